Background: an optimization exercise with open tools, aiming at small area, a short achievable clock period and few clock cycles. Do not read the settings as production practice. In this exercise RTL edits were held to simulation tests only and were not proved equivalent to the original. Runs are listed by start time; runs that overlapped did not see each other's results, and the first one shown may already differ from the original design. The series may have gaps, and a smaller design here may also do less where the tests do not look.

**flow/run.sh**
```bash
#!/bin/bash
# synth_recipe.tcl (not shown) runs the flow's synth.tcl, then flattens the netlist and writes it again
# the make line also repeats each setting of config.mk as NAME=value (left out here)
make -C /OpenROAD-flow-scripts/flow DESIGN_CONFIG=/design/flow/config.mk WORK_HOME=/design/flow/orfs CLKGATE_MAP_FILE= SYNTH_SCRIPT=/design/flow/synth_recipe.tcl finish
```
**flow/config.mk**
```make
export PLATFORM = sky130hd
export DESIGN_NAME = milestone1
export DESIGN_NICKNAME = milestone1
export VERILOG_FILES = /design/flow/design.v
export SDC_FILE = /design/flow/constraint.sdc
export NUM_CORES = 4
export LEC_CHECK = 0
export CAP_MARGIN = 20
export CORE_MARGIN = 2
export CORE_UTILIZATION = 40
export SLEW_MARGIN = 20
```
**flow/constraint.sdc**
```tcl
create_clock -name core_clock -period 20.0 [get_ports {clock}]
set_input_delay 4.0000 -clock core_clock [delete_from_list [all_inputs] [get_ports {clock}]]
set_output_delay 4.0000 -clock core_clock [all_outputs]
set_load 0.01 [all_outputs]
```
**flow/design.v**
```verilog
typedef enum logic [1:0] {
	S_IDLE,
	S_ENABLE_UART_RX,
	S_WAIT_UART_RX,
	S_M1_enable
} top_state_type;
typedef enum logic [4:0] {
	S_M1_IDLE,
	LEAD_IN_0,
	LEAD_IN_1,
	LEAD_IN_2,
	LEAD_IN_3,
	LEAD_IN_4,
	LEAD_IN_5,
	COMM_CASE_1_0,
	COMM_CASE_1_1,
	COMM_CASE_1_2,
	COMM_CASE_1_3,
	COMM_CASE_1_4,
	COMM_CASE_1_5,
	COMM_CASE_2_0,
	COMM_CASE_2_1,
	COMM_CASE_2_2,
	COMM_CASE_2_3,
	COMM_CASE_2_4,
	COMM_CASE_2_5,
	LEAD_OUT_0,
	LEAD_OUT_1,
	LEAD_OUT_2,
	LEAD_OUT_3,
	LEAD_OUT_4,
	LEAD_OUT_5
} M1_state_type;
typedef enum logic [1:0] {
	S_RXC_IDLE,
	S_RXC_SYNC,
	S_RXC_ASSEMBLE_DATA,
	S_RXC_STOP_BIT
} RX_Controller_state_type;
typedef enum logic [2:0] {
	S_US_IDLE,
	S_US_STRIP_FILE_HEADER_1,
	S_US_STRIP_FILE_HEADER_2,
	S_US_START_FIRST_BYTE_RECEIVE,
	S_US_WRITE_FIRST_BYTE,
	S_US_START_SECOND_BYTE_RECEIVE,
	S_US_WRITE_SECOND_BYTE
} UART_SRAM_state_type;
typedef enum logic [3:0] {
	S_VS_WAIT_NEW_PIXEL_ROW,
	S_VS_NEW_PIXEL_ROW_DELAY_1,
	S_VS_NEW_PIXEL_ROW_DELAY_2,
	S_VS_NEW_PIXEL_ROW_DELAY_3,
	S_VS_NEW_PIXEL_ROW_DELAY_4,
	S_VS_NEW_PIXEL_ROW_DELAY_5,
	S_VS_FETCH_PIXEL_DATA_0,
	S_VS_FETCH_PIXEL_DATA_1,
	S_VS_FETCH_PIXEL_DATA_2,
	S_VS_FETCH_PIXEL_DATA_3
} VGA_SRAM_state_type;
`timescale 1ns/100ps
`default_nettype none
module milestone1 (
		input logic clock,                    
		input logic Resetn,
		input logic Enable,
		output	logic [17:0] SRAM_address,
		output 	logic [15:0] SRAM_write_data,
		output	logic SRAM_we_n,
		input		logic [15:0] SRAM_read_data,
		output   logic M1_end
);
logic SRAM_ready;
M1_state_type state;
logic [17:0] U_address; 
logic [17:0] V_address;
logic [17:0] Y_address;
logic [17:0] RGB_address;
logic [63:0] U_values;  
logic [63:0] V_values; 
logic [31:0] Y_values;  
logic [63:0] temp_U;  
logic [63:0] temp_V;  
logic [31:0] temp_prime;  
logic [7:0] Uprime_values;  
logic [7:0] Vprime_values;  
logic [31:0] RGB_values;  
logic [7:0] redo, rede, greeno, greene, blueo, bluee;  
logic [31:0] red_calc, green_calc, blue_calc;  
logic [31:0] Uprime_odd;  
logic [31:0] Vprime_odd;  
logic FC_check;  
logic [7:0] some_counter;  
logic [7:0] pic_end;  
logic [31:0] mult_op1, mult_op2, mult_op3, mult_op4, mult_op5, mult_op6, Mult_result1, Mult_result2, Mult_result3;  
logic [63:0] Mult_result1_long, Mult_result2_long, Mult_result3_long;  
always_ff @(posedge clock or negedge Resetn) begin
	if (~Resetn) begin
		state <= S_M1_IDLE;
		SRAM_address <= 18'h00000;
		SRAM_write_data <= 16'h0000;
		SRAM_we_n <= 1'b1;
		U_address <= 18'd38400; 
		V_address <= 18'd57600;
		Y_address <= 18'h00000;
		RGB_address <= 18'd146944;
		U_values <= 64'b000000;
		V_values <= 64'b000000;
		Y_values <= 32'b00000;
		Uprime_values <= 16'b0000;
		Vprime_values <= 16'b0000;
		Uprime_odd <= 32'b00000;
		Vprime_odd <= 32'b00000;
		RGB_values <= 48'b000000;
		M1_end <= 1'b0;
		some_counter <= 8'b000;
		pic_end <= 8'b000;
		temp_U <= 64'b000000;
		temp_V <= 64'b000000;
		FC_check <= 1'b0;
		end 
		else begin
			case(state)
			S_M1_IDLE: begin
				if (Enable == 1 && pic_end != 240) begin
					U_values <= 64'b000000;
					V_values <= 64'b000000;
					Y_values <= 32'b00000;
					SRAM_we_n <= 1'b1;
					Uprime_values <= 16'b0000;
					Vprime_values <= 16'b0000;
					Uprime_odd <= 32'b00000;
					Vprime_odd <= 32'b00000;
					RGB_values <= 48'b000000;
					some_counter <= 8'h000;
					temp_U <= 64'b000000;
					temp_V <= 64'b000000;
					SRAM_we_n <= 1;
					SRAM_address <= U_address;  
					U_address <= U_address + 1'h1;  
					FC_check <= 1'b0;
					state <= LEAD_IN_0;		
				end
				else  if (pic_end >= 240) begin
					SRAM_we_n <= 1;
					M1_end <= 1'b1;	
				end
			end	
			LEAD_IN_0: begin  
				SRAM_address <= V_address;
				V_address <= V_address + 1'h1;			
				state <= LEAD_IN_1;
			end
			LEAD_IN_1: begin  
				SRAM_address <= Y_address;
				Y_address <= Y_address + 1'h1;		
				state <= LEAD_IN_2;
			end
			LEAD_IN_2: begin  
				SRAM_address <= U_address;
				U_address <= U_address + 1'h1;		
				U_values[63:48] <= SRAM_read_data;  
				state <= LEAD_IN_3;
			end
			LEAD_IN_3: begin  
				SRAM_address <= V_address;
				V_address <= V_address + 1'h1;
				V_values[63:48] <= SRAM_read_data;  
				state <= LEAD_IN_4;
			end
			LEAD_IN_4: begin
				Y_values[31:16] <= SRAM_read_data;  
				state <= LEAD_IN_5;
			end
			LEAD_IN_5:begin  
				U_values[47:32] <= SRAM_read_data;
				state <= COMM_CASE_1_0;			
			end
			COMM_CASE_1_0: begin
				if (FC_check == 0) begin 
					Uprime_values[7:0] <= U_values[63:56];
					Vprime_values[7:0] <= V_values[63:56];
					V_values[47:32] <= SRAM_read_data;
				end else begin
					Uprime_values[7:0] <= U_values[47:40];
					Vprime_values[7:0] <= V_values[47:40];
				end
				Uprime_odd[31:0] <= {{8{temp_prime[31]}},temp_prime[31:8]}; 
				SRAM_we_n <= 1;
				if (some_counter >= 'd156)
					SRAM_address <= U_address;
				else begin
					SRAM_address <= U_address;
					U_address <= U_address + 1'h1;
				end
				state <= COMM_CASE_1_1;
			end
			COMM_CASE_1_1: begin
				Vprime_odd[31:0] <= {{8{temp_prime[31]}},temp_prime[31:8]};
				if (FC_check == 1) begin
					temp_U[63:8] <= U_values[55:0];
					temp_V[63:8] <= V_values[55:0];
				end						
				if (some_counter >= 'd156)
					SRAM_address <= V_address;
				else begin
					SRAM_address <= V_address;
					V_address <= V_address + 1'h1;
				end
				state <= COMM_CASE_1_2;
			end
			COMM_CASE_1_2: begin
				if (FC_check == 1) begin
					U_values[63:0] <= temp_U[63:0];
					V_values[63:0] <= temp_V[63:0];
				end
				RGB_values[31:24] <= rede;  
				RGB_values[23:16] <= bluee;  
				if (some_counter >= 159)
					SRAM_address <= Y_address;
				else begin
					SRAM_address <= Y_address;	
					Y_address <= Y_address + 1'h1;
				end
				state <= COMM_CASE_1_3;				
			end
			COMM_CASE_1_3: begin				
				if (FC_check == 0)
					U_values[31:16] <= SRAM_read_data;
				else
					U_values[23:8] <= SRAM_read_data;
				SRAM_address <= RGB_address;
				RGB_address <= RGB_address + 1'h1;	
				SRAM_we_n <= 0;
				SRAM_write_data <= {{RGB_values[31:24]}, {greene[7:0]}};  
				state <= COMM_CASE_1_4;
			end
			COMM_CASE_1_4: begin
				if (FC_check == 0)
					V_values[31:16] <= SRAM_read_data;
				else
					V_values[23:8] <= SRAM_read_data;
				RGB_values[15:8] <= redo;  
				RGB_values[7:0] <= blueo;  
				SRAM_address <= RGB_address;
				RGB_address <= RGB_address + 1'h1;
				SRAM_write_data <= {{RGB_values[23:16]}, {redo[7:0]}};
				some_counter <= some_counter + 1;
				state <= COMM_CASE_1_5;	
			end
			COMM_CASE_1_5: begin
				Y_values[15:0] <= SRAM_read_data;
				SRAM_write_data <= {{greeno[7:0]}, {RGB_values[7:0]}};
				SRAM_address <= RGB_address;
				RGB_address <= RGB_address + 1'h1;
				if(some_counter == 159)  
					state <= LEAD_OUT_0;	
				else
					state <= COMM_CASE_2_0;
			end
			COMM_CASE_2_0: begin
				if (FC_check == 0) begin
					Uprime_values[7:0] <= U_values[55:48];
					Vprime_values[7:0] <= V_values[55:48];
				end else begin
					Uprime_values[7:0] <= U_values[47:40];
					Vprime_values[7:0] <= V_values[47:40];
				end
				Uprime_odd[31:0] <= {{8{temp_prime[31]}},temp_prime[31:8]};
				SRAM_we_n <= 1;
				SRAM_address <= Y_address;
				Y_address <= Y_address + 1'h1;
				state <= COMM_CASE_2_1;
			end
			COMM_CASE_2_1: begin
				Vprime_odd[31:0] <= {{8{temp_prime[31]}},temp_prime[31:8]}; 
				state <= COMM_CASE_2_2;
			end
			COMM_CASE_2_2: begin
				if (FC_check == 1) begin
					temp_U[63:8] <= U_values[55:0];
					temp_V[63:8] <= V_values[55:0];
				end	
				RGB_values[31:24] <= rede;  
				RGB_values[23:16] <= bluee;  
				state <= COMM_CASE_2_3;
			end
			COMM_CASE_2_3: begin
				if (FC_check == 1) begin
					U_values[63:0] <= temp_U[63:0];
					V_values[63:0] <= temp_V[63:0];
				end	
				Y_values[31:16] <= SRAM_read_data;
				SRAM_address <= RGB_address;
				SRAM_we_n <= 0;
				SRAM_write_data <= {{RGB_values[31:24]}, {greene[7:0]}};  
				RGB_address <= RGB_address + 1'h1;	
				state <= COMM_CASE_2_4;
			end
			COMM_CASE_2_4: begin
				RGB_values[15:8] <= redo;  
				RGB_values[7:0] <= blueo;  
				some_counter <= some_counter + 1;
				SRAM_address <= RGB_address;
				RGB_address <= RGB_address + 1'h1;	
				SRAM_write_data <= {{RGB_values[23:16]}, {redo[7:0]}};
				FC_check <= 1;
				state <= COMM_CASE_2_5;
			end
			COMM_CASE_2_5: begin
				SRAM_address <= RGB_address;
				RGB_address <= RGB_address + 1'h1;	
				SRAM_write_data <= {{greeno[7:0]}, {RGB_values[7:0]}};
				if(some_counter == 159) begin
					state <= LEAD_OUT_0;	
				end
				else
					state <= COMM_CASE_1_0;
			end
			LEAD_OUT_0: begin
				SRAM_we_n <= 1;
				Uprime_values[7:0] <= U_values[47:40];
				Vprime_values[7:0] <= V_values[47:40];		
				Uprime_odd[31:0] <= {{8{temp_prime[31]}},temp_prime[31:8]};
				state <= LEAD_OUT_1;
			end
			LEAD_OUT_1: begin
				Vprime_odd[31:0] <= {{8{temp_prime[31]}},temp_prime[31:8]};
				state <= LEAD_OUT_2;
			end
			LEAD_OUT_2: begin
				RGB_values[31:24] <= rede;  
				RGB_values[23:16] <= bluee;  
				state <= LEAD_OUT_3;
			end
			LEAD_OUT_3: begin
				SRAM_address <= RGB_address;
				SRAM_write_data <= {{RGB_values[31:24]}, {greene[7:0]}};  
				SRAM_we_n <= 0;
				RGB_address <= RGB_address + 1;
				state <= LEAD_OUT_4;
			end
			LEAD_OUT_4: begin
				RGB_values[15:8] <= redo;  
				RGB_values[7:0] <= blueo;  
				FC_check <= 0;
				SRAM_address <= RGB_address;
				SRAM_write_data <= {{RGB_values[23:16]}, {redo[7:0]}};	
				RGB_address <= RGB_address + 1;
				state <= LEAD_OUT_5;
			end
			LEAD_OUT_5: begin
				SRAM_address <= RGB_address;
				SRAM_write_data <= {{greeno[7:0]}, {RGB_values[7:0]}};
				RGB_address <= RGB_address + 1'h1;
				pic_end <= pic_end + 1;
				state <= S_M1_IDLE;
			end
			default: state <= S_M1_IDLE;
			endcase			
end
end
always_comb begin
	mult_op1 = 0;
	mult_op2 = 0;
	mult_op3 = 0;
	mult_op4 = 0;
	mult_op5 = 0;
	mult_op6 = 0;
	case(state)
	COMM_CASE_1_0: begin
	if (FC_check == 0) begin
		mult_op1 = 32'd21;
		mult_op2 = U_values[63:56] + U_values[39:32];
		mult_op3 = -32'd52; 
		mult_op4 = U_values[63:56] + U_values[47:40];
		mult_op5 = 32'd159;
		mult_op6 = U_values[63:56] + U_values[55:48];
	end
	else if (some_counter == 158) begin
		mult_op1 = 32'd21;
		mult_op2 = U_values[63:56] + U_values[39:32];
		mult_op3 = -32'd52; 
		mult_op4 = U_values[55:48] + U_values[39:32];
		mult_op5 = 32'd159;
		mult_op6 = U_values[47:40] + U_values[39:32];
	end
	else begin
		mult_op1 = 32'd21;
		mult_op2 = U_values[63:56] + U_values[23:16];
		mult_op3 = -32'd52; 
		mult_op4 = U_values[55:48] + U_values[31:24];
		mult_op5 = 32'd159;
		mult_op6 = U_values[47:40] + U_values[39:32];
	end
	end
	COMM_CASE_1_1: begin
	if (FC_check == 0) begin
		mult_op1 = 32'd21;
		mult_op2 = V_values[63:56] + V_values[39:32];
		mult_op3 = -32'd52; 
		mult_op4 = V_values[63:56] + V_values[47:40];
		mult_op5 = 32'd159;
		mult_op6 = V_values[63:56] + V_values[55:48];
	end 
	else if (some_counter == 158) begin
		mult_op1 = 32'd21;
		mult_op2 = V_values[63:56] + V_values[39:32];
		mult_op3 = -32'd52; 
		mult_op4 = V_values[55:48] + V_values[39:32];
		mult_op5 = 32'd159;
		mult_op6 = V_values[47:40] + V_values[39:32];
	end
	else begin	
		mult_op1 = 32'd21;
		mult_op2 = V_values[63:56] + V_values[23:16];
		mult_op3 = -32'd52; 
		mult_op4 = V_values[55:48] + V_values[31:24];
		mult_op5 = 32'd159;
		mult_op6 = V_values[47:40] + V_values[39:32];
	end
	end
	COMM_CASE_1_2: begin
		mult_op1 = Y_values[31:24] + (-32'd16);
		mult_op2 = 32'd76284;
		mult_op3 = Vprime_values[7:0] + (-32'd128);
		mult_op4 = 32'd104595;
		mult_op5 = Uprime_values[7:0] + (-32'd128);
		mult_op6 = 32'd132251;
	end
	COMM_CASE_1_3: begin
		mult_op1 = Y_values[31:24] + (-32'd16);
		mult_op2 = 32'd76284;
		mult_op3 = Vprime_values[7:0] + (-32'd128);
		mult_op4 = -32'd53281;
		mult_op5 = Uprime_values[7:0] + (-32'd128);
		mult_op6 = -32'd25624;
	end
	COMM_CASE_1_4: begin
		mult_op1 = Y_values[23:16] + (-32'd16);
		mult_op2 = 32'd76284;
		mult_op3 = Vprime_odd[31:0] + (-32'd128);
		mult_op4 = 32'd104595;
		mult_op5 = Uprime_odd[31:0] + (-32'd128);
		mult_op6 = 32'd132251;
	end
	COMM_CASE_1_5: begin
		mult_op1 = Y_values[23:16] + (-32'd16);
		mult_op2 = 32'd76284;
		mult_op3 = Vprime_odd[31:0] + (-32'd128);
		mult_op4 = -32'd53281;
		mult_op5 = Uprime_odd[31:0] + (-32'd128);
		mult_op6 = -32'd25624;
	end
	COMM_CASE_2_0: begin
	if (FC_check == 0) begin
		mult_op1 = 32'd21;
		mult_op2 = U_values[63:56] + U_values[31:24];
		mult_op3 = -32'd52; 
		mult_op4 = U_values[63:56] + U_values[39:32];
		mult_op5 = 32'd159;
		mult_op6 = U_values[55:48] + U_values[47:40];
	end 
	else if (some_counter == 157) begin
		mult_op1 = 32'd21;
		mult_op2 = U_values[63:56] + U_values[31:24];
		mult_op3 = -32'd52; 
		mult_op4 = U_values[55:48] + U_values[31:24];
		mult_op5 = 32'd159;
		mult_op6 = U_values[47:40] + U_values[39:32];
	end else begin	
		mult_op1 = 32'd21;
		mult_op2 = U_values[63:56] + U_values[23:16];
		mult_op3 = -32'd52; 
		mult_op4 = U_values[55:48] + U_values[31:24];
		mult_op5 = 32'd159;
		mult_op6 = U_values[47:40] + U_values[39:32];
	end
	end
	COMM_CASE_2_1: begin
	if (FC_check == 0) begin
		mult_op1 = 32'd21;
		mult_op2 = V_values[63:56] + V_values[31:24];
		mult_op3 = -32'd52; 
		mult_op4 = V_values[63:56] + V_values[39:32];
		mult_op5 = 32'd159;
		mult_op6 = V_values[55:48] + V_values[47:40];
	end else if (some_counter == 157) begin
		mult_op1 = 32'd21;
		mult_op2 = V_values[63:56] + V_values[31:24];
		mult_op3 = -32'd52; 
		mult_op4 = V_values[55:48] + V_values[31:24];
		mult_op5 = 32'd159;
		mult_op6 = V_values[47:40] + V_values[39:32];
	end else begin	
		mult_op1 = 32'd21;
		mult_op2 = V_values[63:56] + V_values[23:16];
		mult_op3 = -32'd52; 
		mult_op4 = V_values[55:48] + V_values[31:24];
		mult_op5 = 32'd159;
		mult_op6 = V_values[47:40] + V_values[39:32];
	end
	end
	COMM_CASE_2_2: begin
		mult_op1 = Y_values[15:8] + (-32'd16);
		mult_op2 = 32'd76284;
		mult_op3 = Vprime_values[7:0] + (-32'd128);
		mult_op4 = 32'd104595;
		mult_op5 = Uprime_values[7:0] + (-32'd128);
		mult_op6 = 32'd132251;
	end
	COMM_CASE_2_3: begin
		mult_op1 = Y_values[15:8] + (-32'd16);
		mult_op2 = 32'd76284;
		mult_op3 = Vprime_values[7:0] + (-32'd128);
		mult_op4 = -32'd53281;
		mult_op5 = Uprime_values[7:0] + (-32'd128);
		mult_op6 = -32'd25624;
	end
	COMM_CASE_2_4: begin
		mult_op1 = Y_values[7:0] + (-32'd16);
		mult_op2 = 32'd76284;
		mult_op3 = Vprime_odd[31:0] + (-32'd128);
		mult_op4 = 32'd104595;
		mult_op5 = Uprime_odd[31:0] + (-32'd128);
		mult_op6 = 32'd132251;
	end
	COMM_CASE_2_5: begin
		mult_op1 = Y_values[7:0] + (-32'd16);
		mult_op2 = 32'd76284;
		mult_op3 = Vprime_odd[31:0] + (-32'd128);
		mult_op4 = -32'd53281;
		mult_op5 = Uprime_odd[31:0] + (-32'd128);
		mult_op6 = -32'd25624;
	end
	LEAD_OUT_0: begin
		mult_op1 = 32'd21;
		mult_op2 = U_values[63:56] + U_values[47:40];
		mult_op3 = -32'd52; 
		mult_op4 = U_values[55:48] + U_values[47:40];
		mult_op5 = 32'd159;
		mult_op6 = U_values[47:40] + U_values[47:40];
	end
	LEAD_OUT_1: begin
		mult_op1 = 32'd21;
		mult_op2 = V_values[63:56] + V_values[47:40];
		mult_op3 = -32'd52; 
		mult_op4 = V_values[55:48] + V_values[47:40];
		mult_op5 = 32'd159;
		mult_op6 = V_values[47:40] + V_values[47:40];
	end
	LEAD_OUT_2: begin
		mult_op1 = Y_values[15:8] + (-32'd16);
		mult_op2 = 32'd76284;
		mult_op3 = Vprime_values[7:0] + (-32'd128);
		mult_op4 = 32'd104595;
		mult_op5 = Uprime_values[7:0] + (-32'd128);
		mult_op6 = 32'd132251;
	end
	LEAD_OUT_3: begin
		mult_op1 = Y_values[15:8] + (-32'd16);
		mult_op2 = 32'd76284;
		mult_op3 = Vprime_values[7:0] + (-32'd128);
		mult_op4 = -32'd53281;
		mult_op5 = Uprime_values[7:0] + (-32'd128);
		mult_op6 = -32'd25624;
	end
	LEAD_OUT_4: begin
		mult_op1 = Y_values[7:0] + (-32'd16);
		mult_op2 = 32'd76284;
		mult_op3 = Vprime_odd[31:0] + (-32'd128);
		mult_op4 = 32'd104595;
		mult_op5 = Uprime_odd[31:0] + (-32'd128);
		mult_op6 = 32'd132251;
	end
	LEAD_OUT_5: begin
		mult_op1 = Y_values[7:0] + (-32'd16);
		mult_op2 = 32'd76284;
		mult_op3 = Vprime_odd[31:0] + (-32'd128);
		mult_op4 = -32'd53281;
		mult_op5 = Uprime_odd[31:0] + (-32'd128);
		mult_op6 = -32'd25624;
	end
	endcase
end
assign Mult_result1_long = mult_op1* mult_op2;
assign Mult_result2_long = mult_op3* mult_op4;
assign Mult_result3_long = mult_op5* mult_op6;
assign Mult_result1 = Mult_result1_long[31:0];
assign Mult_result2 = Mult_result2_long[31:0];
assign Mult_result3 = Mult_result3_long[31:0];
assign temp_prime[31:0] = Mult_result1 + Mult_result2 + Mult_result3 + 32'd128;
always_comb begin
	red_calc = Mult_result1 + Mult_result2;
	green_calc = Mult_result1 + Mult_result2 + Mult_result3;
	blue_calc = Mult_result1 + Mult_result3;
	if(red_calc[31] == 1) begin
		redo = 8'd0;
		rede = 8'd0;
	end else 
	if(red_calc[30:24] > 0) begin
			redo = 8'd255;
			rede = 8'd255;
	end else begin
		redo = red_calc[23:16];
		rede = red_calc[23:16];
	end
	if(green_calc[31] == 1) begin
		greeno = 8'd0;
		greene = 8'd0;
	end else 
	if(green_calc[30:24] > 0) begin
			greeno = 8'd255;
			greene = 8'd255;
	end else begin
		greeno = green_calc[23:16];
		greene = green_calc[23:16];
	end
	if(blue_calc[31] == 1) begin
		blueo = 8'd0;
		bluee = 8'd0;
	end else 
	if(blue_calc[30:24] > 0) begin
			blueo = 8'd255;
			bluee = 8'd255;
	end else begin
		blueo = blue_calc[23:16];
		bluee = blue_calc[23:16];
	end
end
endmodule
```
==> results of run 1 <==
## final cells by class
cell class	count	area share, %
Clock buffer	73	2.04
Clock inverter	16	0.348
Inverter	1281	6.86
Multi-Input combinational cell	5283	68.7
Sequential cell	458	16.4
Tap cell	2175	3.88
Timing Repair Buffer	147	1.80
## worst max-delay path: cells and delay by family, from the launching register on
| kind | cells | cell delay (ps) |
|---|---|---|
| fa+ha+maj | 18 | 7760 |
| xor+xnor | 3 | 980 |
| compound gates | 17 | 3680 |
| simple gates | 18 | 4040 |
| flops | 1 | 1060 |
| buf+inv | 12 | 810 |
## layer usage
metal	up-vias	GRT usage, %	part of all wire [%]	wire length (um)
met5	-	0	0	0
met4	0	9.69	4.4	9720
li1	23500	-	-	-
met2	1933	41.6	45	99300
met3	381	3.14	6.5	14300
met1	26300	37.4	44	97600
## cells by family (layout without fill, tap and decap cells)
group / Yosys count / after routing / synth area share, %
compound gates: 1418 / 1418 / 14.4
other cells: 2 / 54 / 0.0115
mux: 38 / 38 / 0.603
xor+xnor: 400 / 400 / 5.47
buf+inv: 1546 / 1517 / 9.05
simple gates: 1850 / 1850 / 12.8
fa+ha+maj: 1523 / 1523 / 40.1
flops: 458 / 458 / 17.6
## cell usage after synthesis (17+ instances only)
cell      number
a211oi_1      41
a21o_1        90
a21oi_1      375
a221o_1       18
a221oi_1      35
a222oi_1      35
a22o_1        73
a22oi_1      120
a31oi_1       45
and2_1        26
and3_1        38
buf_1         23
buf_2         17
clkbuf_1     211
dfrtp_1      443
fa_1         941
ha_1         582
inv_1       1280
mux2i_1       28
nand2_1      767
nand2b_1      70
nand3_1       89
nand4_1       32
nor2_1       497
nor2b_1       58
nor3_1       106
o211ai_1      22
o21a_1        31
o21ai_0      309
o21ai_1       17
o21bai_1      48
o22ai_1       27
or2_2         38
or3_1         35
xnor2_1      271
xor2_1       123
## stage by stage
stage,util [%],area (um^2),worst slack [ps]
after detailed placement,42.2,68400,1800
after CTS,43.2,70100,1690
after global placement,42.2,68400,1990
after global routing,43.2,70100,256
final,43.2,70100,1530
after floorplan,-,65400,3490
## flip-flops by register name (all words and copies together) (netlist names)
register	flops
SRAM_address	18
M1_end	1
some_counter	8
state	5
temp_U	48
RGB_values	24
Y_values	32
Uprime_values	8
U_address	18
temp_V	48
FC_check	1
U_values	56
Vprime_odd	24
pic_end	8
SRAM_we_n	1
V_values	56
SRAM_write_data	16
Uprime_odd	24
V_address	18
RGB_address	18
Y_address	18
Vprime_values	8
## worst paths after layout
| kind | start | end | slack [ps] | depth (start not counted) |
|---|---|---|---|---|
| setup / recovery | state[4] | SRAM_write_data[3] | 1530 | 68 |
| hold / removal | Y_address[17] | Y_address[17] | 480 | 1 |
| setup reg to reg | state[4] | SRAM_write_data[3] | 1530 | 68 |
| hold reg to reg | Y_address[17] | Y_address[17] | 480 | 1 |
| max in group asynchronous | Resetn | Vprime_odd[13] | 14280 | 3 |
| min in group asynchronous | Resetn | Y_address[14] | 3390 | 1 |
==> flow_summary.ini, run 1 <==
[synth]
syn_area_per_cell_um2 = 9.01
syn_inst = 7235
synth-seq-cells = 458
synthTopCellsByArea = fa_1, dfrtp_1, ha_1
syn_area_um2 = 65200
yosysTopAreaCell = fa_1
synth.distinct_cells = 115
yosys_warnings = 1
ys_seq_area_share_pct = 17.6
synth-edff-count = 0
synth_ff_type = dfrtp_1
synth_top_area_share_pct = 28.9
async_flop_share_pct = 100

[global_routing]
grt_max_degree = 151
gr-total-overflow = 0
antenna_found_initial = 4
grt_pass1_wl_um = 335000
grt_pass1_vias = 52600
track_usage_pct = 26.5

[clock_network]
cts_buffers = 49
postCtsResizedCells = 0
cts_hold_buf = 0
clk_pin_slew_ps = 70
htreeDepth = 2
clk_latency_ps = 640
root_buffer = clkbuf_16
post_cts_buffers = 0
clock_sinks = 458
cts_tree = built
clk_path_buf_depth = 3

[timing]
whs_ps = 475
period_share_pct = 92.4
fin_crit_ps = 18470
final.setup_skew_ps = 50.7
tightest_slew_ps = 1260
relSlewSlack_pct = 15.9
fin_tns_setup_ps = 0
slew_viol_final = 0
setup_viol = 0
finalHoldViolations = 0
rsz0062_at_grt = false
clock.fmax_ghz = 0.0541

[status]
status = no timing/DRC/antenna violations

[routing]
routed_wl_um = 221000
wl_per_cell_um = 23.4
avgViaCountPerCell = 5.53
drtIter0Drc = 5121
detailroute.via_count = 52100
dr.pass1.iters = 7
drc = 0
ant_nets = 0

[place]
place_congestion = 1.00
port_buffers = 54
dpl.cell_count = 9344
dp_hpwl_um = 182000

[setup_path]
critPathMaxStageDelay_ps = 1060
cpMaxStageDelayCell = dfrtp_1
cp.required_ps = 20480
start_kind = flip-flop
crit_type = reg2reg
cpMostUsedCell = fa_1
cp-end-kind = flip-flop
cp_max_fo = 38
crit_arrival_ps = 18960

[floorplan]
core-area_um2 = 162000
die_w_um = 408
num_rows = 148
die_y_um = 408
die-area_um2 = 166000
ioPinCount = 55
start_util_pct = 40.2

[layout]
mostFrequentLayoutCells = inv_1, fa_1, nand2_1
seqCellArea_um2 = 11500
fillers = 16100
fin_nets = 8762
multi_input_area_um2 = 48200
num_antenna_cells = 0
layout-drive-gt1-share_pct = 4.37
mostFrequentLayoutCell = inv_1
fin_cells = 9433
areaGrowthSynthToFinish_pct = 7.59

[hold_path]
holdCritPathClass = reg2reg

[run]
maxCapViolations = 0
Testbench counts, summed over its fixed seeds: cycles 928,328.
Power of run 1 is left out: the tool's default activity adds up to more than one toggle a clock period on the data nets, which glitch-free logic cannot reach.
==> run 2, diff against run 1 <==
==> flow/design.v (replaced) <==
`timescale 1ns/100ps
`default_nettype none
module milestone1 (
		input logic clock,
		input logic Resetn,
		input logic Enable,
		output	logic [17:0] SRAM_address,
		output 	logic [15:0] SRAM_write_data,
		output	logic SRAM_we_n,
		input		logic [15:0] SRAM_read_data,
		output   logic M1_end
);
localparam [1:0] S_IDLE = 2'd0, S_BLK = 2'd1, S_FRM = 2'd2, S_DONE = 2'd3;
logic [1:0] state;
logic [2:0] pos;         
logic [7:0] col;         
logic [15:0] m;          
logic fin;               
logic have_prev;         
logic [17:0] rgb_addr;
logic [7:0] up0, up1, up2, up3, up4, up5, ust;
logic [7:0] vp0, vp1, vp2, vp3, vp4, vp5, vst;
logic [15:0] yreg;
logic [9:0] uo, vo;      
logic [7:0] b0reg;
wire [7:0] in_hi = SRAM_read_data[15:8];
wire [7:0] in_lo = SRAM_read_data[7:0];
wire f_v = (pos == 3'd3);    
wire [7:0] fa = f_v ? vp0 : up0;
wire [7:0] fb = f_v ? vp1 : up1;
wire [7:0] fc = f_v ? vp2 : up2;
wire [7:0] fd = f_v ? vp3 : up3;
wire [7:0] fe = f_v ? vp4 : up4;
wire [7:0] ff = f_v ? vp5 : up5;
wire [8:0] s1 = fa + ff;
wire [8:0] s2 = fb + fe;
wire [8:0] s3 = fc + fd;
wire [17:0] fsum = (18'd0 + s1) + (18'd0 + {s1, 2'd0}) + (18'd0 + {s1, 4'd0}) + (18'd0 + {{~s2}, 2'd0}) + (18'd0 + {s2, 4'd0}) + (18'd0 + {{~s2}, 6'd0}) + (18'd0 + {~s3}) + (18'd0 + {s3, 5'd0}) + (18'd0 + {s3, 7'd0}) + 18'd227013;
wire [9:0] fout = fsum[17:8];
wire even = (pos == 3'd3);
wire [7:0] py = even ? yreg[15:8] : yreg[7:0];
wire [9:0] pu = even ? {2'b00, up3} : uo;
wire [9:0] pv = even ? {2'b00, vp2} : vo;
wire [26:0] rs = (27'd0 + {{~py}, 2'd0}) + (27'd0 + {py, 9'd0}) + (27'd0 + {py, 11'd0}) + (27'd0 + {py, 13'd0}) + (27'd0 + {py, 16'd0}) + (27'd0 + {~{~pv[9],pv[8:0]}}) + (27'd0 + {{~pv[9],pv[8:0]}, 2'd0}) + (27'd0 + {{~pv[9],pv[8:0]}, 4'd0}) + (27'd0 + {{~pv[9],pv[8:0]}, 7'd0}) + (27'd0 + {{~{~pv[9],pv[8:0]}}, 11'd0}) + (27'd0 + {{~pv[9],pv[8:0]}, 13'd0}) + (27'd0 + {{~{~pv[9],pv[8:0]}}, 15'd0}) + (27'd0 + {{~pv[9],pv[8:0]}, 17'd0}) + 27'd30437573;
wire [26:0] gs = (27'd0 + {{~py}, 2'd0}) + (27'd0 + {py, 9'd0}) + (27'd0 + {py, 11'd0}) + (27'd0 + {py, 13'd0}) + (27'd0 + {py, 16'd0}) + (27'd0 + {{~pu[9],pu[8:0]}, 3'd0}) + (27'd0 + {{~{~pu[9],pu[8:0]}}, 5'd0}) + (27'd0 + {{~{~pu[9],pu[8:0]}}, 10'd0}) + (27'd0 + {{~pu[9],pu[8:0]}, 13'd0}) + (27'd0 + {{~{~pu[9],pu[8:0]}}, 15'd0}) + (27'd0 + {~{~pv[9],pv[8:0]}}) + (27'd0 + {{~{~pv[9],pv[8:0]}}, 5'd0}) + (27'd0 + {{~{~pv[9],pv[8:0]}}, 12'd0}) + (27'd0 + {{~pv[9],pv[8:0]}, 14'd0}) + (27'd0 + {{~{~pv[9],pv[8:0]}}, 16'd0}) + 27'd77626117;
wire [26:0] bs = (27'd0 + {{~py}, 2'd0}) + (27'd0 + {py, 9'd0}) + (27'd0 + {py, 11'd0}) + (27'd0 + {py, 13'd0}) + (27'd0 + {py, 16'd0}) + (27'd0 + {~{~pu[9],pu[8:0]}}) + (27'd0 + {{~{~pu[9],pu[8:0]}}, 2'd0}) + (27'd0 + {{~pu[9],pu[8:0]}, 5'd0}) + (27'd0 + {{~pu[9],pu[8:0]}, 7'd0}) + (27'd0 + {{~pu[9],pu[8:0]}, 10'd0}) + (27'd0 + {{~pu[9],pu[8:0]}, 17'd0}) + 27'd48350409;
function automatic [7:0] clip(input logic [26:0] s);
	if (s[26]) clip = 8'd0;
	else if (|s[25:24]) clip = 8'd255;
	else clip = s[23:16];
endfunction
wire [7:0] rc = clip(rs);
wire [7:0] gc = clip(gs);
wire [7:0] bc = clip(bs);
always_ff @(posedge clock) begin
	if (state == S_FRM && pos == 3'd2) yreg <= SRAM_read_data;
	if (state == S_FRM && pos == 3'd3) begin
		vo <= fout;
		b0reg <= bc;
	end
	if (state == S_FRM && pos == 3'd4) uo <= fout;
	case (pos)
		3'd1: SRAM_write_data <= {b0reg, rc};
		3'd2: SRAM_write_data <= {gc, bc};
		default: SRAM_write_data <= {rc, gc};
	endcase
end
logic u_sh;
logic [7:0] u_new;
always_comb begin
	u_sh = 1'b0;
	u_new = up5;
	if (state == S_BLK) begin
		case (pos)
			3'd2: begin u_sh = 1'b1; u_new = in_hi; end
			3'd3, 3'd4, 3'd5: u_sh = 1'b1;
			3'd6: begin u_sh = 1'b1; u_new = ust; end
			default: ;
		endcase
	end else if (state == S_FRM) begin
		if (pos == 3'd0 && col == 8'd0) begin u_sh = 1'b1; u_new = in_hi; end
		if (pos == 3'd3) begin
			u_sh = 1'b1;
			if (col <= 8'd156) u_new = col[0] ? in_hi : ust;
		end
	end
end
wire u_ld = (state == S_BLK && pos == 3'd2) || (state == S_FRM && (pos == 3'd0 && col == 8'd0 || pos == 3'd3 && col[0]));
logic v_sh;
logic [7:0] v_new;
always_comb begin
	v_sh = 1'b0;
	v_new = vp5;
	if (state == S_BLK) begin
		case (pos)
			3'd3: begin v_sh = 1'b1; v_new = in_hi; end
			3'd4, 3'd5: v_sh = 1'b1;
			3'd6: begin v_sh = 1'b1; v_new = vst; end
			default: ;
		endcase
	end else if (state == S_FRM) begin
		if (col == 8'd0 && pos == 3'd1) begin v_sh = 1'b1; v_new = in_hi; end
		if (col == 8'd0 && pos == 3'd2) begin v_sh = 1'b1; v_new = vst; end
		if (pos == 3'd3) begin
			v_sh = 1'b1;
			if (col <= 8'd155) v_new = col[0] ? vst : in_hi;
		end
	end
end
wire v_ld = (state == S_BLK && pos == 3'd3) || (state == S_FRM && (pos == 3'd1 && col == 8'd0 || pos == 3'd3 && !col[0]));
always_ff @(posedge clock) begin
	if (u_sh) begin
		up0 <= up1; up1 <= up2; up2 <= up3; up3 <= up4; up4 <= up5; up5 <= u_new;
	end
	if (u_ld) ust <= in_lo;
	if (v_sh) begin
		vp0 <= vp1; vp1 <= vp2; vp2 <= vp3; vp3 <= vp4; vp4 <= vp5; vp5 <= v_new;
	end
	if (v_ld) vst <= in_lo;
end
wire [14:0] mh = m[15:1];
logic [17:0] c_addr;
logic c_v;
logic [1:0] c_off;
always_comb begin
	c_addr = (c_v ? 18'd57600 : 18'd38400) + {3'd0, mh} + {16'd0, c_off};
end
logic [1:0] n_state;
logic [2:0] n_pos;
logic n_rd, n_wr;
always_comb begin
	n_state = state;
	n_pos = pos + 3'd1;
	c_v = 1'b0;
	c_off = 2'd2;
	n_rd = 1'b0;
	n_wr = 1'b0;
	case (state)
		S_IDLE: begin
			n_pos = 3'd0;
			if (Enable) begin
				n_state = S_BLK;
				n_rd = 1'b1; c_v = 1'b0; c_off = 2'd0;    
			end
		end
		S_BLK: begin
			case (pos)
				3'd0: begin n_rd = 1'b1; c_v = 1'b1; c_off = 2'd0; end  
				3'd4: begin n_rd = 1'b1; c_v = 1'b0; c_off = 2'd1; end  
				3'd5: begin n_rd = 1'b1; c_v = 1'b1; c_off = 2'd1; end  
				3'd6: begin n_state = S_FRM; n_pos = 3'd0; n_rd = 1'b1; end  
				default: ;
			endcase
		end
		S_FRM: begin
			case (pos)
				3'd0: begin
					c_v = ~col[0];
					n_rd = ~fin & (col[0] ? (col <= 8'd155) : (col <= 8'd154));
				end
				3'd1: n_wr = have_prev;
				3'd2: n_wr = have_prev;
				3'd3: begin
					n_wr = ~fin;
					if (fin) n_state = S_DONE;
				end
				3'd4: begin
					n_pos = 3'd0;
					if (col == 8'd159) begin
						if (m != 16'd38399) begin n_state = S_BLK; n_rd = 1'b1; c_v = 1'b0; c_off = 2'd1; end
					end else n_rd = 1'b1;    
				end
				default: ;
			endcase
		end
		default: n_pos = 3'd0;
	endcase
end
wire [15:0] m_inc = m + 16'd1;
always_ff @(posedge clock or negedge Resetn) begin
	if (~Resetn) begin
		state <= S_IDLE;
		pos <= 3'd0;
		SRAM_we_n <= 1'b1;
		M1_end <= 1'b0;
	end else begin
		state <= n_state;
		pos <= n_pos;
		SRAM_we_n <= ~n_wr;
		if (state == S_FRM && pos == 3'd3 && fin) M1_end <= 1'b1;
	end
end
always_ff @(posedge clock) begin
	if (state == S_IDLE) begin
		m <= 16'd0;
		col <= 8'd0;
		fin <= 1'b0;
		have_prev <= 1'b0;
		rgb_addr <= 18'd146944;
	end else begin
		if (state == S_FRM && pos == 3'd4) begin
			have_prev <= 1'b1;
			if (col == 8'd159) begin
				col <= 8'd0;
				if (m == 16'd38399) fin <= 1'b1;
			end else col <= col + 8'd1;
			m <= m_inc;
		end
		if (n_wr) rgb_addr <= rgb_addr + 18'd1;
	end
	if (n_wr) SRAM_address <= rgb_addr;
	else if (state == S_FRM && pos == 3'd4 && n_state == S_FRM) SRAM_address <= {2'b00, m_inc};
	else if (state == S_BLK && pos == 3'd6) SRAM_address <= {2'b00, m};
	else if (state == S_IDLE) SRAM_address <= 18'd38400;
	else SRAM_address <= c_addr;
end
endmodule
==> flow_summary.ini, run 2 <==
[clock_network]
root_buffer = clkbuf_16
clk_path_buf_depth = 3
cts_hold_buf = 0
postCtsResizedCells = 0
cts_tree = built
clk_pin_slew_ps = 60
htreeDepth = 1
clk_latency_ps = 570
clock_sinks = 241
post_cts_buffers = 0
cts_buffers = 27

[global_routing]
grt-busiest-layer = met2
grt_pass1_vias = 16600
met2_usage_pct = 33.8
gr-total-overflow = 0
grt_util_met3_pct = 3.05
grt_pass1_wl_um = 93000
grtUsageMet1_pct = 27.1
track_usage_pct = 20.1
grt_max_degree = 58
antenna_found_initial = 3

[synth]
synth.distinct_cells = 88
synth_top_family_by_area = adder cells
ys_seq_area_share_pct = 28.3
synth-seq-cells = 241
synth_top_area_share_pct = 20.6
syn_area_um2 = 22700
yosysTopAreaCell = edfxtp_1
synthMuxAreaShare_pct = 3.06
synth-simple-area-share_pct = 9.39
synth_most_common_cell = inv_1
synth_common_cells = inv_1, ha_1, fa_1
synthTopCellsByArea = edfxtp_1, fa_1, ha_1
synth-edff-count = 156
post_synth_xor_area_fraction_pct = 5.20
syn_inst = 2186
async_flop_share_pct = 2.90
yosys_warnings = 1
synth-compound-area-share_pct = 12.3
synth_adder_area_share_pct = 35.4
syn_area_per_cell_um2 = 10.4
synth_ff_type = edfxtp_1

[timing]
relSlewSlack_pct = 29.9
period_share_pct = 49.9
tightest_slew_ps = 1050
clock.fmax_ghz = 0.100
whs_ps = 441
rsz0062_at_grt = false
final.setup_skew_ps = 15.4
finalHoldViolations = 0
slew_viol_final = 0
fin_tns_setup_ps = 0
fin_crit_ps = 9970
setup_viol = 0

[setup_path]
critPathMaxStageDelay_ps = 700
crit_arrival_ps = 10480
cpMostUsedCell = fa_1
cpMaxStageDelayCell = dfrtp_1
cp.required_ps = 20510
crit_type = reg2reg
cp_max_fo = 33
start_kind = flip-flop
cp-end-kind = flip-flop

[status]
status = no timing/DRC/antenna violations

[place]
dp_hpwl_um = 47000
place_congestion = 0.885
port_buffers = 54

[floorplan]
die_w_um = 242
core-area_um2 = 56300
start_util_pct = 40.4
ioPinCount = 55
die-area_um2 = 58700
num_rows = 87
die_y_um = 242

[routing]
dr.pass1.iters = 6
drtIter0Drc = 958
detailroute.via_count = 16000
drc = 0
ant_nets = 0
avgViaCountPerCell = 5.30
routed_wl_um = 59300
wl_per_cell_um = 19.7

[layout]
seqCellArea_um2 = 6420
areaGrowthSynthToFinish_pct = 10.4
fillers = 5260
layout-drive-gt1-share_pct = 6.32
mostFrequentLayoutCell = inv_1
post-route-util_pct = 44.6
mostFrequentLayoutCells = inv_1, ha_1, fa_1
multi_input_area_um2 = 14900
fin_nets = 2778
num_antenna_cells = 0
reg.largest.list = SRAM_address x18, rgb_addr x18

[hold_path]
holdCritPathClass = reg2reg

[run]
maxCapViolations = 0
run 2: cell types whose count changed after synthesis, sizes merged, moves of 156 or more:
cell and change:
a21oi -277, clkbuf -169, dfrtp -437, edfxtp +156
fa -730, ha -276, inv -959, nand2 -660
nor2 -366, o21ai -243, xnor2 -200
run 2: routing by layer:
layer,share of wire [%],routed length (um)
met4,2.8,1670
met2,47,28200
met3,4.2,2490
met5,0.069,41
met1,45,26900
run 2: metrics by stage:
step                area [um^2]  instances  setup WS, ps
global placement          24200       2969         10320
floorplan                 22700       2186         11150
CTS                       25100       3018         10030
finish                    25100       3018         10030
global route              25100       3018          9300
detailed placement        24200       2969         10090
run 2: cell families (layout without fill, tap and decap cells):
logic type / Yosys count / count (layout)
xor gates and xnor gates: 135 / 135
adders and majority gates: 517 / 517
and+or+nand+nor: 438 / 438
AOI/OAI and AO/OA: 414 / 414
DFF: 241 / 241
muxes: 64 / 64
buffers and inverters: 377 / 453
run 2: path summary, 6_finish.rpt:
path	start	endpoint	slack (ps)	cells past startpoint
max in group asynchronous	Resetn	SRAM_we_n	15870	1
min in group asynchronous	Resetn	pos[1]	3770	1
min	vp4[2]	vp3[2]	440	0
min reg2reg	vp4[2]	vp3[2]	440	0
max	pos[2]	SRAM_write_data[14]	10030	29
max reg2reg	pos[2]	SRAM_write_data[14]	10030	29
run 2: final cells by class:
cell class / count / share of cell area, %
Sequential cell: 241 / 25.6
Clock inverter: 12 / 0.449
Clock buffer: 37 / 3.00
Multi-Input combinational cell: 1568 / 59.4
Tap cell: 756 / 3.77
Inverter: 323 / 4.83
Timing Repair Buffer: 81 / 2.96
run 2: critical path: cells and delay by family (launching register included):
family / cells / cell delay (ps)
flip-flops: 1 / 700
multiplexers: 2 / 1350
AND/OR/NAND/NOR: 4 / 600
adder cells (fa/ha/maj): 9 / 4090
AO/OA/AOI/OAI: 10 / 2100
buffers and inverters: 3 / 650
XOR/XNOR: 1 / 410
Testbench counts for the RTL of run 2, summed over its fixed seeds: cycles 774,744.
Power of run 2 is not shown: the default activity estimate is doubtful for this run.
==> run 3, diff against run 2 <==
==> flow/design.v (replaced) <==
`timescale 1ns/100ps
`default_nettype none
module milestone1 (
		input logic clock,
		input logic Resetn,
		input logic Enable,
		output	logic [17:0] SRAM_address,
		output 	logic [15:0] SRAM_write_data,
		output	logic SRAM_we_n,
		input		logic [15:0] SRAM_read_data,
		output   logic M1_end
);
localparam [1:0] S_IDLE = 2'd0, S_BLK = 2'd1, S_FRM = 2'd2, S_DONE = 2'd3;
logic [1:0] state;
logic [2:0] pos;         
logic [7:0] col;         
logic [15:0] m;          
logic fin;               
logic have_prev;         
logic [17:0] rgb_addr;
logic [7:0] up0, up1, up2, up3, up4, up5, ust;
logic [7:0] vp0, vp1, vp2, vp3, vp4, vp5, vst;
logic [7:0] ylo;         
logic [7:0] py;
logic [9:0] pu, pv;
logic [7:0] b0reg;
logic fsel;              
wire [7:0] in_hi = SRAM_read_data[15:8];
wire [7:0] in_lo = SRAM_read_data[7:0];
wire frm = (state == S_FRM);
wire [7:0] fa = fsel ? vp0 : up0;
wire [7:0] fb = fsel ? vp1 : up1;
wire [7:0] fc = fsel ? vp2 : up2;
wire [7:0] fd = fsel ? vp3 : up3;
wire [7:0] fe = fsel ? vp4 : up4;
wire [7:0] ff = fsel ? vp5 : up5;
wire [8:0] s1 = fa + ff;
wire [8:0] s2 = fb + fe;
wire [8:0] s3 = fc + fd;
wire [8:0] ft_r1 = s1;
wire [8:0] ft_r2 = s1;
wire [8:0] ft_r3 = s1;
wire [8:0] ft_r4 = {~s2};
wire [8:0] ft_r5 = s2;
wire [8:0] ft_r6 = {~s2};
wire [8:0] ft_r7 = {~s3};
wire [8:0] ft_r8 = s3;
wire [8:0] ft_r9 = s3;
wire ft_10;
wire ft_11;
assign ft_10 = ft_r1[7] ^ ft_r2[5];
assign ft_11 = ft_r1[7] & ft_r2[5];
wire ft_12;
wire ft_13;
assign ft_12 = ft_r1[8] ^ ft_r2[6];
assign ft_13 = ft_r1[8] & ft_r2[6];
wire ft_14;
wire ft_15;
assign ft_14 = ft_r1[5] ^ ft_r2[3];
assign ft_15 = ft_r1[5] & ft_r2[3];
wire ft_16;
wire ft_17;
assign ft_16 = ft_r1[6] ^ ft_r2[4] ^ ft_r3[2];
assign ft_17 = (ft_r1[6] & ft_r2[4]) | (ft_r1[6] & ft_r3[2]) | (ft_r2[4] & ft_r3[2]);
wire ft_18;
wire ft_19;
assign ft_18 = ft_r4[4] ^ ft_r5[2] ^ ft_r6[0];
assign ft_19 = (ft_r4[4] & ft_r5[2]) | (ft_r4[4] & ft_r6[0]) | (ft_r5[2] & ft_r6[0]);
wire ft_20;
wire ft_21;
assign ft_20 = ft_r3[3] ^ ft_r4[5] ^ ft_r5[3];
assign ft_21 = (ft_r3[3] & ft_r4[5]) | (ft_r3[3] & ft_r5[3]) | (ft_r4[5] & ft_r5[3]);
wire ft_22;
wire ft_23;
assign ft_22 = ft_r6[1] ^ ft_r7[7] ^ ft_r8[2];
assign ft_23 = (ft_r6[1] & ft_r7[7]) | (ft_r6[1] & ft_r8[2]) | (ft_r7[7] & ft_r8[2]);
wire ft_24;
wire ft_25;
assign ft_24 = ft_r9[0] ^ 1'b1;
assign ft_25 = ft_r9[0] & 1'b1;
wire ft_26;
wire ft_27;
assign ft_26 = ft_r3[4] ^ ft_r4[6] ^ ft_r5[4];
assign ft_27 = (ft_r3[4] & ft_r4[6]) | (ft_r3[4] & ft_r5[4]) | (ft_r4[6] & ft_r5[4]);
wire ft_28;
wire ft_29;
assign ft_28 = ft_r6[2] ^ ft_r7[8] ^ ft_r8[3];
assign ft_29 = (ft_r6[2] & ft_r7[8]) | (ft_r6[2] & ft_r8[3]) | (ft_r7[8] & ft_r8[3]);
wire ft_30;
wire ft_31;
assign ft_30 = ft_r9[1] ^ ft_11 ^ ft_12;
assign ft_31 = (ft_r9[1] & ft_11) | (ft_r9[1] & ft_12) | (ft_11 & ft_12);
wire ft_32;
wire ft_33;
assign ft_32 = ft_r2[7] ^ ft_r3[5] ^ ft_r4[7];
assign ft_33 = (ft_r2[7] & ft_r3[5]) | (ft_r2[7] & ft_r4[7]) | (ft_r3[5] & ft_r4[7]);
wire ft_34;
wire ft_35;
assign ft_34 = ft_r5[5] ^ ft_r6[3] ^ ft_r8[4];
assign ft_35 = (ft_r5[5] & ft_r6[3]) | (ft_r5[5] & ft_r8[4]) | (ft_r6[3] & ft_r8[4]);
wire ft_36;
wire ft_37;
assign ft_36 = ft_r9[2] ^ 1'b1 ^ ft_13;
assign ft_37 = (ft_r9[2] & 1'b1) | (ft_r9[2] & ft_13) | (1'b1 & ft_13);
wire ft_38;
wire ft_39;
assign ft_38 = ft_r2[8] ^ ft_r3[6] ^ ft_r4[8];
assign ft_39 = (ft_r2[8] & ft_r3[6]) | (ft_r2[8] & ft_r4[8]) | (ft_r3[6] & ft_r4[8]);
wire ft_40;
wire ft_41;
assign ft_40 = ft_r5[6] ^ ft_r6[4] ^ ft_r8[5];
assign ft_41 = (ft_r5[6] & ft_r6[4]) | (ft_r5[6] & ft_r8[5]) | (ft_r6[4] & ft_r8[5]);
wire ft_42;
wire ft_43;
assign ft_42 = ft_r9[3] ^ 1'b1;
assign ft_43 = ft_r9[3] & 1'b1;
wire ft_44;
wire ft_45;
assign ft_44 = ft_r3[7] ^ ft_r5[7] ^ ft_r6[5];
assign ft_45 = (ft_r3[7] & ft_r5[7]) | (ft_r3[7] & ft_r6[5]) | (ft_r5[7] & ft_r6[5]);
wire ft_46;
wire ft_47;
assign ft_46 = ft_r3[8] ^ ft_r5[8];
assign ft_47 = ft_r3[8] & ft_r5[8];
wire ft_48;
wire ft_49;
assign ft_48 = ft_r1[2] ^ ft_r2[0];
assign ft_49 = ft_r1[2] & ft_r2[0];
wire ft_50;
wire ft_51;
assign ft_50 = ft_r1[3] ^ ft_r2[1];
assign ft_51 = ft_r1[3] & ft_r2[1];
wire ft_52;
wire ft_53;
assign ft_52 = ft_r1[4] ^ ft_r2[2] ^ ft_r3[0];
assign ft_53 = (ft_r1[4] & ft_r2[2]) | (ft_r1[4] & ft_r3[0]) | (ft_r2[2] & ft_r3[0]);
wire ft_54;
wire ft_55;
assign ft_54 = ft_r4[2] ^ ft_r5[0];
assign ft_55 = ft_r4[2] & ft_r5[0];
wire ft_56;
wire ft_57;
assign ft_56 = ft_r3[1] ^ ft_r4[3] ^ ft_r5[1];
assign ft_57 = (ft_r3[1] & ft_r4[3]) | (ft_r3[1] & ft_r5[1]) | (ft_r4[3] & ft_r5[1]);
wire ft_58;
wire ft_59;
assign ft_58 = ft_r7[5] ^ ft_r8[0] ^ ft_14;
assign ft_59 = (ft_r7[5] & ft_r8[0]) | (ft_r7[5] & ft_14) | (ft_r8[0] & ft_14);
wire ft_60;
wire ft_61;
assign ft_60 = ft_r7[6] ^ ft_r8[1] ^ 1'b1;
assign ft_61 = (ft_r7[6] & ft_r8[1]) | (ft_r7[6] & 1'b1) | (ft_r8[1] & 1'b1);
wire ft_62;
wire ft_63;
assign ft_62 = ft_15 ^ ft_16 ^ ft_18;
assign ft_63 = (ft_15 & ft_16) | (ft_15 & ft_18) | (ft_16 & ft_18);
wire ft_64;
wire ft_65;
assign ft_64 = ft_10 ^ ft_17 ^ ft_19;
assign ft_65 = (ft_10 & ft_17) | (ft_10 & ft_19) | (ft_17 & ft_19);
wire ft_66;
wire ft_67;
assign ft_66 = ft_20 ^ ft_22 ^ ft_24;
assign ft_67 = (ft_20 & ft_22) | (ft_20 & ft_24) | (ft_22 & ft_24);
wire ft_68;
wire ft_69;
assign ft_68 = ft_21 ^ ft_23 ^ ft_25;
assign ft_69 = (ft_21 & ft_23) | (ft_21 & ft_25) | (ft_23 & ft_25);
wire ft_70;
wire ft_71;
assign ft_70 = ft_26 ^ ft_28 ^ ft_30;
assign ft_71 = (ft_26 & ft_28) | (ft_26 & ft_30) | (ft_28 & ft_30);
wire ft_72;
wire ft_73;
assign ft_72 = ft_27 ^ ft_29 ^ ft_31;
assign ft_73 = (ft_27 & ft_29) | (ft_27 & ft_31) | (ft_29 & ft_31);
wire ft_74;
wire ft_75;
assign ft_74 = ft_32 ^ ft_34 ^ ft_36;
assign ft_75 = (ft_32 & ft_34) | (ft_32 & ft_36) | (ft_34 & ft_36);
wire ft_76;
wire ft_77;
assign ft_76 = ft_33 ^ ft_35 ^ ft_37;
assign ft_77 = (ft_33 & ft_35) | (ft_33 & ft_37) | (ft_35 & ft_37);
wire ft_78;
wire ft_79;
assign ft_78 = ft_38 ^ ft_40 ^ ft_42;
assign ft_79 = (ft_38 & ft_40) | (ft_38 & ft_42) | (ft_40 & ft_42);
wire ft_80;
wire ft_81;
assign ft_80 = ft_r8[6] ^ ft_r9[4] ^ ft_39;
assign ft_81 = (ft_r8[6] & ft_r9[4]) | (ft_r8[6] & ft_39) | (ft_r9[4] & ft_39);
wire ft_82;
wire ft_83;
assign ft_82 = ft_41 ^ ft_43 ^ ft_44;
assign ft_83 = (ft_41 & ft_43) | (ft_41 & ft_44) | (ft_43 & ft_44);
wire ft_84;
wire ft_85;
assign ft_84 = ft_r6[6] ^ ft_r8[7] ^ ft_r9[5];
assign ft_85 = (ft_r6[6] & ft_r8[7]) | (ft_r6[6] & ft_r9[5]) | (ft_r8[7] & ft_r9[5]);
wire ft_86;
wire ft_87;
assign ft_86 = 1'b1 ^ ft_45 ^ ft_46;
assign ft_87 = (1'b1 & ft_45) | (1'b1 & ft_46) | (ft_45 & ft_46);
wire ft_88;
wire ft_89;
assign ft_88 = ft_r6[7] ^ ft_r8[8] ^ ft_r9[6];
assign ft_89 = (ft_r6[7] & ft_r8[8]) | (ft_r6[7] & ft_r9[6]) | (ft_r8[8] & ft_r9[6]);
wire ft_90;
wire ft_91;
assign ft_90 = 1'b1 ^ ft_47;
assign ft_91 = 1'b1 & ft_47;
wire ft_92;
wire ft_93;
assign ft_92 = ft_r6[8] ^ ft_r9[7];
assign ft_93 = ft_r6[8] & ft_r9[7];
wire ft_94;
wire ft_95;
assign ft_94 = ft_r4[0] ^ ft_r7[2];
assign ft_95 = ft_r4[0] & ft_r7[2];
wire ft_96;
wire ft_97;
assign ft_96 = ft_r4[1] ^ ft_r7[3] ^ ft_49;
assign ft_97 = (ft_r4[1] & ft_r7[3]) | (ft_r4[1] & ft_49) | (ft_r7[3] & ft_49);
wire ft_98;
wire ft_99;
assign ft_98 = ft_r7[4] ^ ft_51 ^ ft_52;
assign ft_99 = (ft_r7[4] & ft_51) | (ft_r7[4] & ft_52) | (ft_51 & ft_52);
wire ft_100;
wire ft_101;
assign ft_100 = ft_53 ^ ft_55 ^ ft_56;
assign ft_101 = (ft_53 & ft_55) | (ft_53 & ft_56) | (ft_55 & ft_56);
wire ft_102;
wire ft_103;
assign ft_102 = ft_57 ^ ft_59 ^ ft_60;
assign ft_103 = (ft_57 & ft_59) | (ft_57 & ft_60) | (ft_59 & ft_60);
wire ft_104;
wire ft_105;
assign ft_104 = ft_61 ^ ft_63 ^ ft_64;
assign ft_105 = (ft_61 & ft_63) | (ft_61 & ft_64) | (ft_63 & ft_64);
wire ft_106;
wire ft_107;
assign ft_106 = ft_65 ^ ft_67 ^ ft_68;
assign ft_107 = (ft_65 & ft_67) | (ft_65 & ft_68) | (ft_67 & ft_68);
wire ft_108;
wire ft_109;
assign ft_108 = ft_69 ^ ft_71 ^ ft_72;
assign ft_109 = (ft_69 & ft_71) | (ft_69 & ft_72) | (ft_71 & ft_72);
wire ft_110;
wire ft_111;
assign ft_110 = ft_73 ^ ft_75 ^ ft_76;
assign ft_111 = (ft_73 & ft_75) | (ft_73 & ft_76) | (ft_75 & ft_76);
wire ft_112;
wire ft_113;
assign ft_112 = ft_77 ^ ft_79 ^ ft_80;
assign ft_113 = (ft_77 & ft_79) | (ft_77 & ft_80) | (ft_79 & ft_80);
wire ft_114;
wire ft_115;
assign ft_114 = ft_81 ^ ft_83 ^ ft_84;
assign ft_115 = (ft_81 & ft_83) | (ft_81 & ft_84) | (ft_83 & ft_84);
wire ft_116;
wire ft_117;
assign ft_116 = ft_85 ^ ft_87 ^ ft_88;
assign ft_117 = (ft_85 & ft_87) | (ft_85 & ft_88) | (ft_87 & ft_88);
wire ft_118;
wire ft_119;
assign ft_118 = 1'b1 ^ ft_89 ^ ft_91;
assign ft_119 = (1'b1 & ft_89) | (1'b1 & ft_91) | (ft_89 & ft_91);
wire ft_120;
wire ft_121;
assign ft_120 = ft_r1[0] ^ ft_r7[0];
assign ft_121 = ft_r1[0] & ft_r7[0];
wire ft_122;
wire ft_123;
assign ft_122 = ft_r1[1] ^ ft_r7[1];
assign ft_123 = ft_r1[1] & ft_r7[1];
wire ft_124;
wire ft_125;
assign ft_124 = 1'b1 ^ ft_48 ^ ft_94;
assign ft_125 = (1'b1 & ft_48) | (1'b1 & ft_94) | (ft_48 & ft_94);
wire ft_126;
wire ft_127;
assign ft_126 = ft_50 ^ ft_95 ^ ft_96;
assign ft_127 = (ft_50 & ft_95) | (ft_50 & ft_96) | (ft_95 & ft_96);
wire ft_128;
wire ft_129;
assign ft_128 = ft_54 ^ ft_97 ^ ft_98;
assign ft_129 = (ft_54 & ft_97) | (ft_54 & ft_98) | (ft_97 & ft_98);
wire ft_130;
wire ft_131;
assign ft_130 = ft_58 ^ ft_99 ^ ft_100;
assign ft_131 = (ft_58 & ft_99) | (ft_58 & ft_100) | (ft_99 & ft_100);
wire ft_132;
wire ft_133;
assign ft_132 = ft_62 ^ ft_101 ^ ft_102;
assign ft_133 = (ft_62 & ft_101) | (ft_62 & ft_102) | (ft_101 & ft_102);
wire ft_134;
wire ft_135;
assign ft_134 = ft_66 ^ ft_103 ^ ft_104;
assign ft_135 = (ft_66 & ft_103) | (ft_66 & ft_104) | (ft_103 & ft_104);
wire ft_136;
wire ft_137;
assign ft_136 = ft_70 ^ ft_105 ^ ft_106;
assign ft_137 = (ft_70 & ft_105) | (ft_70 & ft_106) | (ft_105 & ft_106);
wire ft_138;
wire ft_139;
assign ft_138 = ft_74 ^ ft_107 ^ ft_108;
assign ft_139 = (ft_74 & ft_107) | (ft_74 & ft_108) | (ft_107 & ft_108);
wire ft_140;
wire ft_141;
assign ft_140 = ft_78 ^ ft_109 ^ ft_110;
assign ft_141 = (ft_78 & ft_109) | (ft_78 & ft_110) | (ft_109 & ft_110);
wire ft_142;
wire ft_143;
assign ft_142 = ft_82 ^ ft_111 ^ ft_112;
assign ft_143 = (ft_82 & ft_111) | (ft_82 & ft_112) | (ft_111 & ft_112);
wire ft_144;
wire ft_145;
assign ft_144 = ft_86 ^ ft_113 ^ ft_114;
assign ft_145 = (ft_86 & ft_113) | (ft_86 & ft_114) | (ft_113 & ft_114);
wire ft_146;
wire ft_147;
assign ft_146 = ft_90 ^ ft_115 ^ ft_116;
assign ft_147 = (ft_90 & ft_115) | (ft_90 & ft_116) | (ft_115 & ft_116);
wire ft_148;
wire ft_149;
assign ft_148 = ft_92 ^ ft_117 ^ ft_118;
assign ft_149 = (ft_92 & ft_117) | (ft_92 & ft_118) | (ft_117 & ft_118);
wire ft_150;
wire ft_151;
assign ft_150 = ft_r9[8] ^ ft_93 ^ ft_119;
assign ft_151 = (ft_r9[8] & ft_93) | (ft_r9[8] & ft_119) | (ft_93 & ft_119);
wire [17:0] ft_a = {1'b1, 1'b1, ft_149, ft_147, ft_145, ft_143, ft_141, ft_139, ft_137, ft_135, ft_133, ft_131, ft_129, ft_127, ft_125, ft_123, ft_121, 1'b1};
wire [17:0] ft_b = {1'b0, ft_151, ft_150, ft_148, ft_146, ft_144, ft_142, ft_140, ft_138, ft_136, ft_134, ft_132, ft_130, ft_128, ft_126, ft_124, ft_122, ft_120};
wire [17:0] fsum = ft_a + ft_b;
wire [9:0] fout = fsum[17:8];
wire [7:0] rt_r1 = {~py};
wire [7:0] rt_r2 = py;
wire [7:0] rt_r3 = py;
wire [7:0] rt_r4 = py;
wire [7:0] rt_r5 = py;
wire [9:0] rt_r6 = {~{~pv[9],pv[8:0]}};
wire [9:0] rt_r7 = {~pv[9],pv[8:0]};
wire [9:0] rt_r8 = {~pv[9],pv[8:0]};
wire [9:0] rt_r9 = {~pv[9],pv[8:0]};
wire [9:0] rt_r10 = {~{~pv[9],pv[8:0]}};
wire [9:0] rt_r11 = {~pv[9],pv[8:0]};
wire [9:0] rt_r12 = {~{~pv[9],pv[8:0]}};
wire [9:0] rt_r13 = {~pv[9],pv[8:0]};
wire rt_14;
wire rt_15;
assign rt_14 = rt_r2[4] ^ rt_r3[2] ^ rt_r4[0];
assign rt_15 = (rt_r2[4] & rt_r3[2]) | (rt_r2[4] & rt_r4[0]) | (rt_r3[2] & rt_r4[0]);
wire rt_16;
wire rt_17;
assign rt_16 = rt_r2[5] ^ rt_r3[3] ^ rt_r4[1];
assign rt_17 = (rt_r2[5] & rt_r3[3]) | (rt_r2[5] & rt_r4[1]) | (rt_r3[3] & rt_r4[1]);
wire rt_18;
wire rt_19;
assign rt_18 = rt_r2[6] ^ rt_r3[4] ^ rt_r4[2];
assign rt_19 = (rt_r2[6] & rt_r3[4]) | (rt_r2[6] & rt_r4[2]) | (rt_r3[4] & rt_r4[2]);
wire rt_20;
wire rt_21;
assign rt_20 = rt_r2[7] ^ rt_r3[5] ^ rt_r4[3];
assign rt_21 = (rt_r2[7] & rt_r3[5]) | (rt_r2[7] & rt_r4[3]) | (rt_r3[5] & rt_r4[3]);
wire rt_22;
wire rt_23;
assign rt_22 = rt_r5[0] ^ rt_r9[9];
assign rt_23 = rt_r5[0] & rt_r9[9];
wire rt_24;
wire rt_25;
assign rt_24 = rt_r3[6] ^ rt_r4[4] ^ rt_r5[1];
assign rt_25 = (rt_r3[6] & rt_r4[4]) | (rt_r3[6] & rt_r5[1]) | (rt_r4[4] & rt_r5[1]);
wire rt_26;
wire rt_27;
assign rt_26 = rt_r10[6] ^ rt_r11[4];
assign rt_27 = rt_r10[6] & rt_r11[4];
wire rt_28;
wire rt_29;
assign rt_28 = rt_r3[7] ^ rt_r4[5] ^ rt_r5[2];
assign rt_29 = (rt_r3[7] & rt_r4[5]) | (rt_r3[7] & rt_r5[2]) | (rt_r4[5] & rt_r5[2]);
wire rt_30;
wire rt_31;
assign rt_30 = rt_r10[7] ^ rt_r11[5];
assign rt_31 = rt_r10[7] & rt_r11[5];
wire rt_32;
wire rt_33;
assign rt_32 = rt_r4[6] ^ rt_r5[3] ^ rt_r10[8];
assign rt_33 = (rt_r4[6] & rt_r5[3]) | (rt_r4[6] & rt_r10[8]) | (rt_r5[3] & rt_r10[8]);
wire rt_34;
wire rt_35;
assign rt_34 = rt_r4[7] ^ rt_r5[4] ^ rt_r10[9];
assign rt_35 = (rt_r4[7] & rt_r5[4]) | (rt_r4[7] & rt_r10[9]) | (rt_r5[4] & rt_r10[9]);
wire rt_36;
wire rt_37;
assign rt_36 = rt_r1[4] ^ rt_r6[6];
assign rt_37 = rt_r1[4] & rt_r6[6];
wire rt_38;
wire rt_39;
assign rt_38 = rt_r1[5] ^ rt_r6[7] ^ rt_r7[5];
assign rt_39 = (rt_r1[5] & rt_r6[7]) | (rt_r1[5] & rt_r7[5]) | (rt_r6[7] & rt_r7[5]);
wire rt_40;
wire rt_41;
assign rt_40 = rt_r8[3] ^ rt_r9[0];
assign rt_41 = rt_r8[3] & rt_r9[0];
wire rt_42;
wire rt_43;
assign rt_42 = rt_r1[6] ^ rt_r6[8] ^ rt_r7[6];
assign rt_43 = (rt_r1[6] & rt_r6[8]) | (rt_r1[6] & rt_r7[6]) | (rt_r6[8] & rt_r7[6]);
wire rt_44;
wire rt_45;
assign rt_44 = rt_r8[4] ^ rt_r9[1];
assign rt_45 = rt_r8[4] & rt_r9[1];
wire rt_46;
wire rt_47;
assign rt_46 = rt_r1[7] ^ rt_r2[0] ^ rt_r6[9];
assign rt_47 = (rt_r1[7] & rt_r2[0]) | (rt_r1[7] & rt_r6[9]) | (rt_r2[0] & rt_r6[9]);
wire rt_48;
wire rt_49;
assign rt_48 = rt_r7[7] ^ rt_r8[5] ^ rt_r9[2];
assign rt_49 = (rt_r7[7] & rt_r8[5]) | (rt_r7[7] & rt_r9[2]) | (rt_r8[5] & rt_r9[2]);
wire rt_50;
wire rt_51;
assign rt_50 = rt_r2[1] ^ rt_r7[8] ^ rt_r8[6];
assign rt_51 = (rt_r2[1] & rt_r7[8]) | (rt_r2[1] & rt_r8[6]) | (rt_r7[8] & rt_r8[6]);
wire rt_52;
wire rt_53;
assign rt_52 = rt_r2[2] ^ rt_r3[0] ^ rt_r7[9];
assign rt_53 = (rt_r2[2] & rt_r3[0]) | (rt_r2[2] & rt_r7[9]) | (rt_r3[0] & rt_r7[9]);
wire rt_54;
wire rt_55;
assign rt_54 = rt_r8[7] ^ rt_r9[4];
assign rt_55 = rt_r8[7] & rt_r9[4];
wire rt_56;
wire rt_57;
assign rt_56 = rt_r2[3] ^ rt_r3[1] ^ rt_r8[8];
assign rt_57 = (rt_r2[3] & rt_r3[1]) | (rt_r2[3] & rt_r8[8]) | (rt_r3[1] & rt_r8[8]);
wire rt_58;
wire rt_59;
assign rt_58 = rt_r9[5] ^ rt_r10[1] ^ 1'b1;
assign rt_59 = (rt_r9[5] & rt_r10[1]) | (rt_r9[5] & 1'b1) | (rt_r10[1] & 1'b1);
wire rt_60;
wire rt_61;
assign rt_60 = rt_r8[9] ^ rt_r9[6] ^ rt_r10[2];
assign rt_61 = (rt_r8[9] & rt_r9[6]) | (rt_r8[9] & rt_r10[2]) | (rt_r9[6] & rt_r10[2]);
wire rt_62;
wire rt_63;
assign rt_62 = rt_r11[0] ^ 1'b1 ^ rt_14;
assign rt_63 = (rt_r11[0] & 1'b1) | (rt_r11[0] & rt_14) | (1'b1 & rt_14);
wire rt_64;
wire rt_65;
assign rt_64 = rt_r9[7] ^ rt_r10[3] ^ rt_r11[1];
assign rt_65 = (rt_r9[7] & rt_r10[3]) | (rt_r9[7] & rt_r11[1]) | (rt_r10[3] & rt_r11[1]);
wire rt_66;
wire rt_67;
assign rt_66 = 1'b1 ^ rt_15 ^ rt_16;
assign rt_67 = (1'b1 & rt_15) | (1'b1 & rt_16) | (rt_15 & rt_16);
wire rt_68;
wire rt_69;
assign rt_68 = rt_r9[8] ^ rt_r10[4] ^ rt_r11[2];
assign rt_69 = (rt_r9[8] & rt_r10[4]) | (rt_r9[8] & rt_r11[2]) | (rt_r10[4] & rt_r11[2]);
wire rt_70;
wire rt_71;
assign rt_70 = rt_r12[0] ^ rt_17 ^ rt_18;
assign rt_71 = (rt_r12[0] & rt_17) | (rt_r12[0] & rt_18) | (rt_17 & rt_18);
wire rt_72;
wire rt_73;
assign rt_72 = rt_r10[5] ^ rt_r11[3] ^ rt_r12[1];
assign rt_73 = (rt_r10[5] & rt_r11[3]) | (rt_r10[5] & rt_r12[1]) | (rt_r11[3] & rt_r12[1]);
wire rt_74;
wire rt_75;
assign rt_74 = rt_19 ^ rt_20 ^ rt_22;
assign rt_75 = (rt_19 & rt_20) | (rt_19 & rt_22) | (rt_20 & rt_22);
wire rt_76;
wire rt_77;
assign rt_76 = rt_r12[2] ^ rt_r13[0] ^ rt_21;
assign rt_77 = (rt_r12[2] & rt_r13[0]) | (rt_r12[2] & rt_21) | (rt_r13[0] & rt_21);
wire rt_78;
wire rt_79;
assign rt_78 = rt_23 ^ rt_24 ^ rt_26;
assign rt_79 = (rt_23 & rt_24) | (rt_23 & rt_26) | (rt_24 & rt_26);
wire rt_80;
wire rt_81;
assign rt_80 = rt_r12[3] ^ rt_r13[1] ^ rt_25;
assign rt_81 = (rt_r12[3] & rt_r13[1]) | (rt_r12[3] & rt_25) | (rt_r13[1] & rt_25);
wire rt_82;
wire rt_83;
assign rt_82 = rt_27 ^ rt_28 ^ rt_30;
assign rt_83 = (rt_27 & rt_28) | (rt_27 & rt_30) | (rt_28 & rt_30);
wire rt_84;
wire rt_85;
assign rt_84 = rt_r11[6] ^ rt_r12[4] ^ rt_r13[2];
assign rt_85 = (rt_r11[6] & rt_r12[4]) | (rt_r11[6] & rt_r13[2]) | (rt_r12[4] & rt_r13[2]);
wire rt_86;
wire rt_87;
assign rt_86 = rt_29 ^ rt_31 ^ rt_32;
assign rt_87 = (rt_29 & rt_31) | (rt_29 & rt_32) | (rt_31 & rt_32);
wire rt_88;
wire rt_89;
assign rt_88 = rt_r11[7] ^ rt_r12[5] ^ rt_r13[3];
assign rt_89 = (rt_r11[7] & rt_r12[5]) | (rt_r11[7] & rt_r13[3]) | (rt_r12[5] & rt_r13[3]);
wire rt_90;
wire rt_91;
assign rt_90 = 1'b1 ^ rt_33 ^ rt_34;
assign rt_91 = (1'b1 & rt_33) | (1'b1 & rt_34) | (rt_33 & rt_34);
wire rt_92;
wire rt_93;
assign rt_92 = rt_r5[5] ^ rt_r11[8] ^ rt_r12[6];
assign rt_93 = (rt_r5[5] & rt_r11[8]) | (rt_r5[5] & rt_r12[6]) | (rt_r11[8] & rt_r12[6]);
wire rt_94;
wire rt_95;
assign rt_94 = rt_r13[4] ^ rt_35;
assign rt_95 = rt_r13[4] & rt_35;
wire rt_96;
wire rt_97;
assign rt_96 = rt_r5[6] ^ rt_r11[9] ^ rt_r12[7];
assign rt_97 = (rt_r5[6] & rt_r11[9]) | (rt_r5[6] & rt_r12[7]) | (rt_r11[9] & rt_r12[7]);
wire rt_98;
wire rt_99;
assign rt_98 = rt_r13[5] ^ 1'b1;
assign rt_99 = rt_r13[5] & 1'b1;
wire rt_100;
wire rt_101;
assign rt_100 = rt_r5[7] ^ rt_r12[8] ^ rt_r13[6];
assign rt_101 = (rt_r5[7] & rt_r12[8]) | (rt_r5[7] & rt_r13[6]) | (rt_r12[8] & rt_r13[6]);
wire rt_102;
wire rt_103;
assign rt_102 = rt_r1[0] ^ rt_r6[2];
assign rt_103 = rt_r1[0] & rt_r6[2];
wire rt_104;
wire rt_105;
assign rt_104 = rt_r1[1] ^ rt_r6[3];
assign rt_105 = rt_r1[1] & rt_r6[3];
wire rt_106;
wire rt_107;
assign rt_106 = rt_r1[2] ^ rt_r6[4] ^ rt_r7[2];
assign rt_107 = (rt_r1[2] & rt_r6[4]) | (rt_r1[2] & rt_r7[2]) | (rt_r6[4] & rt_r7[2]);
wire rt_108;
wire rt_109;
assign rt_108 = rt_r1[3] ^ rt_r6[5] ^ rt_r7[3];
assign rt_109 = (rt_r1[3] & rt_r6[5]) | (rt_r1[3] & rt_r7[3]) | (rt_r6[5] & rt_r7[3]);
wire rt_110;
wire rt_111;
assign rt_110 = rt_r7[4] ^ rt_r8[2] ^ 1'b1;
assign rt_111 = (rt_r7[4] & rt_r8[2]) | (rt_r7[4] & 1'b1) | (rt_r8[2] & 1'b1);
wire rt_112;
wire rt_113;
assign rt_112 = 1'b1 ^ rt_37 ^ rt_38;
assign rt_113 = (1'b1 & rt_37) | (1'b1 & rt_38) | (rt_37 & rt_38);
wire rt_114;
wire rt_115;
assign rt_114 = rt_39 ^ rt_41 ^ rt_42;
assign rt_115 = (rt_39 & rt_41) | (rt_39 & rt_42) | (rt_41 & rt_42);
wire rt_116;
wire rt_117;
assign rt_116 = rt_43 ^ rt_45 ^ rt_46;
assign rt_117 = (rt_43 & rt_45) | (rt_43 & rt_46) | (rt_45 & rt_46);
wire rt_118;
wire rt_119;
assign rt_118 = rt_r9[3] ^ rt_47 ^ rt_49;
assign rt_119 = (rt_r9[3] & rt_47) | (rt_r9[3] & rt_49) | (rt_47 & rt_49);
wire rt_120;
wire rt_121;
assign rt_120 = rt_r10[0] ^ rt_51 ^ rt_52;
assign rt_121 = (rt_r10[0] & rt_51) | (rt_r10[0] & rt_52) | (rt_51 & rt_52);
wire rt_122;
wire rt_123;
assign rt_122 = rt_53 ^ rt_55 ^ rt_56;
assign rt_123 = (rt_53 & rt_55) | (rt_53 & rt_56) | (rt_55 & rt_56);
wire rt_124;
wire rt_125;
assign rt_124 = rt_57 ^ rt_59 ^ rt_60;
assign rt_125 = (rt_57 & rt_59) | (rt_57 & rt_60) | (rt_59 & rt_60);
wire rt_126;
wire rt_127;
assign rt_126 = rt_61 ^ rt_63 ^ rt_64;
assign rt_127 = (rt_61 & rt_63) | (rt_61 & rt_64) | (rt_63 & rt_64);
wire rt_128;
wire rt_129;
assign rt_128 = rt_65 ^ rt_67 ^ rt_68;
assign rt_129 = (rt_65 & rt_67) | (rt_65 & rt_68) | (rt_67 & rt_68);
wire rt_130;
wire rt_131;
assign rt_130 = rt_69 ^ rt_71 ^ rt_72;
assign rt_131 = (rt_69 & rt_71) | (rt_69 & rt_72) | (rt_71 & rt_72);
wire rt_132;
wire rt_133;
assign rt_132 = rt_73 ^ rt_75 ^ rt_76;
assign rt_133 = (rt_73 & rt_75) | (rt_73 & rt_76) | (rt_75 & rt_76);
wire rt_134;
wire rt_135;
assign rt_134 = rt_77 ^ rt_79 ^ rt_80;
assign rt_135 = (rt_77 & rt_79) | (rt_77 & rt_80) | (rt_79 & rt_80);
wire rt_136;
wire rt_137;
assign rt_136 = rt_81 ^ rt_83 ^ rt_84;
assign rt_137 = (rt_81 & rt_83) | (rt_81 & rt_84) | (rt_83 & rt_84);
wire rt_138;
wire rt_139;
assign rt_138 = rt_85 ^ rt_87 ^ rt_88;
assign rt_139 = (rt_85 & rt_87) | (rt_85 & rt_88) | (rt_87 & rt_88);
wire rt_140;
wire rt_141;
assign rt_140 = rt_89 ^ rt_91 ^ rt_92;
assign rt_141 = (rt_89 & rt_91) | (rt_89 & rt_92) | (rt_91 & rt_92);
wire rt_142;
wire rt_143;
assign rt_142 = rt_93 ^ rt_95 ^ rt_96;
assign rt_143 = (rt_93 & rt_95) | (rt_93 & rt_96) | (rt_95 & rt_96);
wire rt_144;
wire rt_145;
assign rt_144 = 1'b1 ^ rt_97 ^ rt_99;
assign rt_145 = (1'b1 & rt_97) | (1'b1 & rt_99) | (rt_97 & rt_99);
wire rt_146;
wire rt_147;
assign rt_146 = rt_r12[9] ^ rt_r13[7] ^ 1'b1;
assign rt_147 = (rt_r12[9] & rt_r13[7]) | (rt_r12[9] & 1'b1) | (rt_r13[7] & 1'b1);
wire rt_148;
wire rt_149;
assign rt_148 = rt_r7[0] ^ 1'b1;
assign rt_149 = rt_r7[0] & 1'b1;
wire rt_150;
wire rt_151;
assign rt_150 = rt_r7[1] ^ rt_103 ^ rt_104;
assign rt_151 = (rt_r7[1] & rt_103) | (rt_r7[1] & rt_104) | (rt_103 & rt_104);
wire rt_152;
wire rt_153;
assign rt_152 = rt_r8[0] ^ rt_105 ^ rt_106;
assign rt_153 = (rt_r8[0] & rt_105) | (rt_r8[0] & rt_106) | (rt_105 & rt_106);
wire rt_154;
wire rt_155;
assign rt_154 = rt_r8[1] ^ rt_107 ^ rt_108;
assign rt_155 = (rt_r8[1] & rt_107) | (rt_r8[1] & rt_108) | (rt_107 & rt_108);
wire rt_156;
wire rt_157;
assign rt_156 = rt_36 ^ rt_109 ^ rt_110;
assign rt_157 = (rt_36 & rt_109) | (rt_36 & rt_110) | (rt_109 & rt_110);
wire rt_158;
wire rt_159;
assign rt_158 = rt_40 ^ rt_111 ^ rt_112;
assign rt_159 = (rt_40 & rt_111) | (rt_40 & rt_112) | (rt_111 & rt_112);
wire rt_160;
wire rt_161;
assign rt_160 = rt_44 ^ rt_113 ^ rt_114;
assign rt_161 = (rt_44 & rt_113) | (rt_44 & rt_114) | (rt_113 & rt_114);
wire rt_162;
wire rt_163;
assign rt_162 = rt_48 ^ rt_115 ^ rt_116;
assign rt_163 = (rt_48 & rt_115) | (rt_48 & rt_116) | (rt_115 & rt_116);
wire rt_164;
wire rt_165;
assign rt_164 = rt_50 ^ rt_117 ^ rt_118;
assign rt_165 = (rt_50 & rt_117) | (rt_50 & rt_118) | (rt_117 & rt_118);
wire rt_166;
wire rt_167;
assign rt_166 = rt_54 ^ rt_119 ^ rt_120;
assign rt_167 = (rt_54 & rt_119) | (rt_54 & rt_120) | (rt_119 & rt_120);
wire rt_168;
wire rt_169;
assign rt_168 = rt_58 ^ rt_121 ^ rt_122;
assign rt_169 = (rt_58 & rt_121) | (rt_58 & rt_122) | (rt_121 & rt_122);
wire rt_170;
wire rt_171;
assign rt_170 = rt_62 ^ rt_123 ^ rt_124;
assign rt_171 = (rt_62 & rt_123) | (rt_62 & rt_124) | (rt_123 & rt_124);
wire rt_172;
wire rt_173;
assign rt_172 = rt_66 ^ rt_125 ^ rt_126;
assign rt_173 = (rt_66 & rt_125) | (rt_66 & rt_126) | (rt_125 & rt_126);
wire rt_174;
wire rt_175;
assign rt_174 = rt_70 ^ rt_127 ^ rt_128;
assign rt_175 = (rt_70 & rt_127) | (rt_70 & rt_128) | (rt_127 & rt_128);
wire rt_176;
wire rt_177;
assign rt_176 = rt_74 ^ rt_129 ^ rt_130;
assign rt_177 = (rt_74 & rt_129) | (rt_74 & rt_130) | (rt_129 & rt_130);
wire rt_178;
wire rt_179;
assign rt_178 = rt_78 ^ rt_131 ^ rt_132;
assign rt_179 = (rt_78 & rt_131) | (rt_78 & rt_132) | (rt_131 & rt_132);
wire rt_180;
wire rt_181;
assign rt_180 = rt_82 ^ rt_133 ^ rt_134;
assign rt_181 = (rt_82 & rt_133) | (rt_82 & rt_134) | (rt_133 & rt_134);
wire rt_182;
wire rt_183;
assign rt_182 = rt_86 ^ rt_135 ^ rt_136;
assign rt_183 = (rt_86 & rt_135) | (rt_86 & rt_136) | (rt_135 & rt_136);
wire rt_184;
wire rt_185;
assign rt_184 = rt_90 ^ rt_137 ^ rt_138;
assign rt_185 = (rt_90 & rt_137) | (rt_90 & rt_138) | (rt_137 & rt_138);
wire rt_186;
wire rt_187;
assign rt_186 = rt_94 ^ rt_139 ^ rt_140;
assign rt_187 = (rt_94 & rt_139) | (rt_94 & rt_140) | (rt_139 & rt_140);
wire rt_188;
wire rt_189;
assign rt_188 = rt_98 ^ rt_141 ^ rt_142;
assign rt_189 = (rt_98 & rt_141) | (rt_98 & rt_142) | (rt_141 & rt_142);
wire rt_190;
wire rt_191;
assign rt_190 = rt_100 ^ rt_143 ^ rt_144;
assign rt_191 = (rt_100 & rt_143) | (rt_100 & rt_144) | (rt_143 & rt_144);
wire rt_192;
wire rt_193;
assign rt_192 = rt_101 ^ rt_145 ^ rt_146;
assign rt_193 = (rt_101 & rt_145) | (rt_101 & rt_146) | (rt_145 & rt_146);
wire rt_194;
wire rt_195;
assign rt_194 = rt_r13[8] ^ rt_147;
assign rt_195 = rt_r13[8] & rt_147;
wire [26:0] rt_a = {rt_r13[9], rt_193, rt_191, rt_189, rt_187, rt_185, rt_183, rt_181, rt_179, rt_177, rt_175, rt_173, rt_171, rt_169, rt_167, rt_165, rt_163, rt_161, rt_159, rt_157, rt_155, rt_153, rt_151, rt_149, rt_102, rt_r6[1], rt_r6[0]};
wire [26:0] rt_b = {rt_195, rt_194, rt_192, rt_190, rt_188, rt_186, rt_184, rt_182, rt_180, rt_178, rt_176, rt_174, rt_172, rt_170, rt_168, rt_166, rt_164, rt_162, rt_160, rt_158, rt_156, rt_154, rt_152, rt_150, rt_148, 1'b0, 1'b1};
wire [26:0] rs = rt_a + rt_b;
wire [7:0] gt_r1 = {~py};
wire [7:0] gt_r2 = py;
wire [7:0] gt_r3 = py;
wire [7:0] gt_r4 = py;
wire [7:0] gt_r5 = py;
wire [9:0] gt_r6 = {~pu[9],pu[8:0]};
wire [9:0] gt_r7 = {~{~pu[9],pu[8:0]}};
wire [9:0] gt_r8 = {~{~pu[9],pu[8:0]}};
wire [9:0] gt_r9 = {~pu[9],pu[8:0]};
wire [9:0] gt_r10 = {~{~pu[9],pu[8:0]}};
wire [9:0] gt_r11 = {~{~pv[9],pv[8:0]}};
wire [9:0] gt_r12 = {~{~pv[9],pv[8:0]}};
wire [9:0] gt_r13 = {~{~pv[9],pv[8:0]}};
wire [9:0] gt_r14 = {~pv[9],pv[8:0]};
wire [9:0] gt_r15 = {~{~pv[9],pv[8:0]}};
wire gt_16;
wire gt_17;
assign gt_16 = gt_r2[5] ^ gt_r3[3];
assign gt_17 = gt_r2[5] & gt_r3[3];
wire gt_18;
wire gt_19;
assign gt_18 = gt_r2[7] ^ gt_r3[5];
assign gt_19 = gt_r2[7] & gt_r3[5];
wire gt_20;
wire gt_21;
assign gt_20 = gt_r3[6] ^ gt_r4[4];
assign gt_21 = gt_r3[6] & gt_r4[4];
wire gt_22;
wire gt_23;
assign gt_22 = gt_r3[7] ^ gt_r4[5];
assign gt_23 = gt_r3[7] & gt_r4[5];
wire gt_24;
wire gt_25;
assign gt_24 = gt_r1[7] ^ gt_r2[0];
assign gt_25 = gt_r1[7] & gt_r2[0];
wire gt_26;
wire gt_27;
assign gt_26 = gt_r2[2] ^ gt_r3[0];
assign gt_27 = gt_r2[2] & gt_r3[0];
wire gt_28;
wire gt_29;
assign gt_28 = gt_r2[3] ^ gt_r3[1] ^ gt_r6[9];
assign gt_29 = (gt_r2[3] & gt_r3[1]) | (gt_r2[3] & gt_r6[9]) | (gt_r3[1] & gt_r6[9]);
wire gt_30;
wire gt_31;
assign gt_30 = gt_r7[7] ^ gt_r8[2];
assign gt_31 = gt_r7[7] & gt_r8[2];
wire gt_32;
wire gt_33;
assign gt_32 = gt_r2[4] ^ gt_r3[2] ^ gt_r4[0];
assign gt_33 = (gt_r2[4] & gt_r3[2]) | (gt_r2[4] & gt_r4[0]) | (gt_r3[2] & gt_r4[0]);
wire gt_34;
wire gt_35;
assign gt_34 = gt_r7[8] ^ gt_r8[3] ^ gt_r9[0];
assign gt_35 = (gt_r7[8] & gt_r8[3]) | (gt_r7[8] & gt_r9[0]) | (gt_r8[3] & gt_r9[0]);
wire gt_36;
wire gt_37;
assign gt_36 = gt_r12[8] ^ gt_r13[1];
assign gt_37 = gt_r12[8] & gt_r13[1];
wire gt_38;
wire gt_39;
assign gt_38 = gt_r4[1] ^ gt_r7[9] ^ gt_r8[4];
assign gt_39 = (gt_r4[1] & gt_r7[9]) | (gt_r4[1] & gt_r8[4]) | (gt_r7[9] & gt_r8[4]);
wire gt_40;
wire gt_41;
assign gt_40 = gt_r9[1] ^ gt_r12[9] ^ gt_r13[2];
assign gt_41 = (gt_r9[1] & gt_r12[9]) | (gt_r9[1] & gt_r13[2]) | (gt_r12[9] & gt_r13[2]);
wire gt_42;
wire gt_43;
assign gt_42 = gt_r14[0] ^ 1'b1 ^ gt_16;
assign gt_43 = (gt_r14[0] & 1'b1) | (gt_r14[0] & gt_16) | (1'b1 & gt_16);
wire gt_44;
wire gt_45;
assign gt_44 = gt_r2[6] ^ gt_r3[4] ^ gt_r4[2];
assign gt_45 = (gt_r2[6] & gt_r3[4]) | (gt_r2[6] & gt_r4[2]) | (gt_r3[4] & gt_r4[2]);
wire gt_46;
wire gt_47;
assign gt_46 = gt_r8[5] ^ gt_r9[2] ^ gt_r10[0];
assign gt_47 = (gt_r8[5] & gt_r9[2]) | (gt_r8[5] & gt_r10[0]) | (gt_r9[2] & gt_r10[0]);
wire gt_48;
wire gt_49;
assign gt_48 = gt_r13[3] ^ gt_r14[1] ^ gt_17;
assign gt_49 = (gt_r13[3] & gt_r14[1]) | (gt_r13[3] & gt_17) | (gt_r14[1] & gt_17);
wire gt_50;
wire gt_51;
assign gt_50 = gt_r4[3] ^ gt_r5[0] ^ gt_r8[6];
assign gt_51 = (gt_r4[3] & gt_r5[0]) | (gt_r4[3] & gt_r8[6]) | (gt_r5[0] & gt_r8[6]);
wire gt_52;
wire gt_53;
assign gt_52 = gt_r9[3] ^ gt_r10[1] ^ gt_r13[4];
assign gt_53 = (gt_r9[3] & gt_r10[1]) | (gt_r9[3] & gt_r13[4]) | (gt_r10[1] & gt_r13[4]);
wire gt_54;
wire gt_55;
assign gt_54 = gt_r14[2] ^ gt_r15[0] ^ gt_18;
assign gt_55 = (gt_r14[2] & gt_r15[0]) | (gt_r14[2] & gt_18) | (gt_r15[0] & gt_18);
wire gt_56;
wire gt_57;
assign gt_56 = gt_r5[1] ^ gt_r8[7] ^ gt_r9[4];
assign gt_57 = (gt_r5[1] & gt_r8[7]) | (gt_r5[1] & gt_r9[4]) | (gt_r8[7] & gt_r9[4]);
wire gt_58;
wire gt_59;
assign gt_58 = gt_r10[2] ^ gt_r13[5] ^ gt_r14[3];
assign gt_59 = (gt_r10[2] & gt_r13[5]) | (gt_r10[2] & gt_r14[3]) | (gt_r13[5] & gt_r14[3]);
wire gt_60;
wire gt_61;
assign gt_60 = gt_r15[1] ^ gt_19 ^ gt_20;
assign gt_61 = (gt_r15[1] & gt_19) | (gt_r15[1] & gt_20) | (gt_19 & gt_20);
wire gt_62;
wire gt_63;
assign gt_62 = gt_r5[2] ^ gt_r8[8] ^ gt_r9[5];
assign gt_63 = (gt_r5[2] & gt_r8[8]) | (gt_r5[2] & gt_r9[5]) | (gt_r8[8] & gt_r9[5]);
wire gt_64;
wire gt_65;
assign gt_64 = gt_r10[3] ^ gt_r13[6] ^ gt_r14[4];
assign gt_65 = (gt_r10[3] & gt_r13[6]) | (gt_r10[3] & gt_r14[4]) | (gt_r13[6] & gt_r14[4]);
wire gt_66;
wire gt_67;
assign gt_66 = gt_r15[2] ^ gt_21 ^ gt_22;
assign gt_67 = (gt_r15[2] & gt_21) | (gt_r15[2] & gt_22) | (gt_21 & gt_22);
wire gt_68;
wire gt_69;
assign gt_68 = gt_r4[6] ^ gt_r5[3] ^ gt_r8[9];
assign gt_69 = (gt_r4[6] & gt_r5[3]) | (gt_r4[6] & gt_r8[9]) | (gt_r5[3] & gt_r8[9]);
wire gt_70;
wire gt_71;
assign gt_70 = gt_r9[6] ^ gt_r10[4] ^ gt_r13[7];
assign gt_71 = (gt_r9[6] & gt_r10[4]) | (gt_r9[6] & gt_r13[7]) | (gt_r10[4] & gt_r13[7]);
wire gt_72;
wire gt_73;
assign gt_72 = gt_r14[5] ^ gt_r15[3] ^ gt_23;
assign gt_73 = (gt_r14[5] & gt_r15[3]) | (gt_r14[5] & gt_23) | (gt_r15[3] & gt_23);
wire gt_74;
wire gt_75;
assign gt_74 = gt_r4[7] ^ gt_r5[4] ^ gt_r9[7];
assign gt_75 = (gt_r4[7] & gt_r5[4]) | (gt_r4[7] & gt_r9[7]) | (gt_r5[4] & gt_r9[7]);
wire gt_76;
wire gt_77;
assign gt_76 = gt_r10[5] ^ gt_r13[8] ^ gt_r14[6];
assign gt_77 = (gt_r10[5] & gt_r13[8]) | (gt_r10[5] & gt_r14[6]) | (gt_r13[8] & gt_r14[6]);
wire gt_78;
wire gt_79;
assign gt_78 = gt_r5[5] ^ gt_r9[8] ^ gt_r10[6];
assign gt_79 = (gt_r5[5] & gt_r9[8]) | (gt_r5[5] & gt_r10[6]) | (gt_r9[8] & gt_r10[6]);
wire gt_80;
wire gt_81;
assign gt_80 = gt_r13[9] ^ gt_r14[7];
assign gt_81 = gt_r13[9] & gt_r14[7];
wire gt_82;
wire gt_83;
assign gt_82 = gt_r5[6] ^ gt_r9[9];
assign gt_83 = gt_r5[6] & gt_r9[9];
wire gt_84;
wire gt_85;
assign gt_84 = gt_r1[3] ^ gt_r6[2];
assign gt_85 = gt_r1[3] & gt_r6[2];
wire gt_86;
wire gt_87;
assign gt_86 = gt_r1[4] ^ gt_r6[3] ^ gt_r7[1];
assign gt_87 = (gt_r1[4] & gt_r6[3]) | (gt_r1[4] & gt_r7[1]) | (gt_r6[3] & gt_r7[1]);
wire gt_88;
wire gt_89;
assign gt_88 = gt_r1[5] ^ gt_r6[4] ^ gt_r7[2];
assign gt_89 = (gt_r1[5] & gt_r6[4]) | (gt_r1[5] & gt_r7[2]) | (gt_r6[4] & gt_r7[2]);
wire gt_90;
wire gt_91;
assign gt_90 = gt_r1[6] ^ gt_r6[5] ^ gt_r7[3];
assign gt_91 = (gt_r1[6] & gt_r6[5]) | (gt_r1[6] & gt_r7[3]) | (gt_r6[5] & gt_r7[3]);
wire gt_92;
wire gt_93;
assign gt_92 = gt_r11[8] ^ gt_r12[3];
assign gt_93 = gt_r11[8] & gt_r12[3];
wire gt_94;
wire gt_95;
assign gt_94 = gt_r6[6] ^ gt_r7[4] ^ gt_r11[9];
assign gt_95 = (gt_r6[6] & gt_r7[4]) | (gt_r6[6] & gt_r11[9]) | (gt_r7[4] & gt_r11[9]);
wire gt_96;
wire gt_97;
assign gt_96 = gt_r12[4] ^ 1'b1 ^ gt_24;
assign gt_97 = (gt_r12[4] & 1'b1) | (gt_r12[4] & gt_24) | (1'b1 & gt_24);
wire gt_98;
wire gt_99;
assign gt_98 = gt_r2[1] ^ gt_r6[7] ^ gt_r7[5];
assign gt_99 = (gt_r2[1] & gt_r6[7]) | (gt_r2[1] & gt_r7[5]) | (gt_r6[7] & gt_r7[5]);
wire gt_100;
wire gt_101;
assign gt_100 = gt_r8[0] ^ gt_r12[5] ^ gt_25;
assign gt_101 = (gt_r8[0] & gt_r12[5]) | (gt_r8[0] & gt_25) | (gt_r12[5] & gt_25);
wire gt_102;
wire gt_103;
assign gt_102 = gt_r6[8] ^ gt_r7[6] ^ gt_r8[1];
assign gt_103 = (gt_r6[8] & gt_r7[6]) | (gt_r6[8] & gt_r8[1]) | (gt_r7[6] & gt_r8[1]);
wire gt_104;
wire gt_105;
assign gt_104 = gt_r12[6] ^ 1'b1 ^ gt_26;
assign gt_105 = (gt_r12[6] & 1'b1) | (gt_r12[6] & gt_26) | (1'b1 & gt_26);
wire gt_106;
wire gt_107;
assign gt_106 = gt_r12[7] ^ gt_r13[0] ^ 1'b1;
assign gt_107 = (gt_r12[7] & gt_r13[0]) | (gt_r12[7] & 1'b1) | (gt_r13[0] & 1'b1);
wire gt_108;
wire gt_109;
assign gt_108 = gt_27 ^ gt_28 ^ gt_30;
assign gt_109 = (gt_27 & gt_28) | (gt_27 & gt_30) | (gt_28 & gt_30);
wire gt_110;
wire gt_111;
assign gt_110 = 1'b1 ^ gt_29 ^ gt_31;
assign gt_111 = (1'b1 & gt_29) | (1'b1 & gt_31) | (gt_29 & gt_31);
wire gt_112;
wire gt_113;
assign gt_112 = gt_32 ^ gt_34 ^ gt_36;
assign gt_113 = (gt_32 & gt_34) | (gt_32 & gt_36) | (gt_34 & gt_36);
wire gt_114;
wire gt_115;
assign gt_114 = gt_33 ^ gt_35 ^ gt_37;
assign gt_115 = (gt_33 & gt_35) | (gt_33 & gt_37) | (gt_35 & gt_37);
wire gt_116;
wire gt_117;
assign gt_116 = gt_38 ^ gt_40 ^ gt_42;
assign gt_117 = (gt_38 & gt_40) | (gt_38 & gt_42) | (gt_40 & gt_42);
wire gt_118;
wire gt_119;
assign gt_118 = gt_39 ^ gt_41 ^ gt_43;
assign gt_119 = (gt_39 & gt_41) | (gt_39 & gt_43) | (gt_41 & gt_43);
wire gt_120;
wire gt_121;
assign gt_120 = gt_44 ^ gt_46 ^ gt_48;
assign gt_121 = (gt_44 & gt_46) | (gt_44 & gt_48) | (gt_46 & gt_48);
wire gt_122;
wire gt_123;
assign gt_122 = gt_45 ^ gt_47 ^ gt_49;
assign gt_123 = (gt_45 & gt_47) | (gt_45 & gt_49) | (gt_47 & gt_49);
wire gt_124;
wire gt_125;
assign gt_124 = gt_50 ^ gt_52 ^ gt_54;
assign gt_125 = (gt_50 & gt_52) | (gt_50 & gt_54) | (gt_52 & gt_54);
wire gt_126;
wire gt_127;
assign gt_126 = gt_51 ^ gt_53 ^ gt_55;
assign gt_127 = (gt_51 & gt_53) | (gt_51 & gt_55) | (gt_53 & gt_55);
wire gt_128;
wire gt_129;
assign gt_128 = gt_56 ^ gt_58 ^ gt_60;
assign gt_129 = (gt_56 & gt_58) | (gt_56 & gt_60) | (gt_58 & gt_60);
wire gt_130;
wire gt_131;
assign gt_130 = gt_57 ^ gt_59 ^ gt_61;
assign gt_131 = (gt_57 & gt_59) | (gt_57 & gt_61) | (gt_59 & gt_61);
wire gt_132;
wire gt_133;
assign gt_132 = gt_62 ^ gt_64 ^ gt_66;
assign gt_133 = (gt_62 & gt_64) | (gt_62 & gt_66) | (gt_64 & gt_66);
wire gt_134;
wire gt_135;
assign gt_134 = gt_63 ^ gt_65 ^ gt_67;
assign gt_135 = (gt_63 & gt_65) | (gt_63 & gt_67) | (gt_65 & gt_67);
wire gt_136;
wire gt_137;
assign gt_136 = gt_68 ^ gt_70 ^ gt_72;
assign gt_137 = (gt_68 & gt_70) | (gt_68 & gt_72) | (gt_70 & gt_72);
wire gt_138;
wire gt_139;
assign gt_138 = gt_r15[4] ^ gt_69 ^ gt_71;
assign gt_139 = (gt_r15[4] & gt_69) | (gt_r15[4] & gt_71) | (gt_69 & gt_71);
wire gt_140;
wire gt_141;
assign gt_140 = gt_73 ^ gt_74 ^ gt_76;
assign gt_141 = (gt_73 & gt_74) | (gt_73 & gt_76) | (gt_74 & gt_76);
wire gt_142;
wire gt_143;
assign gt_142 = gt_r15[5] ^ 1'b1 ^ gt_75;
assign gt_143 = (gt_r15[5] & 1'b1) | (gt_r15[5] & gt_75) | (1'b1 & gt_75);
wire gt_144;
wire gt_145;
assign gt_144 = gt_77 ^ gt_78 ^ gt_80;
assign gt_145 = (gt_77 & gt_78) | (gt_77 & gt_80) | (gt_78 & gt_80);
wire gt_146;
wire gt_147;
assign gt_146 = gt_r10[7] ^ gt_r14[8] ^ gt_r15[6];
assign gt_147 = (gt_r10[7] & gt_r14[8]) | (gt_r10[7] & gt_r15[6]) | (gt_r14[8] & gt_r15[6]);
wire gt_148;
wire gt_149;
assign gt_148 = gt_79 ^ gt_81 ^ gt_82;
assign gt_149 = (gt_79 & gt_81) | (gt_79 & gt_82) | (gt_81 & gt_82);
wire gt_150;
wire gt_151;
assign gt_150 = gt_r5[7] ^ gt_r10[8] ^ gt_r14[9];
assign gt_151 = (gt_r5[7] & gt_r10[8]) | (gt_r5[7] & gt_r14[9]) | (gt_r10[8] & gt_r14[9]);
wire gt_152;
wire gt_153;
assign gt_152 = gt_r15[7] ^ 1'b1 ^ gt_83;
assign gt_153 = (gt_r15[7] & 1'b1) | (gt_r15[7] & gt_83) | (1'b1 & gt_83);
wire gt_154;
wire gt_155;
assign gt_154 = gt_r7[0] ^ gt_r11[5];
assign gt_155 = gt_r7[0] & gt_r11[5];
wire gt_156;
wire gt_157;
assign gt_156 = gt_r11[6] ^ gt_r12[1] ^ gt_85;
assign gt_157 = (gt_r11[6] & gt_r12[1]) | (gt_r11[6] & gt_85) | (gt_r12[1] & gt_85);
wire gt_158;
wire gt_159;
assign gt_158 = gt_r11[7] ^ gt_r12[2] ^ gt_87;
assign gt_159 = (gt_r11[7] & gt_r12[2]) | (gt_r11[7] & gt_87) | (gt_r12[2] & gt_87);
wire gt_160;
wire gt_161;
assign gt_160 = 1'b1 ^ gt_89 ^ gt_90;
assign gt_161 = (1'b1 & gt_89) | (1'b1 & gt_90) | (gt_89 & gt_90);
wire gt_162;
wire gt_163;
assign gt_162 = gt_91 ^ gt_93 ^ gt_94;
assign gt_163 = (gt_91 & gt_93) | (gt_91 & gt_94) | (gt_93 & gt_94);
wire gt_164;
wire gt_165;
assign gt_164 = gt_95 ^ gt_97 ^ gt_98;
assign gt_165 = (gt_95 & gt_97) | (gt_95 & gt_98) | (gt_97 & gt_98);
wire gt_166;
wire gt_167;
assign gt_166 = gt_99 ^ gt_101 ^ gt_102;
assign gt_167 = (gt_99 & gt_101) | (gt_99 & gt_102) | (gt_101 & gt_102);
wire gt_168;
wire gt_169;
assign gt_168 = gt_103 ^ gt_105 ^ gt_106;
assign gt_169 = (gt_103 & gt_105) | (gt_103 & gt_106) | (gt_105 & gt_106);
wire gt_170;
wire gt_171;
assign gt_170 = gt_107 ^ gt_109 ^ gt_110;
assign gt_171 = (gt_107 & gt_109) | (gt_107 & gt_110) | (gt_109 & gt_110);
wire gt_172;
wire gt_173;
assign gt_172 = gt_111 ^ gt_113 ^ gt_114;
assign gt_173 = (gt_111 & gt_113) | (gt_111 & gt_114) | (gt_113 & gt_114);
wire gt_174;
wire gt_175;
assign gt_174 = gt_115 ^ gt_117 ^ gt_118;
assign gt_175 = (gt_115 & gt_117) | (gt_115 & gt_118) | (gt_117 & gt_118);
wire gt_176;
wire gt_177;
assign gt_176 = gt_119 ^ gt_121 ^ gt_122;
assign gt_177 = (gt_119 & gt_121) | (gt_119 & gt_122) | (gt_121 & gt_122);
wire gt_178;
wire gt_179;
assign gt_178 = gt_123 ^ gt_125 ^ gt_126;
assign gt_179 = (gt_123 & gt_125) | (gt_123 & gt_126) | (gt_125 & gt_126);
wire gt_180;
wire gt_181;
assign gt_180 = gt_127 ^ gt_129 ^ gt_130;
assign gt_181 = (gt_127 & gt_129) | (gt_127 & gt_130) | (gt_129 & gt_130);
wire gt_182;
wire gt_183;
assign gt_182 = gt_131 ^ gt_133 ^ gt_134;
assign gt_183 = (gt_131 & gt_133) | (gt_131 & gt_134) | (gt_133 & gt_134);
wire gt_184;
wire gt_185;
assign gt_184 = gt_135 ^ gt_137 ^ gt_138;
assign gt_185 = (gt_135 & gt_137) | (gt_135 & gt_138) | (gt_137 & gt_138);
wire gt_186;
wire gt_187;
assign gt_186 = gt_139 ^ gt_141 ^ gt_142;
assign gt_187 = (gt_139 & gt_141) | (gt_139 & gt_142) | (gt_141 & gt_142);
wire gt_188;
wire gt_189;
assign gt_188 = gt_143 ^ gt_145 ^ gt_146;
assign gt_189 = (gt_143 & gt_145) | (gt_143 & gt_146) | (gt_145 & gt_146);
wire gt_190;
wire gt_191;
assign gt_190 = gt_147 ^ gt_149 ^ gt_150;
assign gt_191 = (gt_147 & gt_149) | (gt_147 & gt_150) | (gt_149 & gt_150);
wire gt_192;
wire gt_193;
assign gt_192 = gt_r10[9] ^ gt_r15[8] ^ gt_151;
assign gt_193 = (gt_r10[9] & gt_r15[8]) | (gt_r10[9] & gt_151) | (gt_r15[8] & gt_151);
wire gt_194;
wire gt_195;
assign gt_194 = gt_r1[0] ^ gt_r11[2];
assign gt_195 = gt_r1[0] & gt_r11[2];
wire gt_196;
wire gt_197;
assign gt_196 = gt_r1[1] ^ gt_r6[0] ^ gt_r11[3];
assign gt_197 = (gt_r1[1] & gt_r6[0]) | (gt_r1[1] & gt_r11[3]) | (gt_r6[0] & gt_r11[3]);
wire gt_198;
wire gt_199;
assign gt_198 = gt_r1[2] ^ gt_r6[1] ^ gt_r11[4];
assign gt_199 = (gt_r1[2] & gt_r6[1]) | (gt_r1[2] & gt_r11[4]) | (gt_r6[1] & gt_r11[4]);
wire gt_200;
wire gt_201;
assign gt_200 = gt_r12[0] ^ gt_84 ^ gt_154;
assign gt_201 = (gt_r12[0] & gt_84) | (gt_r12[0] & gt_154) | (gt_84 & gt_154);
wire gt_202;
wire gt_203;
assign gt_202 = gt_86 ^ gt_155 ^ gt_156;
assign gt_203 = (gt_86 & gt_155) | (gt_86 & gt_156) | (gt_155 & gt_156);
wire gt_204;
wire gt_205;
assign gt_204 = gt_88 ^ gt_157 ^ gt_158;
assign gt_205 = (gt_88 & gt_157) | (gt_88 & gt_158) | (gt_157 & gt_158);
wire gt_206;
wire gt_207;
assign gt_206 = gt_92 ^ gt_159 ^ gt_160;
assign gt_207 = (gt_92 & gt_159) | (gt_92 & gt_160) | (gt_159 & gt_160);
wire gt_208;
wire gt_209;
assign gt_208 = gt_96 ^ gt_161 ^ gt_162;
assign gt_209 = (gt_96 & gt_161) | (gt_96 & gt_162) | (gt_161 & gt_162);
wire gt_210;
wire gt_211;
assign gt_210 = gt_100 ^ gt_163 ^ gt_164;
assign gt_211 = (gt_100 & gt_163) | (gt_100 & gt_164) | (gt_163 & gt_164);
wire gt_212;
wire gt_213;
assign gt_212 = gt_104 ^ gt_165 ^ gt_166;
assign gt_213 = (gt_104 & gt_165) | (gt_104 & gt_166) | (gt_165 & gt_166);
wire gt_214;
wire gt_215;
assign gt_214 = gt_108 ^ gt_167 ^ gt_168;
assign gt_215 = (gt_108 & gt_167) | (gt_108 & gt_168) | (gt_167 & gt_168);
wire gt_216;
wire gt_217;
assign gt_216 = gt_112 ^ gt_169 ^ gt_170;
assign gt_217 = (gt_112 & gt_169) | (gt_112 & gt_170) | (gt_169 & gt_170);
wire gt_218;
wire gt_219;
assign gt_218 = gt_116 ^ gt_171 ^ gt_172;
assign gt_219 = (gt_116 & gt_171) | (gt_116 & gt_172) | (gt_171 & gt_172);
wire gt_220;
wire gt_221;
assign gt_220 = gt_120 ^ gt_173 ^ gt_174;
assign gt_221 = (gt_120 & gt_173) | (gt_120 & gt_174) | (gt_173 & gt_174);
wire gt_222;
wire gt_223;
assign gt_222 = gt_124 ^ gt_175 ^ gt_176;
assign gt_223 = (gt_124 & gt_175) | (gt_124 & gt_176) | (gt_175 & gt_176);
wire gt_224;
wire gt_225;
assign gt_224 = gt_128 ^ gt_177 ^ gt_178;
assign gt_225 = (gt_128 & gt_177) | (gt_128 & gt_178) | (gt_177 & gt_178);
wire gt_226;
wire gt_227;
assign gt_226 = gt_132 ^ gt_179 ^ gt_180;
assign gt_227 = (gt_132 & gt_179) | (gt_132 & gt_180) | (gt_179 & gt_180);
wire gt_228;
wire gt_229;
assign gt_228 = gt_136 ^ gt_181 ^ gt_182;
assign gt_229 = (gt_136 & gt_181) | (gt_136 & gt_182) | (gt_181 & gt_182);
wire gt_230;
wire gt_231;
assign gt_230 = gt_140 ^ gt_183 ^ gt_184;
assign gt_231 = (gt_140 & gt_183) | (gt_140 & gt_184) | (gt_183 & gt_184);
wire gt_232;
wire gt_233;
assign gt_232 = gt_144 ^ gt_185 ^ gt_186;
assign gt_233 = (gt_144 & gt_185) | (gt_144 & gt_186) | (gt_185 & gt_186);
wire gt_234;
wire gt_235;
assign gt_234 = gt_148 ^ gt_187 ^ gt_188;
assign gt_235 = (gt_148 & gt_187) | (gt_148 & gt_188) | (gt_187 & gt_188);
wire gt_236;
wire gt_237;
assign gt_236 = gt_152 ^ gt_189 ^ gt_190;
assign gt_237 = (gt_152 & gt_189) | (gt_152 & gt_190) | (gt_189 & gt_190);
wire gt_238;
wire gt_239;
assign gt_238 = gt_153 ^ gt_191 ^ gt_192;
assign gt_239 = (gt_153 & gt_191) | (gt_153 & gt_192) | (gt_191 & gt_192);
wire gt_240;
wire gt_241;
assign gt_240 = gt_r15[9] ^ gt_193;
assign gt_241 = gt_r15[9] & gt_193;
wire [26:0] gt_a = {1'b1, gt_239, gt_237, gt_235, gt_233, gt_231, gt_229, gt_227, gt_225, gt_223, gt_221, gt_219, gt_217, gt_215, gt_213, gt_211, gt_209, gt_207, gt_205, gt_203, gt_201, gt_199, gt_197, gt_195, 1'b1, gt_r11[1], gt_r11[0]};
wire [26:0] gt_b = {gt_241, gt_240, gt_238, gt_236, gt_234, gt_232, gt_230, gt_228, gt_226, gt_224, gt_222, gt_220, gt_218, gt_216, gt_214, gt_212, gt_210, gt_208, gt_206, gt_204, gt_202, gt_200, gt_198, gt_196, gt_194, 1'b0, 1'b1};
wire [26:0] gs = gt_a + gt_b;
wire [7:0] bt_r1 = {~py};
wire [7:0] bt_r2 = py;
wire [7:0] bt_r3 = py;
wire [7:0] bt_r4 = py;
wire [7:0] bt_r5 = py;
wire [9:0] bt_r6 = {~{~pu[9],pu[8:0]}};
wire [9:0] bt_r7 = {~{~pu[9],pu[8:0]}};
wire [9:0] bt_r8 = {~pu[9],pu[8:0]};
wire [9:0] bt_r9 = {~pu[9],pu[8:0]};
wire [9:0] bt_r10 = {~pu[9],pu[8:0]};
wire [9:0] bt_r11 = {~pu[9],pu[8:0]};
wire bt_12;
wire bt_13;
assign bt_12 = bt_r2[5] ^ bt_r3[3];
assign bt_13 = bt_r2[5] & bt_r3[3];
wire bt_14;
wire bt_15;
assign bt_14 = bt_r2[6] ^ bt_r3[4];
assign bt_15 = bt_r2[6] & bt_r3[4];
wire bt_16;
wire bt_17;
assign bt_16 = bt_r2[7] ^ bt_r3[5] ^ bt_r4[3];
assign bt_17 = (bt_r2[7] & bt_r3[5]) | (bt_r2[7] & bt_r4[3]) | (bt_r3[5] & bt_r4[3]);
wire bt_18;
wire bt_19;
assign bt_18 = bt_r1[4] ^ bt_r6[6];
assign bt_19 = bt_r1[4] & bt_r6[6];
wire bt_20;
wire bt_21;
assign bt_20 = bt_r1[5] ^ bt_r6[7] ^ bt_r7[5];
assign bt_21 = (bt_r1[5] & bt_r6[7]) | (bt_r1[5] & bt_r7[5]) | (bt_r6[7] & bt_r7[5]);
wire bt_22;
wire bt_23;
assign bt_22 = bt_r8[2] ^ bt_r9[0];
assign bt_23 = bt_r8[2] & bt_r9[0];
wire bt_24;
wire bt_25;
assign bt_24 = bt_r1[6] ^ bt_r6[8] ^ bt_r7[6];
assign bt_25 = (bt_r1[6] & bt_r6[8]) | (bt_r1[6] & bt_r7[6]) | (bt_r6[8] & bt_r7[6]);
wire bt_26;
wire bt_27;
assign bt_26 = bt_r8[3] ^ bt_r9[1];
assign bt_27 = bt_r8[3] & bt_r9[1];
wire bt_28;
wire bt_29;
assign bt_28 = bt_r1[7] ^ bt_r2[0] ^ bt_r6[9];
assign bt_29 = (bt_r1[7] & bt_r2[0]) | (bt_r1[7] & bt_r6[9]) | (bt_r2[0] & bt_r6[9]);
wire bt_30;
wire bt_31;
assign bt_30 = bt_r7[7] ^ bt_r8[4] ^ bt_r9[2];
assign bt_31 = (bt_r7[7] & bt_r8[4]) | (bt_r7[7] & bt_r9[2]) | (bt_r8[4] & bt_r9[2]);
wire bt_32;
wire bt_33;
assign bt_32 = bt_r2[1] ^ bt_r7[8] ^ bt_r8[5];
assign bt_33 = (bt_r2[1] & bt_r7[8]) | (bt_r2[1] & bt_r8[5]) | (bt_r7[8] & bt_r8[5]);
wire bt_34;
wire bt_35;
assign bt_34 = bt_r9[3] ^ bt_r10[0] ^ 1'b1;
assign bt_35 = (bt_r9[3] & bt_r10[0]) | (bt_r9[3] & 1'b1) | (bt_r10[0] & 1'b1);
wire bt_36;
wire bt_37;
assign bt_36 = bt_r2[2] ^ bt_r3[0] ^ bt_r7[9];
assign bt_37 = (bt_r2[2] & bt_r3[0]) | (bt_r2[2] & bt_r7[9]) | (bt_r3[0] & bt_r7[9]);
wire bt_38;
wire bt_39;
assign bt_38 = bt_r8[6] ^ bt_r9[4] ^ bt_r10[1];
assign bt_39 = (bt_r8[6] & bt_r9[4]) | (bt_r8[6] & bt_r10[1]) | (bt_r9[4] & bt_r10[1]);
wire bt_40;
wire bt_41;
assign bt_40 = bt_r2[3] ^ bt_r3[1] ^ bt_r8[7];
assign bt_41 = (bt_r2[3] & bt_r3[1]) | (bt_r2[3] & bt_r8[7]) | (bt_r3[1] & bt_r8[7]);
wire bt_42;
wire bt_43;
assign bt_42 = bt_r9[5] ^ bt_r10[2];
assign bt_43 = bt_r9[5] & bt_r10[2];
wire bt_44;
wire bt_45;
assign bt_44 = bt_r2[4] ^ bt_r3[2] ^ bt_r4[0];
assign bt_45 = (bt_r2[4] & bt_r3[2]) | (bt_r2[4] & bt_r4[0]) | (bt_r3[2] & bt_r4[0]);
wire bt_46;
wire bt_47;
assign bt_46 = bt_r8[8] ^ bt_r9[6] ^ bt_r10[3];
assign bt_47 = (bt_r8[8] & bt_r9[6]) | (bt_r8[8] & bt_r10[3]) | (bt_r9[6] & bt_r10[3]);
wire bt_48;
wire bt_49;
assign bt_48 = bt_r4[1] ^ bt_r8[9] ^ bt_r9[7];
assign bt_49 = (bt_r4[1] & bt_r8[9]) | (bt_r4[1] & bt_r9[7]) | (bt_r8[9] & bt_r9[7]);
wire bt_50;
wire bt_51;
assign bt_50 = bt_r10[4] ^ 1'b1 ^ bt_12;
assign bt_51 = (bt_r10[4] & 1'b1) | (bt_r10[4] & bt_12) | (1'b1 & bt_12);
wire bt_52;
wire bt_53;
assign bt_52 = bt_r4[2] ^ bt_r9[8] ^ bt_r10[5];
assign bt_53 = (bt_r4[2] & bt_r9[8]) | (bt_r4[2] & bt_r10[5]) | (bt_r9[8] & bt_r10[5]);
wire bt_54;
wire bt_55;
assign bt_54 = 1'b1 ^ bt_13 ^ bt_14;
assign bt_55 = (1'b1 & bt_13) | (1'b1 & bt_14) | (bt_13 & bt_14);
wire bt_56;
wire bt_57;
assign bt_56 = bt_r5[0] ^ bt_r9[9] ^ bt_r10[6];
assign bt_57 = (bt_r5[0] & bt_r9[9]) | (bt_r5[0] & bt_r10[6]) | (bt_r9[9] & bt_r10[6]);
wire bt_58;
wire bt_59;
assign bt_58 = 1'b1 ^ bt_15 ^ bt_16;
assign bt_59 = (1'b1 & bt_15) | (1'b1 & bt_16) | (bt_15 & bt_16);
wire bt_60;
wire bt_61;
assign bt_60 = bt_r3[6] ^ bt_r4[4] ^ bt_r5[1];
assign bt_61 = (bt_r3[6] & bt_r4[4]) | (bt_r3[6] & bt_r5[1]) | (bt_r4[4] & bt_r5[1]);
wire bt_62;
wire bt_63;
assign bt_62 = bt_r10[7] ^ bt_r11[0] ^ bt_17;
assign bt_63 = (bt_r10[7] & bt_r11[0]) | (bt_r10[7] & bt_17) | (bt_r11[0] & bt_17);
wire bt_64;
wire bt_65;
assign bt_64 = bt_r3[7] ^ bt_r4[5] ^ bt_r5[2];
assign bt_65 = (bt_r3[7] & bt_r4[5]) | (bt_r3[7] & bt_r5[2]) | (bt_r4[5] & bt_r5[2]);
wire bt_66;
wire bt_67;
assign bt_66 = bt_r10[8] ^ bt_r11[1];
assign bt_67 = bt_r10[8] & bt_r11[1];
wire bt_68;
wire bt_69;
assign bt_68 = bt_r4[6] ^ bt_r5[3] ^ bt_r10[9];
assign bt_69 = (bt_r4[6] & bt_r5[3]) | (bt_r4[6] & bt_r10[9]) | (bt_r5[3] & bt_r10[9]);
wire bt_70;
wire bt_71;
assign bt_70 = bt_r1[1] ^ bt_r6[3];
assign bt_71 = bt_r1[1] & bt_r6[3];
wire bt_72;
wire bt_73;
assign bt_72 = bt_r1[2] ^ bt_r6[4];
assign bt_73 = bt_r1[2] & bt_r6[4];
wire bt_74;
wire bt_75;
assign bt_74 = bt_r1[3] ^ bt_r6[5] ^ bt_r7[3];
assign bt_75 = (bt_r1[3] & bt_r6[5]) | (bt_r1[3] & bt_r7[3]) | (bt_r6[5] & bt_r7[3]);
wire bt_76;
wire bt_77;
assign bt_76 = bt_r7[4] ^ bt_r8[1] ^ 1'b1;
assign bt_77 = (bt_r7[4] & bt_r8[1]) | (bt_r7[4] & 1'b1) | (bt_r8[1] & 1'b1);
wire bt_78;
wire bt_79;
assign bt_78 = 1'b1 ^ bt_19 ^ bt_20;
assign bt_79 = (1'b1 & bt_19) | (1'b1 & bt_20) | (bt_19 & bt_20);
wire bt_80;
wire bt_81;
assign bt_80 = bt_21 ^ bt_23 ^ bt_24;
assign bt_81 = (bt_21 & bt_23) | (bt_21 & bt_24) | (bt_23 & bt_24);
wire bt_82;
wire bt_83;
assign bt_82 = bt_25 ^ bt_27 ^ bt_28;
assign bt_83 = (bt_25 & bt_27) | (bt_25 & bt_28) | (bt_27 & bt_28);
wire bt_84;
wire bt_85;
assign bt_84 = bt_29 ^ bt_31 ^ bt_32;
assign bt_85 = (bt_29 & bt_31) | (bt_29 & bt_32) | (bt_31 & bt_32);
wire bt_86;
wire bt_87;
assign bt_86 = bt_33 ^ bt_35 ^ bt_36;
assign bt_87 = (bt_33 & bt_35) | (bt_33 & bt_36) | (bt_35 & bt_36);
wire bt_88;
wire bt_89;
assign bt_88 = bt_37 ^ bt_39 ^ bt_40;
assign bt_89 = (bt_37 & bt_39) | (bt_37 & bt_40) | (bt_39 & bt_40);
wire bt_90;
wire bt_91;
assign bt_90 = bt_41 ^ bt_43 ^ bt_44;
assign bt_91 = (bt_41 & bt_43) | (bt_41 & bt_44) | (bt_43 & bt_44);
wire bt_92;
wire bt_93;
assign bt_92 = bt_45 ^ bt_47 ^ bt_48;
assign bt_93 = (bt_45 & bt_47) | (bt_45 & bt_48) | (bt_47 & bt_48);
wire bt_94;
wire bt_95;
assign bt_94 = bt_49 ^ bt_51 ^ bt_52;
assign bt_95 = (bt_49 & bt_51) | (bt_49 & bt_52) | (bt_51 & bt_52);
wire bt_96;
wire bt_97;
assign bt_96 = bt_53 ^ bt_55 ^ bt_56;
assign bt_97 = (bt_53 & bt_55) | (bt_53 & bt_56) | (bt_55 & bt_56);
wire bt_98;
wire bt_99;
assign bt_98 = bt_57 ^ bt_59 ^ bt_60;
assign bt_99 = (bt_57 & bt_59) | (bt_57 & bt_60) | (bt_59 & bt_60);
wire bt_100;
wire bt_101;
assign bt_100 = bt_61 ^ bt_63 ^ bt_64;
assign bt_101 = (bt_61 & bt_63) | (bt_61 & bt_64) | (bt_63 & bt_64);
wire bt_102;
wire bt_103;
assign bt_102 = bt_r11[2] ^ bt_65 ^ bt_67;
assign bt_103 = (bt_r11[2] & bt_65) | (bt_r11[2] & bt_67) | (bt_65 & bt_67);
wire bt_104;
wire bt_105;
assign bt_104 = bt_r4[7] ^ bt_r5[4] ^ bt_r11[3];
assign bt_105 = (bt_r4[7] & bt_r5[4]) | (bt_r4[7] & bt_r11[3]) | (bt_r5[4] & bt_r11[3]);
wire bt_106;
wire bt_107;
assign bt_106 = bt_r5[5] ^ bt_r11[4];
assign bt_107 = bt_r5[5] & bt_r11[4];
wire bt_108;
wire bt_109;
assign bt_108 = bt_r5[6] ^ bt_r11[5];
assign bt_109 = bt_r5[6] & bt_r11[5];
wire bt_110;
wire bt_111;
assign bt_110 = bt_r5[7] ^ bt_r11[6];
assign bt_111 = bt_r5[7] & bt_r11[6];
wire bt_112;
wire bt_113;
assign bt_112 = bt_r1[0] ^ bt_r6[2];
assign bt_113 = bt_r1[0] & bt_r6[2];
wire bt_114;
wire bt_115;
assign bt_114 = bt_r7[1] ^ 1'b1 ^ bt_70;
assign bt_115 = (bt_r7[1] & 1'b1) | (bt_r7[1] & bt_70) | (1'b1 & bt_70);
wire bt_116;
wire bt_117;
assign bt_116 = bt_r7[2] ^ bt_71 ^ bt_72;
assign bt_117 = (bt_r7[2] & bt_71) | (bt_r7[2] & bt_72) | (bt_71 & bt_72);
wire bt_118;
wire bt_119;
assign bt_118 = bt_r8[0] ^ bt_73 ^ bt_74;
assign bt_119 = (bt_r8[0] & bt_73) | (bt_r8[0] & bt_74) | (bt_73 & bt_74);
wire bt_120;
wire bt_121;
assign bt_120 = bt_18 ^ bt_75 ^ bt_76;
assign bt_121 = (bt_18 & bt_75) | (bt_18 & bt_76) | (bt_75 & bt_76);
wire bt_122;
wire bt_123;
assign bt_122 = bt_22 ^ bt_77 ^ bt_78;
assign bt_123 = (bt_22 & bt_77) | (bt_22 & bt_78) | (bt_77 & bt_78);
wire bt_124;
wire bt_125;
assign bt_124 = bt_26 ^ bt_79 ^ bt_80;
assign bt_125 = (bt_26 & bt_79) | (bt_26 & bt_80) | (bt_79 & bt_80);
wire bt_126;
wire bt_127;
assign bt_126 = bt_30 ^ bt_81 ^ bt_82;
assign bt_127 = (bt_30 & bt_81) | (bt_30 & bt_82) | (bt_81 & bt_82);
wire bt_128;
wire bt_129;
assign bt_128 = bt_34 ^ bt_83 ^ bt_84;
assign bt_129 = (bt_34 & bt_83) | (bt_34 & bt_84) | (bt_83 & bt_84);
wire bt_130;
wire bt_131;
assign bt_130 = bt_38 ^ bt_85 ^ bt_86;
assign bt_131 = (bt_38 & bt_85) | (bt_38 & bt_86) | (bt_85 & bt_86);
wire bt_132;
wire bt_133;
assign bt_132 = bt_42 ^ bt_87 ^ bt_88;
assign bt_133 = (bt_42 & bt_87) | (bt_42 & bt_88) | (bt_87 & bt_88);
wire bt_134;
wire bt_135;
assign bt_134 = bt_46 ^ bt_89 ^ bt_90;
assign bt_135 = (bt_46 & bt_89) | (bt_46 & bt_90) | (bt_89 & bt_90);
wire bt_136;
wire bt_137;
assign bt_136 = bt_50 ^ bt_91 ^ bt_92;
assign bt_137 = (bt_50 & bt_91) | (bt_50 & bt_92) | (bt_91 & bt_92);
wire bt_138;
wire bt_139;
assign bt_138 = bt_54 ^ bt_93 ^ bt_94;
assign bt_139 = (bt_54 & bt_93) | (bt_54 & bt_94) | (bt_93 & bt_94);
wire bt_140;
wire bt_141;
assign bt_140 = bt_58 ^ bt_95 ^ bt_96;
assign bt_141 = (bt_58 & bt_95) | (bt_58 & bt_96) | (bt_95 & bt_96);
wire bt_142;
wire bt_143;
assign bt_142 = bt_62 ^ bt_97 ^ bt_98;
assign bt_143 = (bt_62 & bt_97) | (bt_62 & bt_98) | (bt_97 & bt_98);
wire bt_144;
wire bt_145;
assign bt_144 = bt_66 ^ bt_99 ^ bt_100;
assign bt_145 = (bt_66 & bt_99) | (bt_66 & bt_100) | (bt_99 & bt_100);
wire bt_146;
wire bt_147;
assign bt_146 = bt_68 ^ bt_101 ^ bt_102;
assign bt_147 = (bt_68 & bt_101) | (bt_68 & bt_102) | (bt_101 & bt_102);
wire bt_148;
wire bt_149;
assign bt_148 = bt_69 ^ bt_103 ^ bt_104;
assign bt_149 = (bt_69 & bt_103) | (bt_69 & bt_104) | (bt_103 & bt_104);
wire bt_150;
wire bt_151;
assign bt_150 = 1'b1 ^ bt_105 ^ bt_106;
assign bt_151 = (1'b1 & bt_105) | (1'b1 & bt_106) | (bt_105 & bt_106);
wire bt_152;
wire bt_153;
assign bt_152 = 1'b1 ^ bt_107 ^ bt_108;
assign bt_153 = (1'b1 & bt_107) | (1'b1 & bt_108) | (bt_107 & bt_108);
wire bt_154;
wire bt_155;
assign bt_154 = 1'b1 ^ bt_109 ^ bt_110;
assign bt_155 = (1'b1 & bt_109) | (1'b1 & bt_110) | (bt_109 & bt_110);
wire bt_156;
wire bt_157;
assign bt_156 = bt_r11[7] ^ bt_111;
assign bt_157 = bt_r11[7] & bt_111;
wire bt_158;
wire bt_159;
assign bt_158 = bt_r11[8] ^ 1'b1;
assign bt_159 = bt_r11[8] & 1'b1;
wire [26:0] bt_a = {bt_r11[9], bt_157, bt_155, bt_153, bt_151, bt_149, bt_147, bt_145, bt_143, bt_141, bt_139, bt_137, bt_135, bt_133, bt_131, bt_129, bt_127, bt_125, bt_123, bt_121, bt_119, bt_117, bt_115, bt_113, bt_r7[0], bt_r6[1], bt_r6[0]};
wire [26:0] bt_b = {bt_159, bt_158, bt_156, bt_154, bt_152, bt_150, bt_148, bt_146, bt_144, bt_142, bt_140, bt_138, bt_136, bt_134, bt_132, bt_130, bt_128, bt_126, bt_124, bt_122, bt_120, bt_118, bt_116, bt_114, bt_112, 1'b0, 1'b1};
wire [26:0] bs = bt_a + bt_b;
function automatic [7:0] clip(input logic [26:0] s);
	if (s[26]) clip = 8'd0;
	else if (|s[25:24]) clip = 8'd255;
	else clip = s[23:16];
endfunction
wire [7:0] rc = clip(rs);
wire [7:0] gc = clip(gs);
wire [7:0] bc = clip(bs);
always_ff @(posedge clock) begin
	py <= (pos == 3'd2) ? in_hi : ylo;
	if (frm && pos == 3'd2) ylo <= in_lo;
	if (frm && pos == 3'd2) pu <= {2'b00, up3};
	else if (frm && pos == 3'd4) pu <= fout;
	if (frm && pos == 3'd2) pv <= {2'b00, vp2};
	else if (frm && pos == 3'd3) pv <= fout;
	if (frm && pos == 3'd3) b0reg <= bc;
	case (pos)
		3'd1: SRAM_write_data <= {b0reg, rc};
		3'd2: SRAM_write_data <= {gc, bc};
		default: SRAM_write_data <= {rc, gc};
	endcase
end
logic u_sh;
logic [7:0] u_new;
always_comb begin
	u_sh = 1'b0;
	u_new = up5;
	if (state == S_BLK) begin
		case (pos)
			3'd2: begin u_sh = 1'b1; u_new = in_hi; end
			3'd3, 3'd4, 3'd5: u_sh = 1'b1;
			3'd6: begin u_sh = 1'b1; u_new = ust; end
			default: ;
		endcase
	end else if (frm) begin
		if (pos == 3'd0 && col == 8'd0) begin u_sh = 1'b1; u_new = in_hi; end
		if (pos == 3'd3) begin
			u_sh = 1'b1;
			if (col <= 8'd156) u_new = col[0] ? in_hi : ust;
		end
	end
end
wire u_ld = (state == S_BLK && pos == 3'd2) || (frm && (pos == 3'd0 && col == 8'd0 || pos == 3'd3 && col[0]));
logic v_sh;
logic [7:0] v_new;
always_comb begin
	v_sh = 1'b0;
	v_new = vp5;
	if (state == S_BLK) begin
		case (pos)
			3'd3: begin v_sh = 1'b1; v_new = in_hi; end
			3'd4, 3'd5: v_sh = 1'b1;
			3'd6: begin v_sh = 1'b1; v_new = vst; end
			default: ;
		endcase
	end else if (frm) begin
		if (col == 8'd0 && pos == 3'd1) begin v_sh = 1'b1; v_new = in_hi; end
		if (col == 8'd0 && pos == 3'd2) begin v_sh = 1'b1; v_new = vst; end
		if (pos == 3'd3) begin
			v_sh = 1'b1;
			if (col <= 8'd155) v_new = col[0] ? vst : in_hi;
		end
	end
end
wire v_ld = (state == S_BLK && pos == 3'd3) || (frm && (pos == 3'd1 && col == 8'd0 || pos == 3'd3 && !col[0]));
always_ff @(posedge clock) begin
	if (u_sh) begin
		up0 <= up1; up1 <= up2; up2 <= up3; up3 <= up4; up4 <= up5; up5 <= u_new;
	end
	if (u_ld) ust <= in_lo;
	if (v_sh) begin
		vp0 <= vp1; vp1 <= vp2; vp2 <= vp3; vp3 <= vp4; vp4 <= vp5; vp5 <= v_new;
	end
	if (v_ld) vst <= in_lo;
end
wire [14:0] mh = m[15:1];
logic [17:0] c_addr;
logic c_v;
logic [1:0] c_off;
always_comb begin
	c_addr = (c_v ? 18'd57600 : 18'd38400) + {3'd0, mh} + {16'd0, c_off};
end
logic [1:0] n_state;
logic [2:0] n_pos;
logic n_rd, n_wr;
always_comb begin
	n_state = state;
	n_pos = pos + 3'd1;
	c_v = 1'b0;
	c_off = 2'd2;
	n_rd = 1'b0;
	n_wr = 1'b0;
	case (state)
		S_IDLE: begin
			n_pos = 3'd0;
			if (Enable) begin
				n_state = S_BLK;
				n_rd = 1'b1;    
			end
		end
		S_BLK: begin
			case (pos)
				3'd0: begin n_rd = 1'b1; c_v = 1'b1; c_off = 2'd0; end  
				3'd4: begin n_rd = 1'b1; c_v = 1'b0; c_off = 2'd1; end  
				3'd5: begin n_rd = 1'b1; c_v = 1'b1; c_off = 2'd1; end  
				3'd6: begin n_state = S_FRM; n_pos = 3'd0; n_rd = 1'b1; end  
				default: ;
			endcase
		end
		S_FRM: begin
			case (pos)
				3'd0: begin
					c_v = ~col[0];
					n_rd = ~fin & (col[0] ? (col <= 8'd155) : (col <= 8'd154));
				end
				3'd1: n_wr = have_prev;
				3'd2: n_wr = have_prev;
				3'd3: begin
					n_wr = ~fin;
					if (fin) n_state = S_DONE;
				end
				3'd4: begin
					n_pos = 3'd0;
					if (col == 8'd159) begin
						if (m != 16'd38399) begin n_state = S_BLK; n_rd = 1'b1; c_v = 1'b0; c_off = 2'd1; end
					end else n_rd = 1'b1;    
				end
				default: ;
			endcase
		end
		default: n_pos = 3'd0;
	endcase
end
wire [15:0] m_inc = m + 16'd1;
always_ff @(posedge clock or negedge Resetn) begin
	if (~Resetn) begin
		state <= S_IDLE;
		pos <= 3'd0;
		SRAM_we_n <= 1'b1;
		M1_end <= 1'b0;
	end else begin
		state <= n_state;
		pos <= n_pos;
		SRAM_we_n <= ~n_wr;
		if (frm && pos == 3'd3 && fin) M1_end <= 1'b1;
	end
end
always_ff @(posedge clock) begin
	fsel <= (n_pos == 3'd3);
	if (state == S_IDLE) begin
		m <= 16'd0;
		col <= 8'd0;
		fin <= 1'b0;
		have_prev <= 1'b0;
		rgb_addr <= 18'd146944;
	end else begin
		if (frm && pos == 3'd4) begin
			have_prev <= 1'b1;
			if (col == 8'd159) begin
				col <= 8'd0;
				if (m == 16'd38399) fin <= 1'b1;
			end else col <= col + 8'd1;
			m <= m_inc;
		end
		if (n_wr) rgb_addr <= rgb_addr + 18'd1;
	end
	if (n_wr) SRAM_address <= rgb_addr;
	else if (frm && pos == 3'd4 && n_state == S_FRM) SRAM_address <= {2'b00, m_inc};
	else if (state == S_BLK && pos == 3'd6) SRAM_address <= {2'b00, m};
	else if (state == S_IDLE) SRAM_address <= 18'd38400;
	else SRAM_address <= c_addr;
end
endmodule
==> flow_summary.ini, run 3 <==
[status]
status = no timing/DRC/antenna violations

[layout]
post-route-util_pct = 44.5
num_antenna_cells = 0
mostFrequentLayoutCells = inv_1, fa_1, ha_1
reg.largest.list = SRAM_address x18, rgb_addr x18
layout-drive-gt1-share_pct = 4.99
fin_nets = 2804
areaGrowthSynthToFinish_pct = 10.2
mostFrequentLayoutCell = inv_1

[synth]
synthTopCellsByArea = fa_1, edfxtp_1, ha_1
synth.distinct_cells = 77
syn_area_um2 = 22300
synth-edff-count = 144
async_flop_share_pct = 2.89
yosys_warnings = 1
syn_inst = 2263
ys_seq_area_share_pct = 28.4
syn_area_per_cell_um2 = 9.84
synthMuxAreaShare_pct = 2.79
synth-seq-cells = 242
post_synth_xor_area_fraction_pct = 3.58
synth_top_area_share_pct = 23.2
synth-simple-area-share_pct = 10.0
synth_top_family_by_area = adder cells
synth_adder_area_share_pct = 35.6
synth_ff_type = edfxtp_1
yosysTopAreaCell = fa_1
synth_common_cells = inv_1, fa_1, ha_1
synth-compound-area-share_pct = 10.3
synth_most_common_cell = inv_1

[global_routing]
grt_pass1_vias = 16300
grt_pass1_wl_um = 89500
track_usage_pct = 19.9
grt_max_degree = 49
antenna_found_initial = 1
gr-total-overflow = 0

[routing]
detailroute.via_count = 15700
drtIter0Drc = 854
avgViaCountPerCell = 5.12
routed_wl_um = 55500
drc = 0
dr.pass1.iters = 5
wl_per_cell_um = 18.1
ant_nets = 0

[floorplan]
die-area_um2 = 57600
die_w_um = 240
start_util_pct = 40.4
num_rows = 86
core-area_um2 = 55100
ioPinCount = 55
die_y_um = 240

[timing]
fin_crit_ps = 7410
rsz0062_at_grt = false
whs_ps = 435
relSlewSlack_pct = 33.2
fin_tns_setup_ps = 0
final.setup_skew_ps = 18.2
slew_viol_final = 0
layout_setup_ws_ps = 12590
tightest_slew_ps = 1000
finalHoldViolations = 0
clock.fmax_ghz = 0.135
setup_viol = 0
period_share_pct = 37.0

[clock_network]
cts_tree = built
root_buffer = clkbuf_16
clock_sinks = 242
clk_path_buf_depth = 3
clk_pin_slew_ps = 60
cts_hold_buf = 0
postCtsResizedCells = 0
cts_buffers = 25
post_cts_buffers = 0
htreeDepth = 1
clk_latency_ps = 550

[setup_path]
cp_max_fo = 48
crit_arrival_ps = 7850
worstRegToRegCells = 27
crit_type = reg2reg
cp.required_ps = 20450
cp-end-kind = flip-flop
start_kind = flip-flop

[hold_path]
hold_depth = 0
holdCritPathClass = reg2reg

[place]
port_buffers = 54
dp_hpwl_um = 43800
place_ws_ps = 12590
place_congestion = 0.893

[run]
maxCapViolations = 0
run 3: changes by cell type in the layout (fill, tap and decap cells not counted), sizes merged, moves of 13 or more:
cell | previous run | this run
o221ai | 7 | 21
xnor2 | 74 | 49
dfxtp | 78 | 91
and3 | 38 | 21
o31ai | 20 | 7
xor2 | 61 | 42
mux2i | 21 | 7
nand2 | 109 | 188
fa | 211 | 258
ha | 306 | 220
inv | 325 | 497
buf | 27 | 14
run 3: path summary, 6_finish.rpt:
path / slack [ps] / to / startpoint
worst max register to register: 12590 / pv[8] / fsel
min in group asynchronous: 3750 / pos[0] / Resetn
worst min register to register: 430 / up0[7] / up1[7]
worst max-delay path: 12590 / pv[8] / fsel
worst min-delay path: 430 / up0[7] / up1[7]
max in group asynchronous: 15920 / SRAM_we_n / Resetn
run 3: cells by family (layout without fill, tap and decap cells):
group	count (synthesis)	after routing
buf+inv	547	609
mux	56	56
xor+xnor	91	91
flops	242	242
fa+ha+maj	478	478
simple gates	488	488
compound gates	361	361
run 3: layout make-up:
type | instances | area [um^2]
timing repair buffer | 68 | 666
fill | 5330 | 30600
tap | 748 | 936
inverter | 496 | 1860
multi-input combinational | 1474 | 13900
sequential | 242 | 6320
clock inverter | 16 | 228
clock buffer | 29 | 641
run 3: metal layers:
| metal | track usage (%) | vias up | wire length (um) |
|---|---|---|---|
| met1 | 27.6 | 7791 | 25300 |
| met4 | 5.36 | 0 | 1360 |
| li1 | - | 7458 | - |
| met5 | 0 | - | 0 |
| met2 | 33.4 | 392 | 26300 |
| met3 | 1.95 | 81 | 2610 |
run 3: critical path, cell delays in order (launching register included):
cell      delay, ps
dfxtp_2         310
buf_4           500
mux2_2          410
ha_1            230
fa_1            400
a21oi_1         170
nor2_1           50
nor2_1          170
o21bai_1         90
a21oi_1         230
o21bai_1         90
a21oi_1         390
inv_1           130
fa_1            480
fa_1            530
inv_1            50
fa_1            470
inv_1            50
fa_1            470
inv_1            40
ha_1            330
and3_1          200
a31oi_1         310
a21oi_1         210
a211o_1         330
a21oi_1         270
xnor2_1         140
a22o_1          200
run 3: metrics by stage:
step	instance area [um^2]	instances
5_1_grt	24500	3073
6_report	24500	3073
4_1_cts	24500	3072
3_3_place_gp	23600	3027
2_1_floorplan	22300	2263
3_5_place_dp	23600	3027
Testbench counts for the RTL of run 3, summed over its fixed seeds: cycles 774,744.
Power of run 3 is not shown: the default activity estimate is doubtful for this run.
==> run 4, diff against run 3 <==
==> flow/design.v (replaced) <==
`timescale 1ns/100ps
`default_nettype none
module milestone1 (
		input logic clock,
		input logic Resetn,
		input logic Enable,
		output	logic [17:0] SRAM_address,
		output 	logic [15:0] SRAM_write_data,
		output	logic SRAM_we_n,
		input		logic [15:0] SRAM_read_data,
		output   logic M1_end
);
localparam [1:0] S_IDLE = 2'd0, S_BLK = 2'd1, S_FRM = 2'd2, S_DONE = 2'd3;
logic [1:0] state;
logic [2:0] pos;         
logic [7:0] col;         
logic [15:0] m;          
logic fin;               
logic have_prev;         
logic [17:0] rgb_addr;
logic [7:0] up0, up1, up2, up3, up4, up5, ust;
logic [7:0] vp0, vp1, vp2, vp3, vp4, vp5, vst;
logic [7:0] ylo;         
logic [7:0] py;
logic [9:0] pu, pv, px;
logic lsel;
logic [7:0] b0reg;
logic fsel;              
wire [7:0] in_hi = SRAM_read_data[15:8];
wire [7:0] in_lo = SRAM_read_data[7:0];
wire frm = (state == S_FRM);
wire [7:0] fa = fsel ? vp0 : up0;
wire [7:0] fb = fsel ? vp1 : up1;
wire [7:0] fc = fsel ? vp2 : up2;
wire [7:0] fd = fsel ? vp3 : up3;
wire [7:0] fe = fsel ? vp4 : up4;
wire [7:0] ff = fsel ? vp5 : up5;
wire ft_1;
wire ft_2;
assign ft_1 = fa[5] ^ fa[3];
assign ft_2 = fa[5] & fa[3];
wire ft_3;
wire ft_4;
assign ft_3 = fa[6] ^ fa[4] ^ fa[2];
assign ft_4 = (fa[6] & fa[4]) | (fa[6] & fa[2]) | (fa[4] & fa[2]);
wire ft_5;
wire ft_6;
assign ft_5 = ff[6] ^ ff[4] ^ ff[2];
assign ft_6 = (ff[6] & ff[4]) | (ff[6] & ff[2]) | (ff[4] & ff[2]);
wire ft_7;
wire ft_8;
assign ft_7 = fa[7] ^ fa[5] ^ fa[3];
assign ft_8 = (fa[7] & fa[5]) | (fa[7] & fa[3]) | (fa[5] & fa[3]);
wire ft_9;
wire ft_10;
assign ft_9 = ff[7] ^ ff[5] ^ ff[3];
assign ft_10 = (ff[7] & ff[5]) | (ff[7] & ff[3]) | (ff[5] & ff[3]);
wire ft_11;
wire ft_12;
assign ft_11 = ~fb[5] ^ fb[3] ^ ~fb[1];
assign ft_12 = (~fb[5] & fb[3]) | (~fb[5] & ~fb[1]) | (fb[3] & ~fb[1]);
wire ft_13;
wire ft_14;
assign ft_13 = ~fe[5] ^ fe[3];
assign ft_14 = ~fe[5] & fe[3];
wire ft_15;
wire ft_16;
assign ft_15 = fa[6] ^ fa[4] ^ ff[6];
assign ft_16 = (fa[6] & fa[4]) | (fa[6] & ff[6]) | (fa[4] & ff[6]);
wire ft_17;
wire ft_18;
assign ft_17 = ff[4] ^ ~fb[6] ^ fb[4];
assign ft_18 = (ff[4] & ~fb[6]) | (ff[4] & fb[4]) | (~fb[6] & fb[4]);
wire ft_19;
wire ft_20;
assign ft_19 = ~fb[2] ^ ~fe[6] ^ fe[4];
assign ft_20 = (~fb[2] & ~fe[6]) | (~fb[2] & fe[4]) | (~fe[6] & fe[4]);
wire ft_21;
wire ft_22;
assign ft_21 = fa[7] ^ fa[5] ^ ff[7];
assign ft_22 = (fa[7] & fa[5]) | (fa[7] & ff[7]) | (fa[5] & ff[7]);
wire ft_23;
wire ft_24;
assign ft_23 = ff[5] ^ ~fb[7] ^ fb[5];
assign ft_24 = (ff[5] & ~fb[7]) | (ff[5] & fb[5]) | (~fb[7] & fb[5]);
wire ft_25;
wire ft_26;
assign ft_25 = ~fb[3] ^ ~fe[7];
assign ft_26 = ~fb[3] & ~fe[7];
wire ft_27;
wire ft_28;
assign ft_27 = fa[6] ^ ff[6];
assign ft_28 = fa[6] & ff[6];
wire ft_29;
wire ft_30;
assign ft_29 = fa[4] ^ fa[2] ^ fa[0];
assign ft_30 = (fa[4] & fa[2]) | (fa[4] & fa[0]) | (fa[2] & fa[0]);
wire ft_31;
wire ft_32;
assign ft_31 = ff[4] ^ ff[2];
assign ft_32 = ff[4] & ff[2];
wire ft_33;
wire ft_34;
assign ft_33 = fa[1] ^ ff[5] ^ ff[3];
assign ft_34 = (fa[1] & ff[5]) | (fa[1] & ff[3]) | (ff[5] & ff[3]);
wire ft_35;
wire ft_36;
assign ft_35 = ff[1] ^ ~fb[3] ^ fb[1];
assign ft_36 = (ff[1] & ~fb[3]) | (ff[1] & fb[1]) | (~fb[3] & fb[1]);
wire ft_37;
wire ft_38;
assign ft_37 = ~fe[3] ^ fe[1] ^ ~fc[5];
assign ft_38 = (~fe[3] & fe[1]) | (~fe[3] & ~fc[5]) | (fe[1] & ~fc[5]);
wire ft_39;
wire ft_40;
assign ft_39 = ~fb[4] ^ fb[2] ^ ~fb[0];
assign ft_40 = (~fb[4] & fb[2]) | (~fb[4] & ~fb[0]) | (fb[2] & ~fb[0]);
wire ft_41;
wire ft_42;
assign ft_41 = ~fe[4] ^ fe[2] ^ ~fe[0];
assign ft_42 = (~fe[4] & fe[2]) | (~fe[4] & ~fe[0]) | (fe[2] & ~fe[0]);
wire ft_43;
wire ft_44;
assign ft_43 = ~fc[6] ^ fc[1] ^ ~fd[6];
assign ft_44 = (~fc[6] & fc[1]) | (~fc[6] & ~fd[6]) | (fc[1] & ~fd[6]);
wire ft_45;
wire ft_46;
assign ft_45 = fd[1] ^ ft_2;
assign ft_46 = fd[1] & ft_2;
wire ft_47;
wire ft_48;
assign ft_47 = ~fe[1] ^ ~fc[7] ^ fc[2];
assign ft_48 = (~fe[1] & ~fc[7]) | (~fe[1] & fc[2]) | (~fc[7] & fc[2]);
wire ft_49;
wire ft_50;
assign ft_49 = fc[0] ^ ~fd[7] ^ fd[2];
assign ft_50 = (fc[0] & ~fd[7]) | (fc[0] & fd[2]) | (~fd[7] & fd[2]);
wire ft_51;
wire ft_52;
assign ft_51 = fd[0] ^ ft_4 ^ ft_6;
assign ft_52 = (fd[0] & ft_4) | (fd[0] & ft_6) | (ft_4 & ft_6);
wire ft_53;
wire ft_54;
assign ft_53 = ft_7 ^ ft_9 ^ ft_11;
assign ft_54 = (ft_7 & ft_9) | (ft_7 & ft_11) | (ft_9 & ft_11);
wire ft_55;
wire ft_56;
assign ft_55 = ~fe[2] ^ fc[3] ^ fc[1];
assign ft_56 = (~fe[2] & fc[3]) | (~fe[2] & fc[1]) | (fc[3] & fc[1]);
wire ft_57;
wire ft_58;
assign ft_57 = fd[3] ^ fd[1] ^ 1'b1;
assign ft_58 = (fd[3] & fd[1]) | (fd[3] & 1'b1) | (fd[1] & 1'b1);
wire ft_59;
wire ft_60;
assign ft_59 = ft_8 ^ ft_10 ^ ft_12;
assign ft_60 = (ft_8 & ft_10) | (ft_8 & ft_12) | (ft_10 & ft_12);
wire ft_61;
wire ft_62;
assign ft_61 = ft_14 ^ ft_15 ^ ft_17;
assign ft_62 = (ft_14 & ft_15) | (ft_14 & ft_17) | (ft_15 & ft_17);
wire ft_63;
wire ft_64;
assign ft_63 = fe[5] ^ ~fe[3] ^ fc[4];
assign ft_64 = (fe[5] & ~fe[3]) | (fe[5] & fc[4]) | (~fe[3] & fc[4]);
wire ft_65;
wire ft_66;
assign ft_65 = fc[2] ^ fd[4] ^ fd[2];
assign ft_66 = (fc[2] & fd[4]) | (fc[2] & fd[2]) | (fd[4] & fd[2]);
wire ft_67;
wire ft_68;
assign ft_67 = 1'b1 ^ ft_16 ^ ft_18;
assign ft_68 = (1'b1 & ft_16) | (1'b1 & ft_18) | (ft_16 & ft_18);
wire ft_69;
wire ft_70;
assign ft_69 = ft_20 ^ ft_21 ^ ft_23;
assign ft_70 = (ft_20 & ft_21) | (ft_20 & ft_23) | (ft_21 & ft_23);
wire ft_71;
wire ft_72;
assign ft_71 = fb[6] ^ ~fb[4] ^ fe[6];
assign ft_72 = (fb[6] & ~fb[4]) | (fb[6] & fe[6]) | (~fb[4] & fe[6]);
wire ft_73;
wire ft_74;
assign ft_73 = ~fe[4] ^ fc[5] ^ fc[3];
assign ft_74 = (~fe[4] & fc[5]) | (~fe[4] & fc[3]) | (fc[5] & fc[3]);
wire ft_75;
wire ft_76;
assign ft_75 = fd[5] ^ fd[3] ^ 1'b1;
assign ft_76 = (fd[5] & fd[3]) | (fd[5] & 1'b1) | (fd[3] & 1'b1);
wire ft_77;
wire ft_78;
assign ft_77 = ft_22 ^ ft_24 ^ ft_26;
assign ft_78 = (ft_22 & ft_24) | (ft_22 & ft_26) | (ft_24 & ft_26);
wire ft_79;
wire ft_80;
assign ft_79 = fa[7] ^ ff[7] ^ fb[7];
assign ft_80 = (fa[7] & ff[7]) | (fa[7] & fb[7]) | (ff[7] & fb[7]);
wire ft_81;
wire ft_82;
assign ft_81 = ~fb[5] ^ fe[7] ^ ~fe[5];
assign ft_82 = (~fb[5] & fe[7]) | (~fb[5] & ~fe[5]) | (fe[7] & ~fe[5]);
wire ft_83;
wire ft_84;
assign ft_83 = fc[6] ^ fc[4] ^ fd[6];
assign ft_84 = (fc[6] & fc[4]) | (fc[6] & fd[6]) | (fc[4] & fd[6]);
wire ft_85;
wire ft_86;
assign ft_85 = ~fb[6] ^ ~fe[6];
assign ft_86 = ~fb[6] & ~fe[6];
wire ft_87;
wire ft_88;
assign ft_87 = fa[2] ^ fa[0] ^ ff[2];
assign ft_88 = (fa[2] & fa[0]) | (fa[2] & ff[2]) | (fa[0] & ff[2]);
wire ft_89;
wire ft_90;
assign ft_89 = fa[3] ^ fa[1] ^ ff[3];
assign ft_90 = (fa[3] & fa[1]) | (fa[3] & ff[3]) | (fa[1] & ff[3]);
wire ft_91;
wire ft_92;
assign ft_91 = ff[1] ^ ~fb[1] ^ ~fe[1];
assign ft_92 = (ff[1] & ~fb[1]) | (ff[1] & ~fe[1]) | (~fb[1] & ~fe[1]);
wire ft_93;
wire ft_94;
assign ft_93 = ff[0] ^ ~fb[2] ^ fb[0];
assign ft_94 = (ff[0] & ~fb[2]) | (ff[0] & fb[0]) | (~fb[2] & fb[0]);
wire ft_95;
wire ft_96;
assign ft_95 = ~fe[2] ^ fe[0] ^ ~fc[4];
assign ft_96 = (~fe[2] & fe[0]) | (~fe[2] & ~fc[4]) | (fe[0] & ~fc[4]);
wire ft_97;
wire ft_98;
assign ft_97 = ~fd[4] ^ ft_29;
assign ft_98 = ~fd[4] & ft_29;
wire ft_99;
wire ft_100;
assign ft_99 = fc[0] ^ ~fd[5] ^ fd[0];
assign ft_100 = (fc[0] & ~fd[5]) | (fc[0] & fd[0]) | (~fd[5] & fd[0]);
wire ft_101;
wire ft_102;
assign ft_101 = ft_1 ^ ft_30 ^ ft_32;
assign ft_102 = (ft_1 & ft_30) | (ft_1 & ft_32) | (ft_30 & ft_32);
wire ft_103;
wire ft_104;
assign ft_103 = ft_33 ^ ft_35 ^ ft_37;
assign ft_104 = (ft_33 & ft_35) | (ft_33 & ft_37) | (ft_35 & ft_37);
wire ft_105;
wire ft_106;
assign ft_105 = ft_3 ^ ft_5 ^ ft_34;
assign ft_106 = (ft_3 & ft_5) | (ft_3 & ft_34) | (ft_5 & ft_34);
wire ft_107;
wire ft_108;
assign ft_107 = ft_36 ^ ft_38 ^ ft_39;
assign ft_108 = (ft_36 & ft_38) | (ft_36 & ft_39) | (ft_38 & ft_39);
wire ft_109;
wire ft_110;
assign ft_109 = ft_41 ^ ft_43 ^ ft_45;
assign ft_110 = (ft_41 & ft_43) | (ft_41 & ft_45) | (ft_43 & ft_45);
wire ft_111;
wire ft_112;
assign ft_111 = ft_13 ^ ft_40 ^ ft_42;
assign ft_112 = (ft_13 & ft_40) | (ft_13 & ft_42) | (ft_40 & ft_42);
wire ft_113;
wire ft_114;
assign ft_113 = ft_44 ^ ft_46 ^ ft_47;
assign ft_114 = (ft_44 & ft_46) | (ft_44 & ft_47) | (ft_46 & ft_47);
wire ft_115;
wire ft_116;
assign ft_115 = ft_49 ^ ft_51 ^ ft_53;
assign ft_116 = (ft_49 & ft_51) | (ft_49 & ft_53) | (ft_51 & ft_53);
wire ft_117;
wire ft_118;
assign ft_117 = ft_19 ^ ft_48 ^ ft_50;
assign ft_118 = (ft_19 & ft_48) | (ft_19 & ft_50) | (ft_48 & ft_50);
wire ft_119;
wire ft_120;
assign ft_119 = ft_52 ^ ft_54 ^ ft_55;
assign ft_120 = (ft_52 & ft_54) | (ft_52 & ft_55) | (ft_54 & ft_55);
wire ft_121;
wire ft_122;
assign ft_121 = ft_57 ^ ft_59 ^ ft_61;
assign ft_122 = (ft_57 & ft_59) | (ft_57 & ft_61) | (ft_59 & ft_61);
wire ft_123;
wire ft_124;
assign ft_123 = ft_25 ^ ft_56 ^ ft_58;
assign ft_124 = (ft_25 & ft_56) | (ft_25 & ft_58) | (ft_56 & ft_58);
wire ft_125;
wire ft_126;
assign ft_125 = ft_60 ^ ft_62 ^ ft_63;
assign ft_126 = (ft_60 & ft_62) | (ft_60 & ft_63) | (ft_62 & ft_63);
wire ft_127;
wire ft_128;
assign ft_127 = ft_65 ^ ft_67 ^ ft_69;
assign ft_128 = (ft_65 & ft_67) | (ft_65 & ft_69) | (ft_67 & ft_69);
wire ft_129;
wire ft_130;
assign ft_129 = ft_27 ^ ft_64 ^ ft_66;
assign ft_130 = (ft_27 & ft_64) | (ft_27 & ft_66) | (ft_64 & ft_66);
wire ft_131;
wire ft_132;
assign ft_131 = ft_68 ^ ft_70 ^ ft_71;
assign ft_132 = (ft_68 & ft_70) | (ft_68 & ft_71) | (ft_70 & ft_71);
wire ft_133;
wire ft_134;
assign ft_133 = ft_73 ^ ft_75 ^ ft_77;
assign ft_134 = (ft_73 & ft_75) | (ft_73 & ft_77) | (ft_75 & ft_77);
wire ft_135;
wire ft_136;
assign ft_135 = fd[4] ^ ft_28 ^ ft_72;
assign ft_136 = (fd[4] & ft_28) | (fd[4] & ft_72) | (ft_28 & ft_72);
wire ft_137;
wire ft_138;
assign ft_137 = ft_74 ^ ft_76 ^ ft_78;
assign ft_138 = (ft_74 & ft_76) | (ft_74 & ft_78) | (ft_76 & ft_78);
wire ft_139;
wire ft_140;
assign ft_139 = ft_79 ^ ft_81 ^ ft_83;
assign ft_140 = (ft_79 & ft_81) | (ft_79 & ft_83) | (ft_81 & ft_83);
wire ft_141;
wire ft_142;
assign ft_141 = fc[7] ^ fc[5] ^ fd[7];
assign ft_142 = (fc[7] & fc[5]) | (fc[7] & fd[7]) | (fc[5] & fd[7]);
wire ft_143;
wire ft_144;
assign ft_143 = fd[5] ^ 1'b1 ^ ft_80;
assign ft_144 = (fd[5] & 1'b1) | (fd[5] & ft_80) | (1'b1 & ft_80);
wire ft_145;
wire ft_146;
assign ft_145 = ft_82 ^ ft_84 ^ ft_85;
assign ft_146 = (ft_82 & ft_84) | (ft_82 & ft_85) | (ft_84 & ft_85);
wire ft_147;
wire ft_148;
assign ft_147 = ~fb[7] ^ ~fe[7] ^ fc[6];
assign ft_148 = (~fb[7] & ~fe[7]) | (~fb[7] & fc[6]) | (~fe[7] & fc[6]);
wire ft_149;
wire ft_150;
assign ft_149 = fd[6] ^ 1'b1;
assign ft_150 = fd[6] & 1'b1;
wire ft_151;
wire ft_152;
assign ft_151 = fa[1] ^ ff[1];
assign ft_152 = fa[1] & ff[1];
wire ft_153;
wire ft_154;
assign ft_153 = ff[0] ^ ~fb[0] ^ ~fe[0];
assign ft_154 = (ff[0] & ~fb[0]) | (ff[0] & ~fe[0]) | (~fb[0] & ~fe[0]);
wire ft_155;
wire ft_156;
assign ft_155 = ~fc[2] ^ ~fd[2];
assign ft_156 = ~fc[2] & ~fd[2];
wire ft_157;
wire ft_158;
assign ft_157 = ~fc[3] ^ ~fd[3] ^ 1'b1;
assign ft_158 = (~fc[3] & ~fd[3]) | (~fc[3] & 1'b1) | (~fd[3] & 1'b1);
wire ft_159;
wire ft_160;
assign ft_159 = ft_88 ^ ft_89 ^ ft_91;
assign ft_160 = (ft_88 & ft_89) | (ft_88 & ft_91) | (ft_89 & ft_91);
wire ft_161;
wire ft_162;
assign ft_161 = ft_31 ^ ft_90 ^ ft_92;
assign ft_162 = (ft_31 & ft_90) | (ft_31 & ft_92) | (ft_90 & ft_92);
wire ft_163;
wire ft_164;
assign ft_163 = ft_93 ^ ft_95 ^ ft_97;
assign ft_164 = (ft_93 & ft_95) | (ft_93 & ft_97) | (ft_95 & ft_97);
wire ft_165;
wire ft_166;
assign ft_165 = ft_94 ^ ft_96 ^ ft_98;
assign ft_166 = (ft_94 & ft_96) | (ft_94 & ft_98) | (ft_96 & ft_98);
wire ft_167;
wire ft_168;
assign ft_167 = ft_99 ^ ft_101 ^ ft_103;
assign ft_168 = (ft_99 & ft_101) | (ft_99 & ft_103) | (ft_101 & ft_103);
wire ft_169;
wire ft_170;
assign ft_169 = ft_100 ^ ft_102 ^ ft_104;
assign ft_170 = (ft_100 & ft_102) | (ft_100 & ft_104) | (ft_102 & ft_104);
wire ft_171;
wire ft_172;
assign ft_171 = ft_105 ^ ft_107 ^ ft_109;
assign ft_172 = (ft_105 & ft_107) | (ft_105 & ft_109) | (ft_107 & ft_109);
wire ft_173;
wire ft_174;
assign ft_173 = ft_106 ^ ft_108 ^ ft_110;
assign ft_174 = (ft_106 & ft_108) | (ft_106 & ft_110) | (ft_108 & ft_110);
wire ft_175;
wire ft_176;
assign ft_175 = ft_111 ^ ft_113 ^ ft_115;
assign ft_176 = (ft_111 & ft_113) | (ft_111 & ft_115) | (ft_113 & ft_115);
wire ft_177;
wire ft_178;
assign ft_177 = ft_112 ^ ft_114 ^ ft_116;
assign ft_178 = (ft_112 & ft_114) | (ft_112 & ft_116) | (ft_114 & ft_116);
wire ft_179;
wire ft_180;
assign ft_179 = ft_117 ^ ft_119 ^ ft_121;
assign ft_180 = (ft_117 & ft_119) | (ft_117 & ft_121) | (ft_119 & ft_121);
wire ft_181;
wire ft_182;
assign ft_181 = ft_118 ^ ft_120 ^ ft_122;
assign ft_182 = (ft_118 & ft_120) | (ft_118 & ft_122) | (ft_120 & ft_122);
wire ft_183;
wire ft_184;
assign ft_183 = ft_123 ^ ft_125 ^ ft_127;
assign ft_184 = (ft_123 & ft_125) | (ft_123 & ft_127) | (ft_125 & ft_127);
wire ft_185;
wire ft_186;
assign ft_185 = ft_124 ^ ft_126 ^ ft_128;
assign ft_186 = (ft_124 & ft_126) | (ft_124 & ft_128) | (ft_126 & ft_128);
wire ft_187;
wire ft_188;
assign ft_187 = ft_129 ^ ft_131 ^ ft_133;
assign ft_188 = (ft_129 & ft_131) | (ft_129 & ft_133) | (ft_131 & ft_133);
wire ft_189;
wire ft_190;
assign ft_189 = ft_130 ^ ft_132 ^ ft_134;
assign ft_190 = (ft_130 & ft_132) | (ft_130 & ft_134) | (ft_132 & ft_134);
wire ft_191;
wire ft_192;
assign ft_191 = ft_135 ^ ft_137 ^ ft_139;
assign ft_192 = (ft_135 & ft_137) | (ft_135 & ft_139) | (ft_137 & ft_139);
wire ft_193;
wire ft_194;
assign ft_193 = ft_136 ^ ft_138 ^ ft_140;
assign ft_194 = (ft_136 & ft_138) | (ft_136 & ft_140) | (ft_138 & ft_140);
wire ft_195;
wire ft_196;
assign ft_195 = ft_141 ^ ft_143 ^ ft_145;
assign ft_196 = (ft_141 & ft_143) | (ft_141 & ft_145) | (ft_143 & ft_145);
wire ft_197;
wire ft_198;
assign ft_197 = ft_86 ^ ft_142 ^ ft_144;
assign ft_198 = (ft_86 & ft_142) | (ft_86 & ft_144) | (ft_142 & ft_144);
wire ft_199;
wire ft_200;
assign ft_199 = ft_146 ^ ft_147 ^ ft_149;
assign ft_200 = (ft_146 & ft_147) | (ft_146 & ft_149) | (ft_147 & ft_149);
wire ft_201;
wire ft_202;
assign ft_201 = fc[7] ^ fd[7] ^ 1'b1;
assign ft_202 = (fc[7] & fd[7]) | (fc[7] & 1'b1) | (fd[7] & 1'b1);
wire ft_203;
wire ft_204;
assign ft_203 = ft_148 ^ ft_150;
assign ft_204 = ft_148 & ft_150;
wire ft_205;
wire ft_206;
assign ft_205 = fa[0] ^ ff[0];
assign ft_206 = fa[0] & ff[0];
wire ft_207;
wire ft_208;
assign ft_207 = ~fc[1] ^ ~fd[1] ^ 1'b1;
assign ft_208 = (~fc[1] & ~fd[1]) | (~fc[1] & 1'b1) | (~fd[1] & 1'b1);
wire ft_209;
wire ft_210;
assign ft_209 = ft_87 ^ ft_152 ^ ft_153;
assign ft_210 = (ft_87 & ft_152) | (ft_87 & ft_153) | (ft_152 & ft_153);
wire ft_211;
wire ft_212;
assign ft_211 = ft_154 ^ ft_156 ^ ft_157;
assign ft_212 = (ft_154 & ft_156) | (ft_154 & ft_157) | (ft_156 & ft_157);
wire ft_213;
wire ft_214;
assign ft_213 = ft_158 ^ ft_160 ^ ft_161;
assign ft_214 = (ft_158 & ft_160) | (ft_158 & ft_161) | (ft_160 & ft_161);
wire ft_215;
wire ft_216;
assign ft_215 = ft_162 ^ ft_164 ^ ft_165;
assign ft_216 = (ft_162 & ft_164) | (ft_162 & ft_165) | (ft_164 & ft_165);
wire ft_217;
wire ft_218;
assign ft_217 = ft_166 ^ ft_168 ^ ft_169;
assign ft_218 = (ft_166 & ft_168) | (ft_166 & ft_169) | (ft_168 & ft_169);
wire ft_219;
wire ft_220;
assign ft_219 = ft_170 ^ ft_172 ^ ft_173;
assign ft_220 = (ft_170 & ft_172) | (ft_170 & ft_173) | (ft_172 & ft_173);
wire ft_221;
wire ft_222;
assign ft_221 = ft_174 ^ ft_176 ^ ft_177;
assign ft_222 = (ft_174 & ft_176) | (ft_174 & ft_177) | (ft_176 & ft_177);
wire ft_223;
wire ft_224;
assign ft_223 = ft_178 ^ ft_180 ^ ft_181;
assign ft_224 = (ft_178 & ft_180) | (ft_178 & ft_181) | (ft_180 & ft_181);
wire ft_225;
wire ft_226;
assign ft_225 = ft_182 ^ ft_184 ^ ft_185;
assign ft_226 = (ft_182 & ft_184) | (ft_182 & ft_185) | (ft_184 & ft_185);
wire ft_227;
wire ft_228;
assign ft_227 = ft_186 ^ ft_188 ^ ft_189;
assign ft_228 = (ft_186 & ft_188) | (ft_186 & ft_189) | (ft_188 & ft_189);
wire ft_229;
wire ft_230;
assign ft_229 = ft_190 ^ ft_192 ^ ft_193;
assign ft_230 = (ft_190 & ft_192) | (ft_190 & ft_193) | (ft_192 & ft_193);
wire ft_231;
wire ft_232;
assign ft_231 = ft_194 ^ ft_196 ^ ft_197;
assign ft_232 = (ft_194 & ft_196) | (ft_194 & ft_197) | (ft_196 & ft_197);
wire ft_233;
wire ft_234;
assign ft_233 = ft_198 ^ ft_200 ^ ft_201;
assign ft_234 = (ft_198 & ft_200) | (ft_198 & ft_201) | (ft_200 & ft_201);
wire ft_235;
wire ft_236;
assign ft_235 = ~fc[0] ^ ~fd[0];
assign ft_236 = ~fc[0] & ~fd[0];
wire ft_237;
wire ft_238;
assign ft_237 = ft_151 ^ ft_206 ^ ft_207;
assign ft_238 = (ft_151 & ft_206) | (ft_151 & ft_207) | (ft_206 & ft_207);
wire ft_239;
wire ft_240;
assign ft_239 = ft_155 ^ ft_208 ^ ft_209;
assign ft_240 = (ft_155 & ft_208) | (ft_155 & ft_209) | (ft_208 & ft_209);
wire ft_241;
wire ft_242;
assign ft_241 = ft_159 ^ ft_210 ^ ft_211;
assign ft_242 = (ft_159 & ft_210) | (ft_159 & ft_211) | (ft_210 & ft_211);
wire ft_243;
wire ft_244;
assign ft_243 = ft_163 ^ ft_212 ^ ft_213;
assign ft_244 = (ft_163 & ft_212) | (ft_163 & ft_213) | (ft_212 & ft_213);
wire ft_245;
wire ft_246;
assign ft_245 = ft_167 ^ ft_214 ^ ft_215;
assign ft_246 = (ft_167 & ft_214) | (ft_167 & ft_215) | (ft_214 & ft_215);
wire ft_247;
wire ft_248;
assign ft_247 = ft_171 ^ ft_216 ^ ft_217;
assign ft_248 = (ft_171 & ft_216) | (ft_171 & ft_217) | (ft_216 & ft_217);
wire ft_249;
wire ft_250;
assign ft_249 = ft_175 ^ ft_218 ^ ft_219;
assign ft_250 = (ft_175 & ft_218) | (ft_175 & ft_219) | (ft_218 & ft_219);
wire ft_251;
wire ft_252;
assign ft_251 = ft_179 ^ ft_220 ^ ft_221;
assign ft_252 = (ft_179 & ft_220) | (ft_179 & ft_221) | (ft_220 & ft_221);
wire ft_253;
wire ft_254;
assign ft_253 = ft_183 ^ ft_222 ^ ft_223;
assign ft_254 = (ft_183 & ft_222) | (ft_183 & ft_223) | (ft_222 & ft_223);
wire ft_255;
wire ft_256;
assign ft_255 = ft_187 ^ ft_224 ^ ft_225;
assign ft_256 = (ft_187 & ft_224) | (ft_187 & ft_225) | (ft_224 & ft_225);
wire ft_257;
wire ft_258;
assign ft_257 = ft_191 ^ ft_226 ^ ft_227;
assign ft_258 = (ft_191 & ft_226) | (ft_191 & ft_227) | (ft_226 & ft_227);
wire ft_259;
wire ft_260;
assign ft_259 = ft_195 ^ ft_228 ^ ft_229;
assign ft_260 = (ft_195 & ft_228) | (ft_195 & ft_229) | (ft_228 & ft_229);
wire ft_261;
wire ft_262;
assign ft_261 = ft_199 ^ ft_230 ^ ft_231;
assign ft_262 = (ft_199 & ft_230) | (ft_199 & ft_231) | (ft_230 & ft_231);
wire ft_263;
wire ft_264;
assign ft_263 = ft_203 ^ ft_232 ^ ft_233;
assign ft_264 = (ft_203 & ft_232) | (ft_203 & ft_233) | (ft_232 & ft_233);
wire ft_265;
wire ft_266;
assign ft_265 = ft_202 ^ ft_204 ^ ft_234;
assign ft_266 = (ft_202 & ft_204) | (ft_202 & ft_234) | (ft_204 & ft_234);
wire [17:0] ft_a = {1'b1, 1'b1, ft_264, ft_262, ft_260, ft_258, ft_256, ft_254, ft_252, ft_250, ft_248, ft_246, ft_244, ft_242, ft_240, ft_238, ft_236, ft_205};
wire [17:0] ft_b = {1'b0, ft_266, ft_265, ft_263, ft_261, ft_259, ft_257, ft_255, ft_253, ft_251, ft_249, ft_247, ft_245, ft_243, ft_241, ft_239, ft_237, ft_235};
wire [17:0] fsum = ft_a + ft_b;
wire [9:0] fout = fsum[17:8];
wire lt_1;
wire lt_2;
assign lt_1 = py[4] ^ py[2] ^ py[0];
assign lt_2 = (py[4] & py[2]) | (py[4] & py[0]) | (py[2] & py[0]);
wire lt_3;
wire lt_4;
assign lt_3 = py[5] ^ py[3] ^ py[1];
assign lt_4 = (py[5] & py[3]) | (py[5] & py[1]) | (py[3] & py[1]);
wire lt_5;
wire lt_6;
assign lt_5 = px[7] ^ (~px[9] & ~lsel);
assign lt_6 = px[7] & (~px[9] & ~lsel);
wire lt_7;
wire lt_8;
assign lt_7 = py[6] ^ py[4] ^ py[2];
assign lt_8 = (py[6] & py[4]) | (py[6] & py[2]) | (py[4] & py[2]);
wire lt_9;
wire lt_10;
assign lt_9 = px[8] ^ (lsel ? ~px[4] : px[5]) ^ (px[2] & lsel);
assign lt_10 = (px[8] & (lsel ? ~px[4] : px[5])) | (px[8] & (px[2] & lsel)) | ((lsel ? ~px[4] : px[5]) & (px[2] & lsel));
wire lt_11;
wire lt_12;
assign lt_11 = py[7] ^ py[5] ^ py[3];
assign lt_12 = (py[7] & py[5]) | (py[7] & py[3]) | (py[5] & py[3]);
wire lt_13;
wire lt_14;
assign lt_13 = py[0] ^ ~px[9] ^ (lsel ? ~px[5] : px[6]);
assign lt_14 = (py[0] & ~px[9]) | (py[0] & (lsel ? ~px[5] : px[6])) | (~px[9] & (lsel ? ~px[5] : px[6]));
wire lt_15;
wire lt_16;
assign lt_15 = (px[3] & lsel) ^ (~px[1] & lsel);
assign lt_16 = (px[3] & lsel) & (~px[1] & lsel);
wire lt_17;
wire lt_18;
assign lt_17 = py[6] ^ py[4] ^ py[1];
assign lt_18 = (py[6] & py[4]) | (py[6] & py[1]) | (py[4] & py[1]);
wire lt_19;
wire lt_20;
assign lt_19 = px[0] ^ (lsel ? ~px[6] : px[7]) ^ (px[4] & lsel);
assign lt_20 = (px[0] & (lsel ? ~px[6] : px[7])) | (px[0] & (px[4] & lsel)) | ((lsel ? ~px[6] : px[7]) & (px[4] & lsel));
wire lt_21;
wire lt_22;
assign lt_21 = py[7] ^ py[5] ^ py[2];
assign lt_22 = (py[7] & py[5]) | (py[7] & py[2]) | (py[5] & py[2]);
wire lt_23;
wire lt_24;
assign lt_23 = px[1] ^ (lsel ? ~px[7] : px[8]);
assign lt_24 = px[1] & (lsel ? ~px[7] : px[8]);
wire lt_25;
wire lt_26;
assign lt_25 = py[6] ^ py[3] ^ px[2];
assign lt_26 = (py[6] & py[3]) | (py[6] & px[2]) | (py[3] & px[2]);
wire lt_27;
wire lt_28;
assign lt_27 = py[7] ^ py[4] ^ px[3];
assign lt_28 = (py[7] & py[4]) | (py[7] & px[3]) | (py[4] & px[3]);
wire lt_29;
wire lt_30;
assign lt_29 = ~py[4] ^ ~px[6];
assign lt_30 = ~py[4] & ~px[6];
wire lt_31;
wire lt_32;
assign lt_31 = ~py[5] ^ px[0] ^ ~px[7];
assign lt_32 = (~py[5] & px[0]) | (~py[5] & ~px[7]) | (px[0] & ~px[7]);
wire lt_33;
wire lt_34;
assign lt_33 = (px[5] ^ ~lsel) ^ (lsel ? px[3] : px[2]);
assign lt_34 = (px[5] ^ ~lsel) & (lsel ? px[3] : px[2]);
wire lt_35;
wire lt_36;
assign lt_35 = ~py[6] ^ px[1] ^ ~px[8];
assign lt_36 = (~py[6] & px[1]) | (~py[6] & ~px[8]) | (px[1] & ~px[8]);
wire lt_37;
wire lt_38;
assign lt_37 = (px[6] ^ ~lsel) ^ (lsel ? px[4] : px[3]);
assign lt_38 = (px[6] ^ ~lsel) & (lsel ? px[4] : px[3]);
wire lt_39;
wire lt_40;
assign lt_39 = ~py[7] ^ py[0] ^ px[2];
assign lt_40 = (~py[7] & py[0]) | (~py[7] & px[2]) | (py[0] & px[2]);
wire lt_41;
wire lt_42;
assign lt_41 = px[9] ^ (px[7] ^ ~lsel) ^ (lsel ? px[5] : px[4]);
assign lt_42 = (px[9] & (px[7] ^ ~lsel)) | (px[9] & (lsel ? px[5] : px[4])) | ((px[7] ^ ~lsel) & (lsel ? px[5] : px[4]));
wire lt_43;
wire lt_44;
assign lt_43 = py[1] ^ px[3] ^ (px[8] ^ ~lsel);
assign lt_44 = (py[1] & px[3]) | (py[1] & (px[8] ^ ~lsel)) | (px[3] & (px[8] ^ ~lsel));
wire lt_45;
wire lt_46;
assign lt_45 = (lsel ? px[6] : px[5]) ^ (px[0] & ~lsel) ^ ~lsel;
assign lt_46 = ((lsel ? px[6] : px[5]) & (px[0] & ~lsel)) | ((lsel ? px[6] : px[5]) & ~lsel) | ((px[0] & ~lsel) & ~lsel);
wire lt_47;
wire lt_48;
assign lt_47 = py[2] ^ py[0] ^ px[4];
assign lt_48 = (py[2] & py[0]) | (py[2] & px[4]) | (py[0] & px[4]);
wire lt_49;
wire lt_50;
assign lt_49 = (px[9] ^ lsel) ^ (lsel ? px[7] : px[6]) ^ (lsel ? ~px[0] : px[1]);
assign lt_50 = ((px[9] ^ lsel) & (lsel ? px[7] : px[6])) | ((px[9] ^ lsel) & (lsel ? ~px[0] : px[1])) | ((lsel ? px[7] : px[6]) & (lsel ? ~px[0] : px[1]));
wire lt_51;
wire lt_52;
assign lt_51 = py[3] ^ py[1] ^ px[5];
assign lt_52 = (py[3] & py[1]) | (py[3] & px[5]) | (py[1] & px[5]);
wire lt_53;
wire lt_54;
assign lt_53 = (lsel ? px[8] : px[7]) ^ (lsel ? ~px[1] : px[2]) ^ lsel;
assign lt_54 = ((lsel ? px[8] : px[7]) & (lsel ? ~px[1] : px[2])) | ((lsel ? px[8] : px[7]) & lsel) | ((lsel ? ~px[1] : px[2]) & lsel);
wire lt_55;
wire lt_56;
assign lt_55 = px[6] ^ (lsel ? ~px[9] : px[8]) ^ (lsel ? ~px[2] : px[3]);
assign lt_56 = (px[6] & (lsel ? ~px[9] : px[8])) | (px[6] & (lsel ? ~px[2] : px[3])) | ((lsel ? ~px[9] : px[8]) & (lsel ? ~px[2] : px[3]));
wire lt_57;
wire lt_58;
assign lt_57 = (px[0] & lsel) ^ lsel ^ lt_1;
assign lt_58 = ((px[0] & lsel) & lsel) | ((px[0] & lsel) & lt_1) | (lsel & lt_1);
wire lt_59;
wire lt_60;
assign lt_59 = (lsel ? ~px[3] : px[4]) ^ (px[1] & lsel) ^ 1'b1;
assign lt_60 = ((lsel ? ~px[3] : px[4]) & (px[1] & lsel)) | ((lsel ? ~px[3] : px[4]) & 1'b1) | ((px[1] & lsel) & 1'b1);
wire lt_61;
wire lt_62;
assign lt_61 = lt_2 ^ lt_3 ^ lt_5;
assign lt_62 = (lt_2 & lt_3) | (lt_2 & lt_5) | (lt_3 & lt_5);
wire lt_63;
wire lt_64;
assign lt_63 = (~px[0] & lsel) ^ ~lsel ^ lt_4;
assign lt_64 = ((~px[0] & lsel) & ~lsel) | ((~px[0] & lsel) & lt_4) | (~lsel & lt_4);
wire lt_65;
wire lt_66;
assign lt_65 = lt_6 ^ lt_7 ^ lt_9;
assign lt_66 = (lt_6 & lt_7) | (lt_6 & lt_9) | (lt_7 & lt_9);
wire lt_67;
wire lt_68;
assign lt_67 = ~lsel ^ lt_8 ^ lt_10;
assign lt_68 = (~lsel & lt_8) | (~lsel & lt_10) | (lt_8 & lt_10);
wire lt_69;
wire lt_70;
assign lt_69 = lt_11 ^ lt_13 ^ lt_15;
assign lt_70 = (lt_11 & lt_13) | (lt_11 & lt_15) | (lt_13 & lt_15);
wire lt_71;
wire lt_72;
assign lt_71 = (~px[2] & lsel) ^ lt_12 ^ lt_14;
assign lt_72 = ((~px[2] & lsel) & lt_12) | ((~px[2] & lsel) & lt_14) | (lt_12 & lt_14);
wire lt_73;
wire lt_74;
assign lt_73 = lt_16 ^ lt_17 ^ lt_19;
assign lt_74 = (lt_16 & lt_17) | (lt_16 & lt_19) | (lt_17 & lt_19);
wire lt_75;
wire lt_76;
assign lt_75 = (px[5] & lsel) ^ (~px[3] & lsel) ^ lt_18;
assign lt_76 = ((px[5] & lsel) & (~px[3] & lsel)) | ((px[5] & lsel) & lt_18) | ((~px[3] & lsel) & lt_18);
wire lt_77;
wire lt_78;
assign lt_77 = lt_20 ^ lt_21 ^ lt_23;
assign lt_78 = (lt_20 & lt_21) | (lt_20 & lt_23) | (lt_21 & lt_23);
wire lt_79;
wire lt_80;
assign lt_79 = (lsel ? ~px[8] : ~px[9]) ^ (px[6] & lsel) ^ (~px[4] & lsel);
assign lt_80 = ((lsel ? ~px[8] : ~px[9]) & (px[6] & lsel)) | ((lsel ? ~px[8] : ~px[9]) & (~px[4] & lsel)) | ((px[6] & lsel) & (~px[4] & lsel));
wire lt_81;
wire lt_82;
assign lt_81 = lt_22 ^ lt_24 ^ lt_25;
assign lt_82 = (lt_22 & lt_24) | (lt_22 & lt_25) | (lt_24 & lt_25);
wire lt_83;
wire lt_84;
assign lt_83 = (px[9] & lsel) ^ (px[7] & lsel) ^ (~px[5] & lsel);
assign lt_84 = ((px[9] & lsel) & (px[7] & lsel)) | ((px[9] & lsel) & (~px[5] & lsel)) | ((px[7] & lsel) & (~px[5] & lsel));
wire lt_85;
wire lt_86;
assign lt_85 = lsel ^ lt_26 ^ lt_27;
assign lt_86 = (lsel & lt_26) | (lsel & lt_27) | (lt_26 & lt_27);
wire lt_87;
wire lt_88;
assign lt_87 = py[5] ^ px[4] ^ (px[8] & lsel);
assign lt_88 = (py[5] & px[4]) | (py[5] & (px[8] & lsel)) | (px[4] & (px[8] & lsel));
wire lt_89;
wire lt_90;
assign lt_89 = (~px[6] & lsel) ^ ~lsel ^ lt_28;
assign lt_90 = ((~px[6] & lsel) & ~lsel) | ((~px[6] & lsel) & lt_28) | (~lsel & lt_28);
wire lt_91;
wire lt_92;
assign lt_91 = py[6] ^ px[5] ^ (~px[9] & lsel);
assign lt_92 = (py[6] & px[5]) | (py[6] & (~px[9] & lsel)) | (px[5] & (~px[9] & lsel));
wire lt_93;
wire lt_94;
assign lt_93 = (~px[7] & lsel) ^ 1'b1;
assign lt_94 = (~px[7] & lsel) & 1'b1;
wire lt_95;
wire lt_96;
assign lt_95 = py[7] ^ px[6] ^ (~px[8] & lsel);
assign lt_96 = (py[7] & px[6]) | (py[7] & (~px[8] & lsel)) | (px[6] & (~px[8] & lsel));
wire lt_97;
wire lt_98;
assign lt_97 = ~py[0] ^ ~px[2];
assign lt_98 = ~py[0] & ~px[2];
wire lt_99;
wire lt_100;
assign lt_99 = ~py[1] ^ ~px[3] ^ (px[1] ^ ~lsel);
assign lt_100 = (~py[1] & ~px[3]) | (~py[1] & (px[1] ^ ~lsel)) | (~px[3] & (px[1] ^ ~lsel));
wire lt_101;
wire lt_102;
assign lt_101 = ~py[2] ^ ~px[4] ^ (px[2] ^ ~lsel);
assign lt_102 = (~py[2] & ~px[4]) | (~py[2] & (px[2] ^ ~lsel)) | (~px[4] & (px[2] ^ ~lsel));
wire lt_103;
wire lt_104;
assign lt_103 = ~py[3] ^ ~px[5] ^ (px[3] ^ ~lsel);
assign lt_104 = (~py[3] & ~px[5]) | (~py[3] & (px[3] ^ ~lsel)) | (~px[5] & (px[3] ^ ~lsel));
wire lt_105;
wire lt_106;
assign lt_105 = (px[4] ^ ~lsel) ^ (lsel ? px[2] : px[1]) ^ 1'b1;
assign lt_106 = ((px[4] ^ ~lsel) & (lsel ? px[2] : px[1])) | ((px[4] ^ ~lsel) & 1'b1) | ((lsel ? px[2] : px[1]) & 1'b1);
wire lt_107;
wire lt_108;
assign lt_107 = 1'b1 ^ lt_30 ^ lt_31;
assign lt_108 = (1'b1 & lt_30) | (1'b1 & lt_31) | (lt_30 & lt_31);
wire lt_109;
wire lt_110;
assign lt_109 = lt_32 ^ lt_34 ^ lt_35;
assign lt_110 = (lt_32 & lt_34) | (lt_32 & lt_35) | (lt_34 & lt_35);
wire lt_111;
wire lt_112;
assign lt_111 = lt_36 ^ lt_38 ^ lt_39;
assign lt_112 = (lt_36 & lt_38) | (lt_36 & lt_39) | (lt_38 & lt_39);
wire lt_113;
wire lt_114;
assign lt_113 = lt_40 ^ lt_42 ^ lt_43;
assign lt_114 = (lt_40 & lt_42) | (lt_40 & lt_43) | (lt_42 & lt_43);
wire lt_115;
wire lt_116;
assign lt_115 = lt_44 ^ lt_46 ^ lt_47;
assign lt_116 = (lt_44 & lt_46) | (lt_44 & lt_47) | (lt_46 & lt_47);
wire lt_117;
wire lt_118;
assign lt_117 = lt_48 ^ lt_50 ^ lt_51;
assign lt_118 = (lt_48 & lt_50) | (lt_48 & lt_51) | (lt_50 & lt_51);
wire lt_119;
wire lt_120;
assign lt_119 = lt_52 ^ lt_54 ^ lt_55;
assign lt_120 = (lt_52 & lt_54) | (lt_52 & lt_55) | (lt_54 & lt_55);
wire lt_121;
wire lt_122;
assign lt_121 = lt_56 ^ lt_58 ^ lt_59;
assign lt_122 = (lt_56 & lt_58) | (lt_56 & lt_59) | (lt_58 & lt_59);
wire lt_123;
wire lt_124;
assign lt_123 = lt_60 ^ lt_62 ^ lt_63;
assign lt_124 = (lt_60 & lt_62) | (lt_60 & lt_63) | (lt_62 & lt_63);
wire lt_125;
wire lt_126;
assign lt_125 = lt_64 ^ lt_66 ^ lt_67;
assign lt_126 = (lt_64 & lt_66) | (lt_64 & lt_67) | (lt_66 & lt_67);
wire lt_127;
wire lt_128;
assign lt_127 = lt_68 ^ lt_70 ^ lt_71;
assign lt_128 = (lt_68 & lt_70) | (lt_68 & lt_71) | (lt_70 & lt_71);
wire lt_129;
wire lt_130;
assign lt_129 = lt_72 ^ lt_74 ^ lt_75;
assign lt_130 = (lt_72 & lt_74) | (lt_72 & lt_75) | (lt_74 & lt_75);
wire lt_131;
wire lt_132;
assign lt_131 = lt_76 ^ lt_78 ^ lt_79;
assign lt_132 = (lt_76 & lt_78) | (lt_76 & lt_79) | (lt_78 & lt_79);
wire lt_133;
wire lt_134;
assign lt_133 = lt_80 ^ lt_82 ^ lt_83;
assign lt_134 = (lt_80 & lt_82) | (lt_80 & lt_83) | (lt_82 & lt_83);
wire lt_135;
wire lt_136;
assign lt_135 = lt_84 ^ lt_86 ^ lt_87;
assign lt_136 = (lt_84 & lt_86) | (lt_84 & lt_87) | (lt_86 & lt_87);
wire lt_137;
wire lt_138;
assign lt_137 = lt_88 ^ lt_90 ^ lt_91;
assign lt_138 = (lt_88 & lt_90) | (lt_88 & lt_91) | (lt_90 & lt_91);
wire lt_139;
wire lt_140;
assign lt_139 = 1'b1 ^ lt_92 ^ lt_94;
assign lt_140 = (1'b1 & lt_92) | (1'b1 & lt_94) | (lt_92 & lt_94);
wire lt_141;
wire lt_142;
assign lt_141 = px[7] ^ (px[9] & lsel) ^ lsel;
assign lt_142 = (px[7] & (px[9] & lsel)) | (px[7] & lsel) | ((px[9] & lsel) & lsel);
wire lt_143;
wire lt_144;
assign lt_143 = (px[0] ^ ~lsel) ^ lsel;
assign lt_144 = (px[0] ^ ~lsel) & lsel;
wire lt_145;
wire lt_146;
assign lt_145 = ~lsel ^ lt_98 ^ lt_99;
assign lt_146 = (~lsel & lt_98) | (~lsel & lt_99) | (lt_98 & lt_99);
wire lt_147;
wire lt_148;
assign lt_147 = (px[0] & lsel) ^ lt_100 ^ lt_101;
assign lt_148 = ((px[0] & lsel) & lt_100) | ((px[0] & lsel) & lt_101) | (lt_100 & lt_101);
wire lt_149;
wire lt_150;
assign lt_149 = (lsel ? px[1] : px[0]) ^ lt_102 ^ lt_103;
assign lt_150 = ((lsel ? px[1] : px[0]) & lt_102) | ((lsel ? px[1] : px[0]) & lt_103) | (lt_102 & lt_103);
wire lt_151;
wire lt_152;
assign lt_151 = lt_29 ^ lt_104 ^ lt_105;
assign lt_152 = (lt_29 & lt_104) | (lt_29 & lt_105) | (lt_104 & lt_105);
wire lt_153;
wire lt_154;
assign lt_153 = lt_33 ^ lt_106 ^ lt_107;
assign lt_154 = (lt_33 & lt_106) | (lt_33 & lt_107) | (lt_106 & lt_107);
wire lt_155;
wire lt_156;
assign lt_155 = lt_37 ^ lt_108 ^ lt_109;
assign lt_156 = (lt_37 & lt_108) | (lt_37 & lt_109) | (lt_108 & lt_109);
wire lt_157;
wire lt_158;
assign lt_157 = lt_41 ^ lt_110 ^ lt_111;
assign lt_158 = (lt_41 & lt_110) | (lt_41 & lt_111) | (lt_110 & lt_111);
wire lt_159;
wire lt_160;
assign lt_159 = lt_45 ^ lt_112 ^ lt_113;
assign lt_160 = (lt_45 & lt_112) | (lt_45 & lt_113) | (lt_112 & lt_113);
wire lt_161;
wire lt_162;
assign lt_161 = lt_49 ^ lt_114 ^ lt_115;
assign lt_162 = (lt_49 & lt_114) | (lt_49 & lt_115) | (lt_114 & lt_115);
wire lt_163;
wire lt_164;
assign lt_163 = lt_53 ^ lt_116 ^ lt_117;
assign lt_164 = (lt_53 & lt_116) | (lt_53 & lt_117) | (lt_116 & lt_117);
wire lt_165;
wire lt_166;
assign lt_165 = lt_57 ^ lt_118 ^ lt_119;
assign lt_166 = (lt_57 & lt_118) | (lt_57 & lt_119) | (lt_118 & lt_119);
wire lt_167;
wire lt_168;
assign lt_167 = lt_61 ^ lt_120 ^ lt_121;
assign lt_168 = (lt_61 & lt_120) | (lt_61 & lt_121) | (lt_120 & lt_121);
wire lt_169;
wire lt_170;
assign lt_169 = lt_65 ^ lt_122 ^ lt_123;
assign lt_170 = (lt_65 & lt_122) | (lt_65 & lt_123) | (lt_122 & lt_123);
wire lt_171;
wire lt_172;
assign lt_171 = lt_69 ^ lt_124 ^ lt_125;
assign lt_172 = (lt_69 & lt_124) | (lt_69 & lt_125) | (lt_124 & lt_125);
wire lt_173;
wire lt_174;
assign lt_173 = lt_73 ^ lt_126 ^ lt_127;
assign lt_174 = (lt_73 & lt_126) | (lt_73 & lt_127) | (lt_126 & lt_127);
wire lt_175;
wire lt_176;
assign lt_175 = lt_77 ^ lt_128 ^ lt_129;
assign lt_176 = (lt_77 & lt_128) | (lt_77 & lt_129) | (lt_128 & lt_129);
wire lt_177;
wire lt_178;
assign lt_177 = lt_81 ^ lt_130 ^ lt_131;
assign lt_178 = (lt_81 & lt_130) | (lt_81 & lt_131) | (lt_130 & lt_131);
wire lt_179;
wire lt_180;
assign lt_179 = lt_85 ^ lt_132 ^ lt_133;
assign lt_180 = (lt_85 & lt_132) | (lt_85 & lt_133) | (lt_132 & lt_133);
wire lt_181;
wire lt_182;
assign lt_181 = lt_89 ^ lt_134 ^ lt_135;
assign lt_182 = (lt_89 & lt_134) | (lt_89 & lt_135) | (lt_134 & lt_135);
wire lt_183;
wire lt_184;
assign lt_183 = lt_93 ^ lt_136 ^ lt_137;
assign lt_184 = (lt_93 & lt_136) | (lt_93 & lt_137) | (lt_136 & lt_137);
wire lt_185;
wire lt_186;
assign lt_185 = lt_95 ^ lt_138 ^ lt_139;
assign lt_186 = (lt_95 & lt_138) | (lt_95 & lt_139) | (lt_138 & lt_139);
wire lt_187;
wire lt_188;
assign lt_187 = lt_96 ^ lt_140 ^ lt_141;
assign lt_188 = (lt_96 & lt_140) | (lt_96 & lt_141) | (lt_140 & lt_141);
wire lt_189;
wire lt_190;
assign lt_189 = px[8] ^ ~lsel ^ lt_142;
assign lt_190 = (px[8] & ~lsel) | (px[8] & lt_142) | (~lsel & lt_142);
wire [26:0] lt_a = {~px[9], lt_188, lt_186, lt_184, lt_182, lt_180, lt_178, lt_176, lt_174, lt_172, lt_170, lt_168, lt_166, lt_164, lt_162, lt_160, lt_158, lt_156, lt_154, lt_152, lt_150, lt_148, lt_146, lt_144, lt_97, ~px[1], ~px[0]};
wire [26:0] lt_b = {lt_190, lt_189, lt_187, lt_185, lt_183, lt_181, lt_179, lt_177, lt_175, lt_173, lt_171, lt_169, lt_167, lt_165, lt_163, lt_161, lt_159, lt_157, lt_155, lt_153, lt_151, lt_149, lt_147, lt_145, lt_143, 1'b0, 1'b1};
wire [26:0] ls = lt_a + lt_b;
wire gt_1;
wire gt_2;
assign gt_1 = py[5] ^ py[3];
assign gt_2 = py[5] & py[3];
wire gt_3;
wire gt_4;
assign gt_3 = py[7] ^ py[5];
assign gt_4 = py[7] & py[5];
wire gt_5;
wire gt_6;
assign gt_5 = py[6] ^ py[4];
assign gt_6 = py[6] & py[4];
wire gt_7;
wire gt_8;
assign gt_7 = py[7] ^ py[5];
assign gt_8 = py[7] & py[5];
wire gt_9;
wire gt_10;
assign gt_9 = ~py[7] ^ py[0];
assign gt_10 = ~py[7] & py[0];
wire gt_11;
wire gt_12;
assign gt_11 = py[2] ^ py[0];
assign gt_12 = py[2] & py[0];
wire gt_13;
wire gt_14;
assign gt_13 = py[3] ^ py[1] ^ ~pu[9];
assign gt_14 = (py[3] & py[1]) | (py[3] & ~pu[9]) | (py[1] & ~pu[9]);
wire gt_15;
wire gt_16;
assign gt_15 = ~pu[7] ^ ~pu[2];
assign gt_16 = ~pu[7] & ~pu[2];
wire gt_17;
wire gt_18;
assign gt_17 = py[4] ^ py[2] ^ py[0];
assign gt_18 = (py[4] & py[2]) | (py[4] & py[0]) | (py[2] & py[0]);
wire gt_19;
wire gt_20;
assign gt_19 = ~pu[8] ^ ~pu[3] ^ pu[0];
assign gt_20 = (~pu[8] & ~pu[3]) | (~pu[8] & pu[0]) | (~pu[3] & pu[0]);
wire gt_21;
wire gt_22;
assign gt_21 = ~pv[8] ^ ~pv[1];
assign gt_22 = ~pv[8] & ~pv[1];
wire gt_23;
wire gt_24;
assign gt_23 = py[1] ^ pu[9] ^ ~pu[4];
assign gt_24 = (py[1] & pu[9]) | (py[1] & ~pu[4]) | (pu[9] & ~pu[4]);
wire gt_25;
wire gt_26;
assign gt_25 = pu[1] ^ pv[9] ^ ~pv[2];
assign gt_26 = (pu[1] & pv[9]) | (pu[1] & ~pv[2]) | (pv[9] & ~pv[2]);
wire gt_27;
wire gt_28;
assign gt_27 = pv[0] ^ 1'b1 ^ gt_1;
assign gt_28 = (pv[0] & 1'b1) | (pv[0] & gt_1) | (1'b1 & gt_1);
wire gt_29;
wire gt_30;
assign gt_29 = py[6] ^ py[4] ^ py[2];
assign gt_30 = (py[6] & py[4]) | (py[6] & py[2]) | (py[4] & py[2]);
wire gt_31;
wire gt_32;
assign gt_31 = ~pu[5] ^ pu[2] ^ ~pu[0];
assign gt_32 = (~pu[5] & pu[2]) | (~pu[5] & ~pu[0]) | (pu[2] & ~pu[0]);
wire gt_33;
wire gt_34;
assign gt_33 = ~pv[3] ^ pv[1] ^ gt_2;
assign gt_34 = (~pv[3] & pv[1]) | (~pv[3] & gt_2) | (pv[1] & gt_2);
wire gt_35;
wire gt_36;
assign gt_35 = py[3] ^ py[0] ^ ~pu[6];
assign gt_36 = (py[3] & py[0]) | (py[3] & ~pu[6]) | (py[0] & ~pu[6]);
wire gt_37;
wire gt_38;
assign gt_37 = pu[3] ^ ~pu[1] ^ ~pv[4];
assign gt_38 = (pu[3] & ~pu[1]) | (pu[3] & ~pv[4]) | (~pu[1] & ~pv[4]);
wire gt_39;
wire gt_40;
assign gt_39 = pv[2] ^ ~pv[0] ^ gt_3;
assign gt_40 = (pv[2] & ~pv[0]) | (pv[2] & gt_3) | (~pv[0] & gt_3);
wire gt_41;
wire gt_42;
assign gt_41 = py[1] ^ ~pu[7] ^ pu[4];
assign gt_42 = (py[1] & ~pu[7]) | (py[1] & pu[4]) | (~pu[7] & pu[4]);
wire gt_43;
wire gt_44;
assign gt_43 = ~pu[2] ^ ~pv[5] ^ pv[3];
assign gt_44 = (~pu[2] & ~pv[5]) | (~pu[2] & pv[3]) | (~pv[5] & pv[3]);
wire gt_45;
wire gt_46;
assign gt_45 = ~pv[1] ^ gt_4 ^ gt_5;
assign gt_46 = (~pv[1] & gt_4) | (~pv[1] & gt_5) | (gt_4 & gt_5);
wire gt_47;
wire gt_48;
assign gt_47 = py[2] ^ ~pu[8] ^ pu[5];
assign gt_48 = (py[2] & ~pu[8]) | (py[2] & pu[5]) | (~pu[8] & pu[5]);
wire gt_49;
wire gt_50;
assign gt_49 = ~pu[3] ^ ~pv[6] ^ pv[4];
assign gt_50 = (~pu[3] & ~pv[6]) | (~pu[3] & pv[4]) | (~pv[6] & pv[4]);
wire gt_51;
wire gt_52;
assign gt_51 = ~pv[2] ^ gt_6 ^ gt_7;
assign gt_52 = (~pv[2] & gt_6) | (~pv[2] & gt_7) | (gt_6 & gt_7);
wire gt_53;
wire gt_54;
assign gt_53 = py[6] ^ py[3] ^ pu[9];
assign gt_54 = (py[6] & py[3]) | (py[6] & pu[9]) | (py[3] & pu[9]);
wire gt_55;
wire gt_56;
assign gt_55 = pu[6] ^ ~pu[4] ^ ~pv[7];
assign gt_56 = (pu[6] & ~pu[4]) | (pu[6] & ~pv[7]) | (~pu[4] & ~pv[7]);
wire gt_57;
wire gt_58;
assign gt_57 = pv[5] ^ ~pv[3] ^ gt_8;
assign gt_58 = (pv[5] & ~pv[3]) | (pv[5] & gt_8) | (~pv[3] & gt_8);
wire gt_59;
wire gt_60;
assign gt_59 = py[7] ^ py[4] ^ pu[7];
assign gt_60 = (py[7] & py[4]) | (py[7] & pu[7]) | (py[4] & pu[7]);
wire gt_61;
wire gt_62;
assign gt_61 = ~pu[5] ^ ~pv[8] ^ pv[6];
assign gt_62 = (~pu[5] & ~pv[8]) | (~pu[5] & pv[6]) | (~pv[8] & pv[6]);
wire gt_63;
wire gt_64;
assign gt_63 = py[5] ^ pu[8] ^ ~pu[6];
assign gt_64 = (py[5] & pu[8]) | (py[5] & ~pu[6]) | (pu[8] & ~pu[6]);
wire gt_65;
wire gt_66;
assign gt_65 = pv[9] ^ pv[7];
assign gt_66 = pv[9] & pv[7];
wire gt_67;
wire gt_68;
assign gt_67 = py[6] ^ ~pu[9];
assign gt_68 = py[6] & ~pu[9];
wire gt_69;
wire gt_70;
assign gt_69 = ~py[3] ^ pu[2];
assign gt_70 = ~py[3] & pu[2];
wire gt_71;
wire gt_72;
assign gt_71 = ~py[4] ^ pu[3] ^ ~pu[1];
assign gt_72 = (~py[4] & pu[3]) | (~py[4] & ~pu[1]) | (pu[3] & ~pu[1]);
wire gt_73;
wire gt_74;
assign gt_73 = ~py[5] ^ pu[4] ^ ~pu[2];
assign gt_74 = (~py[5] & pu[4]) | (~py[5] & ~pu[2]) | (pu[4] & ~pu[2]);
wire gt_75;
wire gt_76;
assign gt_75 = ~py[6] ^ pu[5] ^ ~pu[3];
assign gt_76 = (~py[6] & pu[5]) | (~py[6] & ~pu[3]) | (pu[5] & ~pu[3]);
wire gt_77;
wire gt_78;
assign gt_77 = ~pv[8] ^ ~pv[3];
assign gt_78 = ~pv[8] & ~pv[3];
wire gt_79;
wire gt_80;
assign gt_79 = pu[6] ^ ~pu[4] ^ pv[9];
assign gt_80 = (pu[6] & ~pu[4]) | (pu[6] & pv[9]) | (~pu[4] & pv[9]);
wire gt_81;
wire gt_82;
assign gt_81 = ~pv[4] ^ 1'b1 ^ gt_9;
assign gt_82 = (~pv[4] & 1'b1) | (~pv[4] & gt_9) | (1'b1 & gt_9);
wire gt_83;
wire gt_84;
assign gt_83 = py[1] ^ pu[7] ^ ~pu[5];
assign gt_84 = (py[1] & pu[7]) | (py[1] & ~pu[5]) | (pu[7] & ~pu[5]);
wire gt_85;
wire gt_86;
assign gt_85 = ~pu[0] ^ ~pv[5] ^ gt_10;
assign gt_86 = (~pu[0] & ~pv[5]) | (~pu[0] & gt_10) | (~pv[5] & gt_10);
wire gt_87;
wire gt_88;
assign gt_87 = pu[8] ^ ~pu[6] ^ ~pu[1];
assign gt_88 = (pu[8] & ~pu[6]) | (pu[8] & ~pu[1]) | (~pu[6] & ~pu[1]);
wire gt_89;
wire gt_90;
assign gt_89 = ~pv[6] ^ 1'b1 ^ gt_11;
assign gt_90 = (~pv[6] & 1'b1) | (~pv[6] & gt_11) | (1'b1 & gt_11);
wire gt_91;
wire gt_92;
assign gt_91 = ~pv[7] ^ ~pv[0] ^ 1'b1;
assign gt_92 = (~pv[7] & ~pv[0]) | (~pv[7] & 1'b1) | (~pv[0] & 1'b1);
wire gt_93;
wire gt_94;
assign gt_93 = gt_12 ^ gt_13 ^ gt_15;
assign gt_94 = (gt_12 & gt_13) | (gt_12 & gt_15) | (gt_13 & gt_15);
wire gt_95;
wire gt_96;
assign gt_95 = 1'b1 ^ gt_14 ^ gt_16;
assign gt_96 = (1'b1 & gt_14) | (1'b1 & gt_16) | (gt_14 & gt_16);
wire gt_97;
wire gt_98;
assign gt_97 = gt_17 ^ gt_19 ^ gt_21;
assign gt_98 = (gt_17 & gt_19) | (gt_17 & gt_21) | (gt_19 & gt_21);
wire gt_99;
wire gt_100;
assign gt_99 = gt_18 ^ gt_20 ^ gt_22;
assign gt_100 = (gt_18 & gt_20) | (gt_18 & gt_22) | (gt_20 & gt_22);
wire gt_101;
wire gt_102;
assign gt_101 = gt_23 ^ gt_25 ^ gt_27;
assign gt_102 = (gt_23 & gt_25) | (gt_23 & gt_27) | (gt_25 & gt_27);
wire gt_103;
wire gt_104;
assign gt_103 = gt_24 ^ gt_26 ^ gt_28;
assign gt_104 = (gt_24 & gt_26) | (gt_24 & gt_28) | (gt_26 & gt_28);
wire gt_105;
wire gt_106;
assign gt_105 = gt_29 ^ gt_31 ^ gt_33;
assign gt_106 = (gt_29 & gt_31) | (gt_29 & gt_33) | (gt_31 & gt_33);
wire gt_107;
wire gt_108;
assign gt_107 = gt_30 ^ gt_32 ^ gt_34;
assign gt_108 = (gt_30 & gt_32) | (gt_30 & gt_34) | (gt_32 & gt_34);
wire gt_109;
wire gt_110;
assign gt_109 = gt_35 ^ gt_37 ^ gt_39;
assign gt_110 = (gt_35 & gt_37) | (gt_35 & gt_39) | (gt_37 & gt_39);
wire gt_111;
wire gt_112;
assign gt_111 = gt_36 ^ gt_38 ^ gt_40;
assign gt_112 = (gt_36 & gt_38) | (gt_36 & gt_40) | (gt_38 & gt_40);
wire gt_113;
wire gt_114;
assign gt_113 = gt_41 ^ gt_43 ^ gt_45;
assign gt_114 = (gt_41 & gt_43) | (gt_41 & gt_45) | (gt_43 & gt_45);
wire gt_115;
wire gt_116;
assign gt_115 = gt_42 ^ gt_44 ^ gt_46;
assign gt_116 = (gt_42 & gt_44) | (gt_42 & gt_46) | (gt_44 & gt_46);
wire gt_117;
wire gt_118;
assign gt_117 = gt_47 ^ gt_49 ^ gt_51;
assign gt_118 = (gt_47 & gt_49) | (gt_47 & gt_51) | (gt_49 & gt_51);
wire gt_119;
wire gt_120;
assign gt_119 = gt_48 ^ gt_50 ^ gt_52;
assign gt_120 = (gt_48 & gt_50) | (gt_48 & gt_52) | (gt_50 & gt_52);
wire gt_121;
wire gt_122;
assign gt_121 = gt_53 ^ gt_55 ^ gt_57;
assign gt_122 = (gt_53 & gt_55) | (gt_53 & gt_57) | (gt_55 & gt_57);
wire gt_123;
wire gt_124;
assign gt_123 = ~pv[4] ^ gt_54 ^ gt_56;
assign gt_124 = (~pv[4] & gt_54) | (~pv[4] & gt_56) | (gt_54 & gt_56);
wire gt_125;
wire gt_126;
assign gt_125 = gt_58 ^ gt_59 ^ gt_61;
assign gt_126 = (gt_58 & gt_59) | (gt_58 & gt_61) | (gt_59 & gt_61);
wire gt_127;
wire gt_128;
assign gt_127 = ~pv[5] ^ 1'b1 ^ gt_60;
assign gt_128 = (~pv[5] & 1'b1) | (~pv[5] & gt_60) | (1'b1 & gt_60);
wire gt_129;
wire gt_130;
assign gt_129 = gt_62 ^ gt_63 ^ gt_65;
assign gt_130 = (gt_62 & gt_63) | (gt_62 & gt_65) | (gt_63 & gt_65);
wire gt_131;
wire gt_132;
assign gt_131 = ~pu[7] ^ pv[8] ^ ~pv[6];
assign gt_132 = (~pu[7] & pv[8]) | (~pu[7] & ~pv[6]) | (pv[8] & ~pv[6]);
wire gt_133;
wire gt_134;
assign gt_133 = gt_64 ^ gt_66 ^ gt_67;
assign gt_134 = (gt_64 & gt_66) | (gt_64 & gt_67) | (gt_66 & gt_67);
wire gt_135;
wire gt_136;
assign gt_135 = py[7] ^ ~pu[8] ^ ~pv[9];
assign gt_136 = (py[7] & ~pu[8]) | (py[7] & ~pv[9]) | (~pu[8] & ~pv[9]);
wire gt_137;
wire gt_138;
assign gt_137 = ~pv[7] ^ 1'b1 ^ gt_68;
assign gt_138 = (~pv[7] & 1'b1) | (~pv[7] & gt_68) | (1'b1 & gt_68);
wire gt_139;
wire gt_140;
assign gt_139 = ~pu[0] ^ ~pv[5];
assign gt_140 = ~pu[0] & ~pv[5];
wire gt_141;
wire gt_142;
assign gt_141 = ~pv[6] ^ ~pv[1] ^ gt_70;
assign gt_142 = (~pv[6] & ~pv[1]) | (~pv[6] & gt_70) | (~pv[1] & gt_70);
wire gt_143;
wire gt_144;
assign gt_143 = ~pv[7] ^ ~pv[2] ^ gt_72;
assign gt_144 = (~pv[7] & ~pv[2]) | (~pv[7] & gt_72) | (~pv[2] & gt_72);
wire gt_145;
wire gt_146;
assign gt_145 = 1'b1 ^ gt_74 ^ gt_75;
assign gt_146 = (1'b1 & gt_74) | (1'b1 & gt_75) | (gt_74 & gt_75);
wire gt_147;
wire gt_148;
assign gt_147 = gt_76 ^ gt_78 ^ gt_79;
assign gt_148 = (gt_76 & gt_78) | (gt_76 & gt_79) | (gt_78 & gt_79);
wire gt_149;
wire gt_150;
assign gt_149 = gt_80 ^ gt_82 ^ gt_83;
assign gt_150 = (gt_80 & gt_82) | (gt_80 & gt_83) | (gt_82 & gt_83);
wire gt_151;
wire gt_152;
assign gt_151 = gt_84 ^ gt_86 ^ gt_87;
assign gt_152 = (gt_84 & gt_86) | (gt_84 & gt_87) | (gt_86 & gt_87);
wire gt_153;
wire gt_154;
assign gt_153 = gt_88 ^ gt_90 ^ gt_91;
assign gt_154 = (gt_88 & gt_90) | (gt_88 & gt_91) | (gt_90 & gt_91);
wire gt_155;
wire gt_156;
assign gt_155 = gt_92 ^ gt_94 ^ gt_95;
assign gt_156 = (gt_92 & gt_94) | (gt_92 & gt_95) | (gt_94 & gt_95);
wire gt_157;
wire gt_158;
assign gt_157 = gt_96 ^ gt_98 ^ gt_99;
assign gt_158 = (gt_96 & gt_98) | (gt_96 & gt_99) | (gt_98 & gt_99);
wire gt_159;
wire gt_160;
assign gt_159 = gt_100 ^ gt_102 ^ gt_103;
assign gt_160 = (gt_100 & gt_102) | (gt_100 & gt_103) | (gt_102 & gt_103);
wire gt_161;
wire gt_162;
assign gt_161 = gt_104 ^ gt_106 ^ gt_107;
assign gt_162 = (gt_104 & gt_106) | (gt_104 & gt_107) | (gt_106 & gt_107);
wire gt_163;
wire gt_164;
assign gt_163 = gt_108 ^ gt_110 ^ gt_111;
assign gt_164 = (gt_108 & gt_110) | (gt_108 & gt_111) | (gt_110 & gt_111);
wire gt_165;
wire gt_166;
assign gt_165 = gt_112 ^ gt_114 ^ gt_115;
assign gt_166 = (gt_112 & gt_114) | (gt_112 & gt_115) | (gt_114 & gt_115);
wire gt_167;
wire gt_168;
assign gt_167 = gt_116 ^ gt_118 ^ gt_119;
assign gt_168 = (gt_116 & gt_118) | (gt_116 & gt_119) | (gt_118 & gt_119);
wire gt_169;
wire gt_170;
assign gt_169 = gt_120 ^ gt_122 ^ gt_123;
assign gt_170 = (gt_120 & gt_122) | (gt_120 & gt_123) | (gt_122 & gt_123);
wire gt_171;
wire gt_172;
assign gt_171 = gt_124 ^ gt_126 ^ gt_127;
assign gt_172 = (gt_124 & gt_126) | (gt_124 & gt_127) | (gt_126 & gt_127);
wire gt_173;
wire gt_174;
assign gt_173 = gt_128 ^ gt_130 ^ gt_131;
assign gt_174 = (gt_128 & gt_130) | (gt_128 & gt_131) | (gt_130 & gt_131);
wire gt_175;
wire gt_176;
assign gt_175 = gt_132 ^ gt_134 ^ gt_135;
assign gt_176 = (gt_132 & gt_134) | (gt_132 & gt_135) | (gt_134 & gt_135);
wire gt_177;
wire gt_178;
assign gt_177 = pu[9] ^ ~pv[8] ^ gt_136;
assign gt_178 = (pu[9] & ~pv[8]) | (pu[9] & gt_136) | (~pv[8] & gt_136);
wire gt_179;
wire gt_180;
assign gt_179 = ~py[0] ^ ~pv[2];
assign gt_180 = ~py[0] & ~pv[2];
wire gt_181;
wire gt_182;
assign gt_181 = ~py[1] ^ pu[0] ^ ~pv[3];
assign gt_182 = (~py[1] & pu[0]) | (~py[1] & ~pv[3]) | (pu[0] & ~pv[3]);
wire gt_183;
wire gt_184;
assign gt_183 = ~py[2] ^ pu[1] ^ ~pv[4];
assign gt_184 = (~py[2] & pu[1]) | (~py[2] & ~pv[4]) | (pu[1] & ~pv[4]);
wire gt_185;
wire gt_186;
assign gt_185 = ~pv[0] ^ gt_69 ^ gt_139;
assign gt_186 = (~pv[0] & gt_69) | (~pv[0] & gt_139) | (gt_69 & gt_139);
wire gt_187;
wire gt_188;
assign gt_187 = gt_71 ^ gt_140 ^ gt_141;
assign gt_188 = (gt_71 & gt_140) | (gt_71 & gt_141) | (gt_140 & gt_141);
wire gt_189;
wire gt_190;
assign gt_189 = gt_73 ^ gt_142 ^ gt_143;
assign gt_190 = (gt_73 & gt_142) | (gt_73 & gt_143) | (gt_142 & gt_143);
wire gt_191;
wire gt_192;
assign gt_191 = gt_77 ^ gt_144 ^ gt_145;
assign gt_192 = (gt_77 & gt_144) | (gt_77 & gt_145) | (gt_144 & gt_145);
wire gt_193;
wire gt_194;
assign gt_193 = gt_81 ^ gt_146 ^ gt_147;
assign gt_194 = (gt_81 & gt_146) | (gt_81 & gt_147) | (gt_146 & gt_147);
wire gt_195;
wire gt_196;
assign gt_195 = gt_85 ^ gt_148 ^ gt_149;
assign gt_196 = (gt_85 & gt_148) | (gt_85 & gt_149) | (gt_148 & gt_149);
wire gt_197;
wire gt_198;
assign gt_197 = gt_89 ^ gt_150 ^ gt_151;
assign gt_198 = (gt_89 & gt_150) | (gt_89 & gt_151) | (gt_150 & gt_151);
wire gt_199;
wire gt_200;
assign gt_199 = gt_93 ^ gt_152 ^ gt_153;
assign gt_200 = (gt_93 & gt_152) | (gt_93 & gt_153) | (gt_152 & gt_153);
wire gt_201;
wire gt_202;
assign gt_201 = gt_97 ^ gt_154 ^ gt_155;
assign gt_202 = (gt_97 & gt_154) | (gt_97 & gt_155) | (gt_154 & gt_155);
wire gt_203;
wire gt_204;
assign gt_203 = gt_101 ^ gt_156 ^ gt_157;
assign gt_204 = (gt_101 & gt_156) | (gt_101 & gt_157) | (gt_156 & gt_157);
wire gt_205;
wire gt_206;
assign gt_205 = gt_105 ^ gt_158 ^ gt_159;
assign gt_206 = (gt_105 & gt_158) | (gt_105 & gt_159) | (gt_158 & gt_159);
wire gt_207;
wire gt_208;
assign gt_207 = gt_109 ^ gt_160 ^ gt_161;
assign gt_208 = (gt_109 & gt_160) | (gt_109 & gt_161) | (gt_160 & gt_161);
wire gt_209;
wire gt_210;
assign gt_209 = gt_113 ^ gt_162 ^ gt_163;
assign gt_210 = (gt_113 & gt_162) | (gt_113 & gt_163) | (gt_162 & gt_163);
wire gt_211;
wire gt_212;
assign gt_211 = gt_117 ^ gt_164 ^ gt_165;
assign gt_212 = (gt_117 & gt_164) | (gt_117 & gt_165) | (gt_164 & gt_165);
wire gt_213;
wire gt_214;
assign gt_213 = gt_121 ^ gt_166 ^ gt_167;
assign gt_214 = (gt_121 & gt_166) | (gt_121 & gt_167) | (gt_166 & gt_167);
wire gt_215;
wire gt_216;
assign gt_215 = gt_125 ^ gt_168 ^ gt_169;
assign gt_216 = (gt_125 & gt_168) | (gt_125 & gt_169) | (gt_168 & gt_169);
wire gt_217;
wire gt_218;
assign gt_217 = gt_129 ^ gt_170 ^ gt_171;
assign gt_218 = (gt_129 & gt_170) | (gt_129 & gt_171) | (gt_170 & gt_171);
wire gt_219;
wire gt_220;
assign gt_219 = gt_133 ^ gt_172 ^ gt_173;
assign gt_220 = (gt_133 & gt_172) | (gt_133 & gt_173) | (gt_172 & gt_173);
wire gt_221;
wire gt_222;
assign gt_221 = gt_137 ^ gt_174 ^ gt_175;
assign gt_222 = (gt_137 & gt_174) | (gt_137 & gt_175) | (gt_174 & gt_175);
wire gt_223;
wire gt_224;
assign gt_223 = gt_138 ^ gt_176 ^ gt_177;
assign gt_224 = (gt_138 & gt_176) | (gt_138 & gt_177) | (gt_176 & gt_177);
wire gt_225;
wire gt_226;
assign gt_225 = pv[9] ^ gt_178;
assign gt_226 = pv[9] & gt_178;
wire [26:0] gt_a = {1'b1, gt_224, gt_222, gt_220, gt_218, gt_216, gt_214, gt_212, gt_210, gt_208, gt_206, gt_204, gt_202, gt_200, gt_198, gt_196, gt_194, gt_192, gt_190, gt_188, gt_186, gt_184, gt_182, gt_180, 1'b1, ~pv[1], ~pv[0]};
wire [26:0] gt_b = {gt_226, gt_225, gt_223, gt_221, gt_219, gt_217, gt_215, gt_213, gt_211, gt_209, gt_207, gt_205, gt_203, gt_201, gt_199, gt_197, gt_195, gt_193, gt_191, gt_189, gt_187, gt_185, gt_183, gt_181, gt_179, 1'b0, 1'b1};
wire [26:0] gs = gt_a + gt_b;
function automatic [7:0] clip(input logic [26:0] s);
	if (s[26]) clip = 8'd0;
	else if (|s[25:24]) clip = 8'd255;
	else clip = s[23:16];
endfunction
wire [7:0] lc = clip(ls);
wire [7:0] gc = clip(gs);
always_ff @(posedge clock) begin
	py <= (pos == 3'd2) ? in_hi : (pos == 3'd3) ? py : ylo;
	if (frm && pos == 3'd2) ylo <= in_lo;
	if (frm && pos == 3'd2) pu <= {2'b00, up3};
	else if (frm && pos == 3'd4) pu <= fout;
	if (frm && pos == 3'd2) pv <= {2'b00, vp2};
	else if (frm && pos == 3'd3) pv <= fout;
	px <= (pos == 3'd2) ? {2'b00, vp2} : (pos == 3'd0) ? pv : pu;
	lsel <= (pos == 3'd2) || (pos == 3'd0);
	if (frm && pos == 3'd4) b0reg <= lc;
	SRAM_write_data[15:8] <= (pos == 3'd1) ? b0reg : (pos == 3'd2) ? gc : lc;
	SRAM_write_data[7:0] <= (pos == 3'd3) ? gc : lc;
end
logic u_sh;
logic [7:0] u_new;
always_comb begin
	u_sh = 1'b0;
	u_new = up5;
	if (state == S_BLK) begin
		case (pos)
			3'd2: begin u_sh = 1'b1; u_new = in_hi; end
			3'd3, 3'd4, 3'd5: u_sh = 1'b1;
			3'd6: begin u_sh = 1'b1; u_new = ust; end
			default: ;
		endcase
	end else if (frm) begin
		if (pos == 3'd0 && col == 8'd0) begin u_sh = 1'b1; u_new = in_hi; end
		if (pos == 3'd3) begin
			u_sh = 1'b1;
			if (col <= 8'd156) u_new = col[0] ? in_hi : ust;
		end
	end
end
wire u_ld = (state == S_BLK && pos == 3'd2) || (frm && (pos == 3'd0 && col == 8'd0 || pos == 3'd3 && col[0]));
logic v_sh;
logic [7:0] v_new;
always_comb begin
	v_sh = 1'b0;
	v_new = vp5;
	if (state == S_BLK) begin
		case (pos)
			3'd3: begin v_sh = 1'b1; v_new = in_hi; end
			3'd4, 3'd5: v_sh = 1'b1;
			3'd6: begin v_sh = 1'b1; v_new = vst; end
			default: ;
		endcase
	end else if (frm) begin
		if (col == 8'd0 && pos == 3'd1) begin v_sh = 1'b1; v_new = in_hi; end
		if (col == 8'd0 && pos == 3'd2) begin v_sh = 1'b1; v_new = vst; end
		if (pos == 3'd3) begin
			v_sh = 1'b1;
			if (col <= 8'd155) v_new = col[0] ? vst : in_hi;
		end
	end
end
wire v_ld = (state == S_BLK && pos == 3'd3) || (frm && (pos == 3'd1 && col == 8'd0 || pos == 3'd3 && !col[0]));
always_ff @(posedge clock) begin
	if (u_sh) begin
		up0 <= up1; up1 <= up2; up2 <= up3; up3 <= up4; up4 <= up5; up5 <= u_new;
	end
	if (u_ld) ust <= in_lo;
	if (v_sh) begin
		vp0 <= vp1; vp1 <= vp2; vp2 <= vp3; vp3 <= vp4; vp4 <= vp5; vp5 <= v_new;
	end
	if (v_ld) vst <= in_lo;
end
wire [14:0] mh = m[15:1];
logic c_v;
logic [1:0] c_off;
wire [17:0] c_addr = (c_v ? 18'd57600 : 18'd38400) + {3'd0, mh} + {16'd0, c_off};
wire row_end = (col == 8'd159);
wire last = row_end && (m == 16'd38400);
logic [1:0] n_state;
logic [2:0] n_pos;
logic n_wr;
logic a_wr, a_y;
always_comb begin
	n_state = state;
	n_pos = pos + 3'd1;
	c_v = 1'b0;
	c_off = 2'd0;
	n_wr = 1'b0;
	a_wr = 1'b0;
	a_y = 1'b0;
	case (state)
		S_IDLE: begin
			n_pos = 3'd0;
			if (Enable) n_state = S_BLK;
		end
		S_BLK: begin
			case (pos)
				3'd0: c_v = 1'b1;
				3'd4: c_off = 2'd1;
				3'd5: begin c_v = 1'b1; c_off = 2'd1; end
				3'd6: begin n_state = S_FRM; n_pos = 3'd0; a_y = 1'b1; end
				default: ;
			endcase
		end
		S_FRM: begin
			case (pos)
				3'd0: begin c_v = ~col[0]; c_off = 2'd2; end
				3'd1: begin n_wr = have_prev; a_wr = 1'b1; end
				3'd2: begin n_wr = have_prev; a_wr = 1'b1; end
				3'd3: begin
					n_wr = ~fin; a_wr = 1'b1;
					if (fin) n_state = S_DONE;
				end
				3'd4: begin
					n_pos = 3'd0;
					if (row_end && !last) n_state = S_BLK;    
					else a_y = 1'b1;                          
				end
				default: ;
			endcase
		end
		default: n_pos = 3'd0;
	endcase
end
always_ff @(posedge clock or negedge Resetn) begin
	if (~Resetn) begin
		state <= S_IDLE;
		pos <= 3'd0;
		SRAM_we_n <= 1'b1;
		M1_end <= 1'b0;
	end else begin
		state <= n_state;
		pos <= n_pos;
		SRAM_we_n <= ~n_wr;
		if (frm && pos == 3'd3 && fin) M1_end <= 1'b1;
	end
end
always_ff @(posedge clock) begin
	fsel <= (n_pos == 3'd3);
	if (state == S_IDLE) begin
		m <= 16'd0;
		col <= 8'd0;
		fin <= 1'b0;
		have_prev <= 1'b0;
		rgb_addr <= 18'd146944;
	end else begin
		if (frm && pos == 3'd0) m <= m + 16'd1;
		if (frm && pos == 3'd4) begin
			have_prev <= 1'b1;
			col <= row_end ? 8'd0 : col + 8'd1;
			if (last) fin <= 1'b1;
		end
		if (n_wr) rgb_addr <= rgb_addr + 18'd1;
	end
	if (state == S_IDLE) SRAM_address <= 18'd38400;
	else if (a_wr) SRAM_address <= rgb_addr;
	else if (a_y) SRAM_address <= {2'b00, m};
	else SRAM_address <= c_addr;
end
endmodule
==> flow_summary.ini, run 4 <==
[floorplan]
die-area_um2 = 56100
num_rows = 85
start_util_pct = 40.4
core-area_um2 = 53700
die_w_um = 237
ioPinCount = 55
die_y_um = 237

[synth]
synth_top_area_share_pct = 25.6
synth_common_cells = inv_1, fa_1, nand2_1
async_flop_share_pct = 2.77
yosysTopAreaCell = fa_1
synth-edff-count = 152
syn_inst = 2131
synth.distinct_cells = 82
synth_most_common_cell = inv_1
yosys_warnings = 1
ys_seq_area_share_pct = 30.5
synth_ff_type = edfxtp_1
syn_area_um2 = 21700
synthTopCellsByArea = fa_1, edfxtp_1, ha_1
synth-seq-cells = 253
syn_area_per_cell_um2 = 10.2

[routing]
highest_layer = met4
met2_length_um = 26200
routed_wl_um = 54900
detailroute.via_count = 14900
drc = 0
wl_met3_um = 2730
dr.pass1.iters = 5
drtIter0Drc = 1017
ant_nets = 0
wl_per_cell_um = 19.0
wl_met1_um = 24400
avgViaCountPerCell = 5.17

[place]
port_buffers = 54
dp_hpwl_um = 43500
place_congestion = 0.901
place_ws_ps = 13440

[layout]
multi_input_area_um2 = 13100
layout-drive-gt1-share_pct = 4.66
reg.largest.list = SRAM_address x18, rgb_addr x18
fillers = 5014
seqCellArea_um2 = 6630
areaGrowthSynthToFinish_pct = 10.5
num_antenna_cells = 0
mostFrequentLayoutCells = inv_1, fa_1, nand2_1
fin_nets = 2633
post-route-util_pct = 44.7
mostFrequentLayoutCell = inv_1

[setup_path]
start_kind = flip-flop
crit_type = reg2reg
cp-end-kind = flip-flop
crit_arrival_ps = 6850
cp.required_ps = 20310
regToRegSetupSlack_ps = 13460
cp_max_fo = 48

[timing]
rsz0062_at_grt = false
fin_crit_ps = 6540
final.setup_skew_ps = 23.8
clock.fmax_ghz = 0.153
slew_viol_final = 0
tightest_slew_ps = 1100
whs_ps = 440
layout_setup_ws_ps = 13460
finalHoldViolations = 0
relSlewSlack_pct = 26.1
fin_tns_setup_ps = 0
period_share_pct = 32.7
setup_viol = 0

[global_routing]
grt_max_degree = 63
grt_pass1_wl_um = 88400
gr-total-overflow = 0
grt_pass1_vias = 15900
antenna_found_initial = 0
track_usage_pct = 20.2

[clock_network]
clk_pin_slew_ps = 70
post_cts_buffers = 0
root_buffer = clkbuf_16
postCtsResizedCells = 0
cts_hold_buf = 0
htreeDepth = 1
cts_buffers = 27
clk_latency_ps = 560
cts_tree = built
clk_path_buf_depth = 3
clock_sinks = 253

[status]
status = no timing/DRC/antenna violations

[run]
maxCapViolations = 0

[hold_path]
holdCritPathClass = reg2reg
run 4: cells by family after synthesis:
family,Yosys count,share of synthesized area (%)
AOI/OAI and AO/OA,308,9.64
xor gates and xnor gates,61,2.46
adders and majority gates,448,35.4
buffers and inverters,537,9.36
DFF,253,30.5
muxes,58,2.70
and+or+nand+nor,466,9.89
run 4: final timing paths:
path | startpoint | end | cells past startpoint
max reg2reg | fsel | pu[6] | 20
max | fsel | pu[6] | 20
min in group asynchronous | Resetn | M1_end | 1
max in group asynchronous | Resetn | SRAM_we_n | 1
min reg2reg | vp4[5] | vp3[5] | 0
min | vp4[5] | vp3[5] | 0
run 4: routing by layer:
metal	track usage (%)	vias up
met4	5.81	0
li1	-	7000
met1	27.4	7452
met3	2.69	87
met5	0	-
met2	33.8	376
run 4: metrics by stage:
stage / instances / instance area, um^2
after detailed placement: 2835 / 23000
after floorplan: 2131 / 21700
after global routing: 2885 / 24000
final: 2885 / 24000
after CTS: 2885 / 24000
after global placement: 2835 / 23000
run 4: final cells by class:
cell class              instances  share of cell area [%]
flip-flops and latches        253                    27.6
well taps                     696                    3.63
inverters                     481                    7.53
multi-input cells            1341                    54.6
repair buffers                 64                    2.57
clock inverters                17                    1.06
clock buffers                  33                    2.95
run 4: critical path, stage by stage, from the launching register on:
cell and delay (ps):
dfxtp_2 310, buf_4 650, mux2i_1 350, inv_1 130, fa_1 490, inv_1 60, fa_1 540, inv_1 70
fa_1 440, fa_1 550, inv_1 60, fa_1 500, fa_1 490, ha_1 340, a21o_1 170, a21o_1 170
a22oi_1 250, nand3b_1 160, a21oi_1 200, xnor2_1 100, mux2_2 270
Testbench counts for the RTL of run 4, summed over its fixed seeds: cycles 774,744.
Power of run 4 is not shown: the default activity estimate is doubtful for this run.
==> run 5, diff against run 4 <==
--- a/flow/design.v
+++ b/flow/design.v
@@ -16,6 +16,4 @@
 logic [7:0] col;         
 logic [15:0] m;          
-logic fin;               
-logic have_prev;         
 logic [17:0] rgb_addr;
 logic [7:0] up0, up1, up2, up3, up4, up5, ust;
@@ -24,10 +22,15 @@
 logic [7:0] py;
 logic [9:0] pu, pv, px;
-logic lsel;
-logic [7:0] b0reg;
+logic lsel;              
 logic fsel;              
+logic [7:0] b0reg;
+logic [10:0] l_ha, l_hb, g_ha, g_hb;
+logic l_lc, g_lc;
+logic [9:0] f_ha, f_hb;
+logic f_lc;
 wire [7:0] in_hi = SRAM_read_data[15:8];
 wire [7:0] in_lo = SRAM_read_data[7:0];
 wire frm = (state == S_FRM);
+wire tail = (col == 8'd160);
 wire [7:0] fa = fsel ? vp0 : up0;
 wire [7:0] fb = fsel ? vp1 : up1;
@@ -570,6 +573,9 @@
 wire [17:0] ft_a = {1'b1, 1'b1, ft_264, ft_262, ft_260, ft_258, ft_256, ft_254, ft_252, ft_250, ft_248, ft_246, ft_244, ft_242, ft_240, ft_238, ft_236, ft_205};
 wire [17:0] ft_b = {1'b0, ft_266, ft_265, ft_263, ft_261, ft_259, ft_257, ft_255, ft_253, ft_251, ft_249, ft_247, ft_245, ft_243, ft_241, ft_239, ft_237, ft_235};
-wire [17:0] fsum = ft_a + ft_b;
-wire [9:0] fout = fsum[17:8];
+wire [8:0] ft_lo = {1'b0, ft_a[7:0]} + {1'b0, ft_b[7:0]};
+wire ft_lc = ft_lo[8];
+wire [9:0] ft_ha = ft_a[17:8];
+wire [9:0] ft_hb = ft_b[17:8];
+wire [9:0] fout = f_ha + f_hb + {9'd0, f_lc};
 wire lt_1;
 wire lt_2;
@@ -954,5 +960,8 @@
 wire [26:0] lt_a = {~px[9], lt_188, lt_186, lt_184, lt_182, lt_180, lt_178, lt_176, lt_174, lt_172, lt_170, lt_168, lt_166, lt_164, lt_162, lt_160, lt_158, lt_156, lt_154, lt_152, lt_150, lt_148, lt_146, lt_144, lt_97, ~px[1], ~px[0]};
 wire [26:0] lt_b = {lt_190, lt_189, lt_187, lt_185, lt_183, lt_181, lt_179, lt_177, lt_175, lt_173, lt_171, lt_169, lt_167, lt_165, lt_163, lt_161, lt_159, lt_157, lt_155, lt_153, lt_151, lt_149, lt_147, lt_145, lt_143, 1'b0, 1'b1};
-wire [26:0] ls = lt_a + lt_b;
+wire [16:0] lt_lo = {1'b0, lt_a[15:0]} + {1'b0, lt_b[15:0]};
+wire lt_lc = lt_lo[16];
+wire [10:0] lt_ha = lt_a[26:16];
+wire [10:0] lt_hb = lt_b[26:16];
 wire gt_1;
 wire gt_2;
@@ -1409,75 +1418,71 @@
 wire [26:0] gt_a = {1'b1, gt_224, gt_222, gt_220, gt_218, gt_216, gt_214, gt_212, gt_210, gt_208, gt_206, gt_204, gt_202, gt_200, gt_198, gt_196, gt_194, gt_192, gt_190, gt_188, gt_186, gt_184, gt_182, gt_180, 1'b1, ~pv[1], ~pv[0]};
 wire [26:0] gt_b = {gt_226, gt_225, gt_223, gt_221, gt_219, gt_217, gt_215, gt_213, gt_211, gt_209, gt_207, gt_205, gt_203, gt_201, gt_199, gt_197, gt_195, gt_193, gt_191, gt_189, gt_187, gt_185, gt_183, gt_181, gt_179, 1'b0, 1'b1};
-wire [26:0] gs = gt_a + gt_b;
-function automatic [7:0] clip(input logic [26:0] s);
-	if (s[26]) clip = 8'd0;
-	else if (|s[25:24]) clip = 8'd255;
-	else clip = s[23:16];
+wire [16:0] gt_lo = {1'b0, gt_a[15:0]} + {1'b0, gt_b[15:0]};
+wire gt_lc = gt_lo[16];
+wire [10:0] gt_ha = gt_a[26:16];
+wire [10:0] gt_hb = gt_b[26:16];
+function automatic [7:0] clip(input logic [10:0] s);
+	if (s[10]) clip = 8'd0;
+	else if (|s[9:8]) clip = 8'd255;
+	else clip = s[7:0];
 endfunction
-wire [7:0] lc = clip(ls);
-wire [7:0] gc = clip(gs);
+wire [7:0] lc = clip(l_ha + l_hb + {10'd0, l_lc});
+wire [7:0] gc = clip(g_ha + g_hb + {10'd0, g_lc});
 always_ff @(posedge clock) begin
-	py <= (pos == 3'd2) ? in_hi : (pos == 3'd3) ? py : ylo;
+	l_ha <= lt_ha; l_hb <= lt_hb; l_lc <= lt_lc;
+	g_ha <= gt_ha; g_hb <= gt_hb; g_lc <= gt_lc;
+	f_ha <= ft_ha; f_hb <= ft_hb; f_lc <= ft_lc;
+	if (pos == 3'd2) py <= in_hi;
+	else if (pos == 3'd0 || pos == 3'd1) py <= ylo;
 	if (frm && pos == 3'd2) ylo <= in_lo;
-	if (frm && pos == 3'd2) pu <= {2'b00, up3};
-	else if (frm && pos == 3'd4) pu <= fout;
-	if (frm && pos == 3'd2) pv <= {2'b00, vp2};
-	else if (frm && pos == 3'd3) pv <= fout;
-	px <= (pos == 3'd2) ? {2'b00, vp2} : (pos == 3'd0) ? pv : pu;
-	lsel <= (pos == 3'd2) || (pos == 3'd0);
-	if (frm && pos == 3'd4) b0reg <= lc;
-	SRAM_write_data[15:8] <= (pos == 3'd1) ? b0reg : (pos == 3'd2) ? gc : lc;
-	SRAM_write_data[7:0] <= (pos == 3'd3) ? gc : lc;
-end
-logic u_sh;
-logic [7:0] u_new;
-always_comb begin
-	u_sh = 1'b0;
-	u_new = up5;
-	if (state == S_BLK) begin
-		case (pos)
-			3'd2: begin u_sh = 1'b1; u_new = in_hi; end
-			3'd3, 3'd4, 3'd5: u_sh = 1'b1;
-			3'd6: begin u_sh = 1'b1; u_new = ust; end
-			default: ;
-		endcase
-	end else if (frm) begin
-		if (pos == 3'd0 && col == 8'd0) begin u_sh = 1'b1; u_new = in_hi; end
-		if (pos == 3'd3) begin
-			u_sh = 1'b1;
-			if (col <= 8'd156) u_new = col[0] ? in_hi : ust;
-		end
+	px <= (pos == 3'd3) ? {2'b00, vp2} : (pos == 3'd4) ? {2'b00, up3} : fout;
+	lsel <= (pos == 3'd3) || (pos == 3'd0);
+	if (pos == 3'd3) begin
+		pu <= {2'b00, up3};
+		pv <= {2'b00, vp2};
 	end
+	if (pos == 3'd0) pv <= fout;    
+	if (pos == 3'd1) pu <= fout;    
+	fsel <= (pos == 3'd3);
+	if (pos == 3'd1) b0reg <= lc;
+	SRAM_write_data[15:8] <= (pos == 3'd0) ? lc : (pos == 3'd2) ? b0reg : gc;
+	SRAM_write_data[7:0] <= (pos == 3'd0) ? gc : lc;
 end
-wire u_ld = (state == S_BLK && pos == 3'd2) || (frm && (pos == 3'd0 && col == 8'd0 || pos == 3'd3 && col[0]));
-logic v_sh;
-logic [7:0] v_new;
+logic u_sh, u_hi, u_st, u_ld, v_sh, v_hi, v_st, v_ld;
+logic nu_sh, nu_hi, nu_st, nv_sh, nv_hi, nv_st, nv_ld;
 always_comb begin
-	v_sh = 1'b0;
-	v_new = vp5;
+	nu_sh = 1'b0; nu_hi = 1'b0; nu_st = 1'b0;
+	nv_sh = 1'b0; nv_hi = 1'b0; nv_st = 1'b0; nv_ld = 1'b0;
 	if (state == S_BLK) begin
 		case (pos)
-			3'd3: begin v_sh = 1'b1; v_new = in_hi; end
-			3'd4, 3'd5: v_sh = 1'b1;
-			3'd6: begin v_sh = 1'b1; v_new = vst; end
+			3'd1: begin nu_sh = 1'b1; nu_hi = 1'b1; end
+			3'd2: begin nu_sh = 1'b1; nv_sh = 1'b1; nv_hi = 1'b1; nv_ld = 1'b1; end
+			3'd3, 3'd4: begin nu_sh = 1'b1; nv_sh = 1'b1; end
+			3'd5: begin nu_sh = 1'b1; nu_st = 1'b1; nv_sh = 1'b1; nv_st = 1'b1; end
+			3'd6: begin nu_sh = 1'b1; nu_hi = 1'b1; end
 			default: ;
 		endcase
 	end else if (frm) begin
-		if (col == 8'd0 && pos == 3'd1) begin v_sh = 1'b1; v_new = in_hi; end
-		if (col == 8'd0 && pos == 3'd2) begin v_sh = 1'b1; v_new = vst; end
+		if (col == 8'd0 && pos == 3'd0) begin nv_sh = 1'b1; nv_hi = 1'b1; nv_ld = 1'b1; end
+		if (col == 8'd0 && pos == 3'd1) begin nv_sh = 1'b1; nv_st = 1'b1; end
 		if (pos == 3'd3) begin
-			v_sh = 1'b1;
-			if (col <= 8'd155) v_new = col[0] ? vst : in_hi;
+			nu_sh = 1'b1;
+			nv_sh = 1'b1;
+			if (col <= 8'd156) begin nu_hi = col[0]; nu_st = ~col[0]; end
+			if (col <= 8'd155) begin nv_hi = ~col[0]; nv_st = col[0]; nv_ld = ~col[0]; end
 		end
 	end
 end
-wire v_ld = (state == S_BLK && pos == 3'd3) || (frm && (pos == 3'd1 && col == 8'd0 || pos == 3'd3 && !col[0]));
 always_ff @(posedge clock) begin
+	u_sh <= nu_sh; u_hi <= nu_hi; u_st <= nu_st; u_ld <= nu_hi;
+	v_sh <= nv_sh; v_hi <= nv_hi; v_st <= nv_st; v_ld <= nv_ld;
 	if (u_sh) begin
-		up0 <= up1; up1 <= up2; up2 <= up3; up3 <= up4; up4 <= up5; up5 <= u_new;
+		up0 <= up1; up1 <= up2; up2 <= up3; up3 <= up4; up4 <= up5;
+		up5 <= u_hi ? in_hi : u_st ? ust : up5;
 	end
 	if (u_ld) ust <= in_lo;
 	if (v_sh) begin
-		vp0 <= vp1; vp1 <= vp2; vp2 <= vp3; vp3 <= vp4; vp4 <= vp5; vp5 <= v_new;
+		vp0 <= vp1; vp1 <= vp2; vp2 <= vp3; vp3 <= vp4; vp4 <= vp5;
+		vp5 <= v_hi ? in_hi : v_st ? vst : vp5;
 	end
 	if (v_ld) vst <= in_lo;
@@ -1487,6 +1492,5 @@
 logic [1:0] c_off;
 wire [17:0] c_addr = (c_v ? 18'd57600 : 18'd38400) + {3'd0, mh} + {16'd0, c_off};
-wire row_end = (col == 8'd159);
-wire last = row_end && (m == 16'd38400);
+wire last = tail && (m == 16'd38400);
 logic [1:0] n_state;
 logic [2:0] n_pos;
@@ -1517,15 +1521,13 @@
 		S_FRM: begin
 			case (pos)
-				3'd0: begin c_v = ~col[0]; c_off = 2'd2; end
-				3'd1: begin n_wr = have_prev; a_wr = 1'b1; end
-				3'd2: begin n_wr = have_prev; a_wr = 1'b1; end
-				3'd3: begin
-					n_wr = ~fin; a_wr = 1'b1;
-					if (fin) n_state = S_DONE;
-				end
+				3'd0: begin n_wr = (col != 8'd0); a_wr = 1'b1; end
+				3'd1: begin c_v = ~col[0]; c_off = 2'd2; end
+				3'd2: begin n_wr = (col != 8'd0); a_wr = 1'b1; end
+				3'd3: begin n_wr = (col != 8'd0); a_wr = 1'b1; end
 				3'd4: begin
 					n_pos = 3'd0;
-					if (row_end && !last) n_state = S_BLK;    
-					else a_y = 1'b1;                          
+					if (last) n_state = S_DONE;
+					else if (tail) n_state = S_BLK;    
+					else a_y = 1'b1;                   
 				end
 				default: ;
@@ -1545,22 +1547,15 @@
 		pos <= n_pos;
 		SRAM_we_n <= ~n_wr;
-		if (frm && pos == 3'd3 && fin) M1_end <= 1'b1;
+		if (frm && pos == 3'd4 && last) M1_end <= 1'b1;
 	end
 end
 always_ff @(posedge clock) begin
-	fsel <= (n_pos == 3'd3);
 	if (state == S_IDLE) begin
 		m <= 16'd0;
 		col <= 8'd0;
-		fin <= 1'b0;
-		have_prev <= 1'b0;
 		rgb_addr <= 18'd146944;
 	end else begin
-		if (frm && pos == 3'd0) m <= m + 16'd1;
-		if (frm && pos == 3'd4) begin
-			have_prev <= 1'b1;
-			col <= row_end ? 8'd0 : col + 8'd1;
-			if (last) fin <= 1'b1;
-		end
+		if (frm && pos == 3'd1 && !tail) m <= m + 16'd1;
+		if (frm && pos == 3'd4) col <= tail ? 8'd0 : col + 8'd1;
 		if (n_wr) rgb_addr <= rgb_addr + 18'd1;
 	end
==> flow_summary.ini, run 5 <==
[global_routing]
track_usage_pct = 18.1
grt_pass1_wl_um = 81100
grt_pass1_vias = 14900
antenna_found_initial = 0
gr-total-overflow = 0
grt_max_degree = 58

[timing]
final.setup_skew_ps = 27.1
period_share_pct = 27.9
rsz0062_at_grt = false
tightest_slew_ps = 1080
fin_tns_setup_ps = 0
finalHoldViolations = 0
fin_crit_ps = 5590
clock.fmax_ghz = 0.179
setup_viol = 0
slew_viol_final = 0
relSlewSlack_pct = 28.2

[synth]
synth_top_area_share_pct = 25.3
ys_seq_area_share_pct = 35.7
synth_most_common_cell = inv_1
synth_common_cells = inv_1, fa_1, ha_1
synth-seq-cells = 320
async_flop_share_pct = 2.19
synth.distinct_cells = 85
synthTopCellsByArea = fa_1, edfxtp_1, dfxtp_1
synth_ff_type = dfxtp_1
syn_inst = 2003
synth-edff-count = 156
yosys_warnings = 1
syn_area_um2 = 22400
syn_area_per_cell_um2 = 11.2
yosysTopAreaCell = fa_1

[floorplan]
num_rows = 86
die_w_um = 241
start_util_pct = 40.6
die_y_um = 241
die-area_um2 = 58000
core-area_um2 = 55300
ioPinCount = 55

[layout]
num_antenna_cells = 0
layout-drive-gt1-share_pct = 6.52
mostFrequentLayoutCells = inv_1, fa_1, ha_1
fin_nets = 2526
post-route-util_pct = 45.1
mostFrequentLayoutCell = inv_1
fillers = 5115
areaGrowthSynthToFinish_pct = 11.2
reg.largest.list = SRAM_address x18, rgb_addr x18

[clock_network]
clk_path_buf_depth = 3
post_cts_buffers = 0
cts_hold_buf = 0
clock_sinks = 320
clk_latency_ps = 560
postCtsResizedCells = 0
clk_pin_slew_ps = 60
root_buffer = clkbuf_16
cts_tree = built
htreeDepth = 2
cts_buffers = 37

[place]
dp_hpwl_um = 40100
place_congestion = 0.939
port_buffers = 54

[setup_path]
cp-startpoint = SRAM_we_n
cp_cell_sequence = clkdlybuf4s50_1
crit_type = reg2out
cp_num_buf_inv = 1
critPathMaxStageDelay_ps = 530
cpMaxStageDelayCell = clkdlybuf4s50_1
start_kind = flip-flop
crit_arrival_ps = 1590
cp-end-kind = output port
cp.required_ps = 16000
critPathTopFamily = buffers and inverters
cp_max_fo = 1
rr_startpoint = fsel

[hold_path]
holdCritPathClass = reg2reg
worstHoldStart = up1[7]

[routing]
routed_wl_um = 50100
drtIter0Drc = 839
avgViaCountPerCell = 4.94
ant_nets = 0
drc = 0
dr.pass1.iters = 5
detailroute.via_count = 14000
wl_per_cell_um = 17.7

[status]
status = no timing/DRC/antenna violations

[run]
maxCapViolations = 0
run 5: cell types whose count changed after synthesis, moves of 7 or more:
| cell | previous run | this run |
|---|---|---|
| nand2_1 | 187 | 91 |
| dfxtp_1 | 94 | 157 |
| inv_1 | 480 | 443 |
| a21oi_1 | 95 | 61 |
| mux2_2 | 5 | 33 |
| clkbuf_1 | 44 | 30 |
| o22ai_1 | 4 | 17 |
| a221o_1 | 9 | 0 |
| o221ai_1 | 11 | 2 |
| a211oi_1 | 8 | 16 |
| o221a_2 | 8 | 0 |
| nand4_1 | 18 | 11 |
run 5: worst paths after layout:
kind / to / cells past startpoint / slack [ps]
worst max-delay path: SRAM_we_n / 1 / 14410
worst min-delay path: up0[7] / 0 / 440
worst max register to register: f_lc / 14 / 14900
worst min register to register: up0[7] / 0 / 440
max in group asynchronous: SRAM_we_n / 1 / 15940
min in group asynchronous: pos[0] / 1 / 3740
run 5: area by class of cell:
| class | count | area [um^2] | area share, % |
|---|---|---|---|
| inverters | 443 | 1660 | 6.66 |
| clock buffers | 47 | 1010 | 4.06 |
| multi-input cells | 1193 | 12500 | 50.2 |
| clock inverters | 21 | 190 | 0.762 |
| repair buffers | 61 | 606 | 2.43 |
| flip-flops and latches | 320 | 8010 | 32.1 |
| well taps | 748 | 936 | 3.75 |
run 5: kinds of logic (layout without fill, tap and decap cells):
| kind of cell | count (synthesis) | after routing | share of synthesized area, % |
|---|---|---|---|
| adders and majority gates | 451 | 451 | 34.7 |
| and+or+nand+nor | 351 | 351 | 7.66 |
| xor gates and xnor gates | 64 | 64 | 2.53 |
| muxes | 83 | 83 | 3.89 |
| DFF | 320 | 320 | 35.7 |
| AOI/OAI and AO/OA | 244 | 244 | 7.07 |
| buffers and inverters | 490 | 572 | 8.50 |
run 5: layer usage:
layer	track usage [%]	vias up	wire length, um	part of all wire, %
met4	4.10	0	836	1.7
met3	2.54	59	2050	4.1
met2	30.3	259	24200	48
li1	-	6559	-	-
met5	0	-	0	0
met1	25.1	7121	23100	46
run 5: metrics by stage:
stage	worst slack, ps	cell area, um^2	hold slack [ps]	cells
3_3_place_gp	14790	23700	431	2764
4_1_cts	14370	24900	442	2832
5_1_grt	14360	25000	460	2833
3_5_place_dp	14790	23700	431	2764
6_report	14410	25000	436	2833
2_1_floorplan	15140	22400	420	2003
Testbench counts for the RTL of run 5, summed over its fixed seeds: cycles 779,528.
Power of run 5 is not shown: the default activity estimate is doubtful for this run.
==> run 6, diff against run 5 <==
==> flow/flow/run.sh (new file) <==
#!/bin/bash
# Standard layout, with the port buffers made from buf_4 cells instead of the
# default delay-buffer cells, and timing repair aiming at a 15 ns setup margin.
export BUFFER_PORTS_ARGS="-buffer_cell sky130_fd_sc_hd__buf_4"
export SETUP_SLACK_MARGIN=15
bash standard.sh > standard.log 2>&1
==> flow/standard.sh (new file) <==
#!/bin/bash
# synth_recipe.tcl (not shown) runs the flow's synth.tcl, then flattens the netlist and writes it again
# the make line also repeats each setting of config.mk as NAME=value (left out here)
make -C /OpenROAD-flow-scripts/flow DESIGN_CONFIG=/design/flow/config.mk WORK_HOME=/design/flow/orfs CLKGATE_MAP_FILE= SYNTH_SCRIPT=/design/flow/synth_recipe.tcl "${@:-finish}"
removed: flow/run.sh
==> flow_summary.ini, run 6 <==
[hold_path]
whs_endpoint = up0[5]
worstHoldStart = up1[5]
holdCritPathClass = reg2reg
hold_depth = 0

[synth]
synth-edff-count = 156
synthTopCellsByArea = fa_1, edfxtp_1, dfxtp_1
syn_inst = 2003
synth_ff_type = dfxtp_1
synth.distinct_cells = 85
syn_area_um2 = 22400
yosysTopAreaCell = fa_1
synth_most_common_cell = inv_1
syn_area_per_cell_um2 = 11.2
synth-seq-cells = 320
yosys_warnings = 1
synth_top_area_share_pct = 25.3
async_flop_share_pct = 2.19
ys_seq_area_share_pct = 35.7
synth_common_cells = inv_1, fa_1, ha_1

[routing]
wl_per_cell_um = 18.4
ant_nets = 0
dr.pass1.iters = 6
avgViaCountPerCell = 4.95
drc = 0
routed_wl_um = 52200
detailroute.via_count = 14000
drtIter0Drc = 714

[run]
maxCapViolations = 0

[setup_path]
worstRegToRegCells = 14
rr_startpoint = fsel
regToRegSetupSlack_ps = 15230
cp.required_ps = 16000
critPathTopFamily = flip-flops
cp_max_fo = 1
critPathMaxStageDelay_ps = 520
cp_num_buf_inv = 1
r2r_end = f_lc
crit_arrival_ps = 1180
cpMaxStageDelayCell = dfstp_2
cp-end-kind = output port
crit_type = reg2out
cp_cell_sequence = buf_6
start_kind = flip-flop

[clock_network]
cts_buffers = 38
cts_hold_buf = 0
cts_tree = built
clk_path_buf_depth = 3
root_buffer = clkbuf_16
clk_pin_slew_ps = 60
htreeDepth = 2
post_cts_buffers = 0
clk_latency_ps = 560
clock_sinks = 320

[floorplan]
num_rows = 86
die_y_um = 241
start_util_pct = 40.6
die_w_um = 241
ioPinCount = 55
die-area_um2 = 58000
core-area_um2 = 55300

[global_routing]
grt_pass1_wl_um = 83400
antenna_found_initial = 0
gr-total-overflow = 0
track_usage_pct = 18.8
grt_max_degree = 58
grt_pass1_vias = 15000

[place]
dp_hpwl_um = 41700
port_buffers = 54
place_ws_ps = 14920
place_congestion = 0.930

[timing]
finalHoldViolations = 0
final.setup_skew_ps = 30.8
setup_viol = 0
rsz0062_at_grt = true
layout_setup_ws_ps = 14820
slew_viol_final = 0
fin_tns_setup_ps = 0
relSlewSlack_pct = 26.4
tightest_slew_ps = 1100
clock.fmax_ghz = 0.193
period_share_pct = 25.9
fin_crit_ps = 5180

[status]
status = no timing/DRC/antenna violations

[layout]
fillers = 5161
num_antenna_cells = 0
reg.largest.list = SRAM_address x18, rgb_addr x18
fin_nets = 2527
mostFrequentLayoutCells = inv_1, fa_1, ha_1
mostFrequentLayoutCell = inv_1
layout-drive-gt1-share_pct = 10.5
areaGrowthSynthToFinish_pct = 11.5
run 6: how the worst max path moves through the flow:
stage	end	cells after the start	slack (ps)	startpoint
finish	SRAM_we_n	1	14820	SRAM_we_n
global route	SRAM_we_n	1	14780	SRAM_we_n
CTS	SRAM_we_n	1	14790	SRAM_we_n
detailed placement	f_lc	14	14920	fsel
global placement	f_lc	14	15000	fsel
floorplan	f_lc	15	15140	fsel
run 6: worst register-to-register path, stage by stage, from the launching register on:
cell and delay, ps:
dfxtp_2 320, clkbuf_8 440, mux2i_1 420, inv_1 150
fa_1 550, inv_1 50, fa_1 550, fa_1 440
fa_1 500, inv_1 70, fa_1 470, ha_1 210
or3_1 360, o21ai_0 70, a21oi_1 50
run 6: cell type report:
cell class,instances,area [um^2],area share [%]
clock inverters,19,133,0.531
flip-flops and latches,320,8040,32.2
inverters,443,1660,6.65
repair buffers,61,604,2.42
multi-input cells,1193,12500,50.2
well taps,748,936,3.74
clock buffers,51,1080,4.33
run 6: kinds of logic (layout without fill, tap and decap cells):
group / after synthesis / after routing / share of synthesized area, %
XOR/XNOR: 64 / 64 / 2.53
AO/OA/AOI/OAI: 244 / 244 / 7.07
adder cells (fa/ha/maj): 451 / 451 / 34.7
multiplexers: 83 / 83 / 3.89
AND/OR/NAND/NOR: 351 / 351 / 7.66
flip-flops: 320 / 320 / 35.7
buffers and inverters: 490 / 574 / 8.50
run 6: stage by stage:
stage                     cell area [um^2]  util, %  hold slack [ps]  std cells
after floorplan                      22400        -              420       2003
after global placement               23600     42.6              432       2764
after detailed placement             23600     42.6              432       2764
after CTS                            24900     45.0              446       2834
after global routing                 25000     45.2              460       2835
final                                25000     45.2              445       2835
run 6: routing by layer:
layer | GRT usage (%) | vias up | share of wire (%)
met1 | 25.9 | 7157 | 46
met4 | 4.06 | 0 | 1.6
met5 | 0 | - | 0
li1 | - | 6555 | -
met3 | 2.70 | 52 | 4.1
met2 | 31.8 | 277 | 49
run 6: repair_timing:
| action | CTS | global route |
|---|---|---|
| endpoints found under the setup margin | 21 | 33 |
| resized for setup | 33 | 30 |
| endpoints found under the hold margin | 0 | 0 |
Power of run 6 is not shown: the default activity estimate is doubtful for this run.
==> run 7, diff against run 6 <==
--- a/flow/design.v
+++ b/flow/design.v
@@ -17,4 +17,5 @@
 logic [15:0] m;          
 logic [17:0] rgb_addr;
+logic first;             
 logic [7:0] up0, up1, up2, up3, up4, up5, ust;
 logic [7:0] vp0, vp1, vp2, vp3, vp4, vp5, vst;
@@ -33,4 +34,5 @@
 wire frm = (state == S_FRM);
 wire tail = (col == 8'd160);
+wire blk = (state == S_BLK);
 wire [7:0] fa = fsel ? vp0 : up0;
 wire [7:0] fb = fsel ? vp1 : up1;
@@ -1454,11 +1456,13 @@
 	nu_sh = 1'b0; nu_hi = 1'b0; nu_st = 1'b0;
 	nv_sh = 1'b0; nv_hi = 1'b0; nv_st = 1'b0; nv_ld = 1'b0;
-	if (state == S_BLK) begin
+	if (blk) begin
+		if (pos == 3'd0) begin nu_sh = 1'b1; nu_st = 1'b1; nv_sh = 1'b1; end           
+		else begin nu_sh = 1'b1; nu_hi = 1'b1; nv_sh = 1'b1; nv_st = 1'b1; end         
+	end else if (frm && tail) begin
 		case (pos)
 			3'd1: begin nu_sh = 1'b1; nu_hi = 1'b1; end
-			3'd2: begin nu_sh = 1'b1; nv_sh = 1'b1; nv_hi = 1'b1; nv_ld = 1'b1; end
-			3'd3, 3'd4: begin nu_sh = 1'b1; nv_sh = 1'b1; end
-			3'd5: begin nu_sh = 1'b1; nu_st = 1'b1; nv_sh = 1'b1; nv_st = 1'b1; end
-			3'd6: begin nu_sh = 1'b1; nu_hi = 1'b1; end
+			3'd2: nu_sh = 1'b1;
+			3'd3: begin nu_sh = 1'b1; nv_sh = 1'b1; nv_hi = 1'b1; nv_ld = 1'b1; end
+			3'd4: begin nu_sh = 1'b1; nv_sh = 1'b1; end                                 
 			default: ;
 		endcase
@@ -1497,4 +1501,5 @@
 logic n_wr;
 logic a_wr, a_y;
+wire wr_ok = tail ? ~first : (col != 8'd0);
 always_comb begin
 	n_state = state;
@@ -1508,26 +1513,24 @@
 		S_IDLE: begin
 			n_pos = 3'd0;
-			if (Enable) n_state = S_BLK;
+			if (Enable) n_state = S_FRM;    
 		end
 		S_BLK: begin
-			case (pos)
-				3'd0: c_v = 1'b1;
-				3'd4: c_off = 2'd1;
-				3'd5: begin c_v = 1'b1; c_off = 2'd1; end
-				3'd6: begin n_state = S_FRM; n_pos = 3'd0; a_y = 1'b1; end
-				default: ;
-			endcase
+			if (pos == 3'd0) begin c_v = 1'b1; c_off = 2'd1; end    
+			else begin n_state = S_FRM; n_pos = 3'd0; a_y = 1'b1; end
 		end
 		S_FRM: begin
 			case (pos)
-				3'd0: begin n_wr = (col != 8'd0); a_wr = 1'b1; end
-				3'd1: begin c_v = ~col[0]; c_off = 2'd2; end
-				3'd2: begin n_wr = (col != 8'd0); a_wr = 1'b1; end
-				3'd3: begin n_wr = (col != 8'd0); a_wr = 1'b1; end
+				3'd0: begin n_wr = wr_ok; a_wr = 1'b1; end
+				3'd1: begin
+					c_v = tail | ~col[0];
+					c_off = tail ? 2'd0 : 2'd2;
+				end
+				3'd2: begin n_wr = wr_ok; a_wr = 1'b1; end
+				3'd3: begin n_wr = wr_ok; a_wr = 1'b1; end
 				3'd4: begin
 					n_pos = 3'd0;
 					if (last) n_state = S_DONE;
-					else if (tail) n_state = S_BLK;    
-					else a_y = 1'b1;                   
+					else if (tail) begin n_state = S_BLK; c_off = 2'd1; end    
+					else if (col != 8'd159) a_y = 1'b1;                         
 				end
 				default: ;
@@ -1553,9 +1556,13 @@
 	if (state == S_IDLE) begin
 		m <= 16'd0;
-		col <= 8'd0;
+		col <= 8'd160;
+		first <= 1'b1;
 		rgb_addr <= 18'd146944;
 	end else begin
 		if (frm && pos == 3'd1 && !tail) m <= m + 16'd1;
-		if (frm && pos == 3'd4) col <= tail ? 8'd0 : col + 8'd1;
+		if (frm && pos == 3'd4) begin
+			col <= tail ? 8'd0 : col + 8'd1;
+			if (tail) first <= 1'b0;
+		end
 		if (n_wr) rgb_addr <= rgb_addr + 18'd1;
 	end
==> flow_summary.ini, run 7 <==
[setup_path]
cp-end-kind = output port
rr_startpoint = fsel
critPathMaxStageDelay_ps = 530
crit_type = reg2out
critPathTopFamily = flip-flops
crit_arrival_ps = 1170
cp.depth = 1
start_kind = flip-flop
worstRegToRegCells = 13
cp-startpoint = SRAM_we_n
cp_cell_sequence = buf_6
cpMaxStageDelayCell = dfstp_2
cp_max_fo = 1
cp_num_buf_inv = 1
cp.required_ps = 16000

[routing]
drtIter0Drc = 892
avgViaCountPerCell = 5.01
routed_wl_um = 53500
wl_per_cell_um = 18.5
dr.pass1.iters = 5
ant_nets = 0
drc = 0
detailroute.via_count = 14500

[synth]
synth_ff_type = dfxtp_1
synthTopCellsByArea = fa_1, edfxtp_1, dfxtp_1
synth.distinct_cells = 73
yosysTopAreaCell = fa_1
syn_area_um2 = 22600
syn_inst = 2062
synth-seq-cells = 321
ys_seq_area_share_pct = 35.5
synth-edff-count = 156
async_flop_share_pct = 2.18
synth_common_cells = inv_1, fa_1, ha_1
syn_area_per_cell_um2 = 11.0
yosys_warnings = 1
synth_top_area_share_pct = 25.1
synth_most_common_cell = inv_1

[floorplan]
core-area_um2 = 56200
die-area_um2 = 58500
die_y_um = 242
start_util_pct = 40.3
num_rows = 87
die_w_um = 242
ioPinCount = 55

[timing]
final.setup_skew_ps = 18.6
rsz0062_at_grt = true
setup_viol = 0
tightest_slew_ps = 952
clock.fmax_ghz = 0.193
fin_crit_ps = 5170
period_share_pct = 25.9
fin_tns_setup_ps = 0
layout_setup_ws_ps = 14830
relSlewSlack_pct = 36.5
finalHoldViolations = 0
slew_viol_final = 0

[layout]
areaGrowthSynthToFinish_pct = 11.5
mostFrequentLayoutCell = inv_1
mostFrequentLayoutCells = inv_1, fa_1, ha_1
layout-drive-gt1-share_pct = 9.95
fin_cells = 2896
fin_nets = 2579
num_antenna_cells = 0
post-route-util_pct = 44.9
reg.largest.list = SRAM_address x18, rgb_addr x18

[clock_network]
cts_tree = built
htreeDepth = 2
root_buffer = clkbuf_16
cts_buffers = 36
clk_path_buf_depth = 3
clk_pin_slew_ps = 60
post_cts_buffers = 0
clock_sinks = 321
clk_latency_ps = 560

[hold_path]
holdCritPathClass = reg2reg
worstHoldStart = up4[5]
hold_depth = 0

[global_routing]
gr-total-overflow = 0
grt_pass1_wl_um = 85800
grt_max_degree = 52
grt_pass1_vias = 15600
antenna_found_initial = 0
track_usage_pct = 18.6

[status]
status = no timing/DRC/antenna violations

[place]
place_ws_ps = 15020
port_buffers = 54
dp_hpwl_um = 42500
dpl.cell_count = 2830
place_congestion = 0.969

[run]
maxCapViolations = 0
run 7: changes by cell type in the layout (fill, tap and decap cells not counted), moves of 7 or more:
cell      before  now
nor4_1         6   13
nand2b_1       9   17
nand3_1       20   28
nand4_1       11   20
a21oi_1       61   73
nor3_1        25   38
o21ai_1        7    0
run 7: path summary, 6_finish.rpt:
path	endpoint	slack (ps)
setup / recovery	SRAM_we_n	14830
setup reg to reg	f_lc	15190
max in group asynchronous	SRAM_we_n	16530
hold reg to reg	up3[5]	440
min in group asynchronous	state[1]	3250
hold / removal	up3[5]	440
run 7: logic make-up (layout without fill, tap and decap cells):
family          Yosys count  count (layout)  synth area share (%)
mux                      84              84                  3.91
flops                   321             321                  35.5
compound gates          251             251                  7.08
buf+inv                 501             579                  8.36
xor+xnor                 63              63                  2.44
fa+ha+maj               448             448                  34.2
simple gates            394             394                  8.52
run 7: routing by layer:
layer	global-route usage (%)	wire, um	up-vias
met2	31.0	25300	307
li1	-	-	6802
met4	6.01	1570	0
met3	2.67	2450	81
met5	0	0	-
met1	25.2	24100	7314
run 7: cell type report:
class / instances / area (um^2)
Clock inverter: 16 / 158
Sequential cell: 321 / 8070
Tap cell: 756 / 946
Timing Repair Buffer: 69 / 657
Inverter: 444 / 1670
Clock buffer: 50 / 1020
Multi-Input combinational cell: 1240 / 12700
Fill cell: 5317 / 30900
run 7: stage by stage:
stage	area, um^2	hold WS, ps
3_3_place_gp	23900	433
6_report	25200	443
4_1_cts	25200	444
5_1_grt	25200	453
3_5_place_dp	23900	433
2_1_floorplan	22600	420
run 7: timing repair:
action	4_1_cts	5_1_grt
resized for setup	52	18
hold buffers	0	0
setup endpoints to repair	35	34
Testbench counts for the RTL of run 7, summed over its fixed seeds: cycles 774,748.
Power of run 7 is not shown: the default activity estimate is doubtful for this run.
==> run 8, diff against run 7 <==
--- a/flow/design.v
+++ b/flow/design.v
@@ -22,7 +22,7 @@
 logic [7:0] ylo;         
 logic [7:0] py;
-logic [9:0] pu, pv, px;
+logic [9:0] pu, pv;
 logic lsel;              
-logic fsel;              
+logic fsel, fsel2;       
 logic [7:0] b0reg;
 logic [10:0] l_ha, l_hb, g_ha, g_hb;
@@ -38,541 +38,296 @@
 wire [7:0] fb = fsel ? vp1 : up1;
 wire [7:0] fc = fsel ? vp2 : up2;
-wire [7:0] fd = fsel ? vp3 : up3;
-wire [7:0] fe = fsel ? vp4 : up4;
-wire [7:0] ff = fsel ? vp5 : up5;
+wire [7:0] fd = fsel2 ? vp3 : up3;
+wire [7:0] fe = fsel2 ? vp4 : up4;
+wire [7:0] ff = fsel2 ? vp5 : up5;
+wire [8:0] s1 = fa + ff;
+wire [8:0] s2 = fb + fe;
+wire [8:0] s3 = fc + fd;
 wire ft_1;
 wire ft_2;
-assign ft_1 = fa[5] ^ fa[3];
-assign ft_2 = fa[5] & fa[3];
+assign ft_1 = s1[7] ^ s1[5];
+assign ft_2 = s1[7] & s1[5];
 wire ft_3;
 wire ft_4;
-assign ft_3 = fa[6] ^ fa[4] ^ fa[2];
-assign ft_4 = (fa[6] & fa[4]) | (fa[6] & fa[2]) | (fa[4] & fa[2]);
+assign ft_3 = s1[8] ^ s1[6];
+assign ft_4 = s1[8] & s1[6];
 wire ft_5;
 wire ft_6;
-assign ft_5 = ff[6] ^ ff[4] ^ ff[2];
-assign ft_6 = (ff[6] & ff[4]) | (ff[6] & ff[2]) | (ff[4] & ff[2]);
+assign ft_5 = s1[5] ^ s1[3];
+assign ft_6 = s1[5] & s1[3];
 wire ft_7;
 wire ft_8;
-assign ft_7 = fa[7] ^ fa[5] ^ fa[3];
-assign ft_8 = (fa[7] & fa[5]) | (fa[7] & fa[3]) | (fa[5] & fa[3]);
+assign ft_7 = s1[6] ^ s1[4] ^ s1[2];
+assign ft_8 = (s1[6] & s1[4]) | (s1[6] & s1[2]) | (s1[4] & s1[2]);
 wire ft_9;
 wire ft_10;
-assign ft_9 = ff[7] ^ ff[5] ^ ff[3];
-assign ft_10 = (ff[7] & ff[5]) | (ff[7] & ff[3]) | (ff[5] & ff[3]);
+assign ft_9 = ~s2[4] ^ s2[2] ^ ~s2[0];
+assign ft_10 = (~s2[4] & s2[2]) | (~s2[4] & ~s2[0]) | (s2[2] & ~s2[0]);
 wire ft_11;
 wire ft_12;
-assign ft_11 = ~fb[5] ^ fb[3] ^ ~fb[1];
-assign ft_12 = (~fb[5] & fb[3]) | (~fb[5] & ~fb[1]) | (fb[3] & ~fb[1]);
+assign ft_11 = s1[3] ^ ~s2[5] ^ s2[3];
+assign ft_12 = (s1[3] & ~s2[5]) | (s1[3] & s2[3]) | (~s2[5] & s2[3]);
 wire ft_13;
 wire ft_14;
-assign ft_13 = ~fe[5] ^ fe[3];
-assign ft_14 = ~fe[5] & fe[3];
+assign ft_13 = ~s2[1] ^ ~s3[7] ^ s3[2];
+assign ft_14 = (~s2[1] & ~s3[7]) | (~s2[1] & s3[2]) | (~s3[7] & s3[2]);
 wire ft_15;
 wire ft_16;
-assign ft_15 = fa[6] ^ fa[4] ^ ff[6];
-assign ft_16 = (fa[6] & fa[4]) | (fa[6] & ff[6]) | (fa[4] & ff[6]);
+assign ft_15 = s3[0] ^ 1'b1;
+assign ft_16 = s3[0] & 1'b1;
 wire ft_17;
 wire ft_18;
-assign ft_17 = ff[4] ^ ~fb[6] ^ fb[4];
-assign ft_18 = (ff[4] & ~fb[6]) | (ff[4] & fb[4]) | (~fb[6] & fb[4]);
+assign ft_17 = s1[4] ^ ~s2[6] ^ s2[4];
+assign ft_18 = (s1[4] & ~s2[6]) | (s1[4] & s2[4]) | (~s2[6] & s2[4]);
 wire ft_19;
 wire ft_20;
-assign ft_19 = ~fb[2] ^ ~fe[6] ^ fe[4];
-assign ft_20 = (~fb[2] & ~fe[6]) | (~fb[2] & fe[4]) | (~fe[6] & fe[4]);
+assign ft_19 = ~s2[2] ^ ~s3[8] ^ s3[3];
+assign ft_20 = (~s2[2] & ~s3[8]) | (~s2[2] & s3[3]) | (~s3[8] & s3[3]);
 wire ft_21;
 wire ft_22;
-assign ft_21 = fa[7] ^ fa[5] ^ ff[7];
-assign ft_22 = (fa[7] & fa[5]) | (fa[7] & ff[7]) | (fa[5] & ff[7]);
+assign ft_21 = s3[1] ^ ft_2 ^ ft_3;
+assign ft_22 = (s3[1] & ft_2) | (s3[1] & ft_3) | (ft_2 & ft_3);
 wire ft_23;
 wire ft_24;
-assign ft_23 = ff[5] ^ ~fb[7] ^ fb[5];
-assign ft_24 = (ff[5] & ~fb[7]) | (ff[5] & fb[5]) | (~fb[7] & fb[5]);
+assign ft_23 = s1[7] ^ s1[5] ^ ~s2[7];
+assign ft_24 = (s1[7] & s1[5]) | (s1[7] & ~s2[7]) | (s1[5] & ~s2[7]);
 wire ft_25;
 wire ft_26;
-assign ft_25 = ~fb[3] ^ ~fe[7];
-assign ft_26 = ~fb[3] & ~fe[7];
+assign ft_25 = s2[5] ^ ~s2[3] ^ s3[4];
+assign ft_26 = (s2[5] & ~s2[3]) | (s2[5] & s3[4]) | (~s2[3] & s3[4]);
 wire ft_27;
 wire ft_28;
-assign ft_27 = fa[6] ^ ff[6];
-assign ft_28 = fa[6] & ff[6];
+assign ft_27 = s3[2] ^ 1'b1 ^ ft_4;
+assign ft_28 = (s3[2] & 1'b1) | (s3[2] & ft_4) | (1'b1 & ft_4);
 wire ft_29;
 wire ft_30;
-assign ft_29 = fa[4] ^ fa[2] ^ fa[0];
-assign ft_30 = (fa[4] & fa[2]) | (fa[4] & fa[0]) | (fa[2] & fa[0]);
+assign ft_29 = s1[8] ^ s1[6] ^ ~s2[8];
+assign ft_30 = (s1[8] & s1[6]) | (s1[8] & ~s2[8]) | (s1[6] & ~s2[8]);
 wire ft_31;
 wire ft_32;
-assign ft_31 = ff[4] ^ ff[2];
-assign ft_32 = ff[4] & ff[2];
+assign ft_31 = s2[6] ^ ~s2[4] ^ s3[5];
+assign ft_32 = (s2[6] & ~s2[4]) | (s2[6] & s3[5]) | (~s2[4] & s3[5]);
 wire ft_33;
 wire ft_34;
-assign ft_33 = fa[1] ^ ff[5] ^ ff[3];
-assign ft_34 = (fa[1] & ff[5]) | (fa[1] & ff[3]) | (ff[5] & ff[3]);
+assign ft_33 = s3[3] ^ 1'b1;
+assign ft_34 = s3[3] & 1'b1;
 wire ft_35;
 wire ft_36;
-assign ft_35 = ff[1] ^ ~fb[3] ^ fb[1];
-assign ft_36 = (ff[1] & ~fb[3]) | (ff[1] & fb[1]) | (~fb[3] & fb[1]);
+assign ft_35 = s1[7] ^ s2[7] ^ ~s2[5];
+assign ft_36 = (s1[7] & s2[7]) | (s1[7] & ~s2[5]) | (s2[7] & ~s2[5]);
 wire ft_37;
 wire ft_38;
-assign ft_37 = ~fe[3] ^ fe[1] ^ ~fc[5];
-assign ft_38 = (~fe[3] & fe[1]) | (~fe[3] & ~fc[5]) | (fe[1] & ~fc[5]);
+assign ft_37 = s1[8] ^ s2[8];
+assign ft_38 = s1[8] & s2[8];
 wire ft_39;
 wire ft_40;
-assign ft_39 = ~fb[4] ^ fb[2] ^ ~fb[0];
-assign ft_40 = (~fb[4] & fb[2]) | (~fb[4] & ~fb[0]) | (fb[2] & ~fb[0]);
+assign ft_39 = s1[2] ^ s1[0];
+assign ft_40 = s1[2] & s1[0];
 wire ft_41;
 wire ft_42;
-assign ft_41 = ~fe[4] ^ fe[2] ^ ~fe[0];
-assign ft_42 = (~fe[4] & fe[2]) | (~fe[4] & ~fe[0]) | (fe[2] & ~fe[0]);
+assign ft_41 = s1[3] ^ s1[1];
+assign ft_42 = s1[3] & s1[1];
 wire ft_43;
 wire ft_44;
-assign ft_43 = ~fc[6] ^ fc[1] ^ ~fd[6];
-assign ft_44 = (~fc[6] & fc[1]) | (~fc[6] & ~fd[6]) | (fc[1] & ~fd[6]);
+assign ft_43 = s1[4] ^ s1[2] ^ s1[0];
+assign ft_44 = (s1[4] & s1[2]) | (s1[4] & s1[0]) | (s1[2] & s1[0]);
 wire ft_45;
 wire ft_46;
-assign ft_45 = fd[1] ^ ft_2;
-assign ft_46 = fd[1] & ft_2;
+assign ft_45 = ~s2[2] ^ s2[0];
+assign ft_46 = ~s2[2] & s2[0];
 wire ft_47;
 wire ft_48;
-assign ft_47 = ~fe[1] ^ ~fc[7] ^ fc[2];
-assign ft_48 = (~fe[1] & ~fc[7]) | (~fe[1] & fc[2]) | (~fc[7] & fc[2]);
+assign ft_47 = s1[1] ^ ~s2[3] ^ s2[1];
+assign ft_48 = (s1[1] & ~s2[3]) | (s1[1] & s2[1]) | (~s2[3] & s2[1]);
 wire ft_49;
 wire ft_50;
-assign ft_49 = fc[0] ^ ~fd[7] ^ fd[2];
-assign ft_50 = (fc[0] & ~fd[7]) | (fc[0] & fd[2]) | (~fd[7] & fd[2]);
+assign ft_49 = ~s3[5] ^ s3[0] ^ ft_5;
+assign ft_50 = (~s3[5] & s3[0]) | (~s3[5] & ft_5) | (s3[0] & ft_5);
 wire ft_51;
 wire ft_52;
-assign ft_51 = fd[0] ^ ft_4 ^ ft_6;
-assign ft_52 = (fd[0] & ft_4) | (fd[0] & ft_6) | (ft_4 & ft_6);
+assign ft_51 = ~s3[6] ^ s3[1] ^ 1'b1;
+assign ft_52 = (~s3[6] & s3[1]) | (~s3[6] & 1'b1) | (s3[1] & 1'b1);
 wire ft_53;
 wire ft_54;
-assign ft_53 = ft_7 ^ ft_9 ^ ft_11;
-assign ft_54 = (ft_7 & ft_9) | (ft_7 & ft_11) | (ft_9 & ft_11);
+assign ft_53 = ft_6 ^ ft_7 ^ ft_9;
+assign ft_54 = (ft_6 & ft_7) | (ft_6 & ft_9) | (ft_7 & ft_9);
 wire ft_55;
 wire ft_56;
-assign ft_55 = ~fe[2] ^ fc[3] ^ fc[1];
-assign ft_56 = (~fe[2] & fc[3]) | (~fe[2] & fc[1]) | (fc[3] & fc[1]);
+assign ft_55 = ft_1 ^ ft_8 ^ ft_10;
+assign ft_56 = (ft_1 & ft_8) | (ft_1 & ft_10) | (ft_8 & ft_10);
 wire ft_57;
 wire ft_58;
-assign ft_57 = fd[3] ^ fd[1] ^ 1'b1;
-assign ft_58 = (fd[3] & fd[1]) | (fd[3] & 1'b1) | (fd[1] & 1'b1);
+assign ft_57 = ft_11 ^ ft_13 ^ ft_15;
+assign ft_58 = (ft_11 & ft_13) | (ft_11 & ft_15) | (ft_13 & ft_15);
 wire ft_59;
 wire ft_60;
-assign ft_59 = ft_8 ^ ft_10 ^ ft_12;
-assign ft_60 = (ft_8 & ft_10) | (ft_8 & ft_12) | (ft_10 & ft_12);
+assign ft_59 = ft_12 ^ ft_14 ^ ft_16;
+assign ft_60 = (ft_12 & ft_14) | (ft_12 & ft_16) | (ft_14 & ft_16);
 wire ft_61;
 wire ft_62;
-assign ft_61 = ft_14 ^ ft_15 ^ ft_17;
-assign ft_62 = (ft_14 & ft_15) | (ft_14 & ft_17) | (ft_15 & ft_17);
+assign ft_61 = ft_17 ^ ft_19 ^ ft_21;
+assign ft_62 = (ft_17 & ft_19) | (ft_17 & ft_21) | (ft_19 & ft_21);
 wire ft_63;
 wire ft_64;
-assign ft_63 = fe[5] ^ ~fe[3] ^ fc[4];
-assign ft_64 = (fe[5] & ~fe[3]) | (fe[5] & fc[4]) | (~fe[3] & fc[4]);
+assign ft_63 = ft_18 ^ ft_20 ^ ft_22;
+assign ft_64 = (ft_18 & ft_20) | (ft_18 & ft_22) | (ft_20 & ft_22);
 wire ft_65;
 wire ft_66;
-assign ft_65 = fc[2] ^ fd[4] ^ fd[2];
-assign ft_66 = (fc[2] & fd[4]) | (fc[2] & fd[2]) | (fd[4] & fd[2]);
+assign ft_65 = ft_23 ^ ft_25 ^ ft_27;
+assign ft_66 = (ft_23 & ft_25) | (ft_23 & ft_27) | (ft_25 & ft_27);
 wire ft_67;
 wire ft_68;
-assign ft_67 = 1'b1 ^ ft_16 ^ ft_18;
-assign ft_68 = (1'b1 & ft_16) | (1'b1 & ft_18) | (ft_16 & ft_18);
+assign ft_67 = ft_24 ^ ft_26 ^ ft_28;
+assign ft_68 = (ft_24 & ft_26) | (ft_24 & ft_28) | (ft_26 & ft_28);
 wire ft_69;
 wire ft_70;
-assign ft_69 = ft_20 ^ ft_21 ^ ft_23;
-assign ft_70 = (ft_20 & ft_21) | (ft_20 & ft_23) | (ft_21 & ft_23);
+assign ft_69 = ft_29 ^ ft_31 ^ ft_33;
+assign ft_70 = (ft_29 & ft_31) | (ft_29 & ft_33) | (ft_31 & ft_33);
 wire ft_71;
 wire ft_72;
-assign ft_71 = fb[6] ^ ~fb[4] ^ fe[6];
-assign ft_72 = (fb[6] & ~fb[4]) | (fb[6] & fe[6]) | (~fb[4] & fe[6]);
+assign ft_71 = s3[6] ^ s3[4] ^ ft_30;
+assign ft_72 = (s3[6] & s3[4]) | (s3[6] & ft_30) | (s3[4] & ft_30);
 wire ft_73;
 wire ft_74;
-assign ft_73 = ~fe[4] ^ fc[5] ^ fc[3];
-assign ft_74 = (~fe[4] & fc[5]) | (~fe[4] & fc[3]) | (fc[5] & fc[3]);
+assign ft_73 = ft_32 ^ ft_34 ^ ft_35;
+assign ft_74 = (ft_32 & ft_34) | (ft_32 & ft_35) | (ft_34 & ft_35);
 wire ft_75;
 wire ft_76;
-assign ft_75 = fd[5] ^ fd[3] ^ 1'b1;
-assign ft_76 = (fd[5] & fd[3]) | (fd[5] & 1'b1) | (fd[3] & 1'b1);
+assign ft_75 = ~s2[6] ^ s3[7] ^ s3[5];
+assign ft_76 = (~s2[6] & s3[7]) | (~s2[6] & s3[5]) | (s3[7] & s3[5]);
 wire ft_77;
 wire ft_78;
-assign ft_77 = ft_22 ^ ft_24 ^ ft_26;
-assign ft_78 = (ft_22 & ft_24) | (ft_22 & ft_26) | (ft_24 & ft_26);
+assign ft_77 = 1'b1 ^ ft_36 ^ ft_37;
+assign ft_78 = (1'b1 & ft_36) | (1'b1 & ft_37) | (ft_36 & ft_37);
 wire ft_79;
 wire ft_80;
-assign ft_79 = fa[7] ^ ff[7] ^ fb[7];
-assign ft_80 = (fa[7] & ff[7]) | (fa[7] & fb[7]) | (ff[7] & fb[7]);
+assign ft_79 = ~s2[7] ^ s3[8] ^ s3[6];
+assign ft_80 = (~s2[7] & s3[8]) | (~s2[7] & s3[6]) | (s3[8] & s3[6]);
 wire ft_81;
 wire ft_82;
-assign ft_81 = ~fb[5] ^ fe[7] ^ ~fe[5];
-assign ft_82 = (~fb[5] & fe[7]) | (~fb[5] & ~fe[5]) | (fe[7] & ~fe[5]);
+assign ft_81 = 1'b1 ^ ft_38;
+assign ft_82 = 1'b1 & ft_38;
 wire ft_83;
 wire ft_84;
-assign ft_83 = fc[6] ^ fc[4] ^ fd[6];
-assign ft_84 = (fc[6] & fc[4]) | (fc[6] & fd[6]) | (fc[4] & fd[6]);
+assign ft_83 = ~s2[8] ^ s3[7];
+assign ft_84 = ~s2[8] & s3[7];
 wire ft_85;
 wire ft_86;
-assign ft_85 = ~fb[6] ^ ~fe[6];
-assign ft_86 = ~fb[6] & ~fe[6];
+assign ft_85 = ~s2[0] ^ ~s3[2];
+assign ft_86 = ~s2[0] & ~s3[2];
 wire ft_87;
 wire ft_88;
-assign ft_87 = fa[2] ^ fa[0] ^ ff[2];
-assign ft_88 = (fa[2] & fa[0]) | (fa[2] & ff[2]) | (fa[0] & ff[2]);
+assign ft_87 = ~s2[1] ^ ~s3[3] ^ ft_40;
+assign ft_88 = (~s2[1] & ~s3[3]) | (~s2[1] & ft_40) | (~s3[3] & ft_40);
 wire ft_89;
 wire ft_90;
-assign ft_89 = fa[3] ^ fa[1] ^ ff[3];
-assign ft_90 = (fa[3] & fa[1]) | (fa[3] & ff[3]) | (fa[1] & ff[3]);
+assign ft_89 = ~s3[4] ^ ft_42 ^ ft_43;
+assign ft_90 = (~s3[4] & ft_42) | (~s3[4] & ft_43) | (ft_42 & ft_43);
 wire ft_91;
 wire ft_92;
-assign ft_91 = ff[1] ^ ~fb[1] ^ ~fe[1];
-assign ft_92 = (ff[1] & ~fb[1]) | (ff[1] & ~fe[1]) | (~fb[1] & ~fe[1]);
+assign ft_91 = ft_44 ^ ft_46 ^ ft_47;
+assign ft_92 = (ft_44 & ft_46) | (ft_44 & ft_47) | (ft_46 & ft_47);
 wire ft_93;
 wire ft_94;
-assign ft_93 = ff[0] ^ ~fb[2] ^ fb[0];
-assign ft_94 = (ff[0] & ~fb[2]) | (ff[0] & fb[0]) | (~fb[2] & fb[0]);
+assign ft_93 = ft_48 ^ ft_50 ^ ft_51;
+assign ft_94 = (ft_48 & ft_50) | (ft_48 & ft_51) | (ft_50 & ft_51);
 wire ft_95;
 wire ft_96;
-assign ft_95 = ~fe[2] ^ fe[0] ^ ~fc[4];
-assign ft_96 = (~fe[2] & fe[0]) | (~fe[2] & ~fc[4]) | (fe[0] & ~fc[4]);
+assign ft_95 = ft_52 ^ ft_54 ^ ft_55;
+assign ft_96 = (ft_52 & ft_54) | (ft_52 & ft_55) | (ft_54 & ft_55);
 wire ft_97;
 wire ft_98;
-assign ft_97 = ~fd[4] ^ ft_29;
-assign ft_98 = ~fd[4] & ft_29;
+assign ft_97 = ft_56 ^ ft_58 ^ ft_59;
+assign ft_98 = (ft_56 & ft_58) | (ft_56 & ft_59) | (ft_58 & ft_59);
 wire ft_99;
 wire ft_100;
-assign ft_99 = fc[0] ^ ~fd[5] ^ fd[0];
-assign ft_100 = (fc[0] & ~fd[5]) | (fc[0] & fd[0]) | (~fd[5] & fd[0]);
+assign ft_99 = ft_60 ^ ft_62 ^ ft_63;
+assign ft_100 = (ft_60 & ft_62) | (ft_60 & ft_63) | (ft_62 & ft_63);
 wire ft_101;
 wire ft_102;
-assign ft_101 = ft_1 ^ ft_30 ^ ft_32;
-assign ft_102 = (ft_1 & ft_30) | (ft_1 & ft_32) | (ft_30 & ft_32);
+assign ft_101 = ft_64 ^ ft_66 ^ ft_67;
+assign ft_102 = (ft_64 & ft_66) | (ft_64 & ft_67) | (ft_66 & ft_67);
 wire ft_103;
 wire ft_104;
-assign ft_103 = ft_33 ^ ft_35 ^ ft_37;
-assign ft_104 = (ft_33 & ft_35) | (ft_33 & ft_37) | (ft_35 & ft_37);
+assign ft_103 = ft_68 ^ ft_70 ^ ft_71;
+assign ft_104 = (ft_68 & ft_70) | (ft_68 & ft_71) | (ft_70 & ft_71);
 wire ft_105;
 wire ft_106;
-assign ft_105 = ft_3 ^ ft_5 ^ ft_34;
-assign ft_106 = (ft_3 & ft_5) | (ft_3 & ft_34) | (ft_5 & ft_34);
+assign ft_105 = ft_72 ^ ft_74 ^ ft_75;
+assign ft_106 = (ft_72 & ft_74) | (ft_72 & ft_75) | (ft_74 & ft_75);
 wire ft_107;
 wire ft_108;
-assign ft_107 = ft_36 ^ ft_38 ^ ft_39;
-assign ft_108 = (ft_36 & ft_38) | (ft_36 & ft_39) | (ft_38 & ft_39);
+assign ft_107 = ft_76 ^ ft_78 ^ ft_79;
+assign ft_108 = (ft_76 & ft_78) | (ft_76 & ft_79) | (ft_78 & ft_79);
 wire ft_109;
 wire ft_110;
-assign ft_109 = ft_41 ^ ft_43 ^ ft_45;
-assign ft_110 = (ft_41 & ft_43) | (ft_41 & ft_45) | (ft_43 & ft_45);
+assign ft_109 = 1'b1 ^ ft_80 ^ ft_82;
+assign ft_110 = (1'b1 & ft_80) | (1'b1 & ft_82) | (ft_80 & ft_82);
 wire ft_111;
 wire ft_112;
-assign ft_111 = ft_13 ^ ft_40 ^ ft_42;
-assign ft_112 = (ft_13 & ft_40) | (ft_13 & ft_42) | (ft_40 & ft_42);
+assign ft_111 = s1[0] ^ ~s3[0];
+assign ft_112 = s1[0] & ~s3[0];
 wire ft_113;
 wire ft_114;
-assign ft_113 = ft_44 ^ ft_46 ^ ft_47;
-assign ft_114 = (ft_44 & ft_46) | (ft_44 & ft_47) | (ft_46 & ft_47);
+assign ft_113 = s1[1] ^ ~s3[1];
+assign ft_114 = s1[1] & ~s3[1];
 wire ft_115;
 wire ft_116;
-assign ft_115 = ft_49 ^ ft_51 ^ ft_53;
-assign ft_116 = (ft_49 & ft_51) | (ft_49 & ft_53) | (ft_51 & ft_53);
+assign ft_115 = 1'b1 ^ ft_39 ^ ft_85;
+assign ft_116 = (1'b1 & ft_39) | (1'b1 & ft_85) | (ft_39 & ft_85);
 wire ft_117;
 wire ft_118;
-assign ft_117 = ft_19 ^ ft_48 ^ ft_50;
-assign ft_118 = (ft_19 & ft_48) | (ft_19 & ft_50) | (ft_48 & ft_50);
+assign ft_117 = ft_41 ^ ft_86 ^ ft_87;
+assign ft_118 = (ft_41 & ft_86) | (ft_41 & ft_87) | (ft_86 & ft_87);
 wire ft_119;
 wire ft_120;
-assign ft_119 = ft_52 ^ ft_54 ^ ft_55;
-assign ft_120 = (ft_52 & ft_54) | (ft_52 & ft_55) | (ft_54 & ft_55);
+assign ft_119 = ft_45 ^ ft_88 ^ ft_89;
+assign ft_120 = (ft_45 & ft_88) | (ft_45 & ft_89) | (ft_88 & ft_89);
 wire ft_121;
 wire ft_122;
-assign ft_121 = ft_57 ^ ft_59 ^ ft_61;
-assign ft_122 = (ft_57 & ft_59) | (ft_57 & ft_61) | (ft_59 & ft_61);
+assign ft_121 = ft_49 ^ ft_90 ^ ft_91;
+assign ft_122 = (ft_49 & ft_90) | (ft_49 & ft_91) | (ft_90 & ft_91);
 wire ft_123;
 wire ft_124;
-assign ft_123 = ft_25 ^ ft_56 ^ ft_58;
-assign ft_124 = (ft_25 & ft_56) | (ft_25 & ft_58) | (ft_56 & ft_58);
+assign ft_123 = ft_53 ^ ft_92 ^ ft_93;
+assign ft_124 = (ft_53 & ft_92) | (ft_53 & ft_93) | (ft_92 & ft_93);
 wire ft_125;
 wire ft_126;
-assign ft_125 = ft_60 ^ ft_62 ^ ft_63;
-assign ft_126 = (ft_60 & ft_62) | (ft_60 & ft_63) | (ft_62 & ft_63);
+assign ft_125 = ft_57 ^ ft_94 ^ ft_95;
+assign ft_126 = (ft_57 & ft_94) | (ft_57 & ft_95) | (ft_94 & ft_95);
 wire ft_127;
 wire ft_128;
-assign ft_127 = ft_65 ^ ft_67 ^ ft_69;
-assign ft_128 = (ft_65 & ft_67) | (ft_65 & ft_69) | (ft_67 & ft_69);
+assign ft_127 = ft_61 ^ ft_96 ^ ft_97;
+assign ft_128 = (ft_61 & ft_96) | (ft_61 & ft_97) | (ft_96 & ft_97);
 wire ft_129;
 wire ft_130;
-assign ft_129 = ft_27 ^ ft_64 ^ ft_66;
-assign ft_130 = (ft_27 & ft_64) | (ft_27 & ft_66) | (ft_64 & ft_66);
+assign ft_129 = ft_65 ^ ft_98 ^ ft_99;
+assign ft_130 = (ft_65 & ft_98) | (ft_65 & ft_99) | (ft_98 & ft_99);
 wire ft_131;
 wire ft_132;
-assign ft_131 = ft_68 ^ ft_70 ^ ft_71;
-assign ft_132 = (ft_68 & ft_70) | (ft_68 & ft_71) | (ft_70 & ft_71);
+assign ft_131 = ft_69 ^ ft_100 ^ ft_101;
+assign ft_132 = (ft_69 & ft_100) | (ft_69 & ft_101) | (ft_100 & ft_101);
 wire ft_133;
 wire ft_134;
-assign ft_133 = ft_73 ^ ft_75 ^ ft_77;
-assign ft_134 = (ft_73 & ft_75) | (ft_73 & ft_77) | (ft_75 & ft_77);
+assign ft_133 = ft_73 ^ ft_102 ^ ft_103;
+assign ft_134 = (ft_73 & ft_102) | (ft_73 & ft_103) | (ft_102 & ft_103);
 wire ft_135;
 wire ft_136;
-assign ft_135 = fd[4] ^ ft_28 ^ ft_72;
-assign ft_136 = (fd[4] & ft_28) | (fd[4] & ft_72) | (ft_28 & ft_72);
+assign ft_135 = ft_77 ^ ft_104 ^ ft_105;
+assign ft_136 = (ft_77 & ft_104) | (ft_77 & ft_105) | (ft_104 & ft_105);
 wire ft_137;
 wire ft_138;
-assign ft_137 = ft_74 ^ ft_76 ^ ft_78;
-assign ft_138 = (ft_74 & ft_76) | (ft_74 & ft_78) | (ft_76 & ft_78);
+assign ft_137 = ft_81 ^ ft_106 ^ ft_107;
+assign ft_138 = (ft_81 & ft_106) | (ft_81 & ft_107) | (ft_106 & ft_107);
 wire ft_139;
 wire ft_140;
-assign ft_139 = ft_79 ^ ft_81 ^ ft_83;
-assign ft_140 = (ft_79 & ft_81) | (ft_79 & ft_83) | (ft_81 & ft_83);
+assign ft_139 = ft_83 ^ ft_108 ^ ft_109;
+assign ft_140 = (ft_83 & ft_108) | (ft_83 & ft_109) | (ft_108 & ft_109);
 wire ft_141;
 wire ft_142;
-assign ft_141 = fc[7] ^ fc[5] ^ fd[7];
-assign ft_142 = (fc[7] & fc[5]) | (fc[7] & fd[7]) | (fc[5] & fd[7]);
-wire ft_143;
-wire ft_144;
-assign ft_143 = fd[5] ^ 1'b1 ^ ft_80;
-assign ft_144 = (fd[5] & 1'b1) | (fd[5] & ft_80) | (1'b1 & ft_80);
-wire ft_145;
-wire ft_146;
-assign ft_145 = ft_82 ^ ft_84 ^ ft_85;
-assign ft_146 = (ft_82 & ft_84) | (ft_82 & ft_85) | (ft_84 & ft_85);
-wire ft_147;
-wire ft_148;
-assign ft_147 = ~fb[7] ^ ~fe[7] ^ fc[6];
-assign ft_148 = (~fb[7] & ~fe[7]) | (~fb[7] & fc[6]) | (~fe[7] & fc[6]);
-wire ft_149;
-wire ft_150;
-assign ft_149 = fd[6] ^ 1'b1;
-assign ft_150 = fd[6] & 1'b1;
-wire ft_151;
-wire ft_152;
-assign ft_151 = fa[1] ^ ff[1];
-assign ft_152 = fa[1] & ff[1];
-wire ft_153;
-wire ft_154;
-assign ft_153 = ff[0] ^ ~fb[0] ^ ~fe[0];
-assign ft_154 = (ff[0] & ~fb[0]) | (ff[0] & ~fe[0]) | (~fb[0] & ~fe[0]);
-wire ft_155;
-wire ft_156;
-assign ft_155 = ~fc[2] ^ ~fd[2];
-assign ft_156 = ~fc[2] & ~fd[2];
-wire ft_157;
-wire ft_158;
-assign ft_157 = ~fc[3] ^ ~fd[3] ^ 1'b1;
-assign ft_158 = (~fc[3] & ~fd[3]) | (~fc[3] & 1'b1) | (~fd[3] & 1'b1);
-wire ft_159;
-wire ft_160;
-assign ft_159 = ft_88 ^ ft_89 ^ ft_91;
-assign ft_160 = (ft_88 & ft_89) | (ft_88 & ft_91) | (ft_89 & ft_91);
-wire ft_161;
-wire ft_162;
-assign ft_161 = ft_31 ^ ft_90 ^ ft_92;
-assign ft_162 = (ft_31 & ft_90) | (ft_31 & ft_92) | (ft_90 & ft_92);
-wire ft_163;
-wire ft_164;
-assign ft_163 = ft_93 ^ ft_95 ^ ft_97;
-assign ft_164 = (ft_93 & ft_95) | (ft_93 & ft_97) | (ft_95 & ft_97);
-wire ft_165;
-wire ft_166;
-assign ft_165 = ft_94 ^ ft_96 ^ ft_98;
-assign ft_166 = (ft_94 & ft_96) | (ft_94 & ft_98) | (ft_96 & ft_98);
-wire ft_167;
-wire ft_168;
-assign ft_167 = ft_99 ^ ft_101 ^ ft_103;
-assign ft_168 = (ft_99 & ft_101) | (ft_99 & ft_103) | (ft_101 & ft_103);
-wire ft_169;
-wire ft_170;
-assign ft_169 = ft_100 ^ ft_102 ^ ft_104;
-assign ft_170 = (ft_100 & ft_102) | (ft_100 & ft_104) | (ft_102 & ft_104);
-wire ft_171;
-wire ft_172;
-assign ft_171 = ft_105 ^ ft_107 ^ ft_109;
-assign ft_172 = (ft_105 & ft_107) | (ft_105 & ft_109) | (ft_107 & ft_109);
-wire ft_173;
-wire ft_174;
-assign ft_173 = ft_106 ^ ft_108 ^ ft_110;
-assign ft_174 = (ft_106 & ft_108) | (ft_106 & ft_110) | (ft_108 & ft_110);
-wire ft_175;
-wire ft_176;
-assign ft_175 = ft_111 ^ ft_113 ^ ft_115;
-assign ft_176 = (ft_111 & ft_113) | (ft_111 & ft_115) | (ft_113 & ft_115);
-wire ft_177;
-wire ft_178;
-assign ft_177 = ft_112 ^ ft_114 ^ ft_116;
-assign ft_178 = (ft_112 & ft_114) | (ft_112 & ft_116) | (ft_114 & ft_116);
-wire ft_179;
-wire ft_180;
-assign ft_179 = ft_117 ^ ft_119 ^ ft_121;
-assign ft_180 = (ft_117 & ft_119) | (ft_117 & ft_121) | (ft_119 & ft_121);
-wire ft_181;
-wire ft_182;
-assign ft_181 = ft_118 ^ ft_120 ^ ft_122;
-assign ft_182 = (ft_118 & ft_120) | (ft_118 & ft_122) | (ft_120 & ft_122);
-wire ft_183;
-wire ft_184;
-assign ft_183 = ft_123 ^ ft_125 ^ ft_127;
-assign ft_184 = (ft_123 & ft_125) | (ft_123 & ft_127) | (ft_125 & ft_127);
-wire ft_185;
-wire ft_186;
-assign ft_185 = ft_124 ^ ft_126 ^ ft_128;
-assign ft_186 = (ft_124 & ft_126) | (ft_124 & ft_128) | (ft_126 & ft_128);
-wire ft_187;
-wire ft_188;
-assign ft_187 = ft_129 ^ ft_131 ^ ft_133;
-assign ft_188 = (ft_129 & ft_131) | (ft_129 & ft_133) | (ft_131 & ft_133);
-wire ft_189;
-wire ft_190;
-assign ft_189 = ft_130 ^ ft_132 ^ ft_134;
-assign ft_190 = (ft_130 & ft_132) | (ft_130 & ft_134) | (ft_132 & ft_134);
-wire ft_191;
-wire ft_192;
-assign ft_191 = ft_135 ^ ft_137 ^ ft_139;
-assign ft_192 = (ft_135 & ft_137) | (ft_135 & ft_139) | (ft_137 & ft_139);
-wire ft_193;
-wire ft_194;
-assign ft_193 = ft_136 ^ ft_138 ^ ft_140;
-assign ft_194 = (ft_136 & ft_138) | (ft_136 & ft_140) | (ft_138 & ft_140);
-wire ft_195;
-wire ft_196;
-assign ft_195 = ft_141 ^ ft_143 ^ ft_145;
-assign ft_196 = (ft_141 & ft_143) | (ft_141 & ft_145) | (ft_143 & ft_145);
-wire ft_197;
-wire ft_198;
-assign ft_197 = ft_86 ^ ft_142 ^ ft_144;
-assign ft_198 = (ft_86 & ft_142) | (ft_86 & ft_144) | (ft_142 & ft_144);
-wire ft_199;
-wire ft_200;
-assign ft_199 = ft_146 ^ ft_147 ^ ft_149;
-assign ft_200 = (ft_146 & ft_147) | (ft_146 & ft_149) | (ft_147 & ft_149);
-wire ft_201;
-wire ft_202;
-assign ft_201 = fc[7] ^ fd[7] ^ 1'b1;
-assign ft_202 = (fc[7] & fd[7]) | (fc[7] & 1'b1) | (fd[7] & 1'b1);
-wire ft_203;
-wire ft_204;
-assign ft_203 = ft_148 ^ ft_150;
-assign ft_204 = ft_148 & ft_150;
-wire ft_205;
-wire ft_206;
-assign ft_205 = fa[0] ^ ff[0];
-assign ft_206 = fa[0] & ff[0];
-wire ft_207;
-wire ft_208;
-assign ft_207 = ~fc[1] ^ ~fd[1] ^ 1'b1;
-assign ft_208 = (~fc[1] & ~fd[1]) | (~fc[1] & 1'b1) | (~fd[1] & 1'b1);
-wire ft_209;
-wire ft_210;
-assign ft_209 = ft_87 ^ ft_152 ^ ft_153;
-assign ft_210 = (ft_87 & ft_152) | (ft_87 & ft_153) | (ft_152 & ft_153);
-wire ft_211;
-wire ft_212;
-assign ft_211 = ft_154 ^ ft_156 ^ ft_157;
-assign ft_212 = (ft_154 & ft_156) | (ft_154 & ft_157) | (ft_156 & ft_157);
-wire ft_213;
-wire ft_214;
-assign ft_213 = ft_158 ^ ft_160 ^ ft_161;
-assign ft_214 = (ft_158 & ft_160) | (ft_158 & ft_161) | (ft_160 & ft_161);
-wire ft_215;
-wire ft_216;
-assign ft_215 = ft_162 ^ ft_164 ^ ft_165;
-assign ft_216 = (ft_162 & ft_164) | (ft_162 & ft_165) | (ft_164 & ft_165);
-wire ft_217;
-wire ft_218;
-assign ft_217 = ft_166 ^ ft_168 ^ ft_169;
-assign ft_218 = (ft_166 & ft_168) | (ft_166 & ft_169) | (ft_168 & ft_169);
-wire ft_219;
-wire ft_220;
-assign ft_219 = ft_170 ^ ft_172 ^ ft_173;
-assign ft_220 = (ft_170 & ft_172) | (ft_170 & ft_173) | (ft_172 & ft_173);
-wire ft_221;
-wire ft_222;
-assign ft_221 = ft_174 ^ ft_176 ^ ft_177;
-assign ft_222 = (ft_174 & ft_176) | (ft_174 & ft_177) | (ft_176 & ft_177);
-wire ft_223;
-wire ft_224;
-assign ft_223 = ft_178 ^ ft_180 ^ ft_181;
-assign ft_224 = (ft_178 & ft_180) | (ft_178 & ft_181) | (ft_180 & ft_181);
-wire ft_225;
-wire ft_226;
-assign ft_225 = ft_182 ^ ft_184 ^ ft_185;
-assign ft_226 = (ft_182 & ft_184) | (ft_182 & ft_185) | (ft_184 & ft_185);
-wire ft_227;
-wire ft_228;
-assign ft_227 = ft_186 ^ ft_188 ^ ft_189;
-assign ft_228 = (ft_186 & ft_188) | (ft_186 & ft_189) | (ft_188 & ft_189);
-wire ft_229;
-wire ft_230;
-assign ft_229 = ft_190 ^ ft_192 ^ ft_193;
-assign ft_230 = (ft_190 & ft_192) | (ft_190 & ft_193) | (ft_192 & ft_193);
-wire ft_231;
-wire ft_232;
-assign ft_231 = ft_194 ^ ft_196 ^ ft_197;
-assign ft_232 = (ft_194 & ft_196) | (ft_194 & ft_197) | (ft_196 & ft_197);
-wire ft_233;
-wire ft_234;
-assign ft_233 = ft_198 ^ ft_200 ^ ft_201;
-assign ft_234 = (ft_198 & ft_200) | (ft_198 & ft_201) | (ft_200 & ft_201);
-wire ft_235;
-wire ft_236;
-assign ft_235 = ~fc[0] ^ ~fd[0];
-assign ft_236 = ~fc[0] & ~fd[0];
-wire ft_237;
-wire ft_238;
-assign ft_237 = ft_151 ^ ft_206 ^ ft_207;
-assign ft_238 = (ft_151 & ft_206) | (ft_151 & ft_207) | (ft_206 & ft_207);
-wire ft_239;
-wire ft_240;
-assign ft_239 = ft_155 ^ ft_208 ^ ft_209;
-assign ft_240 = (ft_155 & ft_208) | (ft_155 & ft_209) | (ft_208 & ft_209);
-wire ft_241;
-wire ft_242;
-assign ft_241 = ft_159 ^ ft_210 ^ ft_211;
-assign ft_242 = (ft_159 & ft_210) | (ft_159 & ft_211) | (ft_210 & ft_211);
-wire ft_243;
-wire ft_244;
-assign ft_243 = ft_163 ^ ft_212 ^ ft_213;
-assign ft_244 = (ft_163 & ft_212) | (ft_163 & ft_213) | (ft_212 & ft_213);
-wire ft_245;
-wire ft_246;
-assign ft_245 = ft_167 ^ ft_214 ^ ft_215;
-assign ft_246 = (ft_167 & ft_214) | (ft_167 & ft_215) | (ft_214 & ft_215);
-wire ft_247;
-wire ft_248;
-assign ft_247 = ft_171 ^ ft_216 ^ ft_217;
-assign ft_248 = (ft_171 & ft_216) | (ft_171 & ft_217) | (ft_216 & ft_217);
-wire ft_249;
-wire ft_250;
-assign ft_249 = ft_175 ^ ft_218 ^ ft_219;
-assign ft_250 = (ft_175 & ft_218) | (ft_175 & ft_219) | (ft_218 & ft_219);
-wire ft_251;
-wire ft_252;
-assign ft_251 = ft_179 ^ ft_220 ^ ft_221;
-assign ft_252 = (ft_179 & ft_220) | (ft_179 & ft_221) | (ft_220 & ft_221);
-wire ft_253;
-wire ft_254;
-assign ft_253 = ft_183 ^ ft_222 ^ ft_223;
-assign ft_254 = (ft_183 & ft_222) | (ft_183 & ft_223) | (ft_222 & ft_223);
-wire ft_255;
-wire ft_256;
-assign ft_255 = ft_187 ^ ft_224 ^ ft_225;
-assign ft_256 = (ft_187 & ft_224) | (ft_187 & ft_225) | (ft_224 & ft_225);
-wire ft_257;
-wire ft_258;
-assign ft_257 = ft_191 ^ ft_226 ^ ft_227;
-assign ft_258 = (ft_191 & ft_226) | (ft_191 & ft_227) | (ft_226 & ft_227);
-wire ft_259;
-wire ft_260;
-assign ft_259 = ft_195 ^ ft_228 ^ ft_229;
-assign ft_260 = (ft_195 & ft_228) | (ft_195 & ft_229) | (ft_228 & ft_229);
-wire ft_261;
-wire ft_262;
-assign ft_261 = ft_199 ^ ft_230 ^ ft_231;
-assign ft_262 = (ft_199 & ft_230) | (ft_199 & ft_231) | (ft_230 & ft_231);
-wire ft_263;
-wire ft_264;
-assign ft_263 = ft_203 ^ ft_232 ^ ft_233;
-assign ft_264 = (ft_203 & ft_232) | (ft_203 & ft_233) | (ft_232 & ft_233);
-wire ft_265;
-wire ft_266;
-assign ft_265 = ft_202 ^ ft_204 ^ ft_234;
-assign ft_266 = (ft_202 & ft_204) | (ft_202 & ft_234) | (ft_204 & ft_234);
-wire [17:0] ft_a = {1'b1, 1'b1, ft_264, ft_262, ft_260, ft_258, ft_256, ft_254, ft_252, ft_250, ft_248, ft_246, ft_244, ft_242, ft_240, ft_238, ft_236, ft_205};
-wire [17:0] ft_b = {1'b0, ft_266, ft_265, ft_263, ft_261, ft_259, ft_257, ft_255, ft_253, ft_251, ft_249, ft_247, ft_245, ft_243, ft_241, ft_239, ft_237, ft_235};
+assign ft_141 = s3[8] ^ ft_84 ^ ft_110;
+assign ft_142 = (s3[8] & ft_84) | (s3[8] & ft_110) | (ft_84 & ft_110);
+wire [17:0] ft_a = {1'b1, 1'b1, ft_140, ft_138, ft_136, ft_134, ft_132, ft_130, ft_128, ft_126, ft_124, ft_122, ft_120, ft_118, ft_116, ft_114, ft_112, 1'b1};
+wire [17:0] ft_b = {1'b0, ft_142, ft_141, ft_139, ft_137, ft_135, ft_133, ft_131, ft_129, ft_127, ft_125, ft_123, ft_121, ft_119, ft_117, ft_115, ft_113, ft_111};
 wire [8:0] ft_lo = {1'b0, ft_a[7:0]} + {1'b0, ft_b[7:0]};
 wire ft_lc = ft_lo[8];
@@ -580,4 +335,5 @@
 wire [9:0] ft_hb = ft_b[17:8];
 wire [9:0] fout = f_ha + f_hb + {9'd0, f_lc};
+wire [9:0] px = lsel ? pv : pu;
 wire lt_1;
 wire lt_2;
@@ -1438,5 +1194,4 @@
 	else if (pos == 3'd0 || pos == 3'd1) py <= ylo;
 	if (frm && pos == 3'd2) ylo <= in_lo;
-	px <= (pos == 3'd3) ? {2'b00, vp2} : (pos == 3'd4) ? {2'b00, up3} : fout;
 	lsel <= (pos == 3'd3) || (pos == 3'd0);
 	if (pos == 3'd3) begin
@@ -1447,4 +1202,5 @@
 	if (pos == 3'd1) pu <= fout;    
 	fsel <= (pos == 3'd3);
+	fsel2 <= frm && (pos == 3'd3);
 	if (pos == 3'd1) b0reg <= lc;
 	SRAM_write_data[15:8] <= (pos == 3'd0) ? lc : (pos == 3'd2) ? b0reg : gc;
@@ -1544,13 +1300,12 @@
 		state <= S_IDLE;
 		pos <= 3'd0;
-		SRAM_we_n <= 1'b1;
 		M1_end <= 1'b0;
 	end else begin
 		state <= n_state;
 		pos <= n_pos;
-		SRAM_we_n <= ~n_wr;
 		if (frm && pos == 3'd4 && last) M1_end <= 1'b1;
 	end
 end
+always_ff @(posedge clock) SRAM_we_n <= ~n_wr;
 always_ff @(posedge clock) begin
 	if (state == S_IDLE) begin
--- a/flow/config.mk
+++ b/flow/config.mk
@@ -9,3 +9,5 @@
 export CORE_MARGIN = 2
 export CORE_UTILIZATION = 40
+export CTS_BUF_LIST = sky130_fd_sc_hd__clkbuf_8
+export CTS_CLUSTER_SIZE = 30
 export SLEW_MARGIN = 20
==> flow_summary.ini, run 8 <==
[synth]
yosys_warnings = 1
synth-compound-area-share_pct = 9.28
synth_top_family_by_area = adder cells
post_synth_xor_area_fraction_pct = 3.58
yosysTopAreaCell = edfxtp_1
synthMuxAreaShare_pct = 3.75
synth_common_cells = inv_1, fa_1, ha_1
ys_seq_area_share_pct = 36.8
async_flop_share_pct = 1.92
syn_inst = 1973
synth_top_area_share_pct = 22.0
synth.distinct_cells = 87
syn_area_um2 = 21300
synth_most_common_cell = inv_1
syn_area_per_cell_um2 = 10.8
synthTopCellsByArea = edfxtp_1, fa_1, dfxtp_1
synth-seq-cells = 312
synth-simple-area-share_pct = 8.91
synth_adder_area_share_pct = 30.1
synth-edff-count = 156
synth_ff_type = edfxtp_1

[setup_path]
cp.required_ps = 16000
endpoint = M1_end
cp-end-kind = output port
cp_cell_sequence = buf_6
r2r_end = f_hb[3]
cp.depth = 1
rr_startpoint = fsel
cp_num_buf_inv = 1
cpMaxStageDelayCell = dfrtp_1
cp_max_fo = 2
start_kind = flip-flop
crit_type = reg2out
critPathMaxStageDelay_ps = 390
crit_arrival_ps = 1160
critPathTopFamily = flip-flops
cp-startpoint = M1_end
regToRegSetupSlack_ps = 15170
worstRegToRegCells = 16

[layout]
mostFrequentLayoutCells = inv_1, fa_1, ha_1
final_area_um2 = 23900
layout-drive-gt1-share_pct = 13.7
fin_nets = 2446
reg.largest.list = SRAM_address x18, rgb_addr x18
areaGrowthSynthToFinish_pct = 12.2
fillers = 4877
mostFrequentLayoutCell = inv_1
num_antenna_cells = 0

[floorplan]
die_w_um = 235
num_rows = 84
ioPinCount = 55
core-area_um2 = 52600
die-area_um2 = 55100
die_y_um = 235
start_util_pct = 40.5

[clock_network]
cts_buffers = 52
clk_pin_slew_ps = 60
cts_hold_buf = 0
root_buffer = clkbuf_8
clk_path_buf_depth = 3
clock_sinks = 312
clk_latency_ps = 660
htreeDepth = 2
cts_tree = built

[routing]
wl_per_cell_um = 19.3
dr.pass1.iters = 7
ant_nets = 0
avgViaCountPerCell = 5.12
drc = 0
drtIter0Drc = 980
routed_wl_um = 53600
detailroute.via_count = 14200

[timing]
clock.fmax_ghz = 0.194
finalHoldViolations = 0
slew_viol_final = 0
final.setup_skew_ps = 44.8
period_share_pct = 25.8
setup_viol = 0
tightest_slew_ps = 1120
rsz0062_at_grt = true
fin_tns_setup_ps = 0
fin_crit_ps = 5160
relSlewSlack_pct = 25.2

[global_routing]
gr-total-overflow = 0
grt_pass1_vias = 14700
grt_max_degree = 42
track_usage_pct = 19.4
grt_pass1_wl_um = 83700
antenna_found_initial = 2

[hold_path]
holdCritPathClass = reg2reg

[place]
dp_hpwl_um = 41800
placed_area_um2 = 22500
place_congestion = 0.943
port_buffers = 54

[status]
status = no timing/DRC/antenna violations

[run]
maxCapViolations = 0
## run 8: per-layer routing
layer	track usage (%)	vias to the layer above	share of wire [%]
met1	26.6	7079	45
met3	2.80	91	4.4
met2	32.2	389	48
met5	0	-	0.030
li1	-	6669	-
met4	5.64	2	2.4
## run 8: repair_timing
action                     CTS  global route
pin swaps                    1             5
buffers inserted             2             2
setup endpoints to repair   43            45
cloned                       0             1
gates resized for setup     70            21
## run 8: cell families (layout without fill, tap and decap cells)
| logic type | count (synthesis) | after routing |
|---|---|---|
| flip-flops | 312 | 312 |
| adder cells (fa/ha/maj) | 380 | 380 |
| AO/OA/AOI/OAI | 298 | 298 |
| AND/OR/NAND/NOR | 396 | 396 |
| buffers and inverters | 428 | 548 |
| multiplexers | 72 | 72 |
| XOR/XNOR | 87 | 87 |
## run 8: final cells by class
class,count,area (um^2),area share [%]
timing repair buffer,70,703,2.94
clock inverter,36,292,1.22
clock buffer,62,853,3.57
sequential,312,7890,33.0
inverter,380,1430,5.97
multi-input combinational,1233,11900,49.7
tap,688,861,3.60
## run 8: worst min path at each step
stage / start / end / cells past startpoint
floorplan: vp1[0] / vp0[0] / 0
global placement: vp4[7] / vp3[7] / 0
detailed placement: up2[7] / up1[7] / 0
CTS: up4[6] / up3[6] / 0
global route: vp3[6] / vp2[6] / 0
finish: up4[6] / up3[6] / 0
## run 8: through the flow
step                std cells  util (%)  hold slack (ps)  worst slack [ps]
floorplan                1973         -              420             15020
global placement         2678      42.7              425             14600
detailed placement       2678      42.7              432             14540
CTS                      2778      45.3              410             14780
global route             2781      45.5              436             14760
finish                   2781      45.5              416             14840
Testbench counts for the RTL of run 8, summed over its fixed seeds: cycles 774,748.
Power of run 8 is not shown: the default activity estimate is doubtful for this run.
==> run 9, diff against run 8 <==
--- a/flow/config.mk
+++ b/flow/config.mk
@@ -9,5 +9,3 @@
 export CORE_MARGIN = 2
 export CORE_UTILIZATION = 40
-export CTS_BUF_LIST = sky130_fd_sc_hd__clkbuf_8
-export CTS_CLUSTER_SIZE = 30
 export SLEW_MARGIN = 20
==> flow_summary.ini, run 9 <==
[synth]
synth-seq-cells = 312
syn_area_per_cell_um2 = 10.8
synth.distinct_cells = 87
synth-edff-count = 156
syn_area_um2 = 21300
yosysTopAreaCell = edfxtp_1
synth_common_cells = inv_1, fa_1, ha_1
syn_inst = 1973
ys_seq_area_share_pct = 36.8
synth_most_common_cell = inv_1
yosys_warnings = 1
synthTopCellsByArea = edfxtp_1, fa_1, dfxtp_1
synth_top_area_share_pct = 22.0
async_flop_share_pct = 1.92
synth_ff_type = edfxtp_1

[layout]
final_area_um2 = 23900
layout-drive-gt1-share_pct = 12.8
reg.largest.list = SRAM_address x18, rgb_addr x18
areaGrowthSynthToFinish_pct = 12.4
num_antenna_cells = 0
post-route-util_pct = 45.5
mostFrequentLayoutCells = inv_1, fa_1, ha_1
mostFrequentLayoutCell = inv_1
fin_nets = 2431

[place]
port_buffers = 54
dp_hpwl_um = 41800
place_congestion = 0.943
placed_area_um2 = 22500

[floorplan]
num_rows = 84
die_w_um = 235
die-area_um2 = 55100
start_util_pct = 40.5
die_y_um = 235
ioPinCount = 55
core-area_um2 = 52600

[routing]
wl_per_cell_um = 19.4
drtIter0Drc = 920
ant_nets = 0
routed_wl_um = 53300
dr.pass1.iters = 5
drc = 0
avgViaCountPerCell = 5.12
detailroute.via_count = 14100

[setup_path]
critPathTopFamily = flip-flops
cp_num_buf_inv = 1
start_kind = flip-flop
crit_arrival_ps = 1080
critPathMaxStageDelay_ps = 390
cp.required_ps = 16000
crit_type = reg2out
rr_startpoint = fsel
cp_max_fo = 2
cpMaxStageDelayCell = dfrtp_1
cp.depth = 1
cp-startpoint = M1_end
endpoint = M1_end
cp_cell_sequence = buf_6
r2r_end = f_hb[2]
cp-end-kind = output port
worstRegToRegCells = 18
regToRegSetupSlack_ps = 15170

[timing]
slew_viol_final = 0
tightest_slew_ps = 1100
relSlewSlack_pct = 26.7
finalHoldViolations = 0
period_share_pct = 25.4
setup_viol = 0
fin_tns_setup_ps = 0
fin_crit_ps = 5080
clock.fmax_ghz = 0.197
whs_ps = 436
rsz0062_at_grt = true
final.setup_skew_ps = 29.3

[clock_network]
clk_pin_slew_ps = 70
cts_tree = built
htreeDepth = 2
clk_latency_ps = 570
root_buffer = clkbuf_16
clk_path_buf_depth = 3
clock_sinks = 312
cts_buffers = 35

[global_routing]
grt_max_degree = 42
track_usage_pct = 19.4
antenna_found_initial = 2
gr-total-overflow = 0
grt_pass1_vias = 14600
grt_pass1_wl_um = 83400

[run]
maxCapViolations = 0

[status]
status = no timing/DRC/antenna violations

[hold_path]
holdCritPathClass = reg2reg
[run 9: cell counts after synthesis]
Identical to the previous run, type by type.
[run 9: worst min-delay path by stage]
| stage | startpoint | end | slack [ps] | cells past startpoint |
|---|---|---|---|---|
| after floorplan | vp1[0] | vp0[0] | 420 | 0 |
| after global placement | vp4[7] | vp3[7] | 420 | 0 |
| after detailed placement | up2[7] | up1[7] | 430 | 0 |
| after CTS | vp4[6] | vp3[6] | 430 | 0 |
| after global routing | vp4[6] | vp3[6] | 440 | 0 |
| final | vp4[6] | vp3[6] | 440 | 0 |
[run 9: cell families (layout without fill, tap and decap cells)]
kind of cell / Yosys count / after routing / synth area share [%]
XOR/XNOR: 87 / 87 / 3.58
flip-flops: 312 / 312 / 36.8
adder cells (fa/ha/maj): 380 / 380 / 30.1
AND/OR/NAND/NOR: 396 / 396 / 8.91
AO/OA/AOI/OAI: 298 / 298 / 9.28
buffers and inverters: 428 / 516 / 7.64
multiplexers: 72 / 72 / 3.75
[run 9: per-layer routing]
metal  up-vias  wire length (um)  share of wire (%)  track usage (%)
li1       6618                 -                  -                -
met1      7025             23900                 45             26.5
met2       361             25600                 48             32.1
met3        80              2450                4.6             3.16
met4         2              1250                2.4             5.12
met5         -                16              0.030                0
[run 9: cell type report]
class | instances | area, um^2
Fill cell | 4854 | 28600
Timing Repair Buffer | 72 | 748
Inverter | 380 | 1430
Multi-Input combinational cell | 1233 | 11900
Sequential cell | 312 | 7890
Clock inverter | 20 | 183
Tap cell | 688 | 861
Clock buffer | 44 | 940
[run 9: metrics by stage]
stage                     setup WS [ps]  cells
after global placement            14600   2678
after CTS                         14880   2744
after global routing              14860   2749
final                             14920   2749
after floorplan                   15020   1973
after detailed placement          14540   2678
[run 9: what timing repair did]
action / CTS / global route
buffers inserted: 2 / 2
cloned: 0 / 2
pin swaps: 1 / 5
hold buffers: 0 / 0
gates resized for setup: 71 / 22
setup endpoints to repair: 43 / 44
Power of run 9 is not shown: the default activity estimate is doubtful for this run.
==> run 10, diff against run 9 <==
--- a/flow/config.mk
+++ b/flow/config.mk
@@ -9,3 +9,5 @@
 export CORE_MARGIN = 2
 export CORE_UTILIZATION = 40
+export CTS_CLUSTER_DIAMETER = 120
+export CTS_CLUSTER_SIZE = 22
 export SLEW_MARGIN = 20
==> flow_summary.ini, run 10 <==
[floorplan]
die_y_um = 235
start_util_pct = 40.5
num_rows = 84
die_w_um = 235
core-area_um2 = 52600
die-area_um2 = 55100
ioPinCount = 55

[layout]
mostFrequentLayoutCells = inv_1, fa_1, ha_1
fillers = 4920
areaGrowthSynthToFinish_pct = 9.32
mostFrequentLayoutCell = inv_1
multi_input_area_um2 = 11900
num_antenna_cells = 0
reg.largest.list = SRAM_address x18, rgb_addr x18
fin_cells = 2716
seqCellArea_um2 = 7880
fin_nets = 2413
layout-drive-gt1-share_pct = 10.9

[routing]
wl_per_cell_um = 19.5
drc = 0
detailroute.via_count = 14000
routed_wl_um = 53000
avgViaCountPerCell = 5.15
dr.pass1.iters = 7
ant_nets = 0
drtIter0Drc = 984

[setup_path]
endpoint = M1_end
start_kind = flip-flop
crit_type = reg2out
cp-startpoint = M1_end
crit_arrival_ps = 1080
cpMaxStageDelayCell = dfrtp_1
critPathMaxStageDelay_ps = 400
r2r_end = f_hb[3]
cp.required_ps = 16000
critPathTopFamily = flip-flops
cp.depth = 1
cp_cell_sequence = buf_6
cp_num_buf_inv = 1
cp-end-kind = output port
worstRegToRegCells = 16
regToRegSetupSlack_ps = 15200
cp_max_fo = 2
rr_startpoint = fsel

[timing]
finalHoldViolations = 0
final.setup_skew_ps = 33.4
whs_ps = 443
fin_crit_ps = 5080
clock.fmax_ghz = 0.197
rsz0062_at_grt = true
tightest_slew_ps = 1090
relSlewSlack_pct = 27.5
slew_viol_final = 0
setup_viol = 0
period_share_pct = 25.4
fin_tns_setup_ps = 0

[hold_path]
holdCritPathClass = reg2reg

[synth]
synth_most_common_cell = inv_1
syn_area_um2 = 21300
async_flop_share_pct = 1.92
ys_seq_area_share_pct = 36.8
synth_ff_type = edfxtp_1
synth-seq-cells = 312
yosysTopAreaCell = edfxtp_1
synth-edff-count = 156
yosys_warnings = 1
synth.distinct_cells = 87
synth_common_cells = inv_1, fa_1, ha_1
synth_top_area_share_pct = 22.0
synthTopCellsByArea = edfxtp_1, fa_1, dfxtp_1
syn_inst = 1973
syn_area_per_cell_um2 = 10.8

[clock_network]
clock_sinks = 312
cts_tree = built
clk_path_buf_depth = 3
htreeDepth = 1
root_buffer = clkbuf_16
clk_latency_ps = 550
clk_pin_slew_ps = 100
cts_buffers = 18

[place]
place_congestion = 0.943
port_buffers = 54
dp_hpwl_um = 41800
dpl.cell_count = 2678

[global_routing]
grt_pass1_vias = 14400
grt_max_degree = 42
gr-total-overflow = 0
track_usage_pct = 19.1
antenna_found_initial = 2
grt_pass1_wl_um = 82600

[run]
maxCapViolations = 0

[status]
status = no timing/DRC/antenna violations
[run 10: cell types whose count changed in the layout (fill, tap and decap cells not counted), sizes merged]
cell	change
inv	-1
buf	-1
clkinvlp	-6
bufinv	-1
clkbuf	-16
clkinv	-8
[run 10: worst min path at each step]
stage	from	end	slack [ps]	cells past startpoint
after floorplan	vp1[0]	vp0[0]	420	0
after global placement	vp4[7]	vp3[7]	420	0
after detailed placement	up2[7]	up1[7]	430	0
after CTS	up1[0]	up0[0]	440	0
after global routing	up1[0]	up0[0]	450	0
final	up1[0]	up0[0]	440	0
[run 10: cells by family after synthesis]
kind of cell               synth area share (%)
and+or+nand+nor                            8.91
adders and majority gates                  30.1
buffers and inverters                      7.64
AOI/OAI and AO/OA                          9.28
xor gates and xnor gates                   3.58
muxes                                      3.75
DFF                                        36.8
[run 10: routing by layer]
layer / routed length [um] / global-route usage (%) / up-vias / share of wire [%]
met5: 16 / 0 / - / 0.030
met3: 2220 / 2.04 / 84 / 4.2
li1: - / - / 6555 / -
met4: 1290 / 4.33 / 2 / 2.4
met1: 23900 / 26.5 / 6999 / 45
met2: 25600 / 32.3 / 349 / 48
[run 10: layout make-up]
cell class                 instances  share of cell area, %
multi-input combinational       1233                   51.0
sequential                       312                   33.9
inverter                         380                   6.13
tap                              688                   3.70
timing repair buffer              71                   3.03
clock buffer                      28                   2.10
clock inverter                     4                  0.167
[run 10: timing repair]
item / CTS / global route
hold buffers: 0 / 0
setup endpoints to repair: 27 / 38
gates resized for setup: 43 / 37
gates cloned: 0 / 2
pin swaps: 1 / 5
buffers inserted: 2 / 2
[run 10: stage by stage]
step,setup WS (ps),cell area [um^2],util [%]
final,14920,23300,44.3
after global routing,14870,23300,44.3
after CTS,14890,23100,44.0
after detailed placement,14540,22500,42.7
after global placement,14600,22500,42.7
after floorplan,15020,21300,-
Power of run 10 is not shown: the default activity estimate is doubtful for this run.
==> run 11, diff against run 10 <==
==> flow/flow/run.sh (replaced) <==
#!/bin/bash
# Standard layout, with the port buffers made from buf_2 cells instead of the
# default delay-buffer cells, and timing repair aiming at a 14.9 ns setup margin.
export BUFFER_PORTS_ARGS="-buffer_cell sky130_fd_sc_hd__buf_2"
export SETUP_SLACK_MARGIN=14.9
bash standard.sh > standard.log 2>&1
==> flow_summary.ini, run 11 <==
[routing]
dr.pass1.iters = 5
drtIter0Drc = 830
wl_per_cell_um = 19.1
ant_nets = 0
drc = 0
routed_wl_um = 52000
detailroute.via_count = 13800
avgViaCountPerCell = 5.10

[synth]
synth-seq-cells = 312
ys_seq_area_share_pct = 36.8
synth_common_cells = inv_1, fa_1, ha_1
async_flop_share_pct = 1.92
yosys_warnings = 1
synth.distinct_cells = 87
syn_area_per_cell_um2 = 10.8
synth_ff_type = edfxtp_1
syn_area_um2 = 21300
yosysTopAreaCell = edfxtp_1
synthTopCellsByArea = edfxtp_1, fa_1, dfxtp_1
synth-edff-count = 156
synth_top_area_share_pct = 22.0
syn_inst = 1973
synth_most_common_cell = inv_1

[timing]
tightest_slew_ps = 1130
final.setup_skew_ps = 26.9
whs_ps = 451
period_share_pct = 25.4
relSlewSlack_pct = 24.1
slew_viol_final = 0
finalHoldViolations = 0
rsz0062_at_grt = true
setup_viol = 0
fin_tns_setup_ps = 0
fin_crit_ps = 5090
clock.fmax_ghz = 0.197

[global_routing]
gr-total-overflow = 0
antenna_found_initial = 0
grt_max_degree = 42
track_usage_pct = 18.8
grt_pass1_vias = 14200
grt_pass1_wl_um = 81500

[layout]
fillers = 4995
multi_input_area_um2 = 11900
seqCellArea_um2 = 7840
layout-drive-gt1-share_pct = 9.13
num_antenna_cells = 0
mostFrequentLayoutCells = inv_1, fa_1, ha_1
reg.largest.list = SRAM_address x18, rgb_addr x18
post-route-util_pct = 43.6
areaGrowthSynthToFinish_pct = 7.66
mostFrequentLayoutCell = inv_1
fin_nets = 2411

[setup_path]
cpMaxStageDelayCell = dfrtp_1
crit_arrival_ps = 1090
cp_cell_sequence = buf_6
start_kind = flip-flop
cp-end-kind = output port
cp_num_buf_inv = 1
cp.depth = 1
crit_type = reg2out
cp-startpoint = M1_end
worstRegToRegCells = 18
regToRegSetupSlack_ps = 15200
endpoint = M1_end
critPathMaxStageDelay_ps = 400
r2r_end = f_lc
cp_max_fo = 2
critPathTopFamily = flip-flops
cp.required_ps = 16000
rr_startpoint = fsel2

[floorplan]
die_y_um = 235
die_w_um = 235
num_rows = 84
ioPinCount = 55
start_util_pct = 40.5
core-area_um2 = 52600
die-area_um2 = 55100

[clock_network]
clock_sinks = 312
root_buffer = clkbuf_16
cts_buffers = 18
clk_path_buf_depth = 3
htreeDepth = 1
cts_hold_buf = 0
cts_tree = built
clk_latency_ps = 550
clk_pin_slew_ps = 100

[hold_path]
hold_depth = 0
worstHoldStart = up1[7]
holdCritPathClass = reg2reg

[run]
maxCapViolations = 0

[place]
dp_hpwl_um = 41600
port_buffers = 54
place_congestion = 0.925

[status]
status = no timing/DRC/antenna violations
## run 11: cell types whose count changed in the layout (fill, tap and decap cells not counted), moves of 24 or more
cell / previous run / this run
buf_2: 0 / 53
buf_4: 37 / 13
buf_6: 30 / 1
dfxtp_1: 116 / 146
dfxtp_2: 33 / 4
## run 11: worst min-delay path by stage
stage          slack, ps  endpoint
2_1_floorplan        420    vp0[0]
3_3_place_gp         430    up0[7]
3_5_place_dp         430    up1[5]
4_1_cts              450    up0[7]
5_1_grt              460    vp2[6]
6_report             450    up0[7]
## run 11: through the flow
| step | cell area [um^2] | instances | setup slack [ps] |
|---|---|---|---|
| 2_1_floorplan | 21300 | 1973 | 15020 |
| 3_3_place_gp | 22300 | 2678 | 14990 |
| 3_5_place_dp | 22300 | 2678 | 14960 |
| 4_1_cts | 22900 | 2710 | 14890 |
| 5_1_grt | 22900 | 2714 | 14880 |
| 6_report | 22900 | 2714 | 14910 |
## run 11: per-layer routing
layer,GRT usage (%),wire [um],vias to the layer above,share of wire [%]
met5,0,0,-,0
li1,-,-,6557,-
met4,4.91,1370,0,2.6
met2,31.8,25300,289,49
met3,2.19,1850,64,3.6
met1,25.7,23400,6922,45
## run 11: area by class of cell
cell class	count	area share, %
clock buffers	30	2.16
flip-flops and latches	312	34.2
multi-input cells	1233	51.7
inverters	380	6.24
well taps	688	3.75
clock inverters	2	0.158
repair buffers	69	1.75
## run 11: kinds of logic (layout without fill, tap and decap cells)
family,count (synthesis),count (layout),share of synthesized area (%)
simple gates,396,396,8.91
fa+ha+maj,380,380,30.1
xor+xnor,87,87,3.58
mux,72,72,3.75
compound gates,298,298,9.28
flops,312,312,36.8
buf+inv,428,481,7.64
## run 11: repair_timing
item / CTS / global route
cloned: 0 / 0
endpoints found under the setup margin: 2 / 8
pin swaps: 0 / 2
setup buffers: 0 / 3
gates resized for setup: 3 / 11
## run 11: worst register-to-register path, cell delays in order, from the launching register on
cell and delay, ps:
dfxtp_1 370, buf_12 200, mux2_2 370, ha_1 210, fa_1 410, a21o_1 180, a21oi_2 200, xnor2_2 170
inv_1 150, fa_1 550, inv_1 50, fa_1 350, inv_1 80, fa_1 410, inv_1 80, fa_1 420
ha_1 300, a21oi_1 120, o21ai_0 90
Power of run 11 is not shown: the default activity estimate is doubtful for this run.
==> run 12, diff against run 11 <==
--- a/flow/design.v
+++ b/flow/design.v
@@ -18,6 +18,7 @@
 logic [17:0] rgb_addr;
 logic first;             
-logic [7:0] up0, up1, up2, up3, up4, up5, ust;
-logic [7:0] vp0, vp1, vp2, vp3, vp4, vp5, vst;
+logic [7:0] up0, up1, up2, up3, up4, up5;
+logic [7:0] vp0, vp1, vp2, vp3, vp4, vp5;
+logic [7:0] st;
 logic [7:0] ylo;         
 logic [7:0] py;
@@ -1207,44 +1208,46 @@
 	SRAM_write_data[7:0] <= (pos == 3'd0) ? gc : lc;
 end
-logic u_sh, u_hi, u_st, u_ld, v_sh, v_hi, v_st, v_ld;
-logic nu_sh, nu_hi, nu_st, nv_sh, nv_hi, nv_st, nv_ld;
+logic u_sh, u_hi, u_lo, u_st, v_sh, v_hi, v_st, st_ld;
+logic nu_sh, nu_hi, nu_lo, nu_st, nv_sh, nv_hi, nv_st, nst_ld;
 always_comb begin
-	nu_sh = 1'b0; nu_hi = 1'b0; nu_st = 1'b0;
-	nv_sh = 1'b0; nv_hi = 1'b0; nv_st = 1'b0; nv_ld = 1'b0;
+	nu_sh = 1'b0; nu_hi = 1'b0; nu_lo = 1'b0; nu_st = 1'b0;
+	nv_sh = 1'b0; nv_hi = 1'b0; nv_st = 1'b0; nst_ld = 1'b0;
 	if (blk) begin
-		if (pos == 3'd0) begin nu_sh = 1'b1; nu_st = 1'b1; nv_sh = 1'b1; end           
-		else begin nu_sh = 1'b1; nu_hi = 1'b1; nv_sh = 1'b1; nv_st = 1'b1; end         
+		case (pos)
+			3'd0: nv_sh = 1'b1;                                                    
+			3'd1: begin nu_sh = 1'b1; nu_lo = 1'b1; nv_sh = 1'b1; nv_st = 1'b1; end    
+			default: begin nv_sh = 1'b1; nv_hi = 1'b1; nst_ld = 1'b1; end             
+		endcase
 	end else if (frm && tail) begin
 		case (pos)
 			3'd1: begin nu_sh = 1'b1; nu_hi = 1'b1; end
 			3'd2: nu_sh = 1'b1;
-			3'd3: begin nu_sh = 1'b1; nv_sh = 1'b1; nv_hi = 1'b1; nv_ld = 1'b1; end
+			3'd3: begin nu_sh = 1'b1; nv_sh = 1'b1; nv_hi = 1'b1; nst_ld = 1'b1; end
 			3'd4: begin nu_sh = 1'b1; nv_sh = 1'b1; end                                 
 			default: ;
 		endcase
 	end else if (frm) begin
-		if (col == 8'd0 && pos == 3'd0) begin nv_sh = 1'b1; nv_hi = 1'b1; nv_ld = 1'b1; end
-		if (col == 8'd0 && pos == 3'd1) begin nv_sh = 1'b1; nv_st = 1'b1; end
+		if (col == 8'd0 && pos == 3'd0) begin nu_sh = 1'b1; nu_hi = 1'b1; nst_ld = 1'b1; nv_sh = 1'b1; nv_st = 1'b1; end
 		if (pos == 3'd3) begin
 			nu_sh = 1'b1;
 			nv_sh = 1'b1;
 			if (col <= 8'd156) begin nu_hi = col[0]; nu_st = ~col[0]; end
-			if (col <= 8'd155) begin nv_hi = ~col[0]; nv_st = col[0]; nv_ld = ~col[0]; end
+			if (col <= 8'd155) begin nv_hi = ~col[0]; nv_st = col[0]; end
+			nst_ld = (col <= 8'd155);
 		end
 	end
 end
 always_ff @(posedge clock) begin
-	u_sh <= nu_sh; u_hi <= nu_hi; u_st <= nu_st; u_ld <= nu_hi;
-	v_sh <= nv_sh; v_hi <= nv_hi; v_st <= nv_st; v_ld <= nv_ld;
+	u_sh <= nu_sh; u_hi <= nu_hi; u_lo <= nu_lo; u_st <= nu_st;
+	v_sh <= nv_sh; v_hi <= nv_hi; v_st <= nv_st; st_ld <= nst_ld;
 	if (u_sh) begin
 		up0 <= up1; up1 <= up2; up2 <= up3; up3 <= up4; up4 <= up5;
-		up5 <= u_hi ? in_hi : u_st ? ust : up5;
+		up5 <= u_hi ? in_hi : u_lo ? in_lo : u_st ? st : up5;
 	end
-	if (u_ld) ust <= in_lo;
 	if (v_sh) begin
 		vp0 <= vp1; vp1 <= vp2; vp2 <= vp3; vp3 <= vp4; vp4 <= vp5;
-		vp5 <= v_hi ? in_hi : v_st ? vst : vp5;
+		vp5 <= v_hi ? in_hi : v_st ? st : vp5;
 	end
-	if (v_ld) vst <= in_lo;
+	if (st_ld) st <= in_lo;
 end
 wire [14:0] mh = m[15:1];
@@ -1272,6 +1275,9 @@
 		end
 		S_BLK: begin
-			if (pos == 3'd0) begin c_v = 1'b1; c_off = 2'd1; end    
-			else begin n_state = S_FRM; n_pos = 3'd0; a_y = 1'b1; end
+			case (pos)
+				3'd0: begin c_v = 1'b1; c_off = 2'd1; end    
+				3'd1: c_off = 2'd1;                          
+				default: begin n_state = S_FRM; n_pos = 3'd0; a_y = 1'b1; end
+			endcase
 		end
 		S_FRM: begin
@@ -1287,5 +1293,5 @@
 					n_pos = 3'd0;
 					if (last) n_state = S_DONE;
-					else if (tail) begin n_state = S_BLK; c_off = 2'd1; end    
+					else if (tail) n_state = S_BLK;    
 					else if (col != 8'd159) a_y = 1'b1;                         
 				end
==> flow_summary.ini, run 12 <==
[status]
status = no timing/DRC/antenna violations

[place]
port_buffers = 54
dp_hpwl_um = 39600
place_congestion = 0.936

[routing]
detailroute.via_count = 13800
highest_layer = met4
dr.pass1.iters = 5
met2_length_um = 23200
wl_per_cell_um = 18.1
wl_met3_um = 2550
drc = 0
ant_nets = 0
wl_met1_um = 22200
routed_wl_um = 49100
drtIter0Drc = 932
avgViaCountPerCell = 5.08

[layout]
num_antenna_cells = 0
layout-drive-gt1-share_pct = 7.88
mostFrequentLayoutCell = inv_1
fin_nets = 2419
reg.largest.list = SRAM_address x18, rgb_addr x18
areaGrowthSynthToFinish_pct = 7.35
mostFrequentLayoutCells = inv_1, fa_1, ha_1
fillers = 4884

[clock_network]
clk_latency_ps = 520
htreeDepth = 1
clk_path_buf_depth = 3
clk_pin_slew_ps = 90
root_buffer = clkbuf_16
cts_tree = built
clock_sinks = 306
cts_buffers = 17

[setup_path]
cp_cell_sequence = buf_2
start_kind = flip-flop
cp.required_ps = 16000
critPathTopFamily = flip-flops
cpMaxStageDelayCell = dfrtp_1
crit_type = reg2out
crit_arrival_ps = 1040
cp_num_buf_inv = 1
cp_max_fo = 2
critPathMaxStageDelay_ps = 390
regToRegSetupSlack_ps = 15160
cp-end-kind = output port

[floorplan]
die_y_um = 233
die-area_um2 = 54400
die_w_um = 233
ioPinCount = 55
core-area_um2 = 51600
num_rows = 83
start_util_pct = 40.7

[synth]
yosys_warnings = 1
synthTopCellsByArea = edfxtp_1, fa_1, dfxtp_1
synth-seq-cells = 306
syn_inst = 1989
syn_area_per_cell_um2 = 10.6
yosysTopAreaCell = edfxtp_1
ys_seq_area_share_pct = 36.4
synth_top_area_share_pct = 21.2
synth_ff_type = dfxtp_1
synth-edff-count = 148
synth_most_common_cell = inv_1
synth.distinct_cells = 68
synth_common_cells = inv_1, fa_1, ha_1
async_flop_share_pct = 1.96
syn_area_um2 = 21000

[timing]
setup_viol = 0
final.setup_skew_ps = 13.3
fin_tns_setup_ps = 0
finalHoldViolations = 0
tightest_slew_ps = 1030
clock.fmax_ghz = 0.198
period_share_pct = 25.2
fin_crit_ps = 5040
relSlewSlack_pct = 31.0
slew_viol_final = 0
rsz0062_at_grt = false

[global_routing]
antenna_found_initial = 0
gr-total-overflow = 0
grt_pass1_vias = 14600
track_usage_pct = 18.7
grt_pass1_wl_um = 78700
grt_max_degree = 58

[hold_path]
holdCritPathClass = reg2reg

[run]
maxCapViolations = 0
[run 12: cell count changes in the layout (fill, tap and decap cells not counted), sizes merged, moves of 8 or more]
| cell | previous run | this run |
|---|---|---|
| nor2 | 114 | 125 |
| nand3 | 21 | 34 |
| mux2i | 10 | 18 |
| o311ai | 8 | 0 |
| nand2 | 132 | 148 |
| a21o | 31 | 22 |
| edfxtp | 156 | 148 |
[run 12: kinds of logic after synthesis]
kind of cell               share of synthesized area [%]
adders and majority gates                           30.5
and+or+nand+nor                                     9.59
muxes                                               3.81
buffers and inverters                               7.65
AOI/OAI and AO/OA                                   8.40
DFF                                                 36.4
xor gates and xnor gates                            3.71
[run 12: stage by stage]
stage	setup WS, ps	utilization (%)	area [um^2]	std cells	hold WS, ps
2_1_floorplan	14990	-	21000	1989	420
4_1_cts	14900	43.6	22500	2710	449
5_1_grt	14910	43.7	22500	2711	462
6_report	14960	43.7	22500	2711	449
3_3_place_gp	14950	42.6	22000	2682	426
3_5_place_dp	14900	42.6	22000	2682	428
[run 12: what timing repair did]
| item | in CTS | in global routing |
|---|---|---|
| setup endpoints to repair | 0 | 6 |
| hold buffers | 0 | 0 |
| resized for setup | 0 | 12 |
| setup buffers | 0 | 1 |
[run 12: area by class of cell]
type / instances / area [um^2] / area share [%]
repair buffers: 65 / 378 / 1.68
inverters: 373 / 1400 / 6.21
clock buffers: 27 / 473 / 2.10
flip-flops and latches: 306 / 7640 / 33.9
multi-input cells: 1259 / 11800 / 52.3
well taps: 680 / 851 / 3.77
clock inverters: 1 / 8.76 / 0.0388
[run 12: final timing paths]
check,from,end,depth (start not counted)
min in group asynchronous,Resetn,pos[0],1
hold / removal,vp1[3],vp0[3],0
hold reg to reg,vp1[3],vp0[3],0
setup / recovery,M1_end,M1_end,1
setup reg to reg,fsel,f_lc,18
max in group asynchronous,Resetn,pos[1],1
[run 12: metal layers]
| metal | GRT usage, % | up-vias |
|---|---|---|
| li1 | - | 6557 |
| met1 | 25.7 | 6831 |
| met2 | 30.9 | 319 |
| met3 | 2.71 | 64 |
| met4 | 4.88 | 0 |
| met5 | 0 | - |
Testbench counts for the RTL of run 12, summed over its fixed seeds: cycles 775,708.
Power of run 12 is not shown: the default activity estimate is doubtful for this run.
==> run 13, diff against run 12 <==
--- a/flow/config.mk
+++ b/flow/config.mk
@@ -8,5 +8,5 @@
 export CAP_MARGIN = 20
 export CORE_MARGIN = 2
-export CORE_UTILIZATION = 40
+export CORE_UTILIZATION = 55
 export CTS_CLUSTER_DIAMETER = 120
 export CTS_CLUSTER_SIZE = 22
==> flow_summary.ini, run 13 <==
[status]
status = no timing/DRC/antenna violations

[setup_path]
start_kind = flip-flop
cp_cell_sequence = buf_2
crit_arrival_ps = 1070
crit_type = reg2out
cp-end-kind = output port
critPathTopFamily = flip-flops
endpoint = M1_end
cp.depth = 1
r2r_end = f_lc
cp_num_buf_inv = 1
rr_startpoint = fsel
regToRegSetupSlack_ps = 15190
critPathMaxStageDelay_ps = 380
worstRegToRegCells = 18
cpMaxStageDelayCell = dfrtp_1
cp_max_fo = 2
cp.required_ps = 16000
cp-startpoint = M1_end

[clock_network]
clk_latency_ps = 540
clock_sinks = 306
htreeDepth = 1
clk_path_buf_depth = 3
cts_tree = built
cts_buffers = 18
clk_pin_slew_ps = 100
root_buffer = clkbuf_16

[floorplan]
die_w_um = 199
num_rows = 71
ioPinCount = 55
die_y_um = 199
die-area_um2 = 39800
core-area_um2 = 37700
start_util_pct = 55.8

[layout]
layout-drive-gt1-share_pct = 8.21
reg.largest.list = SRAM_address x18, rgb_addr x18
areaGrowthSynthToFinish_pct = 6.93
fin_nets = 2421
mostFrequentLayoutCells = inv_1, fa_1, ha_1
mostFrequentLayoutCell = inv_1

[synth]
synth-edff-count = 148
synth_common_cells = inv_1, fa_1, ha_1
synth_ff_type = dfxtp_1
synth-seq-cells = 306
yosys_warnings = 1
syn_area_per_cell_um2 = 10.6
syn_area_um2 = 21000
async_flop_share_pct = 1.96
synth.distinct_cells = 68
synth_top_area_share_pct = 21.2
synthTopCellsByArea = edfxtp_1, fa_1, dfxtp_1
yosysTopAreaCell = edfxtp_1
ys_seq_area_share_pct = 36.4
syn_inst = 1989
synth_most_common_cell = inv_1

[timing]
fin_crit_ps = 5070
fin_tns_setup_ps = 0
final.setup_skew_ps = 28.4
slew_viol_final = 0
clock.fmax_ghz = 0.197
period_share_pct = 25.3
tightest_slew_ps = 1110
setup_viol = 0
rsz0062_at_grt = true
finalHoldViolations = 0
relSlewSlack_pct = 25.9

[routing]
detailroute.via_count = 13800
wl_per_cell_um = 19.5
drc = 0
avgViaCountPerCell = 5.42
routed_wl_um = 49600
drtIter0Drc = 797
ant_nets = 0
dr.pass1.iters = 5

[global_routing]
grt_pass1_wl_um = 77500
antenna_found_initial = 1
track_usage_pct = 25.8
grt_pass1_vias = 14200
gr-total-overflow = 0
grt_max_degree = 59

[run]
maxCapViolations = 0

[hold_path]
holdCritPathClass = reg2reg

[place]
port_buffers = 54
place_congestion = 0.965
dp_hpwl_um = 39500
[run 13: worst min-delay path by stage]
stage | from | to | slack (ps) | depth (start not counted)
after global placement | vp4[4] | vp3[4] | 430 | 0
after global routing | vp4[4] | vp3[4] | 460 | 0
after CTS | vp1[7] | vp0[7] | 450 | 0
after floorplan | vp1[0] | vp0[0] | 420 | 0
after detailed placement | vp4[4] | vp3[4] | 430 | 0
final | vp1[7] | vp0[7] | 450 | 0
[run 13: timing repair]
item	CTS	global route
buffers inserted	0	1
pin swaps	0	1
gates cloned	0	2
hold buffers	0	0
gates resized for setup	1	13
setup endpoints to repair	1	7
[run 13: area by class of cell]
type | instances | area, um^2
Antenna cell | 1 | 2.50
Clock buffer | 29 | 523
Clock inverter | 2 | 32.5
Fill cell | 3336 | 15200
Inverter | 373 | 1400
Multi-Input combinational cell | 1259 | 11800
Sequential cell | 306 | 7640
Tap cell | 511 | 639
Timing Repair Buffer | 66 | 420
[run 13: layer usage]
layer	track usage [%]	vias up	part of all wire, %
met1	33.7	6831	43
li1	-	6558	-
met4	9.96	0	4.0
met2	44.8	318	49
met5	0	-	0
met3	2.45	103	4.1
[run 13: per-stage QoR]
stage / cell area [um^2] / hold slack [ps] / utilization, % / std cells / setup WS, ps
after floorplan: 21000 / 420 / - / 1989 / 14990
after global placement: 21800 / 427 / 57.8 / 2512 / 14910
after detailed placement: 21800 / 429 / 57.8 / 2512 / 14860
after CTS: 22300 / 446 / 59.3 / 2543 / 14900
after global routing: 22500 / 463 / 59.6 / 2547 / 14870
final: 22500 / 446 / 59.6 / 2547 / 14930
[run 13: logic make-up after synthesis]
logic type,count (synthesis),share of synthesized area [%]
AO/OA/AOI/OAI,281,8.40
XOR/XNOR,89,3.71
adder cells (fa/ha/maj),380,30.5
buffers and inverters,424,7.65
flip-flops,306,36.4
multiplexers,73,3.81
AND/OR/NAND/NOR,436,9.59
Power of run 13 is not shown: the default activity estimate is doubtful for this run.
==> run 14, diff against run 13 <==
==> flow/flow/run.sh (replaced) <==
#!/bin/bash
# Standard layout, with the port buffers made from buf_2 cells instead of the
# default delay-buffer cells, and timing repair aiming at a 15.15 ns setup margin.
export BUFFER_PORTS_ARGS="-buffer_cell sky130_fd_sc_hd__buf_2"
export SETUP_SLACK_MARGIN=15.15
bash standard.sh > standard.log 2>&1
--- a/flow/config.mk
+++ b/flow/config.mk
@@ -8,5 +8,5 @@
 export CAP_MARGIN = 20
 export CORE_MARGIN = 2
-export CORE_UTILIZATION = 55
+export CORE_UTILIZATION = 40
 export CTS_CLUSTER_DIAMETER = 120
 export CTS_CLUSTER_SIZE = 22
==> flow_summary.ini, run 14 <==
[status]
status = no timing/DRC/antenna violations

[layout]
num_antenna_cells = 0
mostFrequentLayoutCells = inv_1, fa_1, ha_1
areaGrowthSynthToFinish_pct = 8.86
reg.largest.list = SRAM_address x18, rgb_addr x18
fin_nets = 2425
final_area_um2 = 22900
seqCellArea_um2 = 7670
multi_input_area_um2 = 11800
layout-drive-gt1-share_pct = 9.66
mostFrequentLayoutCell = inv_1
fillers = 4906

[global_routing]
grt_pass1_wl_um = 78100
grt_pass1_vias = 14300
gr-total-overflow = 0
antenna_found_initial = 0
grt_max_degree = 59
track_usage_pct = 18.5

[synth]
synthTopCellsByArea = edfxtp_1, fa_1, dfxtp_1
synth-edff-count = 148
synth_most_common_cell = inv_1
syn_area_per_cell_um2 = 10.6
synth.distinct_cells = 68
yosys_warnings = 1
syn_inst = 1989
synth_common_cells = inv_1, fa_1, ha_1
async_flop_share_pct = 1.96
syn_area_um2 = 21000
synth_ff_type = dfxtp_1
synth_top_area_share_pct = 21.2
synth-seq-cells = 306
yosysTopAreaCell = edfxtp_1
ys_seq_area_share_pct = 36.4

[routing]
ant_nets = 0
drtIter0Drc = 970
detailroute.via_count = 13900
dr.pass1.iters = 7
avgViaCountPerCell = 5.11
routed_wl_um = 49300
wl_per_cell_um = 18.1
drc = 0

[hold_path]
hold_depth = 0
holdCritPathClass = reg2reg

[setup_path]
cp_cell_sequence = buf_2
cp.required_ps = 16000
worstRegToRegCells = 18
endpoint = M1_end
cp-startpoint = M1_end
critPathMaxStageDelay_ps = 410
crit_arrival_ps = 1100
start_kind = flip-flop
cp_num_buf_inv = 1
cp-end-kind = output port
r2r_end = f_lc
cpMaxStageDelayCell = dfrtp_1
cp.depth = 1
rr_startpoint = fsel
regToRegSetupSlack_ps = 15220
crit_type = reg2out
cp_max_fo = 2
critPathTopFamily = flip-flops

[clock_network]
root_buffer = clkbuf_16
clk_pin_slew_ps = 90
cts_buffers = 18
clock_sinks = 306
cts_tree = built
cts_hold_buf = 0
htreeDepth = 1
clk_latency_ps = 540
clk_path_buf_depth = 3

[floorplan]
start_util_pct = 40.7
die_y_um = 233
core-area_um2 = 51600
ioPinCount = 55
num_rows = 83
die-area_um2 = 54400
die_w_um = 233

[timing]
rsz0062_at_grt = true
final.setup_skew_ps = 37.0
fin_crit_ps = 5100
setup_viol = 0
relSlewSlack_pct = 28.6
fin_tns_setup_ps = 0
whs_ps = 442
tightest_slew_ps = 1070
clock.fmax_ghz = 0.196
period_share_pct = 25.5
finalHoldViolations = 0
slew_viol_final = 0

[place]
port_buffers = 54
place_congestion = 0.928
placed_area_um2 = 22000
dp_hpwl_um = 39200

[run]
maxCapViolations = 0
[run 14: kinds of logic after synthesis]
kind of cell	share of synthesized area, %
AO/OA/AOI/OAI	8.40
buffers and inverters	7.65
adder cells (fa/ha/maj)	30.5
multiplexers	3.81
AND/OR/NAND/NOR	9.59
XOR/XNOR	3.71
flip-flops	36.4
[run 14: worst register-to-register path: stages (launching register included)]
cell and delay, ps:
dfxtp_4 380, buf_12 150, mux2_2 350, ha_1 230, fa_1 410, a21o_1 200, a21oi_2 190, xnor2_2 190
inv_1 140, fa_1 540, inv_1 50, fa_1 350, inv_1 90, fa_1 420, inv_1 80, fa_1 420
ha_1 310, a21oi_1 120, o21ai_0 80
[run 14: final cells by class]
cell class | instances | area share [%]
Inverter | 373 | 6.14
Timing Repair inverter | 1 | 0.0219
Tap cell | 680 | 3.72
Clock inverter | 3 | 0.192
Sequential cell | 306 | 33.6
Clock buffer | 28 | 2.13
Timing Repair Buffer | 69 | 2.51
Multi-Input combinational cell | 1259 | 51.7
[run 14: worst min-delay path by stage]
stage               endpoint  slack [ps]    from
floorplan             vp0[0]         420  vp1[0]
global placement      vp3[3]         430  vp4[3]
detailed placement    vp4[3]         430  vp5[3]
CTS                   up3[7]         450  up4[7]
global route          vp3[4]         450  vp4[4]
finish                up3[7]         440  up4[7]
[run 14: metrics by stage]
| step | std cells | setup slack, ps | utilization [%] |
|---|---|---|---|
| finish | 2719 | 14900 | 44.3 |
| global route | 2719 | 14870 | 44.3 |
| CTS | 2711 | 14870 | 43.9 |
| detailed placement | 2680 | 14930 | 42.6 |
| global placement | 2680 | 14970 | 42.6 |
| floorplan | 1989 | 15120 | - |
[run 14: timing repair]
action | CTS | global route
gates resized for setup | 37 | 32
setup buffers | 0 | 5
endpoints found under the setup margin | 42 | 46
cloned | 0 | 3
pin swaps | 0 | 6
[run 14: per-layer routing]
layer	vias to the layer above	track usage, %	wire [um]	part of all wire (%)
li1	6573	-	-	-
met1	6983	25.4	22200	45
met2	295	31.5	23800	48
met3	55	2.22	2490	5.0
met4	0	3.48	910	1.8
met5	-	0	0	0
Power of run 14 is not shown: the default activity estimate is doubtful for this run.
==> run 15, diff against run 14 <==
--- a/flow/design.v
+++ b/flow/design.v
@@ -26,5 +26,4 @@
 logic lsel;              
 logic fsel, fsel2;       
-logic [7:0] b0reg;
 logic [10:0] l_ha, l_hb, g_ha, g_hb;
 logic l_lc, g_lc;
@@ -1204,6 +1203,5 @@
 	fsel <= (pos == 3'd3);
 	fsel2 <= frm && (pos == 3'd3);
-	if (pos == 3'd1) b0reg <= lc;
-	SRAM_write_data[15:8] <= (pos == 3'd0) ? lc : (pos == 3'd2) ? b0reg : gc;
+	if (pos != 3'd2) SRAM_write_data[15:8] <= (pos == 3'd0 || pos == 3'd1) ? lc : gc;
 	SRAM_write_data[7:0] <= (pos == 3'd0) ? gc : lc;
 end
==> flow/flow/run.sh (replaced) <==
#!/bin/bash
# Standard layout, with the port buffers made from buf_2 cells instead of the
# default delay-buffer cells, and timing repair aiming at a 14.9 ns setup margin.
export BUFFER_PORTS_ARGS="-buffer_cell sky130_fd_sc_hd__buf_2"
export SETUP_SLACK_MARGIN=14.9
bash standard.sh > standard.log 2>&1
==> flow_summary.ini, run 15 <==
[status]
status = no timing/DRC/antenna violations

[global_routing]
gr-total-overflow = 0
grt_pass1_wl_um = 77400
track_usage_pct = 18.3
grt_max_degree = 61
grt_pass1_vias = 14200
antenna_found_initial = 0

[place]
place_congestion = 0.928
port_buffers = 54
dp_hpwl_um = 38900
dpl.cell_count = 2651

[floorplan]
die_y_um = 232
die-area_um2 = 54000
core-area_um2 = 51500
num_rows = 83
start_util_pct = 40.5
ioPinCount = 55
die_w_um = 232

[routing]
drc = 0
drtIter0Drc = 854
dr.pass1.iters = 5
routed_wl_um = 48400
wl_per_cell_um = 18.0
detailroute.via_count = 13700
avgViaCountPerCell = 5.08
ant_nets = 0

[layout]
fillers = 4973
layout-drive-gt1-share_pct = 8.97
fin_nets = 2392
multi_input_area_um2 = 11800
num_antenna_cells = 0
reg.largest.list = SRAM_address x18, rgb_addr x18
seqCellArea_um2 = 7480
mostFrequentLayoutCell = inv_1
fin_cells = 2686
areaGrowthSynthToFinish_pct = 7.48
mostFrequentLayoutCells = inv_1, fa_1, ha_1

[synth]
yosys_warnings = 1
synth-edff-count = 148
synth_most_common_cell = inv_1
synth_ff_type = edfxtp_1
ys_seq_area_share_pct = 35.8
synthTopCellsByArea = edfxtp_1, fa_1, dfxtp_1
synth-seq-cells = 298
synth_top_area_share_pct = 21.3
async_flop_share_pct = 2.01
synth_common_cells = inv_1, fa_1, ha_1
syn_area_per_cell_um2 = 10.7
synth.distinct_cells = 75
yosysTopAreaCell = edfxtp_1
syn_area_um2 = 20900
syn_inst = 1960

[setup_path]
cp.required_ps = 16000
rr_startpoint = fsel
r2r_end = f_lc
cpMaxStageDelayCell = edfxtp_1
regToRegSetupSlack_ps = 15180
cp_max_fo = 1
cp_cell_sequence = buf_2
critPathTopFamily = flip-flops
worstRegToRegCells = 18
start_kind = flip-flop
cp_num_buf_inv = 1
cp-end-kind = output port
critPathMaxStageDelay_ps = 390
crit_type = reg2out
crit_arrival_ps = 1060

[hold_path]
whs_endpoint = up1[2]
hold_depth = 0
holdCritPathClass = reg2reg
worstHoldStart = up2[2]

[timing]
fin_tns_setup_ps = 0
tightest_slew_ps = 1040
final.setup_skew_ps = 14.9
period_share_pct = 25.3
fin_crit_ps = 5060
setup_viol = 0
relSlewSlack_pct = 30.6
finalHoldViolations = 0
whs_ps = 449
rsz0062_at_grt = false
slew_viol_final = 0
clock.fmax_ghz = 0.198

[clock_network]
clock_sinks = 298
cts_hold_buf = 0
cts_buffers = 17
cts_tree = built
htreeDepth = 1
clk_pin_slew_ps = 90
clk_latency_ps = 530
root_buffer = clkbuf_16
clk_path_buf_depth = 3

[run]
maxCapViolations = 0
==> run 15: cell count changes after synthesis, moves of 6 or more <==
| cell | delta |
|---|---|
| a21o_1 | +8 |
| a22o_1 | +15 |
| and3_1 | +6 |
| dfxtp_1 | -8 |
| nand2_1 | -9 |
| nand2b_1 | +6 |
| nand3_1 | -14 |
| nor3_1 | -19 |
| o21ai_0 | -7 |
| o22ai_1 | -6 |
| xnor2_1 | +10 |
| xor2_1 | -9 |
==> run 15: layout make-up <==
cell class / count / share of cell area [%]
Inverter: 373 / 6.24
Tap cell: 680 / 3.79
Clock buffer: 28 / 2.08
Timing Repair Buffer: 68 / 1.76
Multi-Input combinational cell: 1237 / 52.7
Clock inverter: 2 / 0.0892
Sequential cell: 298 / 33.3
==> run 15: layer usage <==
layer	up-vias	track usage [%]	part of all wire, %
li1	6462	-	-
met1	6852	25.1	45
met2	272	31.0	48
met3	68	2.51	4.6
met4	0	4.04	2.1
met5	-	0	0
==> run 15: repair_timing <==
action,4_1_cts,5_1_grt
pin swaps,0,2
resized for setup,4,14
buffers inserted,0,5
gates cloned,0,0
endpoints found under the setup margin,6,6
==> run 15: kinds of logic after synthesis <==
| kind of cell | count (synthesis) | share of synthesized area [%] |
|---|---|---|
| AOI/OAI and AO/OA | 291 | 9.17 |
| xor gates and xnor gates | 90 | 3.78 |
| adders and majority gates | 380 | 30.7 |
| buffers and inverters | 425 | 7.78 |
| DFF | 298 | 35.8 |
| muxes | 70 | 3.67 |
| and+or+nand+nor | 406 | 9.13 |
==> run 15: worst max-delay path by stage <==
stage / cells past startpoint / start / end / slack (ps)
after CTS: 18 / fsel / f_lc / 14910
final: 1 / SRAM_write_data[12] / SRAM_write_data[12] / 14940
after global placement: 18 / fsel / f_lc / 14690
after global routing: 18 / fsel / f_lc / 14900
after floorplan: 19 / fsel / f_lc / 15020
after detailed placement: 18 / fsel / f_lc / 14630
==> run 15: through the flow <==
| step | util [%] | worst slack, ps | area, um^2 |
|---|---|---|---|
| after floorplan | - | 15020 | 20900 |
| after global placement | 42.4 | 14690 | 21800 |
| after detailed placement | 42.4 | 14630 | 21800 |
| after CTS | 43.4 | 14910 | 22300 |
| after global routing | 43.6 | 14900 | 22400 |
| final | 43.6 | 14940 | 22400 |
Testbench counts for the RTL of run 15, summed over its fixed seeds: cycles 775,708.
Power of run 15 is not shown: the default activity estimate is doubtful for this run.
==> run 16, diff against run 15 <==
--- a/flow/config.mk
+++ b/flow/config.mk
@@ -9,5 +9,5 @@
 export CORE_MARGIN = 2
 export CORE_UTILIZATION = 40
-export CTS_CLUSTER_DIAMETER = 120
-export CTS_CLUSTER_SIZE = 22
+export CTS_CLUSTER_DIAMETER = 140
+export CTS_CLUSTER_SIZE = 26
 export SLEW_MARGIN = 20
==> flow_summary.ini, run 16 <==
[status]
status = no timing/DRC/antenna violations

[synth]
ys_seq_area_share_pct = 35.8
synth-edff-count = 148
synth_adder_area_share_pct = 30.7
yosysTopAreaCell = edfxtp_1
synth.distinct_cells = 75
synthMuxAreaShare_pct = 3.67
syn_area_per_cell_um2 = 10.7
syn_inst = 1960
synth_most_common_cell = inv_1
synth_top_area_share_pct = 21.3
synth-compound-area-share_pct = 9.17
synth_common_cells = inv_1, fa_1, ha_1
synth-simple-area-share_pct = 9.13
async_flop_share_pct = 2.01
yosys_warnings = 1
synth_ff_type = edfxtp_1
syn_area_um2 = 20900
synth_top_family_by_area = adder cells
synth-seq-cells = 298
post_synth_xor_area_fraction_pct = 3.78
synthTopCellsByArea = edfxtp_1, fa_1, dfxtp_1

[global_routing]
grt_max_degree = 61
grtUsageMet1_pct = 25.1
grt_util_met3_pct = 2.61
grt_pass1_wl_um = 77300
track_usage_pct = 18.3
antenna_found_initial = 0
gr-total-overflow = 0
grt_pass1_vias = 14200
grt-busiest-layer = met2
met2_usage_pct = 30.8

[timing]
finalHoldViolations = 0
clock.fmax_ghz = 0.197
period_share_pct = 25.3
fin_crit_ps = 5070
tightest_slew_ps = 1040
rsz0062_at_grt = true
relSlewSlack_pct = 31.0
slew_viol_final = 0
setup_viol = 0
final.setup_skew_ps = 24.0
fin_tns_setup_ps = 0

[clock_network]
cts_tree = built
clk_latency_ps = 530
clk_pin_slew_ps = 100
cts_hold_buf = 0
root_buffer = clkbuf_16
clock_sinks = 298
clk_path_buf_depth = 3
cts_buffers = 15
htreeDepth = 1

[setup_path]
cpMaxStageDelayCell = dfxtp_1
cp.depth = 1
cp_num_buf_inv = 1
rr_startpoint = fsel
critPathMaxStageDelay_ps = 390
r2r_end = f_lc
worstRegToRegCells = 18
cp.required_ps = 16000
cp_cell_sequence = buf_2
start_kind = flip-flop
crit_arrival_ps = 1070
regToRegSetupSlack_ps = 15170
cp-end-kind = output port
cp-startpoint = SRAM_address[0]
cp_max_fo = 1
critPathTopFamily = flip-flops
crit_type = reg2out
endpoint = SRAM_address[0]

[routing]
wl_per_cell_um = 18.0
drc = 0
avgViaCountPerCell = 5.08
ant_nets = 0
detailroute.via_count = 13600
drtIter0Drc = 912
dr.pass1.iters = 7
routed_wl_um = 48300

[place]
dp_hpwl_um = 38900
dpl.cell_count = 2651
place_congestion = 0.928
placed_area_um2 = 21800
port_buffers = 54

[layout]
fin_nets = 2391
mostFrequentLayoutCells = inv_1, fa_1, ha_1
layout-drive-gt1-share_pct = 8.99
final_area_um2 = 22400
post-route-util_pct = 43.5
mostFrequentLayoutCell = inv_1
num_antenna_cells = 0
reg.largest.list = SRAM_address x18, rgb_addr x18
fin_cells = 2683
areaGrowthSynthToFinish_pct = 7.35
fillers = 4976

[floorplan]
die_w_um = 232
core-area_um2 = 51500
ioPinCount = 55
die-area_um2 = 54000
num_rows = 83
die_y_um = 232
start_util_pct = 40.5

[run]
maxCapViolations = 0

[hold_path]
holdCritPathClass = reg2reg
==> run 16: cell counts after synthesis <==
No cell type changed its count.
==> run 16: worst min path at each step <==
stage / endpoint / depth (start not counted) / start / slack, ps
global placement: vp4[4] / 0 / vp5[4] / 430
CTS: vp0[7] / 0 / vp1[7] / 450
global route: up1[2] / 0 / up2[2] / 460
floorplan: vp0[0] / 0 / vp1[0] / 420
finish: up1[4] / 0 / up2[4] / 450
detailed placement: up1[2] / 0 / up2[2] / 430
==> run 16: layer usage <==
metal | part of all wire [%] | wire length (um)
met5 | 0 | 0
met2 | 48 | 23300
met1 | 45 | 21900
met4 | 2.2 | 1050
met3 | 4.5 | 2170
==> run 16: kinds of logic (layout without fill, tap and decap cells) <==
group,count (synthesis),in the layout
adders and majority gates,380,380
DFF,298,298
buffers and inverters,425,468
muxes,70,70
and+or+nand+nor,406,406
xor gates and xnor gates,90,90
AOI/OAI and AO/OA,291,291
==> run 16: worst reg2reg max path, delay by kind of cell (launching register included) <==
family / cells / cell delay (ps)
flops: 1 / 410
mux: 1 / 360
fa+ha+maj: 7 / 2680
xor+xnor: 1 / 170
buf+inv: 5 / 500
compound gates: 4 / 610
==> run 16: layout make-up <==
cell class | instances | area [um^2] | area share (%)
Multi-Input combinational cell | 1237 | 11800 | 52.8
Sequential cell | 298 | 7480 | 33.4
Inverter | 373 | 1400 | 6.25
Tap cell | 680 | 851 | 3.80
Clock buffer | 24 | 419 | 1.87
Timing Repair Buffer | 69 | 409 | 1.83
Clock inverter | 2 | 25.0 | 0.112
==> run 16: repair_timing <==
action / 4_1_cts / 5_1_grt
cloned: 0 / 0
setup endpoints to repair: 6 / 9
setup buffers: 0 / 6
pin swaps: 0 / 2
gates resized for setup: 5 / 14
==> run 16: through the flow <==
stage	hold WS [ps]	setup slack [ps]
finish	453	14930
global route	463	14890
CTS	453	14910
detailed placement	431	14630
global placement	426	14690
floorplan	420	15020
Power of run 16 is not shown: the default activity estimate is doubtful for this run.
==> run 17, diff against run 16 <==
--- a/flow/design.v
+++ b/flow/design.v
@@ -1308,5 +1308,5 @@
 		state <= n_state;
 		pos <= n_pos;
-		if (frm && pos == 3'd4 && last) M1_end <= 1'b1;
+		M1_end <= (n_state == S_DONE);
 	end
 end
==> flow/flow/run.sh (replaced) <==
#!/bin/bash
# Standard layout, with buf_2 port buffers, timing repair aiming at a 14.9 ns
# setup margin, and no extra buffers along the clock tree's branches.
export BUFFER_PORTS_ARGS="-buffer_cell sky130_fd_sc_hd__buf_2"
export SETUP_SLACK_MARGIN=14.9
export CTS_ARGS="-sink_clustering_enable -repair_clock_nets -sink_clustering_size 22 -sink_clustering_max_diameter 120 -distance_between_buffers 1000 -branching_point_buffers_distance 1000"
bash standard.sh > standard.log 2>&1
--- a/flow/config.mk
+++ b/flow/config.mk
@@ -9,5 +9,5 @@
 export CORE_MARGIN = 2
 export CORE_UTILIZATION = 40
-export CTS_CLUSTER_DIAMETER = 140
-export CTS_CLUSTER_SIZE = 26
+export CTS_CLUSTER_DIAMETER = 120
+export CTS_CLUSTER_SIZE = 22
 export SLEW_MARGIN = 20
==> flow_summary.ini, run 17 <==
[setup_path]
cpMaxStageDelayCell = dfrtp_1
critPathMaxStageDelay_ps = 380
cp_max_fo = 1
cp_num_buf_inv = 1
cp_cell_sequence = buf_2
crit_arrival_ps = 1070
critPathTopFamily = flip-flops
cp-end-kind = output port
crit_type = reg2out
start_kind = flip-flop
cp.required_ps = 16000

[clock_network]
cts_buffers = 18
cts_hold_buf = 0
cts_tree = built
clk_path_buf_depth = 3
clk_pin_slew_ps = 100
clock_sinks = 298
clk_latency_ps = 550
htreeDepth = 1
root_buffer = clkbuf_16

[floorplan]
start_util_pct = 40.4
core-area_um2 = 51200
num_rows = 83
die_w_um = 231
ioPinCount = 55
die-area_um2 = 53500
die_y_um = 231

[layout]
mostFrequentLayoutCells = inv_1, fa_1, ha_1
mostFrequentLayoutCell = inv_1
final_area_um2 = 22300
reg.largest.list = SRAM_address x18, rgb_addr x18
num_antenna_cells = 0
fillers = 4876
fin_nets = 2384
multi_input_area_um2 = 11600
areaGrowthSynthToFinish_pct = 7.70
fin_cells = 2678
layout-drive-gt1-share_pct = 7.86
seqCellArea_um2 = 7480

[routing]
dr.pass1.iters = 5
drc = 0
drtIter0Drc = 842
avgViaCountPerCell = 5.05
routed_wl_um = 47800
detailroute.via_count = 13500
wl_per_cell_um = 17.9
ant_nets = 0

[synth]
ys_seq_area_share_pct = 36.2
syn_inst = 1951
async_flop_share_pct = 2.01
synth-edff-count = 148
synthTopCellsByArea = edfxtp_1, fa_1, dfxtp_1
syn_area_um2 = 20700
yosysTopAreaCell = edfxtp_1
synth_most_common_cell = inv_1
synth_common_cells = inv_1, fa_1, ha_1
synth_ff_type = edfxtp_1
synth-seq-cells = 298
synth.distinct_cells = 61
synth_top_area_share_pct = 21.5
syn_area_per_cell_um2 = 10.6
yosys_warnings = 1

[place]
dp_hpwl_um = 37800
placed_area_um2 = 21700
port_buffers = 54
dpl.cell_count = 2642
place_congestion = 0.922

[timing]
slew_viol_final = 0
fin_tns_setup_ps = 0
clock.fmax_ghz = 0.197
final.setup_skew_ps = 37.9
tightest_slew_ps = 1060
setup_viol = 0
finalHoldViolations = 0
fin_crit_ps = 5070
rsz0062_at_grt = true
period_share_pct = 25.4
whs_ps = 440
relSlewSlack_pct = 29.5

[global_routing]
gr-total-overflow = 0
grt_max_degree = 63
antenna_found_initial = 1
grt_pass1_vias = 14100
grt_pass1_wl_um = 76900
track_usage_pct = 18.4

[status]
status = no timing/DRC/antenna violations

[run]
maxCapViolations = 0

[hold_path]
holdCritPathClass = reg2reg
## run 17: cell type report
| type | instances | share of cell area, % |
|---|---|---|
| multi-input combinational | 1232 | 52.2 |
| sequential | 298 | 33.6 |
| inverter | 370 | 6.25 |
| tap | 680 | 3.82 |
| clock buffer | 28 | 2.19 |
| timing repair buffer | 65 | 1.65 |
| clock inverter | 4 | 0.309 |
| timing repair inverter | 1 | 0.0225 |
## run 17: metal layers
layer	track usage, %	wire length (um)
met5	0	0
met4	3.87	963
met3	2.15	2000
met1	25.4	22000
met2	31.1	22800
## run 17: worst register-to-register path, delay by kind of cell, from the launching register on
family | cells | cell delay, ps
adders and majority gates | 7 | 2830
DFF | 1 | 350
muxes | 1 | 390
buffers and inverters | 3 | 440
xor gates and xnor gates | 1 | 210
AOI/OAI and AO/OA | 4 | 580
## run 17: stage by stage
stage          util (%)  setup slack, ps
4_1_cts            43.4            14900
3_3_place_gp       42.3            14800
5_1_grt            43.5            14860
2_1_floorplan         -            14950
6_report           43.5            14930
3_5_place_dp       42.3            14690
## run 17: final timing paths
check	from	endpoint	slack (ps)	depth (start not counted)
max reg2reg	fsel	f_lc	15100	16
max in group asynchronous	Resetn	pos[2]	16560	1
min in group asynchronous	Resetn	state[0]	3260	1
min reg2reg	up1[0]	up0[0]	440	0
max	M1_end	M1_end	14930	1
min	up1[0]	up0[0]	440	0
## run 17: what timing repair did
| item | in CTS | in global routing |
|---|---|---|
| endpoints found under the setup margin | 2 | 11 |
| pin swaps | 0 | 2 |
| gates cloned | 0 | 1 |
| gates resized for setup | 1 | 8 |
| setup buffers | 0 | 3 |
## run 17: kinds of logic after synthesis
family	count (synthesis)	share of synthesized area, %
flops	298	36.2
compound gates	275	8.11
xor+xnor	97	4.11
fa+ha+maj	381	31.0
buf+inv	421	7.73
simple gates	410	9.22
mux	69	3.65
Testbench counts for the RTL of run 17, summed over its fixed seeds: cycles 775,708.
Power of run 17 is not shown: the default activity estimate is doubtful for this run.
==> run 18, diff against run 17 <==
==> flow/flow/run.sh (replaced) <==
#!/bin/bash
# Standard layout, with buf_2 port buffers, timing repair aiming at a 14.9 ns
# setup margin, and two-level sink clustering in the clock tree.
export BUFFER_PORTS_ARGS="-buffer_cell sky130_fd_sc_hd__buf_2"
export SETUP_SLACK_MARGIN=14.9
export CTS_ARGS="-sink_clustering_enable -repair_clock_nets -sink_clustering_size 22 -sink_clustering_max_diameter 120 -sink_clustering_levels 2"
bash standard.sh > standard.log 2>&1
==> flow_summary.ini, run 18 <==
[place]
place_congestion = 0.922
dpl.cell_count = 2642
dp_hpwl_um = 37800
port_buffers = 54

[status]
status = no timing/DRC/antenna violations

[layout]
areaGrowthSynthToFinish_pct = 7.70
reg.largest.list = SRAM_address x18, rgb_addr x18
mostFrequentLayoutCell = inv_1
fin_cells = 2678
fin_nets = 2384
layout-drive-gt1-share_pct = 7.86
num_antenna_cells = 0
mostFrequentLayoutCells = inv_1, fa_1, ha_1

[floorplan]
num_rows = 83
start_util_pct = 40.4
die_w_um = 231
ioPinCount = 55
core-area_um2 = 51200
die-area_um2 = 53500
die_y_um = 231

[synth]
synth_most_common_cell = inv_1
async_flop_share_pct = 2.01
synthTopCellsByArea = edfxtp_1, fa_1, dfxtp_1
synth_ff_type = edfxtp_1
synth_common_cells = inv_1, fa_1, ha_1
synth-simple-area-share_pct = 9.22
yosys_warnings = 1
syn_area_um2 = 20700
synth-seq-cells = 298
synth-compound-area-share_pct = 8.11
ys_seq_area_share_pct = 36.2
synthMuxAreaShare_pct = 3.65
synth-edff-count = 148
synth.distinct_cells = 61
synth_adder_area_share_pct = 31.0
synth_top_area_share_pct = 21.5
syn_inst = 1951
synth_top_family_by_area = adder cells
yosysTopAreaCell = edfxtp_1
syn_area_per_cell_um2 = 10.6
post_synth_xor_area_fraction_pct = 4.11

[setup_path]
start_kind = flip-flop
crit_type = reg2out
cp.required_ps = 16000
cp_cell_sequence = buf_2
cp-end-kind = output port
critPathMaxStageDelay_ps = 380
crit_arrival_ps = 1070
cp_max_fo = 1
cpMaxStageDelayCell = dfrtp_1
critPathTopFamily = flip-flops
cp_num_buf_inv = 1

[timing]
fin_tns_setup_ps = 0
clock.fmax_ghz = 0.197
rsz0062_at_grt = true
slew_viol_final = 0
period_share_pct = 25.4
tightest_slew_ps = 1060
final.setup_skew_ps = 37.9
relSlewSlack_pct = 29.5
fin_crit_ps = 5070
whs_ps = 440
setup_viol = 0
finalHoldViolations = 0

[routing]
routed_wl_um = 47800
drc = 0
wl_per_cell_um = 17.9
dr.pass1.iters = 5
avgViaCountPerCell = 5.05
drtIter0Drc = 842
detailroute.via_count = 13500
ant_nets = 0

[clock_network]
cts_buffers = 18
clk_latency_ps = 550
cts_hold_buf = 0
clk_pin_slew_ps = 100
clock_sinks = 298
htreeDepth = 1
clk_path_buf_depth = 3
root_buffer = clkbuf_16
cts_tree = built

[global_routing]
grt_pass1_wl_um = 76900
antenna_found_initial = 1
grt_max_degree = 63
track_usage_pct = 18.4
gr-total-overflow = 0
grt_pass1_vias = 14100

[hold_path]
holdCritPathClass = reg2reg

[run]
maxCapViolations = 0
[run 18: per-layer routing]
layer  global-route usage, %  wire length [um]
met2                    31.1             22800
met4                    3.87               963
met3                    2.15              2000
met1                    25.4             22000
met5                       0                 0
[run 18: final timing paths]
path | start | to | slack (ps) | depth (start not counted)
max | M1_end | M1_end | 14930 | 1
min | up1[0] | up0[0] | 440 | 0
max in group asynchronous | Resetn | pos[2] | 16560 | 1
max reg2reg | fsel | f_lc | 15100 | 16
min reg2reg | up1[0] | up0[0] | 440 | 0
min in group asynchronous | Resetn | state[0] | 3260 | 1
[run 18: area by class of cell]
class | count | area (um^2)
flip-flops and latches | 298 | 7480
clock buffers | 28 | 488
clock inverters | 4 | 68.8
well taps | 680 | 851
repair inverters | 1 | 5.00
multi-input cells | 1232 | 11600
inverters | 370 | 1390
repair buffers | 65 | 368
fillers | 4876 | 28900
[run 18: per-stage QoR]
| step | utilization, % | area (um^2) | setup slack [ps] |
|---|---|---|---|
| final | 43.5 | 22300 | 14930 |
| after global routing | 43.5 | 22300 | 14860 |
| after CTS | 43.4 | 22200 | 14900 |
| after detailed placement | 42.3 | 21700 | 14690 |
| after global placement | 42.3 | 21700 | 14800 |
| after floorplan | - | 20700 | 14950 |
[run 18: cells by family (layout without fill, tap and decap cells)]
logic type,count (synthesis),count (layout)
AOI/OAI and AO/OA,275,275
xor gates and xnor gates,97,97
adders and majority gates,381,381
buffers and inverters,421,468
DFF,298,298
muxes,69,69
and+or+nand+nor,410,410
[run 18: repair_timing]
action,in CTS,in global routing
pin swaps,0,2
resized for setup,1,8
setup buffers,0,3
setup endpoints to repair,2,11
cloned,0,1
Power of run 18 is not shown: the default activity estimate is doubtful for this run.
==> run 19, diff against run 18 <==
==> flow/flow/run.sh (replaced) <==
#!/bin/bash
# Standard layout, with the port buffers made from buf_2 cells instead of the
# default delay-buffer cells, and timing repair aiming at a 14.9 ns setup margin.
export BUFFER_PORTS_ARGS="-buffer_cell sky130_fd_sc_hd__buf_2"
export SETUP_SLACK_MARGIN=14.9
bash standard.sh > standard.log 2>&1
==> flow_summary.ini, run 19 <==
[status]
status = no timing/DRC/antenna violations

[setup_path]
cp_num_buf_inv = 1
start_kind = flip-flop
cpMaxStageDelayCell = dfrtp_1
r2r_end = f_lc
cp.required_ps = 16000
crit_type = reg2out
worstRegToRegCells = 16
cp_cell_sequence = buf_2
rr_startpoint = fsel
cp-end-kind = output port
crit_arrival_ps = 1070
critPathMaxStageDelay_ps = 380
cp_max_fo = 1
regToRegSetupSlack_ps = 15100
critPathTopFamily = flip-flops

[place]
place_ws_ps = 14690
dp_hpwl_um = 37800
place_congestion = 0.922
port_buffers = 54

[global_routing]
antenna_found_initial = 1
grt_pass1_vias = 14100
gr-total-overflow = 0
grt_max_degree = 63
grt_pass1_wl_um = 76900
track_usage_pct = 18.4

[floorplan]
core-area_um2 = 51200
die_w_um = 231
ioPinCount = 55
start_util_pct = 40.4
die_y_um = 231
num_rows = 83
die-area_um2 = 53500

[routing]
detailroute.via_count = 13500
drc = 0
ant_nets = 0
wl_met1_um = 22000
met2_length_um = 22800
highest_layer = met4
wl_met3_um = 2000
avgViaCountPerCell = 5.05
wl_per_cell_um = 17.9
dr.pass1.iters = 5
routed_wl_um = 47800
drtIter0Drc = 842

[synth]
synth-seq-cells = 298
synth_top_area_share_pct = 21.5
async_flop_share_pct = 2.01
syn_area_per_cell_um2 = 10.6
synthTopCellsByArea = edfxtp_1, fa_1, dfxtp_1
syn_inst = 1951
synth.distinct_cells = 61
synth_most_common_cell = inv_1
synth_ff_type = edfxtp_1
yosysTopAreaCell = edfxtp_1
yosys_warnings = 1
synth_common_cells = inv_1, fa_1, ha_1
synth-edff-count = 148
syn_area_um2 = 20700
ys_seq_area_share_pct = 36.2

[timing]
clock.fmax_ghz = 0.197
setup_viol = 0
layout_setup_ws_ps = 14930
fin_tns_setup_ps = 0
finalHoldViolations = 0
final.setup_skew_ps = 37.9
fin_crit_ps = 5070
whs_ps = 440
period_share_pct = 25.4
rsz0062_at_grt = true
slew_viol_final = 0
tightest_slew_ps = 1060
relSlewSlack_pct = 29.5

[layout]
reg.largest.list = SRAM_address x18, rgb_addr x18
fin_nets = 2384
mostFrequentLayoutCell = inv_1
layout-drive-gt1-share_pct = 7.86
mostFrequentLayoutCells = inv_1, fa_1, ha_1
num_antenna_cells = 0
areaGrowthSynthToFinish_pct = 7.70
post-route-util_pct = 43.5

[hold_path]
hold_depth = 0
holdCritPathClass = reg2reg
worstHoldStart = up1[0]
whs_endpoint = up0[0]

[clock_network]
cts_buffers = 18
htreeDepth = 1
root_buffer = clkbuf_16
clock_sinks = 298
clk_latency_ps = 550
cts_tree = built
clk_pin_slew_ps = 100
clk_path_buf_depth = 3

[run]
maxCapViolations = 0
## run 19: cell counts after synthesis
No cell type changed its count.
## run 19: worst max-delay path by stage
stage / slack (ps) / cells past startpoint / to / from
final: 14930 / 1 / M1_end / M1_end
after global routing: 14860 / 18 / f_lc / fsel
after CTS: 14900 / 1 / SRAM_write_data[12] / SRAM_write_data[12]
after detailed placement: 14690 / 6 / M1_end / Enable
after global placement: 14800 / 6 / M1_end / Enable
after floorplan: 14950 / 5 / M1_end / Enable
## run 19: layout make-up
cell class | count | area [um^2]
multi-input combinational | 1232 | 11600
clock buffer | 28 | 488
sequential | 298 | 7480
tap | 680 | 851
clock inverter | 4 | 68.8
timing repair inverter | 1 | 5.00
timing repair buffer | 65 | 368
fill | 4876 | 28900
inverter | 370 | 1390
## run 19: stage by stage
step	std cells	instance area [um^2]
after floorplan	1951	20700
after global placement	2642	21700
after detailed placement	2642	21700
after CTS	2674	22200
after global routing	2678	22300
final	2678	22300
## run 19: cells by family after synthesis
family | after synthesis | share of synthesized area [%]
AO/OA/AOI/OAI | 275 | 8.11
XOR/XNOR | 97 | 4.11
adder cells (fa/ha/maj) | 381 | 31.0
buffers and inverters | 421 | 7.73
flip-flops | 298 | 36.2
multiplexers | 69 | 3.65
AND/OR/NAND/NOR | 410 | 9.22
## run 19: what timing repair did
action / 4_1_cts / 5_1_grt
buffers inserted: 0 / 3
setup endpoints to repair: 2 / 11
endpoints found under the hold margin: 0 / 0
hold buffers: 0 / 0
gates cloned: 0 / 1
gates resized for setup: 1 / 8
pin swaps: 0 / 2
## run 19: layer usage
metal	vias to the layer above	GRT usage, %
li1	6436	-
met1	6764	25.4
met2	264	31.1
met3	63	2.15
met4	0	3.87
met5	-	0
Power of run 19 is not shown: the default activity estimate is doubtful for this run.
==> run 20, diff against run 19 <==
==> flow/flow/run.sh (replaced) <==
#!/bin/bash
# Standard layout, with the port buffers made from buf_2 cells instead of the
# default delay-buffer cells, and timing repair aiming at a 15.0 ns setup margin.
export BUFFER_PORTS_ARGS="-buffer_cell sky130_fd_sc_hd__buf_2"
export SETUP_SLACK_MARGIN=15.0
bash standard.sh > standard.log 2>&1
==> flow_summary.ini, run 20 <==
[status]
status = no timing/DRC/antenna violations

[synth]
syn_area_um2 = 20700
synth-edff-count = 148
synth_common_cells = inv_1, fa_1, ha_1
syn_area_per_cell_um2 = 10.6
yosysTopAreaCell = edfxtp_1
syn_inst = 1951
async_flop_share_pct = 2.01
synthTopCellsByArea = edfxtp_1, fa_1, dfxtp_1
synth-seq-cells = 298
yosys_warnings = 1
synth_top_area_share_pct = 21.5
synth_most_common_cell = inv_1
ys_seq_area_share_pct = 36.2
synth.distinct_cells = 61
synth_ff_type = edfxtp_1

[place]
place_congestion = 0.932
port_buffers = 54
dp_hpwl_um = 37900
dpl.cell_count = 2644

[setup_path]
cpMaxStageDelayCell = dfrtp_1
crit_type = reg2out
cp-end-kind = output port
worstRegToRegCells = 16
start_kind = flip-flop
crit_arrival_ps = 1050
cp_max_fo = 1
r2r_end = f_hb[3]
rr_startpoint = fsel
cp_num_buf_inv = 1
critPathMaxStageDelay_ps = 390
cp_cell_sequence = buf_2
critPathTopFamily = flip-flops
cp-startpoint = M1_end
regToRegSetupSlack_ps = 15220
cp.required_ps = 16000

[timing]
whs_ps = 450
fin_tns_setup_ps = 0
rsz0062_at_grt = true
setup_viol = 0
final.setup_skew_ps = 19.6
slew_viol_final = 0
relSlewSlack_pct = 31.2
finalHoldViolations = 0
fin_crit_ps = 5050
tightest_slew_ps = 1030
period_share_pct = 25.3
clock.fmax_ghz = 0.198

[clock_network]
cts_tree = built
clk_pin_slew_ps = 90
root_buffer = clkbuf_16
clock_sinks = 298
htreeDepth = 1
clk_path_buf_depth = 3
cts_buffers = 17
clk_latency_ps = 540

[layout]
mostFrequentLayoutCell = inv_1
layout-drive-gt1-share_pct = 8.57
fin_nets = 2383
reg.largest.list = SRAM_address x18, rgb_addr x18
areaGrowthSynthToFinish_pct = 7.99
mostFrequentLayoutCells = inv_1, fa_1, ha_1
fin_cells = 2675
num_antenna_cells = 0

[global_routing]
gr-total-overflow = 0
track_usage_pct = 18.4
antenna_found_initial = 0
grt_max_degree = 63
grt_pass1_wl_um = 77400
grt_pass1_vias = 14200

[hold_path]
holdCritPathClass = reg2reg
hold_depth = 0
worstHoldStart = vp1[2]
whs_endpoint = vp0[2]

[floorplan]
core-area_um2 = 51200
die_w_um = 231
die-area_um2 = 53500
die_y_um = 231
start_util_pct = 40.4
ioPinCount = 55
num_rows = 83

[routing]
avgViaCountPerCell = 5.06
drc = 0
drtIter0Drc = 770
detailroute.via_count = 13500
routed_wl_um = 47900
ant_nets = 0
wl_per_cell_um = 17.9
dr.pass1.iters = 7

[run]
maxCapViolations = 0
run 20: cell types whose count changed in the layout (fill, tap and decap cells not counted), moves of 2 or more:
cell and change:
buf_2 -11, buf_6 +11, dfxtp_1 -11, dfxtp_2 +11
buf_12 +2, buf_8 -2, clkbuf_1 -2, clkinv_2 +2
inv_8 -2, mux2i_1 -2
run 20: how the worst max path moves through the flow:
stage | endpoint | cells after the start
floorplan | M1_end | 5
global placement | M1_end | 6
detailed placement | M1_end | 6
CTS | SRAM_write_data[13] | 1
global route | SRAM_write_data[9] | 1
finish | M1_end | 1
run 20: repair_timing:
action / 4_1_cts / 5_1_grt
hold buffers: 0 / 0
endpoints found under the hold margin: 0 / 0
pin swaps: 0 / 2
endpoints found under the setup margin: 22 / 37
cloned: 0 / 0
gates resized for setup: 10 / 28
buffers inserted: 0 / 2
run 20: area by class of cell:
cell class                      count  area [um^2]
Clock inverter                      3         18.8
Fill cell                        4929        28900
Clock buffer                       26          480
Multi-Input combinational cell   1232        11600
Sequential cell                   298         7490
Inverter                          370         1390
Tap cell                          680          851
Timing Repair Buffer               66          454
run 20: routing by layer:
metal	GRT usage [%]	wire length [um]	vias to the layer above
li1	-	-	6422
met1	25.0	22100	6826
met2	31.5	23000	236
met3	2.35	1810	56
met4	4.05	904	0
met5	0	0	-
run 20: kinds of logic after synthesis:
logic type                 Yosys count  synth area share, %
AOI/OAI and AO/OA                  275                 8.11
buffers and inverters              421                 7.73
adders and majority gates          381                 31.0
muxes                               69                 3.65
and+or+nand+nor                    410                 9.22
xor gates and xnor gates            97                 4.11
DFF                                298                 36.2
run 20: metrics by stage:
stage	area (um^2)	utilization, %	worst slack (ps)
finish	22300	43.6	14950
global route	22300	43.6	14890
CTS	22200	43.4	14910
detailed placement	21700	42.3	14800
floorplan	20700	-	15040
global placement	21700	42.3	14900
Power of run 20 is not shown: the default activity estimate is doubtful for this run.
==> run 21, diff against run 20 <==
==> flow/flow/run.sh (replaced) <==
#!/bin/bash
# Standard layout, with the port buffers made from buf_2 cells instead of the
# default delay-buffer cells, and timing repair aiming at a 14.9 ns setup margin.
export BUFFER_PORTS_ARGS="-buffer_cell sky130_fd_sc_hd__buf_2"
export SETUP_SLACK_MARGIN=14.9
bash standard.sh > standard.log 2>&1
--- a/flow/config.mk
+++ b/flow/config.mk
@@ -11,3 +11,4 @@
 export CTS_CLUSTER_DIAMETER = 120
 export CTS_CLUSTER_SIZE = 22
+export PLACE_DENSITY = 0.85
 export SLEW_MARGIN = 20
==> flow_summary.ini, run 21 <==
[floorplan]
num_rows = 83
core-area_um2 = 51200
die_w_um = 231
die_y_um = 231
ioPinCount = 55
start_util_pct = 40.4
die-area_um2 = 53500

[setup_path]
start_kind = flip-flop
critPathTopFamily = flip-flops
cp_cell_sequence = buf_2
critPathMaxStageDelay_ps = 390
cp_max_fo = 1
cp_num_buf_inv = 1
crit_arrival_ps = 1080
cpMaxStageDelayCell = edfxtp_1
crit_type = reg2out
cp.required_ps = 16000
cp-end-kind = output port

[timing]
setup_viol = 0
relSlewSlack_pct = 29.3
final.setup_skew_ps = 17.6
whs_ps = 452
fin_tns_setup_ps = 0
tightest_slew_ps = 1060
clock.fmax_ghz = 0.197
finalHoldViolations = 0
fin_crit_ps = 5080
slew_viol_final = 0
period_share_pct = 25.4
rsz0062_at_grt = true

[clock_network]
clock_sinks = 298
root_buffer = clkbuf_16
htreeDepth = 1
cts_tree = built
clk_pin_slew_ps = 90
clk_latency_ps = 540
cts_hold_buf = 0
cts_buffers = 17
clk_path_buf_depth = 3

[routing]
wl_per_cell_um = 18.1
detailroute.via_count = 14000
ant_nets = 0
highest_layer = met4
drc = 0
avgViaCountPerCell = 5.25
wl_met3_um = 3240
routed_wl_um = 48200
drtIter0Drc = 1082
wl_met1_um = 19700
dr.pass1.iters = 5
met2_length_um = 23900

[layout]
areaGrowthSynthToFinish_pct = 7.35
reg.largest.list = SRAM_address x18, rgb_addr x18
post-route-util_pct = 43.4
num_antenna_cells = 0
mostFrequentLayoutCell = inv_1
layout-drive-gt1-share_pct = 7.89
fin_nets = 2379
mostFrequentLayoutCells = inv_1, fa_1, ha_1

[synth]
synth_common_cells = inv_1, fa_1, ha_1
synthTopCellsByArea = edfxtp_1, fa_1, dfxtp_1
synth-seq-cells = 298
syn_inst = 1951
synth_top_area_share_pct = 21.5
synth_ff_type = edfxtp_1
syn_area_um2 = 20700
synth.distinct_cells = 61
yosysTopAreaCell = edfxtp_1
synth-edff-count = 148
syn_area_per_cell_um2 = 10.6
yosys_warnings = 1
async_flop_share_pct = 2.01
ys_seq_area_share_pct = 36.2
synth_most_common_cell = inv_1

[global_routing]
antenna_found_initial = 0
grt_pass1_wl_um = 77000
gr-total-overflow = 0
grt_max_degree = 63
grt_pass1_vias = 14900
track_usage_pct = 18.2

[run]
maxCapViolations = 0

[place]
place_congestion = 0.929
port_buffers = 54
dp_hpwl_um = 38100

[status]
status = no timing/DRC/antenna violations

[hold_path]
holdCritPathClass = reg2reg
## run 21: changes by cell type in the layout (fill, tap and decap cells not counted), moves of 2 or more
cell	before	now
dfxtp_2	13	2
buf_8	0	2
buf_4	10	5
dfxtp_1	131	142
buf_2	43	54
buf_12	2	0
buf_6	11	0
## run 21: final timing paths
kind                                startpoint             endpoint  slack (ps)  cells after the start
max                        SRAM_write_data[10]  SRAM_write_data[10]       14920                      1
min in group asynchronous               Resetn             state[1]        3290                      1
max in group asynchronous               Resetn               pos[1]       16530                      1
min reg2reg                             vp3[7]               vp2[7]         450                      0
max reg2reg                               fsel                 f_lc       15150                     19
min                                     vp3[7]               vp2[7]         450                      0
## run 21: cell families after synthesis
group | share of synthesized area, %
adder cells (fa/ha/maj) | 31.0
AND/OR/NAND/NOR | 9.22
multiplexers | 3.65
AO/OA/AOI/OAI | 8.11
buffers and inverters | 7.73
flip-flops | 36.2
XOR/XNOR | 4.11
## run 21: what timing repair did
| action | 4_1_cts | 5_1_grt |
|---|---|---|
| setup buffers | 0 | 1 |
| setup endpoints to repair | 2 | 10 |
| pin swaps | 0 | 1 |
| gates cloned | 0 | 1 |
| resized for setup | 0 | 13 |
| hold endpoints to repair | 0 | 0 |
## run 21: stage by stage
stage / cells / instance area, um^2 / setup WS (ps)
global placement: 2640 / 21600 / 14790
CTS: 2669 / 22100 / 14890
finish: 2671 / 22200 / 14920
floorplan: 1951 / 20700 / 14950
global route: 2671 / 22200 / 14870
detailed placement: 2640 / 21600 / 14740
## run 21: area by class of cell
class                      count  area (um^2)
fill                        4654        29000
multi-input combinational   1232        11600
sequential                   298         7480
inverter                     370         1390
tap                          680          851
clock buffer                  25          455
timing repair buffer          61          338
clock inverter                 4         40.0
timing repair inverter         1         5.00
## run 21: routing by layer
metal | track usage, % | vias up
met5 | 0 | -
met4 | 5.60 | 0
met3 | 2.55 | 111
met1 | 23.1 | 6964
li1 | - | 6422
met2 | 32.0 | 516
Power of run 21 is not shown: the default activity estimate is doubtful for this run.
==> run 22, diff against run 21 <==
==> flow/flow/run.sh (replaced) <==
#!/bin/bash
# Standard layout, with buf_2 port buffers, timing repair aiming at a 14.9 ns
# setup margin, and clock tree sinks clustered without a diameter limit.
export BUFFER_PORTS_ARGS="-buffer_cell sky130_fd_sc_hd__buf_2"
export SETUP_SLACK_MARGIN=14.9
export CTS_ARGS="-sink_clustering_enable -repair_clock_nets -sink_clustering_size 22 -sink_clustering_max_diameter 400 -clustering_unbalance_ratio 0.2"
bash standard.sh > standard.log 2>&1
--- a/flow/config.mk
+++ b/flow/config.mk
@@ -11,4 +11,3 @@
 export CTS_CLUSTER_DIAMETER = 120
 export CTS_CLUSTER_SIZE = 22
-export PLACE_DENSITY = 0.85
 export SLEW_MARGIN = 20
==> flow_summary.ini, run 22 <==
[synth]
synth_most_common_cell = inv_1
synth.distinct_cells = 61
synth_common_cells = inv_1, fa_1, ha_1
synthTopCellsByArea = edfxtp_1, fa_1, dfxtp_1
ys_seq_area_share_pct = 36.2
synth_top_area_share_pct = 21.5
async_flop_share_pct = 2.01
synth-seq-cells = 298
yosys_warnings = 1
synth-edff-count = 148
syn_area_per_cell_um2 = 10.6
synth_ff_type = edfxtp_1
yosysTopAreaCell = edfxtp_1
syn_inst = 1951
syn_area_um2 = 20700

[clock_network]
clk_path_buf_depth = 3
clk_latency_ps = 560
cts_tree = built
cts_hold_buf = 0
htreeDepth = 1
cts_buffers = 17
clock_sinks = 298
clk_pin_slew_ps = 100
root_buffer = clkbuf_16

[layout]
fillers = 4870
reg.largest.list = SRAM_address x18, rgb_addr x18
num_antenna_cells = 0
seqCellArea_um2 = 7480
fin_nets = 2383
mostFrequentLayoutCells = inv_1, fa_1, ha_1
layout-drive-gt1-share_pct = 7.82
mostFrequentLayoutCell = inv_1
areaGrowthSynthToFinish_pct = 7.43
multi_input_area_um2 = 11600

[setup_path]
cpMaxStageDelayCell = edfxtp_1
critPathMaxStageDelay_ps = 370
cp.required_ps = 16000
crit_arrival_ps = 1080
start_kind = flip-flop
crit_type = reg2out
cp_cell_sequence = buf_2
cp_max_fo = 1
critPathTopFamily = flip-flops
cp-end-kind = output port
cp_num_buf_inv = 1

[floorplan]
core-area_um2 = 51200
num_rows = 83
die_w_um = 231
ioPinCount = 55
start_util_pct = 40.4
die-area_um2 = 53500
die_y_um = 231

[place]
port_buffers = 54
place_congestion = 0.922
dp_hpwl_um = 37800

[global_routing]
track_usage_pct = 18.4
grt_pass1_wl_um = 76800
gr-total-overflow = 0
grt_max_degree = 63
grt_pass1_vias = 14100
antenna_found_initial = 1

[routing]
detailroute.via_count = 13500
drc = 0
ant_nets = 0
routed_wl_um = 47700
drtIter0Drc = 857
dr.pass1.iters = 5
wl_per_cell_um = 17.8
avgViaCountPerCell = 5.05

[timing]
finalHoldViolations = 0
clock.fmax_ghz = 0.197
relSlewSlack_pct = 28.3
period_share_pct = 25.4
slew_viol_final = 0
setup_viol = 0
rsz0062_at_grt = true
tightest_slew_ps = 1080
fin_crit_ps = 5080
final.setup_skew_ps = 46.3
fin_tns_setup_ps = 0

[run]
maxCapViolations = 0

[hold_path]
holdCritPathClass = reg2reg

[status]
status = no timing/DRC/antenna violations
## run 22: layout make-up
| class | instances | area share (%) |
|---|---|---|
| clock inverter | 2 | 0.141 |
| tap | 680 | 3.83 |
| sequential | 298 | 33.7 |
| timing repair inverter | 1 | 0.0225 |
| inverter | 370 | 6.27 |
| clock buffer | 28 | 2.10 |
| multi-input combinational | 1232 | 52.3 |
| timing repair buffer | 65 | 1.66 |
## run 22: per-layer routing
metal	track usage, %	vias to the layer above	wire length (um)
li1	-	6440	-
met1	25.2	6757	21700
met2	31.1	254	22900
met3	2.40	51	2190
met4	3.97	0	895
met5	0	-	0
## run 22: cells by family (layout without fill, tap and decap cells)
logic type / Yosys count / count (layout) / share of synthesized area [%]
muxes: 69 / 69 / 3.65
buffers and inverters: 421 / 466 / 7.73
and+or+nand+nor: 410 / 410 / 9.22
xor gates and xnor gates: 97 / 97 / 4.11
AOI/OAI and AO/OA: 275 / 275 / 8.11
adders and majority gates: 381 / 381 / 31.0
DFF: 298 / 298 / 36.2
## run 22: worst reg2reg max path: stages, from the launching register on
cell and delay (ps):
dfxtp_1 350, buf_8 230, mux2_2 380, ha_1 230, fa_1 410, a21o_1 190
a21oi_2 190, xnor2_1 230, inv_2 110, fa_1 470, fa_1 480, fa_1 490
inv_1 50, fa_1 440, ha_1 310, a21oi_1 120, o21ai_0 80
## run 22: worst paths after layout
| kind | slack (ps) | depth (start not counted) | to | from |
|---|---|---|---|---|
| max reg2reg | 15160 | 16 | f_lc | fsel |
| max | 14920 | 1 | SRAM_write_data[12] | SRAM_write_data[12] |
| max in group asynchronous | 16540 | 1 | pos[2] | Resetn |
| min in group asynchronous | 3260 | 1 | pos[1] | Resetn |
| min reg2reg | 430 | 0 | up1[1] | up2[1] |
| min | 430 | 0 | up1[1] | up2[1] |
## run 22: timing repair
item                       CTS  global route
pin swaps                    0             2
gates resized for setup      1             9
setup endpoints to repair    6            11
cloned                       0             1
setup buffers                0             3
## run 22: metrics by stage
| step | std cells | utilization, % | instance area [um^2] | hold WS [ps] | setup WS (ps) |
|---|---|---|---|---|---|
| after floorplan | 1951 | - | 20700 | 420 | 14950 |
| after global placement | 2642 | 42.3 | 21700 | 424 | 14800 |
| after detailed placement | 2642 | 42.3 | 21700 | 428 | 14690 |
| after CTS | 2672 | 43.3 | 22200 | 427 | 14870 |
| after global routing | 2676 | 43.4 | 22200 | 450 | 14860 |
| final | 2676 | 43.4 | 22200 | 431 | 14920 |
Power of run 22 is not shown: the default activity estimate is doubtful for this run.
==> run 23, diff against run 22 <==
==> flow/flow/run.sh (replaced) <==
#!/bin/bash
# Standard layout, with buf_2 port buffers, timing repair aiming at a 14.9 ns
# setup margin, and balanced clock tree levels.
export BUFFER_PORTS_ARGS="-buffer_cell sky130_fd_sc_hd__buf_2"
export SETUP_SLACK_MARGIN=14.9
export CTS_ARGS="-sink_clustering_enable -repair_clock_nets -sink_clustering_size 22 -sink_clustering_max_diameter 120 -balance_levels -num_static_layers 1"
bash standard.sh > standard.log 2>&1
==> flow_summary.ini, run 23 <==
[status]
status = no timing/DRC/antenna violations

[setup_path]
cp_cell_sequence = buf_2
rr_startpoint = fsel
cpMaxStageDelayCell = dfrtp_1
critPathMaxStageDelay_ps = 380
cp_max_fo = 1
critPathTopFamily = flip-flops
regToRegSetupSlack_ps = 15100
worstRegToRegCells = 16
cp-startpoint = M1_end
start_kind = flip-flop
cp.required_ps = 16000
cp_num_buf_inv = 1
cp-end-kind = output port
crit_arrival_ps = 1080
crit_type = reg2out
r2r_end = f_lc

[timing]
clock.fmax_ghz = 0.197
fin_crit_ps = 5080
tightest_slew_ps = 1050
rsz0062_at_grt = true
fin_tns_setup_ps = 0
setup_viol = 0
layout_setup_ws_ps = 14920
period_share_pct = 25.4
finalHoldViolations = 0
final.setup_skew_ps = 26.7
slew_viol_final = 0
relSlewSlack_pct = 29.9

[routing]
wl_per_cell_um = 17.9
drtIter0Drc = 876
detailroute.via_count = 13500
avgViaCountPerCell = 5.03
dr.pass1.iters = 5
routed_wl_um = 47900
drc = 0
ant_nets = 0

[place]
port_buffers = 54
dpl.cell_count = 2642
place_ws_ps = 14690
dp_hpwl_um = 37800
place_congestion = 0.922

[global_routing]
gr-total-overflow = 0
grt_pass1_wl_um = 77000
grt_pass1_vias = 14100
antenna_found_initial = 1
grt_max_degree = 63
track_usage_pct = 18.4

[layout]
reg.largest.list = SRAM_address x18, rgb_addr x18
mostFrequentLayoutCell = inv_1
areaGrowthSynthToFinish_pct = 7.70
fin_nets = 2384
fin_cells = 2678
mostFrequentLayoutCells = inv_1, fa_1, ha_1
layout-drive-gt1-share_pct = 7.86
num_antenna_cells = 0

[floorplan]
num_rows = 83
die_w_um = 231
die-area_um2 = 53500
core-area_um2 = 51200
die_y_um = 231
start_util_pct = 40.4
ioPinCount = 55

[clock_network]
clk_path_buf_depth = 3
cts_tree = built
clock_sinks = 298
htreeDepth = 1
clk_pin_slew_ps = 100
cts_buffers = 18
cts_hold_buf = 0
clk_latency_ps = 560
root_buffer = clkbuf_16

[synth]
synthTopCellsByArea = edfxtp_1, fa_1, dfxtp_1
syn_inst = 1951
yosysTopAreaCell = edfxtp_1
yosys_warnings = 1
syn_area_per_cell_um2 = 10.6
synth_most_common_cell = inv_1
synth-edff-count = 148
ys_seq_area_share_pct = 36.2
syn_area_um2 = 20700
synth_top_area_share_pct = 21.5
async_flop_share_pct = 2.01
synth.distinct_cells = 61
synth_ff_type = edfxtp_1
synth_common_cells = inv_1, fa_1, ha_1
synth-seq-cells = 298

[hold_path]
hold_depth = 0
worstHoldStart = up1[0]
whs_endpoint = up0[0]
holdCritPathClass = reg2reg

[run]
maxCapViolations = 0
run 23: cell counts after synthesis:
Identical to the previous run, type by type.
run 23: layer usage:
layer  GRT usage, %  vias up  wire length [um]  share of wire [%]
met5          0.827        -                60               0.13
met4           3.45        2               914                1.9
met3           2.30       53              1900                4.0
met2           31.1      242             22900                 48
met1           25.5     6735             22100                 46
li1               -     6436                 -                  -
run 23: worst max-delay path by stage:
stage	end	slack, ps	cells past startpoint
after CTS	M1_end	14900	1
after global placement	M1_end	14800	6
after detailed placement	M1_end	14690	6
final	M1_end	14920	1
after global routing	f_lc	14860	18
after floorplan	M1_end	14950	5
run 23: cell type report:
type | instances | area (um^2)
fillers | 4870 | 28900
multi-input cells | 1232 | 11600
flip-flops and latches | 298 | 7480
inverters | 370 | 1390
well taps | 680 | 851
clock buffers | 28 | 488
repair buffers | 65 | 368
clock inverters | 4 | 68.8
repair inverters | 1 | 5.00
run 23: timing repair:
action,CTS,global route
resized for setup,1,8
setup endpoints to repair,2,13
pin swaps,0,2
buffers inserted,0,3
gates cloned,0,1
run 23: through the flow:
step	cell area [um^2]	hold WS, ps	utilization (%)
after floorplan	20700	420	-
after global placement	21700	424	42.3
after CTS	22200	435	43.4
final	22300	441	43.5
after detailed placement	21700	428	42.3
after global routing	22300	453	43.5
run 23: cell families after synthesis:
kind of cell	after synthesis	share of synthesized area, %
buffers and inverters	421	7.73
and+or+nand+nor	410	9.22
AOI/OAI and AO/OA	275	8.11
muxes	69	3.65
DFF	298	36.2
xor gates and xnor gates	97	4.11
adders and majority gates	381	31.0
Power of run 23 is not shown: the default activity estimate is doubtful for this run.
==> run 24, diff against run 23 <==
==> flow/flow/run.sh (replaced) <==
#!/bin/bash
# Standard layout, with the port buffers made from buf_2 cells instead of the
# default delay-buffer cells.
export BUFFER_PORTS_ARGS="-buffer_cell sky130_fd_sc_hd__buf_2"
bash standard.sh > standard.log 2>&1
==> flow_summary.ini, run 24 <==
[timing]
clock.fmax_ghz = 0.196
relSlewSlack_pct = 29.1
rsz0062_at_grt = false
fin_crit_ps = 5110
finalHoldViolations = 0
period_share_pct = 25.5
slew_viol_final = 0
fin_tns_setup_ps = 0
setup_viol = 0
tightest_slew_ps = 1060
final.setup_skew_ps = 36.9

[synth]
synthTopCellsByArea = edfxtp_1, fa_1, dfxtp_1
synth.distinct_cells = 61
synth-seq-cells = 298
synth_ff_type = edfxtp_1
synth_common_cells = inv_1, fa_1, ha_1
synth-compound-area-share_pct = 8.11
post_synth_xor_area_fraction_pct = 4.11
synth-edff-count = 148
synthMuxAreaShare_pct = 3.65
yosys_warnings = 1
syn_area_per_cell_um2 = 10.6
yosysTopAreaCell = edfxtp_1
synth_most_common_cell = inv_1
synth_adder_area_share_pct = 31.0
syn_area_um2 = 20700
async_flop_share_pct = 2.01
synth_top_family_by_area = adder cells
synth_top_area_share_pct = 21.5
synth-simple-area-share_pct = 9.22
ys_seq_area_share_pct = 36.2
syn_inst = 1951

[setup_path]
regToRegSetupSlack_ps = 14890
crit_type = reg2reg
start_kind = flip-flop
crit_arrival_ps = 5550
cp_max_fo = 24
cp-end-kind = flip-flop
cp.required_ps = 20440

[clock_network]
postCtsResizedCells = 0
clk_pin_slew_ps = 90
cts_buffers = 18
clk_latency_ps = 550
clock_sinks = 298
root_buffer = clkbuf_16
post_cts_buffers = 0
clk_path_buf_depth = 3
cts_hold_buf = 0
cts_tree = built
htreeDepth = 1

[floorplan]
die-area_um2 = 53500
die_y_um = 231
start_util_pct = 40.4
num_rows = 83
die_w_um = 231
ioPinCount = 55
core-area_um2 = 51200

[layout]
layout-drive-gt1-share_pct = 7.52
mostFrequentLayoutCell = inv_1
num_antenna_cells = 0
fillers = 4878
mostFrequentLayoutCells = inv_1, fa_1, ha_1
fin_nets = 2380
reg.largest.list = SRAM_address x18, rgb_addr x18
areaGrowthSynthToFinish_pct = 7.42
post-route-util_pct = 43.4

[global_routing]
antenna_found_initial = 1
grt_max_degree = 63
gr-total-overflow = 0
grt_pass1_wl_um = 76900
track_usage_pct = 18.4
grt_pass1_vias = 14100

[routing]
avgViaCountPerCell = 5.02
ant_nets = 0
drc = 0
wl_per_cell_um = 17.8
drtIter0Drc = 883
routed_wl_um = 47700
detailroute.via_count = 13400
dr.pass1.iters = 5

[hold_path]
holdCritPathClass = reg2reg

[place]
port_buffers = 54
dp_hpwl_um = 37800
place_congestion = 0.922

[run]
maxCapViolations = 0

[status]
status = no timing/DRC/antenna violations
-- run 24: cell counts after synthesis --
Identical to the previous run, type by type.
-- run 24: kinds of logic (layout without fill, tap and decap cells) --
group / count (synthesis) / count (layout)
XOR/XNOR: 97 / 97
flip-flops: 298 / 298
multiplexers: 69 / 69
buffers and inverters: 421 / 464
adder cells (fa/ha/maj): 381 / 381
AO/OA/AOI/OAI: 275 / 275
AND/OR/NAND/NOR: 410 / 410
-- run 24: area by class of cell --
cell class              count  area [um^2]  area share [%]
clock inverters             4         68.8           0.310
repair buffers             62          330            1.49
clock buffers              28          488            2.20
inverters                 370         1390            6.25
well taps                 680          851            3.83
flip-flops and latches    298         7480            33.7
multi-input cells        1232        11600            52.2
-- run 24: final timing paths --
check	depth (start not counted)	startpoint	end
setup / recovery	19	fsel	f_hb[1]
hold / removal	0	up1[0]	up0[0]
setup reg to reg	19	fsel	f_hb[1]
hold reg to reg	0	up1[0]	up0[0]
max in group asynchronous	1	Resetn	pos[2]
min in group asynchronous	1	Resetn	state[0]
-- run 24: worst max-delay path, cell delays in order, from the launching register on --
cell and delay, ps:
dfxtp_1 320, buf_4 320, mux2_2 380, ha_1 220
inv_1 70, fa_1 200, nor2b_1 50, o21ai_0 200
a21boi_0 150, o21ai_0 230, nand2_1 100, xnor2_1 400
inv_1 150, ha_1 320, inv_1 70, fa_1 430
fa_1 400, fa_1 510, inv_1 50, fa_1 420
-- run 24: layer usage --
metal	vias up	part of all wire (%)	global-route usage [%]
met1	6673	46	25.4
met3	57	4.3	2.15
li1	6425	-	-
met4	0	1.9	3.87
met5	-	0	0
met2	274	48	31.1
-- run 24: through the flow --
stage / std cells / cell area, um^2 / hold WS [ps] / setup slack (ps)
6_report: 2674 / 22200 / 440 / 14890
5_1_grt: 2674 / 22200 / 451 / 14580
4_1_cts: 2674 / 22200 / 435 / 14880
3_5_place_dp: 2642 / 21700 / 428 / 14690
3_3_place_gp: 2642 / 21700 / 424 / 14800
2_1_floorplan: 1951 / 20700 / 420 / 14950
Power of run 24 is not shown: the default activity estimate is doubtful for this run.
==> run 25, diff against run 24 <==
==> flow/flow/run.sh (replaced) <==
#!/bin/bash
# Standard layout, with the port buffers made from buf_2 cells instead of the
# default delay-buffer cells, and timing repair aiming at a 14.9 ns setup margin.
export BUFFER_PORTS_ARGS="-buffer_cell sky130_fd_sc_hd__buf_2"
export SETUP_SLACK_MARGIN=14.9
bash standard.sh > standard.log 2>&1
--- a/flow/config.mk
+++ b/flow/config.mk
@@ -12,2 +12,3 @@
 export CTS_CLUSTER_SIZE = 22
 export SLEW_MARGIN = 20
+export TNS_END_PERCENT = 20
==> flow_summary.ini, run 25 <==
[status]
status = no timing/DRC/antenna violations

[clock_network]
clk_pin_slew_ps = 100
cts_tree = built
cts_buffers = 18
clk_path_buf_depth = 3
clk_latency_ps = 550
clock_sinks = 298
root_buffer = clkbuf_16
htreeDepth = 1

[layout]
num_antenna_cells = 0
fin_cells = 2678
layout-drive-gt1-share_pct = 7.86
mostFrequentLayoutCell = inv_1
fillers = 4876
areaGrowthSynthToFinish_pct = 7.70
fin_nets = 2384
reg.largest.list = SRAM_address x18, rgb_addr x18
mostFrequentLayoutCells = inv_1, fa_1, ha_1

[synth]
synth-seq-cells = 298
synth_ff_type = edfxtp_1
synth_common_cells = inv_1, fa_1, ha_1
synthTopCellsByArea = edfxtp_1, fa_1, dfxtp_1
syn_inst = 1951
synth_top_area_share_pct = 21.5
yosys_warnings = 1
synth_most_common_cell = inv_1
syn_area_um2 = 20700
synth-edff-count = 148
async_flop_share_pct = 2.01
syn_area_per_cell_um2 = 10.6
ys_seq_area_share_pct = 36.2
synth.distinct_cells = 61
yosysTopAreaCell = edfxtp_1

[hold_path]
holdCritPathClass = reg2reg

[timing]
clock.fmax_ghz = 0.197
setup_viol = 0
final.setup_skew_ps = 37.9
period_share_pct = 25.4
relSlewSlack_pct = 29.5
tightest_slew_ps = 1060
fin_tns_setup_ps = 0
finalHoldViolations = 0
slew_viol_final = 0
rsz0062_at_grt = true
fin_crit_ps = 5070

[global_routing]
grt_pass1_vias = 14100
grt_pass1_wl_um = 76900
grt_max_degree = 63
antenna_found_initial = 1
track_usage_pct = 18.4
gr-total-overflow = 0

[setup_path]
crit_type = reg2out
cp.required_ps = 16000
cp-end-kind = output port
crit_arrival_ps = 1070
cp_cell_sequence = buf_2
cpMaxStageDelayCell = dfrtp_1
critPathTopFamily = flip-flops
start_kind = flip-flop
critPathMaxStageDelay_ps = 380
cp_num_buf_inv = 1
cp_max_fo = 1

[place]
port_buffers = 54
dpl.cell_count = 2642
place_congestion = 0.922
dp_hpwl_um = 37800

[routing]
dr.pass1.iters = 5
drtIter0Drc = 842
routed_wl_um = 47800
detailroute.via_count = 13500
wl_per_cell_um = 17.9
avgViaCountPerCell = 5.05
ant_nets = 0
drc = 0

[floorplan]
core-area_um2 = 51200
die_w_um = 231
die-area_um2 = 53500
ioPinCount = 55
die_y_um = 231
start_util_pct = 40.4
num_rows = 83

[run]
maxCapViolations = 0
==> run 25: final cells by class <==
cell class	instances	area (um^2)	share of cell area, %
clock inverter	4	68.8	0.309
inverter	370	1390	6.25
multi-input combinational	1232	11600	52.2
tap	680	851	3.82
clock buffer	28	488	2.19
timing repair inverter	1	5.00	0.0225
sequential	298	7480	33.6
timing repair buffer	65	368	1.65
==> run 25: final timing paths <==
| check | startpoint | to | slack, ps | depth (start not counted) |
|---|---|---|---|---|
| max | M1_end | M1_end | 14930 | 1 |
| min reg2reg | up1[0] | up0[0] | 440 | 0 |
| max in group asynchronous | Resetn | pos[2] | 16560 | 1 |
| min in group asynchronous | Resetn | state[0] | 3260 | 1 |
| max reg2reg | fsel | f_lc | 15100 | 16 |
| min | up1[0] | up0[0] | 440 | 0 |
==> run 25: per-layer routing <==
| metal | global-route usage (%) | vias up | part of all wire [%] | routed length [um] |
|---|---|---|---|---|
| li1 | - | 6436 | - | - |
| met1 | 25.4 | 6764 | 46 | 22000 |
| met2 | 31.1 | 264 | 48 | 22800 |
| met3 | 2.15 | 63 | 4.2 | 2000 |
| met4 | 3.87 | 0 | 2.0 | 963 |
| met5 | 0 | - | 0 | 0 |
==> run 25: timing repair <==
action | 4_1_cts | 5_1_grt
gates cloned | 0 | 1
setup buffers | 0 | 3
pin swaps | 0 | 2
setup endpoints to repair | 2 | 11
resized for setup | 1 | 8
hold buffers | 0 | 0
==> run 25: worst reg2reg max path, stage by stage, from the launching register on <==
cell and delay, ps:
dfxtp_1 350, buf_8 220, mux2_2 390, ha_1 230
fa_1 410, a21o_1 190, a21oi_2 190, xnor2_1 210
inv_1 170, fa_1 470, fa_1 480, fa_1 490
inv_1 50, fa_1 440, ha_1 310, a21oi_1 120
o21ai_0 80
==> run 25: cell families after synthesis <==
logic type / after synthesis / synth area share, %
compound gates: 275 / 8.11
fa+ha+maj: 381 / 31.0
simple gates: 410 / 9.22
flops: 298 / 36.2
mux: 69 / 3.65
xor+xnor: 97 / 4.11
buf+inv: 421 / 7.73
==> run 25: through the flow <==
stage	utilization, %	hold WS, ps	setup WS, ps	instance area (um^2)
CTS	43.4	435	14900	22200
finish	43.5	440	14930	22300
global placement	42.3	424	14800	21700
floorplan	-	420	14950	20700
global route	43.5	454	14860	22300
detailed placement	42.3	428	14690	21700
Power of run 25 is not shown: the default activity estimate is doubtful for this run.
==> run 26, diff against run 25 <==
--- a/flow/config.mk
+++ b/flow/config.mk
@@ -11,4 +11,5 @@
 export CTS_CLUSTER_DIAMETER = 120
 export CTS_CLUSTER_SIZE = 22
+export GPL_ROUTABILITY_DRIVEN = 0
+export GPL_TIMING_DRIVEN = 0
 export SLEW_MARGIN = 20
-export TNS_END_PERCENT = 20
==> flow_summary.ini, run 26 <==
[synth]
synth_top_area_share_pct = 21.5
syn_area_um2 = 20700
yosysTopAreaCell = edfxtp_1
syn_inst = 1951
synth.distinct_cells = 61
synth_ff_type = edfxtp_1
ys_seq_area_share_pct = 36.2
synth-edff-count = 148
synth-seq-cells = 298
yosys_warnings = 1
synthTopCellsByArea = edfxtp_1, fa_1, dfxtp_1
synth_most_common_cell = inv_1
async_flop_share_pct = 2.01
syn_area_per_cell_um2 = 10.6
synth_common_cells = inv_1, fa_1, ha_1

[floorplan]
ioPinCount = 55
num_rows = 83
die-area_um2 = 53500
core-area_um2 = 51200
die_w_um = 231
die_y_um = 231
start_util_pct = 40.4

[clock_network]
clk_path_buf_depth = 3
clk_pin_slew_ps = 100
cts_tree = built
clock_sinks = 298
cts_buffers = 18
root_buffer = clkbuf_16
clk_latency_ps = 540
htreeDepth = 1

[hold_path]
holdCritPathClass = reg2reg
hold_depth = 0
worstHoldStart = up4[1]
whs_endpoint = up3[1]

[layout]
mostFrequentLayoutCells = inv_1, fa_1, ha_1
areaGrowthSynthToFinish_pct = 8.88
fillers = 4838
seqCellArea_um2 = 7480
num_antenna_cells = 0
layout-drive-gt1-share_pct = 8.32
reg.largest.list = SRAM_address x18, rgb_addr x18
fin_nets = 2429
mostFrequentLayoutCell = inv_1
multi_input_area_um2 = 11700
fin_cells = 2723

[run]
maxCapViolations = 0

[routing]
routed_wl_um = 48600
ant_nets = 0
wl_per_cell_um = 17.8
dr.pass1.iters = 5
avgViaCountPerCell = 5.06
drtIter0Drc = 967
detailroute.via_count = 13800
drc = 0

[timing]
tightest_slew_ps = 883
rsz0062_at_grt = true
finalHoldViolations = 0
slew_viol_final = 0
setup_viol = 0
fin_crit_ps = 5080
clock.fmax_ghz = 0.197
period_share_pct = 25.4
fin_tns_setup_ps = 0
final.setup_skew_ps = 20.0
relSlewSlack_pct = 40.7

[setup_path]
cp_cell_sequence = buf_2
critPathTopFamily = flip-flops
cp.required_ps = 16000
cpMaxStageDelayCell = edfxtp_1
worstRegToRegCells = 20
rr_startpoint = fsel2
crit_type = reg2out
cp-end-kind = output port
r2r_end = f_lc
cp_max_fo = 1
crit_arrival_ps = 1080
critPathMaxStageDelay_ps = 390
start_kind = flip-flop
regToRegSetupSlack_ps = 15120
cp_num_buf_inv = 1

[place]
dp_hpwl_um = 38900
dpl.cell_count = 2687
port_buffers = 54

[global_routing]
antenna_found_initial = 0
track_usage_pct = 18.7
grt_max_degree = 29
gr-total-overflow = 0
grt_pass1_vias = 14400
grt_pass1_wl_um = 77800

[status]
status = no timing/DRC/antenna violations
## run 26: cell counts after synthesis
No cell type changed its count.
## run 26: kinds of logic (layout without fill, tap and decap cells)
family | Yosys count | after routing | share of synthesized area, %
DFF | 298 | 298 | 36.2
buffers and inverters | 421 | 513 | 7.73
xor gates and xnor gates | 97 | 97 | 4.11
AOI/OAI and AO/OA | 275 | 275 | 8.11
and+or+nand+nor | 410 | 410 | 9.22
adders and majority gates | 381 | 381 | 31.0
muxes | 69 | 69 | 3.65
## run 26: worst max-delay path by stage
stage | from | end | cells past startpoint
after floorplan | Enable | M1_end | 5
after global placement | fsel2 | f_lc | 20
after detailed placement | fsel2 | f_lc | 20
after CTS | SRAM_write_data[12] | SRAM_write_data[12] | 1
after global routing | SRAM_write_data[12] | SRAM_write_data[12] | 1
final | SRAM_write_data[12] | SRAM_write_data[12] | 1
## run 26: area by class of cell
cell class / instances / area share, %
Clock buffer: 28 / 2.17
Tap cell: 680 / 3.78
Inverter: 370 / 6.17
Timing Repair Buffer: 60 / 1.51
Clock inverter: 4 / 0.233
Multi-Input combinational cell: 1232 / 51.8
Sequential cell: 298 / 33.2
Buffer: 51 / 1.12
## run 26: timing repair
item / CTS / global route
hold buffers: 0 / 0
buffers inserted: 1 / 3
resized for setup: 16 / 16
cloned: 0 / 0
endpoints found under the setup margin: 16 / 11
pin swaps: 1 / 4
## run 26: metrics by stage
step                      hold WS, ps  worst slack, ps  cell area (um^2)  utilization, %
after floorplan                   420            14950             20700               -
after global placement            423            14220             21800            42.6
after detailed placement          430            14190             21800            42.7
after CTS                         448            14860             22400            43.8
after global routing              451            14850             22500            44.0
final                             447            14920             22500            44.0
## run 26: layer usage
| metal | wire, um | global-route usage [%] | vias to the layer above |
|---|---|---|---|
| met1 | 22000 | 25.6 | 6881 |
| met3 | 2170 | 1.89 | 73 |
| met4 | 1410 | 5.36 | 0 |
| li1 | - | - | 6508 |
| met5 | 0 | 0 | - |
| met2 | 23000 | 31.4 | 329 |
Power of run 26 is not shown: the default activity estimate is doubtful for this run.

static timing again, ports no longer ideal:
The results above use ideal ports. As a check the final layouts listed here were re-extracted and re-timed, cells and wires unchanged. Step 1 sets driving cells, clkbuf_16 on the clock port and buf_2 on the other inputs (assumed; they add their load-dependent delay and slew). Step 2 adds t to the input delays and takes it off the output delays; t is the mean of the earliest and latest rising clock arrival at the registers after step 1. Input paths then give back, and output paths get back, about the clock's delay inside the block. Three values: no drivers, after step 1, after step 2; two values: the first two.
| run | t, ns | setup WS [ns] | worst setup path at the end | worst data-port slew with drivers (ns) | cell pins on the clock port's net |
|---|---|---|---|---|---|
| run 1 | 0.684 | 1.529 / 1.529 / 1.529 | register to register | 0.05 | 1 |
| run 2 | 0.617 | 10.027 / 10.027 / 10.027 | register to register | 0.09 | 1 |
| run 3 | 0.595 | 12.591 / 12.591 / 12.591 | register to register | 0.03 | 1 |
| run 4 | 0.599 | 13.458 / 13.458 / 13.458 | register to register | 0.05 | 1 |
| run 5 | 0.601 | 14.411 / 14.354 / 14.786 | input to register | 0.04 | 1 |
| run 6 | 0.603 | 14.821 / 14.766 / 15.154 | input to register | 0.04 | 1 |
| run 7 | 0.611 | 14.826 / 14.769 / 15.036 | input to register | 0.06 | 1 |
| run 8 | 0.689 | 14.837 / 14.783 / 15.099 | input to register | 0.07 | 1 |
| run 9 | 0.611 | 14.920 / 14.861 / 15.098 | input to register | 0.07 | 1 |
| run 10 | 0.591 | 14.919 / 14.864 / 15.111 | input to register | 0.07 | 1 |
| run 11 | 0.605 | 14.913 / 14.851 / 15.092 | input to register | 0.09 | 1 |
| run 12 | 0.572 | 14.958 / 14.901 / 14.897 | input to register | 0.04 | 1 |
| run 13 | 0.583 | 14.933 / 14.879 / 14.843 | input to register | 0.09 | 1 |
| run 14 | 0.581 | 14.902 / 14.847 / 14.955 | input to register | 0.04 | 1 |
| run 15 | 0.578 | 14.941 / 14.883 / 14.879 | input to register | 0.05 | 1 |
| run 16 | 0.576 | 14.935 / 14.877 / 14.894 | input to register | 0.05 | 1 |
| run 17 | 0.594 | 14.929 / 14.871 / 14.722 | input to register | 0.03 | 1 |
| run 18 | 0.594 | 14.929 / 14.871 / 14.722 | input to register | 0.03 | 1 |
| run 19 | 0.594 | 14.929 / 14.871 / 14.722 | input to register | 0.03 | 1 |
| run 20 | 0.585 | 14.947 / 14.887 / 14.789 | input to register | 0.10 | 1 |
| run 21 | 0.585 | 14.918 / 14.864 / 14.733 | input to register | 0.04 | 1 |
| run 22 | 0.603 | 14.923 / 14.862 / 14.676 | input to register | 0.03 | 1 |
| run 23 | 0.605 | 14.923 / 14.865 / 14.723 | input to register | 0.03 | 1 |
| run 24 | 0.593 | 14.890 / 14.872 / 14.713 | input to register | 0.03 | 1 |
| run 25 | 0.594 | 14.929 / 14.871 / 14.722 | input to register | 0.03 | 1 |
| run 26 | 0.594 | 14.918 / 14.857 / 14.718 | input to register | 0.03 | 1 |
After both steps every run listed still meets setup and hold. The setup slack of run 22, which loses most, moves by -0.061 ns with the drivers and by -0.247 ns with both steps.
